This is an optimization exercise on Yosys and OpenROAD, whose aim is small area and a short achievable clock period, not a production implementation. At most, simulation tests tie the RTL to the original design; equivalence was not proved. Order is by start time. A run may have started before the one above it ended, and the first run may already hold edits. Not every run is shown, and edits may drop behaviour that the tests do not exercise. The RTL of runs 3, 4, 9 to 14, 17 and 34 was laid out without a check of its function.

[flow/constraint.sdc]
create_clock -name core_clock -period 10.0 [get_ports {clock}]
set_input_delay 2.0000 -clock core_clock [delete_from_list [all_inputs] [get_ports {clock}]]
set_output_delay 2.0000 -clock core_clock [all_outputs]
set_load 0.01 [all_outputs]
[flow/design.v]
module overall_neural_network_training(
	input clock, 
	input reset,
	input inp_1,
	input inp_2,
	input inp_3,
	input inp_4,
	input inp_5,
	input inp_6,
	output outp_1,
	output outp_2,
	output outp_3
);
	wire h_1;
	wire h_2;
	wire h_3;
	wire h_4;
	wire h_5;
	wire h_6;
	wire act_outp_1;
	wire act_outp_2;
	wire act_outp_3;
	reg fin_outp_1;
	reg fin_outp_2;
	reg fin_outp_3;
	reg signed [11:0] wt_h_11; 
	reg signed [11:0] wt_h_12; 
	reg signed [11:0] wt_h_13; 
	reg signed [11:0] wt_h_14; 
	reg signed [11:0] wt_h_15; 
	reg signed [11:0] wt_h_16; 
	reg signed [11:0] wt_h_21; 
	reg signed [11:0] wt_h_22; 
	reg signed [11:0] wt_h_23; 
	reg signed [11:0] wt_h_24; 
	reg signed [11:0] wt_h_25; 
	reg signed [11:0] wt_h_26; 
	reg signed [11:0] wt_h_31; 
	reg signed [11:0] wt_h_32; 
	reg signed [11:0] wt_h_33; 
	reg signed [11:0] wt_h_34; 
	reg signed [11:0] wt_h_35; 
	reg signed [11:0] wt_h_36; 
	reg signed [11:0] wt_h_41; 
	reg signed [11:0] wt_h_42; 
	reg signed [11:0] wt_h_43; 
	reg signed [11:0] wt_h_44; 
	reg signed [11:0] wt_h_45; 
	reg signed [11:0] wt_h_46; 
	reg signed [11:0] wt_h_51; 
	reg signed [11:0] wt_h_52; 
	reg signed [11:0] wt_h_53; 
	reg signed [11:0] wt_h_54; 
	reg signed [11:0] wt_h_55; 
	reg signed [11:0] wt_h_56; 
	reg signed [11:0] wt_h_61; 
	reg signed [11:0] wt_h_62; 
	reg signed [11:0] wt_h_63; 
	reg signed [11:0] wt_h_64; 
	reg signed [11:0] wt_h_65; 
	reg signed [11:0] wt_h_66; 
	reg signed [11:0] wt_o_11; 
	reg signed [11:0] wt_o_12; 
	reg signed [11:0] wt_o_13; 
	reg signed [11:0] wt_o_14; 
	reg signed [11:0] wt_o_15; 
	reg signed [11:0] wt_o_16; 
	reg signed [11:0] wt_o_21; 
	reg signed [11:0] wt_o_22; 
	reg signed [11:0] wt_o_23; 
	reg signed [11:0] wt_o_24; 
	reg signed [11:0] wt_o_25; 
	reg signed [11:0] wt_o_26; 
	reg signed [11:0] wt_o_31; 
	reg signed [11:0] wt_o_32; 
	reg signed [11:0] wt_o_33; 
	reg signed [11:0] wt_o_34; 
	reg signed [11:0] wt_o_35; 
	reg signed [11:0] wt_o_36; 
	wire signed [11:0] dwt_h_11;
	wire signed [11:0] dwt_h_12;
	wire signed [11:0] dwt_h_13;
	wire signed [11:0] dwt_h_14;
	wire signed [11:0] dwt_h_15;
	wire signed [11:0] dwt_h_16;
	wire signed [11:0] dwt_h_21;
	wire signed [11:0] dwt_h_22;
	wire signed [11:0] dwt_h_23;
	wire signed [11:0] dwt_h_24;
	wire signed [11:0] dwt_h_25;
	wire signed [11:0] dwt_h_26;
	wire signed [11:0] dwt_h_31;
	wire signed [11:0] dwt_h_32;
	wire signed [11:0] dwt_h_33;
	wire signed [11:0] dwt_h_34;
	wire signed [11:0] dwt_h_35;
	wire signed [11:0] dwt_h_36;
	wire signed [11:0] dwt_h_41;
	wire signed [11:0] dwt_h_42;
	wire signed [11:0] dwt_h_43;
	wire signed [11:0] dwt_h_44;
	wire signed [11:0] dwt_h_45;
	wire signed [11:0] dwt_h_46;
	wire signed [11:0] dwt_h_51;
	wire signed [11:0] dwt_h_52;
	wire signed [11:0] dwt_h_53;
	wire signed [11:0] dwt_h_54;
	wire signed [11:0] dwt_h_55;
	wire signed [11:0] dwt_h_56;
	wire signed [11:0] dwt_h_61;
	wire signed [11:0] dwt_h_62;
	wire signed [11:0] dwt_h_63;
	wire signed [11:0] dwt_h_64;
	wire signed [11:0] dwt_h_65;
	wire signed [11:0] dwt_h_66;
	wire signed [11:0] dwt_o_11;
	wire signed [11:0] dwt_o_12;
	wire signed [11:0] dwt_o_13;
	wire signed [11:0] dwt_o_14;
	wire signed [11:0] dwt_o_15;
	wire signed [11:0] dwt_o_16;
	wire signed [11:0] dwt_o_21;
	wire signed [11:0] dwt_o_22;
	wire signed [11:0] dwt_o_23;
	wire signed [11:0] dwt_o_24;
	wire signed [11:0] dwt_o_25;
	wire signed [11:0] dwt_o_26;
	wire signed [11:0] dwt_o_31;
	wire signed [11:0] dwt_o_32;
	wire signed [11:0] dwt_o_33;
	wire signed [11:0] dwt_o_34;
	wire signed [11:0] dwt_o_35;
	wire signed [11:0] dwt_o_36;
	wire signed [11:0] wte_h_11 = wt_h_11 + dwt_h_11;
	wire signed [11:0] wte_h_12 = wt_h_12 + dwt_h_12;
	wire signed [11:0] wte_h_13 = wt_h_13 + dwt_h_13;
	wire signed [11:0] wte_h_14 = wt_h_14 + dwt_h_14;
	wire signed [11:0] wte_h_15 = wt_h_15 + dwt_h_15;
	wire signed [11:0] wte_h_16 = wt_h_16 + dwt_h_16;
	wire signed [11:0] wte_h_21 = wt_h_21 + dwt_h_21;
	wire signed [11:0] wte_h_22 = wt_h_22 + dwt_h_22;
	wire signed [11:0] wte_h_23 = wt_h_23 + dwt_h_23;
	wire signed [11:0] wte_h_24 = wt_h_24 + dwt_h_24;
	wire signed [11:0] wte_h_25 = wt_h_25 + dwt_h_25;
	wire signed [11:0] wte_h_26 = wt_h_26 + dwt_h_26;
	wire signed [11:0] wte_h_31 = wt_h_31 + dwt_h_31;
	wire signed [11:0] wte_h_32 = wt_h_32 + dwt_h_32;
	wire signed [11:0] wte_h_33 = wt_h_33 + dwt_h_33;
	wire signed [11:0] wte_h_34 = wt_h_34 + dwt_h_34;
	wire signed [11:0] wte_h_35 = wt_h_35 + dwt_h_35;
	wire signed [11:0] wte_h_36 = wt_h_36 + dwt_h_36;
	wire signed [11:0] wte_h_41 = wt_h_41 + dwt_h_41;
	wire signed [11:0] wte_h_42 = wt_h_42 + dwt_h_42;
	wire signed [11:0] wte_h_43 = wt_h_43 + dwt_h_43;
	wire signed [11:0] wte_h_44 = wt_h_44 + dwt_h_44;
	wire signed [11:0] wte_h_45 = wt_h_45 + dwt_h_45;
	wire signed [11:0] wte_h_46 = wt_h_46 + dwt_h_46;
	wire signed [11:0] wte_h_51 = wt_h_51 + dwt_h_51;
	wire signed [11:0] wte_h_52 = wt_h_52 + dwt_h_52;
	wire signed [11:0] wte_h_53 = wt_h_53 + dwt_h_53;
	wire signed [11:0] wte_h_54 = wt_h_54 + dwt_h_54;
	wire signed [11:0] wte_h_55 = wt_h_55 + dwt_h_55;
	wire signed [11:0] wte_h_56 = wt_h_56 + dwt_h_56;
	wire signed [11:0] wte_h_61 = wt_h_61 + dwt_h_61;
	wire signed [11:0] wte_h_62 = wt_h_62 + dwt_h_62;
	wire signed [11:0] wte_h_63 = wt_h_63 + dwt_h_63;
	wire signed [11:0] wte_h_64 = wt_h_64 + dwt_h_64;
	wire signed [11:0] wte_h_65 = wt_h_65 + dwt_h_65;
	wire signed [11:0] wte_h_66 = wt_h_66 + dwt_h_66;
	wire signed [11:0] wte_o_11 = wt_o_11 + dwt_o_11;
	wire signed [11:0] wte_o_12 = wt_o_12 + dwt_o_12;
	wire signed [11:0] wte_o_13 = wt_o_13 + dwt_o_13;
	wire signed [11:0] wte_o_14 = wt_o_14 + dwt_o_14;
	wire signed [11:0] wte_o_15 = wt_o_15 + dwt_o_15;
	wire signed [11:0] wte_o_16 = wt_o_16 + dwt_o_16;
	wire signed [11:0] wte_o_21 = wt_o_21 + dwt_o_21;
	wire signed [11:0] wte_o_22 = wt_o_22 + dwt_o_22;
	wire signed [11:0] wte_o_23 = wt_o_23 + dwt_o_23;
	wire signed [11:0] wte_o_24 = wt_o_24 + dwt_o_24;
	wire signed [11:0] wte_o_25 = wt_o_25 + dwt_o_25;
	wire signed [11:0] wte_o_26 = wt_o_26 + dwt_o_26;
	wire signed [11:0] wte_o_31 = wt_o_31 + dwt_o_31;
	wire signed [11:0] wte_o_32 = wt_o_32 + dwt_o_32;
	wire signed [11:0] wte_o_33 = wt_o_33 + dwt_o_33;
	wire signed [11:0] wte_o_34 = wt_o_34 + dwt_o_34;
	wire signed [11:0] wte_o_35 = wt_o_35 + dwt_o_35;
	wire signed [11:0] wte_o_36 = wt_o_36 + dwt_o_36;
	spiking_neuron H1(
		.clock(clock),.reset(reset),
		.in1(inp_1),.in2(inp_2),.in3(inp_3),
		.in4(inp_4),.in5(inp_5),.in6(inp_6),
		.wt1(wte_h_11),.wt2(wte_h_12),.wt3(wte_h_13),
		.wt4(wte_h_14),.wt5(wte_h_15),.wt6(wte_h_16),
		.out(h_1)
	);
	stdp_learning LH11(
		.clock(clock),.reset(reset),
		.in_neuron(inp_1),.out_neuron(h_1),
		.delta_weight(dwt_h_11)
	);
	stdp_learning LH12(
		.clock(clock),.reset(reset),
		.in_neuron(inp_2),.out_neuron(h_1),
		.delta_weight(dwt_h_12)
	);
	stdp_learning LH13(
		.clock(clock),.reset(reset),
		.in_neuron(inp_3),.out_neuron(h_1),
		.delta_weight(dwt_h_13)
	);
	stdp_learning LH14(
		.clock(clock),.reset(reset),
		.in_neuron(inp_4),.out_neuron(h_1),
		.delta_weight(dwt_h_14)
	);
	stdp_learning LH15(
		.clock(clock),.reset(reset),
		.in_neuron(inp_5),.out_neuron(h_1),
		.delta_weight(dwt_h_15)
	);
	stdp_learning LH16(
		.clock(clock),.reset(reset),
		.in_neuron(inp_6),.out_neuron(h_1),
		.delta_weight(dwt_h_16)
	);
	spiking_neuron H2(
		.clock(clock),.reset(reset),
		.in1(inp_1),.in2(inp_2),.in3(inp_3),
		.in4(inp_4),.in5(inp_5),.in6(inp_6),
		.wt1(wte_h_21),.wt2(wte_h_22),.wt3(wte_h_23),
		.wt4(wte_h_24),.wt5(wte_h_25),.wt6(wte_h_26),
		.out(h_2)
	);
	stdp_learning LH21(
		.clock(clock),.reset(reset),
		.in_neuron(inp_1),.out_neuron(h_2),
		.delta_weight(dwt_h_21)
	);
	stdp_learning LH22(
		.clock(clock),.reset(reset),
		.in_neuron(inp_2),.out_neuron(h_2),
		.delta_weight(dwt_h_22)
	);
	stdp_learning LH23(
		.clock(clock),.reset(reset),
		.in_neuron(inp_3),.out_neuron(h_2),
		.delta_weight(dwt_h_23)
	);
	stdp_learning LH24(
		.clock(clock),.reset(reset),
		.in_neuron(inp_4),.out_neuron(h_2),
		.delta_weight(dwt_h_24)
	);
	stdp_learning LH25(
		.clock(clock),.reset(reset),
		.in_neuron(inp_5),.out_neuron(h_2),
		.delta_weight(dwt_h_25)
	);
	stdp_learning LH26(
		.clock(clock),.reset(reset),
		.in_neuron(inp_6),.out_neuron(h_2),
		.delta_weight(dwt_h_26)
	);
	spiking_neuron H3(
		.clock(clock),.reset(reset),
		.in1(inp_1),.in2(inp_2),.in3(inp_3),
		.in4(inp_4),.in5(inp_5),.in6(inp_6),
		.wt1(wte_h_31),.wt2(wte_h_32),.wt3(wte_h_33),
		.wt4(wte_h_34),.wt5(wte_h_35),.wt6(wte_h_36),
		.out(h_3)
	);
	stdp_learning LH31(
		.clock(clock),.reset(reset),
		.in_neuron(inp_1),.out_neuron(h_3),
		.delta_weight(dwt_h_31)
	);
	stdp_learning LH32(
		.clock(clock),.reset(reset),
		.in_neuron(inp_2),.out_neuron(h_3),
		.delta_weight(dwt_h_32)
	);
	stdp_learning LH33(
		.clock(clock),.reset(reset),
		.in_neuron(inp_3),.out_neuron(h_3),
		.delta_weight(dwt_h_33)
	);
	stdp_learning LH34(
		.clock(clock),.reset(reset),
		.in_neuron(inp_4),.out_neuron(h_3),
		.delta_weight(dwt_h_34)
	);
	stdp_learning LH35(
		.clock(clock),.reset(reset),
		.in_neuron(inp_5),.out_neuron(h_3),
		.delta_weight(dwt_h_35)
	);
	stdp_learning LH36(
		.clock(clock),.reset(reset),
		.in_neuron(inp_6),.out_neuron(h_3),
		.delta_weight(dwt_h_36)
	);
	spiking_neuron H4(
		.clock(clock),.reset(reset),
		.in1(inp_1),.in2(inp_2),.in3(inp_3),
		.in4(inp_4),.in5(inp_5),.in6(inp_6),
		.wt1(wte_h_41),.wt2(wte_h_42),.wt3(wte_h_43),
		.wt4(wte_h_44),.wt5(wte_h_45),.wt6(wte_h_46),
		.out(h_4)
	);
	stdp_learning LH41(
		.clock(clock),.reset(reset),
		.in_neuron(inp_1),.out_neuron(h_4),
		.delta_weight(dwt_h_41)
	);
	stdp_learning LH42(
		.clock(clock),.reset(reset),
		.in_neuron(inp_2),.out_neuron(h_4),
		.delta_weight(dwt_h_42)
	);
	stdp_learning LH43(
		.clock(clock),.reset(reset),
		.in_neuron(inp_3),.out_neuron(h_4),
		.delta_weight(dwt_h_43)
	);
	stdp_learning LH44(
		.clock(clock),.reset(reset),
		.in_neuron(inp_4),.out_neuron(h_4),
		.delta_weight(dwt_h_44)
	);
	stdp_learning LH45(
		.clock(clock),.reset(reset),
		.in_neuron(inp_5),.out_neuron(h_4),
		.delta_weight(dwt_h_45)
	);
	stdp_learning LH46(
		.clock(clock),.reset(reset),
		.in_neuron(inp_6),.out_neuron(h_4),
		.delta_weight(dwt_h_46)
	);
	spiking_neuron H5(
		.clock(clock),.reset(reset),
		.in1(inp_1),.in2(inp_2),.in3(inp_3),
		.in4(inp_4),.in5(inp_5),.in6(inp_6),
		.wt1(wte_h_51),.wt2(wte_h_52),.wt3(wte_h_53),
		.wt4(wte_h_54),.wt5(wte_h_55),.wt6(wte_h_56),
		.out(h_5)
	);
	stdp_learning LH51(
		.clock(clock),.reset(reset),
		.in_neuron(inp_1),.out_neuron(h_5),
		.delta_weight(dwt_h_51)
	);
	stdp_learning LH52(
		.clock(clock),.reset(reset),
		.in_neuron(inp_2),.out_neuron(h_5),
		.delta_weight(dwt_h_52)
	);
	stdp_learning LH53(
		.clock(clock),.reset(reset),
		.in_neuron(inp_3),.out_neuron(h_5),
		.delta_weight(dwt_h_53)
	);
	stdp_learning LH54(
		.clock(clock),.reset(reset),
		.in_neuron(inp_4),.out_neuron(h_5),
		.delta_weight(dwt_h_54)
	);
	stdp_learning LH55(
		.clock(clock),.reset(reset),
		.in_neuron(inp_5),.out_neuron(h_5),
		.delta_weight(dwt_h_55)
	);
	stdp_learning LH56(
		.clock(clock),.reset(reset),
		.in_neuron(inp_6),.out_neuron(h_5),
		.delta_weight(dwt_h_56)
	);
	spiking_neuron H6(
		.clock(clock),.reset(reset),
		.in1(inp_1),.in2(inp_2),.in3(inp_3),
		.in4(inp_4),.in5(inp_5),.in6(inp_6),
		.wt1(wte_h_61),.wt2(wte_h_62),.wt3(wte_h_63),
		.wt4(wte_h_64),.wt5(wte_h_65),.wt6(wte_h_66),
		.out(h_6)
	);
	stdp_learning LH61(
		.clock(clock),.reset(reset),
		.in_neuron(inp_1),.out_neuron(h_6),
		.delta_weight(dwt_h_61)
	);
	stdp_learning LH62(
		.clock(clock),.reset(reset),
		.in_neuron(inp_2),.out_neuron(h_6),
		.delta_weight(dwt_h_62)
	);
	stdp_learning LH63(
		.clock(clock),.reset(reset),
		.in_neuron(inp_3),.out_neuron(h_6),
		.delta_weight(dwt_h_63)
	);
	stdp_learning LH64(
		.clock(clock),.reset(reset),
		.in_neuron(inp_4),.out_neuron(h_6),
		.delta_weight(dwt_h_64)
	);
	stdp_learning LH65(
		.clock(clock),.reset(reset),
		.in_neuron(inp_5),.out_neuron(h_6),
		.delta_weight(dwt_h_65)
	);
	stdp_learning LH66(
		.clock(clock),.reset(reset),
		.in_neuron(inp_6),.out_neuron(h_6),
		.delta_weight(dwt_h_66)
	);
	spiking_neuron O1(
		.clock(clock),.reset(reset),
		.in1(h_1),.in2(h_2),.in3(h_3),
		.in4(h_4),.in5(h_5),.in6(h_6),
		.wt1(wte_o_11),.wt2(wte_o_12),.wt3(wte_o_13),
		.wt4(wte_o_14),.wt5(wte_o_15),.wt6(wte_o_16),
		.out(act_outp_1)
	);
	stdp_learning LO11(
		.clock(clock),.reset(reset),
		.in_neuron(h_1),.out_neuron(act_outp_1),
		.delta_weight(dwt_o_11)
	);
	stdp_learning LO12(
		.clock(clock),.reset(reset),
		.in_neuron(h_2),.out_neuron(act_outp_1),
		.delta_weight(dwt_o_12)
	);
	stdp_learning LO13(
		.clock(clock),.reset(reset),
		.in_neuron(h_3),.out_neuron(act_outp_1),
		.delta_weight(dwt_o_13)
	);
	stdp_learning LO14(
		.clock(clock),.reset(reset),
		.in_neuron(h_4),.out_neuron(act_outp_1),
		.delta_weight(dwt_o_14)
	);
	stdp_learning LO15(
		.clock(clock),.reset(reset),
		.in_neuron(h_5),.out_neuron(act_outp_1),
		.delta_weight(dwt_o_15)
	);
	stdp_learning LO16(
		.clock(clock),.reset(reset),
		.in_neuron(h_6),.out_neuron(act_outp_1),
		.delta_weight(dwt_o_16)
	);
	spiking_neuron O2(
		.clock(clock),.reset(reset),
		.in1(h_1),.in2(h_2),.in3(h_3),
		.in4(h_4),.in5(h_5),.in6(h_6),
		.wt1(wte_o_21),.wt2(wte_o_22),.wt3(wte_o_23),
		.wt4(wte_o_24),.wt5(wte_o_25),.wt6(wte_o_26),
		.out(act_outp_2)
	);
	stdp_learning LO21(
		.clock(clock),.reset(reset),
		.in_neuron(h_1),.out_neuron(act_outp_2),
		.delta_weight(dwt_o_21)
	);
	stdp_learning LO22(
		.clock(clock),.reset(reset),
		.in_neuron(h_2),.out_neuron(act_outp_2),
		.delta_weight(dwt_o_22)
	);
	stdp_learning LO23(
		.clock(clock),.reset(reset),
		.in_neuron(h_3),.out_neuron(act_outp_2),
		.delta_weight(dwt_o_23)
	);
	stdp_learning LO24(
		.clock(clock),.reset(reset),
		.in_neuron(h_4),.out_neuron(act_outp_2),
		.delta_weight(dwt_o_24)
	);
	stdp_learning LO25(
		.clock(clock),.reset(reset),
		.in_neuron(h_5),.out_neuron(act_outp_2),
		.delta_weight(dwt_o_25)
	);
	stdp_learning LO26(
		.clock(clock),.reset(reset),
		.in_neuron(h_6),.out_neuron(act_outp_2),
		.delta_weight(dwt_o_26)
	);
	spiking_neuron O3(
		.clock(clock),.reset(reset),
		.in1(h_1),.in2(h_2),.in3(h_3),
		.in4(h_4),.in5(h_5),.in6(h_6),
		.wt1(wte_o_31),.wt2(wte_o_32),.wt3(wte_o_33),
		.wt4(wte_o_34),.wt5(wte_o_35),.wt6(wte_o_36),
		.out(act_outp_3)
	);
	stdp_learning LO31(
		.clock(clock),.reset(reset),
		.in_neuron(h_1),.out_neuron(act_outp_3),
		.delta_weight(dwt_o_31)
	);
	stdp_learning LO32(
		.clock(clock),.reset(reset),
		.in_neuron(h_2),.out_neuron(act_outp_3),
		.delta_weight(dwt_o_32)
	);
	stdp_learning LO33(
		.clock(clock),.reset(reset),
		.in_neuron(h_3),.out_neuron(act_outp_3),
		.delta_weight(dwt_o_33)
	);
	stdp_learning LO34(
		.clock(clock),.reset(reset),
		.in_neuron(h_4),.out_neuron(act_outp_3),
		.delta_weight(dwt_o_34)
	);
	stdp_learning LO35(
		.clock(clock),.reset(reset),
		.in_neuron(h_5),.out_neuron(act_outp_3),
		.delta_weight(dwt_o_35)
	);
	stdp_learning LO36(
		.clock(clock),.reset(reset),
		.in_neuron(h_6),.out_neuron(act_outp_3),
		.delta_weight(dwt_o_36)
	);
	always@(posedge clock) 
		begin
			casex({act_outp_1,act_outp_2,act_outp_3}) 
				3'b1xx: {fin_outp_1,fin_outp_2,fin_outp_3} <= 3'b100; 
				3'b01x: {fin_outp_1,fin_outp_2,fin_outp_3} <= 3'b010; 
				3'b001: {fin_outp_1,fin_outp_2,fin_outp_3} <= 3'b001; 
				default: {fin_outp_1,fin_outp_2,fin_outp_3} <= 3'b000; 
			endcase
		end
	always@(posedge clock or posedge reset)
		begin
			if(reset == 1'b1) 
				begin
					wt_h_11 <= - 12'sd23;
					wt_h_12 <= + 12'sd14;
					wt_h_13 <= - 12'sd36;
					wt_h_14 <= + 12'sd23;
					wt_h_15 <= - 12'sd10;
					wt_h_16 <= + 12'sd25;
					wt_h_21 <= + 12'sd32;
					wt_h_22 <= - 12'sd15;
					wt_h_23 <= + 12'sd18;
					wt_h_24 <= - 12'sd37;
					wt_h_25 <= - 12'sd27;
					wt_h_26 <= + 12'sd12;
					wt_h_31 <= - 12'sd22;
					wt_h_32 <= + 12'sd21;
					wt_h_33 <= - 12'sd21;
					wt_h_34 <= + 12'sd16;
					wt_h_35 <= - 12'sd13;
					wt_h_36 <= + 12'sd8;
					wt_h_41 <= + 12'sd19;
					wt_h_42 <= - 12'sd25;
					wt_h_43 <= + 12'sd31;
					wt_h_44 <= + 12'sd33;
					wt_h_45 <= - 12'sd15;
					wt_h_46 <= + 12'sd29;
					wt_h_51 <= - 12'sd5;
					wt_h_52 <= + 12'sd21;
					wt_h_53 <= - 12'sd19;
					wt_h_54 <= + 12'sd3;
					wt_h_55 <= - 12'sd15;
					wt_h_56 <= + 12'sd19;
					wt_h_61 <= - 12'sd31;
					wt_h_62 <= + 12'sd28;
					wt_h_63 <= - 12'sd12;
					wt_h_64 <= + 12'sd37;
					wt_h_65 <= - 12'sd22;
					wt_h_66 <= + 12'sd5;
					wt_o_11 <= - 12'sd11;
					wt_o_12 <= - 12'sd30;
					wt_o_13 <= + 12'sd27;
					wt_o_14 <= + 12'sd20;
					wt_o_15 <= - 12'sd19;
					wt_o_16 <= + 12'sd2;
					wt_o_21 <= - 12'sd28;
					wt_o_22 <= + 12'sd34;
					wt_o_23 <= + 12'sd6;
					wt_o_24 <= - 12'sd30;
					wt_o_25 <= - 12'sd3;
					wt_o_26 <= + 12'sd16;
					wt_o_31 <= - 12'sd30;
					wt_o_32 <= + 12'sd25;
					wt_o_33 <= - 12'sd29;
					wt_o_34 <= + 12'sd35;
					wt_o_35 <= - 12'sd10;
					wt_o_36 <= + 12'sd5;
				end
			else
				begin
					wt_h_11 <= wte_h_11;
					wt_h_12 <= wte_h_12;
					wt_h_13 <= wte_h_13;
					wt_h_14 <= wte_h_14;
					wt_h_15 <= wte_h_15;
					wt_h_16 <= wte_h_16;
					wt_h_21 <= wte_h_21;
					wt_h_22 <= wte_h_22;
					wt_h_23 <= wte_h_23;
					wt_h_24 <= wte_h_24;
					wt_h_25 <= wte_h_25;
					wt_h_26 <= wte_h_26;
					wt_h_31 <= wte_h_31;
					wt_h_32 <= wte_h_32;
					wt_h_33 <= wte_h_33;
					wt_h_34 <= wte_h_34;
					wt_h_35 <= wte_h_35;
					wt_h_36 <= wte_h_36;
					wt_h_41 <= wte_h_41;
					wt_h_42 <= wte_h_42;
					wt_h_43 <= wte_h_43;
					wt_h_44 <= wte_h_44;
					wt_h_45 <= wte_h_45;
					wt_h_46 <= wte_h_46;
					wt_h_51 <= wte_h_51;
					wt_h_52 <= wte_h_52;
					wt_h_53 <= wte_h_53;
					wt_h_54 <= wte_h_54;
					wt_h_55 <= wte_h_55;
					wt_h_56 <= wte_h_56;
					wt_h_61 <= wte_h_61;
					wt_h_62 <= wte_h_62;
					wt_h_63 <= wte_h_63;
					wt_h_64 <= wte_h_64;
					wt_h_65 <= wte_h_65;
					wt_h_66 <= wte_h_66;
					wt_o_11 <= wte_o_11;
					wt_o_12 <= wte_o_12;
					wt_o_13 <= wte_o_13;
					wt_o_14 <= wte_o_14;
					wt_o_15 <= wte_o_15;
					wt_o_16 <= wte_o_16;
					wt_o_21 <= wte_o_21;
					wt_o_22 <= wte_o_22;
					wt_o_23 <= wte_o_23;
					wt_o_24 <= wte_o_24;
					wt_o_25 <= wte_o_25;
					wt_o_26 <= wte_o_26;
					wt_o_31 <= wte_o_31;
					wt_o_32 <= wte_o_32;
					wt_o_33 <= wte_o_33;
					wt_o_34 <= wte_o_34;
					wt_o_35 <= wte_o_35;
					wt_o_36 <= wte_o_36;
				end
		end
	assign {outp_1,outp_2,outp_3} = {fin_outp_1,fin_outp_2,fin_outp_3}; 
endmodule
module spiking_neuron(
	input clock, 
	input reset, 
	input in1,
	input in2,
	input in3,
	input in4,
	input in5,
	input in6,
	input signed [11:0] wt1,
	input signed [11:0] wt2,
	input signed [11:0] wt3,
	input signed [11:0] wt4,
	input signed [11:0] wt5,
	input signed [11:0] wt6,
	output out
);
	localparam signed [19:0] V_rest = + 20'sd10; 
	localparam signed [19:0] V_thre = + 20'sd3700; 
	localparam signed [19:0] V_leak = - 20'sd3; 
	reg signed [19:0] wt_sum; 
	reg signed [19:0] V_memb_now; 
	reg signed [19:0] V_memb_prev; 
	reg out_final; 
	always@(posedge clock or posedge reset) 
		begin
			if(reset == 1'b1) 
				begin
					V_memb_now = 20'd0; 
					V_memb_prev = V_rest; 
					out_final <= 1'b0; 
				end
			else
				begin
					wt_sum = (in1*wt1)+(in2*wt2)+(in3*wt3)+(in4*wt4)+(in5*wt5)+(in6*wt6);
					V_memb_now = V_memb_prev + wt_sum + V_leak;
					V_memb_now = (V_memb_now >= V_rest) ? V_memb_now : V_rest;
					if(V_memb_now >= V_thre) 
						begin
							out_final <= 1'b1; 
							V_memb_now = 20'd0; 
							V_memb_prev = V_rest; 
						end
					else
						begin
							out_final <= 1'b0; 
							V_memb_prev = V_memb_now; 
							V_memb_now = 20'd0; 
						end
				end
		end
	assign out = out_final; 
endmodule
module stdp_learning(
	input clock, 
	input reset, 
	input in_neuron, 
	input out_neuron, 
	output signed [11:0] delta_weight
);
	reg signed [11:0] delta_weight_reg; 
	localparam signed [11:0] A_pluss = + 12'sd1; 
	localparam signed [11:0] A_minus = - 12'sd2; 
	localparam signed [11:0] A_maxi = + 12'sd3; 
	localparam [11:0] thres_pluss = 12'd3; 
	localparam [11:0] thres_minus = 12'd2; 
	reg [11:0] count_pluss_now; 
	reg [11:0] count_minus_now; 
	reg [11:0] count_pluss_prev; 
	reg [11:0] count_minus_prev; 
	always@(posedge clock or posedge reset) 
		begin
			if(reset == 1'b1) 
				begin
					delta_weight_reg <= 12'd0; 
					count_pluss_now = 12'd0; 
					count_minus_now = 12'd0; 
					count_pluss_prev = 12'd0; 
					count_minus_prev = 12'd0; 
				end
			else
				begin
					if(in_neuron == 1'b0 && out_neuron == 1'b0) 
						begin
							delta_weight_reg <= 12'd0; 
							count_pluss_now = count_pluss_prev + 12'd1;
							count_minus_now = count_minus_prev + 12'd1;
							count_pluss_prev = count_pluss_now; 
							count_minus_prev = count_minus_now; 
						end
					else if(in_neuron == 1'b0 && out_neuron == 1'b1) 
						begin
							count_pluss_now = count_pluss_prev + 12'd1;
							if(count_pluss_now <= thres_pluss) 
								begin
									delta_weight_reg <= A_pluss * (12'd1 - (count_pluss_now >>> 1));
									count_pluss_prev = count_pluss_now; 
									count_minus_prev = count_minus_now; 
								end
							else 
								begin
									delta_weight_reg <= 12'd0; 
									count_pluss_prev = count_pluss_now; 
									count_minus_prev = count_minus_now; 
								end
						end
					else if(in_neuron == 1'b1 && out_neuron == 1'b0) 
						begin
							count_minus_now = count_minus_prev + 12'd1;
							if(count_minus_now <= thres_minus) 
								begin
									delta_weight_reg <= A_minus * (12'd1 + (count_minus_now >>> 1));
									count_pluss_prev = count_pluss_now; 
									count_minus_prev = count_minus_now; 
								end
							else 
								begin
									delta_weight_reg <= 12'd0; 
									count_pluss_prev = count_pluss_now; 
									count_minus_prev = count_minus_now; 
								end
						end
					else if(in_neuron == 1'b1 && out_neuron == 1'b1) 
						begin
							delta_weight_reg <= A_maxi; 
							count_pluss_now = count_pluss_prev; 
							count_minus_now = count_minus_prev; 
							count_pluss_prev = 12'd0; 
							count_minus_prev = 12'd0; 
						end
					else 
						begin
							delta_weight_reg <= 12'd0; 
							count_pluss_now = count_pluss_prev; 
							count_minus_now = count_minus_prev; 
							count_pluss_prev = 12'd0; 
							count_minus_prev = 12'd0; 
						end
				end
		end
	assign delta_weight = delta_weight_reg; 
endmodule
[flow/run.sh]
#!/bin/bash
# synth_recipe.tcl (not shown) runs the flow's synth.tcl, then flattens the netlist and writes it again
# the make line also repeats each setting of config.mk as NAME=value (left out here)
make -C /OpenROAD-flow-scripts/flow DESIGN_CONFIG=/design/flow/config.mk WORK_HOME=/design/flow/orfs CLKGATE_MAP_FILE= SYNTH_SCRIPT=/design/flow/synth_recipe.tcl finish
[flow/config.mk]
export PLATFORM = sky130hd
export DESIGN_NAME = overall_neural_network_training
export DESIGN_NICKNAME = overall_neural_network_training
export VERILOG_FILES = /design/flow/design.v
export SDC_FILE = /design/flow/constraint.sdc
export NUM_CORES = 4
export LEC_CHECK = 0
export CAP_MARGIN = 20
export CORE_MARGIN = 2
export CORE_UTILIZATION = 40
export SLEW_MARGIN = 20
==> impl_metrics.ini, run 1 <==
[setup_path]
cpPeakStageDelay_ps = 540
cp_max_fo = 11
cp-end-kind = flop
slowest_stage = fa_1
critPathKind = flop to flop
cp-start-kind = flop
crit_top_cell = fa_1
arrival_ps = 9150
cp.required_ps = 10920

[grt]
grtUsageTotal = 0.175
antenna_found_initial = 33
grt_first_pass_wirelength_um = 1100000
grt_remaining_overflow = 0
grt_pass1_vias = 211000
grt_start_max_net_pins = 173

[synth]
synth-edff-count = 0
syn_inst = 30200
seq_area_frac_synth = 0.345
synth_area_um2 = 297000
ys_types = 108
ys.flop_type = dfrtp_1
synth-async-reset-ratio = 0.999
yosys_warnings = 3
syn_avg_cell_area_um2 = 9.84
ys_ff_latch = 4080

[floorplanning]
die-area_um2 = 749000
die_h_um = 865
rows = 316
ios = 11
core_um2 = 740000
initial_utilization = 0.401
die_w_um = 865

[final_layout]
area_growth_pct = 9.80
final_common_cell = inv_1
layout_common_cells = inv_1 (4565), dfrtp_1 (3738), ha_1 (2790), nand2_1 (2586), xnor2_1 (2258)
drive_above_1_share = 0.0533
layout.nets = 35000

[routing]
dr.pass1.iters = 6
drc = 0
antenna_left = 0
wl_per_cell_um = 16.1
wl_um = 650000
via_per_inst = 4.98
vias = 202000
drt_iter0_drc = 11100

[sta]
setup_tns_ps = 0
drv_slew = 0
holdWs_ps = 412
finalCriticalPeriod_ps = 8230
skew_ps = 131
slew_headroom = 0.269
rsz0062_at_grt = false
worstMarginPinSlew_ps = 1090
finalHoldViolations = 0
setup_violations = 0
final.period_utilization = 0.823
fmax_mhz = 121

[min_path]
hold_class = flop to flop

[clock_tree]
ctsResizeCount = 0
clkTransAtPathRegs_ps = 60
htree_levels = 5
cts-root-buf = clkbuf_16
cts_buffer_depth = 4
cts_setup_buffers = 0
cts_made_buffers = 475
insertion_delay_ps = 1100
hold_buffers = 0
cts_tree = built
cts_sinks = 4080

[run_status]
status = no timing/DRC/antenna violations

[placement]
io_buffers = 10
dp_hpwl_um = 489000
gp_congestion = 0.848

[job]
cap_violations = 0
[cells in the mapped netlist, types with 58 or more instances]
library cell | n | area (um2)
inv_1 | 4570 | 17200
dfrtp_1 | 3747 | 93800
ha_1 | 2790 | 34900
nand2_1 | 2586 | 9710
xnor2_1 | 2258 | 19800
fa_1 | 1998 | 40000
a21o_1 | 1792 | 13500
o21ai_0 | 1608 | 8050
nor2_1 | 1404 | 5270
xor2_1 | 1154 | 10100
a21oi_1 | 1015 | 5080
nand3_1 | 803 | 4020
clkbuf_1 | 656 | 2460
nor3_1 | 356 | 1780
dfstp_2 | 330 | 8670
and2_1 | 296 | 1850
o21bai_1 | 237 | 1780
and3_1 | 226 | 1410
nand2b_1 | 205 | 1280
nand4_1 | 183 | 1140
nor2b_1 | 153 | 957
o22ai_1 | 135 | 845
nor4_1 | 119 | 744
a21boi_0 | 107 | 803
mux2_2 | 107 | 1200
buf_1 | 93 | 349
nand3b_1 | 85 | 638
o21a_1 | 77 | 578
a211oi_1 | 68 | 510
o41ai_1 | 68 | 596
a31oi_1 | 65 | 407
o31a_1 | 58 | 508
[critical path: cells and delay by family, from the launching register on]
| family | cells | cell delay [ps] |
|---|---|---|
| mux | 1 | 390 |
| buf+inv | 4 | 250 |
| fa+ha+maj | 7 | 2840 |
| simple gates | 9 | 2250 |
| compound gates | 10 | 2030 |
| flops | 1 | 370 |
[cell families (layout without fill, tap and decap cells)]
kind of cell	after synthesis	count (layout)	synth area share
and+or+nand+nor	6811	6811	0.108
AOI/OAI and AO/OA	5566	5566	0.120
buffers and inverters	5339	5724	0.0676
adders and majority gates	4788	4788	0.252
DFF	4080	4080	0.345
xor gates and xnor gates	3426	3426	0.102
muxes	157	157	0.00575
other	1	96	0.0000126
[routing by layer]
metal	track usage	share of wire	vias to the layer above
met4	0.0422	0.025	4
met5	0	0.000035	-
met3	0.0214	0.038	824
met1	0.249	0.48	100000
li1	-	-	98300
met2	0.284	0.46	2494
[worst paths after layout]
check	slack, ps	startpoint	endpoint	cells after the start
setup / recovery	1770	wt_h_23[0]$_DFF_PP0_	H2.V_memb_prev[3]$_DFF_PP1_	31
hold / removal	410	LH51.count_pluss_prev[11]$_DFF_PP0_	LH51.count_pluss_now[11]$_DFFE_PP0P_	1
setup reg to reg	1770	wt_h_23[0]$_DFF_PP0_	H2.V_memb_prev[3]$_DFF_PP1_	31
hold reg to reg	410	LH51.count_pluss_prev[11]$_DFF_PP0_	LH51.count_pluss_now[11]$_DFFE_PP0P_	1
max in group asynchronous	6360	reset	LH61.count_minus_now[5]$_DFFE_PP0P_	4
min in group asynchronous	1840	reset	LH26.count_minus_prev[4]$_DFF_PP0_	3
[per-stage QoR]
stage | area (um2) | cells | setup WS (ps) | util
after floorplan | 297000 | 30200 | -48550 | -
after CTS | 326000 | 40500 | 1770 | 0.440
after global placement | 309000 | 39600 | 1240 | 0.417
final | 326000 | 40500 | 1770 | 0.440
after detailed placement | 309000 | 39600 | 1240 | 0.417
after global routing | 326000 | 40500 | 1150 | 0.440
[layout make-up]
cell class              count  area (um2)
fillers                 70500      414000
multi-input cells       20800      175000
flip-flops and latches   4080      103000
inverters                4578       17200
clock buffers             643       13500
well taps                9858       12300
clock inverters           262        3530
repair buffers            241        2170
diodes                     24        60.1
Power of run 1 is left out: the tool's default activity adds up to more than one toggle a clock period on the data nets, which glitch-free logic cannot reach.
==> run 2: changes to the inputs <==
==> flow/design.v (replaced) <==
module overall_neural_network_training(
	input clock,
	input reset,
	input inp_1,
	input inp_2,
	input inp_3,
	input inp_4,
	input inp_5,
	input inp_6,
	output outp_1,
	output outp_2,
	output outp_3
);
	wire [5:0] x = {inp_6, inp_5, inp_4, inp_3, inp_2, inp_1};
	wire [5:0] h;    
	wire [2:0] o;    
	reg  [2:0] fin;  
	localparam [36*12-1:0] INIT_H = {
		12'h005, 12'hFEA, 12'h025, 12'hFF4, 12'h01C, 12'hFE1,    
		12'h013, 12'hFF1, 12'h003, 12'hFED, 12'h015, 12'hFFB,    
		12'h01D, 12'hFF1, 12'h021, 12'h01F, 12'hFE7, 12'h013,    
		12'h008, 12'hFF3, 12'h010, 12'hFEB, 12'h015, 12'hFEA,    
		12'h00C, 12'hFE5, 12'hFDB, 12'h012, 12'hFF1, 12'h020,    
		12'h019, 12'hFF6, 12'h017, 12'hFDC, 12'h00E, 12'hFE9};   
	localparam [18*12-1:0] INIT_O = {
		12'h005, 12'hFF6, 12'h023, 12'hFE3, 12'h019, 12'hFE2,    
		12'h010, 12'hFFD, 12'hFE2, 12'h006, 12'h022, 12'hFE4,    
		12'h002, 12'hFED, 12'h014, 12'h01B, 12'hFE2, 12'hFF5};   
	wire [36*12-1:0] wh;
	wire [18*12-1:0] wo;
	genvar i, j;
	generate
		for (i = 0; i < 6; i = i + 1) begin : hid
			for (j = 0; j < 6; j = j + 1) begin : syn
				synapse #(.INIT(INIT_H[(6*i+j)*12 +: 12])) s (
					.clock(clock), .reset(reset),
					.pre(x[j]), .post(h[i]),
					.w(wh[(6*i+j)*12 +: 12]));
			end
			neuron n (
				.clock(clock), .reset(reset),
				.in(x), .w(wh[72*i +: 72]), .spike(h[i]));
		end
		for (i = 0; i < 3; i = i + 1) begin : out
			for (j = 0; j < 6; j = j + 1) begin : syn
				synapse #(.INIT(INIT_O[(6*i+j)*12 +: 12])) s (
					.clock(clock), .reset(reset),
					.pre(h[j]), .post(o[i]),
					.w(wo[(6*i+j)*12 +: 12]));
			end
			neuron n (
				.clock(clock), .reset(reset),
				.in(h), .w(wo[72*i +: 72]), .spike(o[i]));
		end
	endgenerate
	always @(posedge clock)
		fin <= o[0] ? 3'b100 : o[1] ? 3'b010 : o[2] ? 3'b001 : 3'b000;
	assign {outp_1, outp_2, outp_3} = fin;
endmodule
module neuron(
	input clock,
	input reset,
	input [5:0] in,
	input [71:0] w,
	output reg spike
);
	reg [11:0] v;
	wire [14:0] sum = (in[0] ? w[11:0]  : 12'd0) + (in[1] ? w[23:12] : 12'd0)
	                + (in[2] ? w[35:24] : 12'd0) + (in[3] ? w[47:36] : 12'd0)
	                + (in[4] ? w[59:48] : 12'd0) + (in[5] ? w[71:60] : 12'd0);
	wire [15:0] t = {4'd0, v} + {1'b0, sum} - 16'd3;    
	always @(posedge clock or posedge reset)
		if (reset) begin
			v <= 12'd10;
			spike <= 1'b0;
		end else if (t >= 16'd3700) begin
			v <= 12'd10;
			spike <= 1'b1;
		end else begin
			v <= (t < 16'd10) ? 12'd10 : t[11:0];
			spike <= 1'b0;
		end
endmodule
module synapse #(parameter [11:0] INIT = 12'd0) (
	input clock,
	input reset,
	input pre,
	input post,
	output reg [11:0] w
);
	reg [11:0] cp;    
	reg [11:0] cm;    
	reg f;            
	wire zp = ~|cp[10:0];
	wire zm1 = ~|cm[10:1];
	wire zm = zm1 & ~cm[0];
	wire [11:0] cp_inc = f ? 12'd1 : {cp[10:0], cp[11] ^ cp[7] ^ cp[1] ^ cp[0] ^ zp};
	wire [11:0] cm_inc = f ? 12'd1 : {cm[10:0], cm[11] ^ cm[7] ^ cm[1] ^ cm[0] ^ zm};
	wire p_le1 = f | zp;
	wire m_le1 = f | zm;
	wire m_eq1 = ~f & zm1 & cm[0] & ~cm[11];
	reg [11:0] dw;
	always @(*)
		case ({pre, post})
			2'b01: dw = p_le1 ? 12'd1 : 12'd0;
			2'b10: dw = m_le1 ? 12'hFFE : m_eq1 ? 12'hFFC : 12'd0;
			2'b11: dw = 12'd3;
			default: dw = 12'd0;
		endcase
	always @(posedge clock or posedge reset)
		if (reset) begin
			cp <= 12'd0;
			cm <= 12'd0;
			f <= 1'b0;
			w <= INIT;
		end else begin
			f <= pre & post;
			cp <= pre ? (cp & {12{~(post & f)}}) : cp_inc;
			cm <= post ? (cm & {12{~(pre & f)}}) : cm_inc;
			w <= w + dw;
		end
endmodule
==> run 2 against run 1 <==
  * Still clean
  * Register-to-register slack got worse by 350 ps
  * Worst setup slack got worse by 630 ps
  * Final area shrank 53%
  * Flip-flop and latch count shrank 1962
  * Critical path type is now input pin to flop
==> impl_metrics.ini, run 2 <==
[run_status]
status = no timing/DRC/antenna violations

[synth]
synth_top_cell_by_area = dfrtp_1
synth_area_um2 = 138000
synth-async-reset-ratio = 0.999
ys.flop_type = dfrtp_1
ys_top_cells_by_area = dfrtp_1 (32%), ha_1 (9.9%), dfstp_2 (6.3%), fa_1 (5.7%), xnor2_1 (4.9%)
netlist.area_leader.share = 0.324
synth-edff-count = 0
yosys_warnings = 44
syn_inst = 14400
yosys-top-cells-count = dfrtp_1 (1785), inv_1 (1106), ha_1 (1089)
ys_types = 96
seq_area_frac_synth = 0.387
ys_ff_latch = 2118
synth_most_common_cell = dfrtp_1
syn_avg_cell_area_um2 = 9.59

[grt]
grt_remaining_overflow = 0
grt_start_max_net_pins = 162
grtUsageTotal = 0.165
grt_first_pass_wirelength_um = 495000
grt_pass1_vias = 97600
antenna_found_initial = 10

[final_layout]
area_growth_pct = 9.90
layout.nets = 15700
fill_cells = 32900
final_area_um2 = 152000
largestRegisters = hid.syn.s.cm: 432 flops, hid.syn.s.cp: 432 flops, hid.syn.s.w: 432 flops
layout_common_cells = dfrtp_1 (1776), inv_1 (1105), ha_1 (1089), nand2_1 (1033), o21ai_0 (937)
final_common_cell = dfrtp_1
drive_above_1_share = 0.0664

[routing]
vias = 99700
dr.pass1.iters = 6
drc = 0
via_per_inst = 5.26
wl_um = 290000
antenna_left = 0
wl_per_cell_um = 15.3
drt_iter0_drc = 6153

[min_path]
hold_class = flop to flop
holdPathEnd = hid[2].syn[3].s.w[0]$_DFF_PP0_
hold_start = hid[2].syn[3].s.w[0]$_DFF_PP0_
hold-path-cell-count = 1

[clock_tree]
clkTransAtPathRegs_ps = 60
insertion_delay_ps = 920
cts_sinks = 2118
cts_tree = built
ctsResizeCount = 0
cts_setup_buffers = 0
cts-root-buf = clkbuf_16
cts_buffer_depth = 4
cts_made_buffers = 265
hold_buffers = 0
htree_levels = 5

[placement]
placed_area_um2 = 143000
dp_hpwl_um = 201000
gp_congestion = 0.819
dp_slack_ps = 286
io_buffers = 10

[setup_path]
cp-start-kind = input pin
reg2reg_depth = 31
cp.required_ps = 10780
r2r_end = out[0].n.v[10]$_DFF_PP0_
ff2ff_setup_slack_ps = 1420
cpPeakStageDelay_ps = 530
critPathKind = input pin to flop
slowest_stage = fa_1
cp-end-kind = flop
r2r-start = hid[0].n.spike$_DFF_PP0_
cp_max_fo = 44
arrival_ps = 9650

[floorplanning]
initial_utilization = 0.402
die-area_um2 = 350000
die_h_um = 591
ios = 11
core_um2 = 343000
rows = 215
die_w_um = 591

[sta]
drv_slew = 0
final.setup.worst_slack_ps = 1130
worstMarginPinSlew_ps = 1060
finalHoldViolations = 0
slew_headroom = 0.291
skew_ps = 65.9
finalCriticalPeriod_ps = 8870
fmax_mhz = 113
rsz0062_at_grt = false
final.period_utilization = 0.887
setup_tns_ps = 0
setup_violations = 0

[job]
cap_violations = 0
run 2: cell count changes in the layout (fill, tap and decap cells not counted), moves of 391 or more:
cell      before   now
inv_1       4565  1105
dfrtp_1     3738  1776
ha_1        2790  1089
fa_1        1998   396
a21o_1      1792   200
nand2_1     2586  1033
xnor2_1     2258   772
nor2_1      1390   533
xor2_1      1154   325
o21ai_0     1608   937
a32o_1        35   584
nand2b_1     205   596
run 2: kinds of logic after synthesis:
| group | count (synthesis) | synth area share |
|---|---|---|
| XOR/XNOR | 1097 | 0.0697 |
| buffers and inverters | 1756 | 0.0479 |
| AO/OA/AOI/OAI | 3185 | 0.158 |
| AND/OR/NAND/NOR | 4670 | 0.176 |
| adder cells (fa/ha/maj) | 1485 | 0.156 |
| multiplexers | 74 | 0.00537 |
| flip-flops | 2118 | 0.387 |
run 2: routing by layer:
metal | wire (um) | track usage
met4 | 5710 | 0.0366
met1 | 144000 | 0.238
met2 | 132000 | 0.267
met3 | 8110 | 0.0172
met5 | 13 | 0
run 2: worst max-delay path by stage:
stage	start	to	depth (start not counted)
after CTS	inp_2	hid[5].n.v[1]$_DFF_PP1_	33
after detailed placement	inp_2	hid[5].n.v[1]$_DFF_PP1_	33
after global routing	inp_2	hid[5].n.v[1]$_DFF_PP1_	33
after global placement	inp_2	hid[5].n.v[1]$_DFF_PP1_	33
after floorplan	reset	hid[0].n.spike$_DFF_PP0_	1
final	inp_2	hid[5].n.v[1]$_DFF_PP1_	33
run 2: area by class of cell:
type / count / area, um2 / share of cell area
flip-flops and latches: 2118 / 53400 / 0.353
diodes: 7 / 17.5 / 0.000116
repair buffers: 159 / 1410 / 0.00933
clock buffers: 398 / 7730 / 0.0510
inverters: 1110 / 4170 / 0.0275
clock inverters: 79 / 1180 / 0.00777
multi-input cells: 10500 / 77900 / 0.514
well taps: 4557 / 5700 / 0.0376
run 2: worst max-delay path: cells and delay by family:
family                     cells  cell delay (ps)
AOI/OAI and AO/OA             11             2090
xor gates and xnor gates       3              540
adders and majority gates      7             2890
buffers and inverters          4              530
and+or+nand+nor                8             1550
run 2: metrics by stage:
stage	hold slack (ps)	instances	utilization
global route	518	18900	0.442
floorplan	382	14400	-
CTS	504	18900	0.442
finish	497	18900	0.442
detailed placement	491	18500	0.416
global placement	480	18500	0.416
Power of run 2 is left out for the same reason.
==> run 3: changes to the inputs <==
--- a/flow/design.v
+++ b/flow/design.v
@@ -15,4 +15,16 @@
 	wire [5:0] h;    
 	wire [2:0] o;    
+	wire [2:0] o_nx;  
+	reg  [5:0] xr;   
+	reg  r1;         
+	always @(posedge clock)
+		xr <= x;
+	always @(posedge clock or posedge reset)
+		if (reset) r1 <= 1'b1;
+		else r1 <= 1'b0;
+	wire [5:0] xn = xr & {6{~r1}};
+	wire [5:0] xc = xr | {6{r1}};
+	wire [5:0] hc = h | {6{r1}};
+	wire [2:0] oc = o | {3{r1}};
 	reg  [2:0] fin;  
 	localparam [36*12-1:0] INIT_H = {
@@ -35,10 +47,10 @@
 				synapse #(.INIT(INIT_H[(6*i+j)*12 +: 12])) s (
 					.clock(clock), .reset(reset),
-					.pre(x[j]), .post(h[i]),
+					.pre_w(xn[j]), .post_w(h[i]), .pre_c(xc[j]), .post_c(hc[i]),
 					.w(wh[(6*i+j)*12 +: 12]));
 			end
 			neuron n (
 				.clock(clock), .reset(reset),
-				.in(x), .w(wh[72*i +: 72]), .spike(h[i]));
+				.in(xn), .w(wh[72*i +: 72]), .spike(h[i]), .spike_nx());
 		end
 		for (i = 0; i < 3; i = i + 1) begin : out
@@ -46,14 +58,14 @@
 				synapse #(.INIT(INIT_O[(6*i+j)*12 +: 12])) s (
 					.clock(clock), .reset(reset),
-					.pre(h[j]), .post(o[i]),
+					.pre_w(h[j]), .post_w(o[i]), .pre_c(hc[j]), .post_c(oc[i]),
 					.w(wo[(6*i+j)*12 +: 12]));
 			end
 			neuron n (
 				.clock(clock), .reset(reset),
-				.in(h), .w(wo[72*i +: 72]), .spike(o[i]));
+				.in(h), .w(wo[72*i +: 72]), .spike(o[i]), .spike_nx(o_nx[i]));
 		end
 	endgenerate
 	always @(posedge clock)
-		fin <= o[0] ? 3'b100 : o[1] ? 3'b010 : o[2] ? 3'b001 : 3'b000;
+		fin <= o_nx[0] ? 3'b100 : o_nx[1] ? 3'b010 : o_nx[2] ? 3'b001 : 3'b000;
 	assign {outp_1, outp_2, outp_3} = fin;
 endmodule
@@ -63,5 +75,6 @@
 	input [5:0] in,
 	input [71:0] w,
-	output reg spike
+	output reg spike,
+	output spike_nx
 );
 	reg [11:0] v;
@@ -70,4 +83,5 @@
 	                + (in[4] ? w[59:48] : 12'd0) + (in[5] ? w[71:60] : 12'd0);
 	wire [15:0] t = {4'd0, v} + {1'b0, sum} - 16'd3;    
+	assign spike_nx = (t >= 16'd3700);
 	always @(posedge clock or posedge reset)
 		if (reset) begin
@@ -85,6 +99,8 @@
 	input clock,
 	input reset,
-	input pre,
-	input post,
+	input pre_w,      
+	input post_w,
+	input pre_c,      
+	input post_c,
 	output reg [11:0] w
 );
@@ -102,5 +118,5 @@
 	reg [11:0] dw;
 	always @(*)
-		case ({pre, post})
+		case ({pre_w, post_w})
 			2'b01: dw = p_le1 ? 12'd1 : 12'd0;
 			2'b10: dw = m_le1 ? 12'hFFE : m_eq1 ? 12'hFFC : 12'd0;
@@ -110,13 +126,13 @@
 	always @(posedge clock or posedge reset)
 		if (reset) begin
-			cp <= 12'd0;
-			cm <= 12'd0;
-			f <= 1'b0;
+			f <= 1'b1;
 			w <= INIT;
 		end else begin
-			f <= pre & post;
-			cp <= pre ? (cp & {12{~(post & f)}}) : cp_inc;
-			cm <= post ? (cm & {12{~(pre & f)}}) : cm_inc;
+			f <= pre_c & post_c;
 			w <= w + dw;
 		end
+	always @(posedge clock) begin
+		cp <= pre_c ? (cp & {12{~(post_c & f)}}) : cp_inc;
+		cm <= post_c ? (cm & {12{~(pre_c & f)}}) : cm_inc;
+	end
 endmodule
==> run 3 against run 2 <==
  * Still clean on timing, DRC and antenna
  * Via count rose by 0.80%
  * Clock-buffer cell count fell by 55
  * First-iteration DRC count fell by 13%
  * Synthesized cell count rose by 2.4%
  * Worst setup slack got worse by 220 ps
  * Flip-flop and latch count rose by 7
  * Critical path depth fell by 3
  * Highest routed layer is now met4
==> impl_metrics.ini, run 3 <==
[run_status]
status = no timing/DRC/antenna violations

[setup_path]
cp-start-kind = flop
reg2reg_depth = 30
ff2ff_setup_slack_ps = 910
arrival_ps = 9890
r2r-start = r1$_DFF_PP1_
cp_max_fo = 18
critPathKind = flop to flop
cp-end-kind = flop
slowest_stage = or4b_1
cpPeakStageDelay_ps = 640
cp.required_ps = 10800
crit_top_cell = ha_1
r2r_end = hid[0].n.v[3]$_DFF_PP1_

[grt]
grt_use_met1 = 0.249
antenna_found_initial = 6
grt_busiest_layer = met2
grtUsageTotal = 0.178
grt_first_pass_wirelength_um = 509000
grt_pass1_vias = 97500
grtUsageMet2 = 0.295
grt_start_max_net_pins = 140
grt_use_met3 = 0.0173
grt_remaining_overflow = 0

[floorplanning]
initial_utilization = 0.402
die_w_um = 583
rows = 212
ios = 11
core_um2 = 333000
die-area_um2 = 339000
die_h_um = 583

[placement]
io_buffers = 10
place_inst = 18800
gp_congestion = 0.810
dp_hpwl_um = 220000

[synth]
syn_avg_cell_area_um2 = 9.10
synth-edff-count = 0
synth-async-reset-ratio = 0.386
synth_most_common_cell = nand2_1
yosys_warnings = 44
ys_types = 87
ys_ff_latch = 2125
ys_top_cells_by_area = dfxtp_1 (20%), ha_1 (10%), dfrtp_1 (8.1%), dfstp_2 (7.6%), fa_1 (5.9%)
yosys-top-cells-count = nand2_1 (1320), dfxtp_1 (1305), inv_1 (1196)
netlist.area_leader.share = 0.195
synth_area_um2 = 134000
synth_top_cell_by_area = dfxtp_1
ys.flop_type = dfxtp_1
seq_area_frac_synth = 0.352
syn_inst = 14700

[sta]
fmax_mhz = 110
rsz0062_at_grt = false
finalHoldViolations = 0
drv_slew = 0
slew_headroom = 0.266
final.period_utilization = 0.909
finalCriticalPeriod_ps = 9090
skew_ps = 66.0
worstMarginPinSlew_ps = 1090
setup_violations = 0

[final_layout]
drive_above_1_share = 0.0727
final_cells = 19200
final_common_cell = nand2_1
largestRegisters = hid.syn.s.cm: 432 flops, hid.syn.s.cp: 432 flops, hid.syn.s.w: 432 flops
layout_common_cells = nand2_1 (1320), dfxtp_1 (1305), inv_1 (1195), o21ai_0 (1134), ha_1 (1089)
layout.nets = 16100
fill_cells = 32100
area_growth_pct = 10.1

[routing]
antenna_left = 0
wl_per_cell_um = 16.0
vias = 100000
dr.pass1.iters = 5
wl_um = 307000
via_per_inst = 5.23
drc = 0
drt_iter0_drc = 5378

[min_path]
hold_class = flop to flop
hold-path-cell-count = 1
holdPathEnd = hid[0].syn[4].s.cm[9]$_DFF_P_
hold_start = hid[0].syn[4].s.cm[8]$_DFF_P_

[clock_tree]
cts_setup_buffers = 0
cts_sinks = 2125
htree_levels = 4
cts_made_buffers = 241
hold_buffers = 0
cts_tree = built
ctsResizeCount = 0
clkTransAtPathRegs_ps = 60
cts_buffer_depth = 4
insertion_delay_ps = 930
cts-root-buf = clkbuf_16

[job]
cap_violations = 0
==> run 3: cell types whose count changed in the layout (fill, tap and decap cells not counted), moves of 205 or more <==
cell / delta
nand2b_1: -415
a22o_1: +511
mux2i_1: +566
dfxtp_1: +1302
nor2b_1: -205
nand2_1: +287
a32o_1: -584
dfrtp_1: -1347
nor2_1: +375
nand3_1: -447
==> run 3: worst max-delay path, delay by kind of cell (launching register included) <==
| kind | cells | cell delay, ps |
|---|---|---|
| flops | 1 | 570 |
| compound gates | 13 | 2850 |
| fa+ha+maj | 7 | 2770 |
| buf+inv | 2 | 150 |
| simple gates | 8 | 2640 |
==> run 3: kinds of logic after synthesis <==
family / synth area share
AO/OA/AOI/OAI: 0.160
XOR/XNOR: 0.0698
adder cells (fa/ha/maj): 0.161
buffers and inverters: 0.0469
flip-flops: 0.352
multiplexers: 0.0482
other: 0.0000280
AND/OR/NAND/NOR: 0.162
==> run 3: worst max path at each step <==
stage                          endpoint          from  slack (ps)
2_1_floorplan  hid[0].n.spike$_DFF_PP0_         reset       -2950
3_3_place_gp    hid[3].n.v[3]$_DFF_PP1_  r1$_DFF_PP1_        1070
3_5_place_dp    hid[0].n.v[3]$_DFF_PP1_  r1$_DFF_PP1_         970
4_1_cts         hid[0].n.v[3]$_DFF_PP1_  r1$_DFF_PP1_         910
5_1_grt         hid[0].n.v[4]$_DFF_PP0_  r1$_DFF_PP1_         210
6_report        hid[0].n.v[3]$_DFF_PP1_  r1$_DFF_PP1_         910
==> run 3: final cells by class <==
| class | instances | area [um2] | area share |
|---|---|---|---|
| Tap cell | 4387 | 5490 | 0.0372 |
| Clock inverter | 110 | 1270 | 0.00861 |
| Clock buffer | 343 | 7260 | 0.0492 |
| Antenna cell | 3 | 7.51 | 0.0000509 |
| Sequential cell | 2125 | 47200 | 0.320 |
| Multi-Input combinational cell | 10900 | 80700 | 0.547 |
| Inverter | 1197 | 4500 | 0.0305 |
| Timing Repair Buffer | 128 | 1070 | 0.00728 |
==> run 3: metal layers <==
layer,part of all wire,wire length [um]
met4,0.023,7030
met1,0.49,151000
met2,0.46,141000
met5,0,0
met3,0.028,8470
==> run 3: through the flow <==
| stage | TNS (ps) | utilization | setup WS, ps | cell area (um2) | hold slack, ps |
|---|---|---|---|---|---|
| after floorplan | -1281570 | - | -2950 | 134000 | 464 |
| after global placement | 0 | 0.417 | 1070 | 139000 | 474 |
| after detailed placement | 0 | 0.417 | 973 | 139000 | 477 |
| after CTS | 0 | 0.442 | 909 | 147000 | 470 |
| after global routing | 0 | 0.442 | 211 | 147000 | 490 |
| final | 0 | 0.442 | 910 | 147000 | 476 |
Power of run 3 is left out for the same reason.
==> run 4: changes to the inputs <==
--- a/flow/design.v
+++ b/flow/design.v
@@ -79,19 +79,43 @@
 );
 	reg [11:0] v;
-	wire [14:0] sum = (in[0] ? w[11:0]  : 12'd0) + (in[1] ? w[23:12] : 12'd0)
-	                + (in[2] ? w[35:24] : 12'd0) + (in[3] ? w[47:36] : 12'd0)
-	                + (in[4] ? w[59:48] : 12'd0) + (in[5] ? w[71:60] : 12'd0);
-	wire [15:0] t = {4'd0, v} + {1'b0, sum} - 16'd3;    
-	assign spike_nx = (t >= 16'd3700);
+	wire [15:0] op0 = {4'd0, w[11:0]  & {12{in[0]}}};
+	wire [15:0] op1 = {4'd0, w[23:12] & {12{in[1]}}};
+	wire [15:0] op2 = {4'd0, w[35:24] & {12{in[2]}}};
+	wire [15:0] op3 = {4'd0, w[47:36] & {12{in[3]}}};
+	wire [15:0] op4 = {4'd0, w[59:48] & {12{in[4]}}};
+	wire [15:0] op5 = {4'd0, w[71:60] & {12{in[5]}}};
+	wire [15:0] op6 = {4'd0, v};
+	wire [15:0] s1a = op0 ^ op1 ^ op2;
+	wire [15:0] c1a = ((op0 & op1) | (op0 & op2) | (op1 & op2)) << 1;
+	wire [15:0] s1b = op3 ^ op4 ^ op5;
+	wire [15:0] c1b = ((op3 & op4) | (op3 & op5) | (op4 & op5)) << 1;
+	wire [15:0] s2a = s1a ^ c1a ^ s1b;
+	wire [15:0] c2a = ((s1a & c1a) | (s1a & s1b) | (c1a & s1b)) << 1;
+	wire [15:0] s2b = c1b ^ op6;
+	wire [15:0] c2b = (c1b & op6) << 1;
+	wire [15:0] s3 = s2a ^ c2a ^ s2b;
+	wire [15:0] c3 = ((s2a & c2a) | (s2a & s2b) | (c2a & s2b)) << 1;
+	wire [15:0] s4 = s3 ^ c3 ^ c2b;
+	wire [15:0] c4 = ((s3 & c3) | (s3 & c2b) | (c3 & c2b)) << 1;
+	function [31:0] addk;
+		input [15:0] a, b, k;
+		addk = {a ^ b ^ k, ((a & b) | (a & k) | (b & k)) << 1};
+	endfunction
+	wire [31:0] pt = addk(s4, c4, 16'hFFFD);    
+	wire [31:0] ph = addk(s4, c4, 16'hF189);    
+	wire [31:0] pl = addk(s4, c4, 16'hFFF3);    
+	wire [15:0] t  = pt[31:16] + pt[15:0];
+	wire [15:0] th = ph[31:16] + ph[15:0];
+	wire [15:0] tl = pl[31:16] + pl[15:0];
+	wire fire = ~th[15];    
+	wire low = tl[15];      
+	assign spike_nx = fire;
 	always @(posedge clock or posedge reset)
 		if (reset) begin
 			v <= 12'd10;
 			spike <= 1'b0;
-		end else if (t >= 16'd3700) begin
-			v <= 12'd10;
-			spike <= 1'b1;
 		end else begin
-			v <= (t < 16'd10) ? 12'd10 : t[11:0];
-			spike <= 1'b0;
+			v <= (fire | low) ? 12'd10 : t[11:0];
+			spike <= fire;
 		end
 endmodule
@@ -113,15 +137,25 @@
 	wire [11:0] cp_inc = f ? 12'd1 : {cp[10:0], cp[11] ^ cp[7] ^ cp[1] ^ cp[0] ^ zp};
 	wire [11:0] cm_inc = f ? 12'd1 : {cm[10:0], cm[11] ^ cm[7] ^ cm[1] ^ cm[0] ^ zm};
-	wire p_le1 = f | zp;
-	wire m_le1 = f | zm;
-	wire m_eq1 = ~f & zm1 & cm[0] & ~cm[11];
-	reg [11:0] dw;
-	always @(*)
-		case ({pre_w, post_w})
-			2'b01: dw = p_le1 ? 12'd1 : 12'd0;
-			2'b10: dw = m_le1 ? 12'hFFE : m_eq1 ? 12'hFFC : 12'd0;
-			2'b11: dw = 12'd3;
-			default: dw = 12'd0;
-		endcase
+	wire up1 = ~pre_w & post_w & (f | zp);
+	wire up3 = pre_w & post_w;
+	wire dn2 = pre_w & ~post_w & (f | zm);
+	wire dn4 = pre_w & ~post_w & ~f & zm1 & cm[0] & ~cm[11];
+	wire [2:0] d = {dn2 | dn4, up3 | dn2, up1 | up3};
+	wire [3:0] lo = {1'b0, w[2:0]} + {1'b0, d};
+	wire inc = (up1 | up3) & lo[3];
+	wire dec = (dn2 | dn4) & ~lo[3];
+	reg [11:0] wn;
+	reg all1, all0;
+	integer k;
+	always @(*) begin
+		wn[2:0] = lo[2:0];
+		all1 = inc;
+		all0 = dec;
+		for (k = 3; k < 12; k = k + 1) begin
+			wn[k] = w[k] ^ (all1 | all0);
+			all1 = all1 & w[k];
+			all0 = all0 & ~w[k];
+		end
+	end
 	always @(posedge clock or posedge reset)
 		if (reset) begin
@@ -130,5 +164,5 @@
 		end else begin
 			f <= pre_c & post_c;
-			w <= w + dw;
+			w <= wn;
 		end
 	always @(posedge clock) begin
==> run 4 against run 3 <==
  * Register-to-register slack improved by 2400 ps
  * Core utilization decreased by 0.30 points
  * Cell count is 9.7% lower
  * First-iteration DRC count shrank 5.2%
  * Critical path depth fell by 10
  * Still clean
  * Highest routed layer unchanged
  * Global-route usage about the same
==> impl_metrics.ini, run 4 <==
[setup_path]
cp.required_ps = 10810
startpoint = r1$_DFF_PP1_
critPathKind = flop to flop
slowest_stage = dfstp_4
cpPeakStageDelay_ps = 950
r2r-start = r1$_DFF_PP1_
ff2ff_setup_slack_ps = 3280
path_cells = buf_4 -> nor2b_4 -> buf_4 -> and2_1 -> fa_1 -> fa_1 -> inv_1 -> fa_1 -> inv_1 -> fa_1 -> inv_1 -> ha_1 -> inv_1 -> ha_1 -> a211o_1 -> a21oi_1 -> o21ai_0 -> a211o_1 -> o21bai_1 -> or2_2
arrival_ps = 7540
cp-start-kind = flop
cp-end-kind = flop
cp_max_fo = 42

[final_layout]
largestRegisters = hid.syn.s.cm: 432 flops, hid.syn.s.cp: 432 flops, hid.syn.s.w: 432 flops
area_growth_pct = 9.32
fill_cells = 30000
layout_common_cells = nand2_1 (1964), dfxtp_1 (1302), o21ai_0 (1172), mux2i_1 (981), inv_1 (944)
final_common_cell = nand2_1
layout.nets = 14300
drive_above_1_share = 0.0749
final_area_um2 = 137000

[clock_tree]
cts_sinks = 2125
clkTransAtPathRegs_ps = 60
cts_tree = built
cts_made_buffers = 238
insertion_delay_ps = 930
hold_buffers = 0
htree_levels = 4
ctsResizeCount = 0
cts_buffer_depth = 4
cts_setup_buffers = 0
cts-root-buf = clkbuf_16

[synth]
yosys-top-cells-count = nand2_1 (1964), dfxtp_1 (1305), o21ai_0 (1172)
synth_area_um2 = 125000
synth_most_common_cell = nand2_1
yosys_warnings = 44
synth-edff-count = 0
ys_ff_latch = 2125
ys_top_cells_by_area = dfxtp_1 (21%), fa_1 (9.2%), dfrtp_1 (8.7%), dfstp_2 (8.1%), mux2i_1 (7.8%)
syn_inst = 13300
ys_types = 97
ys.flop_type = dfxtp_1
synth-async-reset-ratio = 0.386
syn_avg_cell_area_um2 = 9.40
netlist.area_leader.share = 0.209
synth_top_cell_by_area = dfxtp_1
seq_area_frac_synth = 0.376

[min_path]
hold_start = hid[3].syn[2].s.w[11]$_DFF_PP0_
hold_class = flop to flop

[floorplanning]
core_um2 = 312000
rows = 205
die_h_um = 564
ios = 11
initial_utilization = 0.402
die_w_um = 564
die-area_um2 = 318000

[sta]
finalCriticalPeriod_ps = 6720
drv_slew = 0
setup_violations = 0
fmax_mhz = 149
holdWs_ps = 456
finalHoldViolations = 0
slew_headroom = 0.246
skew_ps = 72.2
final.period_utilization = 0.672
worstMarginPinSlew_ps = 1120
rsz0062_at_grt = false

[job]
cap_violations = 0

[placement]
io_buffers = 10
gp_congestion = 0.819
dp_hpwl_um = 199000
placed_area_um2 = 129000

[grt]
grt_pass1_vias = 87700
grt_start_max_net_pins = 152
antenna_found_initial = 7
grt_first_pass_wirelength_um = 470000
grt_remaining_overflow = 0
grtUsageTotal = 0.179

[routing]
drt_iter0_drc = 5099
vias = 89900
antenna_left = 0
wl_per_cell_um = 16.4
drc = 0
wl_um = 285000
dr.pass1.iters = 6
via_per_inst = 5.18

[run_status]
status = no timing/DRC/antenna violations
## run 4: cell count changes after synthesis, moves of 235 or more
| cell | delta |
|---|---|
| a22o_1 | -333 |
| and2_1 | -381 |
| ha_1 | -392 |
| inv_1 | -251 |
| mux2i_1 | +341 |
| nand2_1 | +644 |
| nor2_1 | -344 |
| xnor2_1 | -307 |
| xor2_1 | +235 |
## run 4: cell families (layout without fill, tap and decap cells)
family / after synthesis / count (layout) / share of synthesized area
AOI/OAI and AO/OA: 2440 / 2440 / 0.121
muxes: 983 / 983 / 0.0786
other: 1 / 9 / 0.0000299
xor gates and xnor gates: 996 / 996 / 0.0697
buffers and inverters: 1590 / 1481 / 0.0486
adders and majority gates: 1280 / 1280 / 0.162
DFF: 2125 / 2125 / 0.376
and+or+nand+nor: 3903 / 3903 / 0.144
## run 4: critical path: cells and delay by family (launching register included)
kind                     cells  cell delay (ps)
buffers and inverters        6              880
AND/OR/NAND/NOR              3              750
flip-flops                   1              950
AO/OA/AOI/OAI                5             1290
adder cells (fa/ha/maj)      6             2650
## run 4: stage by stage
stage,setup TNS (ps),worst slack (ps),cells,utilization
global route,0,2900,17400,0.439
CTS,0,3250,17300,0.439
global placement,0,3430,16900,0.414
finish,0,3280,17400,0.439
detailed placement,0,3340,16900,0.414
floorplan,-1281570,-2950,13300,-
## run 4: per-layer routing
layer	vias to the layer above	GRT usage	share of wire
li1	45000	-	-
met5	-	0	0
met2	1125	0.286	0.45
met1	43500	0.253	0.49
met4	0	0.0468	0.025
met3	368	0.0232	0.035
## run 4: area by class of cell
cell class,instances,area [um2],area share
multi-input combinational,9603,72200,0.527
antenna,8,20.0,0.000146
clock inverter,87,791,0.00578
timing repair buffer,94,843,0.00616
clock buffer,354,7160,0.0523
sequential,2125,47200,0.344
tap,4140,5180,0.0378
inverter,946,3550,0.0260
## run 4: final timing paths
path | cells past startpoint | endpoint
setup / recovery | 20 | hid[0].n.v[1]$_DFF_PP1_
max in group asynchronous | 4 | out[1].n.v[6]$_DFF_PP0_
setup reg to reg | 20 | hid[0].n.v[1]$_DFF_PP1_
min in group asynchronous | 2 | hid[0].syn[1].s.w[10]$_DFF_PP0_
hold reg to reg | 1 | hid[3].syn[2].s.w[11]$_DFF_PP0_
hold / removal | 1 | hid[3].syn[2].s.w[11]$_DFF_PP0_
Power of run 4 is not shown: the default activity estimate is doubtful for this run.
==> run 5: changes to the inputs <==
--- a/flow/design.v
+++ b/flow/design.v
@@ -16,16 +16,18 @@
 	wire [2:0] o;    
 	wire [2:0] o_nx;  
+	reg  [2:0] fin;  
 	reg  [5:0] xr;   
 	reg  r1;         
-	always @(posedge clock)
-		xr <= x;
 	always @(posedge clock or posedge reset)
-		if (reset) r1 <= 1'b1;
-		else r1 <= 1'b0;
-	wire [5:0] xn = xr & {6{~r1}};
+		if (reset) begin
+			xr <= 6'd0;
+			r1 <= 1'b1;
+		end else begin
+			xr <= x;
+			r1 <= 1'b0;
+		end
 	wire [5:0] xc = xr | {6{r1}};
 	wire [5:0] hc = h | {6{r1}};
 	wire [2:0] oc = o | {3{r1}};
-	reg  [2:0] fin;  
 	localparam [36*12-1:0] INIT_H = {
 		12'h005, 12'hFEA, 12'h025, 12'hFF4, 12'h01C, 12'hFE1,    
@@ -47,10 +49,10 @@
 				synapse #(.INIT(INIT_H[(6*i+j)*12 +: 12])) s (
 					.clock(clock), .reset(reset),
-					.pre_w(xn[j]), .post_w(h[i]), .pre_c(xc[j]), .post_c(hc[i]),
+					.pre_w(xr[j]), .post_w(h[i]), .pre_c(xc[j]), .post_c(hc[i]),
 					.w(wh[(6*i+j)*12 +: 12]));
 			end
 			neuron n (
 				.clock(clock), .reset(reset),
-				.in(xn), .w(wh[72*i +: 72]), .spike(h[i]), .spike_nx());
+				.in(xr), .w(wh[72*i +: 72]), .spike(h[i]), .spike_nx());
 		end
 		for (i = 0; i < 3; i = i + 1) begin : out
@@ -105,5 +107,5 @@
 	wire [31:0] ph = addk(s4, c4, 16'hF189);    
 	wire [31:0] pl = addk(s4, c4, 16'hFFF3);    
-	wire [15:0] t  = pt[31:16] + pt[15:0];
+	wire [11:0] t  = pt[27:16] + pt[11:0];
 	wire [15:0] th = ph[31:16] + ph[15:0];
 	wire [15:0] tl = pl[31:16] + pl[15:0];
@@ -135,6 +137,14 @@
 	wire zm1 = ~|cm[10:1];
 	wire zm = zm1 & ~cm[0];
-	wire [11:0] cp_inc = f ? 12'd1 : {cp[10:0], cp[11] ^ cp[7] ^ cp[1] ^ cp[0] ^ zp};
-	wire [11:0] cm_inc = f ? 12'd1 : {cm[10:0], cm[11] ^ cm[7] ^ cm[1] ^ cm[0] ^ zm};
+	wire fp = cp[11] ^ cp[7] ^ cp[1] ^ cp[0] ^ zp;
+	wire fm = cm[11] ^ cm[7] ^ cm[1] ^ cm[0] ^ zm;
+	wire hold_p = pre_c & ~(post_c & f);
+	wire step_p = ~pre_c & ~f;
+	wire one_p = ~pre_c & f;
+	wire hold_m = post_c & ~(pre_c & f);
+	wire step_m = ~post_c & ~f;
+	wire one_m = ~post_c & f;
+	wire [11:0] cp_nx = ({12{hold_p}} & cp) | ({12{step_p}} & {cp[10:0], fp}) | {11'd0, one_p};
+	wire [11:0] cm_nx = ({12{hold_m}} & cm) | ({12{step_m}} & {cm[10:0], fm}) | {11'd0, one_m};
 	wire up1 = ~pre_w & post_w & (f | zp);
 	wire up3 = pre_w & post_w;
@@ -167,6 +177,6 @@
 		end
 	always @(posedge clock) begin
-		cp <= pre_c ? (cp & {12{~(post_c & f)}}) : cp_inc;
-		cm <= post_c ? (cm & {12{~(pre_c & f)}}) : cm_inc;
+		cp <= cp_nx;
+		cm <= cm_nx;
 	end
 endmodule
==> run 5 against run 4 <==
  * Critical path type unchanged
  * Routed wire length decreased by 2.3%
  * Worst hold slack better by 3.0 ps
  * Critical endpoint unchanged
  * Sequential share of layout area up 0.062 points
  * Area after synthesis decreased by 0.56%
  * Largest cell class unchanged
  * Clock skew shrank 17 ps
  * Flip-flop and latch count unchanged
  * Cell count fell by 0.84%
==> impl_metrics.ini, run 5 <==
[floorplanning]
rows = 204
die-area_um2 = 316000
die_w_um = 562
initial_utilization = 0.403
core_um2 = 309000
die_h_um = 562
ios = 11

[min_path]
hold_start = out[2].syn[5].s.w[11]$_DFF_PP0_
hold_class = flop to flop

[routing]
dr.pass1.iters = 6
antenna_left = 0
vias = 89100
wl_per_cell_um = 16.2
drc = 0
via_per_inst = 5.18
wl_um = 279000
drt_iter0_drc = 5485

[sta]
worstMarginPinSlew_ps = 1110
rsz0062_at_grt = false
finalHoldViolations = 0
setup_violations = 0
skew_ps = 55.3
setup_tns_ps = 0
fmax_mhz = 156
finalCriticalPeriod_ps = 6420
final.period_utilization = 0.642
drv_slew = 0
slew_headroom = 0.252
holdWs_ps = 459

[clock_tree]
insertion_delay_ps = 910
cts_made_buffers = 244
cts-root-buf = clkbuf_16
cts_buffer_depth = 4
ctsResizeCount = 0
cts_tree = built
clkTransAtPathRegs_ps = 60
cts_setup_buffers = 0
hold_buffers = 0
htree_levels = 4
cts_sinks = 2125

[synth]
ys_top_cells_by_area = dfxtp_1 (21%), fa_1 (9.3%), dfrtp_1 (8.9%), dfstp_2 (8.1%), mux2i_1 (7.3%)
ys_ff_latch = 2125
synth-edff-count = 0
synth_area_um2 = 125000
yosys_warnings = 44
ys_types = 88
ys.flop_type = dfxtp_1
syn_inst = 13200
syn_avg_cell_area_um2 = 9.46
synth_most_common_cell = nand2_1
seq_area_frac_synth = 0.379
synth-async-reset-ratio = 0.389
synth_top_cell_by_area = dfxtp_1
netlist.area_leader.share = 0.209
yosys-top-cells-count = nand2_1 (1855), dfxtp_1 (1299), o21ai_0 (1125)

[run_status]
status = no timing/DRC/antenna violations

[grt]
grt_remaining_overflow = 0
antenna_found_initial = 4
grt_first_pass_wirelength_um = 461000
grtUsageTotal = 0.174
grt_pass1_vias = 86100
grt_start_max_net_pins = 135

[setup_path]
cp.required_ps = 10790
arrival_ps = 7200
cp-start-kind = flop
cp_max_fo = 56
critPathKind = flop to flop
r2r-start = xr[4]$_DFF_PP0_
startpoint = xr[4]$_DFF_PP0_
cp-end-kind = flop

[final_layout]
final_common_cell = nand2_1
drive_above_1_share = 0.0765
largestRegisters = hid.syn.s.cm: 432 flops, hid.syn.s.cp: 432 flops, hid.syn.s.w: 432 flops
final_util = 0.442
layout_common_cells = nand2_1 (1855), dfxtp_1 (1299), o21ai_0 (1125), inv_1 (943), mux2i_1 (907)
multi_input_comb_area_um2 = 71600
fill_cells = 29800
layout.nets = 14200
final_cells = 17200
area_growth_pct = 9.86
ff_latch_area_um2 = 47200

[job]
cap_violations = 0

[placement]
dp_hpwl_um = 193000
place_inst = 16800
gp_congestion = 0.832
io_buffers = 10
run 5: cell types whose count changed in the layout (fill, tap and decap cells not counted), sizes merged, moves of 20 or more:
| cell | delta |
|---|---|
| a21o | +41 |
| a22o | +73 |
| mux2i | -74 |
| nand2 | -109 |
| nand3 | +24 |
| nor2b | -28 |
| o21ai | -41 |
| o31ai | +20 |
run 5: logic make-up (layout without fill, tap and decap cells):
group | count (synthesis) | after routing | synth area share
AND/OR/NAND/NOR | 3753 | 3753 | 0.139
AO/OA/AOI/OAI | 2542 | 2542 | 0.130
flip-flops | 2125 | 2125 | 0.379
buffers and inverters | 1565 | 1492 | 0.0474
adder cells (fa/ha/maj) | 1278 | 1278 | 0.163
XOR/XNOR | 993 | 993 | 0.0698
multiplexers | 907 | 907 | 0.0729
other | 1 | 2 | 0.0000301
run 5: path summary, 6_finish.rpt:
check                                                   to  slack [ps]  cells past startpoint
hold / removal             out[2].syn[5].s.w[11]$_DFF_PP0_         460                      1
min in group asynchronous          hid[2].n.v[0]$_DFF_PP0_        1650                      3
setup / recovery                   hid[0].n.v[1]$_DFF_PP1_        3580                     16
hold reg to reg            out[2].syn[5].s.w[11]$_DFF_PP0_         460                      1
max in group asynchronous   out[0].syn[1].s.w[3]$_DFF_PP0_        6530                      5
setup reg to reg                   hid[0].n.v[1]$_DFF_PP1_        3580                     16
run 5: worst max-delay path: stages (launching register included):
cell and delay [ps]:
dfrtp_4 820, buf_4 790, nand2_1 170, fa_1 530, fa_1 460, fa_1 480
fa_1 520, inv_1 50, ha_1 360, inv_1 90, ha_1 280, a21o_1 160
a21oi_1 120, o21ai_0 90, a2111oi_0 540, o22ai_1 450, or2_2 400
run 5: metal layers:
layer,share of wire,up-vias,track usage,wire (um)
li1,-,44700,-,-
met4,0.023,2,0.0415,6380
met3,0.036,350,0.0238,10000
met5,0.000047,-,0,13
met2,0.44,1130,0.272,123000
met1,0.50,42900,0.254,139000
run 5: cell type report:
class / instances / share of cell area
Sequential cell: 2125 / 0.345
Antenna cell: 1 / 0.0000183
Multi-Input combinational cell: 9474 / 0.523
Timing Repair Buffer: 94 / 0.00626
Inverter: 947 / 0.0260
Clock inverter: 90 / 0.00762
Tap cell: 4120 / 0.0377
Clock buffer: 361 / 0.0541
run 5: metrics by stage:
stage	instance area [um2]	setup slack, ps
floorplan	125000	-3030
global placement	128000	3630
detailed placement	128000	3540
CTS	137000	3540
global route	137000	3200
finish	137000	3580
Power of run 5 is not shown: default switching activity piles up to over one toggle a cycle in this logic, so the estimate is an artifact.
==> run 6: changes to the inputs <==
--- a/flow/config.mk
+++ b/flow/config.mk
@@ -9,3 +9,4 @@
 export CORE_MARGIN = 2
 export CORE_UTILIZATION = 40
+export SETUP_SLACK_MARGIN = 4
 export SLEW_MARGIN = 20
==> run 6 against run 5 <==
  * Sequential share of layout area fell by 0.12 points
  * Critical path depth did not move
  * Maximum frequency increased by 12%
  * Final area up 0.35%
  * Clock-buffer cell count stayed put
==> impl_metrics.ini, run 6 <==
[run_status]
status = no timing/DRC/antenna violations

[setup_path]
arrival_ps = 6530
critPathKind = flop to flop
cp.required_ps = 10790
cp-start-kind = flop
ff2ff_setup_slack_ps = 4260
r2r-start = xr[4]$_DFF_PP0_
cp-end-kind = flop
cp_max_fo = 56
reg2reg_depth = 16
r2r_end = hid[4].n.v[10]$_DFF_PP0_

[sta]
finalHoldViolations = 0
setup_violations = 0
drv_slew = 0
finalCriticalPeriod_ps = 5740
final.setup.worst_slack_ps = 4260
skew_ps = 55.0
fmax_mhz = 174
rsz0062_at_grt = false
final.period_utilization = 0.574
slew_headroom = 0.222
worstMarginPinSlew_ps = 1150
setup_tns_ps = 0

[routing]
antenna_left = 0
dr.pass1.iters = 6
via_per_inst = 5.18
drc = 0
drt_iter0_drc = 5584
wl_um = 284000
vias = 89300
wl_per_cell_um = 16.5

[clock_tree]
htree_levels = 4
cts_buffer_depth = 4
cts_made_buffers = 244
cts_tree = built
cts_sinks = 2125
cts-root-buf = clkbuf_16
insertion_delay_ps = 910
clkTransAtPathRegs_ps = 60

[min_path]
hold_start = out[2].syn[5].s.w[11]$_DFF_PP0_
hold_class = flop to flop
holdPathEnd = out[2].syn[5].s.w[11]$_DFF_PP0_
hold-path-cell-count = 1

[synth]
yosys-top-cells-count = nand2_1 (1855), dfxtp_1 (1299), o21ai_0 (1125)
ys_types = 88
ys.flop_type = dfxtp_1
syn_inst = 13200
synth_area_um2 = 125000
ys_top_cells_by_area = dfxtp_1 (21%), fa_1 (9.3%), dfrtp_1 (8.9%), dfstp_2 (8.1%), mux2i_1 (7.3%)
synth-async-reset-ratio = 0.389
syn_avg_cell_area_um2 = 9.46
netlist.area_leader.share = 0.209
ys_ff_latch = 2125
yosys_warnings = 44
synth_top_cell_by_area = dfxtp_1
synth-edff-count = 0
synth_most_common_cell = nand2_1
seq_area_frac_synth = 0.379

[final_layout]
largestRegisters = hid.syn.s.cm: 432 flops, hid.syn.s.cp: 432 flops, hid.syn.s.w: 432 flops
area_growth_pct = 10.2
fill_cells = 29700
final_area_um2 = 137000
layout.nets = 14200
final_common_cell = nand2_1
layout_common_cells = nand2_1 (1855), dfxtp_1 (1299), o21ai_0 (1125), inv_1 (943), mux2i_1 (907)
final_util = 0.444
drive_above_1_share = 0.0786

[placement]
dp_hpwl_um = 193000
io_buffers = 10
dp_slack_ps = 3540
placed_area_um2 = 128000
gp_congestion = 0.832

[floorplanning]
rows = 204
initial_utilization = 0.403
die_h_um = 562
core_um2 = 309000
ios = 11
die_w_um = 562
die-area_um2 = 316000

[grt]
grt_remaining_overflow = 0
grt_pass1_vias = 86300
grt_start_max_net_pins = 135
grt_first_pass_wirelength_um = 465000
grtUsageTotal = 0.177
antenna_found_initial = 6

[job]
cap_violations = 0
[run 6: logic make-up (layout without fill, tap and decap cells)]
| group | count (synthesis) | after routing | synth area share |
|---|---|---|---|
| xor gates and xnor gates | 993 | 993 | 0.0698 |
| buffers and inverters | 1565 | 1515 | 0.0474 |
| and+or+nand+nor | 3753 | 3753 | 0.139 |
| muxes | 907 | 907 | 0.0729 |
| other | 1 | 3 | 0.0000301 |
| adders and majority gates | 1278 | 1278 | 0.163 |
| AOI/OAI and AO/OA | 2542 | 2542 | 0.130 |
| DFF | 2125 | 2125 | 0.379 |
[run 6: worst max-delay path by stage]
stage / start / end / slack [ps] / depth (start not counted)
final: xr[4]$_DFF_PP0_ / hid[4].n.v[10]$_DFF_PP0_ / 4260 / 16
after global routing: hid[3].n.spike$_DFF_PP0_ / out[0].n.v[10]$_DFF_PP0_ / 4000 / 16
after CTS: xr[5]$_DFF_PP0_ / hid[4].n.v[10]$_DFF_PP0_ / 4000 / 16
after detailed placement: xr[4]$_DFF_PP0_ / hid[4].n.v[10]$_DFF_PP0_ / 3540 / 16
after global placement: xr[4]$_DFF_PP0_ / hid[4].n.v[1]$_DFF_PP1_ / 3630 / 16
after floorplan: reset / hid[0].n.spike$_DFF_PP0_ / -3030 / 1
[run 6: repair_timing]
| action | 4_1_cts | 5_1_grt |
|---|---|---|
| setup buffers | 7 | 17 |
| pin swaps | 0 | 0 |
| setup endpoints to repair | 107 | 78 |
| resized for setup | 15 | 13 |
| hold endpoints to repair | 0 | 0 |
| hold buffers | 0 | 0 |
[run 6: layer usage]
metal | up-vias | wire length, um | track usage | part of all wire
li1 | 44700 | - | - | -
met1 | 43100 | 141000 | 0.257 | 0.50
met2 | 1183 | 126000 | 0.276 | 0.44
met3 | 347 | 10700 | 0.0240 | 0.038
met4 | 2 | 6370 | 0.0428 | 0.022
met5 | - | 13 | 0 | 0.000046
[run 6: through the flow]
step                      hold WS, ps  instances
after global routing              478      17200
final                             460      17200
after detailed placement          451      16800
after floorplan                   434      13200
after CTS                         462      17200
after global placement            448      16800
[run 6: worst max-delay path, stage by stage, from the launching register on]
cell	delay (ps)
dfrtp_4	700
buf_12	360
nand2_1	140
fa_1	510
fa_1	510
fa_1	490
inv_1	50
fa_1	470
ha_1	410
inv_1	70
ha_1	280
a21o_1	160
a21o_1	180
a211o_1	290
a211oi_1	320
o22ai_2	260
nor4_1	340
[run 6: cell type report]
class | count | area (um2) | area share
multi-input combinational | 9474 | 71600 | 0.522
sequential | 2125 | 47200 | 0.344
clock buffer | 361 | 7400 | 0.0539
tap | 4120 | 5150 | 0.0375
inverter | 947 | 3560 | 0.0259
timing repair buffer | 117 | 1290 | 0.00939
clock inverter | 90 | 1040 | 0.00759
antenna | 2 | 5.00 | 0.0000365
Power of run 6 is left out for the same reason.
==> run 7: changes to the inputs <==
--- a/flow/config.mk
+++ b/flow/config.mk
@@ -9,4 +9,4 @@
 export CORE_MARGIN = 2
 export CORE_UTILIZATION = 40
-export SETUP_SLACK_MARGIN = 4
+export SETUP_SLACK_MARGIN = 5
 export SLEW_MARGIN = 20
==> run 7 against run 6 <==
  * Still clean
  * Clock skew grew 14 ps
  * Cell count up 1.6%
  * Global-route usage rose by 1.4 points
  * First-iteration DRC count grew 8.6%
  * Critical endpoint is now hid[5].n.v[9]$_DFF_PP0_
==> impl_metrics.ini, run 7 <==
[clock_tree]
insertion_delay_ps = 920
cts_sinks = 2125
clkTransAtPathRegs_ps = 60
cts-root-buf = clkbuf_16
cts_buffer_depth = 4
cts_made_buffers = 235
cts_tree = built
htree_levels = 4

[final_layout]
drive_above_1_share = 0.145
final_common_cell = nand2_1
multi_input_comb_area_um2 = 75400
area_growth_pct = 16.1
largestRegisters = hid.syn.s.cm: 432 flops, hid.syn.s.cp: 432 flops, hid.syn.s.w: 432 flops
final_area_um2 = 145000
layout_common_cells = nand2_1 (1793), dfxtp_1 (1299), o21ai_0 (1096), mux2i_1 (907), inv_1 (878)
layout.nets = 14500
fill_cells = 28800
ff_latch_area_um2 = 47200

[sta]
fmax_mhz = 193
skew_ps = 69.3
final.period_utilization = 0.518
finalCriticalPeriod_ps = 5180
drv_slew = 0
rsz0062_at_grt = true
slew_headroom = 0.226
setup_violations = 0
worstMarginPinSlew_ps = 1140
holdWs_ps = 461
finalHoldViolations = 0

[synth]
synth_compound_area_frac = 0.130
ys_types = 88
yosys_warnings = 44
synth-simple-area-share = 0.139
netlist.area_leader.share = 0.209
seq_area_frac_synth = 0.379
syn_avg_cell_area_um2 = 9.46
synth_area_um2 = 125000
synth_xor_area_frac = 0.0698
syn_inst = 13200
ys_ff_latch = 2125
ys.flop_type = dfxtp_1
synth-edff-count = 0
synth-async-reset-ratio = 0.389
ys_top_cells_by_area = dfxtp_1 (21%), fa_1 (9.3%), dfrtp_1 (8.9%), dfstp_2 (8.1%), mux2i_1 (7.3%)
yosys-top-cells-count = nand2_1 (1855), dfxtp_1 (1299), o21ai_0 (1125)
synth_top_cell_by_area = dfxtp_1
synth_most_common_cell = nand2_1
synth_top_family_by_area = adder cells
synth.mux.area_fraction = 0.0729
synth-adder-area-share = 0.163

[floorplanning]
initial_utilization = 0.403
die_h_um = 562
die-area_um2 = 316000
core_um2 = 309000
die_w_um = 562
ios = 11
rows = 204

[routing]
wl_per_cell_um = 17.8
dr.pass1.iters = 6
via_per_inst = 5.24
drc = 0
antenna_left = 0
vias = 91700
wl_um = 311000
drt_iter0_drc = 6065

[grt]
grt_remaining_overflow = 0
antenna_found_initial = 13
grt_first_pass_wirelength_um = 495000
grt_start_max_net_pins = 130
grtUsageTotal = 0.191
grt_pass1_vias = 88700

[placement]
placed_area_um2 = 129000
gp_congestion = 0.808
dp_hpwl_um = 195000
io_buffers = 10

[setup_path]
arrival_ps = 6000
cp-start-kind = flop
ff2ff_setup_slack_ps = 4820
critPathKind = flop to flop
cp-end-kind = flop
cp_max_fo = 8
cp.required_ps = 10820

[job]
cap_violations = 0

[run_status]
status = no timing/DRC/antenna violations

[min_path]
hold_class = flop to flop
-- run 7: final timing paths --
kind / end / from / depth (start not counted)
max: hid[5].n.v[9]$_DFF_PP0_ / xr[3]$_DFF_PP0_ / 21
min: hid[2].syn[1].s.w[11]$_DFF_PP0_ / hid[2].syn[1].s.w[11]$_DFF_PP0_ / 1
max reg2reg: hid[5].n.v[9]$_DFF_PP0_ / xr[3]$_DFF_PP0_ / 21
min reg2reg: hid[2].syn[1].s.w[11]$_DFF_PP0_ / hid[2].syn[1].s.w[11]$_DFF_PP0_ / 1
max in group asynchronous: hid[4].n.spike$_DFF_PP0_ / reset / 4
min in group asynchronous: hid[2].n.v[11]$_DFF_PP0_ / reset / 2
-- run 7: timing repair --
| action | 4_1_cts | 5_1_grt |
|---|---|---|
| pin swaps | 223 | 314 |
| hold buffers | 0 | 0 |
| buffers inserted | 183 | 71 |
| endpoints found under the setup margin | 120 | 119 |
| gates resized for setup | 491 | 473 |
| cloned | 35 | 10 |
-- run 7: kinds of logic (layout without fill, tap and decap cells) --
kind of cell / after synthesis / count (layout)
adders and majority gates: 1278 / 1278
muxes: 907 / 907
other: 1 / 3
and+or+nand+nor: 3753 / 3754
DFF: 2125 / 2125
xor gates and xnor gates: 993 / 993
AOI/OAI and AO/OA: 2542 / 2544
buffers and inverters: 1565 / 1788
-- run 7: layout make-up --
type / instances / area share
flip-flops and latches: 2125 / 0.326
diodes: 2 / 0.0000346
repair buffers: 396 / 0.0354
well taps: 4120 / 0.0356
multi-input cells: 9477 / 0.521
clock buffers: 340 / 0.0491
clock inverters: 105 / 0.00761
inverters: 947 / 0.0247
-- run 7: critical path, stage by stage (launching register included) --
cell and delay (ps):
dfrtp_4 510, buf_12 140, buf_12 130, buf_6 120, buf_16 150, nand2_4 60
fa_1 430, fa_2 480, fa_1 520, inv_1 50, fa_2 570, inv_2 60
ha_4 290, inv_1 50, ha_2 170, a21boi_0 140, o21bai_2 290, a211oi_4 120
buf_4 150, o21a_1 170, or3_1 350, a21oi_2 120
-- run 7: stage by stage --
stage	util	setup TNS, ps	instances	setup WS [ps]
after detailed placement	0.415	0	16800	3270
after floorplan	-	-1336250	13200	-3030
after CTS	0.458	0	17400	4810
after global routing	0.467	0	17500	4690
final	0.467	0	17500	4820
after global placement	0.415	0	16800	3350
-- run 7: layer usage --
layer  GRT usage  vias up  routed length [um]
met3      0.0192      402               10100
li1            -    45300                   -
met2       0.307     1283              142000
met5           0        -                   0
met4      0.0447        0                7550
met1       0.275    44700              151000
Power of run 7 is left out for the same reason.
==> run 8: changes to the inputs <==
--- a/flow/config.mk
+++ b/flow/config.mk
@@ -8,5 +8,5 @@
 export CAP_MARGIN = 20
 export CORE_MARGIN = 2
-export CORE_UTILIZATION = 40
+export CORE_UTILIZATION = 60
 export SETUP_SLACK_MARGIN = 5
 export SLEW_MARGIN = 20
==> run 8 against run 7 <==
  * Still clean on timing, DRC and antenna
  * Final area decreased by 2.0%
  * Synthesized cell count unchanged
  * Routed wire length is 3.1% higher
  * Non-clock buffer count grew 5
  * Critical path depth fell by 1
  * Flip-flop and latch count did not move
  * Via count up 2.9%
  * Cell count fell by 8.1%
  * First-iteration DRC count grew 3.1%
  * Worst hold slack lost 1.2 ps
==> impl_metrics.ini, run 8 <==
[grt]
grt_busiest_layer = met2
grtUsageMet2 = 0.492
antenna_found_initial = 8
grt_remaining_overflow = 0
grt_pass1_vias = 91700
grt_use_met3 = 0.0351
grt_first_pass_wirelength_um = 499000
grtUsageTotal = 0.293
grt_start_max_net_pins = 156
grt_use_met1 = 0.400

[floorplanning]
initial_utilization = 0.603
ios = 11
die_h_um = 460
die-area_um2 = 211000
rows = 167
die_w_um = 460
core_um2 = 207000

[routing]
via_per_inst = 5.86
drt_iter0_drc = 6250
antenna_left = 0
wl_per_cell_um = 19.9
drc = 0
dr.pass1.iters = 5
vias = 94400
wl_um = 321000

[synth]
ys.flop_type = dfxtp_1
ys_top_cells_by_area = dfxtp_1 (21%), fa_1 (9.3%), dfrtp_1 (8.9%), dfstp_2 (8.1%), mux2i_1 (7.3%)
yosys-top-cells-count = nand2_1 (1855), dfxtp_1 (1299), o21ai_0 (1125)
synth-edff-count = 0
synth-async-reset-ratio = 0.389
synth_top_cell_by_area = dfxtp_1
netlist.area_leader.share = 0.209
ys_types = 88
syn_avg_cell_area_um2 = 9.46
seq_area_frac_synth = 0.379
synth_most_common_cell = nand2_1
yosys_warnings = 44
ys_ff_latch = 2125
syn_inst = 13200
synth_area_um2 = 125000

[placement]
gp_congestion = 0.880
dp_slack_ps = 3570
io_buffers = 10
dp_hpwl_um = 204000

[clock_tree]
htree_levels = 4
cts_buffer_depth = 3
cts-root-buf = clkbuf_16
cts_tree = built
clkTransAtPathRegs_ps = 60
cts_sinks = 2125
cts_made_buffers = 227
insertion_delay_ps = 880
hold_buffers = 0

[sta]
final.setup.worst_slack_ps = 4750
drv_slew = 0
holdWs_ps = 460
worstMarginPinSlew_ps = 1240
skew_ps = 43.9
setup_violations = 0
setup_tns_ps = 0
finalHoldViolations = 0
final.period_utilization = 0.525
finalCriticalPeriod_ps = 5250
slew_headroom = 0.170
fmax_mhz = 190
rsz0062_at_grt = true

[min_path]
hold_class = flop to flop

[setup_path]
r2r_end = hid[5].n.v[9]$_DFF_PP0_
cp_max_fo = 6
cp-start-kind = flop
arrival_ps = 6040
cp.required_ps = 10790
endpoint = hid[5].n.v[9]$_DFF_PP0_
startpoint = xr[0]$_DFF_PP0_
cp-end-kind = flop
critPathKind = flop to flop
r2r-start = xr[0]$_DFF_PP0_
reg2reg_depth = 20
ff2ff_setup_slack_ps = 4750

[final_layout]
layout.nets = 14500
layout_common_cells = nand2_1 (1804), dfxtp_1 (1299), o21ai_0 (1096), mux2i_1 (907), inv_1 (882)
fill_cells = 15900
multi_input_comb_area_um2 = 74700
ff_latch_area_um2 = 47200
largestRegisters = hid.syn.s.cm: 432 flops, hid.syn.s.cp: 432 flops, hid.syn.s.w: 432 flops
drive_above_1_share = 0.134
final_common_cell = nand2_1
area_growth_pct = 13.8

[run_status]
status = no timing/DRC/antenna violations

[job]
cap_violations = 0
==> run 8: cell type report <==
type / instances / share of cell area
multi-input combinational: 9480 / 0.527
antenna: 1 / 0.0000177
clock inverter: 91 / 0.00703
inverter: 947 / 0.0252
tap: 2704 / 0.0239
clock buffer: 345 / 0.0477
sequential: 2125 / 0.333
timing repair buffer: 401 / 0.0361
==> run 8: per-layer routing <==
| layer | up-vias | routed length [um] |
|---|---|---|
| li1 | 45300 | - |
| met3 | 510 | 13100 |
| met4 | 2 | 9700 |
| met5 | - | 13 |
| met2 | 1880 | 154000 |
| met1 | 46700 | 144000 |
==> run 8: logic make-up (layout without fill, tap and decap cells) <==
group	after synthesis	count (layout)	share of synthesized area
adders and majority gates	1278	1278	0.163
AOI/OAI and AO/OA	2542	2547	0.130
buffers and inverters	1565	1784	0.0474
and+or+nand+nor	3753	3754	0.139
DFF	2125	2125	0.379
muxes	907	907	0.0729
xor gates and xnor gates	993	993	0.0698
other	1	2	0.0000301
==> run 8: worst max-delay path, stage by stage, from the launching register on <==
cell,delay (ps)
dfrtp_4,490
buf_12,160
buf_16,140
buf_12,130
clkbuf_16,150
nand2_1,70
fa_1,450
inv_1,100
fa_1,450
fa_1,410
fa_1,550
inv_1,80
ha_4,230
ha_1,190
a21o_1,190
a21o_1,190
a211o_1,340
a211oi_4,370
o22ai_4,180
buf_6,170
a21oi_2,90
==> run 8: timing repair <==
action / 4_1_cts / 5_1_grt
cloned: 33 / 12
endpoints found under the hold margin: 0 / 0
buffers inserted: 149 / 118
gates resized for setup: 340 / 461
endpoints found under the setup margin: 120 / 119
pin swaps: 111 / 275
==> run 8: stage by stage <==
stage / instances / instance area [um2] / utilization
floorplan: 13200 / 125000 / -
global placement: 15300 / 127000 / 0.613
detailed placement: 15300 / 127000 / 0.613
CTS: 16000 / 138000 / 0.670
global route: 16100 / 142000 / 0.686
finish: 16100 / 142000 / 0.686
==> run 8: how the worst min path moves through the flow <==
stage                                          from                               to  slack (ps)  cells past startpoint
floorplan           hid[0].syn[1].s.w[11]$_DFF_PP0_  hid[0].syn[1].s.w[11]$_DFF_PP0_         430                      1
global placement    hid[2].syn[3].s.w[11]$_DFF_PP0_  hid[2].syn[3].s.w[11]$_DFF_PP0_         450                      1
detailed placement  out[1].syn[5].s.w[11]$_DFF_PP0_  out[1].syn[5].s.w[11]$_DFF_PP0_         450                      1
CTS                 out[1].syn[5].s.w[11]$_DFF_PP0_  out[1].syn[5].s.w[11]$_DFF_PP0_         460                      1
global route        hid[5].syn[5].s.w[11]$_DFF_PP0_  hid[5].syn[5].s.w[11]$_DFF_PP0_         470                      1
finish              out[1].syn[5].s.w[11]$_DFF_PP0_  out[1].syn[5].s.w[11]$_DFF_PP0_         460                      1
Power of run 8 is left out for the same reason.
==> run 9: changes to the inputs <==
--- a/flow/design.v
+++ b/flow/design.v
@@ -13,10 +13,11 @@
 );
 	wire [5:0] x = {inp_6, inp_5, inp_4, inp_3, inp_2, inp_1};
-	wire [5:0] h;    
-	wire [2:0] o;    
+	wire [5:0] h;     
+	wire [5:0] h_nx;  
+	wire [2:0] o;     
 	wire [2:0] o_nx;  
-	reg  [2:0] fin;  
-	reg  [5:0] xr;   
-	reg  r1;         
+	reg  [2:0] fin;   
+	reg  [5:0] xr;    
+	reg  r1;          
 	always @(posedge clock or posedge reset)
 		if (reset) begin
@@ -41,6 +42,6 @@
 		12'h010, 12'hFFD, 12'hFE2, 12'h006, 12'h022, 12'hFE4,    
 		12'h002, 12'hFED, 12'h014, 12'h01B, 12'hFE2, 12'hFF5};   
-	wire [36*12-1:0] wh;
-	wire [18*12-1:0] wo;
+	wire [36*12-1:0] whn;    
+	wire [18*12-1:0] won;
 	genvar i, j;
 	generate
@@ -50,9 +51,9 @@
 					.clock(clock), .reset(reset),
 					.pre_w(xr[j]), .post_w(h[i]), .pre_c(xc[j]), .post_c(hc[i]),
-					.w(wh[(6*i+j)*12 +: 12]));
+					.w_nx(whn[(6*i+j)*12 +: 12]));
 			end
-			neuron n (
-				.clock(clock), .reset(reset),
-				.in(xr), .w(wh[72*i +: 72]), .spike(h[i]), .spike_nx());
+			neuron_h n (
+				.clock(clock), .reset(reset), .r1(r1),
+				.in_nx(x), .w_nx(whn[72*i +: 72]), .spike(h[i]), .spike_nx(h_nx[i]));
 		end
 		for (i = 0; i < 3; i = i + 1) begin : out
@@ -61,9 +62,9 @@
 					.clock(clock), .reset(reset),
 					.pre_w(h[j]), .post_w(o[i]), .pre_c(hc[j]), .post_c(oc[i]),
-					.w(wo[(6*i+j)*12 +: 12]));
+					.w_nx(won[(6*i+j)*12 +: 12]));
 			end
-			neuron n (
-				.clock(clock), .reset(reset),
-				.in(h), .w(wo[72*i +: 72]), .spike(o[i]), .spike_nx(o_nx[i]));
+			neuron_o n (
+				.clock(clock), .reset(reset), .r1(r1),
+				.in_nx(h_nx), .w_nx(won[72*i +: 72]), .spike(o[i]), .spike_nx(o_nx[i]));
 		end
 	endgenerate
@@ -72,45 +73,66 @@
 	assign {outp_1, outp_2, outp_3} = fin;
 endmodule
-module neuron(
-	input clock,
-	input reset,
-	input [5:0] in,
-	input [71:0] w,
+module csa_row #(parameter W = 16) (
+	input [W-1:0] a,
+	input [W-1:0] b,
+	input [W-1:0] c,
+	output [W-1:0] s,
+	output [W-1:0] cy
+);
+	assign s = a ^ b ^ c;
+	assign cy = ((a & b) | (a & c) | (b & c)) << 1;
+endmodule
+module lif_update(
+	input [15:0] a,
+	input [15:0] b,
+	input hold,           
+	output [11:0] v_nx,
+	output fire
+);
+	wire [15:0] ts, tc, hs, hc, ls, lc;
+	csa_row rt (.a(a), .b(b), .c(16'hFFFD), .s(ts), .cy(tc));    
+	csa_row rh (.a(a), .b(b), .c(16'hF189), .s(hs), .cy(hc));    
+	csa_row rl (.a(a), .b(b), .c(16'hFFF3), .s(ls), .cy(lc));    
+	wire [11:0] t = ts[11:0] + tc[11:0];
+	wire [15:0] th = hs + hc;
+	wire [15:0] tl = ls + lc;
+	wire f = ~th[15];      
+	wire low = tl[15];     
+	assign fire = f & ~hold;
+	assign v_nx = (f | low | hold) ? 12'd10 : t;
+endmodule
+module neuron_h(
+	input clock,
+	input reset,
+	input r1,
+	input [5:0] in_nx,
+	input [71:0] w_nx,
 	output reg spike,
 	output spike_nx
 );
+	wire [15:0] g0 = {4'd0, w_nx[11:0]  & {12{in_nx[0]}}};
+	wire [15:0] g1 = {4'd0, w_nx[23:12] & {12{in_nx[1]}}};
+	wire [15:0] g2 = {4'd0, w_nx[35:24] & {12{in_nx[2]}}};
+	wire [15:0] g3 = {4'd0, w_nx[47:36] & {12{in_nx[3]}}};
+	wire [15:0] g4 = {4'd0, w_nx[59:48] & {12{in_nx[4]}}};
+	wire [15:0] g5 = {4'd0, w_nx[71:60] & {12{in_nx[5]}}};
+	wire [15:0] sa, ca, sb, cb, s2, c2;
+	csa_row r1a (.a(g0), .b(g1), .c(g2), .s(sa), .cy(ca));
+	csa_row r1b (.a(g3), .b(g4), .c(g5), .s(sb), .cy(cb));
+	csa_row r2  (.a(sa), .b(ca), .c(sb), .s(s2), .cy(c2));
+	reg [12:0] p1;    
+	reg [12:0] p2;    
+	reg [11:0] p3;    
+	always @(posedge clock) begin
+		p1 <= s2[12:0];
+		p2 <= c2[13:1];
+		p3 <= cb[12:1];
+	end
 	reg [11:0] v;
-	wire [15:0] op0 = {4'd0, w[11:0]  & {12{in[0]}}};
-	wire [15:0] op1 = {4'd0, w[23:12] & {12{in[1]}}};
-	wire [15:0] op2 = {4'd0, w[35:24] & {12{in[2]}}};
-	wire [15:0] op3 = {4'd0, w[47:36] & {12{in[3]}}};
-	wire [15:0] op4 = {4'd0, w[59:48] & {12{in[4]}}};
-	wire [15:0] op5 = {4'd0, w[71:60] & {12{in[5]}}};
-	wire [15:0] op6 = {4'd0, v};
-	wire [15:0] s1a = op0 ^ op1 ^ op2;
-	wire [15:0] c1a = ((op0 & op1) | (op0 & op2) | (op1 & op2)) << 1;
-	wire [15:0] s1b = op3 ^ op4 ^ op5;
-	wire [15:0] c1b = ((op3 & op4) | (op3 & op5) | (op4 & op5)) << 1;
-	wire [15:0] s2a = s1a ^ c1a ^ s1b;
-	wire [15:0] c2a = ((s1a & c1a) | (s1a & s1b) | (c1a & s1b)) << 1;
-	wire [15:0] s2b = c1b ^ op6;
-	wire [15:0] c2b = (c1b & op6) << 1;
-	wire [15:0] s3 = s2a ^ c2a ^ s2b;
-	wire [15:0] c3 = ((s2a & c2a) | (s2a & s2b) | (c2a & s2b)) << 1;
-	wire [15:0] s4 = s3 ^ c3 ^ c2b;
-	wire [15:0] c4 = ((s3 & c3) | (s3 & c2b) | (c3 & c2b)) << 1;
-	function [31:0] addk;
-		input [15:0] a, b, k;
-		addk = {a ^ b ^ k, ((a & b) | (a & k) | (b & k)) << 1};
-	endfunction
-	wire [31:0] pt = addk(s4, c4, 16'hFFFD);    
-	wire [31:0] ph = addk(s4, c4, 16'hF189);    
-	wire [31:0] pl = addk(s4, c4, 16'hFFF3);    
-	wire [11:0] t  = pt[27:16] + pt[11:0];
-	wire [15:0] th = ph[31:16] + ph[15:0];
-	wire [15:0] tl = pl[31:16] + pl[15:0];
-	wire fire = ~th[15];    
-	wire low = tl[15];      
-	assign spike_nx = fire;
+	wire [15:0] sx, cx, a, b;
+	csa_row u1 (.a({3'd0, p1}), .b({2'd0, p2, 1'b0}), .c({3'd0, p3, 1'b0}), .s(sx), .cy(cx));
+	csa_row u2 (.a(sx), .b(cx), .c({4'd0, v}), .s(a), .cy(b));
+	wire [11:0] v_nx;
+	lif_update up (.a(a), .b(b), .hold(r1), .v_nx(v_nx), .fire(spike_nx));
 	always @(posedge clock or posedge reset)
 		if (reset) begin
@@ -118,6 +140,50 @@
 			spike <= 1'b0;
 		end else begin
-			v <= (fire | low) ? 12'd10 : t[11:0];
-			spike <= fire;
+			v <= v_nx;
+			spike <= spike_nx;
+		end
+endmodule
+module neuron_o(
+	input clock,
+	input reset,
+	input r1,
+	input [5:0] in_nx,
+	input [71:0] w_nx,
+	output reg spike,
+	output spike_nx
+);
+	wire [15:0] g0 = {4'd0, w_nx[11:0]  & {12{in_nx[0]}}};
+	wire [15:0] g1 = {4'd0, w_nx[23:12] & {12{in_nx[1]}}};
+	wire [15:0] g2 = {4'd0, w_nx[35:24] & {12{in_nx[2]}}};
+	wire [15:0] g3 = {4'd0, w_nx[47:36] & {12{in_nx[3]}}};
+	wire [15:0] g4 = {4'd0, w_nx[59:48] & {12{in_nx[4]}}};
+	wire [15:0] g5 = {4'd0, w_nx[71:60] & {12{in_nx[5]}}};
+	wire [15:0] sa, ca, sb, cb;
+	csa_row r1a (.a(g0), .b(g1), .c(g2), .s(sa), .cy(ca));
+	csa_row r1b (.a(g3), .b(g4), .c(g5), .s(sb), .cy(cb));
+	reg [11:0] q1;    
+	reg [11:0] q2;    
+	reg [11:0] q3;    
+	reg [11:0] q4;    
+	always @(posedge clock) begin
+		q1 <= sa[11:0];
+		q2 <= ca[12:1];
+		q3 <= sb[11:0];
+		q4 <= cb[12:1];
+	end
+	reg [11:0] v;
+	wire [15:0] sx, cx, sy, cy, a, b;
+	csa_row u1 (.a({4'd0, q1}), .b({3'd0, q2, 1'b0}), .c({4'd0, q3}), .s(sx), .cy(cx));
+	csa_row u2 (.a(sx), .b(cx), .c({3'd0, q4, 1'b0}), .s(sy), .cy(cy));
+	csa_row u3 (.a(sy), .b(cy), .c({4'd0, v}), .s(a), .cy(b));
+	wire [11:0] v_nx;
+	lif_update up (.a(a), .b(b), .hold(r1), .v_nx(v_nx), .fire(spike_nx));
+	always @(posedge clock or posedge reset)
+		if (reset) begin
+			v <= 12'd10;
+			spike <= 1'b0;
+		end else begin
+			v <= v_nx;
+			spike <= spike_nx;
 		end
 endmodule
@@ -129,6 +195,7 @@
 	input pre_c,      
 	input post_c,
-	output reg [11:0] w
-);
+	output [11:0] w_nx    
+);
+	reg [11:0] w;
 	reg [11:0] cp;    
 	reg [11:0] cm;    
@@ -168,4 +235,5 @@
 		end
 	end
+	assign w_nx = wn;
 	always @(posedge clock or posedge reset)
 		if (reset) begin
--- a/flow/config.mk
+++ b/flow/config.mk
@@ -8,5 +8,5 @@
 export CAP_MARGIN = 20
 export CORE_MARGIN = 2
-export CORE_UTILIZATION = 60
+export CORE_UTILIZATION = 40
 export SETUP_SLACK_MARGIN = 5
 export SLEW_MARGIN = 20
==> run 9 against run 8 <==
  * Synthesized cell count up 1.9%
  * Area after synthesis increased by 5.8%
  * Critical path type unchanged
  * Highest routed layer unchanged
  * Clock-buffer cell count grew 74
  * Still clean on timing, DRC and antenna
  * Die area is 58% higher
  * Critical path depth down 8
  * Core utilization decreased by 24 points
  * Worst hold slack worse by 1.6 ps
  * Final area up 2.8%
  * Largest cell class unchanged
==> impl_metrics.ini, run 9 <==
[run_status]
status = no timing/DRC/antenna violations

[sta]
finalCriticalPeriod_ps = 4770
finalHoldViolations = 0
skew_ps = 62.5
drv_slew = 0
fmax_mhz = 210
final.setup.worst_slack_ps = 5230
rsz0062_at_grt = false
slew_headroom = 0.237
setup_violations = 0
worstMarginPinSlew_ps = 1140
final.period_utilization = 0.477

[final_layout]
layout.nets = 14500
final_common_cell = dfxtp_1
layout_common_cells = dfxtp_1 (1665), nand2_1 (1590), o21ai_0 (971), inv_1 (953), mux2i_1 (797)
area_growth_pct = 10.5
drive_above_1_share = 0.0822
fill_cells = 31000
largestRegisters = hid.syn.s.cm: 432 flops, hid.syn.s.cp: 432 flops, hid.syn.s.w: 432 flops

[setup_path]
critical_path.top_delay_family = compound AO/OA/AOI/OAI gates
cp-end-kind = flop
cpPeakStageDelay_ps = 680
cp_max_fo = 37
slowest_stage = dfrtp_2
cp.required_ps = 10730
crit_buf_inv = 2
cp-start-kind = flop
arrival_ps = 5490
critPathKind = flop to flop
path_cells = buf_4 -> o31a_1 -> ha_1 -> a21o_1 -> a2111oi_0 -> nand2_1 -> o32ai_1 -> xnor2_1 -> nand2_1 -> fa_1 -> inv_1 -> fa_1
ff2ff_setup_slack_ps = 5230

[routing]
wl_um = 299000
routed-wl-met2_um = 136000
drt_iter0_drc = 5462
highest_layer = met5
antenna_left = 0
via_per_inst = 5.17
vias = 92200
dr.pass1.iters = 7
wl_per_cell_um = 16.8
drt-met1-wl_um = 146000
drc = 0
wl_met3_um = 11000

[grt]
grt_first_pass_wirelength_um = 487000
grt_start_max_net_pins = 149
grtUsageTotal = 0.177
grt_pass1_vias = 90300
antenna_found_initial = 19
grt_remaining_overflow = 0

[clock_tree]
cts-root-buf = clkbuf_16
cts_tree = built
htree_levels = 5
cts_made_buffers = 286
cts_sinks = 2491
cts_buffer_depth = 4
insertion_delay_ps = 880
clkTransAtPathRegs_ps = 60

[synth]
netlist.area_leader.share = 0.253
synth-edff-count = 0
synth_top_cell_by_area = dfxtp_1
ys_top_cells_by_area = dfxtp_1 (25%), fa_1 (8.9%), dfrtp_1 (8.4%), dfstp_2 (7.7%), ha_1 (6.1%)
synth_most_common_cell = dfxtp_1
yosys_warnings = 45
ys.flop_type = dfxtp_1
syn_avg_cell_area_um2 = 9.82
synth-async-reset-ratio = 0.332
seq_area_frac_synth = 0.413
yosys-top-cells-count = dfxtp_1 (1665), nand2_1 (1594), o21ai_0 (972)
ys_types = 94
syn_inst = 13400
ys_ff_latch = 2491
synth_area_um2 = 132000

[placement]
io_buffers = 10
gp_congestion = 0.820
dp_slack_ps = 4650
dp_hpwl_um = 207000

[floorplanning]
die_w_um = 578
die-area_um2 = 334000
die_h_um = 578
initial_utilization = 0.402
ios = 11
rows = 210
core_um2 = 328000

[job]
cap_violations = 0

[min_path]
hold_class = flop to flop
-- run 9: path summary, 6_finish.rpt --
| path | startpoint | end | cells past startpoint |
|---|---|---|---|
| min in group asynchronous | reset | hid[1].n.v[0]$_DFF_PP0_ | 2 |
| setup reg to reg | hid[1].n.spike$_DFF_PP0_ | hid[1].n.p1[7]$_DFF_P_ | 12 |
| hold reg to reg | out[1].syn[5].s.w[11]$_DFF_PP0_ | out[1].syn[5].s.w[11]$_DFF_PP0_ | 1 |
| setup / recovery | hid[1].n.spike$_DFF_PP0_ | hid[1].n.p1[7]$_DFF_P_ | 12 |
| max in group asynchronous | reset | hid[0].syn[4].s.w[3]$_DFF_PP0_ | 4 |
| hold / removal | out[1].syn[5].s.w[11]$_DFF_PP0_ | out[1].syn[5].s.w[11]$_DFF_PP0_ | 1 |
-- run 9: cells by family (layout without fill, tap and decap cells) --
group | Yosys count | after routing | synth area share
multiplexers | 800 | 800 | 0.0608
AO/OA/AOI/OAI | 2441 | 2441 | 0.122
XOR/XNOR | 983 | 983 | 0.0654
AND/OR/NAND/NOR | 3966 | 3966 | 0.146
other | 1 | 3 | 0.0000285
buffers and inverters | 1514 | 1572 | 0.0435
flip-flops | 2491 | 2491 | 0.413
adder cells (fa/ha/maj) | 1224 | 1224 | 0.150
-- run 9: cell type report --
class,instances,area (um2),area share
repair buffers,97,808,0.00555
clock inverters,100,1190,0.00818
flip-flops and latches,2491,54500,0.374
well taps,4346,5440,0.0373
multi-input cells,9415,71800,0.493
diodes,2,5.00,0.0000344
clock buffers,419,8350,0.0573
inverters,956,3590,0.0247
-- run 9: worst register-to-register path, delay by kind of cell (launching register included) --
kind / cells / cell delay, ps
AOI/OAI and AO/OA: 4 / 1580
adders and majority gates: 3 / 1230
xor gates and xnor gates: 1 / 180
buffers and inverters: 2 / 590
DFF: 1 / 680
and+or+nand+nor: 2 / 380
-- run 9: what timing repair did --
item | in CTS | in global routing
hold buffers | 0 | 0
cloned | 0 | 0
setup endpoints to repair | 72 | 1
buffers inserted | 0 | 0
resized for setup | 2 | 1
-- run 9: per-stage QoR --
stage / hold WS [ps] / std cells / setup TNS (ps) / instance area [um2] / utilization
floorplan: 431 / 13400 / -1336250 / 132000 / -
global placement: 441 / 17300 / 0 / 136000 / 0.415
detailed placement: 444 / 17300 / 0 / 136000 / 0.415
CTS: 460 / 17800 / 0 / 146000 / 0.445
global route: 474 / 17800 / 0 / 146000 / 0.445
finish: 458 / 17800 / 0 / 146000 / 0.445
-- run 9: per-layer routing --
metal | global-route usage | vias up
li1 | - | 45900
met1 | 0.252 | 44800
met2 | 0.287 | 1188
met3 | 0.0229 | 393
met4 | 0.0417 | 2
met5 | 0 | -
Power of run 9 is not shown: the default activity estimate is doubtful for this run.
==> run 10: changes to the inputs <==
--- a/flow/config.mk
+++ b/flow/config.mk
@@ -6,4 +6,5 @@
 export NUM_CORES = 4
 export LEC_CHECK = 0
+export ABC_AREA = 1
 export CAP_MARGIN = 20
 export CORE_MARGIN = 2
==> run 10 against run 9 <==
  * Still clean
  * Highest routed layer is now met4
  * Final area is 2.3% lower
  * Maximum frequency increased by 0.62%
  * Via count shrank 0.21%
  * Critical endpoint is now out[0].n.v[6]$_DFF_PP0_
==> impl_metrics.ini, run 10 <==
[clock_tree]
cts_tree = built
cts-root-buf = clkbuf_16
cts_made_buffers = 287
clkTransAtPathRegs_ps = 60
hold_buffers = 0
insertion_delay_ps = 880
cts_buffer_depth = 4
htree_levels = 5
cts_sinks = 2491

[setup_path]
cp_max_fo = 11
cpPeakStageDelay_ps = 530
slowest_stage = fa_1
cp-start-kind = flop
path_cells = fa_1 -> inv_1 -> fa_1 -> inv_1 -> ha_1 -> inv_1 -> ha_1 -> ha_1 -> fa_1 -> a21oi_1 -> nor2_1 -> o21ai_0 -> a21oi_1 -> o21bai_1 -> a21oi_1 -> nor2_1 -> nand3_2 -> nor3b_1
arrival_ps = 5460
crit_buf_inv = 3
reg2reg_depth = 18
critical_path.top_delay_family = adder cells
ff2ff_setup_slack_ps = 5260
cp.required_ps = 10720
cp-end-kind = flop
critPathKind = flop to flop
crit_cells = 18

[sta]
rsz0062_at_grt = false
slew_headroom = 0.334
finalHoldViolations = 0
skew_ps = 44.9
drv_slew = 0
setup_violations = 0
holdWs_ps = 462
finalCriticalPeriod_ps = 4740
final.period_utilization = 0.474
fmax_mhz = 211
worstMarginPinSlew_ps = 1000

[synth]
ys_types = 62
syn_avg_cell_area_um2 = 8.65
ys_top_cells_by_area = dfxtp_1 (26%), inv_1 (9.7%), fa_1 (9.2%), dfrtp_1 (8.6%), dfstp_2 (7.9%)
synth-edff-count = 0
ys_ff_latch = 2491
synth_area_um2 = 128000
netlist.area_leader.share = 0.261
seq_area_frac_synth = 0.427
yosys-top-cells-count = inv_1 (3293), nand2_1 (2034), dfxtp_1 (1665)
ys.flop_type = dfxtp_1
synth_most_common_cell = inv_1
syn_inst = 14800
synth-async-reset-ratio = 0.332
synth_top_cell_by_area = dfxtp_1
yosys_warnings = 45

[routing]
vias = 92000
drc = 0
dr.pass1.iters = 6
wl_per_cell_um = 15.2
drt_iter0_drc = 5906
antenna_left = 0
wl_um = 293000
via_per_inst = 4.78

[min_path]
hold-path-cell-count = 2
hold_class = flop to flop

[run_status]
status = no timing/DRC/antenna violations

[final_layout]
area_growth_pct = 11.4
final_common_cell = inv_1
layout.nets = 16100
drive_above_1_share = 0.0935
largestRegisters = hid.syn.s.cm: 432 flops, hid.syn.s.cp: 432 flops, hid.syn.s.w: 432 flops
layout_common_cells = inv_1 (3286), nand2_1 (2034), dfxtp_1 (1665), o22ai_1 (1241), nor2_1 (1018)

[job]
cap_violations = 0

[grt]
grt_pass1_vias = 89600
antenna_found_initial = 13
grt_remaining_overflow = 0
grt_start_max_net_pins = 151
grtUsageTotal = 0.180
grt_first_pass_wirelength_um = 475000

[floorplanning]
initial_utilization = 0.402
die_w_um = 569
die-area_um2 = 324000
core_um2 = 318000
die_h_um = 569
ios = 11
rows = 207

[placement]
dp_hpwl_um = 209000
gp_congestion = 0.830
io_buffers = 10
==> run 10: cells by family after synthesis <==
kind of cell | share of synthesized area
multiplexers | 0.000245
adder cells (fa/ha/maj) | 0.154
other | 0.0000294
flip-flops | 0.427
XOR/XNOR | 0.0504
AO/OA/AOI/OAI | 0.106
buffers and inverters | 0.111
AND/OR/NAND/NOR | 0.150
==> run 10: worst min-delay path: cells and delay by family (launching register included) <==
kind / cells / cell delay, ps
compound gates: 1 / 70
buf+inv: 1 / 60
flops: 1 / 310
==> run 10: layer usage <==
metal  part of all wire  up-vias  routed length (um)  global-route usage
met3              0.039      386               11300              0.0211
met1               0.50    43400              145000               0.261
met4              0.021        0                6230              0.0422
met2               0.44     1332              130000               0.285
li1                   -    46900                   -                   -
met5                  0        -                   0                   0
==> run 10: final timing paths <==
| check | start | endpoint |
|---|---|---|
| max reg2reg | out[0].n.q3[1]$_DFF_P_ | out[0].n.v[6]$_DFF_PP0_ |
| max | out[0].n.q3[1]$_DFF_P_ | out[0].n.v[6]$_DFF_PP0_ |
| max in group asynchronous | reset | hid[5].n.spike$_DFF_PP0_ |
| min in group asynchronous | reset | hid[3].syn[3].s.w[2]$_DFF_PP0_ |
| min reg2reg | hid[4].syn[4].s.cm[6]$_DFF_P_ | hid[4].syn[4].s.cm[7]$_DFF_P_ |
| min | hid[4].syn[4].s.cm[6]$_DFF_P_ | hid[4].syn[4].s.cm[7]$_DFF_P_ |
==> run 10: layout make-up <==
class	count	area, um2
fill	30800	176000
multi-input combinational	8559	59000
sequential	2491	54500
inverter	3362	12600
clock buffer	432	8580
tap	4180	5230
clock inverter	92	1160
timing repair buffer	138	1120
antenna	4	10.0
==> run 10: repair_timing <==
item | CTS | global route
pin swaps | 0 | 1
buffers inserted | 0 | 7
gates resized for setup | 4 | 16
endpoints found under the setup margin | 77 | 114
cloned | 0 | 1
==> run 10: per-stage QoR <==
| step | instance area (um2) | std cells | worst slack (ps) | util | TNS (ps) |
|---|---|---|---|---|---|
| global route | 142000 | 19300 | 5020 | 0.448 | 0 |
| finish | 142000 | 19300 | 5260 | 0.448 | 0 |
| CTS | 142000 | 19200 | 5080 | 0.447 | 0 |
| floorplan | 128000 | 14800 | -3030 | - | -1336250 |
| global placement | 132000 | 18700 | 4610 | 0.417 | 0 |
| detailed placement | 132000 | 18700 | 4480 | 0.417 | 0 |
Power of run 10 is not shown: the default activity estimate is doubtful for this run.
==> run 11: changes to the inputs <==
--- a/flow/design.v
+++ b/flow/design.v
@@ -87,18 +87,17 @@
 	input [15:0] b,
 	input hold,           
-	output [11:0] v_nx,
+	output [12:0] u_nx,
 	output fire
 );
-	wire [15:0] ts, tc, hs, hc, ls, lc;
+	wire [15:0] ts, tc, ls, lc;
 	csa_row rt (.a(a), .b(b), .c(16'hFFFD), .s(ts), .cy(tc));    
-	csa_row rh (.a(a), .b(b), .c(16'hF189), .s(hs), .cy(hc));    
-	csa_row rl (.a(a), .b(b), .c(16'hFFF3), .s(ls), .cy(lc));    
-	wire [11:0] t = ts[11:0] + tc[11:0];
-	wire [15:0] th = hs + hc;
+	csa_row rl (.a(a), .b(b), .c(16'h0E6A), .s(ls), .cy(lc));    
+	wire [12:0] t = ts[12:0] + tc[12:0];
+	wire [15:0] th = a + b;
 	wire [15:0] tl = ls + lc;
 	wire f = ~th[15];      
 	wire low = tl[15];     
 	assign fire = f & ~hold;
-	assign v_nx = (f | low | hold) ? 12'd10 : t;
+	assign u_nx = (f | low | hold) ? 13'h1193 : t;    
 endmodule
 module neuron_h(
@@ -129,16 +128,16 @@
 		p3 <= cb[12:1];
 	end
-	reg [11:0] v;
+	reg [12:0] u;     
 	wire [15:0] sx, cx, a, b;
 	csa_row u1 (.a({3'd0, p1}), .b({2'd0, p2, 1'b0}), .c({3'd0, p3, 1'b0}), .s(sx), .cy(cx));
-	csa_row u2 (.a(sx), .b(cx), .c({4'd0, v}), .s(a), .cy(b));
-	wire [11:0] v_nx;
-	lif_update up (.a(a), .b(b), .hold(r1), .v_nx(v_nx), .fire(spike_nx));
-	always @(posedge clock or posedge reset)
-		if (reset) begin
-			v <= 12'd10;
+	csa_row u2 (.a(sx), .b(cx), .c({{3{u[12]}}, u}), .s(a), .cy(b));
+	wire [12:0] u_nx;
+	lif_update up (.a(a), .b(b), .hold(r1), .u_nx(u_nx), .fire(spike_nx));
+	always @(posedge clock or posedge reset)
+		if (reset) begin
+			u <= 13'h1193;
 			spike <= 1'b0;
 		end else begin
-			v <= v_nx;
+			u <= u_nx;
 			spike <= spike_nx;
 		end
@@ -172,17 +171,17 @@
 		q4 <= cb[12:1];
 	end
-	reg [11:0] v;
+	reg [12:0] u;     
 	wire [15:0] sx, cx, sy, cy, a, b;
 	csa_row u1 (.a({4'd0, q1}), .b({3'd0, q2, 1'b0}), .c({4'd0, q3}), .s(sx), .cy(cx));
-	csa_row u2 (.a(sx), .b(cx), .c({3'd0, q4, 1'b0}), .s(sy), .cy(cy));
-	csa_row u3 (.a(sy), .b(cy), .c({4'd0, v}), .s(a), .cy(b));
-	wire [11:0] v_nx;
-	lif_update up (.a(a), .b(b), .hold(r1), .v_nx(v_nx), .fire(spike_nx));
-	always @(posedge clock or posedge reset)
-		if (reset) begin
-			v <= 12'd10;
+	csa_row u2 (.a(sx), .b(cx), .c({{3{u[12]}}, u}), .s(sy), .cy(cy));
+	csa_row u3 (.a(sy), .b(cy), .c({3'd0, q4, 1'b0}), .s(a), .cy(b));
+	wire [12:0] u_nx;
+	lif_update up (.a(a), .b(b), .hold(r1), .u_nx(u_nx), .fire(spike_nx));
+	always @(posedge clock or posedge reset)
+		if (reset) begin
+			u <= 13'h1193;
 			spike <= 1'b0;
 		end else begin
-			v <= v_nx;
+			u <= u_nx;
 			spike <= spike_nx;
 		end
@@ -227,8 +226,8 @@
 	always @(*) begin
 		wn[2:0] = lo[2:0];
-		all1 = inc;
-		all0 = dec;
+		all1 = 1'b1;
+		all0 = 1'b1;
 		for (k = 3; k < 12; k = k + 1) begin
-			wn[k] = w[k] ^ (all1 | all0);
+			wn[k] = w[k] ^ ((inc & all1) | (dec & all0));
 			all1 = all1 & w[k];
 			all0 = all0 & ~w[k];
--- a/flow/config.mk
+++ b/flow/config.mk
@@ -6,5 +6,4 @@
 export NUM_CORES = 4
 export LEC_CHECK = 0
-export ABC_AREA = 1
 export CAP_MARGIN = 20
 export CORE_MARGIN = 2
==> run 11 against run 10 <==
  * Clock-buffer cell count is 23 lower
  * Maximum frequency is 0.56% lower
  * Worst hold slack worse by 7.3 ps
  * Core utilization is 0.40 points lower
  * Still clean on timing, DRC and antenna
  * Die area is 4.2% higher
  * First-iteration DRC count is 3.3% lower
  * Routed wire length is 4.8% higher
  * Global-route usage is 0.061 points lower
  * Cell count is 6.3% lower
  * Critical path type unchanged
  * Clock skew is 6.2 ps higher
  * Critical path depth is 5 lower
  * Worst setup slack worse by 27 ps
==> impl_metrics.ini, run 11 <==
[synth]
syn_inst = 13600
synth_top_family_by_area = adder cells
netlist.area_leader.share = 0.250
synth_area_um2 = 133000
yosys_warnings = 45
seq_area_frac_synth = 0.411
syn_avg_cell_area_um2 = 9.77
yosys-top-cells-count = dfxtp_1 (1665), nand2_1 (1592), inv_1 (1115)
synth-simple-area-share = 0.143
ys_ff_latch = 2500
synth-edff-count = 0
synth-async-reset-ratio = 0.334
synth_top_cell_by_area = dfxtp_1
synth.mux.area_fraction = 0.0598
ys_types = 85
synth_compound_area_frac = 0.129
synth-adder-area-share = 0.146
synth_most_common_cell = dfxtp_1
ys.flop_type = dfxtp_1
ys_top_cells_by_area = dfxtp_1 (25%), fa_1 (9.0%), dfstp_2 (8.3%), dfrtp_1 (7.8%), mux2i_1 (5.9%)
synth_xor_area_frac = 0.0641

[routing]
drt_iter0_drc = 5712
vias = 93700
wl_per_cell_um = 17.0
wl_um = 307000
dr.pass1.iters = 6
drc = 0
via_per_inst = 5.19
antenna_left = 0

[final_layout]
largestRegisters = hid.syn.s.cm: 432 flops, hid.syn.s.cp: 432 flops, hid.syn.s.w: 432 flops
layout.nets = 14700
area_growth_pct = 10.3
drive_above_1_share = 0.0800
final_common_cell = dfxtp_1
layout_common_cells = dfxtp_1 (1665), nand2_1 (1592), inv_1 (1112), o21ai_0 (931), mux2i_1 (790)

[floorplanning]
die-area_um2 = 337000
die_w_um = 581
initial_utilization = 0.402
rows = 211
core_um2 = 331000
ios = 11
die_h_um = 581

[grt]
antenna_found_initial = 13
grt_use_met1 = 0.257
grtUsageTotal = 0.180
grtUsageMet2 = 0.287
grt_start_max_net_pins = 152
grt_first_pass_wirelength_um = 500000
grt_use_met3 = 0.0224
grt_pass1_vias = 92100
grt_busiest_layer = met2
grt_remaining_overflow = 0

[clock_tree]
cts_buffer_depth = 4
cts-root-buf = clkbuf_16
clkTransAtPathRegs_ps = 60
cts_made_buffers = 283
cts_tree = built
htree_levels = 5
cts_setup_buffers = 0
cts_sinks = 2500
insertion_delay_ps = 880

[sta]
fmax_mhz = 210
rsz0062_at_grt = false
slew_headroom = 0.241
drv_slew = 0
worstMarginPinSlew_ps = 1120
finalHoldViolations = 0
skew_ps = 51.1
finalCriticalPeriod_ps = 4760
final.period_utilization = 0.476
final.setup.worst_slack_ps = 5240
setup_violations = 0

[min_path]
hold_class = flop to flop

[run_status]
status = no timing/DRC/antenna violations

[setup_path]
cp_max_fo = 36
arrival_ps = 5510
cp-start-kind = flop
critPathKind = flop to flop
cp-end-kind = flop
cp.required_ps = 10740

[job]
cap_violations = 0

[placement]
dp_hpwl_um = 214000
dp_slack_ps = 5030
gp_congestion = 0.821
io_buffers = 10
[run 11: cell families (layout without fill, tap and decap cells)]
kind of cell,after synthesis,count (layout)
flip-flops,2500,2500
multiplexers,795,795
XOR/XNOR,974,974
adder cells (fa/ha/maj),1196,1196
AO/OA/AOI/OAI,2564,2564
buffers and inverters,1658,1716
other,1,4
AND/OR/NAND/NOR,3937,3937
[run 11: metal layers]
metal / part of all wire / vias to the layer above
met5: 0.000052 / -
met4: 0.021 / 2
met3: 0.034 / 390
met2: 0.45 / 1256
met1: 0.49 / 45500
li1: - / 46500
[run 11: final timing paths]
path / depth (start not counted) / slack [ps] / start / end
worst max-delay path: 13 / 5240 / hid[3].n.p3[0]$_DFF_P_ / out[0].n.q3[11]$_DFF_P_
worst min-delay path: 1 / 450 / hid[2].syn[5].s.w[11]$_DFF_PP0_ / hid[2].syn[5].s.w[11]$_DFF_PP0_
worst max register to register: 13 / 5240 / hid[3].n.p3[0]$_DFF_P_ / out[0].n.q3[11]$_DFF_P_
worst min register to register: 1 / 450 / hid[2].syn[5].s.w[11]$_DFF_PP0_ / hid[2].syn[5].s.w[11]$_DFF_PP0_
max in group asynchronous: 4 / 6740 / reset / out[0].syn[5].s.w[10]$_DFF_PP0_
min in group asynchronous: 2 / 1430 / reset / hid[1].n.u[10]$_DFF_PP0_
[run 11: critical path: stages, from the launching register on]
cell      delay, ps
dfxtp_1         310
fa_1            480
ha_1            300
ha_1            270
fa_1            460
a211oi_1        260
o21ai_0         150
nor4b_1         170
or4_1           490
a21oi_4         280
buf_4           530
nand2_1         200
fa_1            570
inv_1            40
[run 11: layout make-up]
class,instances,area (um2)
inverters,1115,4200
fillers,31200,184000
diodes,3,7.51
repair buffers,95,791
clock buffers,409,8170
flip-flops and latches,2500,54800
clock inverters,97,1080
multi-input cells,9467,72300
well taps,4366,5460
[run 11: metrics by stage]
step	util	setup TNS, ps	area (um2)	hold WS (ps)	std cells
floorplan	-	-1294390	133000	431	13600
global placement	0.416	0	137000	442	17500
detailed placement	0.416	0	137000	446	17500
CTS	0.443	0	147000	455	18000
global route	0.444	0	147000	469	18100
finish	0.444	0	147000	454	18100
[run 11: repair_timing]
action	CTS	global route
gates resized for setup	0	9
hold buffers	0	0
endpoints found under the setup margin	0	20
Power of run 11 is not shown: the default activity estimate is doubtful for this run.
==> run 12: changes to the inputs <==
--- a/flow/config.mk
+++ b/flow/config.mk
@@ -6,4 +6,5 @@
 export NUM_CORES = 4
 export LEC_CHECK = 0
+export ABC_AREA = 1
 export CAP_MARGIN = 20
 export CORE_MARGIN = 2
==> run 12 against run 11 <==
  * Area after synthesis rose by 2.8%
  * Cell count rose by 22%
  * Highest routed layer is now met4
  * Worst setup slack got worse by 7.8 ps
  * Still clean on timing, DRC and antenna
  * Critical path depth rose by 4
  * Critical endpoint is now hid[1].n.p1[11]$_DFF_P_
  * Critical path type unchanged
  * Flip-flop and latch count did not move
  * Non-clock buffer count fell by 13
  * Final area rose by 3.1%
  * Worst hold slack improved by 23 ps
  * Clock-buffer cell count rose by 16
  * Core utilization rose by 0.083 points
  * Sequential share of layout area fell by 1.1 points
==> impl_metrics.ini, run 12 <==
[run_status]
status = no timing/DRC/antenna violations

[routing]
wl_um = 337000
drc = 0
vias = 107000
dr.pass1.iters = 6
wl_per_cell_um = 15.3
antenna_left = 0
via_per_inst = 4.84
drt_iter0_drc = 7089

[grt]
grt_first_pass_wirelength_um = 542000
grt_pass1_vias = 102000
antenna_found_initial = 15
grtUsageTotal = 0.193
grt_start_max_net_pins = 135
grt_remaining_overflow = 0

[setup_path]
cp-end-kind = flop
path_cells = buf_4 -> nand2_1 -> nor3_1 -> nand2_1 -> nand2_1 -> ha_1 -> nand2_1 -> nand2_1 -> a31oi_2 -> nor2_1 -> nand2_1 -> nand2_1 -> nand2_1 -> nand3_1 -> fa_1 -> inv_1 -> fa_1
arrival_ps = 5500
cp.required_ps = 10720
slowest_stage = dfrtp_1
cp-start-kind = flop
critPathKind = flop to flop
crit_buf_inv = 2
cp_max_fo = 13
cpPeakStageDelay_ps = 790
critical_path.top_delay_family = simple AND/OR/NAND/NOR gates
crit_top_cell = nand2_1

[placement]
gp_congestion = 0.871
io_buffers = 10
placed_area_um2 = 142000
dp_hpwl_um = 245000

[final_layout]
drive_above_1_share = 0.0649
final_common_cell = inv_1
layout.nets = 18500
fill_cells = 33500
layout_common_cells = inv_1 (3758), nand2_1 (3179), dfxtp_1 (1665), nor2_1 (1313), nand3_1 (1265)
final_area_um2 = 151000
area_growth_pct = 10.5
largestRegisters = hid.syn.s.cm: 432 flops, hid.syn.s.cp: 432 flops, hid.syn.s.w: 432 flops

[floorplanning]
die_w_um = 589
die_h_um = 589
die-area_um2 = 347000
ios = 11
core_um2 = 340000
initial_utilization = 0.402
rows = 214

[synth]
seq_area_frac_synth = 0.400
yosys-top-cells-count = inv_1 (3764), nand2_1 (3179), dfxtp_1 (1665)
synth_top_cell_by_area = dfxtp_1
ys_types = 44
synth_most_common_cell = inv_1
ys_top_cells_by_area = dfxtp_1 (24%), inv_1 (10%), fa_1 (8.8%), nand2_1 (8.7%), dfstp_2 (8.1%)
syn_inst = 17300
ys.flop_type = dfxtp_1
yosys_warnings = 45
synth-edff-count = 0
ys_ff_latch = 2500
synth_area_um2 = 137000
netlist.area_leader.share = 0.243
syn_avg_cell_area_um2 = 7.90
synth-async-reset-ratio = 0.334

[clock_tree]
htree_levels = 5
cts_sinks = 2500
clkTransAtPathRegs_ps = 60
insertion_delay_ps = 860
cts_setup_buffers = 0
cts_tree = built
cts-root-buf = clkbuf_16
cts_made_buffers = 284
cts_buffer_depth = 4

[sta]
slew_headroom = 0.266
final.period_utilization = 0.477
skew_ps = 28.8
drv_slew = 0
finalHoldViolations = 0
worstMarginPinSlew_ps = 1100
fmax_mhz = 210
finalCriticalPeriod_ps = 4770
setup_violations = 0
rsz0062_at_grt = true

[job]
cap_violations = 0

[min_path]
hold_class = flop to flop
run 12: metal layers:
layer  global-route usage  vias to the layer above  share of wire  wire [um]
met1                0.268                    49900           0.48     161000
met4               0.0569                        0          0.030      10100
met5                    0                        -              0          0
met3               0.0197                      483          0.041      14000
met2                0.316                     1854           0.45     153000
li1                     -                    54800              -          -
run 12: worst min-delay path: cells and delay by family, from the launching register on:
family          cells  cell delay [ps]
flops               1              310
compound gates      1               70
buf+inv             1               60
run 12: timing repair:
action | 4_1_cts | 5_1_grt
hold buffers | 0 | 0
resized for setup | 1 | 7
setup endpoints to repair | 3 | 64
run 12: path summary, 6_finish.rpt:
kind,startpoint,to,slack [ps],depth (start not counted)
worst max-delay path,xr[2]$_DFF_PP0_,hid[1].n.p1[11]$_DFF_P_,5230,17
worst min-delay path,hid[0].syn[4].s.cm[3]$_DFF_P_,hid[0].syn[4].s.cm[4]$_DFF_P_,480,2
worst max register to register,xr[2]$_DFF_PP0_,hid[1].n.p1[11]$_DFF_P_,5230,17
worst min register to register,hid[0].syn[4].s.cm[3]$_DFF_P_,hid[0].syn[4].s.cm[4]$_DFF_P_,480,2
max in group asynchronous,reset,hid[4].n.u[11]$_DFF_PP0_,6390,4
min in group asynchronous,reset,hid[0].syn[3].s.f$_DFF_PP1_,1850,2
run 12: area by class of cell:
class,instances,area [um2],area share
antenna,5,12.5,0.0000827
clock buffer,425,8590,0.0568
clock inverter,90,1080,0.00714
inverter,3830,14400,0.0951
multi-input combinational,10600,66100,0.437
sequential,2500,54800,0.362
tap,4536,5680,0.0375
timing repair buffer,82,648,0.00428
run 12: stage by stage:
step | util | setup TNS (ps) | worst slack [ps] | hold slack, ps | instances
floorplan | - | -1294390 | -3130 | 449 | 17300
global placement | 0.416 | 0 | 5000 | 459 | 21600
detailed placement | 0.416 | 0 | 4970 | 466 | 21600
CTS | 0.444 | 0 | 5000 | 482 | 22100
global route | 0.445 | 0 | 4930 | 502 | 22100
finish | 0.445 | 0 | 5230 | 477 | 22100
run 12: cell families after synthesis:
kind of cell               Yosys count  share of synthesized area
adders and majority gates         1196                      0.142
AOI/OAI and AO/OA                 1947                     0.0846
DFF                               2500                      0.400
and+or+nand+nor                   6972                      0.224
xor gates and xnor gates           495                     0.0317
other                                1                  0.0000274
buffers and inverters             4211                      0.117
Power of run 12 is not shown: the default activity estimate is doubtful for this run.
==> run 13: changes to the inputs <==
--- a/flow/design.v
+++ b/flow/design.v
@@ -20,15 +20,21 @@
 	reg  [5:0] xr;    
 	reg  r1;          
+	reg  [5:0] xc;
+	reg  [5:0] hc;
+	reg  [2:0] oc;
 	always @(posedge clock or posedge reset)
 		if (reset) begin
 			xr <= 6'd0;
 			r1 <= 1'b1;
+			xc <= 6'h3F;
+			hc <= 6'h3F;
+			oc <= 3'h7;
 		end else begin
 			xr <= x;
 			r1 <= 1'b0;
-		end
-	wire [5:0] xc = xr | {6{r1}};
-	wire [5:0] hc = h | {6{r1}};
-	wire [2:0] oc = o | {3{r1}};
+			xc <= x;
+			hc <= h_nx;
+			oc <= o_nx;
+		end
 	localparam [36*12-1:0] INIT_H = {
 		12'h005, 12'hFEA, 12'h025, 12'hFF4, 12'h01C, 12'hFE1,    
--- a/flow/config.mk
+++ b/flow/config.mk
@@ -6,5 +6,4 @@
 export NUM_CORES = 4
 export LEC_CHECK = 0
-export ABC_AREA = 1
 export CAP_MARGIN = 20
 export CORE_MARGIN = 2
==> run 13 against run 12 <==
  * Non-clock buffer count is 11 lower
  * Critical path depth is 6 lower
  * Still clean
  * Cell count decreased by 19%
  * Largest cell class unchanged
  * Register-to-register slack lost 30 ps
  * First-iteration DRC count is 19% lower
  * Maximum frequency is 0.70% lower
  * Die area down 3.0%
  * Routed wire length is 13% lower
==> impl_metrics.ini, run 13 <==
[setup_path]
crit_buf_inv = 1
crit_top_cell = fa_1
slowest_stage = a2111oi_0
cp-end-kind = flop
cpPeakStageDelay_ps = 840
critPathKind = flop to flop
cp.required_ps = 10720
path_cells = buf_4 -> o31a_1 -> ha_1 -> a21o_1 -> a2111oi_0 -> nand2b_1 -> o32ai_1 -> xor2_1 -> and2_1 -> fa_1 -> fa_1
cp-start-kind = flop
arrival_ps = 5520
critical_path.top_delay_family = compound AO/OA/AOI/OAI gates
cp_max_fo = 24

[grt]
grt_remaining_overflow = 0
antenna_found_initial = 9
grtUsageTotal = 0.174
grt_pass1_vias = 90000
grt_first_pass_wirelength_um = 485000
grt_start_max_net_pins = 137

[clock_tree]
hold_buffers = 0
insertion_delay_ps = 880
cts_sinks = 2515
cts_buffer_depth = 4
cts_made_buffers = 288
ctsResizeCount = 2
clkTransAtPathRegs_ps = 60
cts_setup_buffers = 0
htree_levels = 5
cts_tree = built
cts-root-buf = clkbuf_16

[sta]
finalCriticalPeriod_ps = 4810
fmax_mhz = 208
setup_violations = 0
drv_slew = 0
holdWs_ps = 459
final.period_utilization = 0.481
worstMarginPinSlew_ps = 1100
finalHoldViolations = 0
rsz0062_at_grt = true
setup_tns_ps = 0
final.setup.worst_slack_ps = 5190
slew_headroom = 0.269
skew_ps = 74.1

[synth]
synth.mux.area_fraction = 0.0504
synth_area_um2 = 133000
synth_top_cell_by_area = dfxtp_1
synth-adder-area-share = 0.147
syn_avg_cell_area_um2 = 9.90
ys.flop_type = dfxtp_1
ys_top_cells_by_area = dfxtp_1 (25%), fa_1 (9.0%), dfstp_2 (8.6%), dfrtp_1 (7.8%), ha_1 (5.6%)
synth_xor_area_frac = 0.0635
seq_area_frac_synth = 0.415
synth-edff-count = 0
synth-simple-area-share = 0.147
ys_ff_latch = 2515
syn_inst = 13400
yosys_warnings = 45
netlist.area_leader.share = 0.251
synth_most_common_cell = dfxtp_1
synth_top_family_by_area = simple AND/OR/NAND/NOR gates
synth_compound_area_frac = 0.129
synth-async-reset-ratio = 0.338
ys_types = 104
yosys-top-cells-count = dfxtp_1 (1665), nand2_1 (1522), inv_1 (1092)

[final_layout]
layout_common_cells = dfxtp_1 (1665), nand2_1 (1522), inv_1 (1091), o21ai_0 (758), mux2i_1 (662)
final_common_cell = dfxtp_1
largestRegisters = hid.syn.s.cm: 432 flops, hid.syn.s.cp: 432 flops, hid.syn.s.w: 432 flops
layout.nets = 14400
area_growth_pct = 10.1
fill_cells = 31000
drive_above_1_share = 0.0805
final_util = 0.443

[floorplanning]
rows = 211
initial_utilization = 0.402
die_h_um = 580
die-area_um2 = 336000
ios = 11
die_w_um = 580
core_um2 = 330000

[min_path]
hold_class = flop to flop

[routing]
vias = 91900
wl_um = 295000
antenna_left = 0
drt_iter0_drc = 5767
dr.pass1.iters = 7
wl_per_cell_um = 16.6
via_per_inst = 5.16
drc = 0

[run_status]
status = no timing/DRC/antenna violations

[job]
cap_violations = 0

[placement]
dp_slack_ps = 4940
io_buffers = 10
dp_hpwl_um = 205000
gp_congestion = 0.807
## run 13: final timing paths
check | startpoint | to | slack (ps) | depth (start not counted)
setup / recovery | hid[1].n.spike$_DFF_PP0_ | hid[1].n.p1[8]$_DFF_P_ | 5190 | 11
hold / removal | hid[3].syn[3].s.w[11]$_DFF_PP0_ | hid[3].syn[3].s.w[11]$_DFF_PP0_ | 460 | 1
setup reg to reg | hid[1].n.spike$_DFF_PP0_ | hid[1].n.p1[8]$_DFF_P_ | 5190 | 11
hold reg to reg | hid[3].syn[3].s.w[11]$_DFF_PP0_ | hid[3].syn[3].s.w[11]$_DFF_PP0_ | 460 | 1
max in group asynchronous | reset | hid[0].n.spike$_DFF_PP0_ | 6440 | 4
min in group asynchronous | reset | xr[0]$_DFF_PP0_ | 1550 | 2
## run 13: cell families (layout without fill, tap and decap cells)
group                    after synthesis  in the layout
AND/OR/NAND/NOR                     3953           3953
AO/OA/AOI/OAI                       2433           2433
buffers and inverters               1685           1686
flip-flops                          2515           2515
XOR/XNOR                             962            962
adder cells (fa/ha/maj)             1196           1196
other                                  1              5
multiplexers                         668            668
## run 13: area by class of cell
class,count,area [um2],area share
Inverter,1094,4110,0.0281
Antenna cell,4,10.0,0.0000685
Clock inverter,85,870,0.00595
Sequential cell,2515,55200,0.378
Multi-Input combinational cell,9213,71300,0.488
Clock buffer,436,8630,0.0591
Timing Repair Buffer,71,588,0.00402
Tap cell,4366,5460,0.0374
## run 13: routing by layer
| layer | vias to the layer above | GRT usage | wire, um |
|---|---|---|---|
| met1 | 44400 | 0.247 | 145000 |
| met2 | 1181 | 0.276 | 132000 |
| met5 | - | 0 | 0 |
| li1 | 45900 | - | - |
| met4 | 0 | 0.0455 | 6970 |
| met3 | 364 | 0.0245 | 11200 |
## run 13: metrics by stage
step	area [um2]	std cells
finish	146000	17800
detailed placement	137000	17300
CTS	146000	17800
global placement	137000	17300
global route	146000	17800
floorplan	133000	13400
Power of run 13 is not shown: the default activity estimate is doubtful for this run.
==> run 14: changes to the inputs <==
--- a/flow/config.mk
+++ b/flow/config.mk
@@ -6,4 +6,5 @@
 export NUM_CORES = 4
 export LEC_CHECK = 0
+export ABC_AREA = 1
 export CAP_MARGIN = 20
 export CORE_MARGIN = 2
==> run 14 against run 13 <==
  * Core utilization rose by 0.17 points
  * Via count rose by 17%
  * Cell count grew 25%
  * Sequential share of layout area down 1.5 points
  * Area after synthesis up 3.5%
  * Clock-buffer cell count shrank 18
  * Flip-flop and latch count unchanged
  * Largest cell class unchanged
==> impl_metrics.ini, run 14 <==
[run_status]
status = no timing/DRC/antenna violations

[sta]
setup_violations = 0
fmax_mhz = 211
rsz0062_at_grt = false
drv_slew = 0
worstMarginPinSlew_ps = 1120
slew_headroom = 0.252
final.period_utilization = 0.473
finalHoldViolations = 0
finalCriticalPeriod_ps = 4730
skew_ps = 58.6

[synth]
netlist.area_leader.share = 0.243
syn_inst = 17400
ys.flop_type = dfxtp_1
syn_avg_cell_area_um2 = 7.90
ys_ff_latch = 2515
synth-async-reset-ratio = 0.338
ys_types = 50
synth-edff-count = 0
synth_most_common_cell = inv_1
yosys_warnings = 45
ys_top_cells_by_area = dfxtp_1 (24%), inv_1 (10%), nand2_1 (9.0%), fa_1 (8.7%), dfstp_2 (8.3%)
yosys-top-cells-count = inv_1 (3787), nand2_1 (3294), dfxtp_1 (1665)
seq_area_frac_synth = 0.401
synth_top_cell_by_area = dfxtp_1
synth_area_um2 = 137000

[placement]
placed_area_um2 = 142000
gp_congestion = 0.879
io_buffers = 10
dp_hpwl_um = 250000
place_inst = 21600

[clock_tree]
cts_buffer_depth = 4
cts_tree = built
cts-root-buf = clkbuf_16
insertion_delay_ps = 870
cts_setup_buffers = 0
cts_sinks = 2515
hold_buffers = 0
clkTransAtPathRegs_ps = 60
cts_made_buffers = 289
htree_levels = 5

[setup_path]
crit_top_cell = nand2_1
cpPeakStageDelay_ps = 560
cp-start-kind = flop
r2r_end = hid[3].n.p1[11]$_DFF_P_
path_cells = clkinv_2 -> nand2_1 -> a21oi_1 -> nand2_1 -> nand2_1 -> ha_1 -> nand2_1 -> nand2_1 -> a31oi_2 -> inv_2 -> nand4_1 -> nand2_1 -> nand2_1 -> nand2_1 -> nor2_1 -> fa_1 -> fa_1
crit_buf_inv = 2
cp_max_fo = 17
slowest_stage = clkinv_2
r2r-start = hid[3].n.spike$_DFF_PP0_
cp.required_ps = 10720
arrival_ps = 5450
ff2ff_setup_slack_ps = 5270
cp-end-kind = flop
critPathKind = flop to flop
critical_path.top_delay_family = adder cells
reg2reg_depth = 17

[floorplanning]
ios = 11
core_um2 = 342000
die_h_um = 590
die-area_um2 = 348000
rows = 215
die_w_um = 590
initial_utilization = 0.401

[grt]
grtUsageTotal = 0.195
grt_pass1_vias = 104000
grt_first_pass_wirelength_um = 551000
antenna_found_initial = 23
grt_remaining_overflow = 0
grt_start_max_net_pins = 136

[final_layout]
final_common_cell = inv_1
drive_above_1_share = 0.0635
area_growth_pct = 10.7
final_cells = 22200
final_area_um2 = 152000
layout_common_cells = inv_1 (3785), nand2_1 (3294), dfxtp_1 (1665), nand3_1 (1351), nor2_1 (1267)
largestRegisters = hid.syn.s.cm: 432 flops, hid.syn.s.cp: 432 flops, hid.syn.s.w: 432 flops
layout.nets = 18600

[min_path]
hold_start = hid[3].syn[3].s.cp[11]$_DFF_P_
hold_class = flop to flop
holdPathEnd = hid[3].syn[3].s.cp[11]$_DFF_P_
hold-path-cell-count = 2

[routing]
vias = 108000
drt_iter0_drc = 7060
wl_um = 342000
wl_per_cell_um = 15.4
antenna_left = 0
drc = 0
dr.pass1.iters = 7
via_per_inst = 4.85

[job]
cap_violations = 0
run 14: cell types whose count changed in the layout (fill, tap and decap cells not counted), sizes merged, moves of 295 or more:
cell   delta
mux2i   -662
inv    +2719
o21ai   -360
nor2    +784
nand2  +1780
o22ai   +983
nand3  +1096
a22o    -420
xnor2   -295
nand4   +360
run 14: per-layer routing:
layer  global-route usage  wire length (um)  vias up
met5                    0                 8        -
met1                0.266            160000    50300
met3               0.0206             14000      482
li1                     -                 -    55000
met4               0.0591             10300        2
met2                0.326            159000     1849
run 14: worst max-delay path by stage:
stage,startpoint,end,cells after the start
3_5_place_dp,hid[1].n.spike$_DFF_PP0_,hid[1].n.p1[7]$_DFF_P_,19
2_1_floorplan,reset,hid[0].n.spike$_DFF_PP0_,1
3_3_place_gp,hid[1].n.spike$_DFF_PP0_,hid[1].n.p1[9]$_DFF_P_,19
6_report,hid[3].n.spike$_DFF_PP0_,hid[3].n.p1[11]$_DFF_P_,17
4_1_cts,hid[3].n.spike$_DFF_PP0_,hid[3].n.p1[9]$_DFF_P_,17
5_1_grt,hid[3].n.spike$_DFF_PP0_,hid[3].n.p1[9]$_DFF_P_,17
run 14: kinds of logic (layout without fill, tap and decap cells):
logic type / count (synthesis) / after routing / synth area share
and+or+nand+nor: 7098 / 7098 / 0.227
adders and majority gates: 1196 / 1196 / 0.142
AOI/OAI and AO/OA: 1890 / 1890 / 0.0825
buffers and inverters: 4214 / 4420 / 0.116
other: 1 / 5 / 0.0000273
DFF: 2515 / 2515 / 0.401
xor gates and xnor gates: 486 / 486 / 0.0310
run 14: worst register-to-register path, cell delays in order, from the launching register on:
cell and delay, ps:
dfrtp_2 360, clkinv_2 560, nand2_1 330, a21oi_1 60, nand2_1 110, nand2_1 280
ha_1 440, nand2_1 70, nand2_1 50, a31oi_2 510, inv_2 220, nand4_1 230
nand2_1 80, nand2_1 60, nand2_1 70, nor2_1 180, fa_1 500, fa_1 480
run 14: cell type report:
type,instances,area [um2]
Multi-Input combinational cell,10700,66300
Clock buffer,418,8520
Fill cell,33900,190000
Inverter,3811,14300
Sequential cell,2515,55200
Tap cell,4557,5700
Antenna cell,4,10.0
Timing Repair Buffer,84,708
Clock inverter,107,1420
run 14: stage by stage:
stage                     utilization  worst slack, ps  setup TNS [ps]  hold WS, ps
after detailed placement        0.415             4640               0          471
after CTS                       0.444             5100               0          482
after global routing            0.444             5010               0          492
after global placement          0.415             4750               0          461
after floorplan                     -            -3320        -1417750          448
final                           0.444             5270               0          479
run 14: what timing repair did:
item,4_1_cts,5_1_grt
endpoints found under the hold margin,0,0
setup endpoints to repair,29,36
resized for setup,4,5
Power of run 14 is not shown: the default activity estimate is doubtful for this run.
==> run 15: changes to the inputs <==
--- a/flow/design.v
+++ b/flow/design.v
@@ -92,18 +92,26 @@
 	input [15:0] a,
 	input [15:0] b,
+	input low,            
 	input hold,           
 	output [12:0] u_nx,
 	output fire
 );
-	wire [15:0] ts, tc, ls, lc;
+	wire [15:0] ts, tc;
 	csa_row rt (.a(a), .b(b), .c(16'hFFFD), .s(ts), .cy(tc));    
-	csa_row rl (.a(a), .b(b), .c(16'h0E6A), .s(ls), .cy(lc));    
 	wire [12:0] t = ts[12:0] + tc[12:0];
 	wire [15:0] th = a + b;
-	wire [15:0] tl = ls + lc;
 	wire f = ~th[15];      
-	wire low = tl[15];     
 	assign fire = f & ~hold;
 	assign u_nx = (f | low | hold) ? 13'h1193 : t;    
+endmodule
+module low_test(
+	input [12:0] u,
+	input big,
+	input [3:0] part,
+	output low
+);
+	assign low = ~big & (((u == 13'h1193) & (part <= 4'd2)) |
+	                     ((u == 13'h1194) & (part <= 4'd1)) |
+	                     ((u == 13'h1195) & (part == 4'd0)));
 endmodule
 module neuron_h(
@@ -139,5 +147,8 @@
 	csa_row u2 (.a(sx), .b(cx), .c({{3{u[12]}}, u}), .s(a), .cy(b));
 	wire [12:0] u_nx;
-	lif_update up (.a(a), .b(b), .hold(r1), .u_nx(u_nx), .fire(spike_nx));
+	wire low;
+	low_test lt (.u(u), .big((|p1[12:2]) | (|p2[12:1]) | (|p3[11:1])),
+		.part({2'b0, p1[1:0]} + {2'b0, p2[0], 1'b0} + {2'b0, p3[0], 1'b0}), .low(low));
+	lif_update up (.a(a), .b(b), .low(low), .hold(r1), .u_nx(u_nx), .fire(spike_nx));
 	always @(posedge clock or posedge reset)
 		if (reset) begin
@@ -183,5 +194,9 @@
 	csa_row u3 (.a(sy), .b(cy), .c({3'd0, q4, 1'b0}), .s(a), .cy(b));
 	wire [12:0] u_nx;
-	lif_update up (.a(a), .b(b), .hold(r1), .u_nx(u_nx), .fire(spike_nx));
+	wire low;
+	low_test lt (.u(u), .big((|q1[11:2]) | (|q2[11:1]) | (|q3[11:2]) | (|q4[11:1])),
+		.part({2'b0, q1[1:0]} + {2'b0, q2[0], 1'b0} + {2'b0, q3[1:0]} + {2'b0, q4[0], 1'b0}),
+		.low(low));
+	lif_update up (.a(a), .b(b), .low(low), .hold(r1), .u_nx(u_nx), .fire(spike_nx));
 	always @(posedge clock or posedge reset)
 		if (reset) begin
--- a/flow/config.mk
+++ b/flow/config.mk
@@ -6,5 +6,4 @@
 export NUM_CORES = 4
 export LEC_CHECK = 0
-export ABC_AREA = 1
 export CAP_MARGIN = 20
 export CORE_MARGIN = 2
==> run 15 against run 14 <==
  * Cell count down 21%
  * Global-route usage down 2.2 points
  * Worst setup slack worse by 4.3 ps
  * Synthesized cell count down 25%
  * Flip-flop and latch count unchanged
  * Via count down 16%
  * Core utilization down 0.24 points
  * Register-to-register slack about the same
  * Critical path type unchanged
  * Critical endpoint is now hid[2].n.p1[8]$_DFF_P_
  * Largest cell class unchanged
==> impl_metrics.ini, run 15 <==
[sta]
rsz0062_at_grt = false
skew_ps = 43.5
slew_headroom = 0.208
finalCriticalPeriod_ps = 4730
drv_slew = 0
holdWs_ps = 453
final.period_utilization = 0.473
setup_violations = 0
fmax_mhz = 211
finalHoldViolations = 0
worstMarginPinSlew_ps = 1180

[final_layout]
final_util = 0.442
fill_cells = 31000
area_growth_pct = 10.2
largestRegisters = hid.syn.s.cm: 432 flops, hid.syn.s.cp: 432 flops, hid.syn.s.w: 432 flops
drive_above_1_share = 0.0829
ff_latch_area_um2 = 55200
layout.nets = 14000
multi_input_comb_area_um2 = 69600
layout_common_cells = dfxtp_1 (1665), nand2_1 (1419), inv_1 (1021), o21ai_0 (663), mux2i_1 (626)
final_area_um2 = 144000
final_common_cell = dfxtp_1

[clock_tree]
clkTransAtPathRegs_ps = 60
cts_made_buffers = 284
hold_buffers = 0
cts_sinks = 2515
htree_levels = 5
cts_tree = built
cts-root-buf = clkbuf_16
cts_buffer_depth = 4
insertion_delay_ps = 900

[synth]
synth-edff-count = 0
synth_most_common_cell = dfxtp_1
synth_top_cell_by_area = dfxtp_1
syn_inst = 13100
synth-async-reset-ratio = 0.338
seq_area_frac_synth = 0.421
netlist.area_leader.share = 0.255
ys.flop_type = dfxtp_1
yosys_warnings = 45
ys_top_cells_by_area = dfxtp_1 (25%), fa_1 (9.1%), dfstp_2 (8.8%), dfrtp_1 (7.9%), ha_1 (4.9%)
ys_types = 101
syn_avg_cell_area_um2 = 9.97
synth_area_um2 = 131000
yosys-top-cells-count = dfxtp_1 (1665), nand2_1 (1419), inv_1 (1024)
ys_ff_latch = 2515

[floorplanning]
die_w_um = 576
die_h_um = 576
die-area_um2 = 332000
initial_utilization = 0.401
rows = 210
core_um2 = 326000
ios = 11

[run_status]
status = no timing/DRC/antenna violations

[grt]
grt_pass1_vias = 89300
grtUsageTotal = 0.173
grt_remaining_overflow = 0
grt_first_pass_wirelength_um = 477000
grt_start_max_net_pins = 154
antenna_found_initial = 10

[routing]
wl_per_cell_um = 16.6
via_per_inst = 5.20
vias = 90800
drc = 0
wl_um = 290000
antenna_left = 0
drt_iter0_drc = 5621
dr.pass1.iters = 6

[setup_path]
critPathKind = flop to flop
path_cells = buf_4 -> inv_1 -> nand2_1 -> nor2_1 -> ha_1 -> a21o_1 -> nor4_2 -> a22oi_1 -> xnor2_1 -> nand2_1 -> fa_1 -> inv_1 -> fa_1
cp-start-kind = flop
slowest_stage = nor4_2
cp_max_fo = 31
cp-end-kind = flop
cpPeakStageDelay_ps = 610
arrival_ps = 5490
cp.required_ps = 10760
ff2ff_setup_slack_ps = 5270

[job]
cap_violations = 0

[placement]
dp_hpwl_um = 202000
placed_area_um2 = 135000
io_buffers = 10
gp_congestion = 0.824

[min_path]
hold_class = flop to flop
## run 15: cell count changes in the layout (fill, tap and decap cells not counted), moves of 319 or more
cell	delta
a22o_1	+319
xnor2_1	+357
nand3_1	-1104
nand4_1	-357
nand2_1	-1875
mux2i_1	+626
nor2_1	-687
o22ai_1	-1012
nor4_1	+338
inv_1	-2764
## run 15: repair_timing
action | 4_1_cts | 5_1_grt
setup buffers | 4 | 4
gates resized for setup | 1 | 3
setup endpoints to repair | 3 | 9
## run 15: logic make-up (layout without fill, tap and decap cells)
kind of cell,Yosys count,after routing,synth area share
compound gates,2328,2328,0.128
xor+xnor,962,962,0.0645
fa+ha+maj,1110,1110,0.140
buf+inv,1630,1620,0.0471
flops,2515,2515,0.421
mux,628,628,0.0481
other cells,1,2,0.0000287
simple gates,3945,3945,0.151
## run 15: routing by layer
layer / track usage / routed length (um) / vias to the layer above
met2: 0.276 / 130000 / 1139
met1: 0.245 / 141000 / 44200
met3: 0.0224 / 10100 / 432
met4: 0.0511 / 8090 / 2
met5: 0 / 15 / -
li1: - / - / 45100
## run 15: final timing paths
| path | end | startpoint | cells past startpoint |
|---|---|---|---|
| max | hid[2].n.p1[8]$_DFF_P_ | hid[2].n.spike$_DFF_PP0_ | 13 |
| min | hid[2].syn[3].s.w[11]$_DFF_PP0_ | hid[2].syn[3].s.w[11]$_DFF_PP0_ | 1 |
| max reg2reg | hid[2].n.p1[8]$_DFF_P_ | hid[2].n.spike$_DFF_PP0_ | 13 |
| min reg2reg | hid[2].syn[3].s.w[11]$_DFF_PP0_ | hid[2].syn[3].s.w[11]$_DFF_PP0_ | 1 |
| max in group asynchronous | hid[3].n.spike$_DFF_PP0_ | reset | 4 |
| min in group asynchronous | out[0].n.u[3]$_DFF_PP0_ | reset | 2 |
## run 15: stage by stage
stage          TNS [ps]  setup WS [ps]  instances
2_1_floorplan  -1417750          -3320      13100
6_report              0           5270      17500
3_5_place_dp          0           4960      16900
3_3_place_gp          0           5020      16900
5_1_grt               0           5020      17500
4_1_cts               0           5160      17500
## run 15: worst max-delay path, delay by kind of cell (launching register included)
kind,cells,cell delay [ps]
adders and majority gates,3,1260
AOI/OAI and AO/OA,2,420
and+or+nand+nor,4,1100
xor gates and xnor gates,1,260
DFF,1,440
buffers and inverters,3,1030
## run 15: area by class of cell
cell class | count | share of cell area
multi-input combinational | 8974 | 0.483
sequential | 2515 | 0.383
clock buffer | 416 | 0.0584
tap | 4346 | 0.0377
inverter | 1026 | 0.0268
clock inverter | 106 | 0.00727
timing repair buffer | 72 | 0.00439
antenna | 1 | 0.0000174
Power of run 15 is not shown: the default activity estimate is doubtful for this run.
==> run 16: changes to the inputs <==
--- a/flow/config.mk
+++ b/flow/config.mk
@@ -8,5 +8,5 @@
 export CAP_MARGIN = 20
 export CORE_MARGIN = 2
-export CORE_UTILIZATION = 40
+export CORE_UTILIZATION = 55
 export SETUP_SLACK_MARGIN = 5
 export SLEW_MARGIN = 20
==> run 16 against run 15 <==
  * Worst hold slack improved by 5.7 ps
  * Clock skew decreased by 1.1 ps
  * Cell count decreased by 6.8%
==> impl_metrics.ini, run 16 <==
[setup_path]
cp_max_fo = 11
arrival_ps = 5500
cp-start-kind = flop
reg2reg_depth = 13
crit_buf_inv = 3
critical_path.top_delay_family = adder cells
r2r-start = xr[0]$_DFF_PP0_
critPathKind = flop to flop
cp.required_ps = 10760
cpPeakStageDelay_ps = 650
ff2ff_setup_slack_ps = 5260
cp-end-kind = flop
r2r_end = hid[3].n.p1[7]$_DFF_P_
path_cells = buf_4 -> inv_1 -> nor2_1 -> ha_1 -> a21o_1 -> a2111o_1 -> nor4b_2 -> mux2i_1 -> xnor2_1 -> nand2_1 -> fa_1 -> inv_1 -> fa_1
slowest_stage = dfrtp_1

[sta]
fmax_mhz = 211
finalHoldViolations = 0
setup_violations = 0
rsz0062_at_grt = false
slew_headroom = 0.206
final.period_utilization = 0.474
drv_slew = 0
skew_ps = 42.4
finalCriticalPeriod_ps = 4740
worstMarginPinSlew_ps = 1180

[clock_tree]
clkTransAtPathRegs_ps = 60
htree_levels = 5
cts_buffer_depth = 4
cts_sinks = 2515
insertion_delay_ps = 920
cts_made_buffers = 292
cts-root-buf = clkbuf_16
cts_tree = built
hold_buffers = 0

[final_layout]
fill_cells = 19800
layout.nets = 14000
area_growth_pct = 9.32
drive_above_1_share = 0.0821
layout_common_cells = dfxtp_1 (1665), nand2_1 (1419), inv_1 (1022), o21ai_0 (663), mux2i_1 (626)
largestRegisters = hid.syn.s.cm: 432 flops, hid.syn.s.cp: 432 flops, hid.syn.s.w: 432 flops
final_util = 0.603
final_common_cell = dfxtp_1

[min_path]
hold_class = flop to flop
holdPathEnd = hid[2].syn[5].s.w[11]$_DFF_PP0_
hold-path-cell-count = 1
hold_start = hid[2].syn[5].s.w[11]$_DFF_PP0_

[synth]
syn_avg_cell_area_um2 = 9.97
synth-async-reset-ratio = 0.338
ys_types = 101
syn_inst = 13100
ys.flop_type = dfxtp_1
yosys_warnings = 45
synth_area_um2 = 131000
ys_ff_latch = 2515
ys_top_cells_by_area = dfxtp_1 (25%), fa_1 (9.1%), dfstp_2 (8.8%), dfrtp_1 (7.9%), ha_1 (4.9%)
synth_most_common_cell = dfxtp_1
seq_area_frac_synth = 0.421
synth-edff-count = 0
synth_top_cell_by_area = dfxtp_1
netlist.area_leader.share = 0.255
yosys-top-cells-count = dfxtp_1 (1665), nand2_1 (1419), inv_1 (1024)

[routing]
via_per_inst = 5.72
vias = 93100
antenna_left = 0
wl_um = 303000
wl_per_cell_um = 18.6
drc = 0
dr.pass1.iters = 6
drt_iter0_drc = 5678

[floorplanning]
rows = 179
ios = 11
die_w_um = 492
initial_utilization = 0.552
core_um2 = 237000
die_h_um = 492
die-area_um2 = 242000

[placement]
io_buffers = 10
gp_congestion = 0.862
dp_hpwl_um = 215000

[run_status]
status = no timing/DRC/antenna violations

[grt]
antenna_found_initial = 9
grt_first_pass_wirelength_um = 492000
grt_pass1_vias = 92700
grt_remaining_overflow = 0
grt_start_max_net_pins = 154
grtUsageTotal = 0.247

[job]
cap_violations = 0
[run 16: how the worst max path moves through the flow]
stage                                   startpoint                        to  slack, ps  cells past startpoint
final                              xr[0]$_DFF_PP0_    hid[3].n.p1[7]$_DFF_P_       5260                     13
after floorplan                              reset  hid[0].n.spike$_DFF_PP0_      -3320                      1
after detailed placement           xr[3]$_DFF_PP0_    hid[2].n.p1[8]$_DFF_P_       5130                     11
after global routing      hid[0].n.spike$_DFF_PP0_    hid[0].n.p1[7]$_DFF_P_       5040                     12
after global placement    hid[1].n.spike$_DFF_PP0_   out[1].n.q1[11]$_DFF_P_       5160                     11
after CTS                          xr[3]$_DFF_PP0_    hid[2].n.p1[8]$_DFF_P_       5140                     11
[run 16: worst reg2reg max path, stage by stage (launching register included)]
cell and delay [ps]:
dfrtp_1 650, buf_4 370, inv_1 410, nor2_1 290, ha_1 270, a21o_1 170
a2111o_1 490, nor4b_2 450, mux2i_1 180, xnor2_1 200, nand2_1 100, fa_1 550
inv_1 50, fa_1 430
[run 16: per-layer routing]
| layer | global-route usage | routed length (um) |
|---|---|---|
| met1 | 0.345 | 143000 |
| met3 | 0.0274 | 10200 |
| met2 | 0.408 | 142000 |
| met5 | 0 | 0 |
| met4 | 0.0681 | 7660 |
[run 16: metrics by stage]
step                      cell area (um2)  cells  worst slack, ps  setup TNS [ps]  hold slack [ps]
after CTS                          143000  16300             5140               0              461
after global placement             133000  15700             5160               0              444
after global routing               143000  16300             5040               0              470
after floorplan                    131000  13100            -3320        -1417750              431
final                              143000  16300             5260               0              458
after detailed placement           133000  15700             5130               0              444
[run 16: repair_timing]
action                     in CTS  in global routing
gates resized for setup         0                  4
setup endpoints to repair       0                 12
setup buffers                   0                  1
[run 16: area by class of cell]
cell class,count,area (um2),area share
diodes,3,7.51,0.0000525
clock buffers,420,8710,0.0609
clock inverters,96,1070,0.00750
inverters,1026,3860,0.0270
multi-input cells,8974,69600,0.487
flip-flops and latches,2515,55200,0.386
well taps,3167,3960,0.0277
repair buffers,65,586,0.00409
[run 16: cell families after synthesis]
logic type                 synth area share
AOI/OAI and AO/OA                     0.128
xor gates and xnor gates             0.0645
adders and majority gates             0.140
buffers and inverters                0.0471
DFF                                   0.421
muxes                                0.0481
other                             0.0000287
and+or+nand+nor                       0.151
Power of run 16 is not shown: the default activity estimate is doubtful for this run.
==> run 17: changes to the inputs <==
--- a/flow/design.v
+++ b/flow/design.v
@@ -234,17 +234,21 @@
 	wire [11:0] cp_nx = ({12{hold_p}} & cp) | ({12{step_p}} & {cp[10:0], fp}) | {11'd0, one_p};
 	wire [11:0] cm_nx = ({12{hold_m}} & cm) | ({12{step_m}} & {cm[10:0], fm}) | {11'd0, one_m};
-	wire up1 = ~pre_w & post_w & (f | zp);
-	wire up3 = pre_w & post_w;
-	wire dn2 = pre_w & ~post_w & (f | zm);
-	wire dn4 = pre_w & ~post_w & ~f & zm1 & cm[0] & ~cm[11];
-	wire [2:0] d = {dn2 | dn4, up3 | dn2, up1 | up3};
-	wire [3:0] lo = {1'b0, w[2:0]} + {1'b0, d};
-	wire inc = (up1 | up3) & lo[3];
-	wire dec = (dn2 | dn4) & ~lo[3];
+	wire up01 = f | zp;                        
+	wire dn2 = f | zm;                         
+	wire dn4 = ~f & zm1 & cm[0] & ~cm[11];     
+	wire [2:0] lo01 = up01 ? w[2:0] + 3'd1 : w[2:0];
+	wire [2:0] lo10 = dn2 ? w[2:0] - 3'd2 : dn4 ? w[2:0] - 3'd4 : w[2:0];
+	wire [2:0] lo11 = w[2:0] + 3'd3;
+	wire inc01 = up01 & (&w[2:0]);
+	wire inc11 = w[2] & (w[1] | w[0]);
+	wire dec10 = (dn2 & ~w[2] & ~w[1]) | (dn4 & ~w[2]);
+	wire [2:0] lo = pre_w ? (post_w ? lo11 : lo10) : (post_w ? lo01 : w[2:0]);
+	wire inc = post_w & (pre_w ? inc11 : inc01);
+	wire dec = pre_w & ~post_w & dec10;
 	reg [11:0] wn;
 	reg all1, all0;
 	integer k;
 	always @(*) begin
-		wn[2:0] = lo[2:0];
+		wn[2:0] = lo;
 		all1 = 1'b1;
 		all0 = 1'b1;
==> run 17 against run 16 <==
  * Global-route usage is 1.4 points higher
  * Clock-buffer cell count is 8 higher
  * Worst hold slack worse by 0.98 ps
  * Clock skew increased by 9.3 ps
  * Sequential share of layout area shrank 1.7 points
  * Cell count increased by 7.3%
  * Maximum frequency rose by 2.8%
  * Largest cell class unchanged
==> impl_metrics.ini, run 17 <==
[run_status]
status = no timing/DRC/antenna violations

[grt]
grtUsageTotal = 0.261
antenna_found_initial = 16
grt_remaining_overflow = 0
grt_pass1_vias = 100000
grt_start_max_net_pins = 131
grt_first_pass_wirelength_um = 539000

[final_layout]
layout.nets = 15100
final_cells = 17500
area_growth_pct = 9.04
largestRegisters = hid.syn.s.cm: 432 flops, hid.syn.s.cp: 432 flops, hid.syn.s.w: 432 flops
fill_cells = 21000
final_util = 0.602
drive_above_1_share = 0.0818
final_common_cell = dfxtp_1
layout_common_cells = dfxtp_1 (1665), inv_1 (1358), nand2_1 (1071), a32o_1 (803), xnor2_1 (648)

[clock_tree]
cts_made_buffers = 297
cts-root-buf = clkbuf_16
cts_buffer_depth = 4
cts_setup_buffers = 0
ctsResizeCount = 0
clkTransAtPathRegs_ps = 60
cts_tree = built
cts_sinks = 2515
insertion_delay_ps = 930
htree_levels = 5
hold_buffers = 0

[placement]
dp_hpwl_um = 240000
dp_slack_ps = 4720
io_buffers = 10
gp_congestion = 0.873
place_inst = 16900

[synth]
ys_top_cells_by_area = dfxtp_1 (24%), dfstp_2 (8.3%), fa_1 (7.9%), dfrtp_1 (7.5%), a32o_1 (5.9%)
ys_types = 101
synth-edff-count = 0
syn_avg_cell_area_um2 = 9.67
netlist.area_leader.share = 0.243
synth_top_cell_by_area = dfxtp_1
seq_area_frac_synth = 0.402
yosys_warnings = 45
yosys-top-cells-count = dfxtp_1 (1665), inv_1 (1364), nand2_1 (1071)
synth_area_um2 = 137000
syn_inst = 14200
ys_ff_latch = 2515
synth-async-reset-ratio = 0.338
synth_most_common_cell = dfxtp_1
ys.flop_type = dfxtp_1

[setup_path]
cp_max_fo = 38
critPathKind = flop to flop
r2r_end = out[2].n.q3[8]$_DFF_P_
cp-start-kind = flop
arrival_ps = 5400
reg2reg_depth = 14
ff2ff_setup_slack_ps = 5380
path_cells = inv_1 -> fa_1 -> fa_1 -> inv_1 -> ha_1 -> and3_1 -> a221o_1 -> a211o_1 -> o211ai_1 -> nor2b_4 -> buf_4 -> o211ai_1 -> fa_1 -> inv_1
slowest_stage = fa_1
r2r-start = hid[5].n.p3[9]$_DFF_P_
cp.required_ps = 10790
cpPeakStageDelay_ps = 590
cp-end-kind = flop

[floorplanning]
core_um2 = 248000
rows = 183
initial_utilization = 0.553
die-area_um2 = 254000
die_h_um = 504
die_w_um = 504
ios = 11

[routing]
antenna_left = 0
via_per_inst = 5.95
wl_per_cell_um = 19.3
wl_um = 337000
dr.pass1.iters = 6
drt_iter0_drc = 7504
drc = 0
vias = 104000

[sta]
final.setup.worst_slack_ps = 5380
fmax_mhz = 217
holdWs_ps = 457
setup_violations = 0
skew_ps = 51.7
finalHoldViolations = 0
finalCriticalPeriod_ps = 4620
worstMarginPinSlew_ps = 1140
final.period_utilization = 0.462
drv_slew = 0
rsz0062_at_grt = false
slew_headroom = 0.241

[min_path]
hold_start = hid[3].syn[3].s.w[11]$_DFF_PP0_
hold-path-cell-count = 1
hold_class = flop to flop
holdPathEnd = hid[3].syn[3].s.w[11]$_DFF_PP0_

[job]
cap_violations = 0
[run 17: how the worst max path moves through the flow]
stage	startpoint	to	slack (ps)	depth (start not counted)
2_1_floorplan	reset	hid[0].n.spike$_DFF_PP0_	-3320	1
3_3_place_gp	inp_3	hid[5].n.p1[9]$_DFF_P_	4830	6
3_5_place_dp	inp_3	hid[1].n.p1[9]$_DFF_P_	4720	6
4_1_cts	hid[5].n.p3[9]$_DFF_P_	out[2].n.q3[8]$_DFF_P_	5350	14
5_1_grt	xr[4]$_DFF_PP0_	hid[5].n.p1[10]$_DFF_P_	5130	9
6_report	hid[5].n.p3[9]$_DFF_P_	out[2].n.q3[8]$_DFF_P_	5380	14
[run 17: final cells by class]
type / count / area, um2 / share of cell area
multi-input cells: 9613 / 74500 / 0.497
flip-flops and latches: 2515 / 55200 / 0.369
inverters: 1365 / 5130 / 0.0343
clock buffers: 428 / 8690 / 0.0581
diodes: 7 / 17.5 / 0.000117
repair buffers: 101 / 851 / 0.00568
clock inverters: 94 / 1140 / 0.00759
well taps: 3330 / 4170 / 0.0278
[run 17: through the flow]
step / instance area (um2) / TNS, ps
after global routing: 150000 / 0
after CTS: 150000 / 0
final: 150000 / 0
after global placement: 140000 / 0
after floorplan: 137000 / -1417750
after detailed placement: 140000 / 0
[run 17: metal layers]
layer	GRT usage	part of all wire
met1	0.372	0.47
met2	0.423	0.46
met3	0.0278	0.041
met4	0.0702	0.025
met5	0	0
[run 17: cells by family (layout without fill, tap and decap cells)]
kind of cell	after synthesis	after routing	share of synthesized area
buffers and inverters	2061	1988	0.0564
xor gates and xnor gates	927	927	0.0591
and+or+nand+nor	4201	4201	0.159
adders and majority gates	1164	1164	0.136
AOI/OAI and AO/OA	2923	2923	0.159
DFF	2515	2515	0.402
muxes	397	397	0.0291
other	1	8	0.0000273
[run 17: worst max-delay path: cells and delay by family (launching register included)]
kind            cells  cell delay (ps)
fa+ha+maj           4             1950
compound gates      4             1130
buf+inv             4              620
simple gates        2              420
flops               1              340
Power of run 17 is not shown: the default activity estimate is doubtful for this run.
==> run 18: changes to the inputs <==
--- a/flow/design.v
+++ b/flow/design.v
@@ -234,21 +234,17 @@
 	wire [11:0] cp_nx = ({12{hold_p}} & cp) | ({12{step_p}} & {cp[10:0], fp}) | {11'd0, one_p};
 	wire [11:0] cm_nx = ({12{hold_m}} & cm) | ({12{step_m}} & {cm[10:0], fm}) | {11'd0, one_m};
-	wire up01 = f | zp;                        
-	wire dn2 = f | zm;                         
-	wire dn4 = ~f & zm1 & cm[0] & ~cm[11];     
-	wire [2:0] lo01 = up01 ? w[2:0] + 3'd1 : w[2:0];
-	wire [2:0] lo10 = dn2 ? w[2:0] - 3'd2 : dn4 ? w[2:0] - 3'd4 : w[2:0];
-	wire [2:0] lo11 = w[2:0] + 3'd3;
-	wire inc01 = up01 & (&w[2:0]);
-	wire inc11 = w[2] & (w[1] | w[0]);
-	wire dec10 = (dn2 & ~w[2] & ~w[1]) | (dn4 & ~w[2]);
-	wire [2:0] lo = pre_w ? (post_w ? lo11 : lo10) : (post_w ? lo01 : w[2:0]);
-	wire inc = post_w & (pre_w ? inc11 : inc01);
-	wire dec = pre_w & ~post_w & dec10;
+	wire up1 = ~pre_w & post_w & (f | zp);
+	wire up3 = pre_w & post_w;
+	wire dn2 = pre_w & ~post_w & (f | zm);
+	wire dn4 = pre_w & ~post_w & ~f & zm1 & cm[0] & ~cm[11];
+	wire [2:0] d = {dn2 | dn4, up3 | dn2, up1 | up3};
+	wire [3:0] lo = {1'b0, w[2:0]} + {1'b0, d};
+	wire inc = (up1 | up3) & lo[3];
+	wire dec = (dn2 | dn4) & ~lo[3];
 	reg [11:0] wn;
 	reg all1, all0;
 	integer k;
 	always @(*) begin
-		wn[2:0] = lo;
+		wn[2:0] = lo[2:0];
 		all1 = 1'b1;
 		all0 = 1'b1;
--- a/flow/config.mk
+++ b/flow/config.mk
@@ -8,5 +8,5 @@
 export CAP_MARGIN = 20
 export CORE_MARGIN = 2
-export CORE_UTILIZATION = 55
+export CORE_UTILIZATION = 65
 export SETUP_SLACK_MARGIN = 5
 export SLEW_MARGIN = 20
==> run 18 against run 17 <==
  * Still clean on timing, DRC and antenna
  * Core utilization up 11 points
  * Worst setup slack worse by 120 ps
  * Critical path depth up 1
  * Non-clock buffer count down 34
  * Synthesized cell count down 7.5%
==> impl_metrics.ini, run 18 <==
[grt]
grt_first_pass_wirelength_um = 484000
grt_pass1_vias = 93700
grt_start_max_net_pins = 135
grtUsageTotal = 0.287
antenna_found_initial = 13
grt_remaining_overflow = 0

[sta]
setup_violations = 0
fmax_mhz = 211
rsz0062_at_grt = true
final.setup.worst_slack_ps = 5260
worstMarginPinSlew_ps = 1070
skew_ps = 46.6
drv_slew = 0
slew_headroom = 0.271
final.period_utilization = 0.474
finalCriticalPeriod_ps = 4740
finalHoldViolations = 0

[setup_path]
r2r_end = hid[1].n.p1[5]$_DFF_P_
arrival_ps = 5530
ff2ff_setup_slack_ps = 5260
r2r-start = hid[1].syn[2].s.cm[1]$_DFF_P_
cp-end-kind = flop
critPathKind = flop to flop
cp-start-kind = flop
reg2reg_depth = 15
startpoint = hid[1].syn[2].s.cm[1]$_DFF_P_
cp.required_ps = 10800
cp_max_fo = 5
endpoint = hid[1].n.p1[5]$_DFF_P_

[final_layout]
largestRegisters = hid.syn.s.cm: 432 flops, hid.syn.s.cp: 432 flops, hid.syn.s.w: 432 flops
drive_above_1_share = 0.0806
area_growth_pct = 8.52
layout_common_cells = dfxtp_1 (1665), nand2_1 (1419), inv_1 (1023), o21ai_0 (663), mux2i_1 (626)
final_common_cell = dfxtp_1
layout.nets = 14000

[synth]
syn_inst = 13100
ys_top_cells_by_area = dfxtp_1 (25%), fa_1 (9.1%), dfstp_2 (8.8%), dfrtp_1 (7.9%), ha_1 (4.9%)
ys_types = 101
yosys-top-cells-count = dfxtp_1 (1665), nand2_1 (1419), inv_1 (1024)
synth-edff-count = 0
yosys_warnings = 45
seq_area_frac_synth = 0.421
ys_ff_latch = 2515
synth_top_cell_by_area = dfxtp_1
ys.flop_type = dfxtp_1
syn_avg_cell_area_um2 = 9.97
netlist.area_leader.share = 0.255
synth_area_um2 = 131000
synth_most_common_cell = dfxtp_1
synth-async-reset-ratio = 0.338

[routing]
vias = 94200
wl_um = 296000
drc = 0
dr.pass1.iters = 6
antenna_left = 0
via_per_inst = 5.99
drt_iter0_drc = 6918
wl_per_cell_um = 18.8

[run_status]
status = no timing/DRC/antenna violations

[floorplanning]
die_w_um = 453
initial_utilization = 0.655
rows = 164
die-area_um2 = 205000
die_h_um = 453
ios = 11
core_um2 = 200000

[clock_tree]
hold_buffers = 0
cts_sinks = 2515
clkTransAtPathRegs_ps = 60
insertion_delay_ps = 940
cts_buffer_depth = 4
cts_setup_buffers = 0
htree_levels = 5
cts_tree = built
cts-root-buf = clkbuf_16
cts_made_buffers = 284

[placement]
gp_congestion = 0.909
dp_slack_ps = 5040
dp_hpwl_um = 208000
io_buffers = 10

[min_path]
hold_start = hid[5].syn[3].s.w[11]$_DFF_PP0_
hold_class = flop to flop

[job]
cap_violations = 0
## run 18: cell count changes after synthesis, sizes merged, moves of 182 or more
cell   previous run  this run
a21oi           426       244
a22o             70       319
a32o            803       315
inv            1364      1025
mux2i           380       626
nand2          1071      1420
## run 18: repair_timing
action / in CTS / in global routing
setup endpoints to repair: 0 / 32
hold endpoints to repair: 0 / 0
resized for setup: 0 / 4
## run 18: kinds of logic after synthesis
| family | after synthesis | synth area share |
|---|---|---|
| mux | 628 | 0.0481 |
| fa+ha+maj | 1110 | 0.140 |
| buf+inv | 1630 | 0.0471 |
| simple gates | 3945 | 0.151 |
| other cells | 1 | 0.0000287 |
| xor+xnor | 962 | 0.0645 |
| flops | 2515 | 0.421 |
| compound gates | 2328 | 0.128 |
## run 18: per-stage QoR
step	std cells	cell area [um2]	hold WS (ps)	utilization	setup TNS [ps]
floorplan	13100	131000	431	-	-1417750
global placement	15200	133000	445	0.663	0
detailed placement	15200	133000	446	0.663	0
CTS	15700	142000	456	0.710	0
global route	15700	142000	480	0.710	0
finish	15700	142000	453	0.710	0
## run 18: worst min-delay path by stage
stage                                      endpoint  slack, ps  cells past startpoint
detailed placement  hid[2].syn[3].s.w[11]$_DFF_PP0_        450                      1
CTS                 hid[4].syn[5].s.w[11]$_DFF_PP0_        460                      1
finish              hid[5].syn[3].s.w[11]$_DFF_PP0_        450                      1
floorplan           hid[2].syn[3].s.w[11]$_DFF_PP0_        430                      1
global placement    hid[4].syn[5].s.w[11]$_DFF_PP0_        440                      1
global route        hid[4].syn[5].s.w[11]$_DFF_PP0_        480                      1
## run 18: layout make-up
cell class	instances	area, um2
multi-input cells	8974	69600
fillers	14900	57900
flip-flops and latches	2515	55200
clock buffers	414	8470
inverters	1026	3850
well taps	2656	3320
clock inverters	82	950
repair buffers	67	556
diodes	6	15.0
## run 18: routing by layer
layer / wire length [um] / track usage / vias up
met3: 14000 / 0.0353 / 479
li1: - / - / 45100
met1: 139000 / 0.411 / 46500
met4: 7740 / 0.0850 / 0
met2: 135000 / 0.458 / 2102
met5: 0 / 0 / -
## run 18: critical path: stages, from the launching register on
cell and delay (ps):
dfxtp_1 350, nor4_1 480, nand3_1 140, nor2_1 140
nor3_2 140, nor2_2 510, ha_1 340, a21o_1 170
a21oi_1 280, nor3b_1 400, a22oi_1 170, xnor2_1 260
nand2_1 130, fa_1 580, inv_1 70, fa_1 420
Power of run 18 is not shown: the default activity estimate is doubtful for this run.
==> run 19: changes to the inputs <==
--- a/flow/design.v
+++ b/flow/design.v
@@ -240,6 +240,9 @@
 	wire [2:0] d = {dn2 | dn4, up3 | dn2, up1 | up3};
 	wire [3:0] lo = {1'b0, w[2:0]} + {1'b0, d};
-	wire inc = (up1 | up3) & lo[3];
-	wire dec = (dn2 | dn4) & ~lo[3];
+	wire inc01 = (f | zp) & (&w[2:0]);
+	wire inc11 = w[2] & (w[1] | w[0]);
+	wire dec10 = ((f | zm) & ~w[2] & ~w[1]) | (~f & zm1 & cm[0] & ~cm[11] & ~w[2]);
+	wire inc = post_w & (pre_w ? inc11 : inc01);
+	wire dec = pre_w & ~post_w & dec10;
 	reg [11:0] wn;
 	reg all1, all0;
--- a/flow/config.mk
+++ b/flow/config.mk
@@ -8,5 +8,5 @@
 export CAP_MARGIN = 20
 export CORE_MARGIN = 2
-export CORE_UTILIZATION = 65
+export CORE_UTILIZATION = 55
 export SETUP_SLACK_MARGIN = 5
 export SLEW_MARGIN = 20
==> run 19 against run 18 <==
  * Still clean on timing, DRC and antenna
  * Maximum frequency up 3.3%
  * First-iteration DRC count down 2.8%
  * Critical path depth down 3
  * Sequential share of layout area down 1.1 points
  * Worst setup slack better by 150 ps
  * Flip-flop and latch count unchanged
  * Register-to-register slack better by 150 ps
  * Core utilization down 11 points
  * Cell count up 8.6%
  * Clock skew down 3.7 ps
  * Critical path type unchanged
  * Highest routed layer is now met5
==> impl_metrics.ini, run 19 <==
[sta]
fmax_mhz = 218
final.period_utilization = 0.458
rsz0062_at_grt = false
finalCriticalPeriod_ps = 4580
drv_slew = 0
slew_headroom = 0.297
setup_violations = 0
skew_ps = 42.9
worstMarginPinSlew_ps = 1050
finalHoldViolations = 0

[synth]
synth-edff-count = 0
ys.flop_type = dfxtp_1
ys_top_cells_by_area = dfxtp_1 (25%), fa_1 (8.9%), dfstp_2 (8.5%), dfrtp_1 (7.7%), xnor2_1 (5.0%)
syn_inst = 13900
ys_types = 90
netlist.area_leader.share = 0.248
ys_ff_latch = 2515
synth_area_um2 = 134000
syn_avg_cell_area_um2 = 9.65
seq_area_frac_synth = 0.411
synth_top_cell_by_area = dfxtp_1
yosys_warnings = 45
yosys-top-cells-count = dfxtp_1 (1665), nand2_1 (1441), inv_1 (1147)
synth-async-reset-ratio = 0.338
synth_most_common_cell = dfxtp_1

[min_path]
hold_class = flop to flop
hold_start = hid[4].syn[3].s.w[11]$_DFF_PP0_
holdPathEnd = hid[4].syn[3].s.w[11]$_DFF_PP0_
hold-path-cell-count = 1

[routing]
antenna_left = 0
drc = 0
wl_per_cell_um = 17.8
drt_iter0_drc = 6721
dr.pass1.iters = 5
via_per_inst = 5.70
vias = 97400
wl_um = 304000

[grt]
grtUsageTotal = 0.243
antenna_found_initial = 10
grt_remaining_overflow = 0
grt_first_pass_wirelength_um = 501000
grt_pass1_vias = 95800
grt_start_max_net_pins = 145

[setup_path]
cp.required_ps = 10810
r2r_end = out[2].n.u[1]$_DFF_PP1_
ff2ff_setup_slack_ps = 5420
reg2reg_depth = 12
critPathKind = flop to flop
arrival_ps = 5400
cp-start-kind = flop
cp_max_fo = 8
r2r-start = out[2].n.q3[11]$_DFF_P_
cp-end-kind = flop

[clock_tree]
htree_levels = 5
cts-root-buf = clkbuf_16
cts_sinks = 2515
cts_tree = built
cts_setup_buffers = 0
ctsResizeCount = 0
hold_buffers = 0
cts_buffer_depth = 4
cts_made_buffers = 294
clkTransAtPathRegs_ps = 60
insertion_delay_ps = 920

[final_layout]
largestRegisters = hid.syn.s.cm: 432 flops, hid.syn.s.cp: 432 flops, hid.syn.s.w: 432 flops
final_common_cell = dfxtp_1
layout_common_cells = dfxtp_1 (1665), nand2_1 (1441), inv_1 (1146), o21ai_0 (902), xnor2_1 (773)
drive_above_1_share = 0.0764
layout.nets = 14700
final_cells = 17100
area_growth_pct = 8.92

[placement]
gp_congestion = 0.854
dp_hpwl_um = 214000
io_buffers = 10
place_inst = 16600

[floorplanning]
core_um2 = 243000
rows = 181
die_h_um = 498
initial_utilization = 0.553
ios = 11
die_w_um = 498
die-area_um2 = 248000

[run_status]
status = no timing/DRC/antenna violations

[job]
cap_violations = 0
-- run 19: cells by family after synthesis --
logic type                 count (synthesis)  share of synthesized area
DFF                                     2515                      0.411
muxes                                    685                     0.0512
other                                      1                  0.0000279
xor gates and xnor gates                 991                     0.0646
buffers and inverters                   1765                     0.0495
and+or+nand+nor                         4373                      0.165
adders and majority gates               1007                      0.127
AOI/OAI and AO/OA                       2576                      0.132
-- run 19: through the flow --
step | utilization | instance area (um2) | hold WS [ps] | TNS, ps | worst slack, ps
6_report | 0.602 | 146000 | 458 | 0 | 5420
5_1_grt | 0.602 | 146000 | 478 | 0 | 5140
4_1_cts | 0.602 | 146000 | 456 | 0 | 5360
3_5_place_dp | 0.563 | 137000 | 446 | 0 | 5390
3_3_place_gp | 0.563 | 137000 | 445 | 0 | 5020
2_1_floorplan | - | 134000 | 431 | -1417750 | -3320
-- run 19: layout make-up --
type	instances	area, um2
antenna	4	10.0
clock buffer	453	8760
clock inverter	65	786
fill	20500	96700
inverter	1147	4310
multi-input combinational	9633	72600
sequential	2515	55200
tap	3202	4010
timing repair buffer	69	596
-- run 19: critical path, cell delays in order (launching register included) --
cell and delay (ps):
dfxtp_1 330, fa_1 420, inv_1 90, fa_1 420, fa_1 490, inv_1 40
ha_1 310, a21oi_1 80, o21ai_0 340, mux2_2 410, a311oi_4 800, nand2_1 380
or2_2 380
-- run 19: layer usage --
layer	global-route usage	vias up	share of wire
met3	0.0344	485	0.044
met4	0.0697	4	0.027
li1	-	47600	-
met5	0	-	0.000076
met1	0.352	47700	0.48
met2	0.379	1526	0.45
-- run 19: worst max-delay path by stage --
stage                                  startpoint  cells after the start                       end
after CTS                 out[2].n.q3[11]$_DFF_P_                     12   out[2].n.u[1]$_DFF_PP1_
after detailed placement  out[2].n.q3[11]$_DFF_P_                     12   out[2].n.u[1]$_DFF_PP1_
after global placement    out[2].n.q3[11]$_DFF_P_                     12   out[2].n.u[1]$_DFF_PP1_
after global routing       out[2].n.q3[3]$_DFF_P_                     12   out[2].n.u[1]$_DFF_PP1_
after floorplan                             reset                      1  hid[0].n.spike$_DFF_PP0_
final                     out[2].n.q3[11]$_DFF_P_                     12   out[2].n.u[1]$_DFF_PP1_
Power of run 19 is not shown: the default activity estimate is doubtful for this run.
==> run 20: changes to the inputs <==
--- a/flow/design.v
+++ b/flow/design.v
@@ -240,9 +240,6 @@
 	wire [2:0] d = {dn2 | dn4, up3 | dn2, up1 | up3};
 	wire [3:0] lo = {1'b0, w[2:0]} + {1'b0, d};
-	wire inc01 = (f | zp) & (&w[2:0]);
-	wire inc11 = w[2] & (w[1] | w[0]);
-	wire dec10 = ((f | zm) & ~w[2] & ~w[1]) | (~f & zm1 & cm[0] & ~cm[11] & ~w[2]);
-	wire inc = post_w & (pre_w ? inc11 : inc01);
-	wire dec = pre_w & ~post_w & dec10;
+	wire inc = (up1 | up3) & lo[3];
+	wire dec = (dn2 | dn4) & ~lo[3];
 	reg [11:0] wn;
 	reg all1, all0;
==> flow/flow/run.sh (new file) <==
#!/bin/bash
set -euo pipefail
SETUP_SLACK_MARGIN=6 bash standard.sh > standard.log 2>&1
==> flow/standard.sh (new file) <==
#!/bin/bash
# synth_recipe.tcl (not shown) runs the flow's synth.tcl, then flattens the netlist and writes it again
# the make line also repeats each setting of config.mk as NAME=value (left out here)
make -C /OpenROAD-flow-scripts/flow DESIGN_CONFIG=/design/flow/config.mk WORK_HOME=/design/flow/orfs CLKGATE_MAP_FILE= SYNTH_SCRIPT=/design/flow/synth_recipe.tcl "${@:-finish}"
--- a/flow/config.mk
+++ b/flow/config.mk
@@ -9,4 +9,3 @@
 export CORE_MARGIN = 2
 export CORE_UTILIZATION = 55
-export SETUP_SLACK_MARGIN = 5
 export SLEW_MARGIN = 20
removed: flow/run.sh
==> run 20 against run 19 <==
  * Area after synthesis decreased by 2.6%
  * Final area increased by 3.3%
  * Core utilization increased by 3.5 points
  * Via count decreased by 2.3%
  * Clock skew decreased by 1.8 ps
  * Routed wire length increased by 6.1%
  * Synthesized cell count decreased by 5.7%
  * First-iteration DRC count decreased by 7.7%
  * Register-to-register slack improved by 480 ps
  * Worst hold slack improved by 2.2 ps
  * Worst setup slack improved by 480 ps
  * Largest cell class unchanged
==> impl_metrics.ini, run 20 <==
[run_status]
status = no timing/DRC/antenna violations

[placement]
dp_hpwl_um = 211000
gp_congestion = 0.873
placed_area_um2 = 133000
io_buffers = 10

[final_layout]
final_area_um2 = 151000
multi_input_comb_area_um2 = 74400
fill_cells = 19000
final_common_cell = dfxtp_1
ff_latch_area_um2 = 55400
largestRegisters = hid.syn.s.cm: 432 flops, hid.syn.s.cp: 432 flops, hid.syn.s.w: 432 flops
layout.nets = 14300
drive_above_1_share = 0.152
layout_common_cells = dfxtp_1 (1599), nand2_1 (1309), inv_1 (1005), o21ai_0 (644), mux2i_1 (626)
area_growth_pct = 15.5

[synth]
synth-adder-area-share = 0.140
synth-async-reset-ratio = 0.338
synth-edff-count = 0
synth_most_common_cell = dfxtp_1
seq_area_frac_synth = 0.421
synth_top_cell_by_area = dfxtp_1
syn_inst = 13100
ys_top_cells_by_area = dfxtp_1 (25%), fa_1 (9.1%), dfstp_2 (8.8%), dfrtp_1 (7.9%), ha_1 (4.9%)
yosys-top-cells-count = dfxtp_1 (1665), nand2_1 (1419), inv_1 (1024)
synth_compound_area_frac = 0.128
synth_xor_area_frac = 0.0645
yosys_warnings = 45
synth-simple-area-share = 0.151
netlist.area_leader.share = 0.255
synth_top_family_by_area = simple AND/OR/NAND/NOR gates
ys.flop_type = dfxtp_1
synth_area_um2 = 131000
ys_ff_latch = 2515
syn_avg_cell_area_um2 = 9.97
ys_types = 101
synth.mux.area_fraction = 0.0481

[grt]
grt_start_max_net_pins = 134
grtUsageTotal = 0.255
antenna_found_initial = 20
grt_first_pass_wirelength_um = 503000
grt_pass1_vias = 93700
grt_remaining_overflow = 0

[clock_tree]
cts_tree = built
cts_made_buffers = 292
cts_buffer_depth = 4
insertion_delay_ps = 920
cts-root-buf = clkbuf_16
cts_sinks = 2515
clkTransAtPathRegs_ps = 60
htree_levels = 5

[floorplanning]
initial_utilization = 0.552
die-area_um2 = 242000
die_h_um = 492
rows = 179
die_w_um = 492
ios = 11
core_um2 = 237000

[routing]
wl_per_cell_um = 19.5
via_per_inst = 5.74
drt_iter0_drc = 6206
drc = 0
dr.pass1.iters = 6
antenna_left = 0
vias = 95100
wl_um = 323000

[sta]
skew_ps = 41.1
rsz0062_at_grt = true
holdWs_ps = 461
finalHoldViolations = 0
setup_violations = 0
worstMarginPinSlew_ps = 1070
drv_slew = 0
finalCriticalPeriod_ps = 4100
final.period_utilization = 0.410
slew_headroom = 0.287
fmax_mhz = 244

[setup_path]
cp-end-kind = flop
cp-start-kind = flop
cp.required_ps = 10790
arrival_ps = 4890
critPathKind = flop to flop
cp_max_fo = 8

[job]
cap_violations = 0

[min_path]
hold_class = flop to flop
## run 20: cell types whose count changed after synthesis, sizes merged, moves of 74 or more
cell    delta
xor2     +154
ha       +109
inv      -122
a22o     +133
xnor2    -183
o21ai    -232
a21o      +74
nand3     -82
nand2b   -127
a21oi    -141
## run 20: metal layers
metal  vias to the layer above  wire length (um)  track usage
met1                     47200            148000        0.353
met2                      1724            151000        0.414
met5                         -                19            0
met3                       518             13300       0.0333
li1                      45700                 -            -
met4                         2             10700       0.0870
## run 20: worst max-delay path, stage by stage (launching register included)
cell and delay, ps:
dfxtp_4 360, fa_1 580, fa_2 470, fa_2 370
a211oi_2 220, o21ai_1 100, a211o_1 300, a21o_4 240
a21oi_4 170, buf_12 200, buf_12 130, buf_16 140
nand2_2 70, fa_2 560, inv_1 30
## run 20: through the flow
stage,worst slack (ps),std cells,TNS (ps),util
floorplan,-3320,13100,-1417750,-
global placement,5000,15800,0,0.562
detailed placement,5280,15800,0,0.562
CTS,5900,16400,0,0.617
global route,5780,16600,0,0.637
finish,5900,16600,0,0.637
## run 20: worst paths after layout
check                                                 from                              end  slack (ps)  cells past startpoint
max reg2reg                         hid[2].n.p1[2]$_DFF_P_           out[2].n.q1[2]$_DFF_P_        5900                     14
min in group asynchronous                            reset   hid[0].syn[4].s.w[3]$_DFF_PP0_        1620                      2
min                        hid[1].syn[0].s.w[11]$_DFF_PP0_  hid[1].syn[0].s.w[11]$_DFF_PP0_         460                      1
min reg2reg                hid[1].syn[0].s.w[11]$_DFF_PP0_  hid[1].syn[0].s.w[11]$_DFF_PP0_         460                      1
max                                 hid[2].n.p1[2]$_DFF_P_           out[2].n.q1[2]$_DFF_P_        5900                     14
max in group asynchronous                            reset                  xr[4]$_DFF_PP0_        6460                      4
## run 20: kinds of logic after synthesis
logic type,after synthesis
adder cells (fa/ha/maj),1110
flip-flops,2515
AO/OA/AOI/OAI,2328
other,1
buffers and inverters,1630
XOR/XNOR,962
multiplexers,628
AND/OR/NAND/NOR,3945
## run 20: final cells by class
type	instances	area share
Multi-Input combinational cell	8974	0.492
Timing Repair Buffer	367	0.0280
Clock buffer	451	0.0575
Inverter	1026	0.0257
Clock inverter	62	0.00402
Sequential cell	2515	0.366
Tap cell	3167	0.0262
Antenna cell	7	0.000116
## run 20: what timing repair did
action,in CTS,in global routing
pin swaps,95,328
hold buffers,0,0
setup buffers,84,171
cloned,27,13
setup endpoints to repair,290,287
resized for setup,395,669
endpoints found under the hold margin,0,0
Power of run 20 is not shown: the default activity estimate is doubtful for this run.
==> run 21: changes to the inputs <==
==> flow/flow/run.sh (replaced) <==
#!/bin/bash
set -euo pipefail
SETUP_SLACK_MARGIN=7 bash standard.sh > standard.log 2>&1
==> run 21 against run 20 <==
  * Highest routed layer unchanged
  * Worst hold slack lost 7.0 ps
  * Sequential share of layout area shrank 3.0 points
  * Critical path type unchanged
  * Die area is the same
==> impl_metrics.ini, run 21 <==
[final_layout]
layout_common_cells = dfxtp_1 (1504), nand2_1 (1249), inv_1 (866), o21ai_0 (617), mux2i_1 (611)
drive_above_1_share = 0.277
final_common_cell = dfxtp_1
final_cells = 17300
layout.nets = 15000
area_growth_pct = 26.4
final_area_um2 = 165000
largestRegisters = hid.syn.s.cm: 432 flops, hid.syn.s.cp: 432 flops, hid.syn.s.w: 432 flops

[grt]
grt_pass1_vias = 99000
grt_use_met1 = 0.376
grt_busiest_layer = met2
grt_use_met3 = 0.0372
grt_first_pass_wirelength_um = 538000
grtUsageTotal = 0.274
grtUsageMet2 = 0.452
antenna_found_initial = 13
grt_remaining_overflow = 0
grt_start_max_net_pins = 116

[clock_tree]
cts-root-buf = clkbuf_16
hold_buffers = 0
clkTransAtPathRegs_ps = 60
cts_buffer_depth = 4
cts_made_buffers = 297
htree_levels = 5
cts_tree = built
cts_sinks = 2515
insertion_delay_ps = 930

[synth]
ys_types = 101
synth_top_cell_by_area = dfxtp_1
netlist.area_leader.share = 0.255
yosys-top-cells-count = dfxtp_1 (1665), nand2_1 (1419), inv_1 (1024)
syn_avg_cell_area_um2 = 9.97
synth_area_um2 = 131000
ys_ff_latch = 2515
synth_most_common_cell = dfxtp_1
synth-edff-count = 0
syn_inst = 13100
ys_top_cells_by_area = dfxtp_1 (25%), fa_1 (9.1%), dfstp_2 (8.8%), dfrtp_1 (7.9%), ha_1 (4.9%)
seq_area_frac_synth = 0.421
yosys_warnings = 45
ys.flop_type = dfxtp_1
synth-async-reset-ratio = 0.338

[placement]
gp_congestion = 0.865
place_inst = 15700
placed_area_um2 = 133000
dp_hpwl_um = 213000
io_buffers = 10
dp_slack_ps = 5130

[sta]
fmax_mhz = 240
setup_violations = 0
drv_slew = 0
setup_tns_ps = 0
slew_headroom = 0.346
rsz0062_at_grt = true
final.setup.worst_slack_ps = 5840
worstMarginPinSlew_ps = 980
final.period_utilization = 0.416
finalCriticalPeriod_ps = 4160
skew_ps = 56.7
finalHoldViolations = 0

[setup_path]
cp-start-kind = flop
critPathKind = flop to flop
cp_max_fo = 5
cp-end-kind = flop
ff2ff_setup_slack_ps = 5840
cp.required_ps = 10820
arrival_ps = 4980

[floorplanning]
rows = 179
die_w_um = 492
die-area_um2 = 242000
initial_utilization = 0.552
ios = 11
core_um2 = 237000
die_h_um = 492

[routing]
drt_iter0_drc = 6761
drc = 0
wl_per_cell_um = 20.3
vias = 99800
antenna_left = 0
via_per_inst = 5.78
wl_um = 351000
dr.pass1.iters = 5

[run_status]
status = no timing/DRC/antenna violations

[job]
cap_violations = 0

[min_path]
hold_class = flop to flop
[run 21: cell families (layout without fill, tap and decap cells)]
family                     count (synthesis)  after routing  share of synthesized area
AOI/OAI and AO/OA                       2328           2329                      0.128
xor gates and xnor gates                 962            962                     0.0645
muxes                                    628            628                     0.0481
adders and majority gates               1110           1110                      0.140
buffers and inverters                   1630           2598                     0.0471
and+or+nand+nor                         3945           3946                      0.151
other                                      1              6                  0.0000287
DFF                                     2515           2515                      0.421
[run 21: path summary, 6_finish.rpt]
path / from / cells after the start / end
worst max register to register: hid[1].n.p1[12]$_DFF_P_ / 15 / out[0].n.q1[6]$_DFF_P_
max in group asynchronous: reset / 5 / hid[4].syn[0].s.w[10]$_DFF_PP1_
worst min-delay path: hid[3].syn[5].s.w[11]$_DFF_PP0_ / 1 / hid[3].syn[5].s.w[11]$_DFF_PP0_
worst max-delay path: hid[1].n.p1[12]$_DFF_P_ / 15 / out[0].n.q1[6]$_DFF_P_
min in group asynchronous: reset / 2 / hid[0].syn[2].s.w[11]$_DFF_PP1_
worst min register to register: hid[3].syn[5].s.w[11]$_DFF_PP0_ / 1 / hid[3].syn[5].s.w[11]$_DFF_PP0_
[run 21: routing by layer]
metal  routed length, um  up-vias  share of wire
met3               15200      661          0.043
li1                    -    47100              -
met4               11200        2          0.032
met5                  13        -       0.000037
met2              167000     2028           0.48
met1              157000    50000           0.45
[run 21: critical path: stages, from the launching register on]
cell,delay (ps)
dfxtp_1,410
fa_1,450
fa_1,530
ha_4,210
a21o_1,150
a211o_1,340
o22a_1,260
a21o_1,250
a21oi_4,160
buf_12,130
buf_12,140
buf_12,160
buf_16,170
nand2_1,90
fa_2,530
inv_1,40
[run 21: layout make-up]
type                       instances  area [um2]
timing repair inverter             1        8.76
tap                             3167        3960
sequential                      2515       55600
fill                           17300       71800
clock inverter                    82         941
multi-input combinational       8976       80800
antenna                            5        12.5
clock buffer                     439        8780
inverter                        1026        3950
timing repair buffer            1050       11300
[run 21: timing repair]
action                     4_1_cts  5_1_grt
buffers inserted               632      306
pin swaps                      735      760
gates cloned                    41        8
setup endpoints to repair     1556     1206
hold endpoints to repair         0        0
resized for setup             1710     1226
[run 21: per-stage QoR]
step	hold WS, ps	util
global route	466	0.697
floorplan	431	-
detailed placement	447	0.562
finish	454	0.697
global placement	447	0.562
CTS	459	0.663
Power of run 21 is not shown: the default activity estimate is doubtful for this run.
==> run 22: changes to the inputs <==
==> flow/flow/run.sh (replaced) <==
#!/bin/bash
set -euo pipefail
SETUP_SLACK_MARGIN=6.5 bash standard.sh > standard.log 2>&1
==> run 22 against run 21 <==
  * Critical endpoint is now out[2].n.q1[11]$_DFF_P_
  * Still clean
  * Register-to-register slack better by 20 ps
  * Worst setup slack better by 17 ps
  * Die area unchanged
  * Cell count down 1.8%
  * Core utilization down 2.9 points
  * Critical path type unchanged
==> impl_metrics.ini, run 22 <==
[run_status]
status = no timing/DRC/antenna violations

[placement]
io_buffers = 10
dp_hpwl_um = 211000
gp_congestion = 0.854

[routing]
vias = 97500
wl_per_cell_um = 19.8
dr.pass1.iters = 8
drc = 0
via_per_inst = 5.76
antenna_left = 0
drt_iter0_drc = 6339
wl_um = 336000

[synth]
netlist.area_leader.share = 0.255
syn_inst = 13100
synth_top_cell_by_area = dfxtp_1
synth-edff-count = 0
yosys_warnings = 45
ys_types = 101
yosys-top-cells-count = dfxtp_1 (1665), nand2_1 (1419), inv_1 (1024)
ys_top_cells_by_area = dfxtp_1 (25%), fa_1 (9.1%), dfstp_2 (8.8%), dfrtp_1 (7.9%), ha_1 (4.9%)
seq_area_frac_synth = 0.421
syn_avg_cell_area_um2 = 9.97
synth_area_um2 = 131000
synth_most_common_cell = dfxtp_1
ys_ff_latch = 2515
ys.flop_type = dfxtp_1
synth-async-reset-ratio = 0.338

[setup_path]
cp_max_fo = 4
r2r-start = hid[2].n.p3[11]$_DFF_P_
startpoint = hid[2].n.p3[11]$_DFF_P_
arrival_ps = 4960
cp-end-kind = flop
cp-start-kind = flop
cp.required_ps = 10810
critPathKind = flop to flop

[sta]
setup_violations = 0
drv_slew = 0
finalHoldViolations = 0
worstMarginPinSlew_ps = 1160
final.period_utilization = 0.414
holdWs_ps = 462
skew_ps = 38.9
finalCriticalPeriod_ps = 4140
slew_headroom = 0.226
rsz0062_at_grt = true
fmax_mhz = 241

[grt]
antenna_found_initial = 9
grt_start_max_net_pins = 149
grt_pass1_vias = 97800
grt_remaining_overflow = 0
grtUsageTotal = 0.269
grt_first_pass_wirelength_um = 529000

[final_layout]
final_common_cell = dfxtp_1
layout.nets = 14700
area_growth_pct = 21.2
largestRegisters = hid.syn.s.cm: 432 flops, hid.syn.s.cp: 432 flops, hid.syn.s.w: 432 flops
drive_above_1_share = 0.226
layout_common_cells = dfxtp_1 (1542), nand2_1 (1217), inv_1 (888), o21ai_0 (626), mux2i_1 (622)

[clock_tree]
cts_tree = built
htree_levels = 5
clkTransAtPathRegs_ps = 60
cts-root-buf = clkbuf_16
insertion_delay_ps = 920
cts_sinks = 2515
cts_made_buffers = 296
hold_buffers = 0
cts_buffer_depth = 4

[min_path]
hold_class = flop to flop
hold_start = hid[4].syn[5].s.w[11]$_DFF_PP0_

[floorplanning]
core_um2 = 237000
die_w_um = 492
initial_utilization = 0.552
die_h_um = 492
die-area_um2 = 242000
rows = 179
ios = 11

[job]
cap_violations = 0
==> run 22: cell types whose count changed in the layout (fill, tap and decap cells not counted), moves of 38 or more <==
cell	before	now
buf_6	300	131
dfxtp_1	1504	1542
nor4_4	150	101
buf_4	595	461
nor4_1	147	205
xnor2_1	487	540
xnor2_2	95	44
fa_1	350	411
fa_2	247	186
nand2_4	111	155
==> run 22: critical path, stage by stage (launching register included) <==
cell	delay, ps
dfxtp_1	390
fa_1	460
fa_1	560
ha_4	220
a21o_1	150
a211o_1	300
o22a_1	250
a21o_1	240
a21oi_4	160
buf_12	130
buf_12	130
buf_16	130
buf_16	120
buf_16	160
nand2_4	60
fa_2	520
inv_1	30
==> run 22: stage by stage <==
step | TNS, ps | cells | setup WS, ps | util | area, um2
after global placement | 0 | 15700 | 4750 | 0.562 | 133000
after global routing | 0 | 16900 | 5620 | 0.669 | 159000
after CTS | 0 | 16800 | 5870 | 0.650 | 154000
after floorplan | -1417750 | 13100 | -3320 | - | 131000
after detailed placement | 0 | 15700 | 4790 | 0.562 | 133000
final | 0 | 16900 | 5860 | 0.669 | 159000
==> run 22: repair_timing <==
action / 4_1_cts / 5_1_grt
gates resized for setup: 1390 / 712
pin swaps: 569 / 461
cloned: 44 / 3
setup endpoints to repair: 472 / 573
setup buffers: 445 / 178
==> run 22: layout make-up <==
| type | instances | area, um2 |
|---|---|---|
| clock buffer | 434 | 8620 |
| sequential | 2515 | 55500 |
| antenna | 5 | 12.5 |
| clock inverter | 89 | 957 |
| inverter | 1026 | 3910 |
| multi-input combinational | 8976 | 77600 |
| fill | 18000 | 78600 |
| timing repair buffer | 732 | 8030 |
| tap | 3167 | 3960 |
==> run 22: cell families (layout without fill, tap and decap cells) <==
family | after synthesis | after routing | share of synthesized area
compound gates | 2328 | 2329 | 0.128
xor+xnor | 962 | 963 | 0.0645
fa+ha+maj | 1110 | 1110 | 0.140
buf+inv | 1630 | 2281 | 0.0471
flops | 2515 | 2515 | 0.421
mux | 628 | 628 | 0.0481
other cells | 1 | 6 | 0.0000287
simple gates | 3945 | 3945 | 0.151
==> run 22: worst paths after layout <==
check | end | slack [ps] | depth (start not counted)
max reg2reg | out[2].n.q1[11]$_DFF_P_ | 5860 | 16
min | hid[4].syn[5].s.w[11]$_DFF_PP0_ | 460 | 1
max in group asynchronous | out[0].syn[5].s.w[0]$_DFF_PP0_ | 6710 | 4
min reg2reg | hid[4].syn[5].s.w[11]$_DFF_PP0_ | 460 | 1
max | out[2].n.q1[11]$_DFF_P_ | 5860 | 16
min in group asynchronous | hid[0].n.u[5]$_DFF_PP0_ | 1500 | 2
==> run 22: metal layers <==
layer / GRT usage / wire (um) / up-vias
li1: - / - / 46400
met1: 0.371 / 152000 / 48700
met2: 0.441 / 159000 / 1794
met3: 0.0352 / 14400 / 560
met4: 0.0837 / 10500 / 0
met5: 0 / 0 / -
Power of run 22 is not shown: the default activity estimate is doubtful for this run.
==> run 23: changes to the inputs <==
--- a/flow/design.v
+++ b/flow/design.v
@@ -240,6 +240,9 @@
 	wire [2:0] d = {dn2 | dn4, up3 | dn2, up1 | up3};
 	wire [3:0] lo = {1'b0, w[2:0]} + {1'b0, d};
-	wire inc = (up1 | up3) & lo[3];
-	wire dec = (dn2 | dn4) & ~lo[3];
+	wire inc01 = (f | zp) & (&w[2:0]);
+	wire inc11 = w[2] & (w[1] | w[0]);
+	wire dec10 = ((f | zm) & ~w[2] & ~w[1]) | (~f & zm1 & cm[0] & ~cm[11] & ~w[2]);
+	wire inc = post_w & (pre_w ? inc11 : inc01);
+	wire dec = pre_w & ~post_w & dec10;
 	reg [11:0] wn;
 	reg all1, all0;
==> flow/flow/run.sh (replaced) <==
#!/bin/bash
set -euo pipefail
SETUP_SLACK_MARGIN=6 bash standard.sh > standard.log 2>&1
==> run 23 against run 22 <==
  * Clock skew hardly changed
  * Routed wire length fell by 3.7%
  * Critical path depth up 1
  * Core utilization shrank 5.3 points
  * Critical endpoint is now out[2].n.q1[3]$_DFF_P_
==> impl_metrics.ini, run 23 <==
[floorplanning]
die_w_um = 498
die-area_um2 = 248000
core_um2 = 243000
initial_utilization = 0.553
ios = 11
rows = 181
die_h_um = 498

[synth]
ys_types = 90
synth_top_cell_by_area = dfxtp_1
netlist.area_leader.share = 0.248
synth_area_um2 = 134000
ys.flop_type = dfxtp_1
synth_most_common_cell = dfxtp_1
syn_avg_cell_area_um2 = 9.65
synth-adder-area-share = 0.127
synth-simple-area-share = 0.165
synth-edff-count = 0
synth-async-reset-ratio = 0.338
seq_area_frac_synth = 0.411
synth_compound_area_frac = 0.132
ys_top_cells_by_area = dfxtp_1 (25%), fa_1 (8.9%), dfstp_2 (8.5%), dfrtp_1 (7.7%), xnor2_1 (5.0%)
yosys_warnings = 45
ys_ff_latch = 2515
yosys-top-cells-count = dfxtp_1 (1665), nand2_1 (1441), inv_1 (1147)
syn_inst = 13900
synth_top_family_by_area = simple AND/OR/NAND/NOR gates
synth_xor_area_frac = 0.0646
synth.mux.area_fraction = 0.0512

[final_layout]
final_area_um2 = 150000
drive_above_1_share = 0.104
final_cells = 17200
area_growth_pct = 11.4
layout.nets = 14800
layout_common_cells = dfxtp_1 (1627), nand2_1 (1384), inv_1 (1124), o21ai_0 (872), xnor2_1 (772)
largestRegisters = hid.syn.s.cm: 432 flops, hid.syn.s.cp: 432 flops, hid.syn.s.w: 432 flops
final_common_cell = dfxtp_1

[grt]
grt_remaining_overflow = 0
grt_pass1_vias = 97600
grt_first_pass_wirelength_um = 520000
antenna_found_initial = 21
grt_start_max_net_pins = 131
grtUsageTotal = 0.256

[setup_path]
cp-end-kind = flop
cp_max_fo = 4
critPathKind = flop to flop
cp.required_ps = 10800
arrival_ps = 4920
cp-start-kind = flop

[clock_tree]
insertion_delay_ps = 920
cts_made_buffers = 299
htree_levels = 5
clkTransAtPathRegs_ps = 60
cts_tree = built
cts-root-buf = clkbuf_16
cts_sinks = 2515
cts_buffer_depth = 4

[placement]
place_inst = 16600
dp_hpwl_um = 219000
placed_area_um2 = 137000
gp_congestion = 0.865
dp_slack_ps = 5240
io_buffers = 10

[sta]
slew_headroom = 0.223
final.period_utilization = 0.412
fmax_mhz = 243
drv_slew = 0
setup_violations = 0
skew_ps = 39.2
finalCriticalPeriod_ps = 4120
setup_tns_ps = 0
rsz0062_at_grt = true
final.setup.worst_slack_ps = 5880
worstMarginPinSlew_ps = 1170
finalHoldViolations = 0

[routing]
vias = 98600
via_per_inst = 5.73
drt_iter0_drc = 7142
antenna_left = 0
dr.pass1.iters = 6
wl_per_cell_um = 18.8
drc = 0
wl_um = 323000

[run_status]
status = no timing/DRC/antenna violations

[job]
cap_violations = 0

[min_path]
hold_class = flop to flop
==> run 23: cell types whose count changed after synthesis, sizes merged, moves of 127 or more <==
cell / previous run / this run
nand2b: 100 / 227
xnor2: 590 / 773
a21oi: 244 / 385
xor2: 372 / 218
a22o: 319 / 186
o21ai: 673 / 905
==> run 23: cell families after synthesis <==
logic type / Yosys count
other: 1
buffers and inverters: 1765
and+or+nand+nor: 4373
DFF: 2515
AOI/OAI and AO/OA: 2576
xor gates and xnor gates: 991
adders and majority gates: 1007
muxes: 685
==> run 23: layout make-up <==
cell class / instances / area [um2]
diodes: 6 / 15.0
clock inverters: 71 / 756
fillers: 20200 / 93400
multi-input cells: 9633 / 73900
flip-flops and latches: 2515 / 55300
inverters: 1147 / 4310
clock buffers: 459 / 9000
repair buffers: 187 / 2330
well taps: 3202 / 4010
==> run 23: worst max-delay path, cell delays in order (launching register included) <==
cell,delay (ps)
dfxtp_2,330
fa_1,550
inv_2,40
fa_1,510
inv_2,50
ha_4,220
a21oi_2,140
o21ai_2,80
or4_1,510
mux2_4,300
a21oi_4,150
buf_12,150
buf_12,140
buf_12,110
buf_16,110
nand2_1,70
fa_2,520
inv_1,40
==> run 23: final timing paths <==
check                                                start                               to  slack, ps  cells after the start
setup / recovery                   hid[0].n.p1[12]$_DFF_P_           out[2].n.q1[3]$_DFF_P_       5880                     17
hold / removal             hid[0].syn[5].s.w[11]$_DFF_PP0_  hid[0].syn[5].s.w[11]$_DFF_PP0_        460                      1
setup reg to reg                   hid[0].n.p1[12]$_DFF_P_           out[2].n.q1[3]$_DFF_P_       5880                     17
hold reg to reg            hid[0].syn[5].s.w[11]$_DFF_PP0_  hid[0].syn[5].s.w[11]$_DFF_PP0_        460                      1
min in group asynchronous                            reset   hid[2].syn[0].s.w[4]$_DFF_PP0_       1460                      2
max in group asynchronous                            reset                  xr[3]$_DFF_PP0_       6410                      4
==> run 23: per-layer routing <==
metal | global-route usage | up-vias | wire length (um)
met2 | 0.404 | 1780 | 146000
met1 | 0.361 | 48500 | 153000
li1 | - | 47800 | -
met4 | 0.0797 | 4 | 9210
met5 | 0 | - | 18
met3 | 0.0392 | 484 | 15200
==> run 23: per-stage QoR <==
step	hold slack, ps	utilization
after floorplan	431	-
after global placement	444	0.562
after detailed placement	444	0.562
after CTS	460	0.609
after global routing	486	0.616
final	460	0.616
==> run 23: timing repair <==
action / in CTS / in global routing
setup buffers: 42 / 53
hold buffers: 0 / 0
endpoints found under the hold margin: 0 / 0
gates resized for setup: 157 / 257
pin swaps: 42 / 140
cloned: 18 / 8
setup endpoints to repair: 236 / 255
Power of run 23 is not shown: the default activity estimate is doubtful for this run.
==> run 24: changes to the inputs <==
--- a/flow/config.mk
+++ b/flow/config.mk
@@ -9,3 +9,5 @@
 export CORE_MARGIN = 2
 export CORE_UTILIZATION = 55
+export CTS_BUF_LIST = sky130_fd_sc_hd__clkbuf_8
+export CTS_CLUSTER_SIZE = 20
 export SLEW_MARGIN = 20
==> run 24 against run 23 <==
  * Still clean on timing, DRC and antenna
  * Critical path depth shrank 2
  * Sequential share of layout area is essentially flat
  * Synthesized cell count is the same
  * Cell count grew 1.7%
  * Worst hold slack lost 2.4 ps
  * Die area is the same
  * Global-route usage grew 0.12 points
  * First-iteration DRC count shrank 4.2%
  * Highest routed layer is now met4
  * Maximum frequency grew 0.98%
==> impl_metrics.ini, run 24 <==
[run_status]
status = no timing/DRC/antenna violations

[synth]
syn_avg_cell_area_um2 = 9.65
synth.mux.area_fraction = 0.0512
seq_area_frac_synth = 0.411
yosys_warnings = 45
synth-async-reset-ratio = 0.338
synth_xor_area_frac = 0.0646
ys_ff_latch = 2515
synth_most_common_cell = dfxtp_1
netlist.area_leader.share = 0.248
synth_top_cell_by_area = dfxtp_1
ys.flop_type = dfxtp_1
synth-edff-count = 0
synth_area_um2 = 134000
synth-adder-area-share = 0.127
yosys-top-cells-count = dfxtp_1 (1665), nand2_1 (1441), inv_1 (1147)
ys_top_cells_by_area = dfxtp_1 (25%), fa_1 (8.9%), dfstp_2 (8.5%), dfrtp_1 (7.7%), xnor2_1 (5.0%)
synth-simple-area-share = 0.165
synth_compound_area_frac = 0.132
ys_types = 90
syn_inst = 13900
synth_top_family_by_area = simple AND/OR/NAND/NOR gates

[routing]
drt_iter0_drc = 6840
vias = 99500
antenna_left = 0
via_per_inst = 5.68
drc = 0
wl_per_cell_um = 18.6
wl_um = 325000
dr.pass1.iters = 6

[final_layout]
final_util = 0.615
area_growth_pct = 11.2
layout_common_cells = dfxtp_1 (1639), nand2_1 (1364), inv_1 (1266), o21ai_0 (874), xnor2_1 (772)
fill_cells = 20400
drive_above_1_share = 0.118
final_common_cell = dfxtp_1
largestRegisters = hid.syn.s.cm: 432 flops, hid.syn.s.cp: 432 flops, hid.syn.s.w: 432 flops
final_area_um2 = 149000
layout.nets = 14900
final_cells = 17500

[grt]
grt_pass1_vias = 98900
antenna_found_initial = 20
grtUsageTotal = 0.257
grt_start_max_net_pins = 131
grt_remaining_overflow = 0
grt_first_pass_wirelength_um = 523000

[sta]
drv_slew = 0
slew_headroom = 0.231
final.period_utilization = 0.408
worstMarginPinSlew_ps = 1150
rsz0062_at_grt = true
skew_ps = 58.1
finalHoldViolations = 0
finalCriticalPeriod_ps = 4080
holdWs_ps = 457
fmax_mhz = 245
setup_violations = 0

[placement]
io_buffers = 10
dp_hpwl_um = 219000
gp_congestion = 0.865
place_inst = 16600
placed_area_um2 = 137000

[floorplanning]
die_w_um = 498
initial_utilization = 0.553
core_um2 = 243000
rows = 181
die_h_um = 498
die-area_um2 = 248000
ios = 11

[clock_tree]
insertion_delay_ps = 1100
cts-root-buf = clkbuf_8
cts_tree = built
cts_buffer_depth = 4
clkTransAtPathRegs_ps = 70
htree_levels = 5
cts_made_buffers = 444
cts_sinks = 2515

[min_path]
hold_class = flop to flop
hold_start = hid[0].syn[5].s.w[11]$_DFF_PP0_

[setup_path]
r2r-start = hid[0].n.p1[8]$_DFF_P_
cp_max_fo = 6
cp.required_ps = 10950
critPathKind = flop to flop
cp-start-kind = flop
ff2ff_setup_slack_ps = 5920
startpoint = hid[0].n.p1[8]$_DFF_P_
cp-end-kind = flop
arrival_ps = 5030

[job]
cap_violations = 0
run 24: what timing repair did:
action,4_1_cts,5_1_grt
hold buffers,0,0
pin swaps,40,116
cloned,17,10
gates resized for setup,158,267
buffers inserted,33,53
endpoints found under the setup margin,235,260
run 24: worst paths after layout:
path                            cells after the start                         endpoint
worst min register to register                      1  hid[0].syn[5].s.w[11]$_DFF_PP0_
worst max register to register                     15          out[2].n.q1[11]$_DFF_P_
min in group asynchronous                           2   hid[2].syn[0].s.w[4]$_DFF_PP0_
worst max-delay path                               15          out[2].n.q1[11]$_DFF_P_
max in group asynchronous                           4                  xr[2]$_DFF_PP0_
worst min-delay path                                1  hid[0].syn[5].s.w[11]$_DFF_PP0_
run 24: worst max-delay path: stages, from the launching register on:
cell and delay [ps]:
dfxtp_2 330, inv_2 40, fa_1 500, fa_1 590, inv_2 70, ha_4 240
a211oi_2 230, nor2_2 70, or4_1 410, mux2_4 300, a21oi_4 150, buf_12 190
buf_12 180, nand2_4 60, fa_1 540, inv_1 40
run 24: per-stage QoR:
| step | setup TNS [ps] | worst slack (ps) |
|---|---|---|
| global placement | 0 | 4870 |
| finish | 0 | 5920 |
| floorplan | -1417750 | -3320 |
| detailed placement | 0 | 5240 |
| global route | 0 | 5820 |
| CTS | 0 | 5910 |
run 24: kinds of logic after synthesis:
family / count (synthesis)
buffers and inverters: 1765
AND/OR/NAND/NOR: 4373
XOR/XNOR: 991
adder cells (fa/ha/maj): 1007
flip-flops: 2515
other: 1
AO/OA/AOI/OAI: 2576
multiplexers: 685
run 24: cell type report:
type / instances / area [um2] / share of cell area
sequential: 2515 / 55300 / 0.370
multi-input combinational: 9633 / 74000 / 0.495
clock buffer: 579 / 7970 / 0.0533
inverter: 1147 / 4310 / 0.0288
timing repair buffer: 179 / 2240 / 0.0150
tap: 3202 / 4010 / 0.0268
antenna: 19 / 47.5 / 0.000318
clock inverter: 236 / 1540 / 0.0103
run 24: routing by layer:
layer	vias up	share of wire	track usage	wire, um
li1	48200	-	-	-
met5	-	0	0	0
met3	526	0.047	0.0389	15200
met2	1853	0.45	0.407	147000
met4	0	0.025	0.0768	8110
met1	48900	0.47	0.363	154000
Power of run 24 is not shown: the default activity estimate is doubtful for this run.
==> run 25: changes to the inputs <==
--- a/flow/config.mk
+++ b/flow/config.mk
@@ -9,5 +9,5 @@
 export CORE_MARGIN = 2
 export CORE_UTILIZATION = 55
-export CTS_BUF_LIST = sky130_fd_sc_hd__clkbuf_8
-export CTS_CLUSTER_SIZE = 20
+export CTS_BUF_LIST = sky130_fd_sc_hd__clkbuf_4 sky130_fd_sc_hd__clkbuf_8
+export CTS_CLUSTER_SIZE = 30
 export SLEW_MARGIN = 20
==> run 25 against run 24 <==
  * Clock skew down 1.6 ps
  * Die area is the same
  * Register-to-register slack got worse by 30 ps
  * Cell count about the same
  * Synthesized cell count did not move
  * Area after synthesis did not move
  * Routed wire length shrank 0.20%
  * Global-route usage hardly changed
  * Worst setup slack got worse by 29 ps
  * Final area increased by 0.21%
  * Flip-flop and latch count unchanged
==> impl_metrics.ini, run 25 <==
[run_status]
status = no timing/DRC/antenna violations

[routing]
vias = 99400
wl_um = 324000
highest_layer = met5
drc = 0
wl_per_cell_um = 18.5
wl_met3_um = 15900
drt-met1-wl_um = 153000
via_per_inst = 5.68
routed-wl-met2_um = 147000
dr.pass1.iters = 6
antenna_left = 0
drt_iter0_drc = 6852

[synth]
synth_area_um2 = 134000
syn_inst = 13900
synth_most_common_cell = dfxtp_1
yosys_warnings = 45
netlist.area_leader.share = 0.248
syn_avg_cell_area_um2 = 9.65
synth_top_cell_by_area = dfxtp_1
yosys-top-cells-count = dfxtp_1 (1665), nand2_1 (1441), inv_1 (1147)
synth-async-reset-ratio = 0.338
ys_ff_latch = 2515
ys.flop_type = dfxtp_1
ys_types = 90
seq_area_frac_synth = 0.411
ys_top_cells_by_area = dfxtp_1 (25%), fa_1 (8.9%), dfstp_2 (8.5%), dfrtp_1 (7.7%), xnor2_1 (5.0%)
synth-edff-count = 0

[sta]
worstMarginPinSlew_ps = 1140
finalHoldViolations = 0
drv_slew = 0
rsz0062_at_grt = true
setup_tns_ps = 0
setup_violations = 0
slew_headroom = 0.238
final.period_utilization = 0.411
finalCriticalPeriod_ps = 4110
skew_ps = 56.5
fmax_mhz = 243

[clock_tree]
cts_made_buffers = 444
insertion_delay_ps = 1100
cts_sinks = 2515
cts-root-buf = clkbuf_8
cts_buffer_depth = 4
clkTransAtPathRegs_ps = 70
hold_buffers = 0
htree_levels = 5
cts_tree = built

[setup_path]
arrival_ps = 5050
critPathKind = flop to flop
cp_max_fo = 8
reg2reg_depth = 15
r2r_end = out[2].n.q1[11]$_DFF_P_
ff2ff_setup_slack_ps = 5890
r2r-start = hid[0].n.p1[8]$_DFF_P_
cp-start-kind = flop
cp.required_ps = 10940
cp-end-kind = flop

[final_layout]
final_area_um2 = 150000
layout_common_cells = dfxtp_1 (1640), nand2_1 (1370), inv_1 (1131), o21ai_0 (875), xnor2_1 (772)
drive_above_1_share = 0.126
largestRegisters = hid.syn.s.cm: 432 flops, hid.syn.s.cp: 432 flops, hid.syn.s.w: 432 flops
final_cells = 17500
layout.nets = 14900
final_util = 0.616
final_common_cell = dfxtp_1
area_growth_pct = 11.5

[job]
cap_violations = 0

[grt]
grt_remaining_overflow = 0
grtUsageTotal = 0.256
grt_pass1_vias = 98900
grt_first_pass_wirelength_um = 523000
grt_start_max_net_pins = 131
antenna_found_initial = 18

[placement]
gp_congestion = 0.865
place_inst = 16600
io_buffers = 10
placed_area_um2 = 137000
dp_hpwl_um = 219000

[min_path]
hold-path-cell-count = 1
hold_class = flop to flop
holdPathEnd = hid[0].syn[5].s.w[11]$_DFF_PP0_
hold_start = hid[0].syn[5].s.w[11]$_DFF_PP0_

[floorplanning]
die_h_um = 498
die-area_um2 = 248000
die_w_um = 498
rows = 181
initial_utilization = 0.553
ios = 11
core_um2 = 243000
-- run 25: cell counts after synthesis --
Identical to the previous run, type by type.
-- run 25: worst max-delay path by stage --
stage,startpoint,to,slack [ps]
finish,hid[0].n.p1[8]$_DFF_P_,out[2].n.q1[11]$_DFF_P_,5890
CTS,hid[4].n.p1[2]$_DFF_P_,out[0].n.q3[1]$_DFF_P_,5930
global placement,out[2].n.q3[3]$_DFF_P_,out[2].n.u[1]$_DFF_PP1_,4870
floorplan,reset,hid[0].n.spike$_DFF_PP0_,-3320
detailed placement,out[2].n.q3[3]$_DFF_P_,out[2].n.u[1]$_DFF_PP1_,5240
global route,hid[0].n.p1[8]$_DFF_P_,out[2].n.q1[9]$_DFF_P_,5800
-- run 25: what timing repair did --
item,in CTS,in global routing
setup buffers,27,55
resized for setup,143,264
setup endpoints to repair,235,256
pin swaps,35,113
gates cloned,16,11
-- run 25: area by class of cell --
class | count | area, um2
inverter | 1147 | 4310
clock buffer | 714 | 8990
antenna | 15 | 37.5
clock inverter | 101 | 982
multi-input combinational | 9633 | 73900
sequential | 2515 | 55300
fill | 20400 | 93300
timing repair buffer | 175 | 2240
tap | 3202 | 4010
-- run 25: cells by family (layout without fill, tap and decap cells) --
family          count (synthesis)  count (layout)  synth area share
compound gates               2576            2576             0.132
buf+inv                      1765            2137            0.0495
mux                           685             685            0.0512
other cells                     1              16         0.0000279
simple gates                 4373            4373             0.165
fa+ha+maj                    1007            1007             0.127
xor+xnor                      991             991            0.0646
flops                        2515            2515             0.411
-- run 25: worst max-delay path, cell delays in order (launching register included) --
cell and delay (ps):
dfxtp_2 330, inv_2 40, fa_1 500, fa_1 590, inv_2 70, ha_4 240
a211oi_2 230, nor2_2 70, or4_1 410, mux2_4 300, a21oi_4 150, buf_12 200
buf_12 180, nand2_2 80, fa_1 540, inv_1 40
-- run 25: layer usage --
metal | vias to the layer above | track usage
met5 | - | 0
met4 | 2 | 0.0769
met3 | 548 | 0.0389
met2 | 1929 | 0.406
met1 | 48700 | 0.362
li1 | 48200 | -
-- run 25: per-stage QoR --
stage	hold slack, ps	worst slack [ps]
2_1_floorplan	431	-3320
3_3_place_gp	444	4870
3_5_place_dp	444	5240
4_1_cts	461	5930
5_1_grt	487	5800
6_report	457	5890
Power of run 25 is not shown: the default activity estimate is doubtful for this run.
==> run 26: changes to the inputs <==
--- a/flow/config.mk
+++ b/flow/config.mk
@@ -6,8 +6,8 @@
 export NUM_CORES = 4
 export LEC_CHECK = 0
-export CAP_MARGIN = 20
+export CAP_MARGIN = 10
 export CORE_MARGIN = 2
 export CORE_UTILIZATION = 55
-export CTS_BUF_LIST = sky130_fd_sc_hd__clkbuf_4 sky130_fd_sc_hd__clkbuf_8
-export CTS_CLUSTER_SIZE = 30
-export SLEW_MARGIN = 20
+export CTS_BUF_LIST = sky130_fd_sc_hd__clkbuf_8
+export CTS_CLUSTER_SIZE = 20
+export SLEW_MARGIN = 10
==> run 26 against run 25 <==
  * Cell count about the same
  * Critical path type unchanged
  * Synthesized cell count unchanged
  * Clock skew grew 18 ps
  * Still clean on timing, DRC and antenna
  * Register-to-register slack lost 70 ps
  * Critical endpoint is now out[0].n.q1[11]$_DFF_P_
  * Via count increased by 0.36%
  * Die area unchanged
  * Area after synthesis unchanged
  * Largest cell class unchanged
  * Non-clock buffer count rose by 9
==> impl_metrics.ini, run 26 <==
[run_status]
status = no timing/DRC/antenna violations

[sta]
setup_violations = 0
finalCriticalPeriod_ps = 4180
final.period_utilization = 0.418
skew_ps = 74.3
slew_headroom = 0.246
rsz0062_at_grt = true
fmax_mhz = 239
finalHoldViolations = 0
worstMarginPinSlew_ps = 1130
drv_slew = 0

[synth]
synth_most_common_cell = dfxtp_1
ys.flop_type = dfxtp_1
seq_area_frac_synth = 0.411
yosys-top-cells-count = dfxtp_1 (1665), nand2_1 (1441), inv_1 (1147)
synth-simple-area-share = 0.165
synth_top_cell_by_area = dfxtp_1
synth-async-reset-ratio = 0.338
syn_avg_cell_area_um2 = 9.65
ys_ff_latch = 2515
synth_area_um2 = 134000
synth-edff-count = 0
synth-adder-area-share = 0.127
netlist.area_leader.share = 0.248
synth.mux.area_fraction = 0.0512
syn_inst = 13900
synth_top_family_by_area = simple AND/OR/NAND/NOR gates
ys_types = 90
yosys_warnings = 45
ys_top_cells_by_area = dfxtp_1 (25%), fa_1 (8.9%), dfstp_2 (8.5%), dfrtp_1 (7.7%), xnor2_1 (5.0%)
synth_compound_area_frac = 0.132
synth_xor_area_frac = 0.0646

[setup_path]
path_cells = fa_1 -> inv_1 -> fa_1 -> inv_2 -> ha_4 -> a21oi_2 -> o21ai_2 -> or4_4 -> mux2_4 -> a21oi_4 -> buf_12 -> buf_4 -> buf_12 -> buf_16 -> buf_12 -> nand2_2 -> fa_1 -> inv_1
startpoint = hid[0].n.p3[11]$_DFF_P_
r2r-start = hid[0].n.p3[11]$_DFF_P_
cp-start-kind = flop
cp_max_fo = 5
critPathKind = flop to flop
crit_buf_inv = 8
critical_path.top_delay_family = adder cells
arrival_ps = 5190
slowest_stage = fa_1
cp.required_ps = 11010
ff2ff_setup_slack_ps = 5820
cpPeakStageDelay_ps = 530
r2r_end = out[0].n.q1[11]$_DFF_P_
reg2reg_depth = 18
cp-end-kind = flop

[grt]
grt_first_pass_wirelength_um = 526000
antenna_found_initial = 14
grt_start_max_net_pins = 131
grt_remaining_overflow = 0
grt_pass1_vias = 99200
grtUsageTotal = 0.257

[placement]
place_inst = 16600
dp_hpwl_um = 219000
gp_congestion = 0.865
io_buffers = 10

[routing]
vias = 99800
drt_iter0_drc = 6797
via_per_inst = 5.70
wl_per_cell_um = 18.6
drc = 0
dr.pass1.iters = 6
antenna_left = 0
wl_um = 325000

[final_layout]
drive_above_1_share = 0.121
final_cells = 17500
layout_common_cells = dfxtp_1 (1632), nand2_1 (1356), inv_1 (1253), o21ai_0 (873), xnor2_1 (772)
largestRegisters = hid.syn.s.cm: 432 flops, hid.syn.s.cp: 432 flops, hid.syn.s.w: 432 flops
area_growth_pct = 11.4
final_common_cell = dfxtp_1
layout.nets = 14900

[clock_tree]
cts_made_buffers = 443
cts_sinks = 2515
clkTransAtPathRegs_ps = 70
htree_levels = 5
insertion_delay_ps = 1110
cts-root-buf = clkbuf_8
cts_tree = built
cts_buffer_depth = 4

[min_path]
hold_start = hid[4].syn[3].s.w[11]$_DFF_PP0_
holdPathEnd = hid[4].syn[3].s.w[11]$_DFF_PP0_
hold_class = flop to flop
hold-path-cell-count = 1

[floorplanning]
rows = 181
core_um2 = 243000
die_w_um = 498
ios = 11
die-area_um2 = 248000
die_h_um = 498
initial_utilization = 0.553

[job]
cap_violations = 0
## run 26: cell types whose count changed in the layout (fill, tap and decap cells not counted), sizes merged, moves of 4 or more
cell and change:
buf +12, bufinv -4, clkbuf -128, clkinv -6, diode -4, inv +125
## run 26: layer usage
layer  global-route usage  part of all wire
met5                    0          0.000049
met2                0.410              0.45
met1                0.369              0.48
met3               0.0319             0.045
met4               0.0710             0.024
## run 26: worst max path at each step
| stage | to | slack [ps] | cells past startpoint |
|---|---|---|---|
| CTS | out[2].n.q3[8]$_DFF_P_ | 5860 | 15 |
| detailed placement | out[2].n.u[1]$_DFF_PP1_ | 5210 | 12 |
| global route | out[2].n.q1[5]$_DFF_P_ | 5750 | 17 |
| finish | out[0].n.q1[11]$_DFF_P_ | 5820 | 18 |
| floorplan | hid[0].n.spike$_DFF_PP0_ | -3320 | 1 |
| global placement | out[2].n.u[1]$_DFF_PP1_ | 4870 | 12 |
## run 26: logic make-up (layout without fill, tap and decap cells)
group           count (synthesis)  count (layout)
mux                           685             685
xor+xnor                      991             991
other cells                     1              12
flops                        2515            2515
compound gates               2576            2577
simple gates                 4373            4373
buf+inv                      1765            2138
fa+ha+maj                    1007            1007
## run 26: through the flow
step	TNS (ps)	cell area (um2)	hold slack, ps	setup WS [ps]	utilization
global placement	0	137000	444	4870	0.562
detailed placement	0	137000	444	5210	0.562
global route	0	150000	486	5750	0.616
CTS	0	148000	454	5860	0.609
floorplan	-1417750	134000	431	-3320	-
finish	0	150000	463	5820	0.616
## run 26: area by class of cell
class / instances / area (um2)
well taps: 3202 / 4010
diodes: 11 / 27.5
fillers: 20400 / 93400
inverters: 1147 / 4310
repair buffers: 184 / 2450
clock inverters: 217 / 1300
flip-flops and latches: 2515 / 55300
multi-input cells: 9634 / 74100
clock buffers: 590 / 8120
## run 26: worst register-to-register path, delay by kind of cell, from the launching register on
kind	cells	cell delay, ps
AOI/OAI and AO/OA	3	400
muxes	1	300
adders and majority gates	4	1750
buffers and inverters	8	800
and+or+nand+nor	2	570
DFF	1	330
## run 26: what timing repair did
action                                  4_1_cts  5_1_grt
pin swaps                                    68      113
hold buffers                                  0        0
endpoints found under the setup margin      236      249
setup buffers                                47       43
gates cloned                                 22        7
resized for setup                           208      277
Power of run 26 is not shown: the default activity estimate is doubtful for this run.
==> run 27: changes to the inputs <==
--- a/flow/config.mk
+++ b/flow/config.mk
@@ -6,8 +6,8 @@
 export NUM_CORES = 4
 export LEC_CHECK = 0
-export CAP_MARGIN = 10
+export CAP_MARGIN = 20
 export CORE_MARGIN = 2
-export CORE_UTILIZATION = 55
+export CORE_UTILIZATION = 65
 export CTS_BUF_LIST = sky130_fd_sc_hd__clkbuf_8
 export CTS_CLUSTER_SIZE = 20
-export SLEW_MARGIN = 10
+export SLEW_MARGIN = 20
==> run 27 against run 26 <==
  * Critical path depth decreased by 4
  * Maximum frequency increased by 2.8%
  * Clock skew decreased by 16 ps
  * Still clean
  * Die area decreased by 15%
  * Worst setup slack improved by 120 ps
  * First-iteration DRC count increased by 7.7%
  * Highest routed layer unchanged
  * Worst hold slack got worse by 1.0 ps
  * Routed wire length decreased by 3.6%
  * Sequential share of layout area increased by 0.46 points
==> impl_metrics.ini, run 27 <==
[run_status]
status = no timing/DRC/antenna violations

[grt]
grtUsageTotal = 0.292
grt_start_max_net_pins = 152
grt_use_met1 = 0.403
antenna_found_initial = 10
grt_use_met3 = 0.0461
grt_busiest_layer = met2
grt_first_pass_wirelength_um = 508000
grt_pass1_vias = 99500
grt_remaining_overflow = 0
grtUsageMet2 = 0.469

[final_layout]
drive_above_1_share = 0.111
layout.nets = 14900
layout_common_cells = dfxtp_1 (1634), nand2_1 (1397), inv_1 (1269), o21ai_0 (877), xnor2_1 (773)
area_growth_pct = 10.0
ff_latch_area_um2 = 55300
multi_input_comb_area_um2 = 73800
final_common_cell = dfxtp_1
fill_cells = 15200
largestRegisters = hid.syn.s.cm: 432 flops, hid.syn.s.cp: 432 flops, hid.syn.s.w: 432 flops

[routing]
vias = 101000
drc = 0
drt_iter0_drc = 7318
dr.pass1.iters = 6
via_per_inst = 5.94
antenna_left = 0
wl_per_cell_um = 18.5
wl_um = 313000

[synth]
ys.flop_type = dfxtp_1
seq_area_frac_synth = 0.411
ys_ff_latch = 2515
yosys_warnings = 45
synth-edff-count = 0
netlist.area_leader.share = 0.248
synth-async-reset-ratio = 0.338
syn_inst = 13900
ys_top_cells_by_area = dfxtp_1 (25%), fa_1 (8.9%), dfstp_2 (8.5%), dfrtp_1 (7.7%), xnor2_1 (5.0%)
yosys-top-cells-count = dfxtp_1 (1665), nand2_1 (1441), inv_1 (1147)
synth_area_um2 = 134000
synth_most_common_cell = dfxtp_1
syn_avg_cell_area_um2 = 9.65
ys_types = 90
synth_top_cell_by_area = dfxtp_1

[min_path]
hold_class = flop to flop
hold_start = hid[3].syn[0].s.w[11]$_DFF_PP0_

[sta]
slew_headroom = 0.264
final.period_utilization = 0.406
holdWs_ps = 462
skew_ps = 58.5
setup_violations = 0
setup_tns_ps = 0
fmax_mhz = 246
worstMarginPinSlew_ps = 1100
final.setup.worst_slack_ps = 5940
finalCriticalPeriod_ps = 4060
finalHoldViolations = 0
drv_slew = 0
rsz0062_at_grt = true

[setup_path]
r2r-start = out[1].n.q3[3]$_DFF_P_
cp.required_ps = 11010
cp-end-kind = flop
cp-start-kind = flop
path_cells = fa_1 -> inv_1 -> fa_1 -> fa_1 -> inv_1 -> ha_1 -> inv_2 -> ha_4 -> nand4b_1 -> nand2_2 -> a41oi_2 -> a21oi_2 -> or4_1 -> a31o_2
cp_max_fo = 4
slowest_stage = fa_1
cpPeakStageDelay_ps = 550
crit_buf_inv = 3
critPathKind = flop to flop
crit_top_cell = fa_1
arrival_ps = 5070
critical_path.top_delay_family = adder cells
startpoint = out[1].n.q3[3]$_DFF_P_

[clock_tree]
cts_sinks = 2515
cts_buffer_depth = 4
htree_levels = 5
cts_tree = built
clkTransAtPathRegs_ps = 60
cts_made_buffers = 425
insertion_delay_ps = 1110
cts-root-buf = clkbuf_8
hold_buffers = 0

[placement]
dp_slack_ps = 5220
gp_congestion = 0.913
dp_hpwl_um = 211000
io_buffers = 10

[floorplanning]
ios = 11
die_h_um = 459
rows = 166
die_w_um = 459
initial_utilization = 0.655
core_um2 = 205000
die-area_um2 = 210000

[job]
cap_violations = 0
## run 27: path summary, 6_finish.rpt
kind / endpoint / slack (ps) / cells after the start
min reg2reg: hid[3].syn[0].s.w[11]$_DFF_PP0_ / 460 / 1
min: hid[3].syn[0].s.w[11]$_DFF_PP0_ / 460 / 1
min in group asynchronous: hid[1].syn[5].s.w[0]$_DFF_PP0_ / 1350 / 2
max: out[1].n.u[12]$_DFF_PP1_ / 5940 / 14
max reg2reg: out[1].n.u[12]$_DFF_PP1_ / 5940 / 14
max in group asynchronous: hid[4].n.spike$_DFF_PP0_ / 6760 / 4
## run 27: what timing repair did
action	CTS	global route
gates cloned	14	12
setup buffers	25	42
endpoints found under the setup margin	222	205
pin swaps	31	109
gates resized for setup	121	230
## run 27: kinds of logic (layout without fill, tap and decap cells)
logic type,Yosys count,after routing,share of synthesized area
adder cells (fa/ha/maj),1007,1007,0.127
other,1,8,0.0000279
XOR/XNOR,991,991,0.0646
multiplexers,685,685,0.0512
buffers and inverters,1765,2077,0.0495
AND/OR/NAND/NOR,4373,4373,0.165
AO/OA/AOI/OAI,2576,2577,0.132
flip-flops,2515,2515,0.411
## run 27: stage by stage
stage	area, um2	utilization	instances
6_report	148000	0.721	16900
5_1_grt	148000	0.721	16900
4_1_cts	146000	0.713	16900
3_5_place_dp	136000	0.664	16000
3_3_place_gp	136000	0.663	16000
2_1_floorplan	134000	-	13900
## run 27: worst register-to-register path, stage by stage, from the launching register on
cell,delay [ps]
dfxtp_2,350
fa_1,550
inv_1,60
fa_1,480
fa_1,530
inv_1,50
ha_1,320
inv_2,90
ha_4,220
nand4b_1,100
nand2_2,90
a41oi_2,230
a21oi_2,120
or4_1,520
a31o_2,280
## run 27: area by class of cell
type	count	area share
Multi-Input combinational cell	9634	0.500
Sequential cell	2515	0.374
Clock buffer	550	0.0512
Inverter	1147	0.0292
Tap cell	2688	0.0228
Timing Repair Buffer	153	0.0134
Clock inverter	227	0.00947
Antenna cell	7	0.000119
## run 27: routing by layer
layer,up-vias,part of all wire
met1,49600,0.45
met3,600,0.054
met4,4,0.030
met2,2231,0.47
li1,48200,-
met5,-,0.000073
Power of run 27 is not shown: the default activity estimate is doubtful for this run.
==> run 28: changes to the inputs <==
--- a/flow/config.mk
+++ b/flow/config.mk
@@ -6,4 +6,5 @@
 export NUM_CORES = 4
 export LEC_CHECK = 0
+export ABC_AREA = 1
 export CAP_MARGIN = 20
 export CORE_MARGIN = 2
==> run 28 against run 27 <==
  * Sequential share of layout area down 0.49 points
  * Critical path depth up 7
  * Register-to-register slack better by 50 ps
  * Maximum frequency up 1.3%
  * Critical endpoint is now out[2].n.q1[11]$_DFF_P_
  * Highest routed layer is now met4
==> impl_metrics.ini, run 28 <==
[setup_path]
arrival_ps = 4970
critPathKind = flop to flop
endpoint = out[2].n.q1[11]$_DFF_P_
r2r-start = hid[2].n.p2[4]$_DFF_P_
slowest_stage = fa_1
cp-end-kind = flop
crit_buf_inv = 8
crit_cells = 21
cp_max_fo = 4
cpPeakStageDelay_ps = 550
critical_path.top_delay_family = adder cells
reg2reg_depth = 21
path_cells = inv_1 -> fa_1 -> fa_1 -> inv_1 -> ha_4 -> nand2_2 -> inv_2 -> nand4_1 -> o211ai_1 -> nand2_1 -> nand2_1 -> nand2_2 -> nand2_4 -> nor2_4 -> buf_12 -> clkbuf_16 -> buf_16 -> buf_12 -> nand3_4 -> fa_1 -> inv_1
cp-start-kind = flop
ff2ff_setup_slack_ps = 5990
startpoint = hid[2].n.p2[4]$_DFF_P_
cp.required_ps = 10960
r2r_end = out[2].n.q1[11]$_DFF_P_

[synth]
ys_types = 52
ys.flop_type = dfxtp_1
ys_ff_latch = 2515
synth_area_um2 = 136000
synth_most_common_cell = inv_1
synth_top_cell_by_area = dfxtp_1
synth-edff-count = 0
yosys_warnings = 45
yosys-top-cells-count = inv_1 (3845), nand2_1 (3041), dfxtp_1 (1665)
netlist.area_leader.share = 0.246
syn_inst = 17300
synth-async-reset-ratio = 0.338
syn_avg_cell_area_um2 = 7.85
ys_top_cells_by_area = dfxtp_1 (25%), inv_1 (11%), fa_1 (8.8%), dfstp_2 (8.4%), nand2_1 (8.4%)
seq_area_frac_synth = 0.406

[sta]
worstMarginPinSlew_ps = 1140
rsz0062_at_grt = true
final.setup.worst_slack_ps = 5990
final.period_utilization = 0.401
drv_slew = 0
setup_violations = 0
finalHoldViolations = 0
skew_ps = 59.7
fmax_mhz = 249
finalCriticalPeriod_ps = 4010
slew_headroom = 0.238

[floorplanning]
initial_utilization = 0.655
ios = 11
die-area_um2 = 213000
core_um2 = 207000
die_h_um = 461
die_w_um = 461
rows = 167

[run_status]
status = no timing/DRC/antenna violations

[routing]
wl_um = 340000
dr.pass1.iters = 9
vias = 111000
drt_iter0_drc = 8622
drc = 0
via_per_inst = 5.34
wl_per_cell_um = 16.4
antenna_left = 0

[final_layout]
area_growth_pct = 10.0
layout_common_cells = inv_1 (3968), nand2_1 (3027), dfxtp_1 (1661), nand3_1 (1548), nor2_1 (1395)
drive_above_1_share = 0.0878
largestRegisters = hid.syn.s.cm: 432 flops, hid.syn.s.cp: 432 flops, hid.syn.s.w: 432 flops
layout.nets = 18600
final_common_cell = inv_1

[clock_tree]
cts_tree = built
clkTransAtPathRegs_ps = 70
cts_sinks = 2515
htree_levels = 5
cts_made_buffers = 430
cts-root-buf = clkbuf_8
insertion_delay_ps = 1100
cts_buffer_depth = 4

[job]
cap_violations = 0

[grt]
grt_remaining_overflow = 0
antenna_found_initial = 15
grt_start_max_net_pins = 151
grtUsageTotal = 0.310
grt_first_pass_wirelength_um = 533000
grt_pass1_vias = 104000

[placement]
dp_slack_ps = 4870
dp_hpwl_um = 236000
gp_congestion = 0.891
io_buffers = 10

[min_path]
hold_class = flop to flop
run 28: changes by cell type after synthesis, moves of 251 or more:
cell / change
and2_1: -251
o21ai_0: -488
inv_1: +2698
o22ai_1: +1202
clkbuf_1: -282
nand3_1: +1251
nor2_1: +756
mux2i_1: -673
nand2_1: +1600
a32o_1: -269
xnor2_1: -571
run 28: cells by family (layout without fill, tap and decap cells):
group                      count (synthesis)  after routing  share of synthesized area
AOI/OAI and AO/OA                       2068           2068                     0.0940
xor gates and xnor gates                 499            499                     0.0326
adders and majority gates               1001           1001                      0.125
buffers and inverters                   4263           4877                      0.120
DFF                                     2515           2515                      0.406
other                                      1              9                  0.0000276
and+or+nand+nor                         6948           6949                      0.222
run 28: repair_timing:
action                     CTS  global route
gates resized for setup     25           115
setup buffers               10            30
pin swaps                    2            47
setup endpoints to repair  167           130
gates cloned                 1            22
hold buffers                 0             0
run 28: routing by layer:
| layer | part of all wire | vias to the layer above | wire length, um | track usage |
|---|---|---|---|---|
| li1 | - | 55300 | - | - |
| met1 | 0.46 | 51700 | 155000 | 0.438 |
| met2 | 0.45 | 2838 | 152000 | 0.494 |
| met3 | 0.059 | 684 | 19900 | 0.0397 |
| met4 | 0.038 | 0 | 12800 | 0.102 |
| met5 | 0 | - | 0 | 0 |
run 28: layout make-up:
type                       instances  area [um2]
antenna                            8        20.0
clock buffer                     551        7580
clock inverter                   234        1490
fill                           17100       57900
inverter                        3882       14600
multi-input combinational      10500       64800
sequential                      2515       55200
tap                             2788        3490
timing repair buffer             210        2210
run 28: worst reg2reg max path: stages, from the launching register on:
cell       delay, ps
dfxtp_1          320
inv_1             70
fa_1             520
fa_1             550
inv_1             80
ha_4             260
nand2_2           80
inv_2             30
nand4_1           60
o211ai_1         140
nand2_1          150
nand2_1           80
nand2_2           80
nand2_4          100
nor2_4           180
buf_12           150
clkbuf_16        150
buf_16           110
buf_12           160
nand3_4           90
fa_1             510
inv_1             40
run 28: how the worst min path moves through the flow:
stage                                      to  depth (start not counted)                      startpoint
5_1_grt         hid[2].syn[5].s.cm[6]$_DFF_P_                          2   hid[2].syn[5].s.cm[5]$_DFF_P_
6_report       hid[0].syn[5].s.cp[11]$_DFF_P_                          2  hid[0].syn[5].s.cp[11]$_DFF_P_
4_1_cts         hid[2].syn[5].s.cm[6]$_DFF_P_                          2   hid[2].syn[5].s.cm[5]$_DFF_P_
3_5_place_dp   hid[0].syn[5].s.cp[11]$_DFF_P_                          2  hid[0].syn[5].s.cp[11]$_DFF_P_
3_3_place_gp   hid[2].syn[3].s.cp[11]$_DFF_P_                          2  hid[2].syn[3].s.cp[11]$_DFF_P_
2_1_floorplan  hid[2].syn[2].s.cp[11]$_DFF_P_                          2  hid[2].syn[2].s.cp[11]$_DFF_P_
run 28: stage by stage:
stage           TNS, ps  utilization  area (um2)  hold WS (ps)  instances
6_report              0        0.720      149000           478      20700
5_1_grt               0        0.720      149000           492      20700
4_1_cts               0        0.714      148000           473      20600
3_5_place_dp          0        0.669      139000           468      19800
3_3_place_gp          0        0.669      139000           465      19800
2_1_floorplan  -1417750            -      136000           452      17300
Power of run 28 is not shown: the default activity estimate is doubtful for this run.
==> run 29: changes to the inputs <==
--- a/flow/config.mk
+++ b/flow/config.mk
@@ -6,9 +6,9 @@
 export NUM_CORES = 4
 export LEC_CHECK = 0
-export ABC_AREA = 1
 export CAP_MARGIN = 20
 export CORE_MARGIN = 2
 export CORE_UTILIZATION = 65
-export CTS_BUF_LIST = sky130_fd_sc_hd__clkbuf_8
-export CTS_CLUSTER_SIZE = 20
+export CTS_BUF_LIST = sky130_fd_sc_hd__clkbuf_16
+export CTS_CLUSTER_DIAMETER = 80
+export CTS_CLUSTER_SIZE = 30
 export SLEW_MARGIN = 20
==> run 29 against run 28 <==
  * Sequential share of layout area up 1.5 points
  * Highest routed layer is now met5
  * Clock-buffer cell count down 404
  * First-iteration DRC count down 12%
  * Non-clock buffer count down 52
  * Critical endpoint is now out[0].n.q1[4]$_DFF_P_
  * Die area down 1.1%
==> impl_metrics.ini, run 29 <==
[sta]
skew_ps = 38.1
finalHoldViolations = 0
final.period_utilization = 0.414
rsz0062_at_grt = true
finalCriticalPeriod_ps = 4140
slew_headroom = 0.274
setup_violations = 0
fmax_mhz = 241
worstMarginPinSlew_ps = 1090
drv_slew = 0
holdWs_ps = 465

[synth]
ys_top_cells_by_area = dfxtp_1 (25%), fa_1 (8.9%), dfstp_2 (8.5%), dfrtp_1 (7.7%), xnor2_1 (5.0%)
yosys-top-cells-count = dfxtp_1 (1665), nand2_1 (1441), inv_1 (1147)
syn_avg_cell_area_um2 = 9.65
syn_inst = 13900
ys.flop_type = dfxtp_1
ys_ff_latch = 2515
synth_area_um2 = 134000
synth_top_cell_by_area = dfxtp_1
ys_types = 90
synth-edff-count = 0
synth-async-reset-ratio = 0.338
seq_area_frac_synth = 0.411
netlist.area_leader.share = 0.248
yosys_warnings = 45
synth_most_common_cell = dfxtp_1

[setup_path]
arrival_ps = 4880
cp-start-kind = flop
cp-end-kind = flop
critPathKind = flop to flop
slowest_stage = fa_1
cp.required_ps = 10740
cpPeakStageDelay_ps = 540
r2r-start = hid[0].n.p3[11]$_DFF_P_
path_cells = fa_1 -> inv_1 -> fa_1 -> inv_2 -> ha_4 -> a21oi_2 -> o21ai_2 -> or4_4 -> mux2_4 -> a21oi_4 -> buf_12 -> buf_16 -> buf_12 -> buf_12 -> nand2_4 -> fa_1 -> inv_1
reg2reg_depth = 17
ff2ff_setup_slack_ps = 5860
crit_buf_inv = 7
r2r_end = out[0].n.q1[4]$_DFF_P_
cp_max_fo = 3
critical_path.top_delay_family = adder cells

[grt]
grt_pass1_vias = 96700
grt_first_pass_wirelength_um = 498000
antenna_found_initial = 9
grt_remaining_overflow = 0
grt_start_max_net_pins = 152
grtUsageTotal = 0.286

[routing]
antenna_left = 0
vias = 98700
dr.pass1.iters = 8
wl_um = 308000
drt-met1-wl_um = 141000
wl_per_cell_um = 18.8
highest_layer = met5
drc = 0
drt_iter0_drc = 7628
wl_met3_um = 14900
routed-wl-met2_um = 144000
via_per_inst = 6.02

[final_layout]
drive_above_1_share = 0.0870
largestRegisters = hid.syn.s.cm: 432 flops, hid.syn.s.cp: 432 flops, hid.syn.s.w: 432 flops
fill_cells = 15500
layout_common_cells = dfxtp_1 (1626), nand2_1 (1407), inv_1 (1133), o21ai_0 (877), xnor2_1 (773)
final_common_cell = dfxtp_1
layout.nets = 14600
area_growth_pct = 7.02

[clock_tree]
htree_levels = 4
insertion_delay_ps = 830
cts_tree = built
hold_buffers = 0
cts_buffer_depth = 3
cts_made_buffers = 141
cts_sinks = 2515
cts-root-buf = clkbuf_16
clkTransAtPathRegs_ps = 110

[min_path]
hold_class = flop to flop
hold_start = hid[3].syn[0].s.w[11]$_DFF_PP0_
holdPathEnd = hid[3].syn[0].s.w[11]$_DFF_PP0_
hold-path-cell-count = 1

[floorplanning]
die_w_um = 459
core_um2 = 205000
die_h_um = 459
ios = 11
initial_utilization = 0.655
rows = 166
die-area_um2 = 210000

[placement]
dp_hpwl_um = 211000
gp_congestion = 0.913
io_buffers = 10

[job]
cap_violations = 0

[run_status]
status = no timing/DRC/antenna violations
[run 29: changes by cell type after synthesis, sizes merged, moves of 269 or more]
| cell | previous run | this run |
|---|---|---|
| o21ai | 421 | 905 |
| inv | 3864 | 1147 |
| a32o | 0 | 269 |
| o22ai | 1233 | 31 |
| clkbuf | 257 | 537 |
| nand3 | 1580 | 329 |
| nor2 | 1428 | 642 |
| xnor2 | 202 | 773 |
| mux2i | 0 | 673 |
| nand2 | 3098 | 1442 |
[run 29: cell type report]
type,count,area (um2),area share
diodes,4,10.0,0.0000696
clock buffers,147,3680,0.0256
clock inverters,106,1400,0.00973
inverters,1147,4310,0.0300
multi-input cells,9634,73700,0.513
flip-flops and latches,2515,55300,0.385
well taps,2688,3360,0.0234
repair buffers,158,1960,0.0137
[run 29: cells by family after synthesis]
group,synth area share
and+or+nand+nor,0.165
other,0.0000279
buffers and inverters,0.0495
xor gates and xnor gates,0.0646
adders and majority gates,0.127
muxes,0.0512
AOI/OAI and AO/OA,0.132
DFF,0.411
[run 29: layer usage]
metal  global-route usage  vias to the layer above
li1                     -                    47400
met1                0.401                    48900
met2                0.469                     1990
met3               0.0384                      393
met4               0.0728                        2
met5                    0                        -
[run 29: how the worst max path moves through the flow]
stage | startpoint | depth (start not counted) | end
after floorplan | reset | 1 | hid[0].n.spike$_DFF_PP0_
after global placement | out[2].n.q3[3]$_DFF_P_ | 12 | out[2].n.u[1]$_DFF_PP1_
after detailed placement | out[2].n.q3[3]$_DFF_P_ | 12 | out[2].n.u[1]$_DFF_PP1_
after CTS | hid[0].n.p3[11]$_DFF_P_ | 17 | out[0].n.q1[4]$_DFF_P_
after global routing | hid[0].n.p3[11]$_DFF_P_ | 17 | out[0].n.q1[4]$_DFF_P_
final | hid[0].n.p3[11]$_DFF_P_ | 17 | out[0].n.q1[4]$_DFF_P_
[run 29: what timing repair did]
action	in CTS	in global routing
buffers inserted	36	39
setup endpoints to repair	219	230
gates resized for setup	122	227
pin swaps	26	93
cloned	9	14
[run 29: per-stage QoR]
stage	area, um2	utilization	instances	setup TNS [ps]	setup slack (ps)
2_1_floorplan	134000	-	13900	-1417750	-3320
3_3_place_gp	136000	0.663	16000	0	5290
3_5_place_dp	136000	0.664	16000	0	5220
4_1_cts	142000	0.694	16300	0	5970
5_1_grt	144000	0.701	16400	0	5750
6_report	144000	0.701	16400	0	5860
Power of run 29 is not shown: the default activity estimate is doubtful for this run.
==> run 30: changes to the inputs <==
--- a/flow/config.mk
+++ b/flow/config.mk
@@ -10,5 +10,5 @@
 export CORE_UTILIZATION = 65
 export CTS_BUF_LIST = sky130_fd_sc_hd__clkbuf_16
-export CTS_CLUSTER_DIAMETER = 80
+export CTS_CLUSTER_DIAMETER = 60
 export CTS_CLUSTER_SIZE = 30
 export SLEW_MARGIN = 20
==> run 30 against run 29 <==
  * Cell count up 0.45%
  * Worst hold slack better by 2.3 ps
  * Flip-flop and latch count is the same
  * Clock-buffer cell count is 35 higher
  * Via count about the same
  * First-iteration DRC count decreased by 3.4%
  * Sequential share of layout area fell by 0.37 points
  * Critical path depth decreased by 3
  * Critical endpoint is now out[1].n.u[12]$_DFF_PP1_
==> impl_metrics.ini, run 30 <==
[run_status]
status = no timing/DRC/antenna violations

[placement]
dp_slack_ps = 5220
dp_hpwl_um = 211000
gp_congestion = 0.913
io_buffers = 10

[final_layout]
area_growth_pct = 8.04
layout_common_cells = dfxtp_1 (1631), nand2_1 (1408), inv_1 (1142), o21ai_0 (877), xnor2_1 (773)
final_util = 0.708
drive_above_1_share = 0.0908
largestRegisters = hid.syn.s.cm: 432 flops, hid.syn.s.cp: 432 flops, hid.syn.s.w: 432 flops
final_common_cell = dfxtp_1
layout.nets = 14600

[clock_tree]
clkTransAtPathRegs_ps = 100
cts-root-buf = clkbuf_16
insertion_delay_ps = 870
cts_tree = built
cts_made_buffers = 172
cts_buffer_depth = 3
hold_buffers = 0
htree_levels = 4
cts_sinks = 2515

[routing]
wl_per_cell_um = 18.7
wl_um = 308000
drc = 0
via_per_inst = 5.99
dr.pass1.iters = 6
antenna_left = 0
vias = 98600
drt_iter0_drc = 7372

[synth]
synth_xor_area_frac = 0.0646
synth_top_family_by_area = simple AND/OR/NAND/NOR gates
ys_ff_latch = 2515
synth_most_common_cell = dfxtp_1
synth.mux.area_fraction = 0.0512
synth-edff-count = 0
yosys-top-cells-count = dfxtp_1 (1665), nand2_1 (1441), inv_1 (1147)
netlist.area_leader.share = 0.248
synth-adder-area-share = 0.127
synth-simple-area-share = 0.165
ys.flop_type = dfxtp_1
syn_avg_cell_area_um2 = 9.65
yosys_warnings = 45
ys_types = 90
syn_inst = 13900
synth_top_cell_by_area = dfxtp_1
synth_compound_area_frac = 0.132
ys_top_cells_by_area = dfxtp_1 (25%), fa_1 (8.9%), dfstp_2 (8.5%), dfrtp_1 (7.7%), xnor2_1 (5.0%)
synth_area_um2 = 134000
synth-async-reset-ratio = 0.338
seq_area_frac_synth = 0.411

[sta]
setup_violations = 0
final.period_utilization = 0.406
final.setup.worst_slack_ps = 5940
worstMarginPinSlew_ps = 1090
finalCriticalPeriod_ps = 4060
rsz0062_at_grt = true
drv_slew = 0
skew_ps = 52.8
slew_headroom = 0.275
finalHoldViolations = 0
fmax_mhz = 247

[setup_path]
cp.required_ps = 10780
slowest_stage = fa_1
cp-end-kind = flop
arrival_ps = 4830
cp_max_fo = 4
cpPeakStageDelay_ps = 550
crit_top_cell = fa_1
critPathKind = flop to flop
path_cells = fa_1 -> inv_1 -> fa_1 -> fa_1 -> inv_1 -> ha_1 -> inv_2 -> ha_4 -> nand4b_1 -> nand2_2 -> a41oi_2 -> a21oi_2 -> or4_1 -> a31o_2
cp-start-kind = flop

[floorplanning]
die_h_um = 459
core_um2 = 205000
die-area_um2 = 210000
rows = 166
die_w_um = 459
ios = 11
initial_utilization = 0.655

[grt]
grt_remaining_overflow = 0
grtUsageTotal = 0.287
antenna_found_initial = 7
grt_start_max_net_pins = 152
grt_first_pass_wirelength_um = 500000
grt_pass1_vias = 97000

[min_path]
hold_class = flop to flop

[job]
cap_violations = 0
-- run 30: worst max-delay path: cells and delay by family, from the launching register on --
family / cells / cell delay (ps)
buf+inv: 3 / 200
fa+ha+maj: 5 / 2080
flops: 1 / 350
compound gates: 3 / 640
simple gates: 3 / 710
-- run 30: layout make-up --
cell class | instances | area, um2
Clock inverter | 143 | 1770
Clock buffer | 182 | 4550
Antenna cell | 8 | 20.0
Tap cell | 2688 | 3360
Inverter | 1147 | 4310
Multi-Input combinational cell | 9633 | 73800
Sequential cell | 2515 | 55300
Timing Repair Buffer | 157 | 2030
Fill cell | 15400 | 59900
-- run 30: timing repair --
item / CTS / global route
cloned: 13 / 11
setup buffers: 26 / 46
resized for setup: 115 / 220
pin swaps: 28 / 100
endpoints found under the hold margin: 0 / 0
setup endpoints to repair: 225 / 235
-- run 30: path summary, 6_finish.rpt --
kind                                                  from                              end  slack (ps)  cells past startpoint
setup reg to reg                    out[1].n.q3[3]$_DFF_P_         out[1].n.u[12]$_DFF_PP1_        5940                     14
min in group asynchronous                            reset  hid[1].syn[2].s.w[11]$_DFF_PP0_        1580                      2
hold reg to reg            hid[3].syn[0].s.w[11]$_DFF_PP0_  hid[3].syn[0].s.w[11]$_DFF_PP0_         470                      1
setup / recovery                    out[1].n.q3[3]$_DFF_P_         out[1].n.u[12]$_DFF_PP1_        5940                     14
hold / removal             hid[3].syn[0].s.w[11]$_DFF_PP0_  hid[3].syn[0].s.w[11]$_DFF_PP0_         470                      1
max in group asynchronous                            reset         hid[2].n.spike$_DFF_PP0_        6530                      4
-- run 30: per-layer routing --
layer,vias up,global-route usage,wire length (um)
met5,-,0,7
met4,2,0.0757,7120
met3,383,0.0379,14800
met2,1899,0.469,145000
met1,48800,0.404,141000
li1,47500,-,-
-- run 30: cells by family after synthesis --
logic type               Yosys count
AND/OR/NAND/NOR                 4373
AO/OA/AOI/OAI                   2576
flip-flops                      2515
buffers and inverters           1765
adder cells (fa/ha/maj)         1007
XOR/XNOR                         991
multiplexers                     685
other                              1
-- run 30: stage by stage --
step / hold WS [ps] / setup TNS (ps) / instances / cell area [um2]
after detailed placement: 449 / 0 / 16000 / 136000
after global placement: 446 / 0 / 16000 / 136000
after CTS: 466 / 0 / 16400 / 143000
final: 467 / 0 / 16500 / 145000
after floorplan: 431 / -1417750 / 13900 / 134000
after global routing: 486 / 0 / 16500 / 145000
Power of run 30 is not shown: the default activity estimate is doubtful for this run.
==> run 31: changes to the inputs <==
--- a/flow/config.mk
+++ b/flow/config.mk
@@ -10,5 +10,5 @@
 export CORE_UTILIZATION = 65
 export CTS_BUF_LIST = sky130_fd_sc_hd__clkbuf_16
-export CTS_CLUSTER_DIAMETER = 60
-export CTS_CLUSTER_SIZE = 30
+export CTS_CLUSTER_DIAMETER = 70
+export CTS_CLUSTER_SIZE = 24
 export SLEW_MARGIN = 20
==> run 31 against run 30 <==
  * Still clean
  * Worst hold slack lost 3.1 ps
  * Core utilization decreased by 0.59 points
  * Die area is the same
  * Routed wire length grew 0.12%
  * Largest cell class unchanged
==> impl_metrics.ini, run 31 <==
[run_status]
status = no timing/DRC/antenna violations

[clock_tree]
htree_levels = 4
insertion_delay_ps = 840
cts_buffer_depth = 3
cts_made_buffers = 149
cts-root-buf = clkbuf_16
clkTransAtPathRegs_ps = 90
cts_tree = built
cts_sinks = 2515

[sta]
final.period_utilization = 0.410
worstMarginPinSlew_ps = 1090
setup_violations = 0
slew_headroom = 0.275
finalHoldViolations = 0
fmax_mhz = 244
rsz0062_at_grt = true
skew_ps = 31.2
drv_slew = 0
finalCriticalPeriod_ps = 4100
holdWs_ps = 464

[grt]
grt_remaining_overflow = 0
grtUsageTotal = 0.285
grt_pass1_vias = 96600
grt_start_max_net_pins = 152
grt_first_pass_wirelength_um = 497000
antenna_found_initial = 9

[routing]
dr.pass1.iters = 6
highest_layer = met5
drc = 0
wl_um = 308000
vias = 98600
antenna_left = 0
wl_per_cell_um = 18.8
wl_met3_um = 16000
via_per_inst = 6.00
routed-wl-met2_um = 144000
drt-met1-wl_um = 141000
drt_iter0_drc = 7550

[job]
cap_violations = 0

[placement]
gp_congestion = 0.913
dp_hpwl_um = 211000
io_buffers = 10

[synth]
ys_ff_latch = 2515
ys_top_cells_by_area = dfxtp_1 (25%), fa_1 (8.9%), dfstp_2 (8.5%), dfrtp_1 (7.7%), xnor2_1 (5.0%)
netlist.area_leader.share = 0.248
synth_top_cell_by_area = dfxtp_1
ys_types = 90
synth-edff-count = 0
synth_most_common_cell = dfxtp_1
ys.flop_type = dfxtp_1
seq_area_frac_synth = 0.411
synth-async-reset-ratio = 0.338
synth_area_um2 = 134000
syn_avg_cell_area_um2 = 9.65
syn_inst = 13900
yosys_warnings = 45
yosys-top-cells-count = dfxtp_1 (1665), nand2_1 (1441), inv_1 (1147)

[final_layout]
largestRegisters = hid.syn.s.cm: 432 flops, hid.syn.s.cp: 432 flops, hid.syn.s.w: 432 flops
area_growth_pct = 7.15
drive_above_1_share = 0.0901
layout_common_cells = dfxtp_1 (1622), nand2_1 (1365), inv_1 (1161), o21ai_0 (876), xnor2_1 (773)
final_util = 0.702
final_common_cell = dfxtp_1
layout.nets = 14600

[setup_path]
cp_max_fo = 4
cp.required_ps = 10740
cp-start-kind = flop
critPathKind = flop to flop
ff2ff_setup_slack_ps = 5900
r2r_end = out[0].n.q1[2]$_DFF_P_
arrival_ps = 4840
r2r-start = hid[0].n.p3[7]$_DFF_P_
reg2reg_depth = 16
cp-end-kind = flop

[floorplanning]
core_um2 = 205000
die_w_um = 459
initial_utilization = 0.655
ios = 11
die_h_um = 459
die-area_um2 = 210000
rows = 166

[min_path]
hold_class = flop to flop
holdPathEnd = hid[3].syn[0].s.w[11]$_DFF_PP0_
hold-path-cell-count = 1
hold_start = hid[3].syn[0].s.w[11]$_DFF_PP0_
## run 31: final cells by class
class                   instances  area, um2
multi-input cells            9633      73900
fillers                     15500      61100
flip-flops and latches       2515      55300
diodes                          5       12.5
repair buffers                158       2040
clock buffers                 153       3830
well taps                    2688       3360
inverters                    1147       4310
clock inverters               127       1090
## run 31: critical path, stage by stage (launching register included)
cell      delay (ps)
dfxtp_2          340
inv_2             40
fa_1             480
fa_1             530
inv_2             60
ha_4             240
a211oi_2         180
nor2_1           100
or4_4            430
mux2_4           300
a21oi_4          190
buf_8            180
buf_8            150
buf_16           140
nand2_1           70
fa_2             540
inv_1             40
## run 31: what timing repair did
item,CTS,global route
hold buffers,0,0
cloned,10,18
setup buffers,29,40
endpoints found under the setup margin,218,217
resized for setup,134,281
pin swaps,32,123
## run 31: worst max-delay path by stage
stage,start,end,slack [ps],depth (start not counted)
2_1_floorplan,reset,hid[0].n.spike$_DFF_PP0_,-3320,1
3_3_place_gp,out[2].n.q3[3]$_DFF_P_,out[2].n.u[1]$_DFF_PP1_,5290,12
3_5_place_dp,out[2].n.q3[3]$_DFF_P_,out[2].n.u[1]$_DFF_PP1_,5220,12
4_1_cts,hid[0].n.p3[11]$_DFF_P_,out[2].n.q1[8]$_DFF_P_,5940,16
5_1_grt,hid[0].n.p3[7]$_DFF_P_,out[0].n.q1[10]$_DFF_P_,5790,16
6_report,hid[0].n.p3[7]$_DFF_P_,out[0].n.q1[2]$_DFF_P_,5900,16
## run 31: cells by family (layout without fill, tap and decap cells)
family / after synthesis / in the layout / synth area share
xor gates and xnor gates: 991 / 991 / 0.0646
buffers and inverters: 1765 / 1585 / 0.0495
muxes: 685 / 685 / 0.0512
DFF: 2515 / 2515 / 0.411
other: 1 / 6 / 0.0000279
and+or+nand+nor: 4373 / 4373 / 0.165
adders and majority gates: 1007 / 1007 / 0.127
AOI/OAI and AO/OA: 2576 / 2576 / 0.132
## run 31: layer usage
metal  GRT usage  up-vias
li1            -    47400
met4      0.0710        2
met1       0.400    48900
met5           0        -
met2       0.466     1956
met3      0.0400      361
## run 31: stage by stage
step,cells,setup WS (ps),cell area [um2],TNS [ps]
floorplan,13900,-3320,134000,-1417750
global placement,16000,5290,136000,0
detailed placement,16000,5220,136000,0
CTS,16400,5940,142000,0
global route,16400,5790,144000,0
finish,16400,5900,144000,0
Power of run 31 is not shown: the default activity estimate is doubtful for this run.
==> run 32: changes to the inputs <==
==> flow/flow/run.sh (replaced) <==
#!/bin/bash
set -euo pipefail
SETUP_SLACK_MARGIN=6.25 bash standard.sh > standard.log 2>&1
==> run 32 against run 31 <==
  * Core utilization is 1.6 points higher
  * Largest cell class unchanged
  * Still clean
  * Flip-flop and latch count did not move
  * Maximum frequency shrank 1.3%
  * Die area unchanged
==> impl_metrics.ini, run 32 <==
[clock_tree]
htree_levels = 4
hold_buffers = 0
clkTransAtPathRegs_ps = 90
cts_made_buffers = 151
cts_buffer_depth = 3
insertion_delay_ps = 830
cts_sinks = 2515
cts-root-buf = clkbuf_16
cts_tree = built

[setup_path]
arrival_ps = 4890
cp-start-kind = flop
cp.required_ps = 10730
cp-end-kind = flop
critPathKind = flop to flop
cp_max_fo = 5

[floorplanning]
die_w_um = 459
core_um2 = 205000
rows = 166
ios = 11
die-area_um2 = 210000
die_h_um = 459
initial_utilization = 0.655

[synth]
synth-async-reset-ratio = 0.338
ys.flop_type = dfxtp_1
syn_inst = 13900
seq_area_frac_synth = 0.411
netlist.area_leader.share = 0.248
ys_ff_latch = 2515
synth_most_common_cell = dfxtp_1
yosys-top-cells-count = dfxtp_1 (1665), nand2_1 (1441), inv_1 (1147)
syn_avg_cell_area_um2 = 9.65
synth_top_cell_by_area = dfxtp_1
ys_types = 90
synth_area_um2 = 134000
synth-edff-count = 0
yosys_warnings = 45
ys_top_cells_by_area = dfxtp_1 (25%), fa_1 (8.9%), dfstp_2 (8.5%), dfrtp_1 (7.7%), xnor2_1 (5.0%)

[sta]
finalCriticalPeriod_ps = 4160
worstMarginPinSlew_ps = 1120
drv_slew = 0
finalHoldViolations = 0
fmax_mhz = 241
final.period_utilization = 0.416
skew_ps = 32.8
setup_violations = 0
slew_headroom = 0.253
rsz0062_at_grt = true

[routing]
vias = 99800
wl_met3_um = 17100
drt-met1-wl_um = 144000
drt_iter0_drc = 7768
drc = 0
routed-wl-met2_um = 149000
wl_per_cell_um = 19.3
antenna_left = 0
highest_layer = met5
dr.pass1.iters = 6
wl_um = 319000
via_per_inst = 6.04

[placement]
io_buffers = 10
placed_area_um2 = 136000
gp_congestion = 0.882
dp_hpwl_um = 211000
place_inst = 16000

[final_layout]
final_common_cell = dfxtp_1
fill_cells = 15100
final_cells = 16500
final_area_um2 = 147000
largestRegisters = hid.syn.s.cm: 432 flops, hid.syn.s.cp: 432 flops, hid.syn.s.w: 432 flops
layout_common_cells = dfxtp_1 (1592), nand2_1 (1333), inv_1 (1085), o21ai_0 (849), xnor2_1 (768)
layout.nets = 14700
area_growth_pct = 9.53
drive_above_1_share = 0.121
final_util = 0.718

[grt]
grt_pass1_vias = 97700
grt_start_max_net_pins = 141
grt_first_pass_wirelength_um = 508000
grt_remaining_overflow = 0
grtUsageTotal = 0.294
antenna_found_initial = 19

[run_status]
status = no timing/DRC/antenna violations

[job]
cap_violations = 0

[min_path]
hold_class = flop to flop
-- run 32: cell counts after synthesis --
No cell type changed its count.
-- run 32: path summary, 6_finish.rpt --
kind | start | end | slack [ps] | cells after the start
max in group asynchronous | reset | hid[3].n.spike$_DFF_PP0_ | 6480 | 4
max reg2reg | hid[4].n.p1[8]$_DFF_P_ | out[1].n.q3[3]$_DFF_P_ | 5840 | 17
max | hid[4].n.p1[8]$_DFF_P_ | out[1].n.q3[3]$_DFF_P_ | 5840 | 17
min in group asynchronous | reset | hid[1].syn[0].s.w[1]$_DFF_PP0_ | 1570 | 2
min reg2reg | hid[0].syn[5].s.w[11]$_DFF_PP0_ | hid[0].syn[5].s.w[11]$_DFF_PP0_ | 470 | 1
min | hid[0].syn[5].s.w[11]$_DFF_PP0_ | hid[0].syn[5].s.w[11]$_DFF_PP0_ | 470 | 1
-- run 32: area by class of cell --
type	instances	area, um2	share of cell area
clock inverter	113	1100	0.00749
timing repair buffer	263	3350	0.0228
antenna	3	7.51	0.0000510
multi-input combinational	9634	75500	0.513
tap	2688	3360	0.0229
inverter	1147	4320	0.0293
clock buffer	163	4080	0.0277
sequential	2515	55400	0.376
-- run 32: critical path, stage by stage, from the launching register on --
cell      delay [ps]
dfxtp_1          360
inv_1             60
fa_1             460
fa_1             550
inv_1             90
ha_4             250
a211oi_2         220
o21bai_1         130
a211oi_2         280
and4bb_4         300
nor2_4           140
buf_12           140
buf_12           130
buf_12           130
buf_16           170
nand2_4           60
fa_2             530
inv_1             40
-- run 32: layer usage --
metal / global-route usage / vias up
met3: 0.0433 / 444
li1: - / 47600
met4: 0.0746 / 2
met1: 0.414 / 49500
met5: 0 / -
met2: 0.478 / 2118
-- run 32: what timing repair did --
action,in CTS,in global routing
pin swaps,157,156
buffers inserted,102,68
resized for setup,524,395
setup endpoints to repair,298,354
gates cloned,31,3
-- run 32: metrics by stage --
stage	TNS [ps]	hold slack (ps)	setup slack, ps
3_3_place_gp	0	445	5240
6_report	0	465	5840
5_1_grt	0	480	5770
3_5_place_dp	0	451	5170
4_1_cts	0	467	5940
2_1_floorplan	-1417750	431	-3320
-- run 32: cells by family (layout without fill, tap and decap cells) --
group / count (synthesis) / in the layout / synth area share
AND/OR/NAND/NOR: 4373 / 4374 / 0.165
flip-flops: 2515 / 2515 / 0.411
adder cells (fa/ha/maj): 1007 / 1007 / 0.127
other: 1 / 4 / 0.0000279
AO/OA/AOI/OAI: 2576 / 2576 / 0.132
XOR/XNOR: 991 / 991 / 0.0646
multiplexers: 685 / 685 / 0.0512
buffers and inverters: 1765 / 1686 / 0.0495
Power of run 32 is not shown: the default activity estimate is doubtful for this run.
==> run 33: changes to the inputs <==
--- a/flow/design.v
+++ b/flow/design.v
@@ -240,9 +240,6 @@
 	wire [2:0] d = {dn2 | dn4, up3 | dn2, up1 | up3};
 	wire [3:0] lo = {1'b0, w[2:0]} + {1'b0, d};
-	wire inc01 = (f | zp) & (&w[2:0]);
-	wire inc11 = w[2] & (w[1] | w[0]);
-	wire dec10 = ((f | zm) & ~w[2] & ~w[1]) | (~f & zm1 & cm[0] & ~cm[11] & ~w[2]);
-	wire inc = post_w & (pre_w ? inc11 : inc01);
-	wire dec = pre_w & ~post_w & dec10;
+	wire inc = (up1 | up3) & lo[3];
+	wire dec = (dn2 | dn4) & ~lo[3];
 	reg [11:0] wn;
 	reg all1, all0;
==> flow/flow/run.sh (replaced) <==
#!/bin/bash
set -euo pipefail
SETUP_SLACK_MARGIN=6 bash standard.sh > standard.log 2>&1
==> run 33 against run 32 <==
  * Worst hold slack barely moved
  * Non-clock buffer count is 133 higher
  * Flip-flop and latch count stayed put
  * Cell count down 4.1%
  * Via count is 4.4% lower
  * Sequential share of layout area is 0.17 points higher
  * Largest cell class unchanged
  * Synthesized cell count shrank 5.7%
  * Critical endpoint is now hid[3].n.p1[7]$_DFF_P_
  * Routed wire length is 1.9% lower
  * Area after synthesis shrank 2.6%
  * First-iteration DRC count fell by 12%
==> impl_metrics.ini, run 33 <==
[run_status]
status = no timing/DRC/antenna violations

[setup_path]
reg2reg_depth = 13
cp-end-kind = flop
cpPeakStageDelay_ps = 570
path_cells = a311oi_2 -> nor2_1 -> ha_1 -> a21o_1 -> a2111o_1 -> nor4b_4 -> buf_4 -> mux2i_1 -> xnor2_1 -> nand2_1 -> fa_1 -> inv_1 -> fa_2
critPathKind = flop to flop
r2r_end = hid[3].n.p1[7]$_DFF_P_
cp.required_ps = 10790
slowest_stage = dfrtp_4
cp_max_fo = 4
ff2ff_setup_slack_ps = 5780
r2r-start = xr[0]$_DFF_PP0_
arrival_ps = 5010
cp-start-kind = flop

[floorplanning]
core_um2 = 200000
die_w_um = 453
die-area_um2 = 205000
ios = 11
rows = 164
die_h_um = 453
initial_utilization = 0.655

[grt]
grt_pass1_vias = 93700
antenna_found_initial = 6
grt_first_pass_wirelength_um = 490000
grt_start_max_net_pins = 136
grt_remaining_overflow = 0
grtUsageTotal = 0.293

[sta]
holdWs_ps = 465
finalCriticalPeriod_ps = 4220
setup_tns_ps = 0
setup_violations = 0
drv_slew = 0
fmax_mhz = 237
slew_headroom = 0.310
final.setup.worst_slack_ps = 5780
worstMarginPinSlew_ps = 1040
finalHoldViolations = 0
skew_ps = 37.2
final.period_utilization = 0.422
rsz0062_at_grt = true

[placement]
io_buffers = 10
placed_area_um2 = 133000
dp_hpwl_um = 205000
dp_slack_ps = 5060
gp_congestion = 0.890

[synth]
syn_avg_cell_area_um2 = 9.97
yosys_warnings = 45
synth_top_cell_by_area = dfxtp_1
netlist.area_leader.share = 0.255
ys_ff_latch = 2515
yosys-top-cells-count = dfxtp_1 (1665), nand2_1 (1419), inv_1 (1024)
synth_most_common_cell = dfxtp_1
seq_area_frac_synth = 0.421
synth-edff-count = 0
ys.flop_type = dfxtp_1
synth-async-reset-ratio = 0.338
synth_area_um2 = 131000
syn_inst = 13100
ys_types = 101
ys_top_cells_by_area = dfxtp_1 (25%), fa_1 (9.1%), dfstp_2 (8.8%), dfrtp_1 (7.9%), ha_1 (4.9%)

[final_layout]
drive_above_1_share = 0.144
largestRegisters = hid.syn.s.cm: 432 flops, hid.syn.s.cp: 432 flops, hid.syn.s.w: 432 flops
area_growth_pct = 11.9
fill_cells = 14100
final_area_um2 = 146000
layout.nets = 14200
layout_common_cells = dfxtp_1 (1591), nand2_1 (1265), inv_1 (1037), o21ai_0 (648), mux2i_1 (624)
final_common_cell = dfxtp_1

[min_path]
hold_start = hid[2].syn[1].s.w[11]$_DFF_PP0_
hold_class = flop to flop
holdPathEnd = hid[2].syn[1].s.w[11]$_DFF_PP0_
hold-path-cell-count = 1

[routing]
antenna_left = 0
via_per_inst = 6.02
vias = 95400
dr.pass1.iters = 6
drc = 0
drt_iter0_drc = 6811
wl_um = 313000
wl_per_cell_um = 19.7

[clock_tree]
cts_buffer_depth = 3
hold_buffers = 0
cts_made_buffers = 149
cts_tree = built
cts-root-buf = clkbuf_16
cts_sinks = 2515
insertion_delay_ps = 840
htree_levels = 4
clkTransAtPathRegs_ps = 100

[job]
cap_violations = 0
[run 33: worst max path at each step]
| stage | to | start | slack, ps | depth (start not counted) |
|---|---|---|---|---|
| detailed placement | hid[5].n.p1[5]$_DFF_P_ | hid[5].n.spike$_DFF_PP0_ | 5060 | 12 |
| CTS | hid[3].n.p1[8]$_DFF_P_ | hid[3].syn[0].s.cm[6]$_DFF_P_ | 5830 | 12 |
| global placement | hid[5].n.p1[11]$_DFF_P_ | hid[5].n.spike$_DFF_PP0_ | 5130 | 12 |
| global route | hid[3].n.p1[7]$_DFF_P_ | hid[3].syn[0].s.cm[7]$_DFF_P_ | 5620 | 16 |
| finish | hid[3].n.p1[7]$_DFF_P_ | xr[0]$_DFF_PP0_ | 5780 | 13 |
| floorplan | hid[0].n.spike$_DFF_PP0_ | reset | -3320 | 1 |
[run 33: stage by stage]
stage | instances | util
floorplan | 13100 | -
global placement | 15200 | 0.663
detailed placement | 15200 | 0.663
CTS | 15600 | 0.707
global route | 15800 | 0.733
finish | 15800 | 0.733
[run 33: kinds of logic after synthesis]
logic type,count (synthesis),share of synthesized area
simple gates,3945,0.151
flops,2515,0.421
compound gates,2328,0.128
buf+inv,1630,0.0471
fa+ha+maj,1110,0.140
xor+xnor,962,0.0645
mux,628,0.0481
other cells,1,0.0000287
[run 33: repair_timing]
item / CTS / global route
setup endpoints to repair: 302 / 289
gates cloned: 27 / 14
pin swaps: 100 / 385
gates resized for setup: 384 / 744
setup buffers: 105 / 183
[run 33: critical path, delay by kind of cell, from the launching register on]
family,cells,cell delay [ps]
xor gates and xnor gates,1,250
muxes,1,80
buffers and inverters,2,250
adders and majority gates,3,1250
DFF,1,570
AOI/OAI and AO/OA,3,1170
and+or+nand+nor,3,590
[run 33: final cells by class]
cell class | count | area (um2) | share of cell area
Multi-Input combinational cell | 8974 | 74300 | 0.507
Sequential cell | 2515 | 55400 | 0.378
Timing Repair Buffer | 396 | 4480 | 0.0306
Clock buffer | 164 | 4100 | 0.0280
Inverter | 1026 | 3890 | 0.0266
Tap cell | 2656 | 3320 | 0.0227
Clock inverter | 112 | 1030 | 0.00705
Antenna cell | 2 | 5.00 | 0.0000342
[run 33: layer usage]
layer | track usage | vias to the layer above | wire length (um)
met1 | 0.403 | 47400 | 140000
li1 | - | 45400 | -
met2 | 0.487 | 2050 | 149000
met3 | 0.0311 | 483 | 13000
met5 | 0 | - | 0
met4 | 0.0926 | 0 | 11300
Power of run 33 is not shown: the default activity estimate is doubtful for this run.
==> run 34: changes to the inputs <==
--- a/flow/design.v
+++ b/flow/design.v
@@ -234,17 +234,21 @@
 	wire [11:0] cp_nx = ({12{hold_p}} & cp) | ({12{step_p}} & {cp[10:0], fp}) | {11'd0, one_p};
 	wire [11:0] cm_nx = ({12{hold_m}} & cm) | ({12{step_m}} & {cm[10:0], fm}) | {11'd0, one_m};
-	wire up1 = ~pre_w & post_w & (f | zp);
-	wire up3 = pre_w & post_w;
-	wire dn2 = pre_w & ~post_w & (f | zm);
-	wire dn4 = pre_w & ~post_w & ~f & zm1 & cm[0] & ~cm[11];
-	wire [2:0] d = {dn2 | dn4, up3 | dn2, up1 | up3};
-	wire [3:0] lo = {1'b0, w[2:0]} + {1'b0, d};
-	wire inc = (up1 | up3) & lo[3];
-	wire dec = (dn2 | dn4) & ~lo[3];
+	wire up01 = f | zp;                        
+	wire dn2 = f | zm;                         
+	wire dn4 = ~f & zm1 & cm[0] & ~cm[11];     
+	wire [2:0] lo01 = up01 ? w[2:0] + 3'd1 : w[2:0];
+	wire [2:0] lo10 = dn2 ? w[2:0] - 3'd2 : dn4 ? w[2:0] - 3'd4 : w[2:0];
+	wire [2:0] lo11 = w[2:0] + 3'd3;
+	wire inc01 = up01 & (&w[2:0]);
+	wire inc11 = w[2] & (w[1] | w[0]);
+	wire dec10 = (dn2 & ~w[2] & ~w[1]) | (dn4 & ~w[2]);
+	wire [2:0] lo = pre_w ? (post_w ? lo11 : lo10) : (post_w ? lo01 : w[2:0]);
+	wire inc = post_w & (pre_w ? inc11 : inc01);
+	wire dec = pre_w & ~post_w & dec10;
 	reg [11:0] wn;
 	reg all1, all0;
 	integer k;
 	always @(*) begin
-		wn[2:0] = lo[2:0];
+		wn[2:0] = lo;
 		all1 = 1'b1;
 		all0 = 1'b1;
==> run 34 against run 33 <==
  * Critical endpoint is now out[2].n.q1[1]$_DFF_P_
  * Clock skew is 5.5 ps higher
  * Flip-flop and latch count stayed put
  * Largest cell class unchanged
  * First-iteration DRC count is 30% higher
  * Sequential share of layout area is 0.58 points lower
  * Die area is 4.9% higher
  * Non-clock buffer count is 170 lower
  * Clock-buffer cell count is 2 higher
==> impl_metrics.ini, run 34 <==
[sta]
finalCriticalPeriod_ps = 4140
drv_slew = 0
setup_violations = 0
setup_tns_ps = 0
worstMarginPinSlew_ps = 1050
finalHoldViolations = 0
final.setup.worst_slack_ps = 5860
fmax_mhz = 242
slew_headroom = 0.299
rsz0062_at_grt = true
skew_ps = 42.8
final.period_utilization = 0.414

[synth]
yosys-top-cells-count = dfxtp_1 (1665), inv_1 (1364), nand2_1 (1071)
synth-async-reset-ratio = 0.338
synth_top_cell_by_area = dfxtp_1
ys.flop_type = dfxtp_1
netlist.area_leader.share = 0.243
synth-edff-count = 0
synth_most_common_cell = dfxtp_1
ys_types = 101
ys_ff_latch = 2515
syn_inst = 14200
syn_avg_cell_area_um2 = 9.67
seq_area_frac_synth = 0.402
yosys_warnings = 45
synth_area_um2 = 137000
ys_top_cells_by_area = dfxtp_1 (24%), dfstp_2 (8.3%), fa_1 (7.9%), dfrtp_1 (7.5%), a32o_1 (5.9%)

[routing]
drc = 0
via_per_inst = 6.23
wl_um = 335000
wl_per_cell_um = 19.9
dr.pass1.iters = 9
drt_iter0_drc = 8884
antenna_left = 0
vias = 105000

[placement]
io_buffers = 10
dp_hpwl_um = 228000
gp_congestion = 0.899
dp_slack_ps = 4910

[clock_tree]
clkTransAtPathRegs_ps = 100
cts_made_buffers = 156
hold_buffers = 0
cts_buffer_depth = 3
cts_tree = built
htree_levels = 4
cts_sinks = 2515
cts-root-buf = clkbuf_16
insertion_delay_ps = 850

[floorplanning]
ios = 11
core_um2 = 210000
initial_utilization = 0.654
die-area_um2 = 215000
rows = 168
die_h_um = 464
die_w_um = 464

[grt]
grt_pass1_vias = 101000
grtUsageTotal = 0.299
grt_first_pass_wirelength_um = 529000
antenna_found_initial = 14
grt_remaining_overflow = 0
grt_start_max_net_pins = 156

[setup_path]
ff2ff_setup_slack_ps = 5860
cp-end-kind = flop
cp-start-kind = flop
reg2reg_depth = 16
critPathKind = flop to flop
cp_max_fo = 5
cp.required_ps = 10740
r2r_end = out[2].n.q1[1]$_DFF_P_
arrival_ps = 4880
r2r-start = hid[1].n.p1[1]$_DFF_P_

[min_path]
hold_start = hid[3].syn[5].s.w[11]$_DFF_PP0_
holdPathEnd = hid[3].syn[5].s.w[11]$_DFF_PP0_
hold_class = flop to flop
hold-path-cell-count = 1

[final_layout]
layout.nets = 15100
final_util = 0.708
layout_common_cells = dfxtp_1 (1620), inv_1 (1364), nand2_1 (989), a32o_1 (803), xnor2_1 (648)
area_growth_pct = 8.23
drive_above_1_share = 0.102
largestRegisters = hid.syn.s.cm: 432 flops, hid.syn.s.cp: 432 flops, hid.syn.s.w: 432 flops
final_common_cell = dfxtp_1
fill_cells = 15700

[run_status]
status = no timing/DRC/antenna violations

[job]
cap_violations = 0
-- run 34: cell types whose count changed in the layout (fill, tap and decap cells not counted), moves of 123 or more --
cell     previous run  this run
a21oi_1           225       404
a32o_1            315       803
buf_4             262       125
mux2i_1           624       378
inv_1            1037      1364
a22o_1            319        70
nor4_1            225       365
nand3_1           231       354
nand2_1          1265       989
nor3_1            240       381
-- run 34: critical path, stage by stage, from the launching register on --
cell,delay [ps]
dfxtp_1,330
fa_1,610
ha_1,290
ha_4,190
fa_2,380
a211oi_2,190
o21ai_1,100
a211o_1,310
a211o_1,320
a21oi_4,160
buf_12,160
buf_6,120
buf_12,100
buf_16,150
nand2_2,70
fa_2,520
inv_1,40
-- run 34: timing repair --
action | CTS | global route
pin swaps | 81 | 146
gates cloned | 25 | 11
setup buffers | 58 | 46
endpoints found under the setup margin | 270 | 262
resized for setup | 214 | 305
-- run 34: stage by stage --
stage / instances / area (um2) / hold WS [ps]
detailed placement: 16400 / 139000 / 454
CTS: 16800 / 147000 / 467
global route: 16800 / 149000 / 481
global placement: 16400 / 139000 / 446
finish: 16800 / 149000 / 460
floorplan: 14200 / 137000 / 431
-- run 34: metal layers --
layer,track usage,part of all wire,vias to the layer above
li1,-,-,49700
met1,0.420,0.45,52000
met2,0.484,0.46,2704
met3,0.0380,0.060,495
met4,0.0897,0.029,0
met5,0,0,-
-- run 34: worst max path at each step --
stage | start | end | cells after the start
finish | hid[1].n.p1[1]$_DFF_P_ | out[2].n.q1[1]$_DFF_P_ | 16
global route | hid[1].n.p1[1]$_DFF_P_ | out[2].n.q1[1]$_DFF_P_ | 16
CTS | hid[1].n.p1[2]$_DFF_P_ | out[1].n.q1[11]$_DFF_P_ | 15
detailed placement | inp_4 | hid[1].n.p1[2]$_DFF_P_ | 6
global placement | inp_4 | hid[1].n.p1[2]$_DFF_P_ | 6
floorplan | reset | hid[0].n.spike$_DFF_PP0_ | 1
-- run 34: logic make-up (layout without fill, tap and decap cells) --
group / after synthesis / after routing / share of synthesized area
multiplexers: 397 / 397 / 0.0291
XOR/XNOR: 927 / 927 / 0.0591
AO/OA/AOI/OAI: 2923 / 2924 / 0.159
other: 1 / 11 / 0.0000273
adder cells (fa/ha/maj): 1164 / 1164 / 0.136
buffers and inverters: 2061 / 1881 / 0.0564
AND/OR/NAND/NOR: 4201 / 4202 / 0.159
flip-flops: 2515 / 2515 / 0.402
-- run 34: cell type report --
class / count / area (um2) / area share
inverter: 1365 / 5140 / 0.0346
antenna: 10 / 25.0 / 0.000168
clock inverter: 124 / 1260 / 0.00851
multi-input combinational: 9615 / 76300 / 0.513
tap: 2805 / 3510 / 0.0236
sequential: 2515 / 55300 / 0.372
timing repair buffer: 226 / 2930 / 0.0197
clock buffer: 166 / 4150 / 0.0280
Power of run 34 is not shown: the default activity estimate is doubtful for this run.

-- what the ideal ports hide --
The flow's constraints put no driver on any port. The routed layouts listed below were extracted and timed again, unchanged, in two steps. Step 1: set_driving_cell puts a clkbuf_16 on clock and a buf_2 on each other input, an assumption about the parent block. Step 2 moves the port delays by t, midway between the first and last clock arrival at a register: inputs arrive t later, outputs are due t later. That takes back most of the time a late clock gives input paths. Slacks: ideal / step 1 / step 2; pairs: ideal / step 1.
| run | t (ns) | setup slack, ns | slew at the worst register clock pin (ns) |
|---|---|---|---|
| run 1 | 1.165 | 1.769 / 1.769 / 1.160 | 0.07 / 0.07 |
| run 2 | 0.993 | 1.135 / 1.095 / 0.102 | 0.06 / 0.06 |
| run 3 | 1.005 | 0.910 / 0.910 / 0.910 | 0.07 / 0.07 |
| run 4 | 0.993 | 3.276 / 3.276 / 3.276 | 0.07 / 0.07 |
| run 5 | 0.978 | 3.585 / 3.585 / 3.585 | 0.07 / 0.07 |
| run 6 | 0.976 | 4.262 / 4.262 / 4.262 | 0.07 / 0.07 |
| run 7 | 1.002 | 4.818 / 4.818 / 4.818 | 0.07 / 0.07 |
| run 8 | 0.950 | 4.747 / 4.747 / 4.747 | 0.07 / 0.07 |
| run 9 | 0.942 | 5.233 / 5.233 / 5.233 | 0.06 / 0.06 |
| run 10 | 0.956 | 5.263 / 5.263 / 4.935 | 0.07 / 0.07 |
| run 11 | 0.952 | 5.236 / 5.236 / 5.236 | 0.07 / 0.07 |
| run 12 | 0.941 | 5.228 / 5.228 / 4.942 | 0.06 / 0.06 |
| run 13 | 0.943 | 5.195 / 5.195 / 5.195 | 0.07 / 0.07 |
| run 14 | 0.948 | 5.271 / 5.271 / 4.844 | 0.07 / 0.07 |
| run 15 | 0.970 | 5.267 / 5.267 / 5.267 | 0.07 / 0.07 |
| run 16 | 0.987 | 5.255 / 5.255 / 5.255 | 0.07 / 0.07 |
| run 17 | 0.992 | 5.384 / 5.384 / 4.875 | 0.07 / 0.07 |
| run 18 | 0.996 | 5.264 / 5.264 / 5.264 | 0.06 / 0.06 |
| run 19 | 0.991 | 5.416 / 5.416 / 5.416 | 0.06 / 0.06 |
| run 20 | 0.990 | 5.901 / 5.901 / 5.312 | 0.07 / 0.07 |
| run 21 | 1.000 | 5.841 / 5.841 / 5.585 | 0.07 / 0.07 |
| run 22 | 1.010 | 5.858 / 5.858 / 5.360 | 0.07 / 0.07 |
| run 23 | 0.985 | 5.880 / 5.880 / 5.385 | 0.06 / 0.06 |
| run 24 | 1.157 | 5.920 / 5.920 / 5.411 | 0.07 / 0.07 |
| run 25 | 1.151 | 5.891 / 5.891 / 5.414 | 0.07 / 0.07 |
| run 26 | 1.157 | 5.823 / 5.823 / 5.395 | 0.07 / 0.07 |
| run 27 | 1.163 | 5.938 / 5.938 / 5.527 | 0.07 / 0.07 |
| run 28 | 1.155 | 5.989 / 5.989 / 5.197 | 0.07 / 0.07 |
| run 29 | 0.899 | 5.856 / 5.856 / 5.527 | 0.11 / 0.11 |
| run 30 | 0.933 | 5.943 / 5.943 / 5.512 | 0.11 / 0.11 |
| run 31 | 0.911 | 5.897 / 5.897 / 5.585 | 0.10 / 0.10 |
| run 32 | 0.901 | 5.843 / 5.843 / 5.505 | 0.10 / 0.10 |
| run 33 | 0.916 | 5.781 / 5.781 / 5.386 | 0.10 / 0.10 |
| run 34 | 0.922 | 5.861 / 5.861 / 5.217 | 0.10 / 0.10 |
After both steps every run listed still meets setup and hold. The setup slack of run 2, which loses most, moves by -0.040 ns with the drivers and by -1.033 ns with both steps.
